What follows belongs to an exercise in optimizing a design on an open flow for small area; a production flow would make more cautious choices. At most, simulation tests tie the RTL to the original design; equivalence was not proved. Runs are listed by start time; runs that overlapped did not see each other's results, and the first one shown may already differ from the original design. Not every run is shown, and edits may drop behaviour that the tests do not exercise. Only the layout flow was run in runs 1 to 5, 7, 13 to 15 and 23; the RTL was not checked for function there.

[flow/config.mk]
export PLATFORM = sky130hd
export DESIGN_NAME = delqa_ethmac
export DESIGN_NICKNAME = delqa_ethmac
export VERILOG_FILES = /design/flow/design.v
export SDC_FILE = /design/flow/constraint.sdc
export NUM_CORES = 4
export LEC_CHECK = 0
export CAP_MARGIN = 20
export CORE_MARGIN = 2
export CORE_UTILIZATION = 40
export SLEW_MARGIN = 20
[flow/run.sh]
#!/bin/bash
# synth_recipe.tcl (not shown) runs the flow's synth.tcl, then flattens the netlist and writes it again
# the make line also repeats each setting of config.mk as NAME=value (left out here)
make -C /OpenROAD-flow-scripts/flow DESIGN_CONFIG=/design/flow/config.mk WORK_HOME=/design/flow/orfs CLKGATE_MAP_FILE= SYNTH_SCRIPT=/design/flow/synth_recipe.tcl finish
[flow/design.v]
module crc_n(
   input [7:0] data_in,
   input crc_en,
   output [31:0] crc_out,
   output [31:0] crc_next,
   input rst,
   input clk
);
reg [31:0]  lfsr_q, lfsr_c;
wire [7:0]  data;
assign crc_out = lfsr_q;
assign crc_next = rst ? {32{1'b1}} : (crc_en ? lfsr_c : lfsr_q);
assign data={data_in[0],data_in[1],data_in[2],data_in[3],data_in[4],data_in[5],data_in[6],data_in[7]};
always @(*) begin
   lfsr_c[0] = lfsr_q[24] ^ lfsr_q[30] ^ data[0] ^ data[6];
   lfsr_c[1] = lfsr_q[24] ^ lfsr_q[25] ^ lfsr_q[30] ^ lfsr_q[31] ^ data[0] ^ data[1] ^ data[6] ^ data[7];
   lfsr_c[2] = lfsr_q[24] ^ lfsr_q[25] ^ lfsr_q[26] ^ lfsr_q[30] ^ lfsr_q[31] ^ data[0] ^ data[1] ^ data[2] ^ data[6] ^ data[7];
   lfsr_c[3] = lfsr_q[25] ^ lfsr_q[26] ^ lfsr_q[27] ^ lfsr_q[31] ^ data[1] ^ data[2] ^ data[3] ^ data[7];
   lfsr_c[4] = lfsr_q[24] ^ lfsr_q[26] ^ lfsr_q[27] ^ lfsr_q[28] ^ lfsr_q[30] ^ data[0] ^ data[2] ^ data[3] ^ data[4] ^ data[6];
   lfsr_c[5] = lfsr_q[24] ^ lfsr_q[25] ^ lfsr_q[27] ^ lfsr_q[28] ^ lfsr_q[29] ^ lfsr_q[30] ^ lfsr_q[31] ^ data[0] ^ data[1] ^ data[3] ^ data[4] ^ data[5] ^ data[6] ^ data[7];
   lfsr_c[6] = lfsr_q[25] ^ lfsr_q[26] ^ lfsr_q[28] ^ lfsr_q[29] ^ lfsr_q[30] ^ lfsr_q[31] ^ data[1] ^ data[2] ^ data[4] ^ data[5] ^ data[6] ^ data[7];
   lfsr_c[7] = lfsr_q[24] ^ lfsr_q[26] ^ lfsr_q[27] ^ lfsr_q[29] ^ lfsr_q[31] ^ data[0] ^ data[2] ^ data[3] ^ data[5] ^ data[7];
   lfsr_c[8] = lfsr_q[0] ^ lfsr_q[24] ^ lfsr_q[25] ^ lfsr_q[27] ^ lfsr_q[28] ^ data[0] ^ data[1] ^ data[3] ^ data[4];
   lfsr_c[9] = lfsr_q[1] ^ lfsr_q[25] ^ lfsr_q[26] ^ lfsr_q[28] ^ lfsr_q[29] ^ data[1] ^ data[2] ^ data[4] ^ data[5];
   lfsr_c[10] = lfsr_q[2] ^ lfsr_q[24] ^ lfsr_q[26] ^ lfsr_q[27] ^ lfsr_q[29] ^ data[0] ^ data[2] ^ data[3] ^ data[5];
   lfsr_c[11] = lfsr_q[3] ^ lfsr_q[24] ^ lfsr_q[25] ^ lfsr_q[27] ^ lfsr_q[28] ^ data[0] ^ data[1] ^ data[3] ^ data[4];
   lfsr_c[12] = lfsr_q[4] ^ lfsr_q[24] ^ lfsr_q[25] ^ lfsr_q[26] ^ lfsr_q[28] ^ lfsr_q[29] ^ lfsr_q[30] ^ data[0] ^ data[1] ^ data[2] ^ data[4] ^ data[5] ^ data[6];
   lfsr_c[13] = lfsr_q[5] ^ lfsr_q[25] ^ lfsr_q[26] ^ lfsr_q[27] ^ lfsr_q[29] ^ lfsr_q[30] ^ lfsr_q[31] ^ data[1] ^ data[2] ^ data[3] ^ data[5] ^ data[6] ^ data[7];
   lfsr_c[14] = lfsr_q[6] ^ lfsr_q[26] ^ lfsr_q[27] ^ lfsr_q[28] ^ lfsr_q[30] ^ lfsr_q[31] ^ data[2] ^ data[3] ^ data[4] ^ data[6] ^ data[7];
   lfsr_c[15] = lfsr_q[7] ^ lfsr_q[27] ^ lfsr_q[28] ^ lfsr_q[29] ^ lfsr_q[31] ^ data[3] ^ data[4] ^ data[5] ^ data[7];
   lfsr_c[16] = lfsr_q[8] ^ lfsr_q[24] ^ lfsr_q[28] ^ lfsr_q[29] ^ data[0] ^ data[4] ^ data[5];
   lfsr_c[17] = lfsr_q[9] ^ lfsr_q[25] ^ lfsr_q[29] ^ lfsr_q[30] ^ data[1] ^ data[5] ^ data[6];
   lfsr_c[18] = lfsr_q[10] ^ lfsr_q[26] ^ lfsr_q[30] ^ lfsr_q[31] ^ data[2] ^ data[6] ^ data[7];
   lfsr_c[19] = lfsr_q[11] ^ lfsr_q[27] ^ lfsr_q[31] ^ data[3] ^ data[7];
   lfsr_c[20] = lfsr_q[12] ^ lfsr_q[28] ^ data[4];
   lfsr_c[21] = lfsr_q[13] ^ lfsr_q[29] ^ data[5];
   lfsr_c[22] = lfsr_q[14] ^ lfsr_q[24] ^ data[0];
   lfsr_c[23] = lfsr_q[15] ^ lfsr_q[24] ^ lfsr_q[25] ^ lfsr_q[30] ^ data[0] ^ data[1] ^ data[6];
   lfsr_c[24] = lfsr_q[16] ^ lfsr_q[25] ^ lfsr_q[26] ^ lfsr_q[31] ^ data[1] ^ data[2] ^ data[7];
   lfsr_c[25] = lfsr_q[17] ^ lfsr_q[26] ^ lfsr_q[27] ^ data[2] ^ data[3];
   lfsr_c[26] = lfsr_q[18] ^ lfsr_q[24] ^ lfsr_q[27] ^ lfsr_q[28] ^ lfsr_q[30] ^ data[0] ^ data[3] ^ data[4] ^ data[6];
   lfsr_c[27] = lfsr_q[19] ^ lfsr_q[25] ^ lfsr_q[28] ^ lfsr_q[29] ^ lfsr_q[31] ^ data[1] ^ data[4] ^ data[5] ^ data[7];
   lfsr_c[28] = lfsr_q[20] ^ lfsr_q[26] ^ lfsr_q[29] ^ lfsr_q[30] ^ data[2] ^ data[5] ^ data[6];
   lfsr_c[29] = lfsr_q[21] ^ lfsr_q[27] ^ lfsr_q[30] ^ lfsr_q[31] ^ data[3] ^ data[6] ^ data[7];
   lfsr_c[30] = lfsr_q[22] ^ lfsr_q[28] ^ lfsr_q[31] ^ data[4] ^ data[7];
   lfsr_c[31] = lfsr_q[23] ^ lfsr_q[29] ^ data[5];
end
always @(posedge clk) begin
   if(rst) begin
      lfsr_q <= {32{1'b1}};
   end
   else begin
      lfsr_q <= crc_en ? lfsr_c : lfsr_q;
   end
end
endmodule
module ethsend(
	input					clk,			 
	input					clr,			 
	input					txena,		 
	output reg			txdone,		 
	output reg			txen,			 
	output reg [7:0]	dataout,		 
	input      [31:0]	crc,			 
	input      [15:0]	txbdata,		 
	output reg [9:0]	txbaddr,		 
	input      [10:0]	txcntb,		 
	input					skipb,		 
	output reg			crcen,		 
	output reg			crcre,		 
	output				err_gen		 
);
reg         txer;
assign err_gen = txer;
reg  [10:0] i;				 
reg  [15:0] bufdat;		 
reg  [1:0]  bc;			 
localparam IDLE		= 3'd0;
localparam SENDPRE	= 3'd1;
localparam SENDDATA	= 3'd2;
localparam SENDCRC	= 3'd3;
localparam TXDELAY	= 3'd4;
localparam WAITDONE	= 3'd5;
reg  [2:0]  tx_state;
always@(posedge clk) begin
	if(clr) begin
		tx_state <= IDLE;
		txen <= 1'b0;
		txdone <= 1'b0;
	end
	else begin
		case(tx_state)
			IDLE: begin
				txer <= 1'b0;					 
				txen <= 1'b0;					 
				crcen <= 1'b0;					 
				crcre <= 1'b1;					 
				txbaddr <= 10'o0;				 
				i <= 11'b0;						 
				bc <= 2'o0;						 
				txdone <= 1'b0;				 
				if(txena == 1'b1) begin
					tx_state <= SENDPRE;
					if(skipb) begin			 
						bc <= 2'o1;				 
						txbaddr <= 10'o1;		
					end
				end
			end
			SENDPRE: begin		 
				txen<=1'b1;						 
				crcre<=1'b1;					 
				if(i < 7) begin				 
					dataout[7:0] <= 8'h55;	 
					i <= i + 1'b1;
				end
				else begin
					dataout[7:0] <= 8'hD5;	 
					i <= txcntb;				 
					bufdat <= txbdata;		 
					txbaddr <= txbaddr + 1'b1;		 
					tx_state <= SENDDATA;	 
				end
			end
			SENDDATA: begin	 
				crcen <= 1'b1;					 
				crcre <= 1'b0;					 
				if(i == 11'h7FF) begin		 
					i <= 11'h0;					 
					tx_state <= SENDCRC;		 
					if(bc == 2'o0) begin
						dataout[7:0] <= bufdat[7:0];
					end
					else if(bc == 2'o1) begin
						dataout[7:0] <= bufdat[15:8];
						bc <= 2'o0;
					end
				end
				else begin									 
					i <= i + 1'b1;							 
					case(bc)									 
						2'o0: begin
							dataout[7:0] <= bufdat[7:0];  
							bc <= bc + 1'b1;				   
						end
						2'o1: begin
							dataout[7:0] <= bufdat[15:8];  
							bc <= 2'b0;						 
							bufdat <= txbdata;			 
							txbaddr <= txbaddr + 1'b1;	 
						end
					endcase
				end
         end
			SENDCRC: begin		 
				crcen <= 1'b0;
				case(bc)
					2'o0: begin
						dataout[7:0] <= {~crc[24], ~crc[25], ~crc[26], ~crc[27], ~crc[28], ~crc[29], ~crc[30], ~crc[31]};
						bc <= bc + 1'b1;
					end
					2'o1: begin
						dataout[7:0] <= {~crc[16], ~crc[17], ~crc[18], ~crc[19], ~crc[20], ~crc[21], ~crc[22], ~crc[23]};
						bc <= bc + 1'b1;
					end
					2'o2: begin
						dataout[7:0] <= {~crc[8], ~crc[9], ~crc[10], ~crc[11], ~crc[12], ~crc[13], ~crc[14], ~crc[15]};
						bc <= bc + 1'b1;
					end
					2'o3: begin
						dataout[7:0] <= {~crc[0], ~crc[1], ~crc[2], ~crc[3], ~crc[4], ~crc[5], ~crc[6], ~crc[7]};
						bc <= bc + 1'b1;
						tx_state <= TXDELAY;
					end
				endcase
			end
			TXDELAY: begin		 
				txen <= 1'b0;					 
				dataout <= 8'hFF;				 
				if(i < 11'd12) i <= i + 1'b1;	 
				else begin
					txdone <= 1'b1;			
					tx_state <= WAITDONE;	 
				end
			end
			WAITDONE: begin	 
				if(txena == 1'b0) begin		 
					txdone <= 1'b0;			 
					tx_state <= IDLE;			 
				end
			end
		endcase
	end
end
endmodule
module ethreceive(
	input					clk,			 
	input					clr,			 
	input					rxena,		 
	input      [7:0]	datain,		 
	input					rxdv,			 
	input					rxer,			 
	input      [31:0]	crc,			 
	input					rxdone,		 
	output reg [10:0]	rxcntb,		 
	output reg [9:0]	rxbaddr,		 
	output reg [15:0]	rxbdata,		 
	output reg			rxwrn,		 
	output reg			rxrdy,		 
	output				crcen,		 
	output				crcre,		 
	output				err_gen,		 
	output				err_crc,		 
	output [47:0]		mac_data,
	output				mac_rdy,
	input					cmp_done,
	input					cmp_res,
   output [1:0]      sfrtyp
);
reg  [2:0]	ic;				 
reg  [1:0]	bc;				 
reg  [47:0]	recmac;			 
reg  [7:0]	bufdat;			 
reg			rx_gen_error;	 
reg			rx_crc_error;	 
reg  [5:0]	sigwait;        
reg  [1:0]  spfrtyp;
assign {err_gen, err_crc} = {rx_gen_error, rx_crc_error};
assign mac_data = recmac;
assign mac_rdy = ic[2] & ic[1] & ~ic[0];
assign sfrtyp = spfrtyp;
localparam IDLE		= 3'd0;
localparam SIX_55		= 3'd1;
localparam SPD_D5		= 3'd2;
localparam RX_DATA	= 3'd3;
localparam RX_LAST	= 3'd4;
localparam RX_CRC		= 3'd5;
localparam CHK_MAC	= 3'd6;
localparam FINISH		= 3'd7;
reg  [3:0]  rx_state;
assign crcen = (rx_state == RX_DATA) & rxdv & ~rxer;
assign crcre = (rx_state == IDLE);
always@(posedge clk) begin
   if(clr) begin
      rx_state <= IDLE;		 
      rxrdy <= 1'b0;			 
      rx_gen_error <= 1'b0;
      rx_crc_error <= 1'b0;
      rxwrn <= 1'b0;
      ic <= 3'o0;
   end
   else begin
      case(rx_state)
         IDLE: begin			 
				rxcntb <= 11'o0000;									 
				rxbaddr <= 10'o1777;									 
				rxwrn <= 1'b0;											 
				ic <= 3'o0;												 
				bc <= 2'o0;												 
				sigwait <= 6'b111111;
				if((rxdv == 1'b1) && (rxena == 1'b1)) begin	 
					if(datain[7:0] == 8'h55) begin				 
						rx_gen_error <= 1'b0;						 
						rx_crc_error <= 1'b0;						 
						rx_state<=SIX_55;								 
					end
					else
						rx_state<=IDLE;
				end
			end
			SIX_55: begin		 
				if(rxer == 1'b0) begin
					if ((datain[7:0] == 8'h55) & (rxdv == 1'b1)) begin
						if(ic == 3'd5) begin
							ic <= 3'd0; rx_state <= SPD_D5;
						end
						else
							ic <= ic + 1'd1;
					end
					else begin
						rx_gen_error <= 1'b1;
						rx_state<=IDLE;
					end
				end
				else begin
					rx_gen_error <= 1'b1;
					rx_state<=IDLE;
				end
			end
			SPD_D5: begin		 
				if(rxer == 1'b0) begin
					if((datain[7:0] == 8'hd5) && (rxdv == 1'b1)) begin
						ic <= 3'd0; rx_state <= RX_DATA;
					end
					else begin
						rx_gen_error <= 1'b1;
						rx_state <= IDLE;
					end
				end
				else begin
					rx_gen_error <= 1'b1;
					rx_state <= IDLE;
				end
			end
			RX_DATA: begin		 
				if(rxer == 1'b1) begin								 
					rx_gen_error <= 1'b1;							 
					rx_state <= IDLE;									 
				end
				else begin
					if(rxdv == 1'b1) begin							 
						rxcntb <= rxcntb + 1'd1;					 
						if(ic < 3'd6) begin							 
							recmac <= {datain[7:0], recmac[47:8]};	 
							ic <= ic + 1'd1;								 
						end
						case(bc)
							2'o0: begin
								bufdat <= datain[7:0];				 
								bc <= bc + 1'b1;						 
								rxwrn <= 1'b0;							 
							end
							2'o1: begin
								rxbdata <= {datain[7:0], bufdat[7:0]};	 
								rxwrn <= 1'b1;							 
								bc <= 2'o0;								 
								rxbaddr <= rxbaddr + 1'b1;			 
							end
						endcase
					end
					else begin											 
						rxwrn <= 1'b0;									 
						rx_state <= RX_LAST;							 
					end
				end
			end
			RX_LAST: begin
				case(bc)
					2'o1: begin											 
						rxbdata <= {8'b0,bufdat[7:0]};			 
						rxwrn <= 1'b1;
						bc <= 2'o0;
					end
					2'o0: begin											 
						rxwrn <= 1'b0;									 
						rx_state <= RX_CRC;							 
					end
				endcase
			end
			RX_CRC: begin		 
				rx_state <= CHK_MAC;									 
				rxcntb <= rxcntb - 11'd4;							 
				if(crc != 32'hC704DD7B) begin						 
					rx_crc_error <= 1'b1;							 
				end
			end
			CHK_MAC: begin
				if(cmp_done) begin
					if(cmp_res)
						rx_state <= FINISH;
					else
						rx_state <= IDLE;
				end
				else begin
					sigwait <= sigwait -1'b1;
					if(|sigwait == 1'b0)
						rx_state <= IDLE;
				end
			end
			FINISH: begin
				if(rxdone == 1'b1) begin							 
					rxrdy <= 1'b0;										 
					rx_state <= IDLE;									 
				end
				else rxrdy <= 1'b1;									 
			end
			default: rx_state <= IDLE;
		endcase
	end
end
always@(posedge clk) begin
   if(clr) spfrtyp <= 2'b0;
   else case(rx_state)
      IDLE: spfrtyp <= 2'b0;
      RX_DATA: begin
         if(rxbaddr == 10'o6) begin
            case(rxbdata)
               16'o0220: spfrtyp <= 2'b01;    
               16'o1140: spfrtyp <= 2'b10;    
            endcase
         end
      end
   endcase
end
endmodule
module delqa_ethmac(
   input          clk,         
   input          rst,         
   input          rx_ena,      
   input          loop,        
   input          skipb,       
   input          tx_req,      
   input          rx_done,     
   input  [10:0]  tx_cnt,      
   output [9:0]   txb_adr,     
   input  [15:0]  txb_dat,     
   output         tx_done,     
   output         e_txen,      
   output [7:0]   e_txd,       
   input          e_rxdv,      
   input          e_rxer,      
   input  [7:0]   e_rxd,       
   output         rxb_we,      
   output [9:0]   rxb_adr,     
   output [15:0]  rxb_dat,     
   output [10:0]  rx_cnt,      
   output         rx_rdy,      
   output         rx_err,      
   output         rx_crc_err,  
   output [1:0]   sfrtyp,      
   output         mac_rdy,     
   output [47:0]  mac_data,    
   input          cmp_done,    
   input          cmp_res      
);
wire [31:0] crctx, crctx_next, crcrx, crcrx_next;
wire        crcentx, crcretx, crcenrx, crcrerx;
wire        txens, txers;
wire [7:0]  txdb;
assign e_txen = loop ? 1'b0 : txens;
assign e_txd  = txdb;
ethsend ethsendm(
   .clk(clk),
   .clr(rst),
   .txena(tx_req),
   .txdone(tx_done),
   .txen(txens),
   .dataout(txdb),
   .crc(crctx_next),
   .txbdata(txb_dat),
   .txbaddr(txb_adr),
   .txcntb(tx_cnt),
   .skipb(skipb),
   .crcen(crcentx),
   .crcre(crcretx),
   .err_gen(txers)
);
crc_n crc_tx(
   .clk(clk),
   .rst(crcretx),
   .data_in(txdb),
   .crc_en(crcentx),
   .crc_out(crctx),
   .crc_next(crctx_next)
);
wire [7:0]  rxdbl = loop ? txdb  : e_rxd;
wire        rxdvl = loop ? txens : e_rxdv;
wire        rxerl = loop ? txers : e_rxer;
wire        rxena = loop | rx_ena;
ethreceive ethrcvm(
   .clk(clk),
   .clr(rst),
   .rxena(rxena),
   .datain(rxdbl),
   .rxdv(rxdvl),
   .rxer(rxerl),
   .rxcntb(rx_cnt),
   .rxbaddr(rxb_adr),
   .rxbdata(rxb_dat),
   .rxwrn(rxb_we),
   .rxrdy(rx_rdy),
   .rxdone(rx_done),
   .crc(crcrx),
   .crcen(crcenrx),
   .crcre(crcrerx),
   .err_gen(rx_err),
   .err_crc(rx_crc_err),
   .mac_data(mac_data),
   .mac_rdy(mac_rdy),
   .cmp_done(cmp_done),
   .cmp_res(cmp_res),
   .sfrtyp(sfrtyp)
);
crc_n crc_rx(
   .clk(clk),
   .rst(crcrerx),
   .data_in(rxdbl),
   .crc_en(crcenrx),
   .crc_out(crcrx),
   .crc_next(crcrx_next)
);
endmodule
[flow/constraint.sdc]
create_clock -name core_clock -period 8.0 [get_ports {clk}]
set_input_delay 1.6000 -clock core_clock [delete_from_list [all_inputs] [get_ports {clk}]]
set_output_delay 1.6000 -clock core_clock [all_outputs]
set_load 0.01 [all_outputs]
==> flow_summary.html, run 1 <==
<table>
<tr><th>Metric</th><th>Value</th></tr>
<tr><th colspan="2">Worst setup path</th></tr>
<tr><td>Data arrival time of the critical path</td><td>3.06 ns</td></tr>
<tr><td>Element type at the critical path end</td><td>output pin</td></tr>
<tr><td>Startpoint-to-endpoint class of the critical path</td><td>input port to output pin</td></tr>
<tr><td>Maximum fanout along the worst path</td><td>20</td></tr>
<tr><td>Element type at the critical path start</td><td>input port</td></tr>
<tr><td>Data required time of the critical path</td><td>6.40 ns</td></tr>
<tr><th colspan="2">Synthesis</th></tr>
<tr><td>Multiplexer share of the synthesized area</td><td>2.13%</td></tr>
<tr><td>Most repeated cell in the gate-level netlist after synthesis</td><td>edfxtp_1</td></tr>
<tr><td>Commonest cells in the synthesized netlist</td><td>edfxtp_1 (150), nand2_1 (97), nor2_1 (94), xnor2_1 (82), dfxtp_1 (81)</td></tr>
<tr><td>Post-synth EDFFs</td><td>150</td></tr>
<tr><td>Area share of and/or/nand/nor cells after synthesis</td><td>13.8%</td></tr>
<tr><td>Count of distinct cell types in the synthesized netlist</td><td>78</td></tr>
<tr><td>Mapped Nets</td><td>1167</td></tr>
<tr><td>Total of flip-flops plus latches after synthesis</td><td>231</td></tr>
<tr><td>Flip-flop cell with the highest count after synthesis</td><td>edfxtp_1</td></tr>
<tr><td>Post-synthesis sequential area ratio</td><td>50.4%</td></tr>
<tr><td>Synth top area cells</td><td>edfxtp_1 (37%), dfxtp_1 (13%), xnor2_1 (5.9%), xor2_1 (3.1%), nand2_1 (3.0%)</td></tr>
<tr><td>Post-synthesis share of cell area spent on full adders, half adders and majority gates</td><td>1.85%</td></tr>
<tr><td>FFs w/ async S/R, synth</td><td>0%</td></tr>
<tr><td>Compound-Gate Fraction of Synth Area</td><td>12.3%</td></tr>
<tr><td>Cell area after synthesis</td><td>0.0121 sq mm</td></tr>
<tr><td>Share of the synthesized area in the top cell type</td><td>37.1%</td></tr>
<tr><td>Yosys warning count</td><td>3</td></tr>
<tr><td>Synth Area per Inst</td><td>11.0 sq um</td></tr>
<tr><td>Main combinational cell family by area after synthesis</td><td>XOR/XNOR gates</td></tr>
<tr><td>Post-synth top area cell</td><td>edfxtp_1</td></tr>
<tr><td>Cell count after synthesis</td><td>1103</td></tr>
<tr><td>Area share of xor/xnor cells in the synthesized design</td><td>16.8%</td></tr>
<tr><th colspan="2">Clocking</th></tr>
<tr><td>Clock Tree Buf Depth</td><td>3</td></tr>
<tr><td>H-tree levels</td><td>1</td></tr>
<tr><td>Clock transition at the registers of the reported paths</td><td>0.06 ns</td></tr>
<tr><td>Number of hold buffers added after CTS</td><td>0</td></tr>
<tr><td>Buffers inserted by post-CTS timing repair</td><td>0</td></tr>
<tr><td>Clock root cell</td><td>clkbuf_16</td></tr>
<tr><td>TritonCTS Buffers</td><td>26</td></tr>
<tr><td>Clock tree from TritonCTS</td><td>done</td></tr>
<tr><td>Skew-Pair Late Insertion Delay</td><td>0.53 ns</td></tr>
<tr><td>Clock Sinks</td><td>231</td></tr>
<tr><td>Quantity of gates resized following cts</td><td>0</td></tr>
<tr><th colspan="2">Floorplanning</th></tr>
<tr><td>Die area</td><td>0.0318 sq mm</td></tr>
<tr><td>Vertical die dimension</td><td>178 microns</td></tr>
<tr><td>Horizontal extent of the die</td><td>178 microns</td></tr>
<tr><td>Row cnt</td><td>63</td></tr>
<tr><td>Initial Util</td><td>40.8%</td></tr>
<tr><td>Number of primary I/O pins</td><td>158</td></tr>
<tr><td>Placeable core region</td><td>0.0298 sq mm</td></tr>
<tr><th colspan="2">Global routing</th></tr>
<tr><td>Total global routing overflow</td><td>0</td></tr>
<tr><td>First-pass GRT wire length</td><td>46.9 mm</td></tr>
<tr><td>Via count of the first global-routing pass</td><td>8419</td></tr>
<tr><td>Maximum number of pins on one net before global-route repair</td><td>60</td></tr>
<tr><td>Number of antenna violations at the first check in global routing</td><td>1</td></tr>
<tr><td>Total global-route track usage</td><td>18.7%</td></tr>
<tr><th colspan="2">Detailed routing</th></tr>
<tr><td>Drt initial violations</td><td>736</td></tr>
<tr><td>Routed length per instance</td><td>18.0 microns</td></tr>
<tr><td>Antenna-violating nets left</td><td>0</td></tr>
<tr><td>Via total after detailed routing</td><td>8786</td></tr>
<tr><td>Initial DRT Pass Iterations</td><td>5</td></tr>
<tr><td>Vias per cell</td><td>5.30</td></tr>
<tr><td>Final wirelength</td><td>29.9 mm</td></tr>
<tr><td>DRC</td><td>0</td></tr>
<tr><th colspan="2">Run status</th></tr>
<tr><td>Result of the run</td><td>complete, no violations</td></tr>
<tr><th colspan="2">STA</th></tr>
<tr><td>Fin Setup TNS</td><td>0 ns</td></tr>
<tr><td>Tcrit/Tclk final</td><td>58.2%</td></tr>
<tr><td>Transition time at the pin with the least slew margin</td><td>0.920 ns</td></tr>
<tr><td>Highest clock rate</td><td>215 MHz</td></tr>
<tr><td>Final Setup Violations</td><td>0</td></tr>
<tr><td>Worst relative slew slack</td><td>38.7%</td></tr>
<tr><td>Count of endpoints failing hold in the final timing report</td><td>0</td></tr>
<tr><td>Fin Clk Skew</td><td>0.0123 ns</td></tr>
<tr><td>Count of pins over their slew limit</td><td>0</td></tr>
<tr><td>Shortest period the worst path allows</td><td>4.66 ns</td></tr>
<tr><td>RSZ-0062 raised after global routing</td><td>false</td></tr>
<tr><th colspan="2">Final layout</th></tr>
<tr><td>Number of nets in the final layout</td><td>1311</td></tr>
<tr><td>Syn-to-layout area delta</td><td>22.5%</td></tr>
<tr><td>Share of cells above drive strength 1</td><td>6.47%</td></tr>
<tr><td>Filler instances</td><td>2736</td></tr>
<tr><th colspan="2">Placement</th></tr>
<tr><td>Buffers on Ports</td><td>157</td></tr>
<tr><td>Routability-driven placement congestion ratio</td><td>0.843</td></tr>
<tr><td>Placed wire-length estimate</td><td>21.6 mm</td></tr>
<tr><th colspan="2">Min path</th></tr>
<tr><td>Path class of the lowest-slack min-delay path</td><td>register to register</td></tr>
<tr><th colspan="2">Run</th></tr>
<tr><td>Maximum Capacitance Violations</td><td>0</td></tr>
</table>
-- area by class of cell --
type | instances | area, sq um | share of cell area [%]
repair buffers | 167 | 1650 | 11.1
well taps | 390 | 488 | 3.28
clock buffers | 39 | 709 | 4.77
flip-flops and latches | 231 | 6130 | 41.2
multi-input cells | 789 | 5730 | 38.5
inverters | 32 | 120 | 0.807
diodes | 1 | 2.50 | 0.0168
clock inverters | 9 | 57.6 | 0.387
-- path summary, 6_finish.rpt --
check                                            to                 from  cells past startpoint  slack [ns]
worst max-delay path                         e_txen                 loop                      4        3.34
worst min-delay path             ethrcvm.rxbdata[1]    ethrcvm.bufdat[1]                      0        0.41
worst max register to register  ethsendm.dataout[3]  ethsendm.dataout[5]                      6        4.98
worst min register to register   ethrcvm.rxbdata[1]    ethrcvm.bufdat[1]                      0        0.41
-- metal layers --
metal	track usage, %	share of wire [%]
met2	30.3	46
met5	0	0
met4	5.56	2.7
met3	2.86	5.9
met1	25.9	45
-- flip-flops by register name (all words and copies together) (netlist names), 6 cells and up --
name              cells
ethsendm.txbaddr     10
ethsendm.dataout      8
ethrcvm.rxbdata      16
ethsendm.i           11
ethrcvm.bufdat        8
crc_tx.lfsr_q        32
ethrcvm.rxbaddr      10
ethsendm.bufdat      16
crc_rx.lfsr_q        32
ethrcvm.rxcntb       11
ethrcvm.sigwait       6
ethrcvm.recmac       48
-- per-stage QoR --
stage / instance area (sq um) / hold WS [ns] / util, % / setup WS (ns) / instances
after floorplan: 12100 / 0.400 / - / 1.47 / 1103
after global placement: 14100 / 0.406 / 47.3 / 3.27 / 1609
after detailed placement: 14100 / 0.405 / 47.3 / 3.37 / 1609
after CTS: 14900 / 0.419 / 49.9 / 3.35 / 1657
after global routing: 14900 / 0.423 / 49.9 / 3.31 / 1658
final: 14900 / 0.415 / 49.9 / 3.34 / 1658
-- cell families (layout without fill, tap and decap cells) --
group	Yosys count	count (layout)
AND/OR/NAND/NOR	347	347
flip-flops	231	231
AO/OA/AOI/OAI	229	229
XOR/XNOR	170	170
buffers and inverters	83	247
multiplexers	25	25
adder cells (fa/ha/maj)	18	18
other	0	1
-- placed cells by master (no fill, tap or decap), drive strengths merged, types with 27 or more instances in the layout --
cell,count
clkdlybuf4s50,157
edfxtp,150
xnor2,100
nand2,97
nor2,94
dfxtp,81
a21oi,60
o21ai,59
xor2,45
clkbuf,39
nand3,33
inv,32
nor3,27
-- critical path, cell delays in order --
cell             delay [ns]
clkdlybuf4s50_1        0.39
buf_4                  0.22
nor2b_1                0.24
clkdlybuf4s50_1        0.60
Power of run 1 is not shown: the default activity estimate is doubtful for this run.
==> run 2: changes to the inputs <==
==> flow/design.v (replaced) <==
module crc_n(
   input  [31:0] q,
   input  [7:0]  t,
   output [31:0] nxt
);
wire [31:0] f;
assign f[0]  = t[0] ^ t[6];
assign f[1]  = t[0] ^ t[1] ^ t[6] ^ t[7];
assign f[2]  = t[0] ^ t[1] ^ t[2] ^ t[6] ^ t[7];
assign f[3]  = t[1] ^ t[2] ^ t[3] ^ t[7];
assign f[4]  = t[0] ^ t[2] ^ t[3] ^ t[4] ^ t[6];
assign f[5]  = t[0] ^ t[1] ^ t[3] ^ t[4] ^ t[5] ^ t[6] ^ t[7];
assign f[6]  = t[1] ^ t[2] ^ t[4] ^ t[5] ^ t[6] ^ t[7];
assign f[7]  = t[0] ^ t[2] ^ t[3] ^ t[5] ^ t[7];
assign f[8]  = t[0] ^ t[1] ^ t[3] ^ t[4];
assign f[9]  = t[1] ^ t[2] ^ t[4] ^ t[5];
assign f[10] = t[0] ^ t[2] ^ t[3] ^ t[5];
assign f[11] = t[0] ^ t[1] ^ t[3] ^ t[4];
assign f[12] = t[0] ^ t[1] ^ t[2] ^ t[4] ^ t[5] ^ t[6];
assign f[13] = t[1] ^ t[2] ^ t[3] ^ t[5] ^ t[6] ^ t[7];
assign f[14] = t[2] ^ t[3] ^ t[4] ^ t[6] ^ t[7];
assign f[15] = t[3] ^ t[4] ^ t[5] ^ t[7];
assign f[16] = t[0] ^ t[4] ^ t[5];
assign f[17] = t[1] ^ t[5] ^ t[6];
assign f[18] = t[2] ^ t[6] ^ t[7];
assign f[19] = t[3] ^ t[7];
assign f[20] = t[4];
assign f[21] = t[5];
assign f[22] = t[0];
assign f[23] = t[0] ^ t[1] ^ t[6];
assign f[24] = t[1] ^ t[2] ^ t[7];
assign f[25] = t[2] ^ t[3];
assign f[26] = t[0] ^ t[3] ^ t[4] ^ t[6];
assign f[27] = t[1] ^ t[4] ^ t[5] ^ t[7];
assign f[28] = t[2] ^ t[5] ^ t[6];
assign f[29] = t[3] ^ t[6] ^ t[7];
assign f[30] = t[4] ^ t[7];
assign f[31] = t[5];
assign nxt = {q[23:0], 8'h00} ^ f;
endmodule
module ethsend(
   input             clk,
   input             clr,
   input             txena,       
   output            txdone,      
   output            txen,        
   output     [7:0]  dataout,     
   input      [15:0] txbdata,     
   output     [9:0]  txbaddr,     
   input      [10:0] txcntb,      
   input             skipb        
);
localparam IDLE  = 3'd0;
localparam START = 3'd1;
localparam PRE   = 3'd2;
localparam DATA  = 3'd3;
localparam TAIL  = 3'd4;    
localparam DONE  = 3'd5;
reg  [2:0]  st;
reg  [10:0] p;              
reg  [31:0] crc;
wire s_idle = (st == IDLE);
wire s_pre  = (st == PRE);
wire s_data = (st == DATA);
wire s_tail = (st == TAIL);
assign txbaddr = p[10:1];
assign txdone  = (st == DONE);
assign txen    = s_pre | s_data | (s_tail & (p[3:2] == 2'b00));
wire [7:0]  dbyte  = p[0] ? txbdata[15:8] : txbdata[7:0];
wire        sfd    = (p[2:0] == {~skipb, 1'b1, ~skipb});
wire [10:0] last_p = ~txcntb + {9'd0, skipb, skipb};
wire        last   = (p == last_p);
assign dataout = s_pre  ? {sfd, 7'h55} :
                 s_data ? dbyte :
                 ~{crc[24], crc[25], crc[26], crc[27], crc[28], crc[29], crc[30], crc[31]};
wire [7:0]  t = {8{s_data}} & (crc[31:24] ^
                {dbyte[0], dbyte[1], dbyte[2], dbyte[3], dbyte[4], dbyte[5], dbyte[6], dbyte[7]});
wire [31:0] crc_nxt;
crc_n crc_tx(.q(crc), .t(t), .nxt(crc_nxt));
always @(posedge clk) begin
   crc <= (s_data | s_tail) ? crc_nxt : 32'hFFFFFFFF;
   if (s_idle)
      p <= {7'h7F, skipb, ~skipb, 1'b1, ~skipb};
   else if (s_data & last)
      p <= 11'd0;
   else
      p <= p + 1'b1;
   if (clr)
      st <= IDLE;
   else case (st)
      IDLE:  if (txena) st <= START;
      START: st <= PRE;
      PRE:   if (sfd) st <= DATA;
      DATA:  if (last) st <= TAIL;
      TAIL:  if (p[3:0] == 4'hF) st <= DONE;
      DONE:  if (~txena) st <= IDLE;
      default: st <= IDLE;
   endcase
end
endmodule
module ethreceive(
   input             clk,
   input             clr,
   input             rxena,
   input      [7:0]  datain,
   input             rxdv,
   input             rxer,
   input             rxdone,
   output     [10:0] rxcntb,
   output     [9:0]  rxbaddr,
   output     [15:0] rxbdata,
   output reg        rxwrn,
   output reg        rxrdy,
   output reg        err_gen,
   output reg        err_crc,
   output     [47:0] mac_data,
   output reg        mac_rdy,
   input             cmp_done,
   input             cmp_res,
   output reg [1:0]  sfrtyp
);
localparam IDLE    = 3'd0;
localparam SIX_55  = 3'd1;
localparam SPD_D5  = 3'd2;
localparam RX_DATA = 3'd3;
localparam RX_LAST = 3'd4;
localparam RX_CRC  = 3'd5;
localparam CHK_MAC = 3'd6;
localparam FINISH  = 3'd7;
reg  [2:0]  st;
reg  [10:0] n;
reg  [47:0] recmac;
reg  [7:0]  hi, lo;
reg  [5:0]  tmo;
reg         crc_bad;
reg  [31:0] crc;
wire s_data = (st == RX_DATA);
wire s_last = (st == RX_LAST);
wire byte_ok = s_data & rxdv & ~rxer;
wire n3 = (n == 11'd3);
assign mac_data = recmac;
assign rxbaddr  = n[10:1];
assign rxcntb   = {n[10:1] - 1'b1, n[0]};
assign rxbdata  = {hi & {8{~s_last}}, lo};
wire [7:0]  t = crc[31:24] ^ {datain[0], datain[1], datain[2], datain[3],
                              datain[4], datain[5], datain[6], datain[7]};
wire [31:0] crc_nxt;
crc_n crc_rx(.q(crc), .t(t), .nxt(crc_nxt));
always @(posedge clk) begin
   crc <= s_data ? crc_nxt : 32'hFFFFFFFF;
   if (s_data) crc_bad <= (crc != 32'hC704DD7B);
   if (byte_ok & ~mac_rdy) recmac <= {datain, recmac[47:8]};
   if (byte_ok & ~n[0]) lo <= datain;
   if (byte_ok &  n[0]) hi <= datain;
   if (st == RX_CRC) tmo <= 6'd0;
   else if (st == CHK_MAC) tmo <= tmo + 1'b1;
   case (st)
      IDLE, SPD_D5: n <= 11'h7FE;
      SIX_55:  n <= n + 1'b1;
      RX_DATA: if (byte_ok) n <= n + 1'b1;
      default: ;
   endcase
   if (clr) begin
      st <= IDLE;
      rxrdy <= 1'b0;
      err_gen <= 1'b0;
      err_crc <= 1'b0;
      rxwrn <= 1'b0;
      mac_rdy <= 1'b0;
      sfrtyp <= 2'b00;
   end
   else begin
      case (st)
         IDLE: begin
            rxwrn <= 1'b0;
            mac_rdy <= 1'b0;
            sfrtyp <= 2'b00;
            if (rxdv & rxena & (datain == 8'h55)) begin
               err_gen <= 1'b0;
               err_crc <= 1'b0;
               st <= SIX_55;
            end
         end
         SIX_55: begin
            if (~rxer & rxdv & (datain == 8'h55)) begin
               if (n3) st <= SPD_D5;
            end
            else begin
               err_gen <= 1'b1;
               st <= IDLE;
            end
         end
         SPD_D5: begin
            if (~rxer & rxdv & (datain == 8'hD5))
               st <= RX_DATA;
            else begin
               err_gen <= 1'b1;
               st <= IDLE;
            end
         end
         RX_DATA: begin
            if (rxwrn & (n[10:1] == 10'd6)) begin
               if ({hi, lo} == 16'o0220) sfrtyp <= 2'b01;
               if ({hi, lo} == 16'o1140) sfrtyp <= 2'b10;
            end
            if (rxer) begin
               err_gen <= 1'b1;
               st <= IDLE;
            end
            else if (rxdv) begin
               if (n3) mac_rdy <= 1'b1;
               rxwrn <= n[0];
            end
            else begin
               rxwrn <= 1'b0;
               st <= RX_LAST;
            end
         end
         RX_LAST: begin
            if (n[0] & ~rxwrn)
               rxwrn <= 1'b1;
            else begin
               rxwrn <= 1'b0;
               st <= RX_CRC;
            end
         end
         RX_CRC: begin
            if (crc_bad) err_crc <= 1'b1;
            st <= CHK_MAC;
         end
         CHK_MAC: begin
            if (cmp_done)
               st <= cmp_res ? FINISH : IDLE;
            else if (tmo == 6'd63)
               st <= IDLE;
         end
         FINISH: begin
            if (rxdone) begin
               rxrdy <= 1'b0;
               st <= IDLE;
            end
            else rxrdy <= 1'b1;
         end
      endcase
   end
end
endmodule
module delqa_ethmac(
   input          clk,         
   input          rst,         
   input          rx_ena,      
   input          loop,        
   input          skipb,       
   input          tx_req,      
   input          rx_done,     
   input  [10:0]  tx_cnt,      
   output [9:0]   txb_adr,     
   input  [15:0]  txb_dat,     
   output         tx_done,     
   output         e_txen,      
   output [7:0]   e_txd,       
   input          e_rxdv,      
   input          e_rxer,      
   input  [7:0]   e_rxd,       
   output         rxb_we,      
   output [9:0]   rxb_adr,     
   output [15:0]  rxb_dat,     
   output [10:0]  rx_cnt,      
   output         rx_rdy,      
   output         rx_err,      
   output         rx_crc_err,  
   output [1:0]   sfrtyp,      
   output         mac_rdy,     
   output [47:0]  mac_data,    
   input          cmp_done,    
   input          cmp_res      
);
wire        txens;
wire [7:0]  txdb;
assign e_txen = ~loop & txens;
assign e_txd  = txdb;
ethsend ethsendm(
   .clk(clk),
   .clr(rst),
   .txena(tx_req),
   .txdone(tx_done),
   .txen(txens),
   .dataout(txdb),
   .txbdata(txb_dat),
   .txbaddr(txb_adr),
   .txcntb(tx_cnt),
   .skipb(skipb)
);
ethreceive ethrcvm(
   .clk(clk),
   .clr(rst),
   .rxena(loop | rx_ena),
   .datain(loop ? txdb : e_rxd),
   .rxdv(loop ? txens : e_rxdv),
   .rxer(~loop & e_rxer),
   .rxdone(rx_done),
   .rxcntb(rx_cnt),
   .rxbaddr(rxb_adr),
   .rxbdata(rxb_dat),
   .rxwrn(rxb_we),
   .rxrdy(rx_rdy),
   .err_gen(rx_err),
   .err_crc(rx_crc_err),
   .mac_data(mac_data),
   .mac_rdy(mac_rdy),
   .cmp_done(cmp_done),
   .cmp_res(cmp_res),
   .sfrtyp(sfrtyp)
);
endmodule
==> run 2 against run 1 <==
Register-to-register slack got worse by 0.33 ns. Clock skew increased by 0.0011 ns. Setup slack got worse by 0.91 ns. First-iteration DRC count decreased by 50%. Utilization increased by 1.2 points. Design area decreased by 25%. Final cell count decreased by 25%. Flip-flop and latch count decreased by 61. Clock-buffer cell count decreased by 21. Via count decreased by 28%. Largest cell class is now multi-input gates. Highest routed layer unchanged.
==> flow_summary.html, run 2 <==
<table>
<tr><th>Metric</th><th>Value</th></tr>
<tr><th colspan="2">STA</th></tr>
<tr><td>Transition time at the pin with the least slew margin</td><td>0.942 ns (was 0.920 ns)</td></tr>
<tr><td>Count of pins over their slew limit</td><td>0 (unchanged)</td></tr>
<tr><td>RSZ-0062 raised after global routing</td><td>false (unchanged)</td></tr>
<tr><td>Fin Setup TNS</td><td>0 ns (unchanged)</td></tr>
<tr><td>Highest clock rate</td><td>180 MHz (was 215 MHz)</td></tr>
<tr><td>Tcrit/Tclk final</td><td>69.6% (was 58.2%)</td></tr>
<tr><td>Count of endpoints failing hold in the final timing report</td><td>0 (unchanged)</td></tr>
<tr><td>Fin Clk Skew</td><td>0.0134 ns (was 0.0123 ns)</td></tr>
<tr><td>Smallest setup slack after layout</td><td>2.43 ns (was 3.34 ns)</td></tr>
<tr><td>Shortest period the worst path allows</td><td>5.57 ns (was 4.66 ns)</td></tr>
<tr><td>Worst relative slew slack</td><td>37.1% (was 38.7%)</td></tr>
<tr><td>Final Setup Violations</td><td>0 (unchanged)</td></tr>
<tr><th colspan="2">Synthesis</th></tr>
<tr><td>Cell area after synthesis</td><td>0.00879 sq mm (was 0.0121 sq mm)</td></tr>
<tr><td>Synth top area cells</td><td>edfxtp_1 (26%), dfxtp_1 (21%), xnor2_1 (8.5%), xor2_1 (5.8%), nand2_1 (4.4%) (was edfxtp_1 (37%), dfxtp_1 (13%), xnor2_1 (5.9%), xor2_1 (3.1%), nand2_1 (3.0%))</td></tr>
<tr><td>Mapped Nets</td><td>867 (was 1167)</td></tr>
<tr><td>Synth Area per Inst</td><td>10.8 sq um (was 11.0 sq um)</td></tr>
<tr><td>Yosys warning count</td><td>2 (was 3)</td></tr>
<tr><td>Cell count after synthesis</td><td>812 (was 1103)</td></tr>
<tr><td>Share of the synthesized area in the top cell type</td><td>26.0% (was 37.1%)</td></tr>
<tr><td>Post-synth EDFFs</td><td>76 (was 150)</td></tr>
<tr><td>Commonest cells in the synthesized netlist</td><td>nand2_1 (102), dfxtp_1 (94), xnor2_1 (85), edfxtp_1 (76), xor2_1 (58) (was edfxtp_1 (150), nand2_1 (97), nor2_1 (94), xnor2_1 (82), dfxtp_1 (81))</td></tr>
<tr><td>Post-synth top area cell</td><td>edfxtp_1 (unchanged)</td></tr>
<tr><td>Post-synthesis sequential area ratio</td><td>47.4% (was 50.4%)</td></tr>
<tr><td>Most repeated cell in the gate-level netlist after synthesis</td><td>nand2_1 (was edfxtp_1)</td></tr>
<tr><td>Count of distinct cell types in the synthesized netlist</td><td>83 (was 78)</td></tr>
<tr><td>Flip-flop cell with the highest count after synthesis</td><td>dfxtp_1 (was edfxtp_1)</td></tr>
<tr><td>FFs w/ async S/R, synth</td><td>0% (unchanged)</td></tr>
<tr><td>Total of flip-flops plus latches after synthesis</td><td>170 (was 231)</td></tr>
<tr><th colspan="2">Worst setup path</th></tr>
<tr><td>Cell family with most CP delay</td><td>buffers and inverters (unchanged)</td></tr>
<tr><td>Maximum fanout along the worst path</td><td>5 (was 20)</td></tr>
<tr><td>Data arrival time of the critical path</td><td>3.97 ns (was 3.06 ns)</td></tr>
<tr><td>Worst path buffer plus inverter count</td><td>2 (was 3)</td></tr>
<tr><td>Worst R2R Start</td><td>ethsendm.st[0] (was ethsendm.dataout[5])</td></tr>
<tr><td>Data required time of the critical path</td><td>6.40 ns (about the same)</td></tr>
<tr><td>Element type at the critical path start</td><td>input port (unchanged)</td></tr>
<tr><td>Capturing point of the worst reg2reg path</td><td>ethrcvm.crc[6] (was ethsendm.dataout[3])</td></tr>
<tr><td>CP most frequent cell</td><td>clkdlybuf4s50_1 (unchanged)</td></tr>
<tr><td>Startpoint-to-endpoint class of the critical path</td><td>input port to output pin (unchanged)</td></tr>
<tr><td>Critical-path cell with the highest stage delay</td><td>clkdlybuf4s50_1 (unchanged)</td></tr>
<tr><td>Element type at the critical path end</td><td>output pin (unchanged)</td></tr>
<tr><td>Worst-path cell chain</td><td>clkdlybuf4s50_1 -&gt; or3b_2 -&gt; a21boi_1 -&gt; o211ai_1 -&gt; o21ai_0 -&gt; clkdlybuf4s50_1 (was clkdlybuf4s50_1 -&gt; buf_4 -&gt; nor2b_1 -&gt; clkdlybuf4s50_1)</td></tr>
<tr><td>FF-to-FF path depth</td><td>6 (unchanged)</td></tr>
<tr><td>Highest cell delay on the worst timing path</td><td>0.61 ns (was 0.60 ns)</td></tr>
<tr><td>R2R Setup Slk</td><td>4.65 ns (was 4.98 ns)</td></tr>
<tr><th colspan="2">Final layout</th></tr>
<tr><td>Number of nets in the final layout</td><td>1005 (was 1311)</td></tr>
<tr><td>Share of cells above drive strength 1</td><td>7.68% (was 6.47%)</td></tr>
<tr><td>Register area</td><td>0.00416 sq mm (was 0.00613 sq mm)</td></tr>
<tr><td>Syn-to-layout area delta</td><td>26.3% (was 22.5%)</td></tr>
<tr><td>Footprint of the multi-input gates</td><td>0.00432 sq mm (was 0.00573 sq mm)</td></tr>
<tr><td>Biggest registers after layout</td><td>ethrcvm.recmac: 48 flops, ethrcvm.crc: 32 flops, ethsendm.crc: 32 flops (was ethrcvm.recmac: 48 flops, crc_rx.lfsr_q: 32 flops, crc_tx.lfsr_q: 32 flops)</td></tr>
<tr><td>Count of placed standard cells in the final layout, fillers left out</td><td>1244 (was 1658)</td></tr>
<tr><td>Filler instances</td><td>1965 (was 2736)</td></tr>
<tr><td>Leading cell type in the layout, fill and taps excluded</td><td>clkdlybuf4s50_1 (unchanged)</td></tr>
<tr><td>Flip-flop count of the largest register, all copies and words added</td><td>48 (unchanged)</td></tr>
<tr><td>Most flop-heavy register</td><td>ethrcvm.recmac (unchanged)</td></tr>
<tr><td>Highest-count cells in the layout ignoring fill and taps</td><td>clkdlybuf4s50_1 (157), nand2_1 (102), dfxtp_1 (94), xnor2_1 (85), edfxtp_1 (76) (was clkdlybuf4s50_1 (157), edfxtp_1 (150), nand2_1 (97), nor2_1 (94), xnor2_1 (82))</td></tr>
<tr><th colspan="2">Placement</th></tr>
<tr><td>Placed cells</td><td>1211 (was 1609)</td></tr>
<tr><td>Buffers on Ports</td><td>157 (unchanged)</td></tr>
<tr><td>Placed wire-length estimate</td><td>15.9 mm (was 21.6 mm)</td></tr>
<tr><td>Pre-CTS setup slack</td><td>2.45 ns (was 3.37 ns)</td></tr>
<tr><td>Routability-driven placement congestion ratio</td><td>0.810 (was 0.843)</td></tr>
<tr><th colspan="2">Run status</th></tr>
<tr><td>Result of the run</td><td>complete, no violations (unchanged)</td></tr>
<tr><th colspan="2">Min path</th></tr>
<tr><td>Path class of the lowest-slack min-delay path</td><td>register to register (unchanged)</td></tr>
<tr><td>Critical hold path startpoint</td><td>ethrcvm.recmac[40] (was ethrcvm.bufdat[1])</td></tr>
<tr><td>WHS Path Cells</td><td>0 (unchanged)</td></tr>
<tr><td>Worst Hold End</td><td>ethrcvm.recmac[32] (was ethrcvm.rxbdata[1])</td></tr>
<tr><th colspan="2">Run</th></tr>
<tr><td>Maximum Capacitance Violations</td><td>0 (unchanged)</td></tr>
<tr><th colspan="2">Floorplanning</th></tr>
<tr><td>Initial Util</td><td>40.5% (was 40.8%)</td></tr>
<tr><td>Number of primary I/O pins</td><td>158 (unchanged)</td></tr>
<tr><td>Placeable core region</td><td>0.0217 sq mm (was 0.0298 sq mm)</td></tr>
<tr><td>Horizontal extent of the die</td><td>152 microns (was 178 microns)</td></tr>
<tr><td>Die area</td><td>0.0232 sq mm (was 0.0318 sq mm)</td></tr>
<tr><td>Vertical die dimension</td><td>152 microns (was 178 microns)</td></tr>
<tr><td>Row cnt</td><td>54 (was 63)</td></tr>
<tr><th colspan="2">Detailed routing</th></tr>
<tr><td>Final wirelength</td><td>21.3 mm (was 29.9 mm)</td></tr>
<tr><td>Via total after detailed routing</td><td>6304 (was 8786)</td></tr>
<tr><td>Vias per cell</td><td>5.07 (was 5.30)</td></tr>
<tr><td>Routed length per instance</td><td>17.1 microns (was 18.0 microns)</td></tr>
<tr><td>Drt initial violations</td><td>371 (was 736)</td></tr>
<tr><td>DRC</td><td>0 (unchanged)</td></tr>
<tr><td>Initial DRT Pass Iterations</td><td>4 (was 5)</td></tr>
<tr><td>Antenna-violating nets left</td><td>0 (unchanged)</td></tr>
<tr><th colspan="2">Clocking</th></tr>
<tr><td>TritonCTS Buffers</td><td>17 (was 26)</td></tr>
<tr><td>Buffers inserted by post-CTS timing repair</td><td>0 (unchanged)</td></tr>
<tr><td>Skew-Pair Late Insertion Delay</td><td>0.43 ns (was 0.53 ns)</td></tr>
<tr><td>Clock Sinks</td><td>170 (was 231)</td></tr>
<tr><td>Number of hold buffers added after CTS</td><td>0 (unchanged)</td></tr>
<tr><td>Clock tree from TritonCTS</td><td>done (unchanged)</td></tr>
<tr><td>Clock Tree Buf Depth</td><td>2 (was 3)</td></tr>
<tr><td>Quantity of gates resized following cts</td><td>0 (unchanged)</td></tr>
<tr><td>Clock transition at the registers of the reported paths</td><td>0.07 ns (was 0.06 ns)</td></tr>
<tr><td>Clock root cell</td><td>clkbuf_16 (unchanged)</td></tr>
<tr><td>H-tree levels</td><td>4 (was 1)</td></tr>
<tr><th colspan="2">Global routing</th></tr>
<tr><td>Number of antenna violations at the first check in global routing</td><td>1 (unchanged)</td></tr>
<tr><td>Total global routing overflow</td><td>0 (unchanged)</td></tr>
<tr><td>Total global-route track usage</td><td>18.4% (was 18.7%)</td></tr>
<tr><td>Via count of the first global-routing pass</td><td>6135 (was 8419)</td></tr>
<tr><td>First-pass GRT wire length</td><td>33.6 mm (was 46.9 mm)</td></tr>
<tr><td>Maximum number of pins on one net before global-route repair</td><td>49 (was 60)</td></tr>
</table>
-- run 2: cell types whose count changed after synthesis, sizes merged, moves of 10 or more --
cell and delta:
edfxtp -74, nor2 -47, o21ai -45, a21oi -43, clkbuf -23, o211ai -22, nand3 -15, xor2 +15
buf +14, nor3 -14, dfxtp +13, xor3 -11, ha -10
-- run 2: worst max-delay path by stage --
| stage | from | to | slack [ns] | cells past startpoint |
|---|---|---|---|---|
| after floorplan | loop | ethrcvm.recmac[0] | 3.14 | 6 |
| after global placement | skipb | e_txd[7] | 2.44 | 6 |
| after detailed placement | skipb | e_txd[7] | 2.45 | 6 |
| after CTS | skipb | e_txd[7] | 2.43 | 6 |
| after global routing | skipb | e_txd[7] | 2.25 | 6 |
| final | skipb | e_txd[7] | 2.43 | 6 |
-- run 2: area by class of cell --
type	instances	area share (%)
multi-input cells	576	38.9
inverters	24	0.811
diodes	1	0.0225
clock inverters	14	1.31
flip-flops and latches	170	37.5
clock buffers	18	3.87
well taps	280	3.16
repair buffers	161	14.4
-- run 2: stage by stage --
step	cell area [sq um]	util, %	hold slack [ns]
5_1_grt	11100	51.2	0.460
3_3_place_gp	10500	48.5	0.427
3_5_place_dp	10500	48.5	0.431
4_1_cts	11100	51.2	0.450
2_1_floorplan	8790	-	0.443
6_report	11100	51.2	0.448
-- run 2: worst reg2reg max path, cell delays in order (launching register included) --
cell and delay, ns:
dfxtp_1 0.58, and3b_1 0.72, a31o_2 0.34, xor2_1 0.66
xnor2_2 0.32, xnor3_1 0.48, nand2b_1 0.14
-- run 2: logic make-up (layout without fill, tap and decap cells) --
family	Yosys count	count (layout)	share of synthesized area, %
and+or+nand+nor	278	278	16.4
DFF	170	170	47.4
xor gates and xnor gates	168	168	20.5
AOI/OAI and AO/OA	100	100	8.35
buffers and inverters	66	217	3.61
muxes	21	21	2.48
adders and majority gates	9	9	1.37
other	0	1	0
-- run 2: per-layer routing --
layer	part of all wire, %	vias to the layer above	global-route usage (%)	wire, microns
met5	0	-	0	0
li1	-	3127	-	-
met2	49	127	30.7	10300
met1	46	3038	23.7	9840
met3	4.4	12	4.55	927
met4	0.94	0	5.03	201
Power of run 2 is not shown: the default activity estimate is doubtful for this run.
==> run 3: changes to the inputs <==
--- a/flow/config.mk
+++ b/flow/config.mk
@@ -9,3 +9,3 @@
 export CORE_MARGIN = 2
-export CORE_UTILIZATION = 40
+export CORE_UTILIZATION = 65
 export SLEW_MARGIN = 20
==> run 3 against run 2 <==
Still clean. Final cell count is 8.6% lower. Routed wire length rose by 0.58%. Worst hold slack got worse by 0.00093 ns. Sequential share of layout area rose by 0.45 points. Design area down 1.2%. Utilization rose by 32 points. Area after synthesis stayed put. First-iteration DRC count increased by 75%. Critical endpoint unchanged. Largest cell class unchanged.
==> flow_summary.html, run 3 <==
<table>
<tr><th>Metric</th><th>Value</th></tr>
<tr><th colspan="2">Min path</th></tr>
<tr><td>Critical hold path startpoint</td><td>ethrcvm.recmac[45] (was ethrcvm.recmac[40])</td></tr>
<tr><td>Path class of the lowest-slack min-delay path</td><td>register to register (unchanged)</td></tr>
<tr><th colspan="2">Worst setup path</th></tr>
<tr><td>Data required time of the critical path</td><td>6.40 ns (about the same)</td></tr>
<tr><td>Startpoint-to-endpoint class of the critical path</td><td>input port to output pin (unchanged)</td></tr>
<tr><td>Critical-path cell with the highest stage delay</td><td>clkdlybuf4s50_1 (unchanged)</td></tr>
<tr><td>Maximum fanout along the worst path</td><td>5 (unchanged)</td></tr>
<tr><td>CP most frequent cell</td><td>clkdlybuf4s50_1 (unchanged)</td></tr>
<tr><td>Worst-path cell chain</td><td>clkdlybuf4s50_1 -&gt; or3b_2 -&gt; a21boi_1 -&gt; o211ai_1 -&gt; o21ai_0 -&gt; clkdlybuf4s50_1 (unchanged)</td></tr>
<tr><td>Data arrival time of the critical path</td><td>3.87 ns (was 3.97 ns)</td></tr>
<tr><td>Highest cell delay on the worst timing path</td><td>0.61 ns (about the same)</td></tr>
<tr><td>Setup crit start</td><td>skipb (unchanged)</td></tr>
<tr><td>Worst R2R Start</td><td>ethrcvm.st[0] (was ethsendm.st[0])</td></tr>
<tr><td>Element type at the critical path start</td><td>input port (unchanged)</td></tr>
<tr><td>Element type at the critical path end</td><td>output pin (unchanged)</td></tr>
<tr><th colspan="2">Detailed routing</th></tr>
<tr><td>Drt initial violations</td><td>648 (was 371)</td></tr>
<tr><td>Vias per cell</td><td>5.88 (was 5.07)</td></tr>
<tr><td>Via total after detailed routing</td><td>6681 (was 6304)</td></tr>
<tr><td>Routed length per instance</td><td>18.9 microns (was 17.1 microns)</td></tr>
<tr><td>Initial DRT Pass Iterations</td><td>5 (was 4)</td></tr>
<tr><td>DRC</td><td>0 (unchanged)</td></tr>
<tr><td>Antenna-violating nets left</td><td>0 (unchanged)</td></tr>
<tr><td>Final wirelength</td><td>21.4 mm (was 21.3 mm)</td></tr>
<tr><th colspan="2">STA</th></tr>
<tr><td>Smallest setup slack after layout</td><td>2.53 ns (was 2.43 ns)</td></tr>
<tr><td>Count of endpoints failing hold in the final timing report</td><td>0 (unchanged)</td></tr>
<tr><td>Tcrit/Tclk final</td><td>68.4% (was 69.6%)</td></tr>
<tr><td>Fin Clk Skew</td><td>0.0107 ns (was 0.0134 ns)</td></tr>
<tr><td>RSZ-0062 raised after global routing</td><td>false (unchanged)</td></tr>
<tr><td>Fin Setup TNS</td><td>0 ns (unchanged)</td></tr>
<tr><td>Worst relative slew slack</td><td>31.8% (was 37.1%)</td></tr>
<tr><td>Highest clock rate</td><td>183 MHz (was 180 MHz)</td></tr>
<tr><td>Final Setup Violations</td><td>0 (unchanged)</td></tr>
<tr><td>Shortest period the worst path allows</td><td>5.47 ns (was 5.57 ns)</td></tr>
<tr><td>Count of pins over their slew limit</td><td>0 (unchanged)</td></tr>
<tr><td>Hold Worst Slack</td><td>0.448 ns (about the same)</td></tr>
<tr><td>Transition time at the pin with the least slew margin</td><td>1.02 ns (was 0.942 ns)</td></tr>
<tr><th colspan="2">Synthesis</th></tr>
<tr><td>Most repeated cell in the gate-level netlist after synthesis</td><td>nand2_1 (unchanged)</td></tr>
<tr><td>Count of distinct cell types in the synthesized netlist</td><td>83 (unchanged)</td></tr>
<tr><td>FFs w/ async S/R, synth</td><td>0% (unchanged)</td></tr>
<tr><td>Post-synthesis share of cell area spent on full adders, half adders and majority gates</td><td>1.37% (unchanged)</td></tr>
<tr><td>Multiplexer share of the synthesized area</td><td>2.48% (unchanged)</td></tr>
<tr><td>Commonest cells in the synthesized netlist</td><td>nand2_1 (102), dfxtp_1 (94), xnor2_1 (85), edfxtp_1 (76), xor2_1 (58) (unchanged)</td></tr>
<tr><td>Area share of xor/xnor cells in the synthesized design</td><td>20.5% (unchanged)</td></tr>
<tr><td>Mapped Nets</td><td>867 (unchanged)</td></tr>
<tr><td>Main combinational cell family by area after synthesis</td><td>XOR/XNOR gates (unchanged)</td></tr>
<tr><td>Cell area after synthesis</td><td>0.00879 sq mm (unchanged)</td></tr>
<tr><td>Area share of and/or/nand/nor cells after synthesis</td><td>16.4% (unchanged)</td></tr>
<tr><td>Synth Area per Inst</td><td>10.8 sq um (unchanged)</td></tr>
<tr><td>Post-synth top area cell</td><td>edfxtp_1 (unchanged)</td></tr>
<tr><td>Flip-flop cell with the highest count after synthesis</td><td>dfxtp_1 (unchanged)</td></tr>
<tr><td>Share of the synthesized area in the top cell type</td><td>26.0% (unchanged)</td></tr>
<tr><td>Yosys warning count</td><td>2 (unchanged)</td></tr>
<tr><td>Post-synth EDFFs</td><td>76 (unchanged)</td></tr>
<tr><td>Total of flip-flops plus latches after synthesis</td><td>170 (unchanged)</td></tr>
<tr><td>Synth top area cells</td><td>edfxtp_1 (26%), dfxtp_1 (21%), xnor2_1 (8.5%), xor2_1 (5.8%), nand2_1 (4.4%) (unchanged)</td></tr>
<tr><td>Cell count after synthesis</td><td>812 (unchanged)</td></tr>
<tr><td>Compound-Gate Fraction of Synth Area</td><td>8.35% (unchanged)</td></tr>
<tr><td>Post-synthesis sequential area ratio</td><td>47.4% (unchanged)</td></tr>
<tr><th colspan="2">Final layout</th></tr>
<tr><td>Biggest registers after layout</td><td>ethrcvm.recmac: 48 flops, ethrcvm.crc: 32 flops, ethsendm.crc: 32 flops (unchanged)</td></tr>
<tr><td>Share of cells above drive strength 1</td><td>7.80% (was 7.68%)</td></tr>
<tr><td>Number of nets in the final layout</td><td>1003 (was 1005)</td></tr>
<tr><td>Most flop-heavy register</td><td>ethrcvm.recmac (unchanged)</td></tr>
<tr><td>Syn-to-layout area delta</td><td>24.8% (was 26.3%)</td></tr>
<tr><td>Leading cell type in the layout, fill and taps excluded</td><td>clkdlybuf4s50_1 (unchanged)</td></tr>
<tr><td>Antenna diode count</td><td>0 (was 1)</td></tr>
<tr><td>Flip-flop count of the largest register, all copies and words added</td><td>48 (unchanged)</td></tr>
<tr><td>Highest-count cells in the layout ignoring fill and taps</td><td>clkdlybuf4s50_1 (157), nand2_1 (102), dfxtp_1 (94), xnor2_1 (85), edfxtp_1 (76) (unchanged)</td></tr>
<tr><th colspan="2">Floorplanning</th></tr>
<tr><td>Placeable core region</td><td>0.0132 sq mm (was 0.0217 sq mm)</td></tr>
<tr><td>Die area</td><td>0.0145 sq mm (was 0.0232 sq mm)</td></tr>
<tr><td>Initial Util</td><td>66.4% (was 40.5%)</td></tr>
<tr><td>Horizontal extent of the die</td><td>120 microns (was 152 microns)</td></tr>
<tr><td>Vertical die dimension</td><td>120 microns (was 152 microns)</td></tr>
<tr><td>Number of primary I/O pins</td><td>158 (unchanged)</td></tr>
<tr><td>Row cnt</td><td>42 (was 54)</td></tr>
<tr><th colspan="2">Placement</th></tr>
<tr><td>Routability-driven placement congestion ratio</td><td>0.909 (was 0.810)</td></tr>
<tr><td>Pre-CTS setup slack</td><td>2.55 ns (was 2.45 ns)</td></tr>
<tr><td>Buffers on Ports</td><td>157 (unchanged)</td></tr>
<tr><td>Placed wire-length estimate</td><td>15.6 mm (was 15.9 mm)</td></tr>
<tr><th colspan="2">Clocking</th></tr>
<tr><td>Clock Tree Buf Depth</td><td>2 (unchanged)</td></tr>
<tr><td>Quantity of gates resized following cts</td><td>0 (unchanged)</td></tr>
<tr><td>Number of hold buffers added after CTS</td><td>0 (unchanged)</td></tr>
<tr><td>Clock transition at the registers of the reported paths</td><td>0.06 ns (was 0.07 ns)</td></tr>
<tr><td>H-tree levels</td><td>4 (unchanged)</td></tr>
<tr><td>Clock Sinks</td><td>170 (unchanged)</td></tr>
<tr><td>Skew-Pair Late Insertion Delay</td><td>0.44 ns (was 0.43 ns)</td></tr>
<tr><td>Buffers inserted by post-CTS timing repair</td><td>0 (unchanged)</td></tr>
<tr><td>Clock root cell</td><td>clkbuf_16 (unchanged)</td></tr>
<tr><td>Clock tree from TritonCTS</td><td>done (unchanged)</td></tr>
<tr><td>TritonCTS Buffers</td><td>17 (unchanged)</td></tr>
<tr><th colspan="2">Global routing</th></tr>
<tr><td>Maximum number of pins on one net before global-route repair</td><td>49 (unchanged)</td></tr>
<tr><td>Number of antenna violations at the first check in global routing</td><td>0 (was 1)</td></tr>
<tr><td>Via count of the first global-routing pass</td><td>6538 (was 6135)</td></tr>
<tr><td>Total global-route track usage</td><td>30.1% (was 18.4%)</td></tr>
<tr><td>Total global routing overflow</td><td>0 (unchanged)</td></tr>
<tr><td>First-pass GRT wire length</td><td>33.6 mm (about the same)</td></tr>
<tr><th colspan="2">Run</th></tr>
<tr><td>Maximum Capacitance Violations</td><td>0 (unchanged)</td></tr>
<tr><th colspan="2">Run status</th></tr>
<tr><td>Result of the run</td><td>complete, no violations (unchanged)</td></tr>
</table>
==> run 3: kinds of logic (layout without fill, tap and decap cells) <==
kind of cell               Yosys count  after routing
and+or+nand+nor                    278            278
DFF                                170            170
xor gates and xnor gates           168            168
AOI/OAI and AO/OA                  100            100
buffers and inverters               66            215
muxes                               21             21
adders and majority gates            9              9
==> run 3: final timing paths <==
kind                              to  slack (ns)  cells after the start
setup / recovery            e_txd[7]        2.53                      6
hold / removal    ethrcvm.recmac[37]        0.45                      0
setup reg to reg  ethrcvm.recmac[19]        4.03                      6
hold reg to reg   ethrcvm.recmac[37]        0.45                      0
==> run 3: final cells by class <==
| class | count | area [sq um] |
|---|---|---|
| multi-input cells | 576 | 4320 |
| flip-flops and latches | 170 | 4160 |
| fillers | 763 | 2270 |
| repair buffers | 159 | 1590 |
| clock buffers | 17 | 425 |
| well taps | 176 | 220 |
| clock inverters | 15 | 165 |
| inverters | 24 | 90.1 |
==> run 3: stage by stage <==
| stage | instances | util, % | instance area [sq um] |
|---|---|---|---|
| after global routing | 1137 | 82.8 | 11000 |
| after floorplan | 812 | - | 8790 |
| after global placement | 1105 | 78.4 | 10400 |
| after CTS | 1137 | 82.8 | 11000 |
| after detailed placement | 1105 | 78.4 | 10400 |
| final | 1137 | 82.8 | 11000 |
==> run 3: routing by layer <==
| metal | up-vias | wire length [microns] | global-route usage [%] | part of all wire [%] |
|---|---|---|---|---|
| met5 | - | 0 | 0 | 0 |
| met4 | 0 | 740 | 14.8 | 3.5 |
| met3 | 64 | 1340 | 6.42 | 6.2 |
| met2 | 271 | 10900 | 52.3 | 51 |
| met1 | 3223 | 8490 | 35.3 | 40 |
| li1 | 3123 | - | - | - |
==> run 3: worst max-delay path, delay by kind of cell <==
family	cells	cell delay (ns)
AND/OR/NAND/NOR	1	0.47
AO/OA/AOI/OAI	3	0.63
buffers and inverters	2	1.17
Power of run 3 is not shown: the default activity estimate is doubtful for this run.
==> run 4: changes to the inputs <==
==> flow/flow/run.sh (new file) <==
#!/bin/bash
# Standard ORFS layout, but the port buffers that global placement inserts
# are the smallest buffer cell instead of the default choice.
set -euo pipefail
export BUFFER_PORTS_ARGS="-buffer_cell sky130_fd_sc_hd__buf_1"
bash standard.sh finish > standard_flow.log 2>&1
==> flow/standard.sh (new file) <==
#!/bin/bash
# synth_recipe.tcl (not shown) runs the flow's synth.tcl, then flattens the netlist and writes it again
# the make line also repeats each setting of config.mk as NAME=value (left out here)
make -C /OpenROAD-flow-scripts/flow DESIGN_CONFIG=/design/flow/config.mk WORK_HOME=/design/flow/orfs CLKGATE_MAP_FILE= SYNTH_SCRIPT=/design/flow/synth_recipe.tcl "${@:-finish}"
--- a/flow/config.mk
+++ b/flow/config.mk
@@ -9,3 +9,3 @@
 export CORE_MARGIN = 2
-export CORE_UTILIZATION = 65
+export CORE_UTILIZATION = 40
 export SLEW_MARGIN = 20
removed: flow/run.sh
==> run 4 against run 3 <==
Clock-buffer cell count unchanged. Clock skew increased by 0.0038 ns. Non-clock buffer count increased by 1. Utilization fell by 36 points. Die area is 60% higher. Design area shrank 7.6%. Critical path type unchanged.
==> flow_summary.html, run 4 <==
<table>
<tr><th>Metric</th><th>Value</th></tr>
<tr><th colspan="2">Synthesis</th></tr>
<tr><td>Main combinational cell family by area after synthesis</td><td>XOR/XNOR gates (unchanged)</td></tr>
<tr><td>Total of flip-flops plus latches after synthesis</td><td>170 (unchanged)</td></tr>
<tr><td>Synth Area per Inst</td><td>10.8 sq um (unchanged)</td></tr>
<tr><td>Cell area after synthesis</td><td>0.00879 sq mm (unchanged)</td></tr>
<tr><td>Synth top area cells</td><td>edfxtp_1 (26%), dfxtp_1 (21%), xnor2_1 (8.5%), xor2_1 (5.8%), nand2_1 (4.4%) (unchanged)</td></tr>
<tr><td>Area share of and/or/nand/nor cells after synthesis</td><td>16.4% (unchanged)</td></tr>
<tr><td>Share of the synthesized area in the top cell type</td><td>26.0% (unchanged)</td></tr>
<tr><td>FFs w/ async S/R, synth</td><td>0% (unchanged)</td></tr>
<tr><td>Count of distinct cell types in the synthesized netlist</td><td>83 (unchanged)</td></tr>
<tr><td>Post-synthesis share of cell area spent on full adders, half adders and majority gates</td><td>1.37% (unchanged)</td></tr>
<tr><td>Cell count after synthesis</td><td>812 (unchanged)</td></tr>
<tr><td>Most repeated cell in the gate-level netlist after synthesis</td><td>nand2_1 (unchanged)</td></tr>
<tr><td>Post-synth top area cell</td><td>edfxtp_1 (unchanged)</td></tr>
<tr><td>Commonest cells in the synthesized netlist</td><td>nand2_1 (102), dfxtp_1 (94), xnor2_1 (85), edfxtp_1 (76), xor2_1 (58) (unchanged)</td></tr>
<tr><td>Yosys warning count</td><td>2 (unchanged)</td></tr>
<tr><td>Flip-flop cell with the highest count after synthesis</td><td>dfxtp_1 (unchanged)</td></tr>
<tr><td>Post-synthesis sequential area ratio</td><td>47.4% (unchanged)</td></tr>
<tr><td>Post-synth EDFFs</td><td>76 (unchanged)</td></tr>
<tr><td>Multiplexer share of the synthesized area</td><td>2.48% (unchanged)</td></tr>
<tr><td>Compound-Gate Fraction of Synth Area</td><td>8.35% (unchanged)</td></tr>
<tr><td>Mapped Nets</td><td>867 (unchanged)</td></tr>
<tr><td>Area share of xor/xnor cells in the synthesized design</td><td>20.5% (unchanged)</td></tr>
<tr><th colspan="2">Min path</th></tr>
<tr><td>Worst Hold End</td><td>ethrcvm.recmac[32] (was ethrcvm.recmac[37])</td></tr>
<tr><td>Path class of the lowest-slack min-delay path</td><td>register to register (unchanged)</td></tr>
<tr><td>Critical hold path startpoint</td><td>ethrcvm.recmac[40] (was ethrcvm.recmac[45])</td></tr>
<tr><td>WHS Path Cells</td><td>0 (unchanged)</td></tr>
<tr><th colspan="2">Worst setup path</th></tr>
<tr><td>Startpoint-to-endpoint class of the critical path</td><td>input port to output pin (unchanged)</td></tr>
<tr><td>Critical-path cell with the highest stage delay</td><td>or3b_2 (was clkdlybuf4s50_1)</td></tr>
<tr><td>Capturing point of the worst reg2reg path</td><td>ethrcvm.recmac[40] (was ethrcvm.recmac[19])</td></tr>
<tr><td>Data required time of the critical path</td><td>6.40 ns (about the same)</td></tr>
<tr><td>R2R Setup Slk</td><td>4.17 ns (was 4.03 ns)</td></tr>
<tr><td>Element type at the critical path start</td><td>input port (unchanged)</td></tr>
<tr><td>Worst R2R Start</td><td>ethrcvm.st[0] (unchanged)</td></tr>
<tr><td>FF-to-FF path depth</td><td>6 (unchanged)</td></tr>
<tr><td>Highest cell delay on the worst timing path</td><td>0.45 ns (was 0.61 ns)</td></tr>
<tr><td>Worst path buffer plus inverter count</td><td>2 (unchanged)</td></tr>
<tr><td>Maximum fanout along the worst path</td><td>5 (unchanged)</td></tr>
<tr><td>Worst-path cell chain</td><td>buf_1 -&gt; or3b_2 -&gt; a21boi_1 -&gt; o211ai_1 -&gt; o21ai_0 -&gt; buf_1 (was clkdlybuf4s50_1 -&gt; or3b_2 -&gt; a21boi_1 -&gt; o211ai_1 -&gt; o21ai_0 -&gt; clkdlybuf4s50_1)</td></tr>
<tr><td>Cell family with most CP delay</td><td>compound AO/OA/AOI/OAI gates (was buffers and inverters)</td></tr>
<tr><td>Element type at the critical path end</td><td>output pin (unchanged)</td></tr>
<tr><td>Data arrival time of the critical path</td><td>3.15 ns (was 3.87 ns)</td></tr>
<tr><td>CP most frequent cell</td><td>buf_1 (was clkdlybuf4s50_1)</td></tr>
<tr><th colspan="2">Detailed routing</th></tr>
<tr><td>Via total after detailed routing</td><td>6298 (was 6681)</td></tr>
<tr><td>Initial DRT Pass Iterations</td><td>4 (was 5)</td></tr>
<tr><td>Vias per cell</td><td>5.07 (was 5.88)</td></tr>
<tr><td>Antenna-violating nets left</td><td>0 (unchanged)</td></tr>
<tr><td>Final wirelength</td><td>20.5 mm (was 21.4 mm)</td></tr>
<tr><td>Drt initial violations</td><td>382 (was 648)</td></tr>
<tr><td>DRC</td><td>0 (unchanged)</td></tr>
<tr><td>Routed length per instance</td><td>16.5 microns (was 18.9 microns)</td></tr>
<tr><th colspan="2">Clocking</th></tr>
<tr><td>Clock Sinks</td><td>170 (unchanged)</td></tr>
<tr><td>H-tree levels</td><td>4 (unchanged)</td></tr>
<tr><td>TritonCTS Buffers</td><td>17 (unchanged)</td></tr>
<tr><td>Number of hold buffers added after CTS</td><td>0 (unchanged)</td></tr>
<tr><td>Buffers inserted by post-CTS timing repair</td><td>0 (unchanged)</td></tr>
<tr><td>Quantity of gates resized following cts</td><td>0 (unchanged)</td></tr>
<tr><td>Clock root cell</td><td>clkbuf_16 (unchanged)</td></tr>
<tr><td>Clock transition at the registers of the reported paths</td><td>0.07 ns (was 0.06 ns)</td></tr>
<tr><td>Skew-Pair Late Insertion Delay</td><td>0.43 ns (was 0.44 ns)</td></tr>
<tr><td>Clock tree from TritonCTS</td><td>done (unchanged)</td></tr>
<tr><td>Clock Tree Buf Depth</td><td>2 (unchanged)</td></tr>
<tr><th colspan="2">STA</th></tr>
<tr><td>Highest clock rate</td><td>210 MHz (was 183 MHz)</td></tr>
<tr><td>Tcrit/Tclk final</td><td>59.4% (was 68.4%)</td></tr>
<tr><td>Shortest period the worst path allows</td><td>4.75 ns (was 5.47 ns)</td></tr>
<tr><td>Transition time at the pin with the least slew margin</td><td>1.03 ns (was 1.02 ns)</td></tr>
<tr><td>Fin Setup TNS</td><td>0 ns (unchanged)</td></tr>
<tr><td>Final Setup Violations</td><td>0 (unchanged)</td></tr>
<tr><td>RSZ-0062 raised after global routing</td><td>false (unchanged)</td></tr>
<tr><td>Worst relative slew slack</td><td>31.2% (was 31.8%)</td></tr>
<tr><td>Count of pins over their slew limit</td><td>0 (unchanged)</td></tr>
<tr><td>Fin Clk Skew</td><td>0.0146 ns (was 0.0107 ns)</td></tr>
<tr><td>Count of endpoints failing hold in the final timing report</td><td>0 (unchanged)</td></tr>
<tr><th colspan="2">Floorplanning</th></tr>
<tr><td>Horizontal extent of the die</td><td>152 microns (was 120 microns)</td></tr>
<tr><td>Number of primary I/O pins</td><td>158 (unchanged)</td></tr>
<tr><td>Initial Util</td><td>40.5% (was 66.4%)</td></tr>
<tr><td>Placeable core region</td><td>0.0217 sq mm (was 0.0132 sq mm)</td></tr>
<tr><td>Vertical die dimension</td><td>152 microns (was 120 microns)</td></tr>
<tr><td>Row cnt</td><td>54 (was 42)</td></tr>
<tr><td>Die area</td><td>0.0232 sq mm (was 0.0145 sq mm)</td></tr>
<tr><th colspan="2">Global routing</th></tr>
<tr><td>First-pass GRT wire length</td><td>32.8 mm (was 33.6 mm)</td></tr>
<tr><td>Number of antenna violations at the first check in global routing</td><td>1 (was 0)</td></tr>
<tr><td>Maximum number of pins on one net before global-route repair</td><td>49 (unchanged)</td></tr>
<tr><td>Via count of the first global-routing pass</td><td>6109 (was 6538)</td></tr>
<tr><td>Total global routing overflow</td><td>0 (unchanged)</td></tr>
<tr><td>Total global-route track usage</td><td>17.9% (was 30.1%)</td></tr>
<tr><th colspan="2">Final layout</th></tr>
<tr><td>Leading cell type in the layout, fill and taps excluded</td><td>buf_1 (was clkdlybuf4s50_1)</td></tr>
<tr><td>Number of nets in the final layout</td><td>1004 (was 1003)</td></tr>
<tr><td>Syn-to-layout area delta</td><td>15.3% (was 24.8%)</td></tr>
<tr><td>Highest-count cells in the layout ignoring fill and taps</td><td>buf_1 (157), nand2_1 (102), dfxtp_1 (94), xnor2_1 (85), edfxtp_1 (76) (was clkdlybuf4s50_1 (157), nand2_1 (102), dfxtp_1 (94), xnor2_1 (85), edfxtp_1 (76))</td></tr>
<tr><td>Count of placed standard cells in the final layout, fillers left out</td><td>1243 (was 1137)</td></tr>
<tr><td>Biggest registers after layout</td><td>ethrcvm.recmac: 48 flops, ethrcvm.crc: 32 flops, ethsendm.crc: 32 flops (unchanged)</td></tr>
<tr><td>Share of cells above drive strength 1</td><td>7.90% (was 7.80%)</td></tr>
<tr><td>Most flop-heavy register</td><td>ethrcvm.recmac (unchanged)</td></tr>
<tr><td>Flip-flop count of the largest register, all copies and words added</td><td>48 (unchanged)</td></tr>
<tr><td>Final instance area</td><td>0.0101 sq mm (was 0.0110 sq mm)</td></tr>
<tr><th colspan="2">Placement</th></tr>
<tr><td>Routability-driven placement congestion ratio</td><td>0.797 (was 0.909)</td></tr>
<tr><td>Placed wire-length estimate</td><td>15.5 mm (was 15.6 mm)</td></tr>
<tr><td>Standard cell area after detailed placement</td><td>0.00954 sq mm (was 0.0104 sq mm)</td></tr>
<tr><td>Placed cells</td><td>1210 (was 1105)</td></tr>
<tr><td>Buffers on Ports</td><td>157 (unchanged)</td></tr>
<tr><th colspan="2">Run</th></tr>
<tr><td>Maximum Capacitance Violations</td><td>0 (unchanged)</td></tr>
<tr><th colspan="2">Run status</th></tr>
<tr><td>Result of the run</td><td>complete, no violations (unchanged)</td></tr>
</table>
run 4: stage by stage:
step                hold WS [ns]  worst slack, ns  util [%]
detailed placement         0.432             3.25      44.0
global route               0.453             3.12      46.7
CTS                        0.445             3.24      46.7
floorplan                  0.443             3.14         -
finish                     0.440             3.25      46.8
global placement           0.429             3.25      44.0
run 4: cells by family after synthesis:
logic type / after synthesis
buffers and inverters: 66
XOR/XNOR: 168
adder cells (fa/ha/maj): 9
flip-flops: 170
multiplexers: 21
AO/OA/AOI/OAI: 100
AND/OR/NAND/NOR: 278
run 4: worst max path at each step:
stage	end	slack (ns)	startpoint	depth (start not counted)
after detailed placement	e_txd[7]	3.25	skipb	6
after CTS	e_txd[7]	3.24	skipb	6
after floorplan	ethrcvm.recmac[0]	3.14	loop	6
final	e_txd[7]	3.25	skipb	6
after global placement	e_txd[7]	3.25	skipb	6
after global routing	e_txd[7]	3.12	skipb	6
run 4: final cells by class:
class,count,area [sq um]
Antenna cell,1,2.50
Sequential cell,170,4160
Timing Repair Buffer,160,612
Clock buffer,17,425
Clock inverter,15,178
Inverter,24,90.1
Fill cell,2120,11500
Tap cell,280,350
Multi-Input combinational cell,576,4320
run 4: layer usage:
layer | up-vias | track usage, % | part of all wire [%] | routed length, microns
li1 | 3111 | - | - | -
met1 | 3025 | 23.0 | 46 | 9390
met2 | 147 | 30.3 | 48 | 9880
met3 | 15 | 4.10 | 4.8 | 974
met4 | 0 | 5.03 | 1.2 | 253
met5 | - | 0 | 0 | 0
Power of run 4 is not shown: the default activity estimate is doubtful for this run.
==> run 5: changes to the inputs <==
==> flow/run.sh (new file) <==
#!/bin/bash
# synth_recipe.tcl (not shown) runs the flow's synth.tcl, then flattens the netlist and writes it again
# the make line also repeats each setting of config.mk as NAME=value (left out here)
make -C /OpenROAD-flow-scripts/flow DESIGN_CONFIG=/design/flow/config.mk WORK_HOME=/design/flow/orfs CLKGATE_MAP_FILE= SYNTH_SCRIPT=/design/flow/synth_recipe.tcl finish
--- a/flow/config.mk
+++ b/flow/config.mk
@@ -10,2 +10,3 @@
 export CORE_UTILIZATION = 40
+export CTS_BUF_LIST = sky130_fd_sc_hd__clkbuf_8
 export SLEW_MARGIN = 20
removed: flow/flow/run.sh
removed: flow/standard.sh
==> run 5 against run 4 <==
Critical path type unchanged. Design area up 7.6%. Highest routed layer unchanged. Utilization rose by 3.5 points. Critical path depth unchanged.
==> flow_summary.html, run 5 <==
<table>
<tr><th>Metric</th><th>Value</th></tr>
<tr><th colspan="2">Detailed routing</th></tr>
<tr><td>Routed length per instance</td><td>17.0 microns (was 16.5 microns)</td></tr>
<tr><td>Via total after detailed routing</td><td>6330 (was 6298)</td></tr>
<tr><td>DRC</td><td>0 (unchanged)</td></tr>
<tr><td>Final wirelength</td><td>21.2 mm (was 20.5 mm)</td></tr>
<tr><td>Drt initial violations</td><td>406 (was 382)</td></tr>
<tr><td>Vias per cell</td><td>5.09 (was 5.07)</td></tr>
<tr><td>Antenna-violating nets left</td><td>0 (unchanged)</td></tr>
<tr><td>Initial DRT Pass Iterations</td><td>4 (unchanged)</td></tr>
<tr><th colspan="2">Global routing</th></tr>
<tr><td>Met2 Resource Use GR</td><td>30.5% (was 30.3%)</td></tr>
<tr><td>Met1 track utilization from global routing</td><td>23.7% (was 23.0%)</td></tr>
<tr><td>Global-route met3 utilization</td><td>4.29% (was 4.10%)</td></tr>
<tr><td>Maximum number of pins on one net before global-route repair</td><td>49 (unchanged)</td></tr>
<tr><td>Total global-route track usage</td><td>18.3% (was 17.9%)</td></tr>
<tr><td>Via count of the first global-routing pass</td><td>6105 (was 6109)</td></tr>
<tr><td>First-pass GRT wire length</td><td>33.4 mm (was 32.8 mm)</td></tr>
<tr><td>GR peak layer</td><td>met2 (unchanged)</td></tr>
<tr><td>Total global routing overflow</td><td>0 (unchanged)</td></tr>
<tr><td>Number of antenna violations at the first check in global routing</td><td>1 (unchanged)</td></tr>
<tr><th colspan="2">Synthesis</th></tr>
<tr><td>Most repeated cell in the gate-level netlist after synthesis</td><td>nand2_1 (unchanged)</td></tr>
<tr><td>Total of flip-flops plus latches after synthesis</td><td>170 (unchanged)</td></tr>
<tr><td>Mapped Nets</td><td>867 (unchanged)</td></tr>
<tr><td>Yosys warning count</td><td>2 (unchanged)</td></tr>
<tr><td>Post-synthesis share of cell area spent on full adders, half adders and majority gates</td><td>1.37% (unchanged)</td></tr>
<tr><td>Main combinational cell family by area after synthesis</td><td>XOR/XNOR gates (unchanged)</td></tr>
<tr><td>Post-synthesis sequential area ratio</td><td>47.4% (unchanged)</td></tr>
<tr><td>Count of distinct cell types in the synthesized netlist</td><td>83 (unchanged)</td></tr>
<tr><td>Compound-Gate Fraction of Synth Area</td><td>8.35% (unchanged)</td></tr>
<tr><td>Post-synth top area cell</td><td>edfxtp_1 (unchanged)</td></tr>
<tr><td>Synth top area cells</td><td>edfxtp_1 (26%), dfxtp_1 (21%), xnor2_1 (8.5%), xor2_1 (5.8%), nand2_1 (4.4%) (unchanged)</td></tr>
<tr><td>Commonest cells in the synthesized netlist</td><td>nand2_1 (102), dfxtp_1 (94), xnor2_1 (85), edfxtp_1 (76), xor2_1 (58) (unchanged)</td></tr>
<tr><td>Synth Area per Inst</td><td>10.8 sq um (unchanged)</td></tr>
<tr><td>Post-synth EDFFs</td><td>76 (unchanged)</td></tr>
<tr><td>Area share of xor/xnor cells in the synthesized design</td><td>20.5% (unchanged)</td></tr>
<tr><td>Area share of and/or/nand/nor cells after synthesis</td><td>16.4% (unchanged)</td></tr>
<tr><td>Multiplexer share of the synthesized area</td><td>2.48% (unchanged)</td></tr>
<tr><td>Share of the synthesized area in the top cell type</td><td>26.0% (unchanged)</td></tr>
<tr><td>Cell area after synthesis</td><td>0.00879 sq mm (unchanged)</td></tr>
<tr><td>FFs w/ async S/R, synth</td><td>0% (unchanged)</td></tr>
<tr><td>Cell count after synthesis</td><td>812 (unchanged)</td></tr>
<tr><td>Flip-flop cell with the highest count after synthesis</td><td>dfxtp_1 (unchanged)</td></tr>
<tr><th colspan="2">Worst setup path</th></tr>
<tr><td>Worst path buffer plus inverter count</td><td>2 (unchanged)</td></tr>
<tr><td>Worst R2R Start</td><td>ethsendm.p[0] (was ethrcvm.st[0])</td></tr>
<tr><td>Critical-path cell with the highest stage delay</td><td>clkdlybuf4s50_1 (was or3b_2)</td></tr>
<tr><td>Highest cell delay on the worst timing path</td><td>0.62 ns (was 0.45 ns)</td></tr>
<tr><td>FF-to-FF path depth</td><td>7 (was 6)</td></tr>
<tr><td>Maximum fanout along the worst path</td><td>5 (unchanged)</td></tr>
<tr><td>Cell family with most CP delay</td><td>buffers and inverters (was compound AO/OA/AOI/OAI gates)</td></tr>
<tr><td>Element type at the critical path start</td><td>input port (unchanged)</td></tr>
<tr><td>Element type at the critical path end</td><td>output pin (unchanged)</td></tr>
<tr><td>Capturing point of the worst reg2reg path</td><td>ethrcvm.crc[27] (was ethrcvm.recmac[40])</td></tr>
<tr><td>R2R Setup Slk</td><td>4.64 ns (was 4.17 ns)</td></tr>
<tr><td>Startpoint-to-endpoint class of the critical path</td><td>input port to output pin (unchanged)</td></tr>
<tr><td>CP most frequent cell</td><td>clkdlybuf4s50_1 (was buf_1)</td></tr>
<tr><td>Data arrival time of the critical path</td><td>3.96 ns (was 3.15 ns)</td></tr>
<tr><td>Worst-path cell chain</td><td>clkdlybuf4s50_1 -&gt; or3b_2 -&gt; a21boi_1 -&gt; o211ai_1 -&gt; o21ai_0 -&gt; clkdlybuf4s50_1 (was buf_1 -&gt; or3b_2 -&gt; a21boi_1 -&gt; o211ai_1 -&gt; o21ai_0 -&gt; buf_1)</td></tr>
<tr><td>Data required time of the critical path</td><td>6.40 ns (about the same)</td></tr>
<tr><th colspan="2">Floorplanning</th></tr>
<tr><td>Horizontal extent of the die</td><td>152 microns (unchanged)</td></tr>
<tr><td>Die area</td><td>0.0232 sq mm (unchanged)</td></tr>
<tr><td>Placeable core region</td><td>0.0217 sq mm (unchanged)</td></tr>
<tr><td>Number of primary I/O pins</td><td>158 (unchanged)</td></tr>
<tr><td>Initial Util</td><td>40.5% (unchanged)</td></tr>
<tr><td>Vertical die dimension</td><td>152 microns (unchanged)</td></tr>
<tr><td>Row cnt</td><td>54 (unchanged)</td></tr>
<tr><th colspan="2">Clocking</th></tr>
<tr><td>Clock tree from TritonCTS</td><td>done (unchanged)</td></tr>
<tr><td>Number of hold buffers added after CTS</td><td>0 (unchanged)</td></tr>
<tr><td>H-tree levels</td><td>4 (unchanged)</td></tr>
<tr><td>Clock Sinks</td><td>170 (unchanged)</td></tr>
<tr><td>TritonCTS Buffers</td><td>17 (unchanged)</td></tr>
<tr><td>Clock transition at the registers of the reported paths</td><td>0.09 ns (was 0.07 ns)</td></tr>
<tr><td>Clock root cell</td><td>clkbuf_8 (was clkbuf_16)</td></tr>
<tr><td>Buffers inserted by post-CTS timing repair</td><td>0 (unchanged)</td></tr>
<tr><td>Quantity of gates resized following cts</td><td>0 (unchanged)</td></tr>
<tr><td>Clock Tree Buf Depth</td><td>2 (unchanged)</td></tr>
<tr><td>Skew-Pair Late Insertion Delay</td><td>0.47 ns (was 0.43 ns)</td></tr>
<tr><th colspan="2">STA</th></tr>
<tr><td>Highest clock rate</td><td>180 MHz (was 210 MHz)</td></tr>
<tr><td>Transition time at the pin with the least slew margin</td><td>0.952 ns (was 1.03 ns)</td></tr>
<tr><td>Tcrit/Tclk final</td><td>69.5% (was 59.4%)</td></tr>
<tr><td>Shortest period the worst path allows</td><td>5.56 ns (was 4.75 ns)</td></tr>
<tr><td>Count of pins over their slew limit</td><td>0 (unchanged)</td></tr>
<tr><td>Fin Clk Skew</td><td>0.0230 ns (was 0.0146 ns)</td></tr>
<tr><td>Fin Setup TNS</td><td>0 ns (unchanged)</td></tr>
<tr><td>Count of endpoints failing hold in the final timing report</td><td>0 (unchanged)</td></tr>
<tr><td>Final Setup Violations</td><td>0 (unchanged)</td></tr>
<tr><td>Worst relative slew slack</td><td>36.4% (was 31.2%)</td></tr>
<tr><td>RSZ-0062 raised after global routing</td><td>false (unchanged)</td></tr>
<tr><th colspan="2">Placement</th></tr>
<tr><td>Buffers on Ports</td><td>157 (unchanged)</td></tr>
<tr><td>Routability-driven placement congestion ratio</td><td>0.810 (was 0.797)</td></tr>
<tr><td>Placed cells</td><td>1211 (was 1210)</td></tr>
<tr><td>Placed wire-length estimate</td><td>15.9 mm (was 15.5 mm)</td></tr>
<tr><th colspan="2">Final layout</th></tr>
<tr><td>Register area</td><td>0.00416 sq mm (unchanged)</td></tr>
<tr><td>Utilization after layout</td><td>50.3% (was 46.8%)</td></tr>
<tr><td>Footprint of the multi-input gates</td><td>0.00432 sq mm (unchanged)</td></tr>
<tr><td>Biggest registers after layout</td><td>ethrcvm.recmac: 48 flops, ethrcvm.crc: 32 flops, ethsendm.crc: 32 flops (unchanged)</td></tr>
<tr><td>Count of placed standard cells in the final layout, fillers left out</td><td>1244 (was 1243)</td></tr>
<tr><td>Share of cells above drive strength 1</td><td>7.68% (was 7.90%)</td></tr>
<tr><td>Highest-count cells in the layout ignoring fill and taps</td><td>clkdlybuf4s50_1 (157), nand2_1 (102), dfxtp_1 (94), xnor2_1 (85), edfxtp_1 (76) (was buf_1 (157), nand2_1 (102), dfxtp_1 (94), xnor2_1 (85), edfxtp_1 (76))</td></tr>
<tr><td>Syn-to-layout area delta</td><td>24.1% (was 15.3%)</td></tr>
<tr><td>Most flop-heavy register</td><td>ethrcvm.recmac (unchanged)</td></tr>
<tr><td>Number of nets in the final layout</td><td>1005 (was 1004)</td></tr>
<tr><td>Flip-flop count of the largest register, all copies and words added</td><td>48 (unchanged)</td></tr>
<tr><td>Filler instances</td><td>1989 (was 2120)</td></tr>
<tr><td>Leading cell type in the layout, fill and taps excluded</td><td>clkdlybuf4s50_1 (was buf_1)</td></tr>
<tr><th colspan="2">Min path</th></tr>
<tr><td>Worst Hold End</td><td>ethrcvm.recmac[32] (unchanged)</td></tr>
<tr><td>WHS Path Cells</td><td>0 (unchanged)</td></tr>
<tr><td>Critical hold path startpoint</td><td>ethrcvm.recmac[40] (unchanged)</td></tr>
<tr><td>Path class of the lowest-slack min-delay path</td><td>register to register (unchanged)</td></tr>
<tr><th colspan="2">Run status</th></tr>
<tr><td>Result of the run</td><td>complete, no violations (unchanged)</td></tr>
<tr><th colspan="2">Run</th></tr>
<tr><td>Maximum Capacitance Violations</td><td>0 (unchanged)</td></tr>
</table>
run 5: cell counts after synthesis:
Identical to the previous run, type by type.
run 5: worst register-to-register path, cell delays in order (launching register included):
cell and delay [ns]:
dfxtp_1 0.87, mux2i_1 0.32, a22oi_1 0.43, o211ai_2 0.34, xnor2_1 0.74, xnor3_1 0.33, xor2_1 0.13, nand2_1 0.07
run 5: worst max path at each step:
| stage | startpoint | to | slack (ns) | depth (start not counted) |
|---|---|---|---|---|
| 2_1_floorplan | loop | ethrcvm.recmac[0] | 3.14 | 6 |
| 3_3_place_gp | skipb | e_txd[7] | 2.44 | 6 |
| 3_5_place_dp | skipb | e_txd[7] | 2.45 | 6 |
| 4_1_cts | skipb | e_txd[7] | 2.43 | 6 |
| 5_1_grt | skipb | e_txd[7] | 2.25 | 6 |
| 6_report | skipb | e_txd[7] | 2.44 | 6 |
run 5: cell families after synthesis:
| group | count (synthesis) |
|---|---|
| mux | 21 |
| simple gates | 278 |
| fa+ha+maj | 9 |
| flops | 170 |
| buf+inv | 66 |
| xor+xnor | 168 |
| compound gates | 100 |
run 5: stage by stage:
stage	hold slack [ns]	setup WS, ns	cell area (sq um)
CTS	0.448	2.43	10900
global route	0.464	2.25	10900
floorplan	0.443	3.14	8790
global placement	0.427	2.44	10500
finish	0.444	2.44	10900
detailed placement	0.431	2.45	10500
run 5: layout make-up:
class | instances | area share [%]
clock buffers | 17 | 2.14
well taps | 280 | 3.21
clock inverters | 15 | 1.36
diodes | 1 | 0.0229
repair buffers | 161 | 14.7
inverters | 24 | 0.826
multi-input cells | 576 | 39.6
flip-flops and latches | 170 | 38.2
run 5: metal layers:
layer,up-vias,wire length [microns],part of all wire [%]
li1,3126,-,-
met1,3051,9860,47
met2,129,10100,48
met3,24,895,4.2
met4,0,355,1.7
met5,-,0,0
Power of run 5 is not shown: the default activity estimate is doubtful for this run.
==> run 6: changes to the inputs <==
--- a/flow/design.v
+++ b/flow/design.v
@@ -69,3 +69,3 @@
 wire [7:0]  dbyte  = p[0] ? txbdata[15:8] : txbdata[7:0];
-wire        sfd    = (p[2:0] == {~skipb, 1'b1, ~skipb});
+wire        sfd    = (p[2:0] == 3'd7);
 wire [10:0] last_p = ~txcntb + {9'd0, skipb, skipb};
@@ -75,4 +75,8 @@
                  ~{crc[24], crc[25], crc[26], crc[27], crc[28], crc[29], crc[30], crc[31]};
-wire [7:0]  t = {8{s_data}} & (crc[31:24] ^
-                {dbyte[0], dbyte[1], dbyte[2], dbyte[3], dbyte[4], dbyte[5], dbyte[6], dbyte[7]});
+wire [1:0]  u = p[1:0];
+wire [7:0]  tpre = {u == 2'd1 | u == 2'd3, u == 2'd0, 1'b0, u == 2'd3,
+                    u[1], u == 2'd0, u[0] ~^ u[1], u != 2'd0};
+wire [7:0]  t = s_data ? (crc[31:24] ^
+                {dbyte[0], dbyte[1], dbyte[2], dbyte[3], dbyte[4], dbyte[5], dbyte[6], dbyte[7]}) :
+                s_tail ? 8'h00 : tpre;
 wire [31:0] crc_nxt;
@@ -80,7 +84,9 @@
 always @(posedge clk) begin
-   crc <= (s_data | s_tail) ? crc_nxt : 32'hFFFFFFFF;
+   crc <= crc_nxt;
    if (s_idle)
-      p <= {7'h7F, skipb, ~skipb, 1'b1, ~skipb};
+      p <= 11'h7F7;
    else if (s_data & last)
       p <= 11'd0;
+   else if (s_pre & sfd)
+      p <= {9'd0, skipb, skipb};
    else
@@ -144,4 +150,7 @@
 assign rxbdata  = {hi & {8{~s_last}}, lo};
-wire [7:0]  t = crc[31:24] ^ {datain[0], datain[1], datain[2], datain[3],
-                              datain[4], datain[5], datain[6], datain[7]};
+wire [1:0]  u = n[1:0];
+wire [7:0]  tpre = {u == 2'd2 | u == 2'd0, u == 2'd1, 1'b0, u == 2'd0,
+                    u == 2'd3 | u == 2'd0, u == 2'd1, u == 2'd1 | u == 2'd0, u != 2'd1};
+wire [7:0]  t = s_data ? (crc[31:24] ^ {datain[0], datain[1], datain[2], datain[3],
+                                        datain[4], datain[5], datain[6], datain[7]}) : tpre;
 wire [31:0] crc_nxt;
@@ -149,3 +158,3 @@
 always @(posedge clk) begin
-   crc <= s_data ? crc_nxt : 32'hFFFFFFFF;
+   crc <= crc_nxt;
    if (s_data) crc_bad <= (crc != 32'hC704DD7B);
--- a/flow/config.mk
+++ b/flow/config.mk
@@ -10,3 +10,2 @@
 export CORE_UTILIZATION = 40
-export CTS_BUF_LIST = sky130_fd_sc_hd__clkbuf_8
 export SLEW_MARGIN = 20
==> run 6 against run 5 <==
Synthesized cell count shrank 3.1%. Die area down 2.4%. Routed wire length is 4.0% lower. Final cell count decreased by 1.8%. Worst hold slack lost 0.017 ns. Area after synthesis shrank 2.5%. Non-clock buffer count stayed put. Critical path depth down 1. Utilization rose by 1.7 points. Critical path type unchanged. Highest routed layer is now met5.
==> flow_summary.html, run 6 <==
<table>
<tr><th>Metric</th><th>Value</th></tr>
<tr><th colspan="2">Detailed routing</th></tr>
<tr><td>Routed length per instance</td><td>16.7 microns (was 17.0 microns)</td></tr>
<tr><td>Final wirelength</td><td>20.3 mm (was 21.2 mm)</td></tr>
<tr><td>DRC</td><td>0 (unchanged)</td></tr>
<tr><td>Via total after detailed routing</td><td>6139 (was 6330)</td></tr>
<tr><td>Vias per cell</td><td>5.03 (was 5.09)</td></tr>
<tr><td>Antenna-violating nets left</td><td>0 (unchanged)</td></tr>
<tr><td>Initial DRT Pass Iterations</td><td>4 (unchanged)</td></tr>
<tr><td>Drt initial violations</td><td>266 (was 406)</td></tr>
<tr><th colspan="2">STA</th></tr>
<tr><td>Count of endpoints failing hold in the final timing report</td><td>0 (unchanged)</td></tr>
<tr><td>Highest clock rate</td><td>206 MHz (was 180 MHz)</td></tr>
<tr><td>Tcrit/Tclk final</td><td>60.7% (was 69.5%)</td></tr>
<tr><td>Final Setup Violations</td><td>0 (unchanged)</td></tr>
<tr><td>Transition time at the pin with the least slew margin</td><td>0.911 ns (was 0.952 ns)</td></tr>
<tr><td>Hold Worst Slack</td><td>0.427 ns (was 0.444 ns)</td></tr>
<tr><td>RSZ-0062 raised after global routing</td><td>false (unchanged)</td></tr>
<tr><td>Count of pins over their slew limit</td><td>0 (unchanged)</td></tr>
<tr><td>Shortest period the worst path allows</td><td>4.86 ns (was 5.56 ns)</td></tr>
<tr><td>Worst relative slew slack</td><td>38.5% (was 36.4%)</td></tr>
<tr><td>Fin Setup TNS</td><td>0 ns (unchanged)</td></tr>
<tr><td>Fin Clk Skew</td><td>0.0121 ns (was 0.0230 ns)</td></tr>
<tr><th colspan="2">Floorplanning</th></tr>
<tr><td>Number of primary I/O pins</td><td>158 (unchanged)</td></tr>
<tr><td>Die area</td><td>0.0226 sq mm (was 0.0232 sq mm)</td></tr>
<tr><td>Vertical die dimension</td><td>150 microns (was 152 microns)</td></tr>
<tr><td>Row cnt</td><td>53 (was 54)</td></tr>
<tr><td>Placeable core region</td><td>0.0210 sq mm (was 0.0217 sq mm)</td></tr>
<tr><td>Horizontal extent of the die</td><td>150 microns (was 152 microns)</td></tr>
<tr><td>Initial Util</td><td>40.8% (was 40.5%)</td></tr>
<tr><th colspan="2">Clocking</th></tr>
<tr><td>Clock tree from TritonCTS</td><td>done (unchanged)</td></tr>
<tr><td>Quantity of gates resized following cts</td><td>0 (unchanged)</td></tr>
<tr><td>Clock Tree Buf Depth</td><td>2 (unchanged)</td></tr>
<tr><td>TritonCTS Buffers</td><td>17 (unchanged)</td></tr>
<tr><td>Number of hold buffers added after CTS</td><td>0 (unchanged)</td></tr>
<tr><td>Clock root cell</td><td>clkbuf_16 (was clkbuf_8)</td></tr>
<tr><td>Clock transition at the registers of the reported paths</td><td>0.07 ns (was 0.09 ns)</td></tr>
<tr><td>H-tree levels</td><td>4 (unchanged)</td></tr>
<tr><td>Skew-Pair Late Insertion Delay</td><td>0.43 ns (was 0.47 ns)</td></tr>
<tr><td>Clock Sinks</td><td>170 (unchanged)</td></tr>
<tr><td>Buffers inserted by post-CTS timing repair</td><td>0 (unchanged)</td></tr>
<tr><th colspan="2">Global routing</th></tr>
<tr><td>Number of antenna violations at the first check in global routing</td><td>1 (unchanged)</td></tr>
<tr><td>Total global routing overflow</td><td>0 (unchanged)</td></tr>
<tr><td>First-pass GRT wire length</td><td>31.8 mm (was 33.4 mm)</td></tr>
<tr><td>Via count of the first global-routing pass</td><td>5920 (was 6105)</td></tr>
<tr><td>Maximum number of pins on one net before global-route repair</td><td>49 (unchanged)</td></tr>
<tr><td>Total global-route track usage</td><td>18.1% (was 18.3%)</td></tr>
<tr><th colspan="2">Synthesis</th></tr>
<tr><td>Count of distinct cell types in the synthesized netlist</td><td>82 (was 83)</td></tr>
<tr><td>Post-synthesis sequential area ratio</td><td>48.5% (was 47.4%)</td></tr>
<tr><td>Share of the synthesized area in the top cell type</td><td>26.6% (was 26.0%)</td></tr>
<tr><td>Post-synth top area cell</td><td>edfxtp_1 (unchanged)</td></tr>
<tr><td>Total of flip-flops plus latches after synthesis</td><td>170 (unchanged)</td></tr>
<tr><td>Post-synth EDFFs</td><td>76 (unchanged)</td></tr>
<tr><td>Cell count after synthesis</td><td>787 (was 812)</td></tr>
<tr><td>Mapped Nets</td><td>848 (was 867)</td></tr>
<tr><td>FFs w/ async S/R, synth</td><td>0% (unchanged)</td></tr>
<tr><td>Most repeated cell in the gate-level netlist after synthesis</td><td>xnor2_1 (was nand2_1)</td></tr>
<tr><td>Flip-flop cell with the highest count after synthesis</td><td>dfxtp_1 (unchanged)</td></tr>
<tr><td>Synth Area per Inst</td><td>10.9 sq um (was 10.8 sq um)</td></tr>
<tr><td>Commonest cells in the synthesized netlist</td><td>xnor2_1 (101), dfxtp_1 (94), edfxtp_1 (76), xor2_1 (61), nor2_1 (57) (was nand2_1 (102), dfxtp_1 (94), xnor2_1 (85), edfxtp_1 (76), xor2_1 (58))</td></tr>
<tr><td>Synth top area cells</td><td>edfxtp_1 (27%), dfxtp_1 (22%), xnor2_1 (10%), xor2_1 (6.2%), nor2_1 (2.5%) (was edfxtp_1 (26%), dfxtp_1 (21%), xnor2_1 (8.5%), xor2_1 (5.8%), nand2_1 (4.4%))</td></tr>
<tr><td>Cell area after synthesis</td><td>0.00858 sq mm (was 0.00879 sq mm)</td></tr>
<tr><td>Yosys warning count</td><td>2 (unchanged)</td></tr>
<tr><th colspan="2">Min path</th></tr>
<tr><td>Critical hold path startpoint</td><td>ethsendm.crc[12] (was ethrcvm.recmac[40])</td></tr>
<tr><td>Path class of the lowest-slack min-delay path</td><td>register to register (unchanged)</td></tr>
<tr><td>Worst Hold End</td><td>ethsendm.crc[20] (was ethrcvm.recmac[32])</td></tr>
<tr><td>WHS Path Cells</td><td>1 (was 0)</td></tr>
<tr><th colspan="2">Placement</th></tr>
<tr><td>Placed wire-length estimate</td><td>15.4 mm (was 15.9 mm)</td></tr>
<tr><td>Buffers on Ports</td><td>157 (unchanged)</td></tr>
<tr><td>Routability-driven placement congestion ratio</td><td>0.830 (was 0.810)</td></tr>
<tr><td>Standard cell area after detailed placement</td><td>0.0103 sq mm (was 0.0105 sq mm)</td></tr>
<tr><th colspan="2">Final layout</th></tr>
<tr><td>Leading cell type in the layout, fill and taps excluded</td><td>clkdlybuf4s50_1 (unchanged)</td></tr>
<tr><td>Biggest registers after layout</td><td>ethrcvm.recmac: 48 flops, ethrcvm.crc: 32 flops, ethsendm.crc: 32 flops (unchanged)</td></tr>
<tr><td>Filler instances</td><td>1903 (was 1989)</td></tr>
<tr><td>Syn-to-layout area delta</td><td>27.5% (was 24.1%)</td></tr>
<tr><td>Footprint of the multi-input gates</td><td>0.00410 sq mm (was 0.00432 sq mm)</td></tr>
<tr><td>Number of nets in the final layout</td><td>993 (was 1005)</td></tr>
<tr><td>Final instance area</td><td>0.0109 sq mm (about the same)</td></tr>
<tr><td>Highest-count cells in the layout ignoring fill and taps</td><td>clkdlybuf4s50_1 (157), xnor2_1 (101), dfxtp_1 (94), edfxtp_1 (76), xor2_1 (61) (was clkdlybuf4s50_1 (157), nand2_1 (102), dfxtp_1 (94), xnor2_1 (85), edfxtp_1 (76))</td></tr>
<tr><td>Flip-flop count of the largest register, all copies and words added</td><td>48 (unchanged)</td></tr>
<tr><td>Share of cells above drive strength 1</td><td>7.62% (was 7.68%)</td></tr>
<tr><td>Most flop-heavy register</td><td>ethrcvm.recmac (unchanged)</td></tr>
<tr><td>Register area</td><td>0.00416 sq mm (unchanged)</td></tr>
<tr><th colspan="2">Worst setup path</th></tr>
<tr><td>Worst R2R Start</td><td>ethsendm.p[0] (unchanged)</td></tr>
<tr><td>FF-to-FF path depth</td><td>9 (was 7)</td></tr>
<tr><td>CP most frequent cell</td><td>clkdlybuf4s50_1 (unchanged)</td></tr>
<tr><td>Critical-path cell with the highest stage delay</td><td>clkdlybuf4s50_1 (unchanged)</td></tr>
<tr><td>Capturing point of the worst reg2reg path</td><td>ethrcvm.crc[7] (was ethrcvm.crc[27])</td></tr>
<tr><td>Cell family with most CP delay</td><td>buffers and inverters (unchanged)</td></tr>
<tr><td>Startpoint-to-endpoint class of the critical path</td><td>input port to output pin (unchanged)</td></tr>
<tr><td>R2R Setup Slk</td><td>4.30 ns (was 4.64 ns)</td></tr>
<tr><td>Worst-path cell chain</td><td>clkdlybuf4s50_1 -&gt; mux2i_1 -&gt; a221o_2 -&gt; inv_1 -&gt; clkdlybuf4s50_1 (was clkdlybuf4s50_1 -&gt; or3b_2 -&gt; a21boi_1 -&gt; o211ai_1 -&gt; o21ai_0 -&gt; clkdlybuf4s50_1)</td></tr>
<tr><td>Data required time of the critical path</td><td>6.40 ns (about the same)</td></tr>
<tr><td>Data arrival time of the critical path</td><td>3.26 ns (was 3.96 ns)</td></tr>
<tr><td>Element type at the critical path start</td><td>input port (unchanged)</td></tr>
<tr><td>Maximum fanout along the worst path</td><td>3 (was 5)</td></tr>
<tr><td>Worst path buffer plus inverter count</td><td>3 (was 2)</td></tr>
<tr><td>Highest cell delay on the worst timing path</td><td>0.53 ns (was 0.62 ns)</td></tr>
<tr><td>Element type at the critical path end</td><td>output pin (unchanged)</td></tr>
<tr><th colspan="2">Run</th></tr>
<tr><td>Maximum Capacitance Violations</td><td>0 (unchanged)</td></tr>
<tr><th colspan="2">Run status</th></tr>
<tr><td>Result of the run</td><td>complete, no violations (unchanged)</td></tr>
</table>
run 6: changes by cell type after synthesis, sizes merged, moves of 6 or more:
cell,change
mux2,-6
ha,+6
a31oi,+6
nor3,+11
o211ai,+6
xnor3,-16
nand2b,-7
nor2,+10
clkbuf,-9
and2,+11
nand2,-58
xnor2,+13
run 6: layout make-up:
class | count | share of cell area (%)
timing repair buffer | 161 | 14.6
clock buffer | 17 | 3.89
clock inverter | 15 | 1.85
antenna | 1 | 0.0229
sequential | 170 | 38.1
tap | 275 | 3.15
multi-input combinational | 556 | 37.5
inverter | 26 | 0.892
run 6: cell families after synthesis:
logic type                 count (synthesis)  share of synthesized area, %
AOI/OAI and AO/OA                        114                          10.3
xor gates and xnor gates                 171                          18.4
adders and majority gates                 15                          2.28
buffers and inverters                     61                          3.73
DFF                                      170                          48.5
muxes                                     11                          1.62
and+or+nand+nor                          245                          15.1
run 6: worst max-delay path by stage:
stage                           start  slack, ns  depth (start not counted)                end
after floorplan                  loop       2.87                          6  ethrcvm.recmac[0]
after global placement    txb_dat[15]       3.14                          5           e_txd[7]
after detailed placement   txb_dat[7]       3.14                          5           e_txd[7]
after CTS                  txb_dat[7]       3.14                          5           e_txd[7]
after global routing      txb_dat[13]       3.09                          4           e_txd[5]
final                     txb_dat[15]       3.14                          5           e_txd[7]
run 6: stage by stage:
step	setup WS (ns)	util, %	std cells
final	3.14	52.0	1221
after global routing	3.09	52.0	1220
after CTS	3.14	52.0	1220
after detailed placement	3.14	49.0	1188
after global placement	3.14	49.0	1188
after floorplan	2.87	-	787
run 6: worst register-to-register path, cell delays in order, from the launching register on:
cell,delay [ns]
dfxtp_1,0.92
ha_1,0.42
ha_1,0.24
nor4b_1,0.07
a221o_2,0.41
a21oi_2,0.48
xor2_1,0.22
mux2i_1,0.38
xor2_1,0.31
xnor2_1,0.11
run 6: layer usage:
layer / up-vias / global-route usage, % / routed length, microns / part of all wire (%)
li1: 3055 / - / - / -
met1: 2881 / 25.0 / 9640 / 47
met2: 182 / 28.6 / 9150 / 45
met3: 19 / 4.24 / 1330 / 6.5
met4: 2 / 4.48 / 199 / 0.98
met5: - / 0 / 13 / 0.064
Power of run 6 is not shown: the default activity estimate is doubtful for this run.
==> run 7: changes to the inputs <==
--- a/flow/design.v
+++ b/flow/design.v
@@ -139,3 +139,2 @@
 reg  [7:0]  hi, lo;
-reg  [5:0]  tmo;
 reg         crc_bad;
@@ -162,5 +161,5 @@
    if (byte_ok & ~n[0]) lo <= datain;
-   if (byte_ok &  n[0]) hi <= datain;
-   if (st == RX_CRC) tmo <= 6'd0;
-   else if (st == CHK_MAC) tmo <= tmo + 1'b1;
+   if (byte_ok & n[0]) hi <= datain;
+   else if (st == RX_CRC) hi[5:0] <= 6'd0;
+   else if (st == CHK_MAC) hi[5:0] <= hi[5:0] + 1'b1;
    case (st)
@@ -242,3 +241,3 @@
                st <= cmp_res ? FINISH : IDLE;
-            else if (tmo == 6'd63)
+            else if (hi[5:0] == 6'd63)
                st <= IDLE;
==> flow/flow/run.sh (new file) <==
#!/bin/bash
# Standard ORFS layout with two changes: the port buffers that global
# placement inserts are the smallest buffer cell, and clock tree synthesis
# uses clkbuf_8 and no dummy loads.
set -euo pipefail
export BUFFER_PORTS_ARGS="-buffer_cell sky130_fd_sc_hd__buf_1"
export CTS_ARGS="-sink_clustering_enable -repair_clock_nets -buf_list sky130_fd_sc_hd__clkbuf_8 -dont_use_dummy_load"
bash standard.sh finish > standard_flow.log 2>&1
==> flow/standard.sh (new file) <==
#!/bin/bash
# synth_recipe.tcl (not shown) runs the flow's synth.tcl, then flattens the netlist and writes it again
# the make line also repeats each setting of config.mk as NAME=value (left out here)
make -C /OpenROAD-flow-scripts/flow DESIGN_CONFIG=/design/flow/config.mk WORK_HOME=/design/flow/orfs CLKGATE_MAP_FILE= SYNTH_SCRIPT=/design/flow/synth_recipe.tcl "${@:-finish}"
removed: flow/run.sh
==> run 7 against run 6 <==
Non-clock buffer count decreased by 1. Routed wire length increased by 4.0%. Fmax increased by 8.4%. Area after synthesis increased by 1.0%. Flip-flop and latch count decreased by 6. Still clean on timing, DRC and antenna. Sequential share of layout area increased by 4.0 points. Global-route usage increased by 0.69 points. Clock skew increased by 0.018 ns.
==> flow_summary.html, run 7 <==
<table>
<tr><th>Metric</th><th>Value</th></tr>
<tr><th colspan="2">Run status</th></tr>
<tr><td>Result of the run</td><td>complete, no violations (unchanged)</td></tr>
<tr><th colspan="2">Synthesis</th></tr>
<tr><td>Post-synthesis sequential area ratio</td><td>46.7% (was 48.5%)</td></tr>
<tr><td>Synth top area cells</td><td>edfxtp_1 (26%), dfxtp_1 (20%), xnor2_1 (9.5%), xor2_1 (6.4%), nor2_1 (2.4%) (was edfxtp_1 (27%), dfxtp_1 (22%), xnor2_1 (10%), xor2_1 (6.2%), nor2_1 (2.5%))</td></tr>
<tr><td>Most repeated cell in the gate-level netlist after synthesis</td><td>xnor2_1 (unchanged)</td></tr>
<tr><td>Count of distinct cell types in the synthesized netlist</td><td>84 (was 82)</td></tr>
<tr><td>Post-synth top area cell</td><td>edfxtp_1 (unchanged)</td></tr>
<tr><td>Total of flip-flops plus latches after synthesis</td><td>164 (was 170)</td></tr>
<tr><td>Yosys warning count</td><td>2 (unchanged)</td></tr>
<tr><td>Cell area after synthesis</td><td>0.00867 sq mm (was 0.00858 sq mm)</td></tr>
<tr><td>Cell count after synthesis</td><td>816 (was 787)</td></tr>
<tr><td>FFs w/ async S/R, synth</td><td>0% (unchanged)</td></tr>
<tr><td>Flip-flop cell with the highest count after synthesis</td><td>dfxtp_1 (unchanged)</td></tr>
<tr><td>Share of the synthesized area in the top cell type</td><td>26.3% (was 26.6%)</td></tr>
<tr><td>Synth Area per Inst</td><td>10.6 sq um (was 10.9 sq um)</td></tr>
<tr><td>Commonest cells in the synthesized netlist</td><td>xnor2_1 (94), dfxtp_1 (88), edfxtp_1 (76), xor2_1 (63), nor2_1 (56) (was xnor2_1 (101), dfxtp_1 (94), edfxtp_1 (76), xor2_1 (61), nor2_1 (57))</td></tr>
<tr><td>Mapped Nets</td><td>879 (was 848)</td></tr>
<tr><td>Post-synth EDFFs</td><td>76 (unchanged)</td></tr>
<tr><th colspan="2">STA</th></tr>
<tr><td>Fin Clk Skew</td><td>0.0301 ns (was 0.0121 ns)</td></tr>
<tr><td>Final Setup Violations</td><td>0 (unchanged)</td></tr>
<tr><td>Hold Worst Slack</td><td>0.428 ns (was 0.427 ns)</td></tr>
<tr><td>Highest clock rate</td><td>223 MHz (was 206 MHz)</td></tr>
<tr><td>Tcrit/Tclk final</td><td>56.0% (was 60.7%)</td></tr>
<tr><td>Count of pins over their slew limit</td><td>0 (unchanged)</td></tr>
<tr><td>Shortest period the worst path allows</td><td>4.48 ns (was 4.86 ns)</td></tr>
<tr><td>Count of endpoints failing hold in the final timing report</td><td>0 (unchanged)</td></tr>
<tr><td>Worst relative slew slack</td><td>36.0% (was 38.5%)</td></tr>
<tr><td>RSZ-0062 raised after global routing</td><td>false (unchanged)</td></tr>
<tr><td>Transition time at the pin with the least slew margin</td><td>0.959 ns (was 0.911 ns)</td></tr>
<tr><td>Fin Setup TNS</td><td>0 ns (unchanged)</td></tr>
<tr><th colspan="2">Detailed routing</th></tr>
<tr><td>Vias per cell</td><td>5.27 (was 5.03)</td></tr>
<tr><td>DRC</td><td>0 (unchanged)</td></tr>
<tr><td>Antenna-violating nets left</td><td>0 (unchanged)</td></tr>
<tr><td>Final wirelength</td><td>21.1 mm (was 20.3 mm)</td></tr>
<tr><td>Routed length per instance</td><td>17.3 microns (was 16.7 microns)</td></tr>
<tr><td>Drt initial violations</td><td>373 (was 266)</td></tr>
<tr><td>Initial DRT Pass Iterations</td><td>4 (unchanged)</td></tr>
<tr><td>Via total after detailed routing</td><td>6442 (was 6139)</td></tr>
<tr><th colspan="2">Clocking</th></tr>
<tr><td>TritonCTS Buffers</td><td>17 (unchanged)</td></tr>
<tr><td>Clock transition at the registers of the reported paths</td><td>0.08 ns (was 0.07 ns)</td></tr>
<tr><td>Clock Sinks</td><td>164 (was 170)</td></tr>
<tr><td>Skew-Pair Late Insertion Delay</td><td>0.45 ns (was 0.43 ns)</td></tr>
<tr><td>Number of hold buffers added after CTS</td><td>0 (unchanged)</td></tr>
<tr><td>H-tree levels</td><td>4 (unchanged)</td></tr>
<tr><td>Clock tree from TritonCTS</td><td>done (unchanged)</td></tr>
<tr><td>Clock root cell</td><td>clkbuf_8 (was clkbuf_16)</td></tr>
<tr><td>Buffers inserted by post-CTS timing repair</td><td>0 (unchanged)</td></tr>
<tr><td>Quantity of gates resized following cts</td><td>0 (unchanged)</td></tr>
<tr><td>Clock Tree Buf Depth</td><td>2 (unchanged)</td></tr>
<tr><th colspan="2">Worst setup path</th></tr>
<tr><td>FF-to-FF path depth</td><td>9 (unchanged)</td></tr>
<tr><td>Data required time of the critical path</td><td>6.40 ns (about the same)</td></tr>
<tr><td>Worst R2R Start</td><td>ethsendm.p[0] (unchanged)</td></tr>
<tr><td>Element type at the critical path end</td><td>output pin (unchanged)</td></tr>
<tr><td>Startpoint-to-endpoint class of the critical path</td><td>register to output pin (was input port to output pin)</td></tr>
<tr><td>Maximum fanout along the worst path</td><td>16 (was 3)</td></tr>
<tr><td>Capturing point of the worst reg2reg path</td><td>ethrcvm.crc[5] (was ethrcvm.crc[7])</td></tr>
<tr><td>Data arrival time of the critical path</td><td>2.88 ns (was 3.26 ns)</td></tr>
<tr><td>R2R Setup Slk</td><td>4.49 ns (was 4.30 ns)</td></tr>
<tr><td>Setup crit start</td><td>ethsendm.p[0] (was txb_dat[15])</td></tr>
<tr><td>Element type at the critical path start</td><td>register (was input port)</td></tr>
<tr><th colspan="2">Global routing</th></tr>
<tr><td>Total global-route track usage</td><td>18.8% (was 18.1%)</td></tr>
<tr><td>Maximum number of pins on one net before global-route repair</td><td>49 (unchanged)</td></tr>
<tr><td>Total global routing overflow</td><td>0 (unchanged)</td></tr>
<tr><td>Number of antenna violations at the first check in global routing</td><td>1 (unchanged)</td></tr>
<tr><td>Via count of the first global-routing pass</td><td>6060 (was 5920)</td></tr>
<tr><td>First-pass GRT wire length</td><td>32.8 mm (was 31.8 mm)</td></tr>
<tr><th colspan="2">Floorplanning</th></tr>
<tr><td>Vertical die dimension</td><td>151 microns (was 150 microns)</td></tr>
<tr><td>Horizontal extent of the die</td><td>151 microns (was 150 microns)</td></tr>
<tr><td>Placeable core region</td><td>0.0212 sq mm (was 0.0210 sq mm)</td></tr>
<tr><td>Row cnt</td><td>53 (unchanged)</td></tr>
<tr><td>Die area</td><td>0.0229 sq mm (was 0.0226 sq mm)</td></tr>
<tr><td>Number of primary I/O pins</td><td>158 (unchanged)</td></tr>
<tr><td>Initial Util</td><td>41.0% (was 40.8%)</td></tr>
<tr><th colspan="2">Placement</th></tr>
<tr><td>Buffers on Ports</td><td>157 (unchanged)</td></tr>
<tr><td>Routability-driven placement congestion ratio</td><td>0.868 (was 0.830)</td></tr>
<tr><td>Placed wire-length estimate</td><td>16.0 mm (was 15.4 mm)</td></tr>
<tr><th colspan="2">Run</th></tr>
<tr><td>Maximum Capacitance Violations</td><td>0 (unchanged)</td></tr>
<tr><th colspan="2">Min path</th></tr>
<tr><td>WHS Path Cells</td><td>1 (unchanged)</td></tr>
<tr><td>Critical hold path startpoint</td><td>ethsendm.crc[3] (was ethsendm.crc[12])</td></tr>
<tr><td>Worst Hold End</td><td>ethsendm.crc[11] (was ethsendm.crc[20])</td></tr>
<tr><td>Path class of the lowest-slack min-delay path</td><td>register to register (unchanged)</td></tr>
<tr><th colspan="2">Final layout</th></tr>
<tr><td>Flip-flop count of the largest register, all copies and words added</td><td>48 (unchanged)</td></tr>
<tr><td>Syn-to-layout area delta</td><td>10.8% (was 27.5%)</td></tr>
<tr><td>Most flop-heavy register</td><td>ethrcvm.recmac (unchanged)</td></tr>
<tr><td>Share of cells above drive strength 1</td><td>6.43% (was 7.62%)</td></tr>
<tr><td>Leading cell type in the layout, fill and taps excluded</td><td>buf_1 (was clkdlybuf4s50_1)</td></tr>
<tr><td>Filler instances</td><td>2082 (was 1903)</td></tr>
<tr><td>Antenna diode count</td><td>0 (was 1)</td></tr>
<tr><td>Highest-count cells in the layout ignoring fill and taps</td><td>buf_1 (157), xnor2_1 (94), dfxtp_1 (88), edfxtp_1 (76), xor2_1 (63) (was clkdlybuf4s50_1 (157), xnor2_1 (101), dfxtp_1 (94), edfxtp_1 (76), xor2_1 (61))</td></tr>
<tr><td>Biggest registers after layout</td><td>ethrcvm.recmac: 48 flops, ethrcvm.crc: 32 flops, ethsendm.crc: 32 flops (unchanged)</td></tr>
<tr><td>Number of nets in the final layout</td><td>1013 (was 993)</td></tr>
</table>
-- run 7: cell types whose count changed after synthesis, moves of 7 or more --
cell / before / now
a21oi_1: 19 / 26
xnor2_1: 101 / 94
o21ai_0: 16 / 33
a31oi_1: 9 / 2
nor3_1: 24 / 14
nor2b_1: 19 / 5
clkbuf_1: 11 / 20
o21ai_1: 1 / 13
-- run 7: how the worst max path moves through the flow --
stage | to | slack (ns) | depth (start not counted)
after floorplan | ethrcvm.recmac[0] | 3.32 | 5
after global placement | ethsendm.p[10] | 3.54 | 10
after detailed placement | ethsendm.p[10] | 3.40 | 10
after CTS | e_txd[7] | 3.39 | 5
after global routing | e_txd[7] | 3.31 | 5
final | e_txd[7] | 3.52 | 5
-- run 7: area by class of cell --
| cell class | instances | area (sq um) | share of cell area (%) |
|---|---|---|---|
| Clock buffer | 17 | 234 | 2.44 |
| Inverter | 25 | 93.8 | 0.977 |
| Multi-Input combinational cell | 582 | 4280 | 44.5 |
| Sequential cell | 164 | 4040 | 42.1 |
| Tap cell | 275 | 344 | 3.58 |
| Timing Repair Buffer | 160 | 612 | 6.37 |
-- run 7: kinds of logic after synthesis --
logic type               share of synthesized area, %
AO/OA/AOI/OAI                                    10.3
XOR/XNOR                                         18.5
adder cells (fa/ha/maj)                          2.54
buffers and inverters                            4.09
flip-flops                                       46.7
multiplexers                                     1.66
AND/OR/NAND/NOR                                  16.3
-- run 7: per-layer routing --
metal	wire length (microns)	part of all wire, %	global-route usage [%]
met5	13	0.061	0
met3	1250	5.9	3.70
met4	307	1.5	5.75
met1	10000	47	26.5
met2	9530	45	29.1
-- run 7: through the flow --
step | utilization [%] | std cells | worst slack, ns | instance area (sq um)
after floorplan | - | 816 | 3.32 | 8670
after global placement | 44.3 | 1206 | 3.54 | 9370
after detailed placement | 44.3 | 1206 | 3.40 | 9370
after CTS | 45.4 | 1223 | 3.39 | 9600
after global routing | 45.4 | 1223 | 3.31 | 9600
final | 45.4 | 1223 | 3.52 | 9600
-- run 7: critical path, stage by stage, from the launching register on --
cell	delay (ns)
dfxtp_1	0.95
ha_1	0.47
ha_1	0.28
nor4b_1	0.07
a221oi_1	0.45
buf_1	0.20
Power of run 7 is not shown: the default activity estimate is doubtful for this run.
==> run 8: changes to the inputs <==
--- a/flow/design.v
+++ b/flow/design.v
@@ -139,2 +139,3 @@
 reg  [7:0]  hi, lo;
+reg  [5:0]  tmo;
 reg         crc_bad;
@@ -161,5 +162,5 @@
    if (byte_ok & ~n[0]) lo <= datain;
-   if (byte_ok & n[0]) hi <= datain;
-   else if (st == RX_CRC) hi[5:0] <= 6'd0;
-   else if (st == CHK_MAC) hi[5:0] <= hi[5:0] + 1'b1;
+   if (byte_ok &  n[0]) hi <= datain;
+   if (st == RX_CRC) tmo <= 6'd0;
+   else if (st == CHK_MAC) tmo <= tmo + 1'b1;
    case (st)
@@ -241,3 +242,3 @@
                st <= cmp_res ? FINISH : IDLE;
-            else if (hi[5:0] == 6'd63)
+            else if (tmo == 6'd63)
                st <= IDLE;
==> flow/flow/run.sh (replaced) <==
#!/bin/bash
# Standard ORFS layout (standard.sh) with three changes:
#  - synthesis maps logic with an area-oriented ABC script (flow/synth.tcl);
#  - the port buffers that global placement inserts are the smallest buffer;
#  - clock tree synthesis uses clkbuf_8 and no dummy loads.
set -euo pipefail
here=$(pwd)
export BUFFER_PORTS_ARGS="-buffer_cell sky130_fd_sc_hd__buf_1"
export CTS_ARGS="-sink_clustering_enable -repair_clock_nets -buf_list sky130_fd_sc_hd__clkbuf_8 -dont_use_dummy_load"
bash standard.sh SYNTH_SCRIPT="$here/flow/synth.tcl" finish > standard_flow.log 2>&1
==> flow/flow/abc_area.script (new file) <==
strash
&get -n
&st
&dc2
&syn2
&dch -f
&nf -R 1000
&put
topo
==> flow/flow/synth.tcl (new file) <==
# The standard flow's synthesis script (synth_recipe.tcl in the work folder), with one
# change: Yosys's abc step maps the logic with flow/abc_area.script, an
# area-oriented ABC script, instead of ORFS's speed script. Registers are
# mapped before abc, so they are the same as in the standard synthesis.
set flow_dir [file dirname [file normalize [info script]]]
proc abc {args} {
  global flow_dir
  set i [lsearch -exact $args -script]
  if {$i >= 0} { lset args [expr {$i + 1}] [file join $flow_dir abc_area.script] }
  yosys abc {*}$args
}
source [file join [file dirname $flow_dir] synth_recipe.tcl]
==> run 8 against run 7 <==
Global-route usage down 1.6 points. Flip-flop and latch count up 6. Critical path depth unchanged. Area after synthesis down 11%. Critical endpoint unchanged. Highest routed layer is now met4.
==> flow_summary.html, run 8 <==
<table>
<tr><th>Metric</th><th>Value</th></tr>
<tr><th colspan="2">Clocking</th></tr>
<tr><td>Clock Tree Buf Depth</td><td>2 (unchanged)</td></tr>
<tr><td>Skew-Pair Late Insertion Delay</td><td>0.45 ns (about the same)</td></tr>
<tr><td>Quantity of gates resized following cts</td><td>0 (unchanged)</td></tr>
<tr><td>Clock tree from TritonCTS</td><td>done (unchanged)</td></tr>
<tr><td>H-tree levels</td><td>4 (unchanged)</td></tr>
<tr><td>Clock transition at the registers of the reported paths</td><td>0.08 ns (about the same)</td></tr>
<tr><td>Buffers inserted by post-CTS timing repair</td><td>0 (unchanged)</td></tr>
<tr><td>Clock root cell</td><td>clkbuf_8 (unchanged)</td></tr>
<tr><td>Clock Sinks</td><td>170 (was 164)</td></tr>
<tr><td>Number of hold buffers added after CTS</td><td>0 (unchanged)</td></tr>
<tr><td>TritonCTS Buffers</td><td>17 (unchanged)</td></tr>
<tr><th colspan="2">Worst setup path</th></tr>
<tr><td>R2R Setup Slk</td><td>3.77 ns (was 4.49 ns)</td></tr>
<tr><td>Data required time of the critical path</td><td>6.40 ns (about the same)</td></tr>
<tr><td>Data arrival time of the critical path</td><td>2.73 ns (was 2.88 ns)</td></tr>
<tr><td>FF-to-FF path depth</td><td>11 (was 9)</td></tr>
<tr><td>Setup crit start</td><td>ethsendm.st[1] (was ethsendm.p[0])</td></tr>
<tr><td>Capturing point of the worst reg2reg path</td><td>ethrcvm.crc[9] (was ethrcvm.crc[5])</td></tr>
<tr><td>Element type at the critical path end</td><td>output pin (unchanged)</td></tr>
<tr><td>Maximum fanout along the worst path</td><td>14 (was 16)</td></tr>
<tr><td>Startpoint-to-endpoint class of the critical path</td><td>register to output pin (unchanged)</td></tr>
<tr><td>Worst R2R Start</td><td>ethsendm.st[1] (was ethsendm.p[0])</td></tr>
<tr><td>Element type at the critical path start</td><td>register (unchanged)</td></tr>
<tr><td>End point of the critical path</td><td>e_txd[7] (unchanged)</td></tr>
<tr><th colspan="2">Run status</th></tr>
<tr><td>Result of the run</td><td>complete, no violations (unchanged)</td></tr>
<tr><th colspan="2">STA</th></tr>
<tr><td>Highest clock rate</td><td>231 MHz (was 223 MHz)</td></tr>
<tr><td>Count of endpoints failing hold in the final timing report</td><td>0 (unchanged)</td></tr>
<tr><td>Fin Clk Skew</td><td>0.0294 ns (was 0.0301 ns)</td></tr>
<tr><td>Worst relative slew slack</td><td>38.0% (was 36.0%)</td></tr>
<tr><td>Count of pins over their slew limit</td><td>0 (unchanged)</td></tr>
<tr><td>RSZ-0062 raised after global routing</td><td>false (unchanged)</td></tr>
<tr><td>Transition time at the pin with the least slew margin</td><td>0.927 ns (was 0.959 ns)</td></tr>
<tr><td>Final Setup Violations</td><td>0 (unchanged)</td></tr>
<tr><td>Fin Setup TNS</td><td>0 ns (unchanged)</td></tr>
<tr><td>Smallest setup slack after layout</td><td>3.67 ns (was 3.52 ns)</td></tr>
<tr><td>Shortest period the worst path allows</td><td>4.33 ns (was 4.48 ns)</td></tr>
<tr><td>Tcrit/Tclk final</td><td>54.1% (was 56.0%)</td></tr>
<tr><th colspan="2">Synthesis</th></tr>
<tr><td>Post-synth EDFFs</td><td>76 (unchanged)</td></tr>
<tr><td>FFs w/ async S/R, synth</td><td>0% (unchanged)</td></tr>
<tr><td>Total of flip-flops plus latches after synthesis</td><td>170 (was 164)</td></tr>
<tr><td>Area share of xor/xnor cells in the synthesized design</td><td>20.7% (was 18.5%)</td></tr>
<tr><td>Most repeated cell in the gate-level netlist after synthesis</td><td>xnor2_1 (unchanged)</td></tr>
<tr><td>Count of distinct cell types in the synthesized netlist</td><td>46 (was 84)</td></tr>
<tr><td>Commonest cells in the synthesized netlist</td><td>xnor2_1 (105), dfxtp_1 (94), xor2_1 (78), edfxtp_1 (76), nor2_1 (59) (was xnor2_1 (94), dfxtp_1 (88), edfxtp_1 (76), xor2_1 (63), nor2_1 (56))</td></tr>
<tr><td>Yosys warning count</td><td>2 (unchanged)</td></tr>
<tr><td>Synth top area cells</td><td>edfxtp_1 (30%), dfxtp_1 (24%), xnor2_1 (12%), xor2_1 (8.8%), nor2_1 (2.9%) (was edfxtp_1 (26%), dfxtp_1 (20%), xnor2_1 (9.5%), xor2_1 (6.4%), nor2_1 (2.4%))</td></tr>
<tr><td>Multiplexer share of the synthesized area</td><td>2.20% (was 1.66%)</td></tr>
<tr><td>Post-synthesis share of cell area spent on full adders, half adders and majority gates</td><td>2.53% (was 2.54%)</td></tr>
<tr><td>Post-synth top area cell</td><td>edfxtp_1 (unchanged)</td></tr>
<tr><td>Post-synthesis sequential area ratio</td><td>53.9% (was 46.7%)</td></tr>
<tr><td>Area share of and/or/nand/nor cells after synthesis</td><td>12.3% (was 16.3%)</td></tr>
<tr><td>Mapped Nets</td><td>747 (was 879)</td></tr>
<tr><td>Flip-flop cell with the highest count after synthesis</td><td>dfxtp_1 (unchanged)</td></tr>
<tr><td>Cell count after synthesis</td><td>686 (was 816)</td></tr>
<tr><td>Cell area after synthesis</td><td>0.00773 sq mm (was 0.00867 sq mm)</td></tr>
<tr><td>Compound-Gate Fraction of Synth Area</td><td>6.10% (was 10.3%)</td></tr>
<tr><td>Share of the synthesized area in the top cell type</td><td>29.5% (was 26.3%)</td></tr>
<tr><td>Synth Area per Inst</td><td>11.3 sq um (was 10.6 sq um)</td></tr>
<tr><td>Main combinational cell family by area after synthesis</td><td>XOR/XNOR gates (unchanged)</td></tr>
<tr><th colspan="2">Placement</th></tr>
<tr><td>Pre-CTS setup slack</td><td>3.28 ns (was 3.40 ns)</td></tr>
<tr><td>Buffers on Ports</td><td>157 (unchanged)</td></tr>
<tr><td>Placed wire-length estimate</td><td>13.4 mm (was 16.0 mm)</td></tr>
<tr><td>Routability-driven placement congestion ratio</td><td>0.853 (was 0.868)</td></tr>
<tr><th colspan="2">Floorplanning</th></tr>
<tr><td>Die area</td><td>0.0205 sq mm (was 0.0229 sq mm)</td></tr>
<tr><td>Placeable core region</td><td>0.0188 sq mm (was 0.0212 sq mm)</td></tr>
<tr><td>Initial Util</td><td>41.0% (about the same)</td></tr>
<tr><td>Row cnt</td><td>50 (was 53)</td></tr>
<tr><td>Number of primary I/O pins</td><td>158 (unchanged)</td></tr>
<tr><td>Vertical die dimension</td><td>143 microns (was 151 microns)</td></tr>
<tr><td>Horizontal extent of the die</td><td>143 microns (was 151 microns)</td></tr>
<tr><th colspan="2">Final layout</th></tr>
<tr><td>Biggest registers after layout</td><td>ethrcvm.recmac: 48 flops, ethrcvm.crc: 32 flops, ethsendm.crc: 32 flops (unchanged)</td></tr>
<tr><td>Syn-to-layout area delta</td><td>14.5% (was 10.8%)</td></tr>
<tr><td>Leading cell type in the layout, fill and taps excluded</td><td>buf_1 (unchanged)</td></tr>
<tr><td>Highest-count cells in the layout ignoring fill and taps</td><td>buf_1 (157), xnor2_1 (105), dfxtp_1 (94), xor2_1 (78), edfxtp_1 (76) (was buf_1 (157), xnor2_1 (94), dfxtp_1 (88), edfxtp_1 (76), xor2_1 (63))</td></tr>
<tr><td>Number of nets in the final layout</td><td>917 (was 1013)</td></tr>
<tr><td>Antenna diode count</td><td>0 (unchanged)</td></tr>
<tr><td>Most flop-heavy register</td><td>ethrcvm.recmac (unchanged)</td></tr>
<tr><td>Share of cells above drive strength 1</td><td>2.69% (was 6.43%)</td></tr>
<tr><td>Utilization after layout</td><td>47.0% (was 45.4%)</td></tr>
<tr><td>Flip-flop count of the largest register, all copies and words added</td><td>48 (unchanged)</td></tr>
<tr><th colspan="2">Detailed routing</th></tr>
<tr><td>Drt initial violations</td><td>261 (was 373)</td></tr>
<tr><td>Vias per cell</td><td>4.90 (was 5.27)</td></tr>
<tr><td>Initial DRT Pass Iterations</td><td>4 (unchanged)</td></tr>
<tr><td>Final wirelength</td><td>17.4 mm (was 21.1 mm)</td></tr>
<tr><td>Via total after detailed routing</td><td>5456 (was 6442)</td></tr>
<tr><td>Routed length per instance</td><td>15.6 microns (was 17.3 microns)</td></tr>
<tr><td>Antenna-violating nets left</td><td>0 (unchanged)</td></tr>
<tr><td>DRC</td><td>0 (unchanged)</td></tr>
<tr><th colspan="2">Global routing</th></tr>
<tr><td>Number of antenna violations at the first check in global routing</td><td>0 (was 1)</td></tr>
<tr><td>Via count of the first global-routing pass</td><td>5181 (was 6060)</td></tr>
<tr><td>Maximum number of pins on one net before global-route repair</td><td>49 (unchanged)</td></tr>
<tr><td>Total global-route track usage</td><td>17.1% (was 18.8%)</td></tr>
<tr><td>First-pass GRT wire length</td><td>26.9 mm (was 32.8 mm)</td></tr>
<tr><td>Total global routing overflow</td><td>0 (unchanged)</td></tr>
<tr><th colspan="2">Min path</th></tr>
<tr><td>Path class of the lowest-slack min-delay path</td><td>register to register (unchanged)</td></tr>
<tr><th colspan="2">Run</th></tr>
<tr><td>Maximum Capacitance Violations</td><td>0 (unchanged)</td></tr>
</table>
==> run 8: cell type report <==
class	instances	area, sq um
Clock buffer	17	234
Multi-Input combinational cell	480	3410
Sequential cell	170	4160
Fill cell	1808	9980
Timing Repair Buffer	161	619
Inverter	26	97.6
Tap cell	260	325
==> run 8: logic make-up after synthesis <==
| family | after synthesis |
|---|---|
| multiplexers | 17 |
| XOR/XNOR | 183 |
| flip-flops | 170 |
| buffers and inverters | 36 |
| AO/OA/AOI/OAI | 77 |
| AND/OR/NAND/NOR | 188 |
| adder cells (fa/ha/maj) | 15 |
==> run 8: metrics by stage <==
step / instance area (sq um) / hold slack (ns) / instances
floorplan: 7730 / 0.409 / 686
global placement: 8610 / 0.412 / 1097
detailed placement: 8610 / 0.415 / 1097
CTS: 8840 / 0.426 / 1114
global route: 8850 / 0.435 / 1114
finish: 8850 / 0.425 / 1114
==> run 8: routing by layer <==
layer	up-vias	global-route usage, %	share of wire (%)
li1	2704	-	-
met1	2588	22.5	46
met2	135	27.1	46
met3	29	4.12	5.5
met4	0	7.19	2.6
met5	-	0	0
==> run 8: worst min-delay path by stage <==
stage | from | endpoint | slack [ns] | cells past startpoint
final | ethsendm.crc[12] | ethsendm.crc[20] | 0.43 | 1
after global routing | ethsendm.crc[23] | ethsendm.crc[31] | 0.43 | 1
after CTS | ethsendm.crc[22] | ethsendm.crc[30] | 0.43 | 1
after floorplan | ethsendm.crc[2] | ethsendm.crc[10] | 0.41 | 1
after detailed placement | ethsendm.crc[22] | ethsendm.crc[30] | 0.42 | 1
after global placement | ethsendm.crc[11] | ethsendm.crc[19] | 0.41 | 1
==> run 8: worst max-delay path, cell delays in order, from the launching register on <==
cell and delay, ns:
dfxtp_1 0.43, nor2b_1 0.66, nand2_1 0.51, o221a_1 0.48
clkinv_1 0.07, buf_1 0.14
Power of run 8 is not shown: the default activity estimate is doubtful for this run.
==> run 9: changes to the inputs <==
--- a/flow/flow/run.sh
+++ b/flow/flow/run.sh
@@ -8,3 +8,3 @@
 export BUFFER_PORTS_ARGS="-buffer_cell sky130_fd_sc_hd__buf_1"
-export CTS_ARGS="-sink_clustering_enable -repair_clock_nets -buf_list sky130_fd_sc_hd__clkbuf_8 -dont_use_dummy_load"
+export CTS_ARGS="-sink_clustering_enable -repair_clock_nets -buf_list sky130_fd_sc_hd__clkbuf_16 -dont_use_dummy_load"
 bash standard.sh SYNTH_SCRIPT="$here/flow/synth.tcl" finish > standard_flow.log 2>&1
==> run 9 against run 8 <==
Critical path type is now input port to register. Flip-flop and latch count unchanged. Still clean. Die area unchanged. Synthesized cell count unchanged.
==> flow_summary.html, run 9 <==
<table>
<tr><th>Metric</th><th>Value</th></tr>
<tr><th colspan="2">Global routing</th></tr>
<tr><td>Via count of the first global-routing pass</td><td>5182 (was 5181)</td></tr>
<tr><td>Maximum number of pins on one net before global-route repair</td><td>49 (unchanged)</td></tr>
<tr><td>First-pass GRT wire length</td><td>27.0 mm (was 26.9 mm)</td></tr>
<tr><td>Total global routing overflow</td><td>0 (unchanged)</td></tr>
<tr><td>Number of antenna violations at the first check in global routing</td><td>0 (unchanged)</td></tr>
<tr><td>Total global-route track usage</td><td>17.2% (was 17.1%)</td></tr>
<tr><th colspan="2">Final layout</th></tr>
<tr><td>Register area</td><td>0.00416 sq mm (unchanged)</td></tr>
<tr><td>Antenna diode count</td><td>0 (unchanged)</td></tr>
<tr><td>Filler instances</td><td>1783 (was 1808)</td></tr>
<tr><td>Number of nets in the final layout</td><td>917 (unchanged)</td></tr>
<tr><td>Footprint of the multi-input gates</td><td>0.00341 sq mm (unchanged)</td></tr>
<tr><td>Leading cell type in the layout, fill and taps excluded</td><td>buf_1 (unchanged)</td></tr>
<tr><td>Share of cells above drive strength 1</td><td>2.69% (unchanged)</td></tr>
<tr><td>Flip-flop count of the largest register, all copies and words added</td><td>48 (unchanged)</td></tr>
<tr><td>Biggest registers after layout</td><td>ethrcvm.recmac: 48 flops, ethrcvm.crc: 32 flops, ethsendm.crc: 32 flops (unchanged)</td></tr>
<tr><td>Utilization after layout</td><td>48.0% (was 47.0%)</td></tr>
<tr><td>Count of placed standard cells in the final layout, fillers left out</td><td>1114 (unchanged)</td></tr>
<tr><td>Most flop-heavy register</td><td>ethrcvm.recmac (unchanged)</td></tr>
<tr><td>Syn-to-layout area delta</td><td>16.9% (was 14.5%)</td></tr>
<tr><td>Highest-count cells in the layout ignoring fill and taps</td><td>buf_1 (157), xnor2_1 (105), dfxtp_1 (94), xor2_1 (78), edfxtp_1 (76) (unchanged)</td></tr>
<tr><th colspan="2">Run status</th></tr>
<tr><td>Result of the run</td><td>complete, no violations (unchanged)</td></tr>
<tr><th colspan="2">Floorplanning</th></tr>
<tr><td>Initial Util</td><td>41.0% (unchanged)</td></tr>
<tr><td>Placeable core region</td><td>0.0188 sq mm (unchanged)</td></tr>
<tr><td>Number of primary I/O pins</td><td>158 (unchanged)</td></tr>
<tr><td>Die area</td><td>0.0205 sq mm (unchanged)</td></tr>
<tr><td>Vertical die dimension</td><td>143 microns (unchanged)</td></tr>
<tr><td>Horizontal extent of the die</td><td>143 microns (unchanged)</td></tr>
<tr><td>Row cnt</td><td>50 (unchanged)</td></tr>
<tr><th colspan="2">Synthesis</th></tr>
<tr><td>Post-synthesis sequential area ratio</td><td>53.9% (unchanged)</td></tr>
<tr><td>Flip-flop cell with the highest count after synthesis</td><td>dfxtp_1 (unchanged)</td></tr>
<tr><td>Share of the synthesized area in the top cell type</td><td>29.5% (unchanged)</td></tr>
<tr><td>Commonest cells in the synthesized netlist</td><td>xnor2_1 (105), dfxtp_1 (94), xor2_1 (78), edfxtp_1 (76), nor2_1 (59) (unchanged)</td></tr>
<tr><td>Most repeated cell in the gate-level netlist after synthesis</td><td>xnor2_1 (unchanged)</td></tr>
<tr><td>Synth Area per Inst</td><td>11.3 sq um (unchanged)</td></tr>
<tr><td>FFs w/ async S/R, synth</td><td>0% (unchanged)</td></tr>
<tr><td>Cell count after synthesis</td><td>686 (unchanged)</td></tr>
<tr><td>Post-synth EDFFs</td><td>76 (unchanged)</td></tr>
<tr><td>Yosys warning count</td><td>2 (unchanged)</td></tr>
<tr><td>Synth top area cells</td><td>edfxtp_1 (30%), dfxtp_1 (24%), xnor2_1 (12%), xor2_1 (8.8%), nor2_1 (2.9%) (unchanged)</td></tr>
<tr><td>Mapped Nets</td><td>747 (unchanged)</td></tr>
<tr><td>Total of flip-flops plus latches after synthesis</td><td>170 (unchanged)</td></tr>
<tr><td>Post-synth top area cell</td><td>edfxtp_1 (unchanged)</td></tr>
<tr><td>Cell area after synthesis</td><td>0.00773 sq mm (unchanged)</td></tr>
<tr><td>Count of distinct cell types in the synthesized netlist</td><td>46 (unchanged)</td></tr>
<tr><th colspan="2">Worst setup path</th></tr>
<tr><td>Cell family with most CP delay</td><td>simple AND/OR/NAND/NOR gates (unchanged)</td></tr>
<tr><td>Worst-path cell chain</td><td>buf_1 -&gt; clkinv_1 -&gt; nor2_1 -&gt; nor2_1 -&gt; nor4_1 -&gt; a41oi_1 -&gt; or4_1 -&gt; nor4_1 -&gt; nor3_1 (was nor2b_1 -&gt; nand2_1 -&gt; o221a_1 -&gt; clkinv_1 -&gt; buf_1)</td></tr>
<tr><td>Highest cell delay on the worst timing path</td><td>0.66 ns (about the same)</td></tr>
<tr><td>Data arrival time of the critical path</td><td>4.58 ns (was 2.73 ns)</td></tr>
<tr><td>Critical-path cell with the highest stage delay</td><td>or4_1 (was nor2b_1)</td></tr>
<tr><td>Startpoint-to-endpoint class of the critical path</td><td>input port to register (was register to output pin)</td></tr>
<tr><td>Maximum fanout along the worst path</td><td>13 (was 14)</td></tr>
<tr><td>WP depth</td><td>9 (was 5)</td></tr>
<tr><td>FF-to-FF path depth</td><td>11 (unchanged)</td></tr>
<tr><td>Data required time of the critical path</td><td>8.27 ns (was 6.40 ns)</td></tr>
<tr><td>Worst path buffer plus inverter count</td><td>2 (unchanged)</td></tr>
<tr><td>Element type at the critical path end</td><td>register (was output pin)</td></tr>
<tr><td>Element type at the critical path start</td><td>input port (was register)</td></tr>
<tr><th colspan="2">Clocking</th></tr>
<tr><td>Clock Sinks</td><td>170 (unchanged)</td></tr>
<tr><td>TritonCTS Buffers</td><td>17 (unchanged)</td></tr>
<tr><td>Quantity of gates resized following cts</td><td>0 (unchanged)</td></tr>
<tr><td>Clock Tree Buf Depth</td><td>2 (unchanged)</td></tr>
<tr><td>Skew-Pair Late Insertion Delay</td><td>0.42 ns (was 0.45 ns)</td></tr>
<tr><td>Number of hold buffers added after CTS</td><td>0 (unchanged)</td></tr>
<tr><td>H-tree levels</td><td>4 (unchanged)</td></tr>
<tr><td>Buffers inserted by post-CTS timing repair</td><td>0 (unchanged)</td></tr>
<tr><td>Clock tree from TritonCTS</td><td>done (unchanged)</td></tr>
<tr><td>Clock transition at the registers of the reported paths</td><td>0.06 ns (was 0.08 ns)</td></tr>
<tr><td>Clock root cell</td><td>clkbuf_16 (was clkbuf_8)</td></tr>
<tr><th colspan="2">Detailed routing</th></tr>
<tr><td>Drt initial violations</td><td>308 (was 261)</td></tr>
<tr><td>Vias per cell</td><td>4.88 (was 4.90)</td></tr>
<tr><td>Antenna-violating nets left</td><td>0 (unchanged)</td></tr>
<tr><td>DRC</td><td>0 (unchanged)</td></tr>
<tr><td>Initial DRT Pass Iterations</td><td>5 (was 4)</td></tr>
<tr><td>Via total after detailed routing</td><td>5441 (was 5456)</td></tr>
<tr><td>Final wirelength</td><td>17.4 mm (about the same)</td></tr>
<tr><td>Routed length per instance</td><td>15.6 microns (about the same)</td></tr>
<tr><th colspan="2">Min path</th></tr>
<tr><td>Path class of the lowest-slack min-delay path</td><td>register to register (unchanged)</td></tr>
<tr><td>WHS Path Cells</td><td>1 (unchanged)</td></tr>
<tr><th colspan="2">STA</th></tr>
<tr><td>Count of pins over their slew limit</td><td>0 (unchanged)</td></tr>
<tr><td>Final Setup Violations</td><td>0 (unchanged)</td></tr>
<tr><td>Tcrit/Tclk final</td><td>53.9% (was 54.1%)</td></tr>
<tr><td>Worst relative slew slack</td><td>38.5% (was 38.0%)</td></tr>
<tr><td>Fin Setup TNS</td><td>0 ns (unchanged)</td></tr>
<tr><td>Highest clock rate</td><td>232 MHz (was 231 MHz)</td></tr>
<tr><td>Transition time at the pin with the least slew margin</td><td>0.919 ns (was 0.927 ns)</td></tr>
<tr><td>Shortest period the worst path allows</td><td>4.31 ns (was 4.33 ns)</td></tr>
<tr><td>RSZ-0062 raised after global routing</td><td>false (unchanged)</td></tr>
<tr><td>Count of endpoints failing hold in the final timing report</td><td>0 (unchanged)</td></tr>
<tr><td>Fin Clk Skew</td><td>0.0219 ns (was 0.0294 ns)</td></tr>
<tr><th colspan="2">Run</th></tr>
<tr><td>Maximum Capacitance Violations</td><td>0 (unchanged)</td></tr>
<tr><th colspan="2">Placement</th></tr>
<tr><td>Placed cells</td><td>1097 (unchanged)</td></tr>
<tr><td>Routability-driven placement congestion ratio</td><td>0.853 (unchanged)</td></tr>
<tr><td>Placed wire-length estimate</td><td>13.4 mm (unchanged)</td></tr>
<tr><td>Buffers on Ports</td><td>157 (unchanged)</td></tr>
</table>
## run 9: cell types whose count changed in the layout (fill, tap and decap cells not counted)
cell / before / now
clkbuf_16: 0 / 17
clkbuf_8: 17 / 0
## run 9: cell type report
type | count | area share [%]
clock buffers | 17 | 4.71
inverters | 26 | 1.08
multi-input cells | 480 | 37.7
flip-flops and latches | 170 | 46.1
well taps | 260 | 3.60
repair buffers | 161 | 6.85
## run 9: worst reg2reg max path: stages, from the launching register on
cell and delay (ns):
dfxtp_1 0.42, nor2b_1 0.66, nand2_1 0.51, o22ai_1 0.45
nor2_1 0.08, nor2_1 0.30, xor2_1 0.18, nor2_1 0.08
nor2_1 0.42, mux2i_1 0.58, xor2_1 0.30, xnor2_1 0.15
## run 9: kinds of logic after synthesis
family / share of synthesized area (%)
xor+xnor: 20.7
fa+ha+maj: 2.53
flops: 53.9
compound gates: 6.10
simple gates: 12.3
buf+inv: 2.23
mux: 2.20
## run 9: final timing paths
path	start	end	slack [ns]
worst max-delay path	loop	ethrcvm.st[2]	3.69
worst min-delay path	ethsendm.crc[12]	ethsendm.crc[20]	0.42
worst max register to register	ethsendm.st[1]	ethrcvm.crc[9]	3.80
worst min register to register	ethsendm.crc[12]	ethsendm.crc[20]	0.42
## run 9: through the flow
stage | instance area (sq um) | setup WS, ns | hold slack (ns)
final | 9040 | 3.69 | 0.422
after global routing | 9040 | 3.42 | 0.431
after CTS | 9030 | 3.72 | 0.423
after detailed placement | 8610 | 3.28 | 0.415
after global placement | 8610 | 3.43 | 0.412
after floorplan | 7730 | 3.31 | 0.409
## run 9: layer usage
layer / track usage [%] / up-vias / part of all wire [%]
met1: 22.7 / 2583 / 47
met3: 4.69 / 20 / 5.4
met5: 0 / - / 0
met2: 27.4 / 132 / 46
met4: 5.89 / 0 / 2.2
li1: - / 2706 / -
Power of run 9 is not shown: the default activity estimate is doubtful for this run.
==> run 10: changes to the inputs <==
--- a/flow/flow/run.sh
+++ b/flow/flow/run.sh
@@ -8,3 +8,3 @@
 export BUFFER_PORTS_ARGS="-buffer_cell sky130_fd_sc_hd__buf_1"
-export CTS_ARGS="-sink_clustering_enable -repair_clock_nets -buf_list sky130_fd_sc_hd__clkbuf_16 -dont_use_dummy_load"
+export CTS_ARGS="-sink_clustering_enable -repair_clock_nets -buf_list sky130_fd_sc_hd__clkbuf_8 -sink_clustering_size 25 -dont_use_dummy_load"
 bash standard.sh SYNTH_SCRIPT="$here/flow/synth.tcl" finish > standard_flow.log 2>&1
==> run 10 against run 9 <==
Setup slack worse by 0.017 ns. Flip-flop and latch count stayed put. First-iteration DRC count is 15% lower. Final cell count stayed put. Clock skew is 0.0076 ns higher. Design area is 2.1% lower. Critical path type is now register to output pin.
==> flow_summary.html, run 10 <==
<table>
<tr><th>Metric</th><th>Value</th></tr>
<tr><th colspan="2">Run status</th></tr>
<tr><td>Result of the run</td><td>complete, no violations (unchanged)</td></tr>
<tr><th colspan="2">Worst setup path</th></tr>
<tr><td>Data required time of the critical path</td><td>6.40 ns (was 8.27 ns)</td></tr>
<tr><td>Worst-path cell chain</td><td>nor2b_1 -&gt; nand2_1 -&gt; o221a_1 -&gt; clkinv_1 -&gt; buf_1 (was buf_1 -&gt; clkinv_1 -&gt; nor2_1 -&gt; nor2_1 -&gt; nor4_1 -&gt; a41oi_1 -&gt; or4_1 -&gt; nor4_1 -&gt; nor3_1)</td></tr>
<tr><td>Critical-path cell with the highest stage delay</td><td>nor2b_1 (was or4_1)</td></tr>
<tr><td>Data arrival time of the critical path</td><td>2.73 ns (was 4.58 ns)</td></tr>
<tr><td>Element type at the critical path start</td><td>register (was input port)</td></tr>
<tr><td>R2R Setup Slk</td><td>3.77 ns (was 3.80 ns)</td></tr>
<tr><td>Element type at the critical path end</td><td>output pin (was register)</td></tr>
<tr><td>Maximum fanout along the worst path</td><td>14 (was 13)</td></tr>
<tr><td>Cell family with most CP delay</td><td>simple AND/OR/NAND/NOR gates (unchanged)</td></tr>
<tr><td>Worst path buffer plus inverter count</td><td>2 (unchanged)</td></tr>
<tr><td>Startpoint-to-endpoint class of the critical path</td><td>register to output pin (was input port to register)</td></tr>
<tr><td>Highest cell delay on the worst timing path</td><td>0.66 ns (about the same)</td></tr>
<tr><th colspan="2">Floorplanning</th></tr>
<tr><td>Row cnt</td><td>50 (unchanged)</td></tr>
<tr><td>Horizontal extent of the die</td><td>143 microns (unchanged)</td></tr>
<tr><td>Die area</td><td>0.0205 sq mm (unchanged)</td></tr>
<tr><td>Number of primary I/O pins</td><td>158 (unchanged)</td></tr>
<tr><td>Initial Util</td><td>41.0% (unchanged)</td></tr>
<tr><td>Vertical die dimension</td><td>143 microns (unchanged)</td></tr>
<tr><td>Placeable core region</td><td>0.0188 sq mm (unchanged)</td></tr>
<tr><th colspan="2">Final layout</th></tr>
<tr><td>Most flop-heavy register</td><td>ethrcvm.recmac (unchanged)</td></tr>
<tr><td>Share of cells above drive strength 1</td><td>2.69% (unchanged)</td></tr>
<tr><td>Highest-count cells in the layout ignoring fill and taps</td><td>buf_1 (157), xnor2_1 (105), dfxtp_1 (94), xor2_1 (78), edfxtp_1 (76) (unchanged)</td></tr>
<tr><td>Biggest registers after layout</td><td>ethrcvm.recmac: 48 flops, ethrcvm.crc: 32 flops, ethsendm.crc: 32 flops (unchanged)</td></tr>
<tr><td>Leading cell type in the layout, fill and taps excluded</td><td>buf_1 (unchanged)</td></tr>
<tr><td>Footprint of the multi-input gates</td><td>0.00341 sq mm (unchanged)</td></tr>
<tr><td>Flip-flop count of the largest register, all copies and words added</td><td>48 (unchanged)</td></tr>
<tr><td>Filler instances</td><td>1808 (was 1783)</td></tr>
<tr><td>Antenna diode count</td><td>0 (unchanged)</td></tr>
<tr><td>Final instance area</td><td>0.00885 sq mm (was 0.00904 sq mm)</td></tr>
<tr><td>Syn-to-layout area delta</td><td>14.5% (was 16.9%)</td></tr>
<tr><td>Number of nets in the final layout</td><td>917 (unchanged)</td></tr>
<tr><td>Register area</td><td>0.00416 sq mm (unchanged)</td></tr>
<tr><th colspan="2">Synthesis</th></tr>
<tr><td>Most repeated cell in the gate-level netlist after synthesis</td><td>xnor2_1 (unchanged)</td></tr>
<tr><td>Post-synth EDFFs</td><td>76 (unchanged)</td></tr>
<tr><td>Synth Area per Inst</td><td>11.3 sq um (unchanged)</td></tr>
<tr><td>Post-synthesis sequential area ratio</td><td>53.9% (unchanged)</td></tr>
<tr><td>Post-synth top area cell</td><td>edfxtp_1 (unchanged)</td></tr>
<tr><td>Flip-flop cell with the highest count after synthesis</td><td>dfxtp_1 (unchanged)</td></tr>
<tr><td>Cell area after synthesis</td><td>0.00773 sq mm (unchanged)</td></tr>
<tr><td>Total of flip-flops plus latches after synthesis</td><td>170 (unchanged)</td></tr>
<tr><td>FFs w/ async S/R, synth</td><td>0% (unchanged)</td></tr>
<tr><td>Commonest cells in the synthesized netlist</td><td>xnor2_1 (105), dfxtp_1 (94), xor2_1 (78), edfxtp_1 (76), nor2_1 (59) (unchanged)</td></tr>
<tr><td>Synth top area cells</td><td>edfxtp_1 (30%), dfxtp_1 (24%), xnor2_1 (12%), xor2_1 (8.8%), nor2_1 (2.9%) (unchanged)</td></tr>
<tr><td>Share of the synthesized area in the top cell type</td><td>29.5% (unchanged)</td></tr>
<tr><td>Count of distinct cell types in the synthesized netlist</td><td>46 (unchanged)</td></tr>
<tr><td>Cell count after synthesis</td><td>686 (unchanged)</td></tr>
<tr><td>Yosys warning count</td><td>2 (unchanged)</td></tr>
<tr><td>Mapped Nets</td><td>747 (unchanged)</td></tr>
<tr><th colspan="2">Clocking</th></tr>
<tr><td>Skew-Pair Late Insertion Delay</td><td>0.45 ns (was 0.42 ns)</td></tr>
<tr><td>Clock Tree Buf Depth</td><td>2 (unchanged)</td></tr>
<tr><td>Clock Sinks</td><td>170 (unchanged)</td></tr>
<tr><td>H-tree levels</td><td>4 (unchanged)</td></tr>
<tr><td>Quantity of gates resized following cts</td><td>0 (unchanged)</td></tr>
<tr><td>Number of hold buffers added after CTS</td><td>0 (unchanged)</td></tr>
<tr><td>TritonCTS Buffers</td><td>17 (unchanged)</td></tr>
<tr><td>Clock tree from TritonCTS</td><td>done (unchanged)</td></tr>
<tr><td>Buffers inserted by post-CTS timing repair</td><td>0 (unchanged)</td></tr>
<tr><td>Clock root cell</td><td>clkbuf_8 (was clkbuf_16)</td></tr>
<tr><td>Clock transition at the registers of the reported paths</td><td>0.08 ns (was 0.06 ns)</td></tr>
<tr><th colspan="2">STA</th></tr>
<tr><td>Transition time at the pin with the least slew margin</td><td>0.927 ns (was 0.919 ns)</td></tr>
<tr><td>Final Setup Violations</td><td>0 (unchanged)</td></tr>
<tr><td>Shortest period the worst path allows</td><td>4.33 ns (was 4.31 ns)</td></tr>
<tr><td>Tcrit/Tclk final</td><td>54.1% (was 53.9%)</td></tr>
<tr><td>Fin Clk Skew</td><td>0.0294 ns (was 0.0219 ns)</td></tr>
<tr><td>Count of endpoints failing hold in the final timing report</td><td>0 (unchanged)</td></tr>
<tr><td>Hold Worst Slack</td><td>0.425 ns (was 0.422 ns)</td></tr>
<tr><td>RSZ-0062 raised after global routing</td><td>false (unchanged)</td></tr>
<tr><td>Highest clock rate</td><td>231 MHz (was 232 MHz)</td></tr>
<tr><td>Count of pins over their slew limit</td><td>0 (unchanged)</td></tr>
<tr><td>Fin Setup TNS</td><td>0 ns (unchanged)</td></tr>
<tr><td>Worst relative slew slack</td><td>38.0% (was 38.5%)</td></tr>
<tr><th colspan="2">Global routing</th></tr>
<tr><td>Total global routing overflow</td><td>0 (unchanged)</td></tr>
<tr><td>First-pass GRT wire length</td><td>26.9 mm (was 27.0 mm)</td></tr>
<tr><td>Maximum number of pins on one net before global-route repair</td><td>49 (unchanged)</td></tr>
<tr><td>Number of antenna violations at the first check in global routing</td><td>0 (unchanged)</td></tr>
<tr><td>Via count of the first global-routing pass</td><td>5181 (was 5182)</td></tr>
<tr><td>Total global-route track usage</td><td>17.1% (was 17.2%)</td></tr>
<tr><th colspan="2">Placement</th></tr>
<tr><td>Routability-driven placement congestion ratio</td><td>0.853 (unchanged)</td></tr>
<tr><td>Buffers on Ports</td><td>157 (unchanged)</td></tr>
<tr><td>Placed wire-length estimate</td><td>13.4 mm (unchanged)</td></tr>
<tr><td>Standard cell area after detailed placement</td><td>0.00861 sq mm (unchanged)</td></tr>
<tr><th colspan="2">Detailed routing</th></tr>
<tr><td>Initial DRT Pass Iterations</td><td>4 (was 5)</td></tr>
<tr><td>Antenna-violating nets left</td><td>0 (unchanged)</td></tr>
<tr><td>Drt initial violations</td><td>261 (was 308)</td></tr>
<tr><td>Routed length per instance</td><td>15.6 microns (about the same)</td></tr>
<tr><td>Vias per cell</td><td>4.90 (was 4.88)</td></tr>
<tr><td>Final wirelength</td><td>17.4 mm (about the same)</td></tr>
<tr><td>DRC</td><td>0 (unchanged)</td></tr>
<tr><td>Via total after detailed routing</td><td>5456 (was 5441)</td></tr>
<tr><th colspan="2">Run</th></tr>
<tr><td>Maximum Capacitance Violations</td><td>0 (unchanged)</td></tr>
<tr><th colspan="2">Min path</th></tr>
<tr><td>Path class of the lowest-slack min-delay path</td><td>register to register (unchanged)</td></tr>
</table>
==> run 10: cell counts after synthesis <==
No cell type changed its count.
==> run 10: area by class of cell <==
class                      count  area share (%)
tap                          260            3.68
multi-input combinational    480            38.5
clock buffer                  17            2.64
sequential                   170            47.1
timing repair buffer         161            7.00
inverter                      26            1.10
==> run 10: path summary, 6_finish.rpt <==
path	from	endpoint	cells past startpoint
max	ethsendm.st[1]	e_txd[7]	5
min	ethsendm.crc[12]	ethsendm.crc[20]	1
max reg2reg	ethsendm.st[1]	ethrcvm.crc[9]	11
min reg2reg	ethsendm.crc[12]	ethsendm.crc[20]	1
==> run 10: stage by stage <==
step	std cells	util [%]	setup WS, ns
2_1_floorplan	686	-	3.31
3_3_place_gp	1097	45.7	3.43
3_5_place_dp	1097	45.7	3.28
4_1_cts	1114	47.0	3.70
5_1_grt	1114	47.0	3.42
6_report	1114	47.0	3.67
==> run 10: cell families after synthesis <==
kind of cell | after synthesis | synth area share (%)
fa+ha+maj | 15 | 2.53
mux | 17 | 2.20
simple gates | 188 | 12.3
flops | 170 | 53.9
buf+inv | 36 | 2.23
compound gates | 77 | 6.10
xor+xnor | 183 | 20.7
==> run 10: per-layer routing <==
layer | GRT usage (%) | vias to the layer above | part of all wire, %
met5 | 0 | - | 0
met4 | 7.19 | 0 | 2.6
met3 | 4.12 | 29 | 5.5
met2 | 27.1 | 135 | 46
met1 | 22.5 | 2588 | 46
li1 | - | 2704 | -
Power of run 10 is not shown: the default activity estimate is doubtful for this run.
==> run 11: changes to the inputs <==
--- a/flow/flow/run.sh
+++ b/flow/flow/run.sh
@@ -8,3 +8,3 @@
 export BUFFER_PORTS_ARGS="-buffer_cell sky130_fd_sc_hd__buf_1"
-export CTS_ARGS="-sink_clustering_enable -repair_clock_nets -buf_list sky130_fd_sc_hd__clkbuf_8 -sink_clustering_size 25 -dont_use_dummy_load"
+export CTS_ARGS="-sink_clustering_enable -repair_clock_nets -buf_list {sky130_fd_sc_hd__clkbuf_4 sky130_fd_sc_hd__clkbuf_8} -dont_use_dummy_load"
 bash standard.sh SYNTH_SCRIPT="$here/flow/synth.tcl" finish > standard_flow.log 2>&1
==> run 11 against run 10 <==
Final cell count stayed put. Setup slack unchanged. Area after synthesis did not move. Sequential share of layout area unchanged. Still clean on timing, DRC and antenna. Flip-flop and latch count did not move. Routed wire length did not move. Clock-buffer cell count did not move. Highest routed layer unchanged. Clock skew unchanged.
==> flow_summary.html, run 11 <==
<table>
<tr><th>Metric</th><th>Value</th></tr>
<tr><th colspan="2">Worst setup path</th></tr>
<tr><td>Element type at the critical path start</td><td>register (unchanged)</td></tr>
<tr><td>Element type at the critical path end</td><td>output pin (unchanged)</td></tr>
<tr><td>Data arrival time of the critical path</td><td>2.73 ns (about the same)</td></tr>
<tr><td>R2R Setup Slk</td><td>3.77 ns (about the same)</td></tr>
<tr><td>Highest cell delay on the worst timing path</td><td>0.66 ns (about the same)</td></tr>
<tr><td>Worst-path cell chain</td><td>nor2b_1 -&gt; nand2_1 -&gt; o221a_1 -&gt; clkinv_1 -&gt; buf_1 (unchanged)</td></tr>
<tr><td>Data required time of the critical path</td><td>6.40 ns (about the same)</td></tr>
<tr><td>Critical-path cell with the highest stage delay</td><td>nor2b_1 (unchanged)</td></tr>
<tr><td>Startpoint-to-endpoint class of the critical path</td><td>register to output pin (unchanged)</td></tr>
<tr><td>Maximum fanout along the worst path</td><td>14 (unchanged)</td></tr>
<tr><th colspan="2">Detailed routing</th></tr>
<tr><td>Total length of routed met2 wires</td><td>7.94 mm (unchanged)</td></tr>
<tr><td>Via total after detailed routing</td><td>5456 (unchanged)</td></tr>
<tr><td>DRC</td><td>0 (unchanged)</td></tr>
<tr><td>Final wirelength</td><td>17.4 mm (unchanged)</td></tr>
<tr><td>Vias per cell</td><td>4.90 (unchanged)</td></tr>
<tr><td>Highest metal layer used by the detailed router</td><td>met4 (unchanged)</td></tr>
<tr><td>Post-route met1 wirelength</td><td>8.07 mm (unchanged)</td></tr>
<tr><td>Antenna-violating nets left</td><td>0 (unchanged)</td></tr>
<tr><td>Length of routed met3 wiring</td><td>959 microns (unchanged)</td></tr>
<tr><td>Routed length per instance</td><td>15.6 microns (unchanged)</td></tr>
<tr><td>Initial DRT Pass Iterations</td><td>4 (unchanged)</td></tr>
<tr><td>Drt initial violations</td><td>261 (unchanged)</td></tr>
<tr><th colspan="2">Synthesis</th></tr>
<tr><td>Synth Area per Inst</td><td>11.3 sq um (unchanged)</td></tr>
<tr><td>Mapped Nets</td><td>747 (unchanged)</td></tr>
<tr><td>Post-synth top area cell</td><td>edfxtp_1 (unchanged)</td></tr>
<tr><td>Post-synthesis share of cell area spent on full adders, half adders and majority gates</td><td>2.53% (unchanged)</td></tr>
<tr><td>Commonest cells in the synthesized netlist</td><td>xnor2_1 (105), dfxtp_1 (94), xor2_1 (78), edfxtp_1 (76), nor2_1 (59) (unchanged)</td></tr>
<tr><td>Main combinational cell family by area after synthesis</td><td>XOR/XNOR gates (unchanged)</td></tr>
<tr><td>Area share of and/or/nand/nor cells after synthesis</td><td>12.3% (unchanged)</td></tr>
<tr><td>Flip-flop cell with the highest count after synthesis</td><td>dfxtp_1 (unchanged)</td></tr>
<tr><td>Count of distinct cell types in the synthesized netlist</td><td>46 (unchanged)</td></tr>
<tr><td>Synth top area cells</td><td>edfxtp_1 (30%), dfxtp_1 (24%), xnor2_1 (12%), xor2_1 (8.8%), nor2_1 (2.9%) (unchanged)</td></tr>
<tr><td>Cell area after synthesis</td><td>0.00773 sq mm (unchanged)</td></tr>
<tr><td>Yosys warning count</td><td>2 (unchanged)</td></tr>
<tr><td>Multiplexer share of the synthesized area</td><td>2.20% (unchanged)</td></tr>
<tr><td>Post-synthesis sequential area ratio</td><td>53.9% (unchanged)</td></tr>
<tr><td>Most repeated cell in the gate-level netlist after synthesis</td><td>xnor2_1 (unchanged)</td></tr>
<tr><td>Compound-Gate Fraction of Synth Area</td><td>6.10% (unchanged)</td></tr>
<tr><td>Total of flip-flops plus latches after synthesis</td><td>170 (unchanged)</td></tr>
<tr><td>FFs w/ async S/R, synth</td><td>0% (unchanged)</td></tr>
<tr><td>Post-synth EDFFs</td><td>76 (unchanged)</td></tr>
<tr><td>Cell count after synthesis</td><td>686 (unchanged)</td></tr>
<tr><td>Area share of xor/xnor cells in the synthesized design</td><td>20.7% (unchanged)</td></tr>
<tr><td>Share of the synthesized area in the top cell type</td><td>29.5% (unchanged)</td></tr>
<tr><th colspan="2">Final layout</th></tr>
<tr><td>Most flop-heavy register</td><td>ethrcvm.recmac (unchanged)</td></tr>
<tr><td>Highest-count cells in the layout ignoring fill and taps</td><td>buf_1 (157), xnor2_1 (105), dfxtp_1 (94), xor2_1 (78), edfxtp_1 (76) (unchanged)</td></tr>
<tr><td>Syn-to-layout area delta</td><td>14.5% (unchanged)</td></tr>
<tr><td>Leading cell type in the layout, fill and taps excluded</td><td>buf_1 (unchanged)</td></tr>
<tr><td>Flip-flop count of the largest register, all copies and words added</td><td>48 (unchanged)</td></tr>
<tr><td>Number of nets in the final layout</td><td>917 (unchanged)</td></tr>
<tr><td>Share of cells above drive strength 1</td><td>2.69% (unchanged)</td></tr>
<tr><td>Filler instances</td><td>1808 (unchanged)</td></tr>
<tr><td>Antenna diode count</td><td>0 (unchanged)</td></tr>
<tr><td>Biggest registers after layout</td><td>ethrcvm.recmac: 48 flops, ethrcvm.crc: 32 flops, ethsendm.crc: 32 flops (unchanged)</td></tr>
<tr><th colspan="2">Clocking</th></tr>
<tr><td>Clock Tree Buf Depth</td><td>2 (unchanged)</td></tr>
<tr><td>Clock root cell</td><td>clkbuf_8 (unchanged)</td></tr>
<tr><td>Buffers inserted by post-CTS timing repair</td><td>0 (unchanged)</td></tr>
<tr><td>TritonCTS Buffers</td><td>17 (unchanged)</td></tr>
<tr><td>Quantity of gates resized following cts</td><td>0 (unchanged)</td></tr>
<tr><td>Clock transition at the registers of the reported paths</td><td>0.08 ns (about the same)</td></tr>
<tr><td>Clock tree from TritonCTS</td><td>done (unchanged)</td></tr>
<tr><td>Skew-Pair Late Insertion Delay</td><td>0.45 ns (about the same)</td></tr>
<tr><td>Number of hold buffers added after CTS</td><td>0 (unchanged)</td></tr>
<tr><td>Clock Sinks</td><td>170 (unchanged)</td></tr>
<tr><td>H-tree levels</td><td>4 (unchanged)</td></tr>
<tr><th colspan="2">Floorplanning</th></tr>
<tr><td>Die area</td><td>0.0205 sq mm (unchanged)</td></tr>
<tr><td>Vertical die dimension</td><td>143 microns (unchanged)</td></tr>
<tr><td>Initial Util</td><td>41.0% (unchanged)</td></tr>
<tr><td>Placeable core region</td><td>0.0188 sq mm (unchanged)</td></tr>
<tr><td>Horizontal extent of the die</td><td>143 microns (unchanged)</td></tr>
<tr><td>Number of primary I/O pins</td><td>158 (unchanged)</td></tr>
<tr><td>Row cnt</td><td>50 (unchanged)</td></tr>
<tr><th colspan="2">Global routing</th></tr>
<tr><td>Total global-route track usage</td><td>17.1% (unchanged)</td></tr>
<tr><td>Via count of the first global-routing pass</td><td>5181 (unchanged)</td></tr>
<tr><td>Maximum number of pins on one net before global-route repair</td><td>49 (unchanged)</td></tr>
<tr><td>Number of antenna violations at the first check in global routing</td><td>0 (unchanged)</td></tr>
<tr><td>First-pass GRT wire length</td><td>26.9 mm (unchanged)</td></tr>
<tr><td>Total global routing overflow</td><td>0 (unchanged)</td></tr>
<tr><th colspan="2">STA</th></tr>
<tr><td>Shortest period the worst path allows</td><td>4.33 ns (unchanged)</td></tr>
<tr><td>Transition time at the pin with the least slew margin</td><td>0.927 ns (unchanged)</td></tr>
<tr><td>Highest clock rate</td><td>231 MHz (unchanged)</td></tr>
<tr><td>Tcrit/Tclk final</td><td>54.1% (unchanged)</td></tr>
<tr><td>Hold Worst Slack</td><td>0.425 ns (unchanged)</td></tr>
<tr><td>Count of endpoints failing hold in the final timing report</td><td>0 (unchanged)</td></tr>
<tr><td>Fin Clk Skew</td><td>0.0294 ns (unchanged)</td></tr>
<tr><td>Final Setup Violations</td><td>0 (unchanged)</td></tr>
<tr><td>RSZ-0062 raised after global routing</td><td>false (unchanged)</td></tr>
<tr><td>Worst relative slew slack</td><td>38.0% (unchanged)</td></tr>
<tr><td>Count of pins over their slew limit</td><td>0 (unchanged)</td></tr>
<tr><td>Fin Setup TNS</td><td>0 ns (unchanged)</td></tr>
<tr><th colspan="2">Run status</th></tr>
<tr><td>Result of the run</td><td>complete, no violations (unchanged)</td></tr>
<tr><th colspan="2">Placement</th></tr>
<tr><td>Routability-driven placement congestion ratio</td><td>0.853 (unchanged)</td></tr>
<tr><td>Placed wire-length estimate</td><td>13.4 mm (unchanged)</td></tr>
<tr><td>Buffers on Ports</td><td>157 (unchanged)</td></tr>
<tr><th colspan="2">Min path</th></tr>
<tr><td>Path class of the lowest-slack min-delay path</td><td>register to register (unchanged)</td></tr>
<tr><th colspan="2">Run</th></tr>
<tr><td>Maximum Capacitance Violations</td><td>0 (unchanged)</td></tr>
</table>
## run 11: metrics by stage
stage / util, % / setup slack (ns) / std cells / instance area [sq um]
floorplan: - / 3.31 / 686 / 7730
detailed placement: 45.7 / 3.28 / 1097 / 8610
CTS: 47.0 / 3.70 / 1114 / 8840
global route: 47.0 / 3.42 / 1114 / 8850
finish: 47.0 / 3.67 / 1114 / 8850
global placement: 45.7 / 3.43 / 1097 / 8610
## run 11: cells by family (layout without fill, tap and decap cells)
| family | after synthesis | after routing |
|---|---|---|
| mux | 17 | 17 |
| simple gates | 188 | 188 |
| buf+inv | 36 | 204 |
| fa+ha+maj | 15 | 15 |
| xor+xnor | 183 | 183 |
| compound gates | 77 | 77 |
| flops | 170 | 170 |
## run 11: final timing paths
path / to / cells past startpoint / start
max: e_txd[7] / 5 / ethsendm.st[1]
min: ethsendm.crc[20] / 1 / ethsendm.crc[12]
max reg2reg: ethrcvm.crc[9] / 11 / ethsendm.st[1]
min reg2reg: ethsendm.crc[20] / 1 / ethsendm.crc[12]
## run 11: area by class of cell
cell class | count | area (sq um) | area share (%)
repair buffers | 161 | 619 | 7.00
inverters | 26 | 97.6 | 1.10
clock buffers | 17 | 234 | 2.64
well taps | 260 | 325 | 3.68
multi-input cells | 480 | 3410 | 38.5
flip-flops and latches | 170 | 4160 | 47.1
## run 11: per-layer routing
metal / GRT usage [%] / vias up
li1: - / 2704
met1: 22.5 / 2588
met2: 27.1 / 135
met3: 4.12 / 29
met4: 7.19 / 0
met5: 0 / -
## run 11: critical path: cells and delay by family (launching register included)
| family | cells | cell delay (ns) |
|---|---|---|
| flip-flops | 1 | 0.43 |
| buffers and inverters | 2 | 0.21 |
| AO/OA/AOI/OAI | 1 | 0.48 |
| AND/OR/NAND/NOR | 2 | 1.17 |
Power of run 11 is not shown: the default activity estimate is doubtful for this run.
==> run 12: changes to the inputs <==
--- a/flow/flow/run.sh
+++ b/flow/flow/run.sh
@@ -8,3 +8,3 @@
 export BUFFER_PORTS_ARGS="-buffer_cell sky130_fd_sc_hd__buf_1"
-export CTS_ARGS="-sink_clustering_enable -repair_clock_nets -buf_list {sky130_fd_sc_hd__clkbuf_4 sky130_fd_sc_hd__clkbuf_8} -dont_use_dummy_load"
+export CTS_ARGS="-sink_clustering_enable -repair_clock_nets -buf_list sky130_fd_sc_hd__clkbuf_8 -sink_clustering_size 30 -sink_clustering_max_diameter 100 -dont_use_dummy_load"
 bash standard.sh SYNTH_SCRIPT="$here/flow/synth.tcl" finish > standard_flow.log 2>&1
==> run 12 against run 11 <==
Still clean on timing, DRC and antenna. First-iteration DRC count is the same. Critical path depth did not move. Design area stayed put. Die area unchanged. Routed wire length unchanged. Synthesized cell count did not move. Sequential share of layout area stayed put. Area after synthesis is the same. Clock-buffer cell count did not move. Via count stayed put.
==> flow_summary.html, run 12 <==
<table>
<tr><th>Metric</th><th>Value</th></tr>
<tr><th colspan="2">Run status</th></tr>
<tr><td>Result of the run</td><td>complete, no violations (unchanged)</td></tr>
<tr><th colspan="2">STA</th></tr>
<tr><td>Worst relative slew slack</td><td>38.0% (unchanged)</td></tr>
<tr><td>Hold Worst Slack</td><td>0.425 ns (unchanged)</td></tr>
<tr><td>Tcrit/Tclk final</td><td>54.1% (unchanged)</td></tr>
<tr><td>Shortest period the worst path allows</td><td>4.33 ns (unchanged)</td></tr>
<tr><td>Final Setup Violations</td><td>0 (unchanged)</td></tr>
<tr><td>Fin Setup TNS</td><td>0 ns (unchanged)</td></tr>
<tr><td>RSZ-0062 raised after global routing</td><td>false (unchanged)</td></tr>
<tr><td>Count of pins over their slew limit</td><td>0 (unchanged)</td></tr>
<tr><td>Transition time at the pin with the least slew margin</td><td>0.927 ns (unchanged)</td></tr>
<tr><td>Fin Clk Skew</td><td>0.0294 ns (unchanged)</td></tr>
<tr><td>Highest clock rate</td><td>231 MHz (unchanged)</td></tr>
<tr><td>Count of endpoints failing hold in the final timing report</td><td>0 (unchanged)</td></tr>
<tr><th colspan="2">Global routing</th></tr>
<tr><td>Total global-route track usage</td><td>17.1% (unchanged)</td></tr>
<tr><td>First-pass GRT wire length</td><td>26.9 mm (unchanged)</td></tr>
<tr><td>Maximum number of pins on one net before global-route repair</td><td>49 (unchanged)</td></tr>
<tr><td>Via count of the first global-routing pass</td><td>5181 (unchanged)</td></tr>
<tr><td>Number of antenna violations at the first check in global routing</td><td>0 (unchanged)</td></tr>
<tr><td>Total global routing overflow</td><td>0 (unchanged)</td></tr>
<tr><th colspan="2">Synthesis</th></tr>
<tr><td>Post-synth EDFFs</td><td>76 (unchanged)</td></tr>
<tr><td>Commonest cells in the synthesized netlist</td><td>xnor2_1 (105), dfxtp_1 (94), xor2_1 (78), edfxtp_1 (76), nor2_1 (59) (unchanged)</td></tr>
<tr><td>Cell area after synthesis</td><td>0.00773 sq mm (unchanged)</td></tr>
<tr><td>Post-synthesis sequential area ratio</td><td>53.9% (unchanged)</td></tr>
<tr><td>Share of the synthesized area in the top cell type</td><td>29.5% (unchanged)</td></tr>
<tr><td>Count of distinct cell types in the synthesized netlist</td><td>46 (unchanged)</td></tr>
<tr><td>Cell count after synthesis</td><td>686 (unchanged)</td></tr>
<tr><td>Most repeated cell in the gate-level netlist after synthesis</td><td>xnor2_1 (unchanged)</td></tr>
<tr><td>Post-synth top area cell</td><td>edfxtp_1 (unchanged)</td></tr>
<tr><td>Total of flip-flops plus latches after synthesis</td><td>170 (unchanged)</td></tr>
<tr><td>Yosys warning count</td><td>2 (unchanged)</td></tr>
<tr><td>Mapped Nets</td><td>747 (unchanged)</td></tr>
<tr><td>Flip-flop cell with the highest count after synthesis</td><td>dfxtp_1 (unchanged)</td></tr>
<tr><td>Synth Area per Inst</td><td>11.3 sq um (unchanged)</td></tr>
<tr><td>Synth top area cells</td><td>edfxtp_1 (30%), dfxtp_1 (24%), xnor2_1 (12%), xor2_1 (8.8%), nor2_1 (2.9%) (unchanged)</td></tr>
<tr><td>FFs w/ async S/R, synth</td><td>0% (unchanged)</td></tr>
<tr><th colspan="2">Floorplanning</th></tr>
<tr><td>Die area</td><td>0.0205 sq mm (unchanged)</td></tr>
<tr><td>Placeable core region</td><td>0.0188 sq mm (unchanged)</td></tr>
<tr><td>Initial Util</td><td>41.0% (unchanged)</td></tr>
<tr><td>Number of primary I/O pins</td><td>158 (unchanged)</td></tr>
<tr><td>Horizontal extent of the die</td><td>143 microns (unchanged)</td></tr>
<tr><td>Vertical die dimension</td><td>143 microns (unchanged)</td></tr>
<tr><td>Row cnt</td><td>50 (unchanged)</td></tr>
<tr><th colspan="2">Worst setup path</th></tr>
<tr><td>R2R Setup Slk</td><td>3.77 ns (about the same)</td></tr>
<tr><td>Capturing point of the worst reg2reg path</td><td>ethrcvm.crc[9] (unchanged)</td></tr>
<tr><td>Highest cell delay on the worst timing path</td><td>0.66 ns (about the same)</td></tr>
<tr><td>Maximum fanout along the worst path</td><td>14 (unchanged)</td></tr>
<tr><td>Worst R2R Start</td><td>ethsendm.st[1] (unchanged)</td></tr>
<tr><td>Element type at the critical path start</td><td>register (unchanged)</td></tr>
<tr><td>Data required time of the critical path</td><td>6.40 ns (about the same)</td></tr>
<tr><td>FF-to-FF path depth</td><td>11 (unchanged)</td></tr>
<tr><td>Critical-path cell with the highest stage delay</td><td>nor2b_1 (unchanged)</td></tr>
<tr><td>Worst-path cell chain</td><td>nor2b_1 -&gt; nand2_1 -&gt; o221a_1 -&gt; clkinv_1 -&gt; buf_1 (unchanged)</td></tr>
<tr><td>Startpoint-to-endpoint class of the critical path</td><td>register to output pin (unchanged)</td></tr>
<tr><td>Data arrival time of the critical path</td><td>2.73 ns (about the same)</td></tr>
<tr><td>Element type at the critical path end</td><td>output pin (unchanged)</td></tr>
<tr><th colspan="2">Clocking</th></tr>
<tr><td>Clock Sinks</td><td>170 (unchanged)</td></tr>
<tr><td>Clock tree from TritonCTS</td><td>done (unchanged)</td></tr>
<tr><td>Clock root cell</td><td>clkbuf_8 (unchanged)</td></tr>
<tr><td>Clock Tree Buf Depth</td><td>2 (unchanged)</td></tr>
<tr><td>Number of hold buffers added after CTS</td><td>0 (unchanged)</td></tr>
<tr><td>TritonCTS Buffers</td><td>17 (unchanged)</td></tr>
<tr><td>H-tree levels</td><td>4 (unchanged)</td></tr>
<tr><td>Buffers inserted by post-CTS timing repair</td><td>0 (unchanged)</td></tr>
<tr><td>Quantity of gates resized following cts</td><td>0 (unchanged)</td></tr>
<tr><td>Clock transition at the registers of the reported paths</td><td>0.08 ns (about the same)</td></tr>
<tr><td>Skew-Pair Late Insertion Delay</td><td>0.45 ns (about the same)</td></tr>
<tr><th colspan="2">Final layout</th></tr>
<tr><td>Flip-flop count of the largest register, all copies and words added</td><td>48 (unchanged)</td></tr>
<tr><td>Antenna diode count</td><td>0 (unchanged)</td></tr>
<tr><td>Number of nets in the final layout</td><td>917 (unchanged)</td></tr>
<tr><td>Highest-count cells in the layout ignoring fill and taps</td><td>buf_1 (157), xnor2_1 (105), dfxtp_1 (94), xor2_1 (78), edfxtp_1 (76) (unchanged)</td></tr>
<tr><td>Leading cell type in the layout, fill and taps excluded</td><td>buf_1 (unchanged)</td></tr>
<tr><td>Filler instances</td><td>1808 (unchanged)</td></tr>
<tr><td>Biggest registers after layout</td><td>ethrcvm.recmac: 48 flops, ethrcvm.crc: 32 flops, ethsendm.crc: 32 flops (unchanged)</td></tr>
<tr><td>Syn-to-layout area delta</td><td>14.5% (unchanged)</td></tr>
<tr><td>Most flop-heavy register</td><td>ethrcvm.recmac (unchanged)</td></tr>
<tr><td>Share of cells above drive strength 1</td><td>2.69% (unchanged)</td></tr>
<tr><td>Final instance area</td><td>0.00885 sq mm (unchanged)</td></tr>
<tr><th colspan="2">Min path</th></tr>
<tr><td>Critical hold path startpoint</td><td>ethsendm.crc[12] (unchanged)</td></tr>
<tr><td>WHS Path Cells</td><td>1 (unchanged)</td></tr>
<tr><td>Path class of the lowest-slack min-delay path</td><td>register to register (unchanged)</td></tr>
<tr><td>Worst Hold End</td><td>ethsendm.crc[20] (unchanged)</td></tr>
<tr><th colspan="2">Run</th></tr>
<tr><td>Maximum Capacitance Violations</td><td>0 (unchanged)</td></tr>
<tr><th colspan="2">Detailed routing</th></tr>
<tr><td>Vias per cell</td><td>4.90 (unchanged)</td></tr>
<tr><td>Via total after detailed routing</td><td>5456 (unchanged)</td></tr>
<tr><td>Initial DRT Pass Iterations</td><td>4 (unchanged)</td></tr>
<tr><td>DRC</td><td>0 (unchanged)</td></tr>
<tr><td>Antenna-violating nets left</td><td>0 (unchanged)</td></tr>
<tr><td>Drt initial violations</td><td>261 (unchanged)</td></tr>
<tr><td>Final wirelength</td><td>17.4 mm (unchanged)</td></tr>
<tr><td>Routed length per instance</td><td>15.6 microns (unchanged)</td></tr>
<tr><th colspan="2">Placement</th></tr>
<tr><td>Standard cell area after detailed placement</td><td>0.00861 sq mm (unchanged)</td></tr>
<tr><td>Buffers on Ports</td><td>157 (unchanged)</td></tr>
<tr><td>Placed wire-length estimate</td><td>13.4 mm (unchanged)</td></tr>
<tr><td>Routability-driven placement congestion ratio</td><td>0.853 (unchanged)</td></tr>
</table>
==> run 12: final cells by class <==
type	instances	area, sq um	area share [%]
Sequential cell	170	4160	47.1
Multi-Input combinational cell	480	3410	38.5
Timing Repair Buffer	161	619	7.00
Tap cell	260	325	3.68
Clock buffer	17	234	2.64
Inverter	26	97.6	1.10
==> run 12: cells by family after synthesis <==
kind of cell / after synthesis / share of synthesized area (%)
XOR/XNOR: 183 / 20.7
buffers and inverters: 36 / 2.23
flip-flops: 170 / 53.9
multiplexers: 17 / 2.20
adder cells (fa/ha/maj): 15 / 2.53
AO/OA/AOI/OAI: 77 / 6.10
AND/OR/NAND/NOR: 188 / 12.3
==> run 12: layer usage <==
metal	vias to the layer above	part of all wire, %	GRT usage [%]
met4	0	2.6	7.19
met5	-	0	0
met3	29	5.5	4.12
met1	2588	46	22.5
met2	135	46	27.1
li1	2704	-	-
==> run 12: per-stage QoR <==
| stage | std cells | setup slack [ns] | utilization (%) |
|---|---|---|---|
| floorplan | 686 | 3.31 | - |
| global placement | 1097 | 3.43 | 45.7 |
| detailed placement | 1097 | 3.28 | 45.7 |
| CTS | 1114 | 3.70 | 47.0 |
| global route | 1114 | 3.42 | 47.0 |
| finish | 1114 | 3.67 | 47.0 |
==> run 12: worst max-delay path, delay by kind of cell (launching register included) <==
family | cells | cell delay, ns
flops | 1 | 0.43
simple gates | 2 | 1.17
buf+inv | 2 | 0.21
compound gates | 1 | 0.48
==> run 12: worst max-delay path by stage <==
stage	slack [ns]	endpoint	cells past startpoint	from
CTS	3.70	e_txd[7]	5	ethsendm.st[1]
finish	3.67	e_txd[7]	5	ethsendm.st[1]
floorplan	3.31	ethrcvm.recmac[0]	4	loop
global placement	3.43	ethrcvm.st[2]	9	loop
global route	3.42	ethrcvm.crc[9]	11	ethsendm.st[1]
detailed placement	3.28	ethrcvm.st[2]	9	loop
Power of run 12 is not shown: the default activity estimate is doubtful for this run.
==> run 13: changes to the inputs <==
--- a/flow/design.v
+++ b/flow/design.v
@@ -139,3 +139,2 @@
 reg  [7:0]  hi, lo;
-reg  [5:0]  tmo;
 reg         crc_bad;
@@ -160,7 +159,7 @@
    if (s_data) crc_bad <= (crc != 32'hC704DD7B);
-   if (byte_ok & ~mac_rdy) recmac <= {datain, recmac[47:8]};
+   if (~mac_rdy) recmac <= {datain, recmac[47:8]};
    if (byte_ok & ~n[0]) lo <= datain;
-   if (byte_ok &  n[0]) hi <= datain;
-   if (st == RX_CRC) tmo <= 6'd0;
-   else if (st == CHK_MAC) tmo <= tmo + 1'b1;
+   if (byte_ok & n[0]) hi <= datain;
+   else if (st == RX_CRC) hi[5:0] <= 6'd0;
+   else if (st == CHK_MAC) hi[5:0] <= hi[5:0] + 1'b1;
    case (st)
@@ -242,3 +241,3 @@
                st <= cmp_res ? FINISH : IDLE;
-            else if (tmo == 6'd63)
+            else if (hi[5:0] == 6'd63)
                st <= IDLE;
==> flow/flow/run.sh (replaced) <==
#!/bin/bash
# Standard ORFS layout (standard.sh) with three changes:
#  - synthesis maps logic with the best of several area-oriented ABC
#    scripts (flow/synth.tcl);
#  - the port buffers that global placement inserts are the smallest buffer;
#  - clock tree synthesis uses clkbuf_8 and no dummy loads.
set -euo pipefail
here=$(pwd)
export BUFFER_PORTS_ARGS="-buffer_cell sky130_fd_sc_hd__buf_1"
export CTS_ARGS="-sink_clustering_enable -repair_clock_nets -buf_list sky130_fd_sc_hd__clkbuf_8 -dont_use_dummy_load"
bash standard.sh SYNTH_SCRIPT="$here/flow/synth.tcl" finish > standard_flow.log 2>&1
==> flow/flow/abc_a11.script (new file) <==
strash
&get -n
&st
&dc2
&syn2
&dch -f
&nf -R 1000
&put
topo
==> flow/flow/abc_a13.script (new file) <==
strash
&get -n
&st
&syn2
&dch -f
&put
amap
topo
==> flow/flow/abc_a14.script (new file) <==
strash
&get -n
&st
&syn3
&dch -f
&nf -R 1000
&put
topo
==> flow/flow/abc_a15.script (new file) <==
strash
&get -n
&st
&syn2
&dch
&nf -R 1000
&put
topo
==> flow/flow/abc_a2.script (new file) <==
strash
&get -n
&st
&dch -f
&nf -R 1000
&put
topo
==> flow/flow/abc_a4.script (new file) <==
strash
dch -f
amap
topo
==> flow/flow/abc_a6.script (new file) <==
strash
&get -n
&st
&syn2
&dch -f
&nf -R 1000
&put
topo
==> flow/flow/abc_a8.script (new file) <==
strash
dc2
dch -f
amap
topo
==> flow/flow/synth.tcl (replaced) <==
# The standard flow's synthesis script (synth_recipe.tcl in the work folder), with one
# change: Yosys's abc step maps the logic with each of the area-oriented ABC
# scripts flow/abc_*.script in turn and keeps the mapping with the smallest
# cell area, instead of using ORFS's speed script. Registers are mapped
# before abc, so they are the same as in the standard synthesis.
set flow_dir [file dirname [file normalize [info script]]]
proc abc {args} {
  global flow_dir
  set i [lsearch -exact $args -script]
  set best ""
  set best_area 1e18
  yosys design -save pre_abc
  foreach s [lsort [glob [file join $flow_dir abc_*.script]]] {
    yosys design -load pre_abc
    lset args [expr {$i + 1}] $s
    yosys abc {*}$args
    set f $::env(OBJECTS_DIR)/abc_try_stat.txt
    yosys tee -q -o $f stat -liberty [lindex $::env(LIB_FILES) 0]
    set fp [open $f r]
    set txt [read $fp]
    close $fp
    regexp {Chip area for module '[^']*': ([0-9.]+)} $txt -> area
    puts "ABC script [file tail $s]: area $area"
    if {$area < $best_area} {
      set best_area $area
      set best $s
      yosys design -save best_abc
    }
  }
  yosys design -load best_abc
  puts "ABC script kept: [file tail $best], area $best_area"
}
source [file join [file dirname $flow_dir] synth_recipe.tcl]
removed: flow/flow/abc_area.script
==> run 13 against run 12 <==
Area after synthesis is 0.86% lower. Flip-flop and latch count fell by 6. First-iteration DRC count increased by 44%. Setup slack got worse by 0.84 ns. Global-route usage up 2.2 points. Sequential share of layout area down 0.77 points. Routed wire length is 12% higher. Clock-buffer cell count unchanged. Via count grew 22%. Synthesized cell count is 28% higher. Design area down 1.3%. Critical path type is now input port to register. Largest cell class unchanged.
==> flow_summary.html, run 13 <==
<table>
<tr><th>Metric</th><th>Value</th></tr>
<tr><th colspan="2">Run status</th></tr>
<tr><td>Result of the run</td><td>complete, no violations (unchanged)</td></tr>
<tr><th colspan="2">Synthesis</th></tr>
<tr><td>Cell area after synthesis</td><td>0.00766 sq mm (was 0.00773 sq mm)</td></tr>
<tr><td>Cell count after synthesis</td><td>876 (was 686)</td></tr>
<tr><td>Post-synth EDFFs</td><td>76 (unchanged)</td></tr>
<tr><td>Total of flip-flops plus latches after synthesis</td><td>164 (was 170)</td></tr>
<tr><td>Post-synth top area cell</td><td>edfxtp_1 (unchanged)</td></tr>
<tr><td>Mapped Nets</td><td>939 (was 747)</td></tr>
<tr><td>Commonest cells in the synthesized netlist</td><td>nor2_1 (138), clkinv_1 (127), a21oi_1 (90), dfxtp_1 (88), o22ai_1 (82) (was xnor2_1 (105), dfxtp_1 (94), xor2_1 (78), edfxtp_1 (76), nor2_1 (59))</td></tr>
<tr><td>Count of distinct cell types in the synthesized netlist</td><td>36 (was 46)</td></tr>
<tr><td>Share of the synthesized area in the top cell type</td><td>29.8% (was 29.5%)</td></tr>
<tr><td>Synth Area per Inst</td><td>8.75 sq um (was 11.3 sq um)</td></tr>
<tr><td>Flip-flop cell with the highest count after synthesis</td><td>dfxtp_1 (unchanged)</td></tr>
<tr><td>Synth top area cells</td><td>edfxtp_1 (30%), dfxtp_1 (23%), nor2_1 (6.8%), o22ai_1 (6.7%), clkinv_1 (6.2%) (was edfxtp_1 (30%), dfxtp_1 (24%), xnor2_1 (12%), xor2_1 (8.8%), nor2_1 (2.9%))</td></tr>
<tr><td>Yosys warning count</td><td>2 (unchanged)</td></tr>
<tr><td>Most repeated cell in the gate-level netlist after synthesis</td><td>nor2_1 (was xnor2_1)</td></tr>
<tr><td>Post-synthesis sequential area ratio</td><td>52.8% (was 53.9%)</td></tr>
<tr><td>FFs w/ async S/R, synth</td><td>0% (unchanged)</td></tr>
<tr><th colspan="2">Detailed routing</th></tr>
<tr><td>DRC</td><td>0 (unchanged)</td></tr>
<tr><td>Initial DRT Pass Iterations</td><td>5 (was 4)</td></tr>
<tr><td>Vias per cell</td><td>5.22 (was 4.90)</td></tr>
<tr><td>Final wirelength</td><td>19.5 mm (was 17.4 mm)</td></tr>
<tr><td>Routed length per instance</td><td>15.2 microns (was 15.6 microns)</td></tr>
<tr><td>Antenna-violating nets left</td><td>0 (unchanged)</td></tr>
<tr><td>Via total after detailed routing</td><td>6667 (was 5456)</td></tr>
<tr><td>Drt initial violations</td><td>376 (was 261)</td></tr>
<tr><th colspan="2">Final layout</th></tr>
<tr><td>Leading cell type in the layout, fill and taps excluded</td><td>buf_1 (unchanged)</td></tr>
<tr><td>Register area</td><td>0.00404 sq mm (was 0.00416 sq mm)</td></tr>
<tr><td>Filler instances</td><td>1889 (was 1808)</td></tr>
<tr><td>Most flop-heavy register</td><td>ethrcvm.recmac (unchanged)</td></tr>
<tr><td>Flip-flop count of the largest register, all copies and words added</td><td>48 (unchanged)</td></tr>
<tr><td>Syn-to-layout area delta</td><td>14.0% (was 14.5%)</td></tr>
<tr><td>Number of nets in the final layout</td><td>1109 (was 917)</td></tr>
<tr><td>Antenna diode count</td><td>0 (unchanged)</td></tr>
<tr><td>Footprint of the multi-input gates</td><td>0.00307 sq mm (was 0.00341 sq mm)</td></tr>
<tr><td>Share of cells above drive strength 1</td><td>2.01% (was 2.69%)</td></tr>
<tr><td>Highest-count cells in the layout ignoring fill and taps</td><td>buf_1 (157), nor2_1 (138), clkinv_1 (127), a21oi_1 (90), dfxtp_1 (88) (was buf_1 (157), xnor2_1 (105), dfxtp_1 (94), xor2_1 (78), edfxtp_1 (76))</td></tr>
<tr><td>Biggest registers after layout</td><td>ethrcvm.recmac: 48 flops, ethrcvm.crc: 32 flops, ethsendm.crc: 32 flops (unchanged)</td></tr>
<tr><th colspan="2">Floorplanning</th></tr>
<tr><td>Row cnt</td><td>50 (unchanged)</td></tr>
<tr><td>Vertical die dimension</td><td>142 microns (was 143 microns)</td></tr>
<tr><td>Number of primary I/O pins</td><td>158 (unchanged)</td></tr>
<tr><td>Initial Util</td><td>40.8% (was 41.0%)</td></tr>
<tr><td>Die area</td><td>0.0203 sq mm (was 0.0205 sq mm)</td></tr>
<tr><td>Placeable core region</td><td>0.0188 sq mm (about the same)</td></tr>
<tr><td>Horizontal extent of the die</td><td>142 microns (was 143 microns)</td></tr>
<tr><th colspan="2">Worst setup path</th></tr>
<tr><td>Setup crit start</td><td>loop (was ethsendm.st[1])</td></tr>
<tr><td>Element type at the critical path end</td><td>register (was output pin)</td></tr>
<tr><td>Worst-path cell chain</td><td>buf_1 -&gt; clkinv_1 -&gt; o22ai_1 -&gt; clkinv_1 -&gt; o221ai_1 -&gt; clkinv_1 -&gt; o22ai_1 -&gt; clkinv_1 -&gt; o22ai_1 -&gt; clkinv_1 -&gt; nor2_1 -&gt; a21oi_1 (was nor2b_1 -&gt; nand2_1 -&gt; o221a_1 -&gt; clkinv_1 -&gt; buf_1)</td></tr>
<tr><td>Worst R2R Start</td><td>ethsendm.st[1] (unchanged)</td></tr>
<tr><td>Maximum fanout along the worst path</td><td>12 (was 14)</td></tr>
<tr><td>R2R Setup Slk</td><td>2.88 ns (was 3.77 ns)</td></tr>
<tr><td>CP most frequent cell</td><td>clkinv_1</td></tr>
<tr><td>Data arrival time of the critical path</td><td>5.48 ns (was 2.73 ns)</td></tr>
<tr><td>Cell family with most CP delay</td><td>compound AO/OA/AOI/OAI gates (was simple AND/OR/NAND/NOR gates)</td></tr>
<tr><td>Highest cell delay on the worst timing path</td><td>0.68 ns (was 0.66 ns)</td></tr>
<tr><td>Critical-path cell with the highest stage delay</td><td>o221ai_1 (was nor2b_1)</td></tr>
<tr><td>Data required time of the critical path</td><td>8.31 ns (was 6.40 ns)</td></tr>
<tr><td>Element type at the critical path start</td><td>input port (was register)</td></tr>
<tr><td>Startpoint-to-endpoint class of the critical path</td><td>input port to register (was register to output pin)</td></tr>
<tr><td>Worst path buffer plus inverter count</td><td>6 (was 2)</td></tr>
<tr><th colspan="2">Min path</th></tr>
<tr><td>Critical hold path startpoint</td><td>ethsendm.crc[11] (was ethsendm.crc[12])</td></tr>
<tr><td>Path class of the lowest-slack min-delay path</td><td>register to register (unchanged)</td></tr>
<tr><th colspan="2">Clocking</th></tr>
<tr><td>Quantity of gates resized following cts</td><td>0 (unchanged)</td></tr>
<tr><td>Clock transition at the registers of the reported paths</td><td>0.07 ns (was 0.08 ns)</td></tr>
<tr><td>Clock tree from TritonCTS</td><td>done (unchanged)</td></tr>
<tr><td>TritonCTS Buffers</td><td>17 (unchanged)</td></tr>
<tr><td>Number of hold buffers added after CTS</td><td>0 (unchanged)</td></tr>
<tr><td>Clock Sinks</td><td>164 (was 170)</td></tr>
<tr><td>H-tree levels</td><td>4 (unchanged)</td></tr>
<tr><td>Clock root cell</td><td>clkbuf_8 (unchanged)</td></tr>
<tr><td>Buffers inserted by post-CTS timing repair</td><td>0 (unchanged)</td></tr>
<tr><td>Clock Tree Buf Depth</td><td>2 (unchanged)</td></tr>
<tr><td>Skew-Pair Late Insertion Delay</td><td>0.45 ns (about the same)</td></tr>
<tr><th colspan="2">Placement</th></tr>
<tr><td>Buffers on Ports</td><td>157 (unchanged)</td></tr>
<tr><td>Placed wire-length estimate</td><td>15.3 mm (was 13.4 mm)</td></tr>
<tr><td>Routability-driven placement congestion ratio</td><td>0.937 (was 0.853)</td></tr>
<tr><th colspan="2">STA</th></tr>
<tr><td>Count of pins over their slew limit</td><td>0 (unchanged)</td></tr>
<tr><td>Count of endpoints failing hold in the final timing report</td><td>0 (unchanged)</td></tr>
<tr><td>Transition time at the pin with the least slew margin</td><td>0.826 ns (was 0.927 ns)</td></tr>
<tr><td>Final Setup Violations</td><td>0 (unchanged)</td></tr>
<tr><td>Highest clock rate</td><td>193 MHz (was 231 MHz)</td></tr>
<tr><td>Fin Setup TNS</td><td>0 ns (unchanged)</td></tr>
<tr><td>Worst relative slew slack</td><td>44.9% (was 38.0%)</td></tr>
<tr><td>Shortest period the worst path allows</td><td>5.17 ns (was 4.33 ns)</td></tr>
<tr><td>Fin Clk Skew</td><td>0.0356 ns (was 0.0294 ns)</td></tr>
<tr><td>RSZ-0062 raised after global routing</td><td>false (unchanged)</td></tr>
<tr><td>Tcrit/Tclk final</td><td>64.6% (was 54.1%)</td></tr>
<tr><th colspan="2">Global routing</th></tr>
<tr><td>First-pass GRT wire length</td><td>30.5 mm (was 26.9 mm)</td></tr>
<tr><td>Maximum number of pins on one net before global-route repair</td><td>49 (unchanged)</td></tr>
<tr><td>Total global routing overflow</td><td>0 (unchanged)</td></tr>
<tr><td>Via count of the first global-routing pass</td><td>6035 (was 5181)</td></tr>
<tr><td>Number of antenna violations at the first check in global routing</td><td>0 (unchanged)</td></tr>
<tr><td>Total global-route track usage</td><td>19.3% (was 17.1%)</td></tr>
<tr><th colspan="2">Run</th></tr>
<tr><td>Maximum Capacitance Violations</td><td>0 (unchanged)</td></tr>
</table>
run 13: cell types whose count changed in the layout (fill, tap and decap cells not counted), sizes merged, moves of 12 or more:
cell / previous run / this run
xnor2: 105 / 1
clkinv: 26 / 127
nor2: 59 / 138
xor2: 78 / 1
o22ai: 6 / 82
a21oi: 19 / 90
nand2: 29 / 65
o21ai: 25 / 58
mux2i: 17 / 0
o221ai: 0 / 12
run 13: routing by layer:
layer	vias up	wire length (microns)	track usage, %
met5	-	0	0
met4	0	447	6.72
met3	29	1180	4.91
met2	194	8760	30.8
met1	2964	9100	25.6
li1	3480	-	-
run 13: kinds of logic after synthesis:
| group | share of synthesized area, % |
|---|---|
| buffers and inverters | 7.20 |
| DFF | 52.8 |
| AOI/OAI and AO/OA | 21.2 |
| adders and majority gates | 2.87 |
| xor gates and xnor gates | 0.229 |
| and+or+nand+nor | 15.8 |
run 13: final cells by class:
type | instances | share of cell area (%)
timing repair buffer | 161 | 7.09
sequential | 164 | 46.3
multi-input combinational | 575 | 35.1
clock buffer | 17 | 2.68
tap | 234 | 3.35
inverter | 127 | 5.46
run 13: metrics by stage:
stage	cells	area, sq um	setup slack [ns]	util (%)	hold WS (ns)
6_report	1278	8730	2.83	46.5	0.429
5_1_grt	1278	8730	2.32	46.5	0.444
4_1_cts	1278	8730	2.95	46.5	0.430
3_5_place_dp	1261	8500	2.50	45.3	0.413
3_3_place_gp	1261	8500	2.69	45.3	0.411
2_1_floorplan	876	7660	3.52	-	0.407
run 13: final timing paths:
| kind | cells after the start | endpoint |
|---|---|---|
| min reg2reg | 1 | ethsendm.crc[19] |
| max reg2reg | 15 | ethrcvm.crc[9] |
| min | 1 | ethsendm.crc[19] |
| max | 12 | ethrcvm.crc[9] |
run 13: worst reg2reg max path, cell delays in order, from the launching register on:
cell and delay [ns]:
dfxtp_1 0.40, clkinv_1 0.13, nor2_1 0.60, nand2_1 0.47
clkinv_1 0.30, a21oi_1 0.15, o22ai_1 0.28, clkinv_1 0.21
o221ai_1 0.68, clkinv_1 0.39, o22ai_1 0.57, clkinv_1 0.25
o22ai_1 0.27, clkinv_1 0.14, nor2_1 0.11, a21oi_1 0.04
Power of run 13 is not shown: the default activity estimate is doubtful for this run.
==> run 14: changes to the inputs <==
--- a/flow/flow/run.sh
+++ b/flow/flow/run.sh
@@ -9,3 +9,3 @@
 export BUFFER_PORTS_ARGS="-buffer_cell sky130_fd_sc_hd__buf_1"
-export CTS_ARGS="-sink_clustering_enable -repair_clock_nets -buf_list sky130_fd_sc_hd__clkbuf_8 -dont_use_dummy_load"
+export CTS_ARGS="-sink_clustering_enable -repair_clock_nets -buf_list sky130_fd_sc_hd__clkbuf_8 -sink_clustering_size 30 -sink_buffer_max_cap_derate 1.0 -dont_use_dummy_load"
 bash standard.sh SYNTH_SCRIPT="$here/flow/synth.tcl" finish > standard_flow.log 2>&1
==> flow/flow/abc_b6.script (new file) <==
strash
&get -n
&st
&syn2
&dch -f
&nf -R 1000
&put
strash
&get -n
&st
&dch -f
&nf -R 1000
&put
topo
==> flow/flow/abc_b7.script (new file) <==
strash
&get -n
&st
&syn2
&dch -f
&nf -R 1000
&st
&dch -f
&put
amap
topo
==> flow/flow/abc_c1.script (new file) <==
strash
&get -n
&st
&syn2
&dch -f
&nf -R 1000
&put
strash
&get -n
&st
&dch -f
&nf -R 1000
&put
strash
&get -n
&st
&dch -f
&nf -R 1000
&put
topo
==> flow/flow/abc_c3.script (new file) <==
strash
&get -n
&st
&syn2
&dch -f
&nf -R 1000
&put
strash
&get -n
&st
&syn2
&dch -f
&nf -R 1000
&put
strash
&get -n
&st
&dch -f
&nf -R 1000
&put
topo
==> flow/flow/abc_c4.script (new file) <==
strash
&get -n
&st
&syn2
&dch -f
&nf -R 1000
&put
strash
&get -n
&st
&dch -f
&nf -R 1000
&put
strash
&get -n
&st
&dch -f
&nf -R 1000
&put
strash
&get -n
&st
&dch -f
&nf -R 1000
&put
strash
&get -n
&st
&dch -f
&nf -R 1000
&put
strash
&get -n
&st
&dch -f
&nf -R 1000
&put
topo
==> flow/flow/abc_e1.script (new file) <==
strash
&get -n
&st
&syn2
&dch -f
&nf -R 1000
&put
strash
&get -n
&st
&syn2
&dch -f
&nf -R 1000
&put
strash
&get -n
&st
&syn2
&dch -f
&nf -R 1000
&put
strash
&get -n
&st
&dch -f
&nf -R 1000
&put
topo
==> flow/flow/abc_e2.script (new file) <==
strash
&get -n
&st
&syn2
&dch -f
&nf -R 1000
&put
strash
&get -n
&st
&syn2
&dch -f
&nf -R 1000
&put
strash
&get -n
&st
&dch -f
&nf -R 1000
&put
strash
&get -n
&st
&dch -f
&nf -R 1000
&put
topo
==> flow/flow/abc_e5.script (new file) <==
strash
&get -n
&st
&syn3
&dch -f
&nf -R 1000
&put
strash
&get -n
&st
&syn2
&dch -f
&nf -R 1000
&put
strash
&get -n
&st
&dch -f
&nf -R 1000
&put
topo
==> flow/flow/abc_e6.script (new file) <==
strash
&get -n
&st
&syn2
&dch -f
&nf -R 1000
&put
strash
&get -n
&st
&syn3
&dch -f
&nf -R 1000
&put
strash
&get -n
&st
&dch -f
&nf -R 1000
&put
topo
removed: flow/flow/abc_a14.script
removed: flow/flow/abc_a15.script
removed: flow/flow/abc_a2.script
removed: flow/flow/abc_a4.script
removed: flow/flow/abc_a6.script
removed: flow/flow/abc_a8.script
==> run 14 against run 13 <==
Utilization down 0.19 points. Global-route usage down 1.8 points. Setup slack better by 0.77 ns. Sequential share of layout area up 0.66 points. Critical path depth up 1. Via count down 18%. Still clean. Routed wire length down 12%. Final cell count down 16%. Design area down 1.4%. Clock-buffer cell count unchanged. Fmax up 17%.
==> flow_summary.html, run 14 <==
<table>
<tr><th>Metric</th><th>Value</th></tr>
<tr><th colspan="2">Worst setup path</th></tr>
<tr><td>Element type at the critical path end</td><td>register (unchanged)</td></tr>
<tr><td>End point of the critical path</td><td>ethsendm.p[4] (was ethrcvm.crc[9])</td></tr>
<tr><td>Startpoint-to-endpoint class of the critical path</td><td>input port to register (unchanged)</td></tr>
<tr><td>Critical-path cell with the highest stage delay</td><td>or4_1 (was o221ai_1)</td></tr>
<tr><td>Maximum fanout along the worst path</td><td>9 (was 12)</td></tr>
<tr><td>FF-to-FF path depth</td><td>10 (was 15)</td></tr>
<tr><td>Worst-path cell chain</td><td>buf_1 -&gt; ha_1 -&gt; clkinv_1 -&gt; fa_1 -&gt; or4_1 -&gt; nor4_1 -&gt; xnor2_1 -&gt; o2111ai_1 -&gt; nor3_1 -&gt; nand2_1 -&gt; nand2_1 -&gt; or2_0 -&gt; o21ai_0 (was buf_1 -&gt; clkinv_1 -&gt; o22ai_1 -&gt; clkinv_1 -&gt; o221ai_1 -&gt; clkinv_1 -&gt; o22ai_1 -&gt; clkinv_1 -&gt; o22ai_1 -&gt; clkinv_1 -&gt; nor2_1 -&gt; a21oi_1)</td></tr>
<tr><td>Worst R2R Start</td><td>ethsendm.st[2] (was ethsendm.st[1])</td></tr>
<tr><td>Capturing point of the worst reg2reg path</td><td>ethrcvm.crc[11] (was ethrcvm.crc[9])</td></tr>
<tr><td>Data required time of the critical path</td><td>8.29 ns (was 8.31 ns)</td></tr>
<tr><td>Setup crit start</td><td>skipb (was loop)</td></tr>
<tr><td>Highest cell delay on the worst timing path</td><td>0.63 ns (was 0.68 ns)</td></tr>
<tr><td>Data arrival time of the critical path</td><td>4.70 ns (was 5.48 ns)</td></tr>
<tr><td>CP most frequent cell</td><td>nand2_1 (was clkinv_1)</td></tr>
<tr><td>R2R Setup Slk</td><td>4.02 ns (was 2.88 ns)</td></tr>
<tr><td>Element type at the critical path start</td><td>input port (unchanged)</td></tr>
<tr><th colspan="2">Global routing</th></tr>
<tr><td>Number of antenna violations at the first check in global routing</td><td>0 (unchanged)</td></tr>
<tr><td>Global-route met3 utilization</td><td>4.32% (was 4.91%)</td></tr>
<tr><td>Via count of the first global-routing pass</td><td>5295 (was 6035)</td></tr>
<tr><td>Met2 Resource Use GR</td><td>28.2% (was 30.8%)</td></tr>
<tr><td>Met1 track utilization from global routing</td><td>22.9% (was 25.6%)</td></tr>
<tr><td>Maximum number of pins on one net before global-route repair</td><td>49 (unchanged)</td></tr>
<tr><td>First-pass GRT wire length</td><td>27.5 mm (was 30.5 mm)</td></tr>
<tr><td>Total global-route track usage</td><td>17.5% (was 19.3%)</td></tr>
<tr><td>GR peak layer</td><td>met2 (unchanged)</td></tr>
<tr><td>Total global routing overflow</td><td>0 (unchanged)</td></tr>
<tr><th colspan="2">STA</th></tr>
<tr><td>Transition time at the pin with the least slew margin</td><td>0.956 ns (was 0.826 ns)</td></tr>
<tr><td>Fin Clk Skew</td><td>0.0188 ns (was 0.0356 ns)</td></tr>
<tr><td>Count of endpoints failing hold in the final timing report</td><td>0 (unchanged)</td></tr>
<tr><td>Fin Setup TNS</td><td>0 ns (unchanged)</td></tr>
<tr><td>Smallest setup slack after layout</td><td>3.59 ns (was 2.83 ns)</td></tr>
<tr><td>Count of pins over their slew limit</td><td>0 (unchanged)</td></tr>
<tr><td>RSZ-0062 raised after global routing</td><td>false (unchanged)</td></tr>
<tr><td>Shortest period the worst path allows</td><td>4.41 ns (was 5.17 ns)</td></tr>
<tr><td>Highest clock rate</td><td>227 MHz (was 193 MHz)</td></tr>
<tr><td>Worst relative slew slack</td><td>36.1% (was 44.9%)</td></tr>
<tr><td>Final Setup Violations</td><td>0 (unchanged)</td></tr>
<tr><td>Tcrit/Tclk final</td><td>55.1% (was 64.6%)</td></tr>
<tr><th colspan="2">Synthesis</th></tr>
<tr><td>Most repeated cell in the gate-level netlist after synthesis</td><td>xnor2_1 (was nor2_1)</td></tr>
<tr><td>Post-synthesis sequential area ratio</td><td>53.6% (was 52.8%)</td></tr>
<tr><td>FFs w/ async S/R, synth</td><td>0% (unchanged)</td></tr>
<tr><td>Total of flip-flops plus latches after synthesis</td><td>164 (unchanged)</td></tr>
<tr><td>Mapped Nets</td><td>738 (was 939)</td></tr>
<tr><td>Flip-flop cell with the highest count after synthesis</td><td>dfxtp_1 (unchanged)</td></tr>
<tr><td>Cell area after synthesis</td><td>0.00755 sq mm (was 0.00766 sq mm)</td></tr>
<tr><td>Synth Area per Inst</td><td>11.2 sq um (was 8.75 sq um)</td></tr>
<tr><td>Commonest cells in the synthesized netlist</td><td>xnor2_1 (109), dfxtp_1 (88), edfxtp_1 (76), xor2_1 (65), nand2_1 (44) (was nor2_1 (138), clkinv_1 (127), a21oi_1 (90), dfxtp_1 (88), o22ai_1 (82))</td></tr>
<tr><td>Yosys warning count</td><td>2 (unchanged)</td></tr>
<tr><td>Share of the synthesized area in the top cell type</td><td>30.2% (was 29.8%)</td></tr>
<tr><td>Count of distinct cell types in the synthesized netlist</td><td>41 (was 36)</td></tr>
<tr><td>Cell count after synthesis</td><td>675 (was 876)</td></tr>
<tr><td>Synth top area cells</td><td>edfxtp_1 (30%), dfxtp_1 (23%), xnor2_1 (13%), xor2_1 (7.5%), ha_1 (2.7%) (was edfxtp_1 (30%), dfxtp_1 (23%), nor2_1 (6.8%), o22ai_1 (6.7%), clkinv_1 (6.2%))</td></tr>
<tr><td>Post-synth EDFFs</td><td>76 (unchanged)</td></tr>
<tr><td>Post-synth top area cell</td><td>edfxtp_1 (unchanged)</td></tr>
<tr><th colspan="2">Clocking</th></tr>
<tr><td>Buffers inserted by post-CTS timing repair</td><td>0 (unchanged)</td></tr>
<tr><td>TritonCTS Buffers</td><td>17 (unchanged)</td></tr>
<tr><td>H-tree levels</td><td>4 (unchanged)</td></tr>
<tr><td>Clock root cell</td><td>clkbuf_8 (unchanged)</td></tr>
<tr><td>Quantity of gates resized following cts</td><td>0 (unchanged)</td></tr>
<tr><td>Clock tree from TritonCTS</td><td>done (unchanged)</td></tr>
<tr><td>Clock Tree Buf Depth</td><td>2 (unchanged)</td></tr>
<tr><td>Number of hold buffers added after CTS</td><td>0 (unchanged)</td></tr>
<tr><td>Clock transition at the registers of the reported paths</td><td>0.08 ns (was 0.07 ns)</td></tr>
<tr><td>Skew-Pair Late Insertion Delay</td><td>0.43 ns (was 0.45 ns)</td></tr>
<tr><td>Clock Sinks</td><td>164 (unchanged)</td></tr>
<tr><th colspan="2">Final layout</th></tr>
<tr><td>Most flop-heavy register</td><td>ethrcvm.recmac (unchanged)</td></tr>
<tr><td>Share of cells above drive strength 1</td><td>2.38% (was 2.01%)</td></tr>
<tr><td>Flip-flop count of the largest register, all copies and words added</td><td>48 (unchanged)</td></tr>
<tr><td>Biggest registers after layout</td><td>ethrcvm.recmac: 48 flops, ethrcvm.crc: 32 flops, ethsendm.crc: 32 flops (unchanged)</td></tr>
<tr><td>Leading cell type in the layout, fill and taps excluded</td><td>buf_1 (unchanged)</td></tr>
<tr><td>Syn-to-layout area delta</td><td>14.1% (was 14.0%)</td></tr>
<tr><td>Highest-count cells in the layout ignoring fill and taps</td><td>buf_1 (157), xnor2_1 (109), dfxtp_1 (88), edfxtp_1 (76), xor2_1 (65) (was buf_1 (157), nor2_1 (138), clkinv_1 (127), a21oi_1 (90), dfxtp_1 (88))</td></tr>
<tr><td>Number of nets in the final layout</td><td>907 (was 1109)</td></tr>
<tr><td>Antenna diode count</td><td>0 (unchanged)</td></tr>
<tr><th colspan="2">Run</th></tr>
<tr><td>Maximum Capacitance Violations</td><td>0 (unchanged)</td></tr>
<tr><th colspan="2">Run status</th></tr>
<tr><td>Result of the run</td><td>complete, no violations (unchanged)</td></tr>
<tr><th colspan="2">Placement</th></tr>
<tr><td>Pre-CTS setup slack</td><td>3.16 ns (was 2.50 ns)</td></tr>
<tr><td>Placed wire-length estimate</td><td>13.3 mm (was 15.3 mm)</td></tr>
<tr><td>Routability-driven placement congestion ratio</td><td>0.873 (was 0.937)</td></tr>
<tr><td>Buffers on Ports</td><td>157 (unchanged)</td></tr>
<tr><th colspan="2">Detailed routing</th></tr>
<tr><td>DRC</td><td>0 (unchanged)</td></tr>
<tr><td>Final wirelength</td><td>17.2 mm (was 19.5 mm)</td></tr>
<tr><td>Via total after detailed routing</td><td>5443 (was 6667)</td></tr>
<tr><td>Initial DRT Pass Iterations</td><td>4 (was 5)</td></tr>
<tr><td>Drt initial violations</td><td>417 (was 376)</td></tr>
<tr><td>Antenna-violating nets left</td><td>0 (unchanged)</td></tr>
<tr><td>Routed length per instance</td><td>16.0 microns (was 15.2 microns)</td></tr>
<tr><td>Vias per cell</td><td>5.06 (was 5.22)</td></tr>
<tr><th colspan="2">Floorplanning</th></tr>
<tr><td>Placeable core region</td><td>0.0186 sq mm (was 0.0188 sq mm)</td></tr>
<tr><td>Vertical die dimension</td><td>141 microns (was 142 microns)</td></tr>
<tr><td>Initial Util</td><td>40.6% (was 40.8%)</td></tr>
<tr><td>Row cnt</td><td>50 (unchanged)</td></tr>
<tr><td>Horizontal extent of the die</td><td>141 microns (was 142 microns)</td></tr>
<tr><td>Die area</td><td>0.0200 sq mm (was 0.0203 sq mm)</td></tr>
<tr><td>Number of primary I/O pins</td><td>158 (unchanged)</td></tr>
<tr><th colspan="2">Min path</th></tr>
<tr><td>Path class of the lowest-slack min-delay path</td><td>register to register (unchanged)</td></tr>
</table>
run 14: cell count changes in the layout (fill, tap and decap cells not counted), sizes merged, moves of 12 or more:
cell,previous run,this run
a21oi,90,25
clkinv,127,26
mux2i,0,12
nand2,65,44
nor2,138,42
o21ai,58,33
o221ai,12,0
o22ai,82,7
xnor2,1,109
xor2,1,65
run 14: logic make-up (layout without fill, tap and decap cells):
group,after synthesis,in the layout,share of synthesized area [%]
buf+inv,36,203,2.29
compound gates,99,99,7.92
simple gates,170,170,11.1
flops,164,164,53.6
mux,15,15,2.04
xor+xnor,174,174,20.2
fa+ha+maj,17,17,2.92
run 14: area by class of cell:
class,count,area (sq um)
Fill cell,1736,9970
Timing Repair Buffer,160,612
Clock buffer,17,234
Sequential cell,164,4040
Inverter,26,97.6
Tap cell,234,293
Multi-Input combinational cell,475,3330
run 14: metrics by stage:
stage	cell area, sq um	instances	hold slack [ns]	utilization [%]
floorplan	7550	675	0.409	-
global placement	8380	1059	0.415	45.1
detailed placement	8380	1059	0.416	45.1
CTS	8610	1076	0.428	46.4
global route	8610	1076	0.440	46.4
finish	8610	1076	0.427	46.4
run 14: worst min path at each step:
stage,from,to,slack (ns),depth (start not counted)
CTS,ethsendm.crc[1],ethsendm.crc[9],0.43,1
finish,ethsendm.crc[1],ethsendm.crc[9],0.43,1
global placement,ethsendm.crc[1],ethsendm.crc[9],0.42,1
floorplan,ethsendm.crc[1],ethsendm.crc[9],0.41,1
detailed placement,ethsendm.crc[1],ethsendm.crc[9],0.42,1
global route,ethsendm.crc[1],ethsendm.crc[9],0.44,1
run 14: worst max-delay path: cells and delay by family:
kind	cells	cell delay [ns]
fa+ha+maj	2	0.61
compound gates	2	0.27
simple gates	6	1.83
buf+inv	2	0.22
xor+xnor	1	0.16
run 14: metal layers:
metal	vias to the layer above	part of all wire, %
met2	154	47
met5	-	0
met3	27	5.4
met4	0	2.5
met1	2574	45
li1	2688	-
Power of run 14 is not shown: the default activity estimate is doubtful for this run.
==> run 15: changes to the inputs <==
--- a/flow/flow/run.sh
+++ b/flow/flow/run.sh
@@ -9,3 +9,3 @@
 export BUFFER_PORTS_ARGS="-buffer_cell sky130_fd_sc_hd__buf_1"
-export CTS_ARGS="-sink_clustering_enable -repair_clock_nets -buf_list sky130_fd_sc_hd__clkbuf_8 -sink_clustering_size 30 -sink_buffer_max_cap_derate 1.0 -dont_use_dummy_load"
+export CTS_ARGS="-sink_clustering_enable -repair_clock_nets -buf_list sky130_fd_sc_hd__clkbuf_8 -dont_use_dummy_load"
 bash standard.sh SYNTH_SCRIPT="$here/flow/synth.tcl" finish > standard_flow.log 2>&1
==> run 15 against run 14 <==
Clock-buffer cell count did not move. Highest routed layer unchanged. Critical path type unchanged. Design area did not move. Routed wire length did not move. Still clean on timing, DRC and antenna. Final cell count did not move. Fmax did not move. Setup slack did not move. Utilization did not move. Die area did not move. Flip-flop and latch count did not move. Sequential share of layout area did not move. Worst hold slack did not move. Synthesized cell count did not move.
==> flow_summary.html, run 15 <==
<table>
<tr><th>Metric</th><th>Value</th></tr>
<tr><th colspan="2">Final layout</th></tr>
<tr><td>Syn-to-layout area delta</td><td>14.1% (unchanged)</td></tr>
<tr><td>Share of cells above drive strength 1</td><td>2.38% (unchanged)</td></tr>
<tr><td>Number of nets in the final layout</td><td>907 (unchanged)</td></tr>
<tr><td>Most flop-heavy register</td><td>ethrcvm.recmac (unchanged)</td></tr>
<tr><td>Antenna diode count</td><td>0 (unchanged)</td></tr>
<tr><td>Leading cell type in the layout, fill and taps excluded</td><td>buf_1 (unchanged)</td></tr>
<tr><td>Flip-flop count of the largest register, all copies and words added</td><td>48 (unchanged)</td></tr>
<tr><td>Filler instances</td><td>1736 (unchanged)</td></tr>
<tr><td>Biggest registers after layout</td><td>ethrcvm.recmac: 48 flops, ethrcvm.crc: 32 flops, ethsendm.crc: 32 flops (unchanged)</td></tr>
<tr><td>Highest-count cells in the layout ignoring fill and taps</td><td>buf_1 (157), xnor2_1 (109), dfxtp_1 (88), edfxtp_1 (76), xor2_1 (65) (unchanged)</td></tr>
<tr><th colspan="2">Global routing</th></tr>
<tr><td>Total global-route track usage</td><td>17.5% (unchanged)</td></tr>
<tr><td>Via count of the first global-routing pass</td><td>5295 (unchanged)</td></tr>
<tr><td>Total global routing overflow</td><td>0 (unchanged)</td></tr>
<tr><td>Maximum number of pins on one net before global-route repair</td><td>49 (unchanged)</td></tr>
<tr><td>Number of antenna violations at the first check in global routing</td><td>0 (unchanged)</td></tr>
<tr><td>First-pass GRT wire length</td><td>27.5 mm (unchanged)</td></tr>
<tr><th colspan="2">STA</th></tr>
<tr><td>Count of pins over their slew limit</td><td>0 (unchanged)</td></tr>
<tr><td>Count of endpoints failing hold in the final timing report</td><td>0 (unchanged)</td></tr>
<tr><td>Smallest setup slack after layout</td><td>3.59 ns (unchanged)</td></tr>
<tr><td>Final Setup Violations</td><td>0 (unchanged)</td></tr>
<tr><td>Hold Worst Slack</td><td>0.427 ns (unchanged)</td></tr>
<tr><td>RSZ-0062 raised after global routing</td><td>false (unchanged)</td></tr>
<tr><td>Transition time at the pin with the least slew margin</td><td>0.956 ns (unchanged)</td></tr>
<tr><td>Worst relative slew slack</td><td>36.1% (unchanged)</td></tr>
<tr><td>Tcrit/Tclk final</td><td>55.1% (unchanged)</td></tr>
<tr><td>Highest clock rate</td><td>227 MHz (unchanged)</td></tr>
<tr><td>Shortest period the worst path allows</td><td>4.41 ns (unchanged)</td></tr>
<tr><td>Fin Setup TNS</td><td>0 ns (unchanged)</td></tr>
<tr><td>Fin Clk Skew</td><td>0.0188 ns (unchanged)</td></tr>
<tr><th colspan="2">Synthesis</th></tr>
<tr><td>Commonest cells in the synthesized netlist</td><td>xnor2_1 (109), dfxtp_1 (88), edfxtp_1 (76), xor2_1 (65), nand2_1 (44) (unchanged)</td></tr>
<tr><td>Synth Area per Inst</td><td>11.2 sq um (unchanged)</td></tr>
<tr><td>FFs w/ async S/R, synth</td><td>0% (unchanged)</td></tr>
<tr><td>Yosys warning count</td><td>2 (unchanged)</td></tr>
<tr><td>Post-synth EDFFs</td><td>76 (unchanged)</td></tr>
<tr><td>Total of flip-flops plus latches after synthesis</td><td>164 (unchanged)</td></tr>
<tr><td>Post-synth top area cell</td><td>edfxtp_1 (unchanged)</td></tr>
<tr><td>Cell count after synthesis</td><td>675 (unchanged)</td></tr>
<tr><td>Count of distinct cell types in the synthesized netlist</td><td>41 (unchanged)</td></tr>
<tr><td>Most repeated cell in the gate-level netlist after synthesis</td><td>xnor2_1 (unchanged)</td></tr>
<tr><td>Mapped Nets</td><td>738 (unchanged)</td></tr>
<tr><td>Cell area after synthesis</td><td>0.00755 sq mm (unchanged)</td></tr>
<tr><td>Share of the synthesized area in the top cell type</td><td>30.2% (unchanged)</td></tr>
<tr><td>Post-synthesis sequential area ratio</td><td>53.6% (unchanged)</td></tr>
<tr><td>Synth top area cells</td><td>edfxtp_1 (30%), dfxtp_1 (23%), xnor2_1 (13%), xor2_1 (7.5%), ha_1 (2.7%) (unchanged)</td></tr>
<tr><td>Flip-flop cell with the highest count after synthesis</td><td>dfxtp_1 (unchanged)</td></tr>
<tr><th colspan="2">Clocking</th></tr>
<tr><td>Buffers inserted by post-CTS timing repair</td><td>0 (unchanged)</td></tr>
<tr><td>TritonCTS Buffers</td><td>17 (unchanged)</td></tr>
<tr><td>Skew-Pair Late Insertion Delay</td><td>0.43 ns (about the same)</td></tr>
<tr><td>H-tree levels</td><td>4 (unchanged)</td></tr>
<tr><td>Clock Tree Buf Depth</td><td>2 (unchanged)</td></tr>
<tr><td>Quantity of gates resized following cts</td><td>0 (unchanged)</td></tr>
<tr><td>Clock root cell</td><td>clkbuf_8 (unchanged)</td></tr>
<tr><td>Number of hold buffers added after CTS</td><td>0 (unchanged)</td></tr>
<tr><td>Clock tree from TritonCTS</td><td>done (unchanged)</td></tr>
<tr><td>Clock Sinks</td><td>164 (unchanged)</td></tr>
<tr><td>Clock transition at the registers of the reported paths</td><td>0.08 ns (about the same)</td></tr>
<tr><th colspan="2">Detailed routing</th></tr>
<tr><td>Routed length per instance</td><td>16.0 microns (unchanged)</td></tr>
<tr><td>Vias per cell</td><td>5.06 (unchanged)</td></tr>
<tr><td>Antenna-violating nets left</td><td>0 (unchanged)</td></tr>
<tr><td>Final wirelength</td><td>17.2 mm (unchanged)</td></tr>
<tr><td>Initial DRT Pass Iterations</td><td>4 (unchanged)</td></tr>
<tr><td>DRC</td><td>0 (unchanged)</td></tr>
<tr><td>Drt initial violations</td><td>417 (unchanged)</td></tr>
<tr><td>Via total after detailed routing</td><td>5443 (unchanged)</td></tr>
<tr><th colspan="2">Floorplanning</th></tr>
<tr><td>Die area</td><td>0.0200 sq mm (unchanged)</td></tr>
<tr><td>Row cnt</td><td>50 (unchanged)</td></tr>
<tr><td>Placeable core region</td><td>0.0186 sq mm (unchanged)</td></tr>
<tr><td>Horizontal extent of the die</td><td>141 microns (unchanged)</td></tr>
<tr><td>Vertical die dimension</td><td>141 microns (unchanged)</td></tr>
<tr><td>Initial Util</td><td>40.6% (unchanged)</td></tr>
<tr><td>Number of primary I/O pins</td><td>158 (unchanged)</td></tr>
<tr><th colspan="2">Placement</th></tr>
<tr><td>Pre-CTS setup slack</td><td>3.16 ns (unchanged)</td></tr>
<tr><td>Routability-driven placement congestion ratio</td><td>0.873 (unchanged)</td></tr>
<tr><td>Placed wire-length estimate</td><td>13.3 mm (unchanged)</td></tr>
<tr><td>Buffers on Ports</td><td>157 (unchanged)</td></tr>
<tr><th colspan="2">Worst setup path</th></tr>
<tr><td>Maximum fanout along the worst path</td><td>9 (unchanged)</td></tr>
<tr><td>R2R Setup Slk</td><td>4.02 ns (about the same)</td></tr>
<tr><td>Element type at the critical path end</td><td>register (unchanged)</td></tr>
<tr><td>Setup crit start</td><td>skipb (unchanged)</td></tr>
<tr><td>Critical-path cell with the highest stage delay</td><td>or4_1 (unchanged)</td></tr>
<tr><td>CP most frequent cell</td><td>nand2_1 (unchanged)</td></tr>
<tr><td>Data required time of the critical path</td><td>8.29 ns (about the same)</td></tr>
<tr><td>Worst R2R Start</td><td>ethsendm.st[2] (unchanged)</td></tr>
<tr><td>WP depth</td><td>13 (unchanged)</td></tr>
<tr><td>Data arrival time of the critical path</td><td>4.70 ns (about the same)</td></tr>
<tr><td>Worst path buffer plus inverter count</td><td>2 (unchanged)</td></tr>
<tr><td>Highest cell delay on the worst timing path</td><td>0.63 ns (about the same)</td></tr>
<tr><td>Startpoint-to-endpoint class of the critical path</td><td>input port to register (unchanged)</td></tr>
<tr><td>Capturing point of the worst reg2reg path</td><td>ethrcvm.crc[11] (unchanged)</td></tr>
<tr><td>Worst-path cell chain</td><td>buf_1 -&gt; ha_1 -&gt; clkinv_1 -&gt; fa_1 -&gt; or4_1 -&gt; nor4_1 -&gt; xnor2_1 -&gt; o2111ai_1 -&gt; nor3_1 -&gt; nand2_1 -&gt; nand2_1 -&gt; or2_0 -&gt; o21ai_0 (unchanged)</td></tr>
<tr><td>Element type at the critical path start</td><td>input port (unchanged)</td></tr>
<tr><td>Cell family with most CP delay</td><td>simple AND/OR/NAND/NOR gates (unchanged)</td></tr>
<tr><td>FF-to-FF path depth</td><td>10 (unchanged)</td></tr>
<tr><td>End point of the critical path</td><td>ethsendm.p[4] (unchanged)</td></tr>
<tr><th colspan="2">Min path</th></tr>
<tr><td>Path class of the lowest-slack min-delay path</td><td>register to register (unchanged)</td></tr>
<tr><th colspan="2">Run status</th></tr>
<tr><td>Result of the run</td><td>complete, no violations (unchanged)</td></tr>
<tr><th colspan="2">Run</th></tr>
<tr><td>Maximum Capacitance Violations</td><td>0 (unchanged)</td></tr>
</table>
run 15: cell counts in the layout (fill, tap and decap cells not counted):
Identical to the previous run, type by type.
run 15: layer usage:
metal	GRT usage [%]	vias up	share of wire, %	routed length, microns
met5	0	-	0	0
li1	-	2688	-	-
met4	6.84	0	2.5	424
met2	28.2	154	47	8050
met3	4.32	27	5.4	932
met1	22.9	2574	45	7830
run 15: cell type report:
cell class	count	area, sq um	share of cell area (%)
flip-flops and latches	164	4040	47.0
multi-input cells	475	3330	38.7
repair buffers	160	612	7.10
well taps	234	293	3.40
clock buffers	17	234	2.72
inverters	26	97.6	1.13
run 15: cells by family (layout without fill, tap and decap cells):
logic type                 count (synthesis)  in the layout  share of synthesized area, %
AOI/OAI and AO/OA                         99             99                          7.92
adders and majority gates                 17             17                          2.92
DFF                                      164            164                          53.6
buffers and inverters                     36            203                          2.29
xor gates and xnor gates                 174            174                          20.2
muxes                                     15             15                          2.04
and+or+nand+nor                          170            170                          11.1
run 15: worst register-to-register path: cells and delay by family, from the launching register on:
family	cells	cell delay (ns)
compound gates	3	1.28
flops	1	0.41
simple gates	3	1.15
xor+xnor	4	1.08
run 15: worst min-delay path by stage:
stage | startpoint | to | slack, ns | cells past startpoint
after floorplan | ethsendm.crc[1] | ethsendm.crc[9] | 0.41 | 1
after global placement | ethsendm.crc[1] | ethsendm.crc[9] | 0.42 | 1
after detailed placement | ethsendm.crc[1] | ethsendm.crc[9] | 0.42 | 1
after CTS | ethsendm.crc[1] | ethsendm.crc[9] | 0.43 | 1
after global routing | ethsendm.crc[1] | ethsendm.crc[9] | 0.44 | 1
final | ethsendm.crc[1] | ethsendm.crc[9] | 0.43 | 1
run 15: metrics by stage:
stage	cells	util (%)	instance area, sq um
floorplan	675	-	7550
detailed placement	1059	45.1	8380
CTS	1076	46.4	8610
finish	1076	46.4	8610
global placement	1059	45.1	8380
global route	1076	46.4	8610
Power of run 15 is not shown: the default activity estimate is doubtful for this run.
==> run 16: changes to the inputs <==
--- a/flow/design.v
+++ b/flow/design.v
@@ -46,3 +46,3 @@
    output            txen,        
-   output     [7:0]  dataout,     
+   output reg [7:0]  dataout,     
    input      [15:0] txbdata,     
@@ -52,26 +52,23 @@
 );
-localparam IDLE  = 3'd0;
-localparam START = 3'd1;
-localparam PRE   = 3'd2;
-localparam DATA  = 3'd3;
-localparam TAIL  = 3'd4;    
-localparam DONE  = 3'd5;
+localparam IDLE     = 3'd0;
+localparam SENDPRE  = 3'd1;
+localparam SENDDATA = 3'd2;
+localparam SENDCRC  = 3'd3;
+localparam TXDELAY  = 3'd4;
+localparam WAITDONE = 3'd5;
 reg  [2:0]  st;
+reg  [10:0] i;              
 reg  [10:0] p;              
+reg  [15:0] bufdat;         
 reg  [31:0] crc;
-wire s_idle = (st == IDLE);
-wire s_pre  = (st == PRE);
-wire s_data = (st == DATA);
-wire s_tail = (st == TAIL);
+wire s_pre  = (st == SENDPRE);
+wire s_data = (st == SENDDATA);
+wire pre7   = s_pre & (i[2:0] == 3'd7);
+wire last   = (i == 11'h7FF);
 assign txbaddr = p[10:1];
-assign txdone  = (st == DONE);
-assign txen    = s_pre | s_data | (s_tail & (p[3:2] == 2'b00));
-wire [7:0]  dbyte  = p[0] ? txbdata[15:8] : txbdata[7:0];
-wire        sfd    = (p[2:0] == 3'd7);
-wire [10:0] last_p = ~txcntb + {9'd0, skipb, skipb};
-wire        last   = (p == last_p);
-assign dataout = s_pre  ? {sfd, 7'h55} :
-                 s_data ? dbyte :
-                 ~{crc[24], crc[25], crc[26], crc[27], crc[28], crc[29], crc[30], crc[31]};
-wire [1:0]  u = p[1:0];
+assign txdone  = (st == WAITDONE);
+assign txen    = (s_pre & (i[2:0] != 3'd0)) | s_data | (st == SENDCRC) |
+                 ((st == TXDELAY) & ~i[3] & ~i[4] & (i[2:0] == 3'd4));
+wire [7:0]  dbyte = p[0] ? bufdat[15:8] : bufdat[7:0];
+wire [1:0]  u = i[1:0];
 wire [7:0]  tpre = {u == 2'd1 | u == 2'd3, u == 2'd0, 1'b0, u == 2'd3,
@@ -80,3 +77,3 @@
                 {dbyte[0], dbyte[1], dbyte[2], dbyte[3], dbyte[4], dbyte[5], dbyte[6], dbyte[7]}) :
-                s_tail ? 8'h00 : tpre;
+                s_pre ? tpre : 8'h00;
 wire [31:0] crc_nxt;
@@ -85,8 +82,18 @@
    crc <= crc_nxt;
-   if (s_idle)
-      p <= 11'h7F7;
+   dataout <= s_pre  ? {pre7, 7'h55} :
+              s_data ? dbyte :
+              ~{crc[24], crc[25], crc[26], crc[27], crc[28], crc[29], crc[30], crc[31]};
+   if (pre7 | (s_data & p[0] & ~last)) bufdat <= txbdata;
+   if (st == IDLE)
+      i <= 11'd0;
+   else if (pre7)
+      i <= txcntb;
    else if (s_data & last)
-      p <= 11'd0;
-   else if (s_pre & sfd)
+      i <= 11'd0;
+   else
+      i <= i + 1'b1;
+   if (st == IDLE)
       p <= {9'd0, skipb, skipb};
+   else if (s_pre)
+      p <= {8'd0, pre7 & p[1], p[1] ^ pre7, p[0]};    
    else
@@ -96,9 +103,9 @@
    else case (st)
-      IDLE:  if (txena) st <= START;
-      START: st <= PRE;
-      PRE:   if (sfd) st <= DATA;
-      DATA:  if (last) st <= TAIL;
-      TAIL:  if (p[3:0] == 4'hF) st <= DONE;
-      DONE:  if (~txena) st <= IDLE;
-      default: st <= IDLE;
+      IDLE:     if (txena) st <= SENDPRE;
+      SENDPRE:  if (pre7) st <= SENDDATA;
+      SENDDATA: if (last) st <= SENDCRC;
+      SENDCRC:  if (i[1:0] == 2'd3) st <= TXDELAY;
+      TXDELAY:  if (i[4]) st <= WAITDONE;
+      WAITDONE: if (~txena) st <= IDLE;
+      default:  st <= IDLE;
    endcase
==> run 16 against run 15 <==
Highest routed layer unchanged. Global-route usage shrank 0.34 points. Still clean on timing, DRC and antenna. Flip-flop and latch count grew 35. Die area grew 12%. First-iteration DRC count shrank 18%. Area after synthesis grew 13%. Register-to-register slack gained 0.24 ns. Worst hold slack lost 0.0092 ns. Largest cell class unchanged. Design area grew 12%. Critical endpoint is now ethrcvm.crc[14]. Final cell count grew 9.6%. Setup slack gained 0.26 ns.
==> flow_summary.html, run 16 <==
<table>
<tr><th>Metric</th><th>Value</th></tr>
<tr><th colspan="2">Synthesis</th></tr>
<tr><td>Flip-flop cell with the highest count after synthesis</td><td>dfxtp_1 (unchanged)</td></tr>
<tr><td>Share of the synthesized area in the top cell type</td><td>32.8% (was 30.2%)</td></tr>
<tr><td>Total of flip-flops plus latches after synthesis</td><td>199 (was 164)</td></tr>
<tr><td>Mapped Nets</td><td>799 (was 738)</td></tr>
<tr><td>Cell area after synthesis</td><td>0.00851 sq mm (was 0.00755 sq mm)</td></tr>
<tr><td>Count of distinct cell types in the synthesized netlist</td><td>46 (was 41)</td></tr>
<tr><td>Cell count after synthesis</td><td>737 (was 675)</td></tr>
<tr><td>Yosys warning count</td><td>2 (unchanged)</td></tr>
<tr><td>Post-synth EDFFs</td><td>93 (was 76)</td></tr>
<tr><td>Synth Area per Inst</td><td>11.5 sq um (was 11.2 sq um)</td></tr>
<tr><td>Synth top area cells</td><td>edfxtp_1 (33%), dfxtp_1 (25%), xnor2_1 (10%), xor2_1 (7.0%), nor2_1 (2.4%) (was edfxtp_1 (30%), dfxtp_1 (23%), xnor2_1 (13%), xor2_1 (7.5%), ha_1 (2.7%))</td></tr>
<tr><td>FFs w/ async S/R, synth</td><td>0% (unchanged)</td></tr>
<tr><td>Post-synth top area cell</td><td>edfxtp_1 (unchanged)</td></tr>
<tr><td>Post-synthesis sequential area ratio</td><td>57.7% (was 53.6%)</td></tr>
<tr><td>Commonest cells in the synthesized netlist</td><td>dfxtp_1 (106), xnor2_1 (98), edfxtp_1 (93), xor2_1 (68), nor2_1 (55) (was xnor2_1 (109), dfxtp_1 (88), edfxtp_1 (76), xor2_1 (65), nand2_1 (44))</td></tr>
<tr><td>Most repeated cell in the gate-level netlist after synthesis</td><td>dfxtp_1 (was xnor2_1)</td></tr>
<tr><th colspan="2">Final layout</th></tr>
<tr><td>Count of placed standard cells in the final layout, fillers left out</td><td>1179 (was 1076)</td></tr>
<tr><td>Share of cells above drive strength 1</td><td>2.32% (was 2.38%)</td></tr>
<tr><td>Syn-to-layout area delta</td><td>13.1% (was 14.1%)</td></tr>
<tr><td>Number of nets in the final layout</td><td>968 (was 907)</td></tr>
<tr><td>Highest-count cells in the layout ignoring fill and taps</td><td>buf_1 (157), dfxtp_1 (106), xnor2_1 (98), edfxtp_1 (93), xor2_1 (68) (was buf_1 (157), xnor2_1 (109), dfxtp_1 (88), edfxtp_1 (76), xor2_1 (65))</td></tr>
<tr><td>Antenna diode count</td><td>0 (unchanged)</td></tr>
<tr><td>Biggest registers after layout</td><td>ethrcvm.recmac: 48 flops, ethrcvm.crc: 32 flops, ethsendm.crc: 32 flops (unchanged)</td></tr>
<tr><td>Leading cell type in the layout, fill and taps excluded</td><td>buf_1 (unchanged)</td></tr>
<tr><td>Most flop-heavy register</td><td>ethrcvm.recmac (unchanged)</td></tr>
<tr><td>Flip-flop count of the largest register, all copies and words added</td><td>48 (unchanged)</td></tr>
<tr><th colspan="2">Clocking</th></tr>
<tr><td>Skew-Pair Late Insertion Delay</td><td>0.47 ns (was 0.43 ns)</td></tr>
<tr><td>Quantity of gates resized following cts</td><td>0 (unchanged)</td></tr>
<tr><td>Number of hold buffers added after CTS</td><td>0 (unchanged)</td></tr>
<tr><td>Clock transition at the registers of the reported paths</td><td>0.09 ns (was 0.08 ns)</td></tr>
<tr><td>Clock root cell</td><td>clkbuf_8 (unchanged)</td></tr>
<tr><td>Clock Sinks</td><td>199 (was 164)</td></tr>
<tr><td>Clock tree from TritonCTS</td><td>done (unchanged)</td></tr>
<tr><td>H-tree levels</td><td>4 (unchanged)</td></tr>
<tr><td>Buffers inserted by post-CTS timing repair</td><td>0 (unchanged)</td></tr>
<tr><td>TritonCTS Buffers</td><td>17 (unchanged)</td></tr>
<tr><td>Clock Tree Buf Depth</td><td>2 (unchanged)</td></tr>
<tr><th colspan="2">Global routing</th></tr>
<tr><td>Met2 Resource Use GR</td><td>28.4% (was 28.2%)</td></tr>
<tr><td>Met1 track utilization from global routing</td><td>22.9% (about the same)</td></tr>
<tr><td>Via count of the first global-routing pass</td><td>5660 (was 5295)</td></tr>
<tr><td>Number of antenna violations at the first check in global routing</td><td>0 (unchanged)</td></tr>
<tr><td>GR peak layer</td><td>met2 (unchanged)</td></tr>
<tr><td>Total global routing overflow</td><td>0 (unchanged)</td></tr>
<tr><td>Global-route met3 utilization</td><td>3.63% (was 4.32%)</td></tr>
<tr><td>First-pass GRT wire length</td><td>29.6 mm (was 27.5 mm)</td></tr>
<tr><td>Total global-route track usage</td><td>17.2% (was 17.5%)</td></tr>
<tr><td>Maximum number of pins on one net before global-route repair</td><td>50 (was 49)</td></tr>
<tr><th colspan="2">Detailed routing</th></tr>
<tr><td>Initial DRT Pass Iterations</td><td>5 (was 4)</td></tr>
<tr><td>Final wirelength</td><td>19.0 mm (was 17.2 mm)</td></tr>
<tr><td>Antenna-violating nets left</td><td>0 (unchanged)</td></tr>
<tr><td>Drt initial violations</td><td>342 (was 417)</td></tr>
<tr><td>DRC</td><td>0 (unchanged)</td></tr>
<tr><td>Via total after detailed routing</td><td>5855 (was 5443)</td></tr>
<tr><td>Vias per cell</td><td>4.97 (was 5.06)</td></tr>
<tr><td>Routed length per instance</td><td>16.1 microns (was 16.0 microns)</td></tr>
<tr><th colspan="2">Worst setup path</th></tr>
<tr><td>Data arrival time of the critical path</td><td>4.48 ns (was 4.70 ns)</td></tr>
<tr><td>Startpoint-to-endpoint class of the critical path</td><td>input port to register (unchanged)</td></tr>
<tr><td>Capturing point of the worst reg2reg path</td><td>ethsendm.crc[11] (was ethrcvm.crc[11])</td></tr>
<tr><td>Data required time of the critical path</td><td>8.33 ns (was 8.29 ns)</td></tr>
<tr><td>Element type at the critical path end</td><td>register (unchanged)</td></tr>
<tr><td>Maximum fanout along the worst path</td><td>15 (was 9)</td></tr>
<tr><td>R2R Setup Slk</td><td>4.26 ns (was 4.02 ns)</td></tr>
<tr><td>FF-to-FF path depth</td><td>7 (was 10)</td></tr>
<tr><td>Worst R2R Start</td><td>ethsendm.st[1] (was ethsendm.st[2])</td></tr>
<tr><td>Element type at the critical path start</td><td>input port (unchanged)</td></tr>
<tr><th colspan="2">STA</th></tr>
<tr><td>Shortest period the worst path allows</td><td>4.14 ns (was 4.41 ns)</td></tr>
<tr><td>Tcrit/Tclk final</td><td>51.8% (was 55.1%)</td></tr>
<tr><td>Fin Clk Skew</td><td>0.0369 ns (was 0.0188 ns)</td></tr>
<tr><td>Highest clock rate</td><td>241 MHz (was 227 MHz)</td></tr>
<tr><td>Final Setup Violations</td><td>0 (unchanged)</td></tr>
<tr><td>Worst relative slew slack</td><td>30.7% (was 36.1%)</td></tr>
<tr><td>Transition time at the pin with the least slew margin</td><td>1.04 ns (was 0.956 ns)</td></tr>
<tr><td>Fin Setup TNS</td><td>0 ns (unchanged)</td></tr>
<tr><td>Count of pins over their slew limit</td><td>0 (unchanged)</td></tr>
<tr><td>RSZ-0062 raised after global routing</td><td>false (unchanged)</td></tr>
<tr><td>Count of endpoints failing hold in the final timing report</td><td>0 (unchanged)</td></tr>
<tr><th colspan="2">Placement</th></tr>
<tr><td>Routability-driven placement congestion ratio</td><td>0.817 (was 0.873)</td></tr>
<tr><td>Placed wire-length estimate</td><td>14.4 mm (was 13.3 mm)</td></tr>
<tr><td>Buffers on Ports</td><td>157 (unchanged)</td></tr>
<tr><td>Placed cells</td><td>1162 (was 1059)</td></tr>
<tr><th colspan="2">Floorplanning</th></tr>
<tr><td>Initial Util</td><td>40.6% (about the same)</td></tr>
<tr><td>Vertical die dimension</td><td>150 microns (was 141 microns)</td></tr>
<tr><td>Horizontal extent of the die</td><td>150 microns (was 141 microns)</td></tr>
<tr><td>Row cnt</td><td>53 (was 50)</td></tr>
<tr><td>Placeable core region</td><td>0.0210 sq mm (was 0.0186 sq mm)</td></tr>
<tr><td>Die area</td><td>0.0225 sq mm (was 0.0200 sq mm)</td></tr>
<tr><td>Number of primary I/O pins</td><td>158 (unchanged)</td></tr>
<tr><th colspan="2">Run status</th></tr>
<tr><td>Result of the run</td><td>complete, no violations (unchanged)</td></tr>
<tr><th colspan="2">Min path</th></tr>
<tr><td>Critical hold path startpoint</td><td>ethsendm.crc[17] (was ethsendm.crc[1])</td></tr>
<tr><td>Path class of the lowest-slack min-delay path</td><td>register to register (unchanged)</td></tr>
<tr><td>WHS Path Cells</td><td>1 (unchanged)</td></tr>
<tr><td>Worst Hold End</td><td>ethsendm.crc[25] (was ethsendm.crc[9])</td></tr>
<tr><th colspan="2">Run</th></tr>
<tr><td>Maximum Capacitance Violations</td><td>0 (unchanged)</td></tr>
</table>
-- run 16: cell types whose count changed in the layout (fill, tap and decap cells not counted), sizes merged, moves of 8 or more --
cell    before  now
a21oi       25   38
a22oi       11    3
dfxtp       88  106
edfxtp      76   93
nand3       10   18
nor2        42   55
o21ai       33   22
o22ai        7   17
xnor2      109   98
-- run 16: logic make-up (layout without fill, tap and decap cells) --
| family | count (synthesis) | count (layout) | synth area share, % |
|---|---|---|---|
| AO/OA/AOI/OAI | 101 | 101 | 7.03 |
| multiplexers | 14 | 14 | 1.73 |
| adder cells (fa/ha/maj) | 16 | 16 | 2.35 |
| AND/OR/NAND/NOR | 209 | 209 | 12.2 |
| buffers and inverters | 32 | 199 | 1.85 |
| XOR/XNOR | 166 | 166 | 17.1 |
| flip-flops | 199 | 199 | 57.7 |
-- run 16: layout make-up --
type	instances	area, sq um
sequential	199	4910
multi-input combinational	506	3440
timing repair buffer	160	612
clock buffer	17	234
tap	275	344
inverter	22	82.6
fill	2057	11300
-- run 16: worst max path at each step --
stage / start / endpoint / cells after the start / slack (ns)
global route: loop / ethrcvm.crc[6] / 9 / 3.53
detailed placement: loop / ethrcvm.crc[14] / 9 / 3.38
global placement: loop / ethrcvm.crc[14] / 9 / 3.47
floorplan: loop / ethrcvm.crc[14] / 8 / 4.41
finish: loop / ethrcvm.crc[14] / 9 / 3.86
CTS: loop / ethrcvm.crc[14] / 9 / 3.89
-- run 16: through the flow --
| stage | setup slack [ns] | hold slack (ns) | util [%] | instance area, sq um |
|---|---|---|---|---|
| after global placement | 3.47 | 0.411 | 44.8 | 9390 |
| after detailed placement | 3.38 | 0.414 | 44.8 | 9390 |
| final | 3.86 | 0.418 | 45.9 | 9630 |
| after floorplan | 4.41 | 0.409 | - | 8510 |
| after CTS | 3.89 | 0.417 | 45.9 | 9630 |
| after global routing | 3.53 | 0.421 | 45.9 | 9630 |
-- run 16: critical path, cell delays in order --
cell      delay, ns
buf_1          0.52
mux2i_1        0.42
clkinv_1       0.18
o21ai_0        0.18
a21oi_1        0.06
a21oi_1        0.54
xnor2_1        0.32
xnor2_1        0.52
xnor2_1        0.13
-- run 16: metal layers --
layer	vias up	part of all wire [%]
li1	2906	-
met1	2807	47
met2	129	48
met3	13	4.3
met4	0	1.1
met5	-	0
Power of run 16 is not shown: the default activity estimate is doubtful for this run.
==> run 17: changes to the inputs <==
--- a/flow/design.v
+++ b/flow/design.v
@@ -61,3 +61,3 @@
 reg  [10:0] p;              
-reg  [15:0] bufdat;         
+reg  [7:0]  blo, bhi;       
 reg  [31:0] crc;
@@ -71,3 +71,4 @@
                  ((st == TXDELAY) & ~i[3] & ~i[4] & (i[2:0] == 3'd4));
-wire [7:0]  dbyte = p[0] ? bufdat[15:8] : bufdat[7:0];
+wire        sample = pre7 | (s_data & p[0] & ~last);
+wire [7:0]  dbyte  = blo;
 wire [1:0]  u = i[1:0];
@@ -85,3 +86,4 @@
               ~{crc[24], crc[25], crc[26], crc[27], crc[28], crc[29], crc[30], crc[31]};
-   if (pre7 | (s_data & p[0] & ~last)) bufdat <= txbdata;
+   bhi <= txbdata[15:8];
+   blo <= ~sample ? bhi : (pre7 & p[0]) ? txbdata[15:8] : txbdata[7:0];
    if (st == IDLE)
==> run 17 against run 16 <==
Critical path depth down 1. Synthesized cell count grew 1.8%. Register-to-register slack better by 0.13 ns. Critical endpoint is now ethrcvm.crc[9]. Fmax increased by 3.4%. Design area shrank 0.94%. Area after synthesis down 1.2%. Setup slack better by 0.14 ns. Highest routed layer unchanged. Clock-buffer cell count stayed put. Clock skew up 0.0032 ns. Final cell count increased by 1.2%. Worst hold slack improved by 0.013 ns. First-iteration DRC count fell by 7.3%.
==> flow_summary.html, run 17 <==
<table>
<tr><th>Metric</th><th>Value</th></tr>
<tr><th colspan="2">Run status</th></tr>
<tr><td>Result of the run</td><td>complete, no violations (unchanged)</td></tr>
<tr><th colspan="2">Final layout</th></tr>
<tr><td>Biggest registers after layout</td><td>ethrcvm.recmac: 48 flops, ethrcvm.crc: 32 flops, ethsendm.crc: 32 flops (unchanged)</td></tr>
<tr><td>Register area</td><td>0.00475 sq mm (was 0.00491 sq mm)</td></tr>
<tr><td>Antenna diode count</td><td>0 (unchanged)</td></tr>
<tr><td>Share of cells above drive strength 1</td><td>2.51% (was 2.32%)</td></tr>
<tr><td>Footprint of the multi-input gates</td><td>0.00350 sq mm (was 0.00344 sq mm)</td></tr>
<tr><td>Syn-to-layout area delta</td><td>13.4% (was 13.1%)</td></tr>
<tr><td>Filler instances</td><td>2039 (was 2057)</td></tr>
<tr><td>Leading cell type in the layout, fill and taps excluded</td><td>buf_1 (unchanged)</td></tr>
<tr><td>Number of nets in the final layout</td><td>982 (was 968)</td></tr>
<tr><td>Highest-count cells in the layout ignoring fill and taps</td><td>buf_1 (157), dfxtp_1 (122), xnor2_1 (95), edfxtp_1 (77), xor2_1 (64) (was buf_1 (157), dfxtp_1 (106), xnor2_1 (98), edfxtp_1 (93), xor2_1 (68))</td></tr>
<tr><td>Flip-flop count of the largest register, all copies and words added</td><td>48 (unchanged)</td></tr>
<tr><td>Most flop-heavy register</td><td>ethrcvm.recmac (unchanged)</td></tr>
<tr><th colspan="2">Worst setup path</th></tr>
<tr><td>Startpoint-to-endpoint class of the critical path</td><td>input port to register (unchanged)</td></tr>
<tr><td>Worst R2R Start</td><td>ethrcvm.st[2] (was ethsendm.st[1])</td></tr>
<tr><td>Element type at the critical path end</td><td>register (unchanged)</td></tr>
<tr><td>FF-to-FF path depth</td><td>8 (was 7)</td></tr>
<tr><td>Capturing point of the worst reg2reg path</td><td>ethrcvm.crc[11] (was ethsendm.crc[11])</td></tr>
<tr><td>Element type at the critical path start</td><td>input port (unchanged)</td></tr>
<tr><td>Data arrival time of the critical path</td><td>4.33 ns (was 4.48 ns)</td></tr>
<tr><td>Data required time of the critical path</td><td>8.33 ns (about the same)</td></tr>
<tr><td>R2R Setup Slk</td><td>4.39 ns (was 4.26 ns)</td></tr>
<tr><td>Maximum fanout along the worst path</td><td>14 (was 15)</td></tr>
<tr><th colspan="2">Floorplanning</th></tr>
<tr><td>Horizontal extent of the die</td><td>149 microns (was 150 microns)</td></tr>
<tr><td>Initial Util</td><td>40.4% (was 40.6%)</td></tr>
<tr><td>Vertical die dimension</td><td>149 microns (was 150 microns)</td></tr>
<tr><td>Placeable core region</td><td>0.0208 sq mm (was 0.0210 sq mm)</td></tr>
<tr><td>Row cnt</td><td>53 (unchanged)</td></tr>
<tr><td>Number of primary I/O pins</td><td>158 (unchanged)</td></tr>
<tr><td>Die area</td><td>0.0222 sq mm (was 0.0225 sq mm)</td></tr>
<tr><th colspan="2">Clocking</th></tr>
<tr><td>Skew-Pair Late Insertion Delay</td><td>0.47 ns (about the same)</td></tr>
<tr><td>Clock root cell</td><td>clkbuf_8 (unchanged)</td></tr>
<tr><td>Buffers inserted by post-CTS timing repair</td><td>0 (unchanged)</td></tr>
<tr><td>Clock tree from TritonCTS</td><td>done (unchanged)</td></tr>
<tr><td>H-tree levels</td><td>4 (unchanged)</td></tr>
<tr><td>Clock Sinks</td><td>199 (unchanged)</td></tr>
<tr><td>Number of hold buffers added after CTS</td><td>0 (unchanged)</td></tr>
<tr><td>TritonCTS Buffers</td><td>17 (unchanged)</td></tr>
<tr><td>Clock Tree Buf Depth</td><td>2 (unchanged)</td></tr>
<tr><td>Clock transition at the registers of the reported paths</td><td>0.11 ns (was 0.09 ns)</td></tr>
<tr><td>Quantity of gates resized following cts</td><td>0 (unchanged)</td></tr>
<tr><th colspan="2">Detailed routing</th></tr>
<tr><td>Antenna-violating nets left</td><td>0 (unchanged)</td></tr>
<tr><td>Final wirelength</td><td>19.4 mm (was 19.0 mm)</td></tr>
<tr><td>Initial DRT Pass Iterations</td><td>5 (unchanged)</td></tr>
<tr><td>Drt initial violations</td><td>317 (was 342)</td></tr>
<tr><td>Via total after detailed routing</td><td>5943 (was 5855)</td></tr>
<tr><td>Routed length per instance</td><td>16.3 microns (was 16.1 microns)</td></tr>
<tr><td>Vias per cell</td><td>4.98 (was 4.97)</td></tr>
<tr><td>DRC</td><td>0 (unchanged)</td></tr>
<tr><th colspan="2">Global routing</th></tr>
<tr><td>Total global-route track usage</td><td>17.5% (was 17.2%)</td></tr>
<tr><td>Global-route met3 utilization</td><td>4.37% (was 3.63%)</td></tr>
<tr><td>Maximum number of pins on one net before global-route repair</td><td>49 (was 50)</td></tr>
<tr><td>Number of antenna violations at the first check in global routing</td><td>0 (unchanged)</td></tr>
<tr><td>Via count of the first global-routing pass</td><td>5636 (was 5660)</td></tr>
<tr><td>First-pass GRT wire length</td><td>30.1 mm (was 29.6 mm)</td></tr>
<tr><td>Met2 Resource Use GR</td><td>26.9% (was 28.4%)</td></tr>
<tr><td>Met1 track utilization from global routing</td><td>24.4% (was 22.9%)</td></tr>
<tr><td>GR peak layer</td><td>met2 (unchanged)</td></tr>
<tr><td>Total global routing overflow</td><td>0 (unchanged)</td></tr>
<tr><th colspan="2">STA</th></tr>
<tr><td>Highest clock rate</td><td>249 MHz (was 241 MHz)</td></tr>
<tr><td>Fin Clk Skew</td><td>0.0401 ns (was 0.0369 ns)</td></tr>
<tr><td>Final Setup Violations</td><td>0 (unchanged)</td></tr>
<tr><td>Shortest period the worst path allows</td><td>4.01 ns (was 4.14 ns)</td></tr>
<tr><td>Count of endpoints failing hold in the final timing report</td><td>0 (unchanged)</td></tr>
<tr><td>Smallest setup slack after layout</td><td>3.99 ns (was 3.86 ns)</td></tr>
<tr><td>Count of pins over their slew limit</td><td>0 (unchanged)</td></tr>
<tr><td>RSZ-0062 raised after global routing</td><td>false (unchanged)</td></tr>
<tr><td>Worst relative slew slack</td><td>30.1% (was 30.7%)</td></tr>
<tr><td>Transition time at the pin with the least slew margin</td><td>1.05 ns (was 1.04 ns)</td></tr>
<tr><td>Tcrit/Tclk final</td><td>50.1% (was 51.8%)</td></tr>
<tr><td>Fin Setup TNS</td><td>0 ns (unchanged)</td></tr>
<tr><th colspan="2">Synthesis</th></tr>
<tr><td>Post-synth top area cell</td><td>dfxtp_1 (was edfxtp_1)</td></tr>
<tr><td>Synth top area cells</td><td>dfxtp_1 (29%), edfxtp_1 (27%), xnor2_1 (9.9%), xor2_1 (6.7%), a21oi_1 (2.6%) (was edfxtp_1 (33%), dfxtp_1 (25%), xnor2_1 (10%), xor2_1 (7.0%), nor2_1 (2.4%))</td></tr>
<tr><td>Post-synth EDFFs</td><td>77 (was 93)</td></tr>
<tr><td>Share of the synthesized area in the top cell type</td><td>29.0% (was 32.8%)</td></tr>
<tr><td>Cell area after synthesis</td><td>0.00841 sq mm (was 0.00851 sq mm)</td></tr>
<tr><td>Commonest cells in the synthesized netlist</td><td>dfxtp_1 (122), xnor2_1 (95), edfxtp_1 (77), xor2_1 (64), nand2_1 (51) (was dfxtp_1 (106), xnor2_1 (98), edfxtp_1 (93), xor2_1 (68), nor2_1 (55))</td></tr>
<tr><td>Cell count after synthesis</td><td>750 (was 737)</td></tr>
<tr><td>Count of distinct cell types in the synthesized netlist</td><td>43 (was 46)</td></tr>
<tr><td>Yosys warning count</td><td>2 (unchanged)</td></tr>
<tr><td>Synth Area per Inst</td><td>11.2 sq um (was 11.5 sq um)</td></tr>
<tr><td>Flip-flop cell with the highest count after synthesis</td><td>dfxtp_1 (unchanged)</td></tr>
<tr><td>Post-synthesis sequential area ratio</td><td>56.5% (was 57.7%)</td></tr>
<tr><td>Most repeated cell in the gate-level netlist after synthesis</td><td>dfxtp_1 (unchanged)</td></tr>
<tr><td>Total of flip-flops plus latches after synthesis</td><td>199 (unchanged)</td></tr>
<tr><td>Mapped Nets</td><td>812 (was 799)</td></tr>
<tr><td>FFs w/ async S/R, synth</td><td>0% (unchanged)</td></tr>
<tr><th colspan="2">Min path</th></tr>
<tr><td>Critical hold path startpoint</td><td>ethsendm.crc[11] (was ethsendm.crc[17])</td></tr>
<tr><td>WHS Path Cells</td><td>1 (unchanged)</td></tr>
<tr><td>Worst Hold End</td><td>ethsendm.crc[19] (was ethsendm.crc[25])</td></tr>
<tr><td>Path class of the lowest-slack min-delay path</td><td>register to register (unchanged)</td></tr>
<tr><th colspan="2">Placement</th></tr>
<tr><td>Placed wire-length estimate</td><td>14.7 mm (was 14.4 mm)</td></tr>
<tr><td>Pre-CTS setup slack</td><td>3.52 ns (was 3.38 ns)</td></tr>
<tr><td>Routability-driven placement congestion ratio</td><td>0.861 (was 0.817)</td></tr>
<tr><td>Buffers on Ports</td><td>157 (unchanged)</td></tr>
<tr><th colspan="2">Run</th></tr>
<tr><td>Maximum Capacitance Violations</td><td>0 (unchanged)</td></tr>
</table>
run 17: cell types whose count changed after synthesis, moves of 6 or more:
| cell | before | now |
|---|---|---|
| o22ai_1 | 17 | 5 |
| dfxtp_1 | 106 | 122 |
| o21ai_0 | 22 | 29 |
| nand3_1 | 18 | 11 |
| edfxtp_1 | 93 | 77 |
| nor2_1 | 55 | 49 |
| a21oi_1 | 38 | 44 |
| a211oi_1 | 0 | 11 |
run 17: stage by stage:
stage | utilization (%) | hold WS, ns | instances | instance area [sq um]
global placement | 44.6 | 0.411 | 1176 | 9300
detailed placement | 44.6 | 0.416 | 1176 | 9300
floorplan | - | 0.401 | 750 | 8410
global route | 45.8 | 0.445 | 1193 | 9540
CTS | 45.8 | 0.432 | 1193 | 9530
finish | 45.8 | 0.431 | 1193 | 9540
run 17: logic make-up after synthesis:
| group | after synthesis | share of synthesized area [%] |
|---|---|---|
| AOI/OAI and AO/OA | 120 | 8.53 |
| adders and majority gates | 16 | 2.38 |
| xor gates and xnor gates | 159 | 16.6 |
| DFF | 199 | 56.5 |
| buffers and inverters | 32 | 1.87 |
| and+or+nand+nor | 210 | 12.4 |
| muxes | 14 | 1.70 |
run 17: how the worst max path moves through the flow:
stage | start | to | slack (ns) | cells after the start
after global placement | loop | ethrcvm.crc[6] | 3.68 | 8
after floorplan | loop | ethrcvm.crc[6] | 4.54 | 5
after detailed placement | loop | ethrcvm.crc[6] | 3.52 | 8
final | loop | ethrcvm.crc[9] | 3.99 | 8
after CTS | loop | e_txen | 3.98 | 3
after global routing | loop | ethrcvm.crc[9] | 3.77 | 8
run 17: final cells by class:
type	instances	share of cell area, %
flip-flops and latches	199	49.9
repair buffers	161	6.49
well taps	275	3.61
clock buffers	17	2.45
multi-input cells	519	36.7
inverters	22	0.866
run 17: worst max-delay path, cell delays in order:
cell and delay, ns:
buf_1 0.50, mux2i_1 0.49, xor2_1 0.12, nand2_1 0.08, o21ai_0 0.36, xnor2_1 0.76
xnor2_1 0.24, xnor2_1 0.17
run 17: metal layers:
| layer | routed length (microns) | share of wire, % |
|---|---|---|
| met1 | 9110 | 47 |
| met3 | 1200 | 6.2 |
| met2 | 8680 | 45 |
| met5 | 0 | 0 |
| met4 | 400 | 2.1 |
Power of run 17 is not shown: the default activity estimate is doubtful for this run.
==> run 18: changes to the inputs <==
--- a/flow/flow/run.sh
+++ b/flow/flow/run.sh
@@ -9,3 +9,3 @@
 export BUFFER_PORTS_ARGS="-buffer_cell sky130_fd_sc_hd__buf_1"
-export CTS_ARGS="-sink_clustering_enable -repair_clock_nets -buf_list sky130_fd_sc_hd__clkbuf_8 -dont_use_dummy_load"
+export CTS_ARGS="-repair_clock_nets -buf_list sky130_fd_sc_hd__clkbuf_8 -dont_use_dummy_load"
 bash standard.sh SYNTH_SCRIPT="$here/flow/synth.tcl" finish > standard_flow.log 2>&1
==> run 18 against run 17 <==
Still clean. Clock-buffer cell count did not move. Sequential share of layout area did not move. Via count did not move. Final cell count stayed put. Non-clock buffer count did not move. Clock skew stayed put. Setup slack unchanged. First-iteration DRC count stayed put. Highest routed layer unchanged.
==> flow_summary.html, run 18 <==
<table>
<tr><th>Metric</th><th>Value</th></tr>
<tr><th colspan="2">Clocking</th></tr>
<tr><td>H-tree levels</td><td>4 (unchanged)</td></tr>
<tr><td>Clock transition at the registers of the reported paths</td><td>0.11 ns (about the same)</td></tr>
<tr><td>Clock Sinks</td><td>199 (unchanged)</td></tr>
<tr><td>TritonCTS Buffers</td><td>17 (unchanged)</td></tr>
<tr><td>Buffers inserted by post-CTS timing repair</td><td>0 (unchanged)</td></tr>
<tr><td>Clock root cell</td><td>clkbuf_8 (unchanged)</td></tr>
<tr><td>Number of hold buffers added after CTS</td><td>0 (unchanged)</td></tr>
<tr><td>Clock tree from TritonCTS</td><td>done (unchanged)</td></tr>
<tr><td>Quantity of gates resized following cts</td><td>0 (unchanged)</td></tr>
<tr><td>Clock Tree Buf Depth</td><td>2 (unchanged)</td></tr>
<tr><td>Skew-Pair Late Insertion Delay</td><td>0.47 ns (about the same)</td></tr>
<tr><th colspan="2">Floorplanning</th></tr>
<tr><td>Die area</td><td>0.0222 sq mm (unchanged)</td></tr>
<tr><td>Horizontal extent of the die</td><td>149 microns (unchanged)</td></tr>
<tr><td>Initial Util</td><td>40.4% (unchanged)</td></tr>
<tr><td>Row cnt</td><td>53 (unchanged)</td></tr>
<tr><td>Vertical die dimension</td><td>149 microns (unchanged)</td></tr>
<tr><td>Placeable core region</td><td>0.0208 sq mm (unchanged)</td></tr>
<tr><td>Number of primary I/O pins</td><td>158 (unchanged)</td></tr>
<tr><th colspan="2">STA</th></tr>
<tr><td>Tcrit/Tclk final</td><td>50.1% (unchanged)</td></tr>
<tr><td>Smallest setup slack after layout</td><td>3.99 ns (unchanged)</td></tr>
<tr><td>Fin Setup TNS</td><td>0 ns (unchanged)</td></tr>
<tr><td>Worst relative slew slack</td><td>30.1% (unchanged)</td></tr>
<tr><td>Final Setup Violations</td><td>0 (unchanged)</td></tr>
<tr><td>Transition time at the pin with the least slew margin</td><td>1.05 ns (unchanged)</td></tr>
<tr><td>Highest clock rate</td><td>249 MHz (unchanged)</td></tr>
<tr><td>RSZ-0062 raised after global routing</td><td>false (unchanged)</td></tr>
<tr><td>Count of endpoints failing hold in the final timing report</td><td>0 (unchanged)</td></tr>
<tr><td>Count of pins over their slew limit</td><td>0 (unchanged)</td></tr>
<tr><td>Fin Clk Skew</td><td>0.0401 ns (unchanged)</td></tr>
<tr><td>Shortest period the worst path allows</td><td>4.01 ns (unchanged)</td></tr>
<tr><th colspan="2">Synthesis</th></tr>
<tr><td>Post-synth EDFFs</td><td>77 (unchanged)</td></tr>
<tr><td>Synth Area per Inst</td><td>11.2 sq um (unchanged)</td></tr>
<tr><td>Cell count after synthesis</td><td>750 (unchanged)</td></tr>
<tr><td>Total of flip-flops plus latches after synthesis</td><td>199 (unchanged)</td></tr>
<tr><td>Cell area after synthesis</td><td>0.00841 sq mm (unchanged)</td></tr>
<tr><td>Count of distinct cell types in the synthesized netlist</td><td>43 (unchanged)</td></tr>
<tr><td>FFs w/ async S/R, synth</td><td>0% (unchanged)</td></tr>
<tr><td>Commonest cells in the synthesized netlist</td><td>dfxtp_1 (122), xnor2_1 (95), edfxtp_1 (77), xor2_1 (64), nand2_1 (51) (unchanged)</td></tr>
<tr><td>Synth top area cells</td><td>dfxtp_1 (29%), edfxtp_1 (27%), xnor2_1 (9.9%), xor2_1 (6.7%), a21oi_1 (2.6%) (unchanged)</td></tr>
<tr><td>Yosys warning count</td><td>2 (unchanged)</td></tr>
<tr><td>Most repeated cell in the gate-level netlist after synthesis</td><td>dfxtp_1 (unchanged)</td></tr>
<tr><td>Flip-flop cell with the highest count after synthesis</td><td>dfxtp_1 (unchanged)</td></tr>
<tr><td>Post-synth top area cell</td><td>dfxtp_1 (unchanged)</td></tr>
<tr><td>Mapped Nets</td><td>812 (unchanged)</td></tr>
<tr><td>Share of the synthesized area in the top cell type</td><td>29.0% (unchanged)</td></tr>
<tr><td>Post-synthesis sequential area ratio</td><td>56.5% (unchanged)</td></tr>
<tr><th colspan="2">Placement</th></tr>
<tr><td>Pre-CTS setup slack</td><td>3.52 ns (unchanged)</td></tr>
<tr><td>Routability-driven placement congestion ratio</td><td>0.861 (unchanged)</td></tr>
<tr><td>Buffers on Ports</td><td>157 (unchanged)</td></tr>
<tr><td>Placed wire-length estimate</td><td>14.7 mm (unchanged)</td></tr>
<tr><th colspan="2">Detailed routing</th></tr>
<tr><td>Final wirelength</td><td>19.4 mm (unchanged)</td></tr>
<tr><td>DRC</td><td>0 (unchanged)</td></tr>
<tr><td>Antenna-violating nets left</td><td>0 (unchanged)</td></tr>
<tr><td>Drt initial violations</td><td>317 (unchanged)</td></tr>
<tr><td>Initial DRT Pass Iterations</td><td>5 (unchanged)</td></tr>
<tr><td>Vias per cell</td><td>4.98 (unchanged)</td></tr>
<tr><td>Via total after detailed routing</td><td>5943 (unchanged)</td></tr>
<tr><td>Routed length per instance</td><td>16.3 microns (unchanged)</td></tr>
<tr><th colspan="2">Global routing</th></tr>
<tr><td>Maximum number of pins on one net before global-route repair</td><td>49 (unchanged)</td></tr>
<tr><td>Number of antenna violations at the first check in global routing</td><td>0 (unchanged)</td></tr>
<tr><td>Total global-route track usage</td><td>17.5% (unchanged)</td></tr>
<tr><td>Via count of the first global-routing pass</td><td>5636 (unchanged)</td></tr>
<tr><td>First-pass GRT wire length</td><td>30.1 mm (unchanged)</td></tr>
<tr><td>Total global routing overflow</td><td>0 (unchanged)</td></tr>
<tr><th colspan="2">Final layout</th></tr>
<tr><td>Share of cells above drive strength 1</td><td>2.51% (unchanged)</td></tr>
<tr><td>Number of nets in the final layout</td><td>982 (unchanged)</td></tr>
<tr><td>Antenna diode count</td><td>0 (unchanged)</td></tr>
<tr><td>Most flop-heavy register</td><td>ethrcvm.recmac (unchanged)</td></tr>
<tr><td>Biggest registers after layout</td><td>ethrcvm.recmac: 48 flops, ethrcvm.crc: 32 flops, ethsendm.crc: 32 flops (unchanged)</td></tr>
<tr><td>Highest-count cells in the layout ignoring fill and taps</td><td>buf_1 (157), dfxtp_1 (122), xnor2_1 (95), edfxtp_1 (77), xor2_1 (64) (unchanged)</td></tr>
<tr><td>Filler instances</td><td>2039 (unchanged)</td></tr>
<tr><td>Leading cell type in the layout, fill and taps excluded</td><td>buf_1 (unchanged)</td></tr>
<tr><td>Register area</td><td>0.00475 sq mm (unchanged)</td></tr>
<tr><td>Flip-flop count of the largest register, all copies and words added</td><td>48 (unchanged)</td></tr>
<tr><td>Footprint of the multi-input gates</td><td>0.00350 sq mm (unchanged)</td></tr>
<tr><td>Syn-to-layout area delta</td><td>13.4% (unchanged)</td></tr>
<tr><th colspan="2">Worst setup path</th></tr>
<tr><td>Element type at the critical path end</td><td>register (unchanged)</td></tr>
<tr><td>Element type at the critical path start</td><td>input port (unchanged)</td></tr>
<tr><td>Startpoint-to-endpoint class of the critical path</td><td>input port to register (unchanged)</td></tr>
<tr><td>Data arrival time of the critical path</td><td>4.33 ns (about the same)</td></tr>
<tr><td>Maximum fanout along the worst path</td><td>14 (unchanged)</td></tr>
<tr><td>Data required time of the critical path</td><td>8.33 ns (about the same)</td></tr>
<tr><th colspan="2">Min path</th></tr>
<tr><td>Path class of the lowest-slack min-delay path</td><td>register to register (unchanged)</td></tr>
<tr><th colspan="2">Run status</th></tr>
<tr><td>Result of the run</td><td>complete, no violations (unchanged)</td></tr>
<tr><th colspan="2">Run</th></tr>
<tr><td>Maximum Capacitance Violations</td><td>0 (unchanged)</td></tr>
</table>
## run 18: cell counts after synthesis
No cell type changed its count.
## run 18: routing by layer
| layer | track usage (%) | wire length, microns |
|---|---|---|
| met1 | 24.4 | 9110 |
| met5 | 0 | 0 |
| met4 | 5.33 | 400 |
| met3 | 4.37 | 1200 |
| met2 | 26.9 | 8680 |
## run 18: cell families after synthesis
logic type / synth area share (%)
compound gates: 8.53
fa+ha+maj: 2.38
simple gates: 12.4
buf+inv: 1.87
flops: 56.5
xor+xnor: 16.6
mux: 1.70
## run 18: final cells by class
cell class / count / share of cell area [%]
sequential: 199 / 49.9
multi-input combinational: 519 / 36.7
timing repair buffer: 161 / 6.49
tap: 275 / 3.61
clock buffer: 17 / 2.45
inverter: 22 / 0.866
## run 18: final timing paths
| check | from | to | slack (ns) | cells after the start |
|---|---|---|---|---|
| setup / recovery | loop | ethrcvm.crc[9] | 3.99 | 8 |
| hold / removal | ethsendm.crc[11] | ethsendm.crc[19] | 0.43 | 1 |
| setup reg to reg | ethrcvm.st[2] | ethrcvm.crc[11] | 4.39 | 8 |
| hold reg to reg | ethsendm.crc[11] | ethsendm.crc[19] | 0.43 | 1 |
## run 18: critical path: stages
cell,delay (ns)
buf_1,0.50
mux2i_1,0.49
xor2_1,0.12
nand2_1,0.08
o21ai_0,0.36
xnor2_1,0.76
xnor2_1,0.24
xnor2_1,0.17
## run 18: stage by stage
step	hold WS (ns)	std cells	util [%]	cell area [sq um]
after floorplan	0.401	750	-	8410
after global placement	0.411	1176	44.6	9300
after detailed placement	0.416	1176	44.6	9300
after CTS	0.432	1193	45.8	9530
after global routing	0.445	1193	45.8	9540
final	0.431	1193	45.8	9540
Power of run 18 is not shown: the default activity estimate is doubtful for this run.
==> run 19: changes to the inputs <==
--- a/flow/flow/run.sh
+++ b/flow/flow/run.sh
@@ -9,3 +9,3 @@
 export BUFFER_PORTS_ARGS="-buffer_cell sky130_fd_sc_hd__buf_1"
-export CTS_ARGS="-repair_clock_nets -buf_list sky130_fd_sc_hd__clkbuf_8 -dont_use_dummy_load"
+export CTS_ARGS="-sink_clustering_enable -repair_clock_nets -buf_list sky130_fd_sc_hd__clkbuf_8 -dont_use_dummy_load"
 bash standard.sh SYNTH_SCRIPT="$here/flow/synth.tcl" finish > standard_flow.log 2>&1
==> flow/flow/abc_f1.script (new file) <==
strash
&get -n
&st
&syn2
&dch -f
&nf -R 1000
&put
strash
&get -n
&st
&deepsyn -T 20
&dch -f
&nf -R 1000
&put
topo
==> flow/flow/abc_h1.script (new file) <==
strash
&get -n
&st
&syn2
&dch -f
&nf -R 1000
&put
strash
&get -n
&st
&deepsyn -T 20 -S 1
&dch -f
&nf -R 1000
&put
topo
==> flow/flow/abc_h2.script (new file) <==
strash
&get -n
&st
&syn2
&dch -f
&nf -R 1000
&put
strash
&get -n
&st
&deepsyn -T 20 -S 2
&dch -f
&nf -R 1000
&put
topo
removed: flow/flow/abc_a11.script
removed: flow/flow/abc_a13.script
removed: flow/flow/abc_b6.script
removed: flow/flow/abc_b7.script
removed: flow/flow/abc_c1.script
removed: flow/flow/abc_c4.script
removed: flow/flow/abc_e1.script
removed: flow/flow/abc_e2.script
removed: flow/flow/abc_e5.script
==> run 19 against run 18 <==
Die area fell by 1.2%. Setup slack lost 0.51 ns. Largest cell class unchanged. Area after synthesis decreased by 1.2%. Global-route usage is essentially flat. Clock-buffer cell count stayed put. Worst hold slack got worse by 0.0024 ns. Critical path depth did not move. Non-clock buffer count shrank 1. Final cell count shrank 0.75%.
==> flow_summary.html, run 19 <==
<table>
<tr><th>Metric</th><th>Value</th></tr>
<tr><th colspan="2">Synthesis</th></tr>
<tr><td>Post-synth EDFFs</td><td>77 (unchanged)</td></tr>
<tr><td>Cell count after synthesis</td><td>747 (was 750)</td></tr>
<tr><td>Synth top area cells</td><td>dfxtp_1 (29%), edfxtp_1 (28%), xnor2_1 (10%), xor2_1 (5.5%), nor2_1 (3.0%) (was dfxtp_1 (29%), edfxtp_1 (27%), xnor2_1 (9.9%), xor2_1 (6.7%), a21oi_1 (2.6%))</td></tr>
<tr><td>Share of the synthesized area in the top cell type</td><td>29.4% (was 29.0%)</td></tr>
<tr><td>Commonest cells in the synthesized netlist</td><td>dfxtp_1 (122), xnor2_1 (95), edfxtp_1 (77), nor2_1 (67), xor2_1 (52) (was dfxtp_1 (122), xnor2_1 (95), edfxtp_1 (77), xor2_1 (64), nand2_1 (51))</td></tr>
<tr><td>Cell area after synthesis</td><td>0.00830 sq mm (was 0.00841 sq mm)</td></tr>
<tr><td>Yosys warning count</td><td>2 (unchanged)</td></tr>
<tr><td>Flip-flop cell with the highest count after synthesis</td><td>dfxtp_1 (unchanged)</td></tr>
<tr><td>Post-synth top area cell</td><td>dfxtp_1 (unchanged)</td></tr>
<tr><td>Total of flip-flops plus latches after synthesis</td><td>199 (unchanged)</td></tr>
<tr><td>Most repeated cell in the gate-level netlist after synthesis</td><td>dfxtp_1 (unchanged)</td></tr>
<tr><td>FFs w/ async S/R, synth</td><td>0% (unchanged)</td></tr>
<tr><td>Mapped Nets</td><td>809 (was 812)</td></tr>
<tr><td>Synth Area per Inst</td><td>11.1 sq um (was 11.2 sq um)</td></tr>
<tr><td>Post-synthesis sequential area ratio</td><td>57.3% (was 56.5%)</td></tr>
<tr><td>Count of distinct cell types in the synthesized netlist</td><td>44 (was 43)</td></tr>
<tr><th colspan="2">Detailed routing</th></tr>
<tr><td>Via total after detailed routing</td><td>5891 (was 5943)</td></tr>
<tr><td>Initial DRT Pass Iterations</td><td>6 (was 5)</td></tr>
<tr><td>Final wirelength</td><td>19.0 mm (was 19.4 mm)</td></tr>
<tr><td>Vias per cell</td><td>4.98 (about the same)</td></tr>
<tr><td>DRC</td><td>0 (unchanged)</td></tr>
<tr><td>Drt initial violations</td><td>304 (was 317)</td></tr>
<tr><td>Antenna-violating nets left</td><td>0 (unchanged)</td></tr>
<tr><td>Routed length per instance</td><td>16.1 microns (was 16.3 microns)</td></tr>
<tr><th colspan="2">Final layout</th></tr>
<tr><td>Antenna diode count</td><td>0 (unchanged)</td></tr>
<tr><td>Flip-flop count of the largest register, all copies and words added</td><td>48 (unchanged)</td></tr>
<tr><td>Most flop-heavy register</td><td>ethrcvm.recmac (unchanged)</td></tr>
<tr><td>Leading cell type in the layout, fill and taps excluded</td><td>buf_1 (unchanged)</td></tr>
<tr><td>Syn-to-layout area delta</td><td>13.3% (was 13.4%)</td></tr>
<tr><td>Share of cells above drive strength 1</td><td>2.19% (was 2.51%)</td></tr>
<tr><td>Count of placed standard cells in the final layout, fillers left out</td><td>1184 (was 1193)</td></tr>
<tr><td>Biggest registers after layout</td><td>ethrcvm.recmac: 48 flops, ethrcvm.crc: 32 flops, ethsendm.crc: 32 flops (unchanged)</td></tr>
<tr><td>Highest-count cells in the layout ignoring fill and taps</td><td>buf_1 (157), dfxtp_1 (122), xnor2_1 (95), edfxtp_1 (77), nor2_1 (67) (was buf_1 (157), dfxtp_1 (122), xnor2_1 (95), edfxtp_1 (77), xor2_1 (64))</td></tr>
<tr><td>Number of nets in the final layout</td><td>978 (was 982)</td></tr>
<tr><th colspan="2">Global routing</th></tr>
<tr><td>Total global-route track usage</td><td>17.5% (about the same)</td></tr>
<tr><td>Total global routing overflow</td><td>0 (unchanged)</td></tr>
<tr><td>First-pass GRT wire length</td><td>29.8 mm (was 30.1 mm)</td></tr>
<tr><td>Maximum number of pins on one net before global-route repair</td><td>49 (unchanged)</td></tr>
<tr><td>Number of antenna violations at the first check in global routing</td><td>0 (unchanged)</td></tr>
<tr><td>Via count of the first global-routing pass</td><td>5550 (was 5636)</td></tr>
<tr><th colspan="2">Worst setup path</th></tr>
<tr><td>WP depth</td><td>8 (unchanged)</td></tr>
<tr><td>Cell family with most CP delay</td><td>simple AND/OR/NAND/NOR gates (was XOR/XNOR gates)</td></tr>
<tr><td>FF-to-FF path depth</td><td>12 (was 8)</td></tr>
<tr><td>Maximum fanout along the worst path</td><td>13 (was 14)</td></tr>
<tr><td>Worst-path cell chain</td><td>clkinv_1 -&gt; nor3_1 -&gt; clkinv_1 -&gt; nand2_1 -&gt; o21ai_0 -&gt; o31a_1 -&gt; nor2_1 -&gt; buf_1 (was buf_1 -&gt; mux2i_1 -&gt; xor2_1 -&gt; nand2_1 -&gt; o21ai_0 -&gt; xnor2_1 -&gt; xnor2_1 -&gt; xnor2_1)</td></tr>
<tr><td>Worst path buffer plus inverter count</td><td>3 (was 1)</td></tr>
<tr><td>Critical-path cell with the highest stage delay</td><td>dfxtp_1 (was xnor2_1)</td></tr>
<tr><td>CP most frequent cell</td><td>clkinv_1 (was xnor2_1)</td></tr>
<tr><td>Data required time of the critical path</td><td>6.40 ns (was 8.33 ns)</td></tr>
<tr><td>Startpoint-to-endpoint class of the critical path</td><td>register to output pin (was input port to register)</td></tr>
<tr><td>Data arrival time of the critical path</td><td>2.92 ns (was 4.33 ns)</td></tr>
<tr><td>Element type at the critical path start</td><td>register (was input port)</td></tr>
<tr><td>Element type at the critical path end</td><td>output pin (was register)</td></tr>
<tr><td>End point of the critical path</td><td>e_txen (was ethrcvm.crc[9])</td></tr>
<tr><td>R2R Setup Slk</td><td>3.92 ns (was 4.39 ns)</td></tr>
<tr><td>Setup crit start</td><td>ethsendm.st[0] (was loop)</td></tr>
<tr><td>Capturing point of the worst reg2reg path</td><td>ethrcvm.hi[4] (was ethrcvm.crc[11])</td></tr>
<tr><td>Highest cell delay on the worst timing path</td><td>0.58 ns (was 0.76 ns)</td></tr>
<tr><td>Worst R2R Start</td><td>ethsendm.st[0] (was ethrcvm.st[2])</td></tr>
<tr><th colspan="2">STA</th></tr>
<tr><td>Shortest period the worst path allows</td><td>4.52 ns (was 4.01 ns)</td></tr>
<tr><td>Final Setup Violations</td><td>0 (unchanged)</td></tr>
<tr><td>RSZ-0062 raised after global routing</td><td>false (unchanged)</td></tr>
<tr><td>Highest clock rate</td><td>221 MHz (was 249 MHz)</td></tr>
<tr><td>Fin Setup TNS</td><td>0 ns (unchanged)</td></tr>
<tr><td>Transition time at the pin with the least slew margin</td><td>0.919 ns (was 1.05 ns)</td></tr>
<tr><td>Fin Clk Skew</td><td>0.0299 ns (was 0.0401 ns)</td></tr>
<tr><td>Count of pins over their slew limit</td><td>0 (unchanged)</td></tr>
<tr><td>Worst relative slew slack</td><td>38.1% (was 30.1%)</td></tr>
<tr><td>Count of endpoints failing hold in the final timing report</td><td>0 (unchanged)</td></tr>
<tr><td>Tcrit/Tclk final</td><td>56.5% (was 50.1%)</td></tr>
<tr><th colspan="2">Clocking</th></tr>
<tr><td>Quantity of gates resized following cts</td><td>0 (unchanged)</td></tr>
<tr><td>Clock Sinks</td><td>199 (unchanged)</td></tr>
<tr><td>Skew-Pair Late Insertion Delay</td><td>0.47 ns (about the same)</td></tr>
<tr><td>Buffers inserted by post-CTS timing repair</td><td>0 (unchanged)</td></tr>
<tr><td>H-tree levels</td><td>4 (unchanged)</td></tr>
<tr><td>Number of hold buffers added after CTS</td><td>0 (unchanged)</td></tr>
<tr><td>Clock root cell</td><td>clkbuf_8 (unchanged)</td></tr>
<tr><td>TritonCTS Buffers</td><td>17 (unchanged)</td></tr>
<tr><td>Clock transition at the registers of the reported paths</td><td>0.09 ns (was 0.11 ns)</td></tr>
<tr><td>Clock tree from TritonCTS</td><td>done (unchanged)</td></tr>
<tr><td>Clock Tree Buf Depth</td><td>2 (unchanged)</td></tr>
<tr><th colspan="2">Floorplanning</th></tr>
<tr><td>Number of primary I/O pins</td><td>158 (unchanged)</td></tr>
<tr><td>Horizontal extent of the die</td><td>148 microns (was 149 microns)</td></tr>
<tr><td>Row cnt</td><td>52 (was 53)</td></tr>
<tr><td>Vertical die dimension</td><td>148 microns (was 149 microns)</td></tr>
<tr><td>Initial Util</td><td>40.9% (was 40.4%)</td></tr>
<tr><td>Die area</td><td>0.0219 sq mm (was 0.0222 sq mm)</td></tr>
<tr><td>Placeable core region</td><td>0.0203 sq mm (was 0.0208 sq mm)</td></tr>
<tr><th colspan="2">Run</th></tr>
<tr><td>Maximum Capacitance Violations</td><td>0 (unchanged)</td></tr>
<tr><th colspan="2">Placement</th></tr>
<tr><td>Routability-driven placement congestion ratio</td><td>0.850 (was 0.861)</td></tr>
<tr><td>Placed cells</td><td>1167 (was 1176)</td></tr>
<tr><td>Placed wire-length estimate</td><td>14.6 mm (was 14.7 mm)</td></tr>
<tr><td>Buffers on Ports</td><td>157 (unchanged)</td></tr>
<tr><th colspan="2">Run status</th></tr>
<tr><td>Result of the run</td><td>complete, no violations (unchanged)</td></tr>
<tr><th colspan="2">Min path</th></tr>
<tr><td>Path class of the lowest-slack min-delay path</td><td>register to register (unchanged)</td></tr>
</table>
==> run 19: how the worst min path moves through the flow <==
stage,endpoint,start,cells after the start
after floorplan,ethsendm.crc[25],ethsendm.crc[17],1
after global placement,ethsendm.crc[20],ethsendm.crc[12],1
after detailed placement,ethsendm.crc[10],ethsendm.crc[2],1
after CTS,ethsendm.crc[25],ethsendm.crc[17],1
after global routing,ethsendm.crc[25],ethsendm.crc[17],1
final,ethsendm.crc[25],ethsendm.crc[17],1
==> run 19: metal layers <==
layer | GRT usage (%) | up-vias | part of all wire (%)
li1 | - | 2922 | -
met3 | 3.80 | 17 | 6.5
met5 | 0 | - | 0
met4 | 5.19 | 0 | 1.4
met1 | 23.4 | 2746 | 46
met2 | 28.5 | 206 | 46
==> run 19: through the flow <==
stage	util, %	instance area [sq um]	setup WS [ns]	hold WS, ns
after floorplan	-	8300	4.50	0.409
after global placement	45.2	9180	3.55	0.417
after detailed placement	45.2	9180	3.34	0.421
after CTS	46.4	9410	3.47	0.426
after global routing	46.4	9410	3.09	0.434
final	46.4	9410	3.48	0.428
==> run 19: worst reg2reg max path, cell delays in order, from the launching register on <==
cell and delay (ns):
dfxtp_1 0.58, clkinv_1 0.19, nor3_1 0.56, clkinv_1 0.34, nand2_1 0.18, o21ai_0 0.10, o31a_1 0.14, nand2_1 0.07
o21ai_0 0.16, nand2b_1 0.28, or2_0 0.41, o21ai_0 0.37, nand2b_1 0.36
==> run 19: final cells by class <==
type,instances,area [sq um]
multi-input cells,513,3380
repair buffers,160,612
flip-flops and latches,199,4750
fillers,2002,10900
inverters,25,93.8
well taps,270,338
clock buffers,17,234
==> run 19: cell families after synthesis <==
logic type               count (synthesis)  share of synthesized area (%)
AO/OA/AOI/OAI                          119                           8.36
XOR/XNOR                               147                           15.5
adder cells (fa/ha/maj)                 16                           2.41
buffers and inverters                   35                           2.03
flip-flops                             199                           57.3
multiplexers                            11                           1.34
AND/OR/NAND/NOR                        220                           13.1
Power of run 19 is not shown: the default activity estimate is doubtful for this run.
==> run 20: changes to the inputs <==
--- a/flow/flow/run.sh
+++ b/flow/flow/run.sh
@@ -9,3 +9,3 @@
 export BUFFER_PORTS_ARGS="-buffer_cell sky130_fd_sc_hd__buf_1"
-export CTS_ARGS="-sink_clustering_enable -repair_clock_nets -buf_list sky130_fd_sc_hd__clkbuf_8 -dont_use_dummy_load"
+export CTS_ARGS="-sink_clustering_enable -sink_clustering_size 25 -sink_clustering_max_diameter 200 -sink_clustering_levels 2 -repair_clock_nets -buf_list sky130_fd_sc_hd__clkbuf_8 -dont_use_dummy_load"
 bash standard.sh SYNTH_SCRIPT="$here/flow/synth.tcl" finish > standard_flow.log 2>&1
==> run 20 against run 19 <==
Still clean on timing, DRC and antenna. Design area unchanged. Global-route usage unchanged. Fmax unchanged. Area after synthesis unchanged. Setup slack unchanged. Critical path type unchanged. Largest cell class unchanged.
==> flow_summary.html, run 20 <==
<table>
<tr><th>Metric</th><th>Value</th></tr>
<tr><th colspan="2">Run status</th></tr>
<tr><td>Result of the run</td><td>complete, no violations (unchanged)</td></tr>
<tr><th colspan="2">Global routing</th></tr>
<tr><td>Via count of the first global-routing pass</td><td>5550 (unchanged)</td></tr>
<tr><td>Total global routing overflow</td><td>0 (unchanged)</td></tr>
<tr><td>Maximum number of pins on one net before global-route repair</td><td>49 (unchanged)</td></tr>
<tr><td>First-pass GRT wire length</td><td>29.8 mm (unchanged)</td></tr>
<tr><td>Number of antenna violations at the first check in global routing</td><td>0 (unchanged)</td></tr>
<tr><td>Total global-route track usage</td><td>17.5% (unchanged)</td></tr>
<tr><th colspan="2">Clocking</th></tr>
<tr><td>Clock transition at the registers of the reported paths</td><td>0.09 ns (about the same)</td></tr>
<tr><td>Buffers inserted by post-CTS timing repair</td><td>0 (unchanged)</td></tr>
<tr><td>Number of hold buffers added after CTS</td><td>0 (unchanged)</td></tr>
<tr><td>Clock tree from TritonCTS</td><td>done (unchanged)</td></tr>
<tr><td>Clock Sinks</td><td>199 (unchanged)</td></tr>
<tr><td>H-tree levels</td><td>4 (unchanged)</td></tr>
<tr><td>Clock Tree Buf Depth</td><td>2 (unchanged)</td></tr>
<tr><td>Clock root cell</td><td>clkbuf_8 (unchanged)</td></tr>
<tr><td>TritonCTS Buffers</td><td>17 (unchanged)</td></tr>
<tr><td>Quantity of gates resized following cts</td><td>0 (unchanged)</td></tr>
<tr><td>Skew-Pair Late Insertion Delay</td><td>0.47 ns (about the same)</td></tr>
<tr><th colspan="2">Synthesis</th></tr>
<tr><td>Synth top area cells</td><td>dfxtp_1 (29%), edfxtp_1 (28%), xnor2_1 (10%), xor2_1 (5.5%), nor2_1 (3.0%) (unchanged)</td></tr>
<tr><td>Synth Area per Inst</td><td>11.1 sq um (unchanged)</td></tr>
<tr><td>Share of the synthesized area in the top cell type</td><td>29.4% (unchanged)</td></tr>
<tr><td>Post-synthesis sequential area ratio</td><td>57.3% (unchanged)</td></tr>
<tr><td>Flip-flop cell with the highest count after synthesis</td><td>dfxtp_1 (unchanged)</td></tr>
<tr><td>Total of flip-flops plus latches after synthesis</td><td>199 (unchanged)</td></tr>
<tr><td>Mapped Nets</td><td>809 (unchanged)</td></tr>
<tr><td>FFs w/ async S/R, synth</td><td>0% (unchanged)</td></tr>
<tr><td>Count of distinct cell types in the synthesized netlist</td><td>44 (unchanged)</td></tr>
<tr><td>Most repeated cell in the gate-level netlist after synthesis</td><td>dfxtp_1 (unchanged)</td></tr>
<tr><td>Cell count after synthesis</td><td>747 (unchanged)</td></tr>
<tr><td>Yosys warning count</td><td>2 (unchanged)</td></tr>
<tr><td>Commonest cells in the synthesized netlist</td><td>dfxtp_1 (122), xnor2_1 (95), edfxtp_1 (77), nor2_1 (67), xor2_1 (52) (unchanged)</td></tr>
<tr><td>Post-synth top area cell</td><td>dfxtp_1 (unchanged)</td></tr>
<tr><td>Post-synth EDFFs</td><td>77 (unchanged)</td></tr>
<tr><td>Cell area after synthesis</td><td>0.00830 sq mm (unchanged)</td></tr>
<tr><th colspan="2">STA</th></tr>
<tr><td>Highest clock rate</td><td>221 MHz (unchanged)</td></tr>
<tr><td>Final Setup Violations</td><td>0 (unchanged)</td></tr>
<tr><td>Fin Setup TNS</td><td>0 ns (unchanged)</td></tr>
<tr><td>Fin Clk Skew</td><td>0.0299 ns (unchanged)</td></tr>
<tr><td>Tcrit/Tclk final</td><td>56.5% (unchanged)</td></tr>
<tr><td>Transition time at the pin with the least slew margin</td><td>0.919 ns (unchanged)</td></tr>
<tr><td>Count of pins over their slew limit</td><td>0 (unchanged)</td></tr>
<tr><td>Count of endpoints failing hold in the final timing report</td><td>0 (unchanged)</td></tr>
<tr><td>Worst relative slew slack</td><td>38.1% (unchanged)</td></tr>
<tr><td>Shortest period the worst path allows</td><td>4.52 ns (unchanged)</td></tr>
<tr><td>RSZ-0062 raised after global routing</td><td>false (unchanged)</td></tr>
<tr><th colspan="2">Detailed routing</th></tr>
<tr><td>Vias per cell</td><td>4.98 (unchanged)</td></tr>
<tr><td>Routed length per instance</td><td>16.1 microns (unchanged)</td></tr>
<tr><td>Initial DRT Pass Iterations</td><td>6 (unchanged)</td></tr>
<tr><td>DRC</td><td>0 (unchanged)</td></tr>
<tr><td>Drt initial violations</td><td>304 (unchanged)</td></tr>
<tr><td>Antenna-violating nets left</td><td>0 (unchanged)</td></tr>
<tr><td>Final wirelength</td><td>19.0 mm (unchanged)</td></tr>
<tr><td>Via total after detailed routing</td><td>5891 (unchanged)</td></tr>
<tr><th colspan="2">Floorplanning</th></tr>
<tr><td>Number of primary I/O pins</td><td>158 (unchanged)</td></tr>
<tr><td>Placeable core region</td><td>0.0203 sq mm (unchanged)</td></tr>
<tr><td>Horizontal extent of the die</td><td>148 microns (unchanged)</td></tr>
<tr><td>Die area</td><td>0.0219 sq mm (unchanged)</td></tr>
<tr><td>Initial Util</td><td>40.9% (unchanged)</td></tr>
<tr><td>Row cnt</td><td>52 (unchanged)</td></tr>
<tr><td>Vertical die dimension</td><td>148 microns (unchanged)</td></tr>
<tr><th colspan="2">Final layout</th></tr>
<tr><td>Most flop-heavy register</td><td>ethrcvm.recmac (unchanged)</td></tr>
<tr><td>Biggest registers after layout</td><td>ethrcvm.recmac: 48 flops, ethrcvm.crc: 32 flops, ethsendm.crc: 32 flops (unchanged)</td></tr>
<tr><td>Count of placed standard cells in the final layout, fillers left out</td><td>1184 (unchanged)</td></tr>
<tr><td>Number of nets in the final layout</td><td>978 (unchanged)</td></tr>
<tr><td>Utilization after layout</td><td>46.4% (unchanged)</td></tr>
<tr><td>Highest-count cells in the layout ignoring fill and taps</td><td>buf_1 (157), dfxtp_1 (122), xnor2_1 (95), edfxtp_1 (77), nor2_1 (67) (unchanged)</td></tr>
<tr><td>Syn-to-layout area delta</td><td>13.3% (unchanged)</td></tr>
<tr><td>Flip-flop count of the largest register, all copies and words added</td><td>48 (unchanged)</td></tr>
<tr><td>Leading cell type in the layout, fill and taps excluded</td><td>buf_1 (unchanged)</td></tr>
<tr><td>Antenna diode count</td><td>0 (unchanged)</td></tr>
<tr><td>Share of cells above drive strength 1</td><td>2.19% (unchanged)</td></tr>
<tr><th colspan="2">Worst setup path</th></tr>
<tr><td>Startpoint-to-endpoint class of the critical path</td><td>register to output pin (unchanged)</td></tr>
<tr><td>Worst-path cell chain</td><td>clkinv_1 -&gt; nor3_1 -&gt; clkinv_1 -&gt; nand2_1 -&gt; o21ai_0 -&gt; o31a_1 -&gt; nor2_1 -&gt; buf_1 (unchanged)</td></tr>
<tr><td>Data required time of the critical path</td><td>6.40 ns (about the same)</td></tr>
<tr><td>FF-to-FF path depth</td><td>12 (unchanged)</td></tr>
<tr><td>Critical-path cell with the highest stage delay</td><td>dfxtp_1 (unchanged)</td></tr>
<tr><td>Element type at the critical path end</td><td>output pin (unchanged)</td></tr>
<tr><td>Setup crit start</td><td>ethsendm.st[0] (unchanged)</td></tr>
<tr><td>Element type at the critical path start</td><td>register (unchanged)</td></tr>
<tr><td>Capturing point of the worst reg2reg path</td><td>ethrcvm.hi[4] (unchanged)</td></tr>
<tr><td>CP most frequent cell</td><td>clkinv_1 (unchanged)</td></tr>
<tr><td>Data arrival time of the critical path</td><td>2.92 ns (about the same)</td></tr>
<tr><td>Worst R2R Start</td><td>ethsendm.st[0] (unchanged)</td></tr>
<tr><td>End point of the critical path</td><td>e_txen (unchanged)</td></tr>
<tr><td>Maximum fanout along the worst path</td><td>13 (unchanged)</td></tr>
<tr><td>R2R Setup Slk</td><td>3.92 ns (about the same)</td></tr>
<tr><td>Highest cell delay on the worst timing path</td><td>0.58 ns (about the same)</td></tr>
<tr><th colspan="2">Run</th></tr>
<tr><td>Maximum Capacitance Violations</td><td>0 (unchanged)</td></tr>
<tr><th colspan="2">Placement</th></tr>
<tr><td>Buffers on Ports</td><td>157 (unchanged)</td></tr>
<tr><td>Routability-driven placement congestion ratio</td><td>0.850 (unchanged)</td></tr>
<tr><td>Placed cells</td><td>1167 (unchanged)</td></tr>
<tr><td>Placed wire-length estimate</td><td>14.6 mm (unchanged)</td></tr>
<tr><th colspan="2">Min path</th></tr>
<tr><td>Critical hold path startpoint</td><td>ethsendm.crc[17] (unchanged)</td></tr>
<tr><td>Path class of the lowest-slack min-delay path</td><td>register to register (unchanged)</td></tr>
</table>
-- run 20: cell type report --
cell class	instances	area [sq um]
clock buffer	17	234
fill	2002	10900
inverter	25	93.8
multi-input combinational	513	3380
sequential	199	4750
tap	270	338
timing repair buffer	160	612
-- run 20: critical path, delay by kind of cell, from the launching register on --
family          cells  cell delay, ns
flops               1            0.58
compound gates      2            0.24
buf+inv             3            0.71
simple gates        3            0.94
-- run 20: logic make-up after synthesis --
| group | after synthesis | share of synthesized area (%) |
|---|---|---|
| AO/OA/AOI/OAI | 119 | 8.36 |
| XOR/XNOR | 147 | 15.5 |
| adder cells (fa/ha/maj) | 16 | 2.41 |
| buffers and inverters | 35 | 2.03 |
| flip-flops | 199 | 57.3 |
| multiplexers | 11 | 1.34 |
| AND/OR/NAND/NOR | 220 | 13.1 |
-- run 20: worst min path at each step --
| stage | endpoint | slack, ns | cells after the start |
|---|---|---|---|
| final | ethsendm.crc[25] | 0.43 | 1 |
| after global routing | ethsendm.crc[25] | 0.43 | 1 |
| after CTS | ethsendm.crc[25] | 0.43 | 1 |
| after detailed placement | ethsendm.crc[10] | 0.42 | 1 |
| after global placement | ethsendm.crc[20] | 0.42 | 1 |
| after floorplan | ethsendm.crc[25] | 0.41 | 1 |
-- run 20: routing by layer --
layer	vias up	part of all wire, %	GRT usage, %
met5	-	0	0
li1	2922	-	-
met3	17	6.5	3.80
met2	206	46	28.5
met1	2746	46	23.4
met4	0	1.4	5.19
-- run 20: stage by stage --
stage	hold slack, ns	setup slack, ns	instance area, sq um
after floorplan	0.409	4.50	8300
after detailed placement	0.421	3.34	9180
after global routing	0.434	3.09	9410
after CTS	0.426	3.47	9410
after global placement	0.417	3.55	9180
final	0.428	3.48	9410
Power of run 20 is not shown: the default activity estimate is doubtful for this run.
==> run 21: changes to the inputs <==
--- a/flow/flow/run.sh
+++ b/flow/flow/run.sh
@@ -9,3 +9,3 @@
 export BUFFER_PORTS_ARGS="-buffer_cell sky130_fd_sc_hd__buf_1"
-export CTS_ARGS="-sink_clustering_enable -sink_clustering_size 25 -sink_clustering_max_diameter 200 -sink_clustering_levels 2 -repair_clock_nets -buf_list sky130_fd_sc_hd__clkbuf_8 -dont_use_dummy_load"
+export CTS_ARGS="-sink_clustering_enable -repair_clock_nets -buf_list sky130_fd_sc_hd__clkbuf_8 -dont_use_dummy_load"
 bash standard.sh SYNTH_SCRIPT="$here/flow/synth.tcl" finish > standard_flow.log 2>&1
==> flow/flow/abc_k2.script (new file) <==
strash
&get -n
&st
&deepsyn -T 30 -S 2
&syn2
&dch -f
&nf -R 1000
&put
strash
&get -n
&st
&deepsyn -T 30 -S 5
&dch -f
&nf -R 1000
&put
topo
==> flow/flow/abc_k3.script (new file) <==
strash
&get -n
&st
&syn2
&dch -f
&nf -R 1000
&put
strash
&get -n
&st
&deepsyn -T 20 -S 2
&dch -f
&nf -R 1000
&put
strash
&get -n
&st
&dch -f
&nf -R 1000
&put
topo
--- a/flow/config.mk
+++ b/flow/config.mk
@@ -10,2 +10,3 @@
 export CORE_UTILIZATION = 40
+export GPL_TIMING_DRIVEN = 0
 export SLEW_MARGIN = 20
removed: flow/flow/abc_c3.script
==> run 21 against run 20 <==
Still clean on timing, DRC and antenna. Die area down 0.35%. Clock skew up 0.0052 ns. Utilization up 0.29 points. Register-to-register slack worse by 0.23 ns. Critical path depth unchanged. Global-route usage down 0.25 points. Flip-flop and latch count unchanged. Worst hold slack worse by 0.0068 ns. Final cell count up 0.59%. Synthesized cell count down 0.27%. Area after synthesis down 0.36%. Critical path type unchanged. Highest routed layer unchanged.
==> flow_summary.html, run 21 <==
<table>
<tr><th>Metric</th><th>Value</th></tr>
<tr><th colspan="2">Detailed routing</th></tr>
<tr><td>Antenna-violating nets left</td><td>0 (unchanged)</td></tr>
<tr><td>Initial DRT Pass Iterations</td><td>5 (was 6)</td></tr>
<tr><td>Vias per cell</td><td>4.92 (was 4.98)</td></tr>
<tr><td>Via total after detailed routing</td><td>5863 (was 5891)</td></tr>
<tr><td>DRC</td><td>0 (unchanged)</td></tr>
<tr><td>Routed length per instance</td><td>15.5 microns (was 16.1 microns)</td></tr>
<tr><td>Final wirelength</td><td>18.5 mm (was 19.0 mm)</td></tr>
<tr><td>Drt initial violations</td><td>335 (was 304)</td></tr>
<tr><th colspan="2">Synthesis</th></tr>
<tr><td>FFs w/ async S/R, synth</td><td>0% (unchanged)</td></tr>
<tr><td>Commonest cells in the synthesized netlist</td><td>dfxtp_1 (122), xnor2_1 (98), edfxtp_1 (77), nor2_1 (65), xor2_1 (51) (was dfxtp_1 (122), xnor2_1 (95), edfxtp_1 (77), nor2_1 (67), xor2_1 (52))</td></tr>
<tr><td>Post-synthesis sequential area ratio</td><td>57.5% (was 57.3%)</td></tr>
<tr><td>Post-synth EDFFs</td><td>77 (unchanged)</td></tr>
<tr><td>Total of flip-flops plus latches after synthesis</td><td>199 (unchanged)</td></tr>
<tr><td>Yosys warning count</td><td>2 (unchanged)</td></tr>
<tr><td>Flip-flop cell with the highest count after synthesis</td><td>dfxtp_1 (unchanged)</td></tr>
<tr><td>Cell area after synthesis</td><td>0.00827 sq mm (was 0.00830 sq mm)</td></tr>
<tr><td>Post-synth top area cell</td><td>dfxtp_1 (unchanged)</td></tr>
<tr><td>Synth top area cells</td><td>dfxtp_1 (30%), edfxtp_1 (28%), xnor2_1 (10%), xor2_1 (5.4%), nor2_1 (2.9%) (was dfxtp_1 (29%), edfxtp_1 (28%), xnor2_1 (10%), xor2_1 (5.5%), nor2_1 (3.0%))</td></tr>
<tr><td>Most repeated cell in the gate-level netlist after synthesis</td><td>dfxtp_1 (unchanged)</td></tr>
<tr><td>Share of the synthesized area in the top cell type</td><td>29.5% (was 29.4%)</td></tr>
<tr><td>Cell count after synthesis</td><td>745 (was 747)</td></tr>
<tr><td>Count of distinct cell types in the synthesized netlist</td><td>42 (was 44)</td></tr>
<tr><td>Synth Area per Inst</td><td>11.1 sq um (about the same)</td></tr>
<tr><td>Mapped Nets</td><td>807 (was 809)</td></tr>
<tr><th colspan="2">Final layout</th></tr>
<tr><td>Highest-count cells in the layout ignoring fill and taps</td><td>buf_1 (157), dfxtp_1 (122), xnor2_1 (98), edfxtp_1 (77), nor2_1 (65) (was buf_1 (157), dfxtp_1 (122), xnor2_1 (95), edfxtp_1 (77), nor2_1 (67))</td></tr>
<tr><td>Share of cells above drive strength 1</td><td>3.37% (was 2.19%)</td></tr>
<tr><td>Count of placed standard cells in the final layout, fillers left out</td><td>1191 (was 1184)</td></tr>
<tr><td>Most flop-heavy register</td><td>ethrcvm.recmac (unchanged)</td></tr>
<tr><td>Final instance area</td><td>0.00947 sq mm (was 0.00941 sq mm)</td></tr>
<tr><td>Flip-flop count of the largest register, all copies and words added</td><td>48 (unchanged)</td></tr>
<tr><td>Syn-to-layout area delta</td><td>14.5% (was 13.3%)</td></tr>
<tr><td>Biggest registers after layout</td><td>ethrcvm.recmac: 48 flops, ethrcvm.crc: 32 flops, ethsendm.crc: 32 flops (unchanged)</td></tr>
<tr><td>Antenna diode count</td><td>0 (unchanged)</td></tr>
<tr><td>Number of nets in the final layout</td><td>985 (was 978)</td></tr>
<tr><td>Leading cell type in the layout, fill and taps excluded</td><td>buf_1 (unchanged)</td></tr>
<tr><th colspan="2">Worst setup path</th></tr>
<tr><td>CP most frequent cell</td><td>nor2_1 (was clkinv_1)</td></tr>
<tr><td>Data arrival time of the critical path</td><td>2.94 ns (was 2.92 ns)</td></tr>
<tr><td>Worst-path cell chain</td><td>nor2_1 -&gt; and2_0 -&gt; clkinv_1 -&gt; nand2_1 -&gt; o21a_1 -&gt; a31oi_1 -&gt; nor2_1 -&gt; buf_1 (was clkinv_1 -&gt; nor3_1 -&gt; clkinv_1 -&gt; nand2_1 -&gt; o21ai_0 -&gt; o31a_1 -&gt; nor2_1 -&gt; buf_1)</td></tr>
<tr><td>Highest cell delay on the worst timing path</td><td>0.71 ns (was 0.58 ns)</td></tr>
<tr><td>Maximum fanout along the worst path</td><td>14 (was 13)</td></tr>
<tr><td>Cell family with most CP delay</td><td>simple AND/OR/NAND/NOR gates (unchanged)</td></tr>
<tr><td>Worst path buffer plus inverter count</td><td>2 (was 3)</td></tr>
<tr><td>Startpoint-to-endpoint class of the critical path</td><td>register to output pin (unchanged)</td></tr>
<tr><td>Data required time of the critical path</td><td>6.40 ns (about the same)</td></tr>
<tr><td>Element type at the critical path start</td><td>register (unchanged)</td></tr>
<tr><td>Critical-path cell with the highest stage delay</td><td>nor2_1 (was dfxtp_1)</td></tr>
<tr><td>Element type at the critical path end</td><td>output pin (unchanged)</td></tr>
<tr><th colspan="2">STA</th></tr>
<tr><td>Fin Clk Skew</td><td>0.0350 ns (was 0.0299 ns)</td></tr>
<tr><td>Transition time at the pin with the least slew margin</td><td>0.918 ns (was 0.919 ns)</td></tr>
<tr><td>Worst relative slew slack</td><td>38.7% (was 38.1%)</td></tr>
<tr><td>Shortest period the worst path allows</td><td>4.54 ns (was 4.52 ns)</td></tr>
<tr><td>Count of endpoints failing hold in the final timing report</td><td>0 (unchanged)</td></tr>
<tr><td>Fin Setup TNS</td><td>0 ns (unchanged)</td></tr>
<tr><td>Count of pins over their slew limit</td><td>0 (unchanged)</td></tr>
<tr><td>Tcrit/Tclk final</td><td>56.7% (was 56.5%)</td></tr>
<tr><td>Highest clock rate</td><td>220 MHz (was 221 MHz)</td></tr>
<tr><td>Final Setup Violations</td><td>0 (unchanged)</td></tr>
<tr><td>RSZ-0062 raised after global routing</td><td>false (unchanged)</td></tr>
<tr><td>Hold Worst Slack</td><td>0.421 ns (was 0.428 ns)</td></tr>
<tr><th colspan="2">Clocking</th></tr>
<tr><td>Skew-Pair Late Insertion Delay</td><td>0.46 ns (was 0.47 ns)</td></tr>
<tr><td>Clock root cell</td><td>clkbuf_8 (unchanged)</td></tr>
<tr><td>Clock Tree Buf Depth</td><td>2 (unchanged)</td></tr>
<tr><td>Buffers inserted by post-CTS timing repair</td><td>0 (unchanged)</td></tr>
<tr><td>Clock Sinks</td><td>199 (unchanged)</td></tr>
<tr><td>Number of hold buffers added after CTS</td><td>0 (unchanged)</td></tr>
<tr><td>Clock tree from TritonCTS</td><td>done (unchanged)</td></tr>
<tr><td>H-tree levels</td><td>4 (unchanged)</td></tr>
<tr><td>TritonCTS Buffers</td><td>17 (unchanged)</td></tr>
<tr><td>Clock transition at the registers of the reported paths</td><td>0.09 ns (about the same)</td></tr>
<tr><td>Quantity of gates resized following cts</td><td>0 (unchanged)</td></tr>
<tr><th colspan="2">Min path</th></tr>
<tr><td>Path class of the lowest-slack min-delay path</td><td>register to register (unchanged)</td></tr>
<tr><th colspan="2">Run</th></tr>
<tr><td>Maximum Capacitance Violations</td><td>0 (unchanged)</td></tr>
<tr><th colspan="2">Placement</th></tr>
<tr><td>Routability-driven placement congestion ratio</td><td>0.812 (was 0.850)</td></tr>
<tr><td>Placed cells</td><td>1174 (was 1167)</td></tr>
<tr><td>Placed wire-length estimate</td><td>14.0 mm (was 14.6 mm)</td></tr>
<tr><td>Standard cell area after detailed placement</td><td>0.00924 sq mm (was 0.00918 sq mm)</td></tr>
<tr><td>Buffers on Ports</td><td>157 (unchanged)</td></tr>
<tr><th colspan="2">Global routing</th></tr>
<tr><td>Via count of the first global-routing pass</td><td>5601 (was 5550)</td></tr>
<tr><td>Total global routing overflow</td><td>0 (unchanged)</td></tr>
<tr><td>Total global-route track usage</td><td>17.2% (was 17.5%)</td></tr>
<tr><td>First-pass GRT wire length</td><td>29.3 mm (was 29.8 mm)</td></tr>
<tr><td>Maximum number of pins on one net before global-route repair</td><td>42 (was 49)</td></tr>
<tr><td>Number of antenna violations at the first check in global routing</td><td>0 (unchanged)</td></tr>
<tr><th colspan="2">Run status</th></tr>
<tr><td>Result of the run</td><td>complete, no violations (unchanged)</td></tr>
<tr><th colspan="2">Floorplanning</th></tr>
<tr><td>Row cnt</td><td>52 (unchanged)</td></tr>
<tr><td>Number of primary I/O pins</td><td>158 (unchanged)</td></tr>
<tr><td>Die area</td><td>0.0219 sq mm (about the same)</td></tr>
<tr><td>Horizontal extent of the die</td><td>148 microns (about the same)</td></tr>
<tr><td>Vertical die dimension</td><td>148 microns (about the same)</td></tr>
<tr><td>Initial Util</td><td>40.8% (was 40.9%)</td></tr>
<tr><td>Placeable core region</td><td>0.0203 sq mm (unchanged)</td></tr>
</table>
==> run 21: layout make-up <==
type / instances / area (sq um)
well taps: 270 / 338
flip-flops and latches: 199 / 4750
plain buffers: 10 / 75.1
clock buffers: 17 / 234
repair buffers: 159 / 617
fillers: 1950 / 10800
multi-input cells: 511 / 3360
inverters: 25 / 95.1
==> run 21: worst paths after layout <==
kind	startpoint	endpoint	slack (ns)	cells past startpoint
min reg2reg	ethsendm.crc[1]	ethsendm.crc[9]	0.42	1
max	ethsendm.st[1]	e_txen	3.46	8
max reg2reg	ethsendm.st[1]	ethrcvm.hi[5]	3.69	12
min	ethsendm.crc[1]	ethsendm.crc[9]	0.42	1
==> run 21: through the flow <==
step	setup slack [ns]	utilization (%)
finish	3.46	46.7
global route	3.16	46.7
CTS	3.46	46.7
detailed placement	3.13	45.5
global placement	3.05	45.3
floorplan	4.52	-
==> run 21: cells by family (layout without fill, tap and decap cells) <==
kind of cell	count (synthesis)	in the layout	synth area share (%)
AOI/OAI and AO/OA	123	123	8.73
adders and majority gates	16	16	2.42
xor gates and xnor gates	149	149	15.8
muxes	10	10	1.22
buffers and inverters	35	211	2.04
DFF	199	199	57.5
and+or+nand+nor	213	213	12.4
==> run 21: per-layer routing <==
metal | global-route usage (%) | routed length, microns
met5 | 0 | 0
met4 | 4.76 | 227
met3 | 3.77 | 823
met2 | 27.7 | 8700
met1 | 23.6 | 8750
Power of run 21 is not shown: the default activity estimate is doubtful for this run.
==> run 22: changes to the inputs <==
--- a/flow/config.mk
+++ b/flow/config.mk
@@ -10,3 +10,2 @@
 export CORE_UTILIZATION = 40
-export GPL_TIMING_DRIVEN = 0
 export SLEW_MARGIN = 20
==> run 22 against run 21 <==
Largest cell class unchanged. Critical path type unchanged. Via count shrank 0.44%. Synthesized cell count unchanged. Critical path depth unchanged. Setup slack improved by 0.018 ns. Still clean. Final cell count decreased by 0.84%.
==> flow_summary.html, run 22 <==
<table>
<tr><th>Metric</th><th>Value</th></tr>
<tr><th colspan="2">Global routing</th></tr>
<tr><td>Total global-route track usage</td><td>17.3% (was 17.2%)</td></tr>
<tr><td>First-pass GRT wire length</td><td>29.2 mm (was 29.3 mm)</td></tr>
<tr><td>Via count of the first global-routing pass</td><td>5597 (was 5601)</td></tr>
<tr><td>Number of antenna violations at the first check in global routing</td><td>0 (unchanged)</td></tr>
<tr><td>Total global routing overflow</td><td>0 (unchanged)</td></tr>
<tr><td>Maximum number of pins on one net before global-route repair</td><td>49 (was 42)</td></tr>
<tr><th colspan="2">Detailed routing</th></tr>
<tr><td>Antenna-violating nets left</td><td>0 (unchanged)</td></tr>
<tr><td>Vias per cell</td><td>4.94 (was 4.92)</td></tr>
<tr><td>Routed length per instance</td><td>16.0 microns (was 15.5 microns)</td></tr>
<tr><td>Drt initial violations</td><td>381 (was 335)</td></tr>
<tr><td>DRC</td><td>0 (unchanged)</td></tr>
<tr><td>Final wirelength</td><td>18.9 mm (was 18.5 mm)</td></tr>
<tr><td>Via total after detailed routing</td><td>5837 (was 5863)</td></tr>
<tr><td>Initial DRT Pass Iterations</td><td>5 (unchanged)</td></tr>
<tr><th colspan="2">Placement</th></tr>
<tr><td>Routability-driven placement congestion ratio</td><td>0.860 (was 0.812)</td></tr>
<tr><td>Placed wire-length estimate</td><td>14.3 mm (was 14.0 mm)</td></tr>
<tr><td>Buffers on Ports</td><td>157 (unchanged)</td></tr>
<tr><th colspan="2">Min path</th></tr>
<tr><td>Path class of the lowest-slack min-delay path</td><td>register to register (unchanged)</td></tr>
<tr><th colspan="2">Floorplanning</th></tr>
<tr><td>Initial Util</td><td>40.8% (unchanged)</td></tr>
<tr><td>Vertical die dimension</td><td>148 microns (unchanged)</td></tr>
<tr><td>Die area</td><td>0.0219 sq mm (unchanged)</td></tr>
<tr><td>Row cnt</td><td>52 (unchanged)</td></tr>
<tr><td>Number of primary I/O pins</td><td>158 (unchanged)</td></tr>
<tr><td>Horizontal extent of the die</td><td>148 microns (unchanged)</td></tr>
<tr><td>Placeable core region</td><td>0.0203 sq mm (unchanged)</td></tr>
<tr><th colspan="2">Final layout</th></tr>
<tr><td>Syn-to-layout area delta</td><td>13.4% (was 14.5%)</td></tr>
<tr><td>Antenna diode count</td><td>0 (unchanged)</td></tr>
<tr><td>Utilization after layout</td><td>46.2% (was 46.7%)</td></tr>
<tr><td>Leading cell type in the layout, fill and taps excluded</td><td>buf_1 (unchanged)</td></tr>
<tr><td>Highest-count cells in the layout ignoring fill and taps</td><td>buf_1 (157), dfxtp_1 (122), xnor2_1 (98), edfxtp_1 (77), nor2_1 (65) (unchanged)</td></tr>
<tr><td>Biggest registers after layout</td><td>ethrcvm.recmac: 48 flops, ethrcvm.crc: 32 flops, ethsendm.crc: 32 flops (unchanged)</td></tr>
<tr><td>Most flop-heavy register</td><td>ethrcvm.recmac (unchanged)</td></tr>
<tr><td>Share of cells above drive strength 1</td><td>2.31% (was 3.37%)</td></tr>
<tr><td>Flip-flop count of the largest register, all copies and words added</td><td>48 (unchanged)</td></tr>
<tr><td>Number of nets in the final layout</td><td>975 (was 985)</td></tr>
<tr><th colspan="2">Synthesis</th></tr>
<tr><td>Main combinational cell family by area after synthesis</td><td>XOR/XNOR gates (unchanged)</td></tr>
<tr><td>Post-synthesis sequential area ratio</td><td>57.5% (unchanged)</td></tr>
<tr><td>FFs w/ async S/R, synth</td><td>0% (unchanged)</td></tr>
<tr><td>Area share of xor/xnor cells in the synthesized design</td><td>15.8% (unchanged)</td></tr>
<tr><td>Mapped Nets</td><td>807 (unchanged)</td></tr>
<tr><td>Share of the synthesized area in the top cell type</td><td>29.5% (unchanged)</td></tr>
<tr><td>Post-synthesis share of cell area spent on full adders, half adders and majority gates</td><td>2.42% (unchanged)</td></tr>
<tr><td>Commonest cells in the synthesized netlist</td><td>dfxtp_1 (122), xnor2_1 (98), edfxtp_1 (77), nor2_1 (65), xor2_1 (51) (unchanged)</td></tr>
<tr><td>Count of distinct cell types in the synthesized netlist</td><td>42 (unchanged)</td></tr>
<tr><td>Synth top area cells</td><td>dfxtp_1 (30%), edfxtp_1 (28%), xnor2_1 (10%), xor2_1 (5.4%), nor2_1 (2.9%) (unchanged)</td></tr>
<tr><td>Compound-Gate Fraction of Synth Area</td><td>8.73% (unchanged)</td></tr>
<tr><td>Most repeated cell in the gate-level netlist after synthesis</td><td>dfxtp_1 (unchanged)</td></tr>
<tr><td>Yosys warning count</td><td>2 (unchanged)</td></tr>
<tr><td>Cell count after synthesis</td><td>745 (unchanged)</td></tr>
<tr><td>Area share of and/or/nand/nor cells after synthesis</td><td>12.4% (unchanged)</td></tr>
<tr><td>Cell area after synthesis</td><td>0.00827 sq mm (unchanged)</td></tr>
<tr><td>Post-synth top area cell</td><td>dfxtp_1 (unchanged)</td></tr>
<tr><td>Flip-flop cell with the highest count after synthesis</td><td>dfxtp_1 (unchanged)</td></tr>
<tr><td>Synth Area per Inst</td><td>11.1 sq um (unchanged)</td></tr>
<tr><td>Post-synth EDFFs</td><td>77 (unchanged)</td></tr>
<tr><td>Multiplexer share of the synthesized area</td><td>1.22% (unchanged)</td></tr>
<tr><td>Total of flip-flops plus latches after synthesis</td><td>199 (unchanged)</td></tr>
<tr><th colspan="2">Clocking</th></tr>
<tr><td>Quantity of gates resized following cts</td><td>0 (unchanged)</td></tr>
<tr><td>Clock root cell</td><td>clkbuf_8 (unchanged)</td></tr>
<tr><td>Clock Tree Buf Depth</td><td>2 (unchanged)</td></tr>
<tr><td>Clock Sinks</td><td>199 (unchanged)</td></tr>
<tr><td>Buffers inserted by post-CTS timing repair</td><td>0 (unchanged)</td></tr>
<tr><td>Clock transition at the registers of the reported paths</td><td>0.09 ns (about the same)</td></tr>
<tr><td>Clock tree from TritonCTS</td><td>done (unchanged)</td></tr>
<tr><td>TritonCTS Buffers</td><td>17 (unchanged)</td></tr>
<tr><td>H-tree levels</td><td>4 (unchanged)</td></tr>
<tr><td>Skew-Pair Late Insertion Delay</td><td>0.47 ns (was 0.46 ns)</td></tr>
<tr><td>Number of hold buffers added after CTS</td><td>0 (unchanged)</td></tr>
<tr><th colspan="2">Worst setup path</th></tr>
<tr><td>WP depth</td><td>8 (unchanged)</td></tr>
<tr><td>CP most frequent cell</td><td>nor2_1 (unchanged)</td></tr>
<tr><td>Cell family with most CP delay</td><td>simple AND/OR/NAND/NOR gates (unchanged)</td></tr>
<tr><td>Capturing point of the worst reg2reg path</td><td>ethrcvm.hi[3] (was ethrcvm.hi[5])</td></tr>
<tr><td>Critical-path cell with the highest stage delay</td><td>nor2_1 (unchanged)</td></tr>
<tr><td>FF-to-FF path depth</td><td>12 (unchanged)</td></tr>
<tr><td>Element type at the critical path start</td><td>register (unchanged)</td></tr>
<tr><td>Startpoint-to-endpoint class of the critical path</td><td>register to output pin (unchanged)</td></tr>
<tr><td>Worst path buffer plus inverter count</td><td>2 (unchanged)</td></tr>
<tr><td>Element type at the critical path end</td><td>output pin (unchanged)</td></tr>
<tr><td>End point of the critical path</td><td>e_txen (unchanged)</td></tr>
<tr><td>R2R Setup Slk</td><td>3.72 ns (was 3.69 ns)</td></tr>
<tr><td>Worst R2R Start</td><td>ethsendm.st[1] (unchanged)</td></tr>
<tr><td>Highest cell delay on the worst timing path</td><td>0.71 ns (about the same)</td></tr>
<tr><td>Data arrival time of the critical path</td><td>2.92 ns (was 2.94 ns)</td></tr>
<tr><td>Data required time of the critical path</td><td>6.40 ns (about the same)</td></tr>
<tr><td>Maximum fanout along the worst path</td><td>14 (unchanged)</td></tr>
<tr><td>Setup crit start</td><td>ethsendm.st[1] (unchanged)</td></tr>
<tr><td>Worst-path cell chain</td><td>nor2_1 -&gt; and2_0 -&gt; clkinv_1 -&gt; nand2_1 -&gt; o21a_1 -&gt; a31oi_1 -&gt; nor2_1 -&gt; buf_1 (unchanged)</td></tr>
<tr><th colspan="2">STA</th></tr>
<tr><td>Worst relative slew slack</td><td>35.7% (was 38.7%)</td></tr>
<tr><td>Count of pins over their slew limit</td><td>0 (unchanged)</td></tr>
<tr><td>RSZ-0062 raised after global routing</td><td>false (unchanged)</td></tr>
<tr><td>Count of endpoints failing hold in the final timing report</td><td>0 (unchanged)</td></tr>
<tr><td>Shortest period the worst path allows</td><td>4.52 ns (was 4.54 ns)</td></tr>
<tr><td>Highest clock rate</td><td>221 MHz (was 220 MHz)</td></tr>
<tr><td>Transition time at the pin with the least slew margin</td><td>0.963 ns (was 0.918 ns)</td></tr>
<tr><td>Hold Worst Slack</td><td>0.418 ns (was 0.421 ns)</td></tr>
<tr><td>Tcrit/Tclk final</td><td>56.5% (was 56.7%)</td></tr>
<tr><td>Fin Clk Skew</td><td>0.0405 ns (was 0.0350 ns)</td></tr>
<tr><td>Final Setup Violations</td><td>0 (unchanged)</td></tr>
<tr><td>Fin Setup TNS</td><td>0 ns (unchanged)</td></tr>
<tr><th colspan="2">Run</th></tr>
<tr><td>Maximum Capacitance Violations</td><td>0 (unchanged)</td></tr>
<tr><th colspan="2">Run status</th></tr>
<tr><td>Result of the run</td><td>complete, no violations (unchanged)</td></tr>
</table>
## run 22: cell families after synthesis
family | count (synthesis)
fa+ha+maj | 16
compound gates | 123
mux | 10
flops | 199
simple gates | 213
buf+inv | 35
xor+xnor | 149
## run 22: worst min-delay path by stage
stage | from | endpoint | slack, ns | cells past startpoint
after global placement | ethsendm.crc[3] | ethsendm.crc[11] | 0.42 | 1
final | ethrcvm.crc[21] | ethrcvm.crc[29] | 0.42 | 1
after floorplan | ethsendm.crc[21] | ethsendm.crc[29] | 0.41 | 1
after detailed placement | ethsendm.crc[21] | ethsendm.crc[29] | 0.42 | 1
after CTS | ethrcvm.recmac[37] | ethrcvm.recmac[29] | 0.43 | 0
after global routing | ethrcvm.crc[21] | ethrcvm.crc[29] | 0.43 | 1
## run 22: through the flow
step	cell area (sq um)	setup slack (ns)	std cells
after CTS	9380	3.47	1181
after global routing	9380	3.20	1181
final	9380	3.48	1181
after detailed placement	9140	3.35	1164
after floorplan	8270	4.52	745
after global placement	9140	3.50	1164
## run 22: layer usage
layer	part of all wire, %	up-vias	wire [microns]	global-route usage [%]
li1	-	2913	-	-
met1	47	2768	8910	22.9
met5	0	-	0	0
met4	1.6	0	300	5.24
met3	4.5	18	844	3.77
met2	47	138	8840	28.7
## run 22: cell type report
type / instances / area (sq um)
repair buffers: 159 / 604
flip-flops and latches: 199 / 4750
fillers: 1966 / 10900
inverters: 25 / 93.8
clock buffers: 17 / 234
well taps: 270 / 338
multi-input cells: 511 / 3360
Power of run 22 is not shown: the default activity estimate is doubtful for this run.
==> run 23: changes to the inputs <==
--- a/flow/design.v
+++ b/flow/design.v
@@ -148,3 +148,2 @@
 reg  [7:0]  hi, lo;
-reg         crc_bad;
 reg  [31:0] crc;
@@ -167,3 +166,2 @@
    crc <= crc_nxt;
-   if (s_data) crc_bad <= (crc != 32'hC704DD7B);
    if (~mac_rdy) recmac <= {datain, recmac[47:8]};
@@ -171,4 +169,5 @@
    if (byte_ok & n[0]) hi <= datain;
-   else if (st == RX_CRC) hi[5:0] <= 6'd0;
-   else if (st == CHK_MAC) hi[5:0] <= hi[5:0] + 1'b1;
+   else if (s_data & ~rxdv & ~rxer) hi[7] <= (crc != 32'hC704DD7B);
+   else if (st == RX_CRC) hi[6:0] <= 7'h7F;
+   else if (st == CHK_MAC) hi[6:0] <= {hi[5:0], hi[6] ^ hi[5]};
    case (st)
@@ -244,3 +243,3 @@
          RX_CRC: begin
-            if (crc_bad) err_crc <= 1'b1;
+            if (hi[7]) err_crc <= 1'b1;
             st <= CHK_MAC;
@@ -250,3 +249,3 @@
                st <= cmp_res ? FINISH : IDLE;
-            else if (hi[5:0] == 6'd63)
+            else if (hi[6:0] == 7'h07)
                st <= IDLE;
==> run 23 against run 22 <==
Still clean. Non-clock buffer count is 1 higher. Design area is 0.23% lower. Routed wire length is 6.0% higher. Largest cell class unchanged.
==> flow_summary.html, run 23 <==
<table>
<tr><th>Metric</th><th>Value</th></tr>
<tr><th colspan="2">Run status</th></tr>
<tr><td>Result of the run</td><td>complete, no violations (unchanged)</td></tr>
<tr><th colspan="2">STA</th></tr>
<tr><td>Smallest setup slack after layout</td><td>3.68 ns (was 3.48 ns)</td></tr>
<tr><td>Count of endpoints failing hold in the final timing report</td><td>0 (unchanged)</td></tr>
<tr><td>Shortest period the worst path allows</td><td>4.32 ns (was 4.52 ns)</td></tr>
<tr><td>Count of pins over their slew limit</td><td>0 (unchanged)</td></tr>
<tr><td>Worst relative slew slack</td><td>24.8% (was 35.7%)</td></tr>
<tr><td>Final Setup Violations</td><td>0 (unchanged)</td></tr>
<tr><td>Highest clock rate</td><td>231 MHz (was 221 MHz)</td></tr>
<tr><td>Fin Setup TNS</td><td>0 ns (unchanged)</td></tr>
<tr><td>RSZ-0062 raised after global routing</td><td>false (unchanged)</td></tr>
<tr><td>Tcrit/Tclk final</td><td>54.0% (was 56.5%)</td></tr>
<tr><td>Transition time at the pin with the least slew margin</td><td>1.12 ns (was 0.963 ns)</td></tr>
<tr><td>Fin Clk Skew</td><td>0.0269 ns (was 0.0405 ns)</td></tr>
<tr><th colspan="2">Global routing</th></tr>
<tr><td>First-pass GRT wire length</td><td>30.8 mm (was 29.2 mm)</td></tr>
<tr><td>Via count of the first global-routing pass</td><td>5741 (was 5597)</td></tr>
<tr><td>Total global routing overflow</td><td>0 (unchanged)</td></tr>
<tr><td>Maximum number of pins on one net before global-route repair</td><td>43 (was 49)</td></tr>
<tr><td>Number of antenna violations at the first check in global routing</td><td>0 (unchanged)</td></tr>
<tr><td>Total global-route track usage</td><td>18.3% (was 17.3%)</td></tr>
<tr><th colspan="2">Placement</th></tr>
<tr><td>Placed wire-length estimate</td><td>15.3 mm (was 14.3 mm)</td></tr>
<tr><td>Pre-CTS setup slack</td><td>3.33 ns (was 3.35 ns)</td></tr>
<tr><td>Buffers on Ports</td><td>157 (unchanged)</td></tr>
<tr><td>Routability-driven placement congestion ratio</td><td>0.914 (was 0.860)</td></tr>
<tr><th colspan="2">Worst setup path</th></tr>
<tr><td>Element type at the critical path start</td><td>input port (was register)</td></tr>
<tr><td>Startpoint-to-endpoint class of the critical path</td><td>input port to register (was register to output pin)</td></tr>
<tr><td>Data required time of the critical path</td><td>8.32 ns (was 6.40 ns)</td></tr>
<tr><td>Element type at the critical path end</td><td>register (was output pin)</td></tr>
<tr><td>Data arrival time of the critical path</td><td>4.64 ns (was 2.92 ns)</td></tr>
<tr><td>R2R Setup Slk</td><td>4.19 ns (was 3.72 ns)</td></tr>
<tr><td>Maximum fanout along the worst path</td><td>13 (was 14)</td></tr>
<tr><th colspan="2">Detailed routing</th></tr>
<tr><td>Vias per cell</td><td>5.16 (was 4.94)</td></tr>
<tr><td>Initial DRT Pass Iterations</td><td>5 (unchanged)</td></tr>
<tr><td>Routed length per instance</td><td>16.8 microns (was 16.0 microns)</td></tr>
<tr><td>Drt initial violations</td><td>394 (was 381)</td></tr>
<tr><td>Final wirelength</td><td>20.0 mm (was 18.9 mm)</td></tr>
<tr><td>Via total after detailed routing</td><td>6167 (was 5837)</td></tr>
<tr><td>Antenna-violating nets left</td><td>0 (unchanged)</td></tr>
<tr><td>DRC</td><td>0 (unchanged)</td></tr>
<tr><th colspan="2">Clocking</th></tr>
<tr><td>Clock Sinks</td><td>198 (was 199)</td></tr>
<tr><td>H-tree levels</td><td>4 (unchanged)</td></tr>
<tr><td>Clock Tree Buf Depth</td><td>2 (unchanged)</td></tr>
<tr><td>Number of hold buffers added after CTS</td><td>0 (unchanged)</td></tr>
<tr><td>Buffers inserted by post-CTS timing repair</td><td>0 (unchanged)</td></tr>
<tr><td>Clock transition at the registers of the reported paths</td><td>0.09 ns (about the same)</td></tr>
<tr><td>Clock root cell</td><td>clkbuf_8 (unchanged)</td></tr>
<tr><td>Clock tree from TritonCTS</td><td>done (unchanged)</td></tr>
<tr><td>Skew-Pair Late Insertion Delay</td><td>0.46 ns (was 0.47 ns)</td></tr>
<tr><td>TritonCTS Buffers</td><td>17 (unchanged)</td></tr>
<tr><td>Quantity of gates resized following cts</td><td>0 (unchanged)</td></tr>
<tr><th colspan="2">Synthesis</th></tr>
<tr><td>Cell area after synthesis</td><td>0.00825 sq mm (was 0.00827 sq mm)</td></tr>
<tr><td>Flip-flop cell with the highest count after synthesis</td><td>dfxtp_1 (unchanged)</td></tr>
<tr><td>Synth top area cells</td><td>dfxtp_1 (30%), edfxtp_1 (28%), xnor2_1 (8.3%), xor2_1 (6.2%), a21oi_1 (3.5%) (was dfxtp_1 (30%), edfxtp_1 (28%), xnor2_1 (10%), xor2_1 (5.4%), nor2_1 (2.9%))</td></tr>
<tr><td>Synth Area per Inst</td><td>10.9 sq um (was 11.1 sq um)</td></tr>
<tr><td>Count of distinct cell types in the synthesized netlist</td><td>42 (unchanged)</td></tr>
<tr><td>FFs w/ async S/R, synth</td><td>0% (unchanged)</td></tr>
<tr><td>Share of the synthesized area in the top cell type</td><td>29.6% (was 29.5%)</td></tr>
<tr><td>Mapped Nets</td><td>817 (was 807)</td></tr>
<tr><td>Post-synth EDFFs</td><td>76 (was 77)</td></tr>
<tr><td>Most repeated cell in the gate-level netlist after synthesis</td><td>dfxtp_1 (unchanged)</td></tr>
<tr><td>Yosys warning count</td><td>2 (unchanged)</td></tr>
<tr><td>Cell count after synthesis</td><td>758 (was 745)</td></tr>
<tr><td>Total of flip-flops plus latches after synthesis</td><td>198 (was 199)</td></tr>
<tr><td>Post-synthesis sequential area ratio</td><td>57.2% (was 57.5%)</td></tr>
<tr><td>Post-synth top area cell</td><td>dfxtp_1 (unchanged)</td></tr>
<tr><td>Commonest cells in the synthesized netlist</td><td>dfxtp_1 (122), xnor2_1 (78), edfxtp_1 (76), nand2_1 (59), nor2_1 (59) (was dfxtp_1 (122), xnor2_1 (98), edfxtp_1 (77), nor2_1 (65), xor2_1 (51))</td></tr>
<tr><th colspan="2">Final layout</th></tr>
<tr><td>Flip-flop count of the largest register, all copies and words added</td><td>48 (unchanged)</td></tr>
<tr><td>Number of nets in the final layout</td><td>986 (was 975)</td></tr>
<tr><td>Share of cells above drive strength 1</td><td>2.16% (was 2.31%)</td></tr>
<tr><td>Highest-count cells in the layout ignoring fill and taps</td><td>buf_1 (157), dfxtp_1 (122), xnor2_1 (78), edfxtp_1 (76) (was buf_1 (157), dfxtp_1 (122), xnor2_1 (98), edfxtp_1 (77), nor2_1 (65))</td></tr>
<tr><td>Antenna diode count</td><td>0 (unchanged)</td></tr>
<tr><td>Syn-to-layout area delta</td><td>13.4% (about the same)</td></tr>
<tr><td>Biggest registers after layout</td><td>ethrcvm.recmac: 48 flops, ethrcvm.crc: 32 flops, ethsendm.crc: 32 flops (unchanged)</td></tr>
<tr><td>Filler instances</td><td>1965 (was 1966)</td></tr>
<tr><td>Most flop-heavy register</td><td>ethrcvm.recmac (unchanged)</td></tr>
<tr><td>Leading cell type in the layout, fill and taps excluded</td><td>buf_1 (unchanged)</td></tr>
<tr><th colspan="2">Floorplanning</th></tr>
<tr><td>Horizontal extent of the die</td><td>148 microns (about the same)</td></tr>
<tr><td>Die area</td><td>0.0218 sq mm (was 0.0219 sq mm)</td></tr>
<tr><td>Vertical die dimension</td><td>148 microns (about the same)</td></tr>
<tr><td>Row cnt</td><td>52 (unchanged)</td></tr>
<tr><td>Number of primary I/O pins</td><td>158 (unchanged)</td></tr>
<tr><td>Initial Util</td><td>40.8% (about the same)</td></tr>
<tr><td>Placeable core region</td><td>0.0202 sq mm (was 0.0203 sq mm)</td></tr>
<tr><th colspan="2">Min path</th></tr>
<tr><td>Path class of the lowest-slack min-delay path</td><td>register to register (unchanged)</td></tr>
<tr><th colspan="2">Run</th></tr>
<tr><td>Maximum Capacitance Violations</td><td>0 (unchanged)</td></tr>
</table>
[run 23: final timing paths]
| check | start | endpoint | cells after the start |
|---|---|---|---|
| max reg2reg | ethrcvm.st[0] | ethrcvm.crc[5] | 7 |
| min reg2reg | ethsendm.crc[0] | ethsendm.crc[8] | 1 |
| min | ethsendm.crc[0] | ethsendm.crc[8] | 1 |
| max | loop | ethrcvm.crc[5] | 8 |
[run 23: worst max-delay path: stages]
cell,delay (ns)
buf_1,0.58
mux2i_1,0.56
xnor2_1,0.22
nor2_1,0.19
a21oi_1,0.12
o21ai_0,0.90
xor2_1,0.24
xor2_1,0.21
[run 23: through the flow]
step | instance area, sq um | hold slack, ns | std cells | util [%]
floorplan | 8250 | 0.409 | 758 | -
global placement | 9130 | 0.411 | 1178 | 45.1
detailed placement | 9130 | 0.417 | 1178 | 45.1
CTS | 9360 | 0.431 | 1195 | 46.3
global route | 9360 | 0.435 | 1195 | 46.3
finish | 9360 | 0.429 | 1195 | 46.3
[run 23: kinds of logic after synthesis]
kind of cell    count (synthesis)  synth area share [%]
compound gates                147                  10.2
xor+xnor                      136                  14.4
fa+ha+maj                      13                  1.97
buf+inv                        33                  1.96
flops                         198                  57.2
mux                             9                  1.09
simple gates                  222                  13.1
[run 23: cell type report]
type                       instances  area, sq um  area share [%]
sequential                       198         4720            50.5
multi-input combinational        527         3370            36.0
clock buffer                      17          234            2.50
tap                              270          338            3.61
inverter                          23         86.3           0.922
timing repair buffer             160          612            6.54
[run 23: metal layers]
metal	share of wire [%]	track usage (%)	up-vias
li1	-	-	2996
met3	6.6	4.10	31
met1	47	25.0	2934
met4	2.1	6.78	0
met2	45	28.5	206
met5	0	0	-
Power of run 23 is not shown: the default activity estimate is doubtful for this run.
==> run 24: changes to the inputs <==
--- a/flow/design.v
+++ b/flow/design.v
@@ -55,5 +55,4 @@
 localparam SENDDATA = 3'd2;
-localparam SENDCRC  = 3'd3;
-localparam TXDELAY  = 3'd4;
-localparam WAITDONE = 3'd5;
+localparam SENDTAIL = 3'd3;    
+localparam WAITDONE = 3'd4;
 reg  [2:0]  st;
@@ -69,4 +68,4 @@
 assign txdone  = (st == WAITDONE);
-assign txen    = (s_pre & (i[2:0] != 3'd0)) | s_data | (st == SENDCRC) |
-                 ((st == TXDELAY) & ~i[3] & ~i[4] & (i[2:0] == 3'd4));
+assign txen    = (s_pre & (i[2:0] != 3'd0)) | s_data |
+                 ((st == SENDTAIL) & ~i[4] & ~i[3] & (~i[2] | (i[1:0] == 2'd0)));
 wire        sample = pre7 | (s_data & p[0] & ~last);
@@ -107,5 +106,4 @@
       SENDPRE:  if (pre7) st <= SENDDATA;
-      SENDDATA: if (last) st <= SENDCRC;
-      SENDCRC:  if (i[1:0] == 2'd3) st <= TXDELAY;
-      TXDELAY:  if (i[4]) st <= WAITDONE;
+      SENDDATA: if (last) st <= SENDTAIL;
+      SENDTAIL: if (i[4]) st <= WAITDONE;
       WAITDONE: if (~txena) st <= IDLE;
@@ -126,4 +124,4 @@
    output     [15:0] rxbdata,
-   output reg        rxwrn,
-   output reg        rxrdy,
+   output            rxwrn,
+   output            rxrdy,
    output reg        err_gen,
@@ -149,2 +147,3 @@
 reg  [31:0] crc;
+reg         wr;         
 wire s_data = (st == RX_DATA);
@@ -154,2 +153,4 @@
 assign mac_data = recmac;
+assign rxwrn    = wr & (st != FINISH);
+assign rxrdy    = wr & (st == FINISH);
 assign rxbaddr  = n[10:1];
@@ -180,6 +181,5 @@
       st <= IDLE;
-      rxrdy <= 1'b0;
       err_gen <= 1'b0;
       err_crc <= 1'b0;
-      rxwrn <= 1'b0;
+      wr <= 1'b0;
       mac_rdy <= 1'b0;
@@ -190,3 +190,3 @@
          IDLE: begin
-            rxwrn <= 1'b0;
+            wr <= 1'b0;
             mac_rdy <= 1'b0;
@@ -217,3 +217,3 @@
          RX_DATA: begin
-            if (rxwrn & (n[10:1] == 10'd6)) begin
+            if (wr & (n[10:1] == 10'd6)) begin
                if ({hi, lo} == 16'o0220) sfrtyp <= 2'b01;
@@ -227,6 +227,6 @@
                if (n3) mac_rdy <= 1'b1;
-               rxwrn <= n[0];
+               wr <= n[0];
             end
             else begin
-               rxwrn <= 1'b0;
+               wr <= 1'b0;
                st <= RX_LAST;
@@ -235,6 +235,6 @@
          RX_LAST: begin
-            if (n[0] & ~rxwrn)
-               rxwrn <= 1'b1;
+            if (n[0] & ~wr)
+               wr <= 1'b1;
             else begin
-               rxwrn <= 1'b0;
+               wr <= 1'b0;
                st <= RX_CRC;
@@ -254,6 +254,6 @@
             if (rxdone) begin
-               rxrdy <= 1'b0;
+               wr <= 1'b0;
                st <= IDLE;
             end
-            else rxrdy <= 1'b1;
+            else wr <= 1'b1;
          end
==> run 24 against run 23 <==
Die area decreased by 0.87%. Still clean. Sequential share of layout area increased by 0.14 points. Clock-buffer cell count unchanged. Final cell count decreased by 1.5%. First-iteration DRC count increased by 3.6%.
==> flow_summary.html, run 24 <==
<table>
<tr><th>Metric</th><th>Value</th></tr>
<tr><th colspan="2">Clocking</th></tr>
<tr><td>Clock Tree Buf Depth</td><td>2 (unchanged)</td></tr>
<tr><td>H-tree levels</td><td>4 (unchanged)</td></tr>
<tr><td>Quantity of gates resized following cts</td><td>0 (unchanged)</td></tr>
<tr><td>Number of hold buffers added after CTS</td><td>0 (unchanged)</td></tr>
<tr><td>Buffers inserted by post-CTS timing repair</td><td>0 (unchanged)</td></tr>
<tr><td>Clock Sinks</td><td>197 (was 198)</td></tr>
<tr><td>Skew-Pair Late Insertion Delay</td><td>0.47 ns (was 0.46 ns)</td></tr>
<tr><td>TritonCTS Buffers</td><td>17 (unchanged)</td></tr>
<tr><td>Clock tree from TritonCTS</td><td>done (unchanged)</td></tr>
<tr><td>Clock transition at the registers of the reported paths</td><td>0.12 ns (was 0.09 ns)</td></tr>
<tr><td>Clock root cell</td><td>clkbuf_8 (unchanged)</td></tr>
<tr><th colspan="2">Synthesis</th></tr>
<tr><td>Post-synthesis sequential area ratio</td><td>57.5% (was 57.2%)</td></tr>
<tr><td>Synth top area cells</td><td>dfxtp_1 (30%), edfxtp_1 (28%), xnor2_1 (9.5%), xor2_1 (5.8%), nor2_1 (3.1%) (was dfxtp_1 (30%), edfxtp_1 (28%), xnor2_1 (8.3%), xor2_1 (6.2%), a21oi_1 (3.5%))</td></tr>
<tr><td>Flip-flop cell with the highest count after synthesis</td><td>dfxtp_1 (unchanged)</td></tr>
<tr><td>Synth Area per Inst</td><td>11.1 sq um (was 10.9 sq um)</td></tr>
<tr><td>Yosys warning count</td><td>2 (unchanged)</td></tr>
<tr><td>Cell area after synthesis</td><td>0.00818 sq mm (was 0.00825 sq mm)</td></tr>
<tr><td>Post-synth EDFFs</td><td>76 (unchanged)</td></tr>
<tr><td>Total of flip-flops plus latches after synthesis</td><td>197 (was 198)</td></tr>
<tr><td>Mapped Nets</td><td>802 (was 817)</td></tr>
<tr><td>Most repeated cell in the gate-level netlist after synthesis</td><td>dfxtp_1 (unchanged)</td></tr>
<tr><td>Count of distinct cell types in the synthesized netlist</td><td>41 (was 42)</td></tr>
<tr><td>Commonest cells in the synthesized netlist</td><td>dfxtp_1 (121), xnor2_1 (89), edfxtp_1 (76), nor2_1 (68), xor2_1 (54) (was dfxtp_1 (122), xnor2_1 (78), edfxtp_1 (76), nand2_1 (59), nor2_1 (59))</td></tr>
<tr><td>Share of the synthesized area in the top cell type</td><td>29.6% (about the same)</td></tr>
<tr><td>Cell count after synthesis</td><td>739 (was 758)</td></tr>
<tr><td>FFs w/ async S/R, synth</td><td>0% (unchanged)</td></tr>
<tr><td>Post-synth top area cell</td><td>dfxtp_1 (unchanged)</td></tr>
<tr><th colspan="2">Final layout</th></tr>
<tr><td>Filler instances</td><td>1946 (was 1965)</td></tr>
<tr><td>Biggest registers after layout</td><td>ethrcvm.recmac: 48 flops, ethrcvm.crc: 32 flops, ethsendm.crc: 32 flops (unchanged)</td></tr>
<tr><td>Leading cell type in the layout, fill and taps excluded</td><td>buf_1 (unchanged)</td></tr>
<tr><td>Utilization after layout</td><td>46.1% (was 46.3%)</td></tr>
<tr><td>Number of nets in the final layout</td><td>972 (was 986)</td></tr>
<tr><td>Count of placed standard cells in the final layout, fillers left out</td><td>1177 (was 1195)</td></tr>
<tr><td>Share of cells above drive strength 1</td><td>2.43% (was 2.16%)</td></tr>
<tr><td>Flip-flop count of the largest register, all copies and words added</td><td>48 (unchanged)</td></tr>
<tr><td>Highest-count cells in the layout ignoring fill and taps</td><td>buf_1 (157), dfxtp_1 (121), xnor2_1 (89), edfxtp_1 (76), nor2_1 (68) (was buf_1 (157), dfxtp_1 (122), xnor2_1 (78), edfxtp_1 (76))</td></tr>
<tr><td>Syn-to-layout area delta</td><td>13.6% (was 13.4%)</td></tr>
<tr><td>Antenna diode count</td><td>0 (unchanged)</td></tr>
<tr><td>Most flop-heavy register</td><td>ethrcvm.recmac (unchanged)</td></tr>
<tr><th colspan="2">STA</th></tr>
<tr><td>Highest clock rate</td><td>220 MHz (was 231 MHz)</td></tr>
<tr><td>Count of pins over their slew limit</td><td>0 (unchanged)</td></tr>
<tr><td>Fin Setup TNS</td><td>0 ns (unchanged)</td></tr>
<tr><td>Tcrit/Tclk final</td><td>56.9% (was 54.0%)</td></tr>
<tr><td>Count of endpoints failing hold in the final timing report</td><td>0 (unchanged)</td></tr>
<tr><td>Fin Clk Skew</td><td>0.0433 ns (was 0.0269 ns)</td></tr>
<tr><td>Worst relative slew slack</td><td>33.2% (was 24.8%)</td></tr>
<tr><td>RSZ-0062 raised after global routing</td><td>false (unchanged)</td></tr>
<tr><td>Transition time at the pin with the least slew margin</td><td>1.00 ns (was 1.12 ns)</td></tr>
<tr><td>Final Setup Violations</td><td>0 (unchanged)</td></tr>
<tr><td>Shortest period the worst path allows</td><td>4.55 ns (was 4.32 ns)</td></tr>
<tr><th colspan="2">Global routing</th></tr>
<tr><td>Via count of the first global-routing pass</td><td>5503 (was 5741)</td></tr>
<tr><td>Number of antenna violations at the first check in global routing</td><td>0 (unchanged)</td></tr>
<tr><td>Maximum number of pins on one net before global-route repair</td><td>49 (was 43)</td></tr>
<tr><td>Total global-route track usage</td><td>17.6% (was 18.3%)</td></tr>
<tr><td>First-pass GRT wire length</td><td>29.6 mm (was 30.8 mm)</td></tr>
<tr><td>Total global routing overflow</td><td>0 (unchanged)</td></tr>
<tr><th colspan="2">Worst setup path</th></tr>
<tr><td>Element type at the critical path start</td><td>register (was input port)</td></tr>
<tr><td>Worst R2R Start</td><td>ethsendm.st[1] (was ethrcvm.st[0])</td></tr>
<tr><td>End point of the critical path</td><td>e_txen (was ethrcvm.crc[5])</td></tr>
<tr><td>Element type at the critical path end</td><td>output pin (was register)</td></tr>
<tr><td>Maximum fanout along the worst path</td><td>13 (unchanged)</td></tr>
<tr><td>Data arrival time of the critical path</td><td>2.95 ns (was 4.64 ns)</td></tr>
<tr><td>FF-to-FF path depth</td><td>15 (was 7)</td></tr>
<tr><td>Data required time of the critical path</td><td>6.40 ns (was 8.32 ns)</td></tr>
<tr><td>Startpoint-to-endpoint class of the critical path</td><td>register to output pin (was input port to register)</td></tr>
<tr><td>R2R Setup Slk</td><td>3.91 ns (was 4.19 ns)</td></tr>
<tr><td>Capturing point of the worst reg2reg path</td><td>ethrcvm.st[0] (was ethrcvm.crc[5])</td></tr>
<tr><td>Setup crit start</td><td>ethsendm.st[1] (was loop)</td></tr>
<tr><th colspan="2">Floorplanning</th></tr>
<tr><td>Vertical die dimension</td><td>147 microns (was 148 microns)</td></tr>
<tr><td>Placeable core region</td><td>0.0202 sq mm (about the same)</td></tr>
<tr><td>Initial Util</td><td>40.6% (was 40.8%)</td></tr>
<tr><td>Die area</td><td>0.0216 sq mm (was 0.0218 sq mm)</td></tr>
<tr><td>Horizontal extent of the die</td><td>147 microns (was 148 microns)</td></tr>
<tr><td>Number of primary I/O pins</td><td>158 (unchanged)</td></tr>
<tr><td>Row cnt</td><td>52 (unchanged)</td></tr>
<tr><th colspan="2">Detailed routing</th></tr>
<tr><td>Routed length per instance</td><td>16.0 microns (was 16.8 microns)</td></tr>
<tr><td>Vias per cell</td><td>4.95 (was 5.16)</td></tr>
<tr><td>Antenna-violating nets left</td><td>0 (unchanged)</td></tr>
<tr><td>DRC</td><td>0 (unchanged)</td></tr>
<tr><td>Via total after detailed routing</td><td>5830 (was 6167)</td></tr>
<tr><td>Final wirelength</td><td>18.8 mm (was 20.0 mm)</td></tr>
<tr><td>Drt initial violations</td><td>408 (was 394)</td></tr>
<tr><td>Initial DRT Pass Iterations</td><td>4 (was 5)</td></tr>
<tr><th colspan="2">Placement</th></tr>
<tr><td>Buffers on Ports</td><td>157 (unchanged)</td></tr>
<tr><td>Placed wire-length estimate</td><td>14.3 mm (was 15.3 mm)</td></tr>
<tr><td>Placed cells</td><td>1160 (was 1178)</td></tr>
<tr><td>Routability-driven placement congestion ratio</td><td>0.876 (was 0.914)</td></tr>
<tr><th colspan="2">Min path</th></tr>
<tr><td>Path class of the lowest-slack min-delay path</td><td>register to register (unchanged)</td></tr>
<tr><th colspan="2">Run status</th></tr>
<tr><td>Result of the run</td><td>complete, no violations (unchanged)</td></tr>
<tr><th colspan="2">Run</th></tr>
<tr><td>Maximum Capacitance Violations</td><td>0 (unchanged)</td></tr>
</table>
run 24: cell count changes in the layout (fill, tap and decap cells not counted), moves of 7 or more:
cell,previous run,this run
and2_0,1,11
nor2b_1,12,4
o21ai_0,43,30
xnor2_1,78,89
a21oi_1,58,39
nand4_1,4,11
nor2_1,59,68
run 24: through the flow:
stage / setup WS [ns] / hold slack, ns / instance area [sq um]
after detailed placement: 3.48 / 0.416 / 9060
after global placement: 3.55 / 0.412 / 9060
after global routing: 3.10 / 0.427 / 9300
after CTS: 3.40 / 0.417 / 9300
after floorplan: 4.46 / 0.409 / 8180
final: 3.45 / 0.415 / 9300
run 24: routing by layer:
| layer | part of all wire [%] | global-route usage, % | vias up |
|---|---|---|---|
| li1 | - | - | 2901 |
| met1 | 47 | 23.7 | 2785 |
| met2 | 48 | 28.7 | 127 |
| met3 | 4.1 | 3.45 | 17 |
| met4 | 1.7 | 5.72 | 0 |
| met5 | 0 | 0 | - |
run 24: cell type report:
cell class	instances	area, sq um	share of cell area [%]
clock buffer	17	234	2.52
tap	270	338	3.63
inverter	24	90.1	0.969
sequential	197	4700	50.6
timing repair buffer	161	619	6.66
multi-input combinational	508	3310	35.6
run 24: cell families (layout without fill, tap and decap cells):
family / count (synthesis) / after routing / share of synthesized area (%)
AO/OA/AOI/OAI: 112 / 112 / 8.02
adder cells (fa/ha/maj): 17 / 17 / 2.60
flip-flops: 197 / 197 / 57.5
multiplexers: 10 / 10 / 1.27
buffers and inverters: 34 / 202 / 2.02
AND/OR/NAND/NOR: 226 / 226 / 13.3
XOR/XNOR: 143 / 143 / 15.3
run 24: critical path, stage by stage, from the launching register on:
cell,delay (ns)
dfxtp_1,0.35
nor2_1,0.66
and2_0,0.57
clkinv_1,0.38
a21oi_1,0.20
a21oi_1,0.09
nor2_1,0.11
buf_1,0.16
run 24: worst min path at each step:
stage	start	endpoint	slack, ns	cells after the start
finish	ethsendm.crc[0]	ethsendm.crc[8]	0.41	1
global route	ethsendm.crc[0]	ethsendm.crc[8]	0.43	1
CTS	ethsendm.crc[0]	ethsendm.crc[8]	0.42	1
detailed placement	ethsendm.crc[11]	ethsendm.crc[19]	0.42	1
global placement	ethsendm.crc[11]	ethsendm.crc[19]	0.41	1
floorplan	ethsendm.crc[11]	ethsendm.crc[19]	0.41	1
Power of run 24 is not shown: the default activity estimate is doubtful for this run.
==> run 25: changes to the inputs <==
==> flow/flow/abc_m4.script (new file) <==
strash
&get -n
&st
&deepsyn -T 30 -S 17
&syn2
&dch -f
&nf -R 1000
&put
strash
&get -n
&st
&deepsyn -T 30 -S 19
&dch -f
&nf -R 1000
&put
strash
&get -n
&st
&dch -f
&nf -R 1000
&put
topo
removed: flow/flow/abc_e6.script
removed: flow/flow/abc_h1.script
==> run 25 against run 24 <==
Design area is the same. Utilization is the same. Register-to-register slack is essentially flat. Sequential share of layout area is the same. Non-clock buffer count is the same. Fmax is the same. Still clean.
==> flow_summary.html, run 25 <==
<table>
<tr><th>Metric</th><th>Value</th></tr>
<tr><th colspan="2">Run status</th></tr>
<tr><td>Result of the run</td><td>complete, no violations (unchanged)</td></tr>
<tr><th colspan="2">Floorplanning</th></tr>
<tr><td>Vertical die dimension</td><td>147 microns (unchanged)</td></tr>
<tr><td>Die area</td><td>0.0216 sq mm (unchanged)</td></tr>
<tr><td>Placeable core region</td><td>0.0202 sq mm (unchanged)</td></tr>
<tr><td>Horizontal extent of the die</td><td>147 microns (unchanged)</td></tr>
<tr><td>Initial Util</td><td>40.6% (unchanged)</td></tr>
<tr><td>Row cnt</td><td>52 (unchanged)</td></tr>
<tr><td>Number of primary I/O pins</td><td>158 (unchanged)</td></tr>
<tr><th colspan="2">Clocking</th></tr>
<tr><td>Clock Sinks</td><td>197 (unchanged)</td></tr>
<tr><td>Buffers inserted by post-CTS timing repair</td><td>0 (unchanged)</td></tr>
<tr><td>Quantity of gates resized following cts</td><td>0 (unchanged)</td></tr>
<tr><td>TritonCTS Buffers</td><td>17 (unchanged)</td></tr>
<tr><td>H-tree levels</td><td>4 (unchanged)</td></tr>
<tr><td>Clock Tree Buf Depth</td><td>2 (unchanged)</td></tr>
<tr><td>Clock root cell</td><td>clkbuf_8 (unchanged)</td></tr>
<tr><td>Skew-Pair Late Insertion Delay</td><td>0.47 ns (about the same)</td></tr>
<tr><td>Clock transition at the registers of the reported paths</td><td>0.12 ns (about the same)</td></tr>
<tr><td>Number of hold buffers added after CTS</td><td>0 (unchanged)</td></tr>
<tr><td>Clock tree from TritonCTS</td><td>done (unchanged)</td></tr>
<tr><th colspan="2">Worst setup path</th></tr>
<tr><td>Startpoint-to-endpoint class of the critical path</td><td>register to output pin (unchanged)</td></tr>
<tr><td>Maximum fanout along the worst path</td><td>13 (unchanged)</td></tr>
<tr><td>Element type at the critical path end</td><td>output pin (unchanged)</td></tr>
<tr><td>Capturing point of the worst reg2reg path</td><td>ethrcvm.st[0] (unchanged)</td></tr>
<tr><td>FF-to-FF path depth</td><td>15 (unchanged)</td></tr>
<tr><td>R2R Setup Slk</td><td>3.91 ns (about the same)</td></tr>
<tr><td>Worst R2R Start</td><td>ethsendm.st[1] (unchanged)</td></tr>
<tr><td>Data arrival time of the critical path</td><td>2.95 ns (about the same)</td></tr>
<tr><td>Data required time of the critical path</td><td>6.40 ns (about the same)</td></tr>
<tr><td>Element type at the critical path start</td><td>register (unchanged)</td></tr>
<tr><th colspan="2">Detailed routing</th></tr>
<tr><td>Via total after detailed routing</td><td>5830 (unchanged)</td></tr>
<tr><td>DRC</td><td>0 (unchanged)</td></tr>
<tr><td>Antenna-violating nets left</td><td>0 (unchanged)</td></tr>
<tr><td>Routed length per instance</td><td>16.0 microns (unchanged)</td></tr>
<tr><td>Initial DRT Pass Iterations</td><td>4 (unchanged)</td></tr>
<tr><td>Final wirelength</td><td>18.8 mm (unchanged)</td></tr>
<tr><td>Vias per cell</td><td>4.95 (unchanged)</td></tr>
<tr><td>Drt initial violations</td><td>408 (unchanged)</td></tr>
<tr><th colspan="2">STA</th></tr>
<tr><td>Count of endpoints failing hold in the final timing report</td><td>0 (unchanged)</td></tr>
<tr><td>Count of pins over their slew limit</td><td>0 (unchanged)</td></tr>
<tr><td>Final Setup Violations</td><td>0 (unchanged)</td></tr>
<tr><td>RSZ-0062 raised after global routing</td><td>false (unchanged)</td></tr>
<tr><td>Fin Setup TNS</td><td>0 ns (unchanged)</td></tr>
<tr><td>Shortest period the worst path allows</td><td>4.55 ns (unchanged)</td></tr>
<tr><td>Worst relative slew slack</td><td>33.2% (unchanged)</td></tr>
<tr><td>Transition time at the pin with the least slew margin</td><td>1.00 ns (unchanged)</td></tr>
<tr><td>Highest clock rate</td><td>220 MHz (unchanged)</td></tr>
<tr><td>Tcrit/Tclk final</td><td>56.9% (unchanged)</td></tr>
<tr><td>Fin Clk Skew</td><td>0.0433 ns (unchanged)</td></tr>
<tr><th colspan="2">Synthesis</th></tr>
<tr><td>Post-synth top area cell</td><td>dfxtp_1 (unchanged)</td></tr>
<tr><td>Share of the synthesized area in the top cell type</td><td>29.6% (unchanged)</td></tr>
<tr><td>Commonest cells in the synthesized netlist</td><td>dfxtp_1 (121), xnor2_1 (89), edfxtp_1 (76), nor2_1 (68), xor2_1 (54) (unchanged)</td></tr>
<tr><td>Post-synth EDFFs</td><td>76 (unchanged)</td></tr>
<tr><td>Cell area after synthesis</td><td>0.00818 sq mm (unchanged)</td></tr>
<tr><td>Count of distinct cell types in the synthesized netlist</td><td>41 (unchanged)</td></tr>
<tr><td>Synth Area per Inst</td><td>11.1 sq um (unchanged)</td></tr>
<tr><td>Cell count after synthesis</td><td>739 (unchanged)</td></tr>
<tr><td>Mapped Nets</td><td>802 (unchanged)</td></tr>
<tr><td>Flip-flop cell with the highest count after synthesis</td><td>dfxtp_1 (unchanged)</td></tr>
<tr><td>Post-synthesis sequential area ratio</td><td>57.5% (unchanged)</td></tr>
<tr><td>Total of flip-flops plus latches after synthesis</td><td>197 (unchanged)</td></tr>
<tr><td>Yosys warning count</td><td>2 (unchanged)</td></tr>
<tr><td>Synth top area cells</td><td>dfxtp_1 (30%), edfxtp_1 (28%), xnor2_1 (9.5%), xor2_1 (5.8%), nor2_1 (3.1%) (unchanged)</td></tr>
<tr><td>Most repeated cell in the gate-level netlist after synthesis</td><td>dfxtp_1 (unchanged)</td></tr>
<tr><td>FFs w/ async S/R, synth</td><td>0% (unchanged)</td></tr>
<tr><th colspan="2">Placement</th></tr>
<tr><td>Routability-driven placement congestion ratio</td><td>0.876 (unchanged)</td></tr>
<tr><td>Placed wire-length estimate</td><td>14.3 mm (unchanged)</td></tr>
<tr><td>Buffers on Ports</td><td>157 (unchanged)</td></tr>
<tr><th colspan="2">Min path</th></tr>
<tr><td>Path class of the lowest-slack min-delay path</td><td>register to register (unchanged)</td></tr>
<tr><td>WHS Path Cells</td><td>1 (unchanged)</td></tr>
<tr><td>Worst Hold End</td><td>ethsendm.crc[8] (unchanged)</td></tr>
<tr><td>Critical hold path startpoint</td><td>ethsendm.crc[0] (unchanged)</td></tr>
<tr><th colspan="2">Global routing</th></tr>
<tr><td>Maximum number of pins on one net before global-route repair</td><td>49 (unchanged)</td></tr>
<tr><td>Total global routing overflow</td><td>0 (unchanged)</td></tr>
<tr><td>Total global-route track usage</td><td>17.6% (unchanged)</td></tr>
<tr><td>Number of antenna violations at the first check in global routing</td><td>0 (unchanged)</td></tr>
<tr><td>First-pass GRT wire length</td><td>29.6 mm (unchanged)</td></tr>
<tr><td>Via count of the first global-routing pass</td><td>5503 (unchanged)</td></tr>
<tr><th colspan="2">Final layout</th></tr>
<tr><td>Utilization after layout</td><td>46.1% (unchanged)</td></tr>
<tr><td>Number of nets in the final layout</td><td>972 (unchanged)</td></tr>
<tr><td>Antenna diode count</td><td>0 (unchanged)</td></tr>
<tr><td>Leading cell type in the layout, fill and taps excluded</td><td>buf_1 (unchanged)</td></tr>
<tr><td>Syn-to-layout area delta</td><td>13.6% (unchanged)</td></tr>
<tr><td>Filler instances</td><td>1946 (unchanged)</td></tr>
<tr><td>Biggest registers after layout</td><td>ethrcvm.recmac: 48 flops, ethrcvm.crc: 32 flops, ethsendm.crc: 32 flops (unchanged)</td></tr>
<tr><td>Flip-flop count of the largest register, all copies and words added</td><td>48 (unchanged)</td></tr>
<tr><td>Highest-count cells in the layout ignoring fill and taps</td><td>buf_1 (157), dfxtp_1 (121), xnor2_1 (89), edfxtp_1 (76), nor2_1 (68) (unchanged)</td></tr>
<tr><td>Most flop-heavy register</td><td>ethrcvm.recmac (unchanged)</td></tr>
<tr><td>Share of cells above drive strength 1</td><td>2.43% (unchanged)</td></tr>
<tr><th colspan="2">Run</th></tr>
<tr><td>Maximum Capacitance Violations</td><td>0 (unchanged)</td></tr>
</table>
## run 25: cell counts in the layout (fill, tap and decap cells not counted)
Identical to the previous run, type by type.
## run 25: worst max-delay path by stage
stage | end | startpoint
after floorplan | ethrcvm.crc[13] | loop
after global placement | ethrcvm.crc[13] | loop
after detailed placement | ethrcvm.crc[13] | loop
after CTS | e_txen | ethsendm.st[1]
after global routing | e_txen | ethsendm.st[1]
final | e_txen | ethsendm.st[1]
## run 25: final cells by class
class / instances / area [sq um] / area share, %
timing repair buffer: 161 / 619 / 6.66
inverter: 24 / 90.1 / 0.969
tap: 270 / 338 / 3.63
clock buffer: 17 / 234 / 2.52
multi-input combinational: 508 / 3310 / 35.6
sequential: 197 / 4700 / 50.6
## run 25: cell families (layout without fill, tap and decap cells)
kind of cell / after synthesis / count (layout) / share of synthesized area, %
AND/OR/NAND/NOR: 226 / 226 / 13.3
flip-flops: 197 / 197 / 57.5
AO/OA/AOI/OAI: 112 / 112 / 8.02
XOR/XNOR: 143 / 143 / 15.3
multiplexers: 10 / 10 / 1.27
adder cells (fa/ha/maj): 17 / 17 / 2.60
buffers and inverters: 34 / 202 / 2.02
## run 25: layer usage
layer	up-vias	wire [microns]	global-route usage, %
li1	2901	-	-
met1	2785	8770	23.7
met2	127	8960	28.7
met3	17	773	3.45
met4	0	314	5.72
met5	-	0	0
## run 25: per-stage QoR
stage               std cells  setup WS (ns)  instance area, sq um  hold WS [ns]
global route             1177           3.10                  9300         0.427
CTS                      1177           3.40                  9300         0.417
detailed placement       1160           3.48                  9060         0.416
finish                   1177           3.45                  9300         0.415
floorplan                 739           4.46                  8180         0.409
global placement         1160           3.55                  9060         0.412
## run 25: worst max-delay path, cell delays in order, from the launching register on
cell and delay [ns]:
dfxtp_1 0.35, nor2_1 0.66, and2_0 0.57, clkinv_1 0.38
a21oi_1 0.20, a21oi_1 0.09, nor2_1 0.11, buf_1 0.16
Power of run 25 is not shown: the default activity estimate is doubtful for this run.
==> run 26: changes to the inputs <==
==> flow/flow/abc_m5.script (new file) <==
strash
&get -n
&st
&deepsyn -T 30 -S 23
&syn2
&dch -f
&nf -R 1000
&put
strash
&get -n
&st
&deepsyn -T 30 -S 29
&dch -f
&nf -R 1000
&put
strash
&get -n
&st
&dch -f
&nf -R 1000
&put
topo
==> flow/flow/abc_m6.script (new file) <==
strash
&get -n
&st
&deepsyn -T 30 -S 31
&syn2
&dch -f
&nf -R 1000
&put
strash
&get -n
&st
&deepsyn -T 30 -S 37
&dch -f
&nf -R 1000
&put
strash
&get -n
&st
&dch -f
&nf -R 1000
&put
topo
==> flow/flow/abc_m7.script (new file) <==
strash
&get -n
&st
&deepsyn -T 30 -S 41
&syn2
&dch -f
&nf -R 1000
&put
strash
&get -n
&st
&deepsyn -T 30 -S 43
&dch -f
&nf -R 1000
&put
strash
&get -n
&st
&dch -f
&nf -R 1000
&put
topo
==> flow/flow/abc_m8.script (new file) <==
strash
&get -n
&st
&deepsyn -T 30 -S 47
&syn2
&dch -f
&nf -R 1000
&put
strash
&get -n
&st
&deepsyn -T 30 -S 53
&dch -f
&nf -R 1000
&put
strash
&get -n
&st
&dch -f
&nf -R 1000
&put
topo
==> run 26 against run 25 <==
Routed wire length stayed put. Clock-buffer cell count did not move. Synthesized cell count unchanged. Critical path type unchanged. Largest cell class unchanged.
==> flow_summary.html, run 26 <==
<table>
<tr><th>Metric</th><th>Value</th></tr>
<tr><th colspan="2">Clocking</th></tr>
<tr><td>H-tree levels</td><td>4 (unchanged)</td></tr>
<tr><td>Clock Sinks</td><td>197 (unchanged)</td></tr>
<tr><td>Skew-Pair Late Insertion Delay</td><td>0.47 ns (about the same)</td></tr>
<tr><td>Clock Tree Buf Depth</td><td>2 (unchanged)</td></tr>
<tr><td>Clock transition at the registers of the reported paths</td><td>0.12 ns (about the same)</td></tr>
<tr><td>Buffers inserted by post-CTS timing repair</td><td>0 (unchanged)</td></tr>
<tr><td>Number of hold buffers added after CTS</td><td>0 (unchanged)</td></tr>
<tr><td>Quantity of gates resized following cts</td><td>0 (unchanged)</td></tr>
<tr><td>TritonCTS Buffers</td><td>17 (unchanged)</td></tr>
<tr><td>Clock root cell</td><td>clkbuf_8 (unchanged)</td></tr>
<tr><td>Clock tree from TritonCTS</td><td>done (unchanged)</td></tr>
<tr><th colspan="2">Worst setup path</th></tr>
<tr><td>Data required time of the critical path</td><td>6.40 ns (about the same)</td></tr>
<tr><td>Element type at the critical path end</td><td>output pin (unchanged)</td></tr>
<tr><td>Critical-path cell with the highest stage delay</td><td>nor2_1 (unchanged)</td></tr>
<tr><td>Worst-path cell chain</td><td>nor2_1 -&gt; and2_0 -&gt; clkinv_1 -&gt; a21oi_1 -&gt; a21oi_1 -&gt; nor2_1 -&gt; buf_1 (unchanged)</td></tr>
<tr><td>Capturing point of the worst reg2reg path</td><td>ethrcvm.st[0] (unchanged)</td></tr>
<tr><td>Maximum fanout along the worst path</td><td>13 (unchanged)</td></tr>
<tr><td>Startpoint-to-endpoint class of the critical path</td><td>register to output pin (unchanged)</td></tr>
<tr><td>End point of the critical path</td><td>e_txen (unchanged)</td></tr>
<tr><td>Element type at the critical path start</td><td>register (unchanged)</td></tr>
<tr><td>FF-to-FF path depth</td><td>15 (unchanged)</td></tr>
<tr><td>Highest cell delay on the worst timing path</td><td>0.66 ns (about the same)</td></tr>
<tr><td>Data arrival time of the critical path</td><td>2.95 ns (about the same)</td></tr>
<tr><td>Setup crit start</td><td>ethsendm.st[1] (unchanged)</td></tr>
<tr><td>R2R Setup Slk</td><td>3.91 ns (about the same)</td></tr>
<tr><td>Worst R2R Start</td><td>ethsendm.st[1] (unchanged)</td></tr>
<tr><th colspan="2">Synthesis</th></tr>
<tr><td>FFs w/ async S/R, synth</td><td>0% (unchanged)</td></tr>
<tr><td>Synth top area cells</td><td>dfxtp_1 (30%), edfxtp_1 (28%), xnor2_1 (9.5%), xor2_1 (5.8%), nor2_1 (3.1%) (unchanged)</td></tr>
<tr><td>Cell area after synthesis</td><td>0.00818 sq mm (unchanged)</td></tr>
<tr><td>Commonest cells in the synthesized netlist</td><td>dfxtp_1 (121), xnor2_1 (89), edfxtp_1 (76), nor2_1 (68), xor2_1 (54) (unchanged)</td></tr>
<tr><td>Post-synthesis sequential area ratio</td><td>57.5% (unchanged)</td></tr>
<tr><td>Yosys warning count</td><td>2 (unchanged)</td></tr>
<tr><td>Most repeated cell in the gate-level netlist after synthesis</td><td>dfxtp_1 (unchanged)</td></tr>
<tr><td>Mapped Nets</td><td>802 (unchanged)</td></tr>
<tr><td>Cell count after synthesis</td><td>739 (unchanged)</td></tr>
<tr><td>Total of flip-flops plus latches after synthesis</td><td>197 (unchanged)</td></tr>
<tr><td>Post-synth top area cell</td><td>dfxtp_1 (unchanged)</td></tr>
<tr><td>Count of distinct cell types in the synthesized netlist</td><td>41 (unchanged)</td></tr>
<tr><td>Synth Area per Inst</td><td>11.1 sq um (unchanged)</td></tr>
<tr><td>Flip-flop cell with the highest count after synthesis</td><td>dfxtp_1 (unchanged)</td></tr>
<tr><td>Share of the synthesized area in the top cell type</td><td>29.6% (unchanged)</td></tr>
<tr><td>Post-synth EDFFs</td><td>76 (unchanged)</td></tr>
<tr><th colspan="2">Final layout</th></tr>
<tr><td>Register area</td><td>0.00470 sq mm (unchanged)</td></tr>
<tr><td>Number of nets in the final layout</td><td>972 (unchanged)</td></tr>
<tr><td>Biggest registers after layout</td><td>ethrcvm.recmac: 48 flops, ethrcvm.crc: 32 flops, ethsendm.crc: 32 flops (unchanged)</td></tr>
<tr><td>Highest-count cells in the layout ignoring fill and taps</td><td>buf_1 (157), dfxtp_1 (121), xnor2_1 (89), edfxtp_1 (76), nor2_1 (68) (unchanged)</td></tr>
<tr><td>Syn-to-layout area delta</td><td>13.6% (unchanged)</td></tr>
<tr><td>Flip-flop count of the largest register, all copies and words added</td><td>48 (unchanged)</td></tr>
<tr><td>Antenna diode count</td><td>0 (unchanged)</td></tr>
<tr><td>Most flop-heavy register</td><td>ethrcvm.recmac (unchanged)</td></tr>
<tr><td>Leading cell type in the layout, fill and taps excluded</td><td>buf_1 (unchanged)</td></tr>
<tr><td>Share of cells above drive strength 1</td><td>2.43% (unchanged)</td></tr>
<tr><td>Filler instances</td><td>1946 (unchanged)</td></tr>
<tr><td>Footprint of the multi-input gates</td><td>0.00331 sq mm (unchanged)</td></tr>
<tr><th colspan="2">Floorplanning</th></tr>
<tr><td>Number of primary I/O pins</td><td>158 (unchanged)</td></tr>
<tr><td>Initial Util</td><td>40.6% (unchanged)</td></tr>
<tr><td>Row cnt</td><td>52 (unchanged)</td></tr>
<tr><td>Vertical die dimension</td><td>147 microns (unchanged)</td></tr>
<tr><td>Die area</td><td>0.0216 sq mm (unchanged)</td></tr>
<tr><td>Horizontal extent of the die</td><td>147 microns (unchanged)</td></tr>
<tr><td>Placeable core region</td><td>0.0202 sq mm (unchanged)</td></tr>
<tr><th colspan="2">STA</th></tr>
<tr><td>RSZ-0062 raised after global routing</td><td>false (unchanged)</td></tr>
<tr><td>Count of endpoints failing hold in the final timing report</td><td>0 (unchanged)</td></tr>
<tr><td>Tcrit/Tclk final</td><td>56.9% (unchanged)</td></tr>
<tr><td>Final Setup Violations</td><td>0 (unchanged)</td></tr>
<tr><td>Shortest period the worst path allows</td><td>4.55 ns (unchanged)</td></tr>
<tr><td>Transition time at the pin with the least slew margin</td><td>1.00 ns (unchanged)</td></tr>
<tr><td>Count of pins over their slew limit</td><td>0 (unchanged)</td></tr>
<tr><td>Highest clock rate</td><td>220 MHz (unchanged)</td></tr>
<tr><td>Worst relative slew slack</td><td>33.2% (unchanged)</td></tr>
<tr><td>Fin Setup TNS</td><td>0 ns (unchanged)</td></tr>
<tr><td>Fin Clk Skew</td><td>0.0433 ns (unchanged)</td></tr>
<tr><td>Smallest setup slack after layout</td><td>3.45 ns (unchanged)</td></tr>
<tr><th colspan="2">Detailed routing</th></tr>
<tr><td>DRC</td><td>0 (unchanged)</td></tr>
<tr><td>Drt initial violations</td><td>408 (unchanged)</td></tr>
<tr><td>Vias per cell</td><td>4.95 (unchanged)</td></tr>
<tr><td>Routed length per instance</td><td>16.0 microns (unchanged)</td></tr>
<tr><td>Antenna-violating nets left</td><td>0 (unchanged)</td></tr>
<tr><td>Via total after detailed routing</td><td>5830 (unchanged)</td></tr>
<tr><td>Final wirelength</td><td>18.8 mm (unchanged)</td></tr>
<tr><td>Initial DRT Pass Iterations</td><td>4 (unchanged)</td></tr>
<tr><th colspan="2">Global routing</th></tr>
<tr><td>Total global routing overflow</td><td>0 (unchanged)</td></tr>
<tr><td>GR peak layer</td><td>met2 (unchanged)</td></tr>
<tr><td>Total global-route track usage</td><td>17.6% (unchanged)</td></tr>
<tr><td>Maximum number of pins on one net before global-route repair</td><td>49 (unchanged)</td></tr>
<tr><td>Global-route met3 utilization</td><td>3.45% (unchanged)</td></tr>
<tr><td>First-pass GRT wire length</td><td>29.6 mm (unchanged)</td></tr>
<tr><td>Via count of the first global-routing pass</td><td>5503 (unchanged)</td></tr>
<tr><td>Met2 Resource Use GR</td><td>28.7% (unchanged)</td></tr>
<tr><td>Number of antenna violations at the first check in global routing</td><td>0 (unchanged)</td></tr>
<tr><td>Met1 track utilization from global routing</td><td>23.7% (unchanged)</td></tr>
<tr><th colspan="2">Placement</th></tr>
<tr><td>Routability-driven placement congestion ratio</td><td>0.876 (unchanged)</td></tr>
<tr><td>Pre-CTS setup slack</td><td>3.48 ns (unchanged)</td></tr>
<tr><td>Placed wire-length estimate</td><td>14.3 mm (unchanged)</td></tr>
<tr><td>Buffers on Ports</td><td>157 (unchanged)</td></tr>
<tr><th colspan="2">Min path</th></tr>
<tr><td>Path class of the lowest-slack min-delay path</td><td>register to register (unchanged)</td></tr>
<tr><td>WHS Path Cells</td><td>1 (unchanged)</td></tr>
<tr><th colspan="2">Run status</th></tr>
<tr><td>Result of the run</td><td>complete, no violations (unchanged)</td></tr>
<tr><th colspan="2">Run</th></tr>
<tr><td>Maximum Capacitance Violations</td><td>0 (unchanged)</td></tr>
</table>
==> run 26: cell type report <==
class / count / area share, %
clock buffer: 17 / 2.52
inverter: 24 / 0.969
multi-input combinational: 508 / 35.6
sequential: 197 / 50.6
tap: 270 / 3.63
timing repair buffer: 161 / 6.66
==> run 26: cell families (layout without fill, tap and decap cells) <==
logic type	after synthesis	count (layout)	synth area share [%]
AOI/OAI and AO/OA	112	112	8.02
DFF	197	197	57.5
buffers and inverters	34	202	2.02
adders and majority gates	17	17	2.60
muxes	10	10	1.27
and+or+nand+nor	226	226	13.3
xor gates and xnor gates	143	143	15.3
==> run 26: metrics by stage <==
stage	area (sq um)	hold slack [ns]	instances	utilization, %
after floorplan	8180	0.409	739	-
after global placement	9060	0.412	1160	44.9
after detailed placement	9060	0.416	1160	44.9
after CTS	9300	0.417	1177	46.1
after global routing	9300	0.427	1177	46.1
final	9300	0.415	1177	46.1
==> run 26: how the worst min path moves through the flow <==
stage,start,to
floorplan,ethsendm.crc[11],ethsendm.crc[19]
global placement,ethsendm.crc[11],ethsendm.crc[19]
detailed placement,ethsendm.crc[11],ethsendm.crc[19]
CTS,ethsendm.crc[0],ethsendm.crc[8]
global route,ethsendm.crc[0],ethsendm.crc[8]
finish,ethsendm.crc[0],ethsendm.crc[8]
==> run 26: routing by layer <==
layer / vias to the layer above / wire (microns)
met4: 0 / 314
met1: 2785 / 8770
li1: 2901 / -
met3: 17 / 773
met5: - / 0
met2: 127 / 8960
==> run 26: critical path: cells and delay by family (launching register included) <==
| kind | cells | cell delay [ns] |
|---|---|---|
| AOI/OAI and AO/OA | 2 | 0.29 |
| buffers and inverters | 2 | 0.54 |
| DFF | 1 | 0.35 |
| and+or+nand+nor | 3 | 1.34 |
Power of run 26 is not shown: the default activity estimate is doubtful for this run.
==> run 27: changes to the inputs <==
--- a/flow/config.mk
+++ b/flow/config.mk
@@ -9,3 +9,4 @@
 export CORE_MARGIN = 2
-export CORE_UTILIZATION = 40
+export CORE_UTILIZATION = 70
+export PLACE_DENSITY = 0.85
 export SLEW_MARGIN = 20
removed: flow/flow/abc_f1.script
removed: flow/flow/abc_h2.script
removed: flow/flow/abc_k2.script
removed: flow/flow/abc_m4.script
removed: flow/flow/abc_m5.script
removed: flow/flow/abc_m6.script
removed: flow/flow/abc_m7.script
removed: flow/flow/abc_m8.script
==> run 27 against run 26 <==
Clock-buffer cell count unchanged. Flip-flop and latch count unchanged. Worst hold slack better by 0.017 ns. Utilization up 34 points. Clock skew down 0.013 ns. Area after synthesis unchanged. Synthesized cell count unchanged. Critical path depth unchanged. Final cell count down 11%. Via count up 5.0%. Fmax up 0.53%. Design area down 1.7%.
==> flow_summary.html, run 27 <==
<table>
<tr><th>Metric</th><th>Value</th></tr>
<tr><th colspan="2">Floorplanning</th></tr>
<tr><td>Initial Util</td><td>71.6% (was 40.6%)</td></tr>
<tr><td>Placeable core region</td><td>0.0114 sq mm (was 0.0202 sq mm)</td></tr>
<tr><td>Number of primary I/O pins</td><td>158 (unchanged)</td></tr>
<tr><td>Vertical die dimension</td><td>112 microns (was 147 microns)</td></tr>
<tr><td>Die area</td><td>0.0126 sq mm (was 0.0216 sq mm)</td></tr>
<tr><td>Horizontal extent of the die</td><td>112 microns (was 147 microns)</td></tr>
<tr><td>Row cnt</td><td>39 (was 52)</td></tr>
<tr><th colspan="2">Detailed routing</th></tr>
<tr><td>DRC</td><td>0 (unchanged)</td></tr>
<tr><td>Via total after detailed routing</td><td>6124 (was 5830)</td></tr>
<tr><td>Routed length per instance</td><td>17.5 microns (was 16.0 microns)</td></tr>
<tr><td>Initial DRT Pass Iterations</td><td>8 (was 4)</td></tr>
<tr><td>Final wirelength</td><td>18.3 mm (was 18.8 mm)</td></tr>
<tr><td>Antenna-violating nets left</td><td>0 (unchanged)</td></tr>
<tr><td>Drt initial violations</td><td>594 (was 408)</td></tr>
<tr><td>Vias per cell</td><td>5.84 (was 4.95)</td></tr>
<tr><th colspan="2">Final layout</th></tr>
<tr><td>Most flop-heavy register</td><td>ethrcvm.recmac (unchanged)</td></tr>
<tr><td>Antenna diode count</td><td>0 (unchanged)</td></tr>
<tr><td>Biggest registers after layout</td><td>ethrcvm.recmac: 48 flops, ethrcvm.crc: 32 flops, ethsendm.crc: 32 flops (unchanged)</td></tr>
<tr><td>Highest-count cells in the layout ignoring fill and taps</td><td>buf_1 (157), dfxtp_1 (121), xnor2_1 (89), edfxtp_1 (76), nor2_1 (68) (unchanged)</td></tr>
<tr><td>Syn-to-layout area delta</td><td>11.7% (was 13.6%)</td></tr>
<tr><td>Flip-flop count of the largest register, all copies and words added</td><td>48 (unchanged)</td></tr>
<tr><td>Number of nets in the final layout</td><td>971 (was 972)</td></tr>
<tr><td>Share of cells above drive strength 1</td><td>2.32% (was 2.43%)</td></tr>
<tr><td>Leading cell type in the layout, fill and taps excluded</td><td>buf_1 (unchanged)</td></tr>
<tr><th colspan="2">Synthesis</th></tr>
<tr><td>Cell area after synthesis</td><td>0.00818 sq mm (unchanged)</td></tr>
<tr><td>FFs w/ async S/R, synth</td><td>0% (unchanged)</td></tr>
<tr><td>Synth top area cells</td><td>dfxtp_1 (30%), edfxtp_1 (28%), xnor2_1 (9.5%), xor2_1 (5.8%), nor2_1 (3.1%) (unchanged)</td></tr>
<tr><td>Yosys warning count</td><td>2 (unchanged)</td></tr>
<tr><td>Cell count after synthesis</td><td>739 (unchanged)</td></tr>
<tr><td>Mapped Nets</td><td>802 (unchanged)</td></tr>
<tr><td>Post-synth top area cell</td><td>dfxtp_1 (unchanged)</td></tr>
<tr><td>Most repeated cell in the gate-level netlist after synthesis</td><td>dfxtp_1 (unchanged)</td></tr>
<tr><td>Post-synth EDFFs</td><td>76 (unchanged)</td></tr>
<tr><td>Flip-flop cell with the highest count after synthesis</td><td>dfxtp_1 (unchanged)</td></tr>
<tr><td>Total of flip-flops plus latches after synthesis</td><td>197 (unchanged)</td></tr>
<tr><td>Count of distinct cell types in the synthesized netlist</td><td>41 (unchanged)</td></tr>
<tr><td>Share of the synthesized area in the top cell type</td><td>29.6% (unchanged)</td></tr>
<tr><td>Synth Area per Inst</td><td>11.1 sq um (unchanged)</td></tr>
<tr><td>Post-synthesis sequential area ratio</td><td>57.5% (unchanged)</td></tr>
<tr><td>Commonest cells in the synthesized netlist</td><td>dfxtp_1 (121), xnor2_1 (89), edfxtp_1 (76), nor2_1 (68), xor2_1 (54) (unchanged)</td></tr>
<tr><th colspan="2">Global routing</th></tr>
<tr><td>Number of antenna violations at the first check in global routing</td><td>0 (unchanged)</td></tr>
<tr><td>First-pass GRT wire length</td><td>29.2 mm (was 29.6 mm)</td></tr>
<tr><td>Total global-route track usage</td><td>29.4% (was 17.6%)</td></tr>
<tr><td>Total global routing overflow</td><td>0 (unchanged)</td></tr>
<tr><td>Via count of the first global-routing pass</td><td>5852 (was 5503)</td></tr>
<tr><td>Maximum number of pins on one net before global-route repair</td><td>49 (unchanged)</td></tr>
<tr><th colspan="2">Clocking</th></tr>
<tr><td>Buffers inserted by post-CTS timing repair</td><td>0 (unchanged)</td></tr>
<tr><td>Clock Tree Buf Depth</td><td>2 (unchanged)</td></tr>
<tr><td>Clock Sinks</td><td>197 (unchanged)</td></tr>
<tr><td>Clock root cell</td><td>clkbuf_8 (unchanged)</td></tr>
<tr><td>Quantity of gates resized following cts</td><td>0 (unchanged)</td></tr>
<tr><td>Skew-Pair Late Insertion Delay</td><td>0.46 ns (was 0.47 ns)</td></tr>
<tr><td>Clock tree from TritonCTS</td><td>done (unchanged)</td></tr>
<tr><td>Clock transition at the registers of the reported paths</td><td>0.09 ns (was 0.12 ns)</td></tr>
<tr><td>TritonCTS Buffers</td><td>17 (unchanged)</td></tr>
<tr><td>H-tree levels</td><td>4 (unchanged)</td></tr>
<tr><td>Number of hold buffers added after CTS</td><td>0 (unchanged)</td></tr>
<tr><th colspan="2">STA</th></tr>
<tr><td>Fin Setup TNS</td><td>0 ns (unchanged)</td></tr>
<tr><td>Tcrit/Tclk final</td><td>56.6% (was 56.9%)</td></tr>
<tr><td>Transition time at the pin with the least slew margin</td><td>1.02 ns (was 1.00 ns)</td></tr>
<tr><td>RSZ-0062 raised after global routing</td><td>false (unchanged)</td></tr>
<tr><td>Shortest period the worst path allows</td><td>4.53 ns (was 4.55 ns)</td></tr>
<tr><td>Fin Clk Skew</td><td>0.0303 ns (was 0.0433 ns)</td></tr>
<tr><td>Count of endpoints failing hold in the final timing report</td><td>0 (unchanged)</td></tr>
<tr><td>Highest clock rate</td><td>221 MHz (was 220 MHz)</td></tr>
<tr><td>Worst relative slew slack</td><td>31.2% (was 33.2%)</td></tr>
<tr><td>Final Setup Violations</td><td>0 (unchanged)</td></tr>
<tr><td>Count of pins over their slew limit</td><td>0 (unchanged)</td></tr>
<tr><th colspan="2">Placement</th></tr>
<tr><td>Placed wire-length estimate</td><td>14.0 mm (was 14.3 mm)</td></tr>
<tr><td>Routability-driven placement congestion ratio</td><td>0.970 (was 0.876)</td></tr>
<tr><td>Buffers on Ports</td><td>157 (unchanged)</td></tr>
<tr><th colspan="2">Worst setup path</th></tr>
<tr><td>Startpoint-to-endpoint class of the critical path</td><td>register to output pin (unchanged)</td></tr>
<tr><td>Capturing point of the worst reg2reg path</td><td>ethrcvm.st[0] (unchanged)</td></tr>
<tr><td>FF-to-FF path depth</td><td>15 (unchanged)</td></tr>
<tr><td>Element type at the critical path end</td><td>output pin (unchanged)</td></tr>
<tr><td>End point of the critical path</td><td>e_txen (unchanged)</td></tr>
<tr><td>R2R Setup Slk</td><td>4.03 ns (was 3.91 ns)</td></tr>
<tr><td>Element type at the critical path start</td><td>register (unchanged)</td></tr>
<tr><td>Worst R2R Start</td><td>ethsendm.st[1] (unchanged)</td></tr>
<tr><td>Data arrival time of the critical path</td><td>2.93 ns (was 2.95 ns)</td></tr>
<tr><td>Maximum fanout along the worst path</td><td>13 (unchanged)</td></tr>
<tr><td>Data required time of the critical path</td><td>6.40 ns (about the same)</td></tr>
<tr><td>Setup crit start</td><td>ethsendm.st[1] (unchanged)</td></tr>
<tr><th colspan="2">Min path</th></tr>
<tr><td>Critical hold path startpoint</td><td>ethsendm.crc[1] (was ethsendm.crc[0])</td></tr>
<tr><td>Path class of the lowest-slack min-delay path</td><td>register to register (unchanged)</td></tr>
<tr><th colspan="2">Run</th></tr>
<tr><td>Maximum Capacitance Violations</td><td>0 (unchanged)</td></tr>
<tr><th colspan="2">Run status</th></tr>
<tr><td>Result of the run</td><td>complete, no violations (unchanged)</td></tr>
</table>
-- run 27: metal layers --
metal / GRT usage, % / vias to the layer above / wire length (microns)
met5: 0 / - / 0
met4: 12.4 / 0 / 475
met3: 6.26 / 34 / 1490
met2: 48.8 / 308 / 8960
met1: 37.9 / 2887 / 7420
li1: - / 2895 / -
-- run 27: how the worst min path moves through the flow --
stage	to	cells past startpoint
floorplan	ethsendm.crc[19]	1
global placement	ethsendm.crc[19]	1
detailed placement	ethsendm.crc[9]	1
CTS	ethsendm.crc[9]	1
global route	ethsendm.crc[19]	1
finish	ethsendm.crc[9]	1
-- run 27: cell families after synthesis --
family,Yosys count,share of synthesized area [%]
DFF,197,57.5
xor gates and xnor gates,143,15.3
adders and majority gates,17,2.60
and+or+nand+nor,226,13.3
muxes,10,1.27
AOI/OAI and AO/OA,112,8.02
buffers and inverters,34,2.02
-- run 27: worst max-delay path, cell delays in order, from the launching register on --
cell	delay [ns]
dfxtp_1	0.35
nor2_1	0.62
and2_0	0.53
clkinv_1	0.31
a21oi_1	0.19
a21oi_1	0.10
nor2_1	0.20
buf_1	0.18
-- run 27: area by class of cell --
| cell class | instances | area, sq um |
|---|---|---|
| flip-flops and latches | 197 | 4700 |
| multi-input cells | 508 | 3310 |
| fillers | 750 | 2280 |
| repair buffers | 160 | 612 |
| clock buffers | 17 | 234 |
| well taps | 143 | 179 |
| inverters | 24 | 90.1 |
-- run 27: through the flow --
stage	area, sq um	utilization (%)	setup WS [ns]	hold WS (ns)	cells
floorplan	8180	-	4.46	0.409	739
global placement	8890	77.9	3.63	0.416	1032
detailed placement	8890	77.9	3.52	0.419	1032
CTS	9130	79.9	3.47	0.434	1049
global route	9130	80.0	3.24	0.439	1049
finish	9130	80.0	3.47	0.432	1049
Power of run 27 is not shown: the default activity estimate is doubtful for this run.

afterwards: timing with drivers on the ports:
How much do the figures lean on ideal ports? The routed layouts below were timed once more, with nothing changed but the port constraints. Step 1: set_driving_cell puts a clkbuf_16 on clk and a buf_2 on each other input, an assumption about the parent block. Step 2 moves the port delays by t, midway between the first and last clock arrival at a register: inputs arrive t later, outputs are due t later. That takes back most of the time a late clock gives input paths. Slacks: ideal / step 1 / step 2; pairs: ideal / step 1.
run | t, ns | slack for setup (ns) | slew at the worst register clock pin (ns) | cell pins on the clock port's net
run 1 | 0.574 | 3.343 / 3.318 / 3.318 | 0.06 / 0.06 | 1
run 2 | 0.469 | 2.434 / 2.391 / 2.391 | 0.07 / 0.07 | 1
run 3 | 0.476 | 2.529 / 2.507 / 2.507 | 0.07 / 0.07 | 1
run 4 | 0.472 | 3.248 / 3.205 / 3.205 | 0.08 / 0.08 | 1
run 5 | 0.506 | 2.438 / 2.395 / 2.395 | 0.10 / 0.10 | 1
run 6 | 0.466 | 3.144 / 3.118 / 3.118 | 0.08 / 0.08 | 1
run 7 | 0.478 | 3.519 / 3.477 / 3.409 | 0.09 / 0.09 | 1
run 8 | 0.479 | 3.670 / 3.627 / 3.241 | 0.09 / 0.09 | 1
run 9 | 0.456 | 3.687 / 3.662 / 3.249 | 0.07 / 0.07 | 1
run 10 | 0.479 | 3.670 / 3.627 / 3.241 | 0.09 / 0.09 | 1
run 11 | 0.479 | 3.670 / 3.627 / 3.241 | 0.09 / 0.09 | 1
run 12 | 0.479 | 3.670 / 3.627 / 3.241 | 0.09 / 0.09 | 1
run 13 | 0.476 | 2.828 / 2.841 / 2.365 | 0.10 / 0.10 | 1
run 14 | 0.464 | 3.595 / 3.610 / 3.146 | 0.08 / 0.08 | 1
run 15 | 0.464 | 3.595 / 3.610 / 3.146 | 0.08 / 0.08 | 1
run 16 | 0.489 | 3.855 / 3.832 / 3.343 | 0.11 / 0.11 | 1
run 17 | 0.485 | 3.991 / 3.944 / 3.495 | 0.11 / 0.11 | 1
run 18 | 0.485 | 3.991 / 3.944 / 3.495 | 0.11 / 0.11 | 1
run 19 | 0.490 | 3.479 / 3.440 / 3.296 | 0.11 / 0.11 | 1
run 20 | 0.490 | 3.479 / 3.440 / 3.296 | 0.11 / 0.11 | 1
run 21 | 0.486 | 3.461 / 3.421 / 3.118 | 0.11 / 0.11 | 1
run 22 | 0.494 | 3.479 / 3.437 / 3.481 | 0.11 / 0.11 | 1
run 23 | 0.491 | 3.678 / 3.671 / 3.180 | 0.10 / 0.10 | 1
run 24 | 0.478 | 3.446 / 3.409 / 3.441 | 0.12 / 0.12 | 1
run 25 | 0.478 | 3.446 / 3.409 / 3.441 | 0.12 / 0.12 | 1
run 26 | 0.478 | 3.446 / 3.409 / 3.441 | 0.12 / 0.12 | 1
run 27 | 0.480 | 3.470 / 3.434 / 3.438 | 0.09 / 0.09 | 1
After both steps every run listed still meets setup and hold. For run 16, which loses most, drivers alone change the setup slack by -0.023 ns; drivers and shift together by -0.512 ns.
